Context: an optimization exercise on an open-source flow, tuned for small area, a short achievable clock period and few clock cycles per item. The choices shown serve that exercise and are no tape-out recipe.
At most, simulation tests tie the RTL to the original design; equivalence was not proved.
Runs are listed by start time; runs that overlapped did not see each other's results, and the first one shown may already differ from the original design.
Not every run is shown, and edits may drop behaviour that the tests do not exercise.
No functional check of the RTL was part of runs 6, 7, 18 to 24, 34, 37 and 38.
Power is estimated from default activity; no workload was simulated.

==> flow/design.v <==
module top_fsm(
        input clk,
        input rst_n,
        input        ram_in_we,
        input [4 :0] ram_in_addr_wr,
        input [7 :0] ram_in_data_wr,
        input [3 :0] ram_out_addr_rd,
        output [15:0] ram_out_data_rd,
        input opmode_in,
        output reg done_out
);
    reg [7:0]  ram_in  [0:31];
    reg [15:0] ram_out [0:15];
    reg        busy;
    always @(posedge clk) begin
        if (ram_in_we)
            ram_in[ram_in_addr_wr] <= ram_in_data_wr;
    end
    integer k;
    always @(posedge clk) begin
        if (opmode_in)
            for (k = 0; k < 16; k = k + 1)
                ram_out[k] <= {ram_in[2*k], ram_in[2*k+1]};
    end
    assign ram_out_data_rd = ram_out[ram_out_addr_rd];
    always @(posedge clk or negedge rst_n) begin
        if (!rst_n)
            busy <= 1'b0;
        else
            busy <= opmode_in;
    end
    always @(posedge clk or negedge rst_n) begin
        if (!rst_n)
            done_out <= 1'b0;
        else if (opmode_in)
            done_out <= 1'b0;
        else if (busy)
            done_out <= 1'b1;
    end
endmodule
==> flow/run.sh <==
#!/bin/bash
# synth_recipe.tcl (not shown) runs the flow's synth.tcl, then flattens the netlist and writes it again
# the make line also repeats each setting of config.mk as NAME=value (left out here)
make -C /OpenROAD-flow-scripts/flow DESIGN_CONFIG=/design/flow/config.mk WORK_HOME=/design/flow/orfs CLKGATE_MAP_FILE= SYNTH_SCRIPT=/design/flow/synth_recipe.tcl finish
==> flow/config.mk <==
export PLATFORM = sky130hd
export DESIGN_NAME = top_fsm
export DESIGN_NICKNAME = top_fsm
export VERILOG_FILES = /design/flow/design.v
export SDC_FILE = /design/flow/constraint.sdc
export NUM_CORES = 4
export LEC_CHECK = 0
export CAP_MARGIN = 20
export CORE_MARGIN = 2
export CORE_UTILIZATION = 40
export SLEW_MARGIN = 20
==> flow/constraint.sdc <==
create_clock -name core_clock -period 4.5 [get_ports {clk}]
set_input_delay 0.9000 -clock core_clock [delete_from_list [all_inputs] [get_ports {clk}]]
set_output_delay 0.9000 -clock core_clock [all_outputs]
set_load 0.01 [all_outputs]
==> results of run 1 <==
-- per-layer routing --
| layer | wire length [um] | global-route usage, % | vias to the layer above |
|---|---|---|---|
| met5 | 0 | 0 | - |
| met3 | 3160 | 4.23 | 64 |
| met2 | 18700 | 28.0 | 359 |
| met4 | 1200 | 6.15 | 0 |
| li1 | - | - | 3835 |
| met1 | 16300 | 23.5 | 4383 |
-- power by group --
group          switching [W]  leakage (nW)  internal [W]
clock network        0.00161         0.674       0.00198
registers          0.0000313          4.84       0.00537
logic               0.000301          1.26      0.000176
total                0.00195          6.77       0.00753
-- sequential cells by signal, indices dropped and copies added (netlist names) --
signal / flops
ram_in: 256
busy: 1
ram_out: 256
done_out: 1
-- worst max path at each step --
stage	from	slack [ns]	to	depth (start not counted)
final	ram_out_addr_rd[3]	0.06	ram_out_data_rd[15]	9
after global routing	ram_out_addr_rd[3]	-0.01	ram_out_data_rd[15]	9
after CTS	ram_out_addr_rd[2]	0.01	ram_out_data_rd[15]	9
after detailed placement	ram_out_addr_rd[0]	-0.04	ram_out_data_rd[8]	7
after global placement	ram_out_addr_rd[3]	-0.09	ram_out_data_rd[14]	6
after floorplan	ram_out_addr_rd[0]	1.39	ram_out_data_rd[10]	7
-- logic make-up (layout without fill, tap and decap cells) --
| logic type | count (synthesis) | after routing |
|---|---|---|
| and+or+nand+nor | 103 | 103 |
| buffers and inverters | 52 | 224 |
| AOI/OAI and AO/OA | 199 | 199 |
| other | 0 | 1 |
| DFF | 514 | 514 |
| muxes | 3 | 3 |
-- worst max-delay path, delay by kind of cell --
| kind | cells | cell delay (ns) |
|---|---|---|
| AO/OA/AOI/OAI | 3 | 0.79 |
| AND/OR/NAND/NOR | 1 | 0.25 |
| buffers and inverters | 5 | 1.58 |
-- layout make-up --
cell class | instances | area [um^2]
multi-input cells | 305 | 1990
repair buffers | 123 | 1110
clock buffers | 59 | 1260
flip-flops and latches | 514 | 15400
clock inverters | 27 | 119
well taps | 585 | 732
inverters | 15 | 56.3
diodes | 1 | 2.50
fillers | 3577 | 22600
-- repair_timing --
action / CTS / global route
endpoints found under the setup margin: 4 / 12
pin swaps: 0 / 0
gates resized for setup: 1 / 11
-- metrics by stage --
stage,utilization (%),setup TNS (ns),cells,power [W],hold slack [ns]
after floorplan,-,0,871,0.00565,0.400
after global placement,44.5,-0.190,1542,0.00597,0.400
after detailed placement,44.5,-0.0649,1542,0.00598,0.405
after CTS,47.7,0,1628,0.00956,0.412
after global routing,47.8,-0.0176,1628,0.00977,0.421
final,47.9,0,1629,0.00947,0.415
-- cells in the final DEF (no fill, tap or decap), types with 3 or more instances in the layout --
cell	synthesis	final
a21oi_1	49	49
a221oi_1	16	12
a221oi_2	0	4
a222oi_1	12	12
a22o_1	15	15
a22oi_1	45	44
a311oi_1	5	4
a31oi_1	6	6
a32oi_1	5	5
and3_1	9	9
buf_12	0	7
buf_4	1	78
clkbuf_1	26	10
clkbuf_16	0	49
clkdlybuf4s50_1	0	35
clkinv_1	0	17
clkinv_2	0	8
edfxtp_1	512	512
inv_1	12	12
inv_2	3	3
nand2_1	15	15
nand3_1	7	7
nand3b_1	6	6
nor2_1	46	45
nor2b_1	9	5
nor2b_2	0	4
o21ai_0	6	6
o21ai_1	11	11
o22ai_1	14	14
o32a_1	11	11
==> impl_metrics.csv, run 1 <==
group,metric,value,unit
timing,slew_viol_final,0,
clock_network,h-tree-depth,2,
floorplan,initial_core_util,40.7,%
synth,synth_most_common_cell,"edfxtp_1",
worst_setup_path,crit_required,3.60,ns
timing,min_period_over_period,98.7,%
clock_network,clock-root-buffer,"clkbuf_16",
run,cap_violations,0,
worst_setup_path,reg2regPathDepth,2,
clock_network,post_cts_buffers,0,
floorplan,die_area,0.0457,mm^2
synth,synth-compound-area-share,8.03,%
worst_setup_path,cp.arrival,3.54,ns
route,routed_wl,39.4,mm
synth,yosysSeqAreaShare,87.7,%
min_path,hold_path_depth,0,
route,drt_iter0_drc,1027,
floorplan,rows,76,
clock_network,cts_tree,"done",
route,wire_per_inst,24.2,um
worst_setup_path,timing.critical_path.mode_cell,"clkdlybuf4s50_1",
synth,synth_top_area_cell,"edfxtp_1",
global_routing,groute.usage.overall,17.5,%
placement,finalWeightedCongestion,0.848,
final_layout,drive_gt1_share,15.9,%
timing,finClkSkew,0.00691,ns
min_path,holdCritStartpoint,"ram_in[13][7]",
floorplan,num_io_pins,38,
synth,syn_area,0.0176,mm^2
global_routing,grt_pass1_wl,56.4,mm
placement,port_buffers,37,
clock_network,cts-hold-fix-buffers,0,
synth,synthTopCellsByCount,"edfxtp_1, a21oi_1, nor2_1, a22oi_1, clkbuf_1",
synth,synth_xor_area_share,0,%
synth,ys_types,38,
route,ant_nets,0,
pwr,p_leak,6.77,nW
synth,synth_area_leaders,"edfxtp_1, a22oi_1, a21oi_1",
synth,synth_area_per_cell,20.2,um^2
worst_setup_path,crit_chain,"clkdlybuf4s50_1, buf_4, inv_2, and3_1, buf_12, a222oi_1, o21ai_1, o32a_1, clkdlybuf4s50_1",
timing,tightest_slew,1.06,ns
worst_setup_path,worstSetupStartpointType,"input port",
timing,setup_ws,0.0587,ns
synth,synthMuxAreaShare,0.178,%
route,via_per_inst,5.30,
clock_network,clk_latency,0.55,ns
timing,fin_crit,4.44,ns
pwr,max-vdd-ir-drop,0.240,mV
synth,yosysWarnings,2,
synth,synth_fa_ha_area_share,0,%
worst_setup_path,critPathMaxStageDelay,0.55,ns
synth,yosys_most_used_dff,"edfxtp_1",
synth,synthArstFlopShare,0.389,%
synth,synth-simple-area-share,2.83,%
floorplan,fp.coreArea,0.0433,mm^2
clock_network,numCtsBuffers,48,
floorplan,die_y,214,um
timing,finalHoldViolations,0,
timing,slew_headroom,28.9,%
final_layout,syn2layout_area_growth,17.7,%
clock_network,cts_sinks,514,
worst_setup_path,slowest_stage,"clkdlybuf4s50_1",
min_path,whs_endpoint,"ram_out[6][7]",
synth,ys_ff_latch,514,
placement,hpwl,24.8,mm
outcome,status,"finished clean",
worst_setup_path,crit_path_end_kind,"output pin",
global_routing,antenna_found_initial,0,
route,drc,0,
worst_setup_path,cp_max_fo,12,
floorplan,die-width,214,um
global_routing,grt_overflow,0,
worst_setup_path,rrSetupSlack,3.85,ns
worst_setup_path,crit_type,"input port to output pin",
placement,pre_cts_slack,-0.0416,ns
synth,postSynthCellCount,871,
final_layout,layout.nets,1028,
global_routing,grt_max_degree,125,
timing,clock.fmax,225,MHz
synth,synth_top_family_by_area,"compound AO/OA/AOI/OAI gates",
worst_setup_path,r2r_start,"done_out",
timing,finalSetupViolations,0,
clock_network,clkTransAtPathRegs,0.06,ns
placement,place_area,0.0193,mm^2
synth,synth_edf_count,512,
global_routing,grt_pass1_vias,8554,
timing,rsz0062_at_grt,"true",
clock_network,clk_path_buf_depth,3,
worst_setup_path,worstReg2RegEnd,"done_out",
synth,synth_nets,892,
synth,synth_top_area_share,87.4,%
min_path,min_path_type,"flip-flop to flip-flop",
route,drtPass1Iterations,6,
route,via_count,8641,
pwr,p_per_area,457,mW/mm^2
final_layout,fin_area,0.0207,mm^2
Testbench counts, summed over its fixed seeds: cycles 384, transfers 192.
==> run 2, diff against run 1 <==
--- a/flow/config.mk
+++ b/flow/config.mk
@@ -9,3 +9,4 @@
 export CORE_MARGIN = 2
 export CORE_UTILIZATION = 40
+export SETUP_SLACK_MARGIN = 1.5
 export SLEW_MARGIN = 20
==> impl_metrics.csv, run 2 <==
group,metric,value,unit
route,via_per_inst,5.44,
placement,port_buffers,37,
timing,whs,0.409,ns
floorplan,initial_core_util,40.7,%
timing,fin_setup_tns,0,ns
clock_network,clk_latency,0.56,ns
worst_setup_path,cp_max_fo,7,
synth,synth_edf_count,512,
worst_setup_path,cp.arrival,2.84,ns
run,cap_violations,0,
synth,synthArstFlopShare,0.389,%
timing,slew_viol_final,0,
global_routing,grt_max_degree,103,
timing,rsz0062_at_grt,"true",
worst_setup_path,cp-startpoint,"ram_out_addr_rd[1]",
pwr,p_leak,7.03,nW
synth,syn_area,0.0176,mm^2
final_layout,layout.nets,1030,
synth,yosysWarnings,2,
synth,ys_ff_latch,514,
final_layout,post-route-util,49.4,%
worst_setup_path,rrSetupSlack,3.84,ns
worst_setup_path,worstSetupStartpointType,"input port",
floorplan,die_area,0.0457,mm^2
synth,synth_area_leaders,"edfxtp_1, a22oi_1, a21oi_1",
clock_network,clock-root-buffer,"clkbuf_16",
worst_setup_path,r2r_start,"ram_in[19][0]",
synth,synthTopCellsByCount,"edfxtp_1, a21oi_1, nor2_1, a22oi_1, clkbuf_1",
timing,finalSetupViolations,0,
synth,synth_top_area_cell,"edfxtp_1",
floorplan,die_y,214,um
global_routing,grt_pass1_wl,59.5,mm
pwr,max-vdd-ir-drop,0.264,mV
route,drtPass1Iterations,7,
min_path,min_path_type,"flip-flop to flip-flop",
clock_network,clk_path_buf_depth,3,
min_path,holdCritStartpoint,"ram_in[17][4]",
clock_network,cts_tree,"done",
synth,yosysSeqAreaShare,87.7,%
final_layout,syn2layout_area_growth,21.5,%
pwr,p_per_area,463,mW/mm^2
global_routing,groute.usage.overall,18.5,%
floorplan,num_io_pins,38,
synth,ys_types,38,
worst_setup_path,cp_num_buf_inv,3,
synth,synth_nets,892,
route,ant_nets,0,
outcome,status,"finished clean",
route,via_count,8882,
worst_setup_path,crit_chain,"buf_12, buf_12, and2_4, a22o_1, a222oi_1, o21ai_1, o32a_1, buf_2",
worst_setup_path,reg2regPathDepth,0,
route,drc,0,
floorplan,die-width,214,um
synth,synth_top_area_share,87.4,%
clock_network,cts_sinks,514,
timing,finClkSkew,0.0100,ns
timing,min_period_over_period,83.0,%
placement,finalWeightedCongestion,0.833,
placement,dp.cells,1502,
synth,synth_most_common_cell,"edfxtp_1",
clock_network,h-tree-depth,2,
clock_network,clkTransAtPathRegs,0.06,ns
pwr,total_power,0.00989,W
worst_setup_path,crit_type,"input port to output pin",
final_layout,final_cells,1632,
clock_network,numCtsBuffers,49,
worst_setup_path,worstReg2RegEnd,"ram_out[9][0]",
global_routing,grt_pass1_vias,8793,
timing,tightest_slew,1.18,ns
route,wire_per_inst,25.7,um
timing,finalHoldViolations,0,
min_path,whs_endpoint,"ram_out[8][4]",
worst_setup_path,critPathMaxStageDelay,0.50,ns
global_routing,antenna_found_initial,1,
worst_setup_path,crit_path_end_kind,"output pin",
synth,synth_area_per_cell,20.2,um^2
final_layout,layout_commonest_cell,"edfxtp_1",
final_layout,fillCellCount,3459,
min_path,hold_path_depth,0,
route,routed_wl,41.9,mm
floorplan,fp.coreArea,0.0433,mm^2
final_layout,drive_gt1_share,23.6,%
floorplan,rows,76,
placement,hpwl,24.4,mm
global_routing,grt_overflow,0,
worst_setup_path,slowest_stage,"a222oi_1",
clock_network,cts-hold-fix-buffers,0,
final_layout,largestRegisters,"ram_in: 256 flops, ram_out: 256 flops",
final_layout,most-common-layout-cells,"edfxtp_1, clkbuf_16, buf_4",
timing,clock.fmax,268,MHz
synth,yosys_most_used_dff,"edfxtp_1",
timing,slew_headroom,20.9,%
worst_setup_path,crit_family,"compound AO/OA/AOI/OAI gates",
worst_setup_path,timing.critical_path.mode_cell,"buf_12",
route,drt_iter0_drc,1141,
timing,fin_crit,3.74,ns
synth,postSynthCellCount,871,
worst_setup_path,crit_required,3.60,ns
==> run 2: logic make-up (layout without fill, tap and decap cells) <==
logic type | count (synthesis) | in the layout | share of synthesized area (%)
AOI/OAI and AO/OA | 199 | 199 | 8.03
buffers and inverters | 52 | 226 | 1.27
DFF | 514 | 514 | 87.7
muxes | 3 | 3 | 0.178
other | 0 | 1 | 0
and+or+nand+nor | 103 | 104 | 2.83
==> run 2: layer usage <==
| metal | vias to the layer above | track usage (%) | part of all wire (%) |
|---|---|---|---|
| met5 | - | 0 | 0 |
| met4 | 0 | 5.36 | 2.4 |
| met3 | 76 | 4.73 | 9.6 |
| met2 | 481 | 30.0 | 48 |
| met1 | 4478 | 24.9 | 40 |
| li1 | 3847 | - | - |
==> run 2: power by group <==
group          total (W)  internal (W)  switching, W  leakage, nW
Clock            0.00396       0.00229       0.00167        0.752
Combinational   0.000525      0.000195      0.000330         1.44
Sequential       0.00540       0.00537     0.0000356         4.84
Total            0.00989       0.00786       0.00203         7.03
==> run 2: how the worst max path moves through the flow <==
stage,end,slack (ns),cells past startpoint
after floorplan,ram_out_data_rd[10],1.41,7
after CTS,ram_out_data_rd[9],0.85,9
after global routing,ram_out_data_rd[9],0.77,9
after detailed placement,ram_out_data_rd[9],0.08,8
after global placement,ram_out_data_rd[10],0.03,8
final,ram_out_data_rd[1],0.76,8
==> run 2: per-stage QoR <==
step | worst slack (ns) | area, um^2
6_report | 0.764 | 21400
5_1_grt | 0.774 | 21400
2_1_floorplan | 1.41 | 17700
3_5_place_dp | 0.0758 | 19000
3_3_place_gp | 0.0303 | 19000
4_1_cts | 0.854 | 21200
==> run 2: cell type report <==
type,instances,area [um^2],area share (%)
multi-input cells,306,2330,10.9
clock inverters,25,218,1.02
clock buffers,63,1320,6.18
repair buffers,123,1290,6.03
flip-flops and latches,514,15400,72.2
diodes,1,2.50,0.0117
well taps,585,732,3.42
inverters,15,56.3,0.263
==> run 2: repair_timing <==
item	in CTS	in global routing
pin swaps	53	38
cloned	9	0
resized for setup	162	27
endpoints found under the setup margin	16	16
setup buffers	24	8
==> run 3, diff against run 2 <==
--- a/flow/config.mk
+++ b/flow/config.mk
@@ -9,4 +9,4 @@
 export CORE_MARGIN = 2
 export CORE_UTILIZATION = 40
-export SETUP_SLACK_MARGIN = 1.5
+export SETUP_SLACK_MARGIN = 2.2
 export SLEW_MARGIN = 20
==> impl_metrics.csv, run 3 <==
group,metric,value,unit
outcome,status,"finished clean",
worst_setup_path,rrSetupSlack,3.84,ns
route,ant_nets,0,
synth,synth_area_leaders,"edfxtp_1, a22oi_1, a21oi_1",
route,via_count,9054,
worst_setup_path,crit_family,"compound AO/OA/AOI/OAI gates",
floorplan,die-width,214,um
synth,postSynthCellCount,871,
worst_setup_path,worstSetupStartpointType,"input port",
worst_setup_path,cp.arrival,2.65,ns
synth,synth_nets,892,
worst_setup_path,crit_type,"input port to output pin",
route,drc,0,
clock_network,clk_latency,0.56,ns
timing,slew_viol_final,0,
worst_setup_path,worstReg2RegEnd,"ram_out[4][7]",
route,drtPass1Iterations,7,
pwr,p_per_area,446,mW/mm^2
pwr,p_leak,7.21,nW
synth,synth_area_per_cell,20.2,um^2
worst_setup_path,critPathMaxStageDelay,0.38,ns
synth,synth_edf_count,512,
synth,yosysWarnings,2,
global_routing,grt_pass1_vias,8980,
worst_setup_path,cp.depth,9,
final_layout,layout_commonest_cell,"edfxtp_1",
min_path,min_path_type,"flip-flop to flip-flop",
worst_setup_path,slowest_stage,"a222oi_1",
global_routing,grt_overflow,0,
clock_network,h-tree-depth,2,
final_layout,layout.nets,1067,
min_path,holdCritStartpoint,"ram_in[15][0]",
final_layout,post-route-util,50.8,%
route,routed_wl,42.0,mm
timing,finClkSkew,0.0170,ns
worst_setup_path,cp-startpoint,"ram_out_addr_rd[2]",
global_routing,grt_pass1_wl,60.4,mm
synth,yosys_most_used_dff,"edfxtp_1",
final_layout,drive_gt1_share,30.4,%
placement,port_buffers,37,
floorplan,die_y,214,um
synth,yosysSeqAreaShare,87.7,%
placement,finalWeightedCongestion,0.823,
route,via_per_inst,5.41,
route,drt_iter0_drc,1120,
global_routing,grt_max_degree,109,
timing,min_period_over_period,79.0,%
timing,tightest_slew,0.925,ns
floorplan,rows,76,
clock_network,cts_tree,"done",
placement,pre_cts_slack,0.0793,ns
synth,syn_area,0.0176,mm^2
clock_network,numCtsBuffers,48,
worst_setup_path,cp_max_fo,7,
run,cap_violations,0,
clock_network,cts_sinks,514,
min_path,hold_path_depth,0,
timing,setup_ws,0.946,ns
synth,synthTopCellsByCount,"edfxtp_1, a21oi_1, nor2_1, a22oi_1, clkbuf_1",
clock_network,clkTransAtPathRegs,0.06,ns
min_path,whs_endpoint,"ram_out[7][0]",
worst_setup_path,reg2regPathDepth,0,
timing,rsz0062_at_grt,"true",
clock_network,cts-hold-fix-buffers,0,
pwr,total_power,0.00981,W
clock_network,clock-root-buffer,"clkbuf_16",
route,wire_per_inst,25.1,um
final_layout,most-common-layout-cells,"edfxtp_1, buf_4, clkbuf_16",
floorplan,num_io_pins,38,
timing,fin_crit,3.55,ns
timing,finalHoldViolations,0,
worst_setup_path,crit_required,3.60,ns
synth,synth_most_common_cell,"edfxtp_1",
synth,synthArstFlopShare,0.389,%
synth,synth_top_area_share,87.4,%
synth,ys_types,38,
clock_network,clk_path_buf_depth,3,
floorplan,initial_core_util,40.7,%
floorplan,die_area,0.0457,mm^2
synth,synth_top_area_cell,"edfxtp_1",
final_layout,syn2layout_area_growth,25.0,%
worst_setup_path,crit_chain,"buf_6, buf_12, and2_4, buf_6, a22o_1, a222oi_1, o21ai_1, o32a_1, buf_2",
timing,fin_setup_tns,0,ns
worst_setup_path,r2r_start,"ram_in[9][7]",
final_layout,largestRegisters,"ram_in: 256 flops, ram_out: 256 flops",
floorplan,fp.coreArea,0.0433,mm^2
worst_setup_path,cp_num_buf_inv,4,
pwr,max-vdd-ir-drop,0.255,mV
synth,ys_ff_latch,514,
worst_setup_path,timing.critical_path.mode_cell,"buf_6",
timing,slew_headroom,38.3,%
timing,clock.fmax,281,MHz
placement,hpwl,25.0,mm
timing,finalSetupViolations,0,
global_routing,antenna_found_initial,4,
global_routing,groute.usage.overall,18.7,%
worst_setup_path,crit_path_end_kind,"output pin",
run 3: metrics by stage:
stage          cells  hold WS, ns  instance area, um^2
6_report        1673        0.405                22000
2_1_floorplan    871        0.400                17800
3_5_place_dp    1521        0.405                19200
5_1_grt         1672        0.419                22000
3_3_place_gp    1521        0.400                19200
4_1_cts         1656        0.412                21700
run 3: how the worst max path moves through the flow:
| stage | endpoint | slack (ns) |
|---|---|---|
| global placement | ram_out_data_rd[4] | 0.03 |
| finish | ram_out_data_rd[1] | 0.95 |
| CTS | ram_out_data_rd[1] | 0.94 |
| detailed placement | ram_out_data_rd[4] | 0.08 |
| global route | ram_out_data_rd[14] | 0.92 |
| floorplan | ram_out_data_rd[10] | 1.41 |
run 3: layer usage:
metal  vias up  routed length, um  GRT usage [%]
met5         -                 24              0
met4         4                883           5.29
met3        65               3710           3.98
met2       452              19900           29.7
met1      4592              17400           26.2
li1       3941                  -              -
run 3: cell families after synthesis:
kind of cell	count (synthesis)	synth area share (%)
AND/OR/NAND/NOR	103	2.83
multiplexers	3	0.178
AO/OA/AOI/OAI	199	8.03
flip-flops	514	87.7
buffers and inverters	52	1.27
run 3: final cells by class:
cell class	instances	area, um^2
Clock inverter	31	235
Timing Repair Buffer	160	1580
Sequential cell	514	15400
Inverter	15	58.8
Tap cell	585	732
Multi-Input combinational cell	307	2680
Antenna cell	2	5.00
Fill cell	3360	21300
Clock buffer	59	1260
run 3: power by group:
| part | switching, W | internal [W] |
|---|---|---|
| registers | 0.0000356 | 0.00537 |
| clock network | 0.00165 | 0.00217 |
| logic | 0.000358 | 0.000223 |
| total | 0.00205 | 0.00776 |
run 3: what timing repair did:
item / 4_1_cts / 5_1_grt
pin swaps: 46 / 29
buffers inserted: 40 / 15
setup endpoints to repair: 233 / 168
cloned: 5 / 0
resized for setup: 219 / 40
==> run 4, diff against run 3 <==
--- a/flow/config.mk
+++ b/flow/config.mk
@@ -8,5 +8,5 @@
 export CAP_MARGIN = 20
 export CORE_MARGIN = 2
-export CORE_UTILIZATION = 40
+export CORE_UTILIZATION = 65
 export SETUP_SLACK_MARGIN = 2.2
 export SLEW_MARGIN = 20
==> impl_metrics.csv, run 4 <==
group,metric,value,unit
floorplan,initial_core_util,65.8,%
final_layout,regArea,0.0154,mm^2
timing,slew_viol_final,0,
timing,finalHoldViolations,0,
synth,yosysSeqAreaShare,87.7,%
run,cap_violations,0,
timing,finalSetupViolations,0,
clock_network,clock-root-buffer,"clkbuf_16",
worst_setup_path,cp_max_fo,9,
synth,ys_types,38,
clock_network,clkTransAtPathRegs,0.06,ns
final_layout,post-route-util,80.5,%
global_routing,grt_pass1_vias,9137,
worst_setup_path,crit_path_end_kind,"output pin",
route,top_layer_used,"met4",
synth,synth_most_common_cell,"edfxtp_1",
final_layout,layout.nets,1060,
timing,whs,0.413,ns
route,routed_wl,41.5,mm
floorplan,die_y,169,um
worst_setup_path,crit_required,3.60,ns
synth,synth_area_leaders,"edfxtp_1, a22oi_1, a21oi_1",
clock_network,clk_path_buf_depth,3,
synth,syn_area,0.0176,mm^2
timing,rsz0062_at_grt,"true",
timing,min_period_over_period,78.4,%
final_layout,diodes,0,
timing,finClkSkew,0.0103,ns
synth,synthTopCellsByCount,"edfxtp_1, a21oi_1, nor2_1, a22oi_1, clkbuf_1",
route,dr_wl_met3,3.88,mm
synth,yosysWarnings,2,
global_routing,grt_max_degree,127,
worst_setup_path,worstSetupStartpointType,"input port",
floorplan,die-width,169,um
min_path,min_path_type,"flip-flop to flip-flop",
placement,place_area,0.0187,mm^2
synth,synth_nets,892,
final_layout,fillCellCount,1316,
clock_network,cts_sinks,514,
route,via_per_inst,6.52,
synth,ys_ff_latch,514,
global_routing,grt_overflow,0,
floorplan,num_io_pins,38,
route,drt-met1-wl,16.1,mm
synth,synth_area_per_cell,20.2,um^2
worst_setup_path,crit_type,"input port to output pin",
final_layout,drive_gt1_share,27.7,%
synth,synth_top_area_cell,"edfxtp_1",
placement,finalWeightedCongestion,0.833,
clock_network,h-tree-depth,2,
pwr,p_leak,7.16,nW
clock_network,cts_tree,"done",
final_layout,most-common-layout-cells,"edfxtp_1, buf_4, clkbuf_16",
synth,synth_edf_count,512,
floorplan,rows,60,
floorplan,fp.coreArea,0.0267,mm^2
timing,slew_headroom,29.7,%
final_layout,largestRegisters,"ram_in: 256 flops, ram_out: 256 flops",
pwr,p_per_area,456,mW/mm^2
final_layout,fin_area,0.0215,mm^2
route,ant_nets,0,
pwr,total_power,0.00981,W
placement,port_buffers,37,
synth,synth_top_area_share,87.4,%
clock_network,clk_latency,0.55,ns
timing,fin_crit,3.53,ns
floorplan,die_area,0.0284,mm^2
route,wire_per_inst,29.3,um
final_layout,multi_input_area,0.00255,mm^2
clock_network,numCtsBuffers,49,
pwr,max-vdd-ir-drop,0.433,mV
route,via_count,9238,
timing,clock.fmax,283,MHz
route,met2_length,20.3,mm
synth,synthArstFlopShare,0.389,%
worst_setup_path,cp.arrival,2.63,ns
route,drtPass1Iterations,7,
global_routing,groute.usage.overall,30.0,%
timing,tightest_slew,1.05,ns
synth,yosys_most_used_dff,"edfxtp_1",
outcome,status,"finished clean",
placement,hpwl,23.8,mm
global_routing,grt_pass1_wl,60.5,mm
final_layout,layout_commonest_cell,"edfxtp_1",
final_layout,syn2layout_area_growth,22.3,%
route,drc,0,
global_routing,antenna_found_initial,0,
route,drt_iter0_drc,1343,
synth,postSynthCellCount,871,
## run 4: cell counts after synthesis
No cell type changed its count.
## run 4: path summary, 6_finish.rpt
path | slack (ns) | start | cells after the start | end
setup / recovery | 0.97 | ram_out_addr_rd[2] | 9 | ram_out_data_rd[15]
hold / removal | 0.41 | ram_in[16][0] | 0 | ram_out[8][8]
setup reg to reg | 3.83 | ram_in[8][2] | 0 | ram_out[4][10]
hold reg to reg | 0.41 | ram_in[16][0] | 0 | ram_out[8][8]
max in group asynchronous | 3.88 | rst_n | 1 | busy
min in group asynchronous | 0.51 | rst_n | 1 | busy
## run 4: logic make-up (layout without fill, tap and decap cells)
family	after synthesis	after routing	share of synthesized area, %
compound gates	199	199	8.03
buf+inv	52	253	1.27
flops	514	514	87.7
mux	3	3	0.178
simple gates	103	106	2.83
## run 4: area by class of cell
class / count / share of cell area [%]
clock buffers: 62 / 6.13
flip-flops and latches: 514 / 71.7
inverters: 15 / 0.285
multi-input cells: 308 / 11.9
clock inverters: 25 / 0.849
repair buffers: 151 / 7.19
well taps: 341 / 1.98
## run 4: metal layers
layer | GRT usage (%) | vias up
met3 | 6.48 | 96
met1 | 43.0 | 4642
met5 | 0 | -
met2 | 48.1 | 592
li1 | - | 3908
met4 | 8.85 | 0
## run 4: worst max-delay path: stages
cell      delay (ns)
buf_12          0.10
buf_12          0.13
nor2_2          0.07
buf_6           0.14
a22o_1          0.19
a222oi_1        0.38
o21ai_1         0.14
o32a_1          0.39
buf_2           0.18
## run 4: per-stage QoR
step / setup slack, ns / TNS [ns] / cells
after CTS: 1.02 / 0 / 1393
after floorplan: 1.41 / 0 / 871
after global routing: 0.903 / 0 / 1416
after global placement: -0.0411 / -0.0411 / 1261
after detailed placement: -0.0866 / -0.0866 / 1261
final: 0.972 / 0 / 1416
## run 4: report_power, final
part,internal (W),total [W],switching (W)
registers,0.00537,0.00540,0.0000345
clock network,0.00223,0.00384,0.00161
logic,0.000216,0.000568,0.000352
## run 4: repair_timing
item,4_1_cts,5_1_grt
hold buffers,0,0
pin swaps,58,27
hold endpoints to repair,0,0
resized for setup,226,23
setup endpoints to repair,249,184
setup buffers,35,23
cloned,10,0
==> run 5, diff against run 4 <==
--- a/flow/config.mk
+++ b/flow/config.mk
@@ -8,5 +8,6 @@
 export CAP_MARGIN = 20
 export CORE_MARGIN = 2
-export CORE_UTILIZATION = 65
+export CORE_UTILIZATION = 40
+export CTS_BUF_LIST = sky130_fd_sc_hd__clkbuf_4 sky130_fd_sc_hd__clkbuf_8
 export SETUP_SLACK_MARGIN = 2.2
 export SLEW_MARGIN = 20
==> impl_metrics.csv, run 5 <==
group,metric,value,unit
route,routed_wl,42.1,mm
pwr,p_per_area,435,mW/mm^2
placement,finalWeightedCongestion,0.823,
synth,synth_nets,892,
floorplan,die_area,0.0457,mm^2
timing,clock.fmax,278,MHz
clock_network,h-tree-depth,3,
floorplan,rows,76,
route,wire_per_inst,24.7,um
pwr,max-vdd-ir-drop,0.185,mV
synth,synthArstFlopShare,0.389,%
floorplan,num_io_pins,38,
worst_setup_path,worstSetupStartpointType,"input port",
timing,min_period_over_period,80.0,%
timing,tightest_slew,0.911,ns
synth,syn_area,0.0176,mm^2
route,via_count,9105,
worst_setup_path,cp.arrival,2.70,ns
placement,port_buffers,37,
floorplan,die_y,214,um
clock_network,numCtsBuffers,77,
synth,yosys_most_used_dff,"edfxtp_1",
synth,ys_ff_latch,514,
clock_network,clk_path_buf_depth,3,
final_layout,final_cells,1705,
final_layout,fillCellCount,3444,
timing,fin_crit,3.60,ns
synth,yosysWarnings,2,
synth,synthTopCellsByCount,"edfxtp_1, a21oi_1, nor2_1, a22oi_1, clkbuf_1",
global_routing,grt_pass1_vias,9205,
run,cap_violations,0,
synth,postSynthCellCount,871,
timing,finClkSkew,0.0282,ns
synth,yosysSeqAreaShare,87.7,%
worst_setup_path,crit_type,"input port to output pin",
route,drc,0,
clock_network,clock-root-buffer,"clkbuf_8",
synth,synth_top_area_share,87.4,%
synth,synth_top_area_cell,"edfxtp_1",
synth,synth_area_per_cell,20.2,um^2
final_layout,layout.nets,1088,
route,drt_iter0_drc,1026,
final_layout,post-route-util,50.1,%
final_layout,layout_commonest_cell,"edfxtp_1",
pwr,p_leak,7.17,nW
clock_network,cts_sinks,514,
worst_setup_path,crit_path_end_kind,"output pin",
final_layout,most-common-layout-cells,"edfxtp_1, buf_4, clkbuf_8",
final_layout,syn2layout_area_growth,23.2,%
placement,dp.cells,1521,
synth,synth_edf_count,512,
floorplan,initial_core_util,40.7,%
worst_setup_path,crit_required,3.60,ns
route,ant_nets,0,
outcome,status,"finished clean",
placement,place_area,0.0192,mm^2
synth,synth_area_leaders,"edfxtp_1, a22oi_1, a21oi_1",
global_routing,grt_overflow,0,
floorplan,die-width,214,um
global_routing,groute.usage.overall,18.7,%
final_layout,drive_gt1_share,31.9,%
worst_setup_path,cp_max_fo,7,
route,via_per_inst,5.34,
final_layout,fin_area,0.0217,mm^2
global_routing,grt_max_degree,109,
timing,finalHoldViolations,0,
clock_network,clk_latency,0.59,ns
route,drtPass1Iterations,5,
synth,synth_most_common_cell,"edfxtp_1",
timing,slew_headroom,39.2,%
timing,rsz0062_at_grt,"true",
global_routing,antenna_found_initial,3,
synth,ys_types,38,
clock_network,cts_tree,"done",
final_layout,largestRegisters,"ram_in: 256 flops, ram_out: 256 flops",
floorplan,fp.coreArea,0.0433,mm^2
timing,finalSetupViolations,0,
placement,hpwl,25.0,mm
clock_network,clkTransAtPathRegs,0.06,ns
timing,fin_setup_tns,0,ns
min_path,min_path_type,"flip-flop to flip-flop",
global_routing,grt_pass1_wl,60.4,mm
timing,slew_viol_final,0,
-- run 5: cell type report --
class                           instances  area (um^2)  area share, %
Sequential cell                       514        15400           71.2
Multi-Input combinational cell        307         2580           11.9
Tap cell                              585          732           3.38
Antenna cell                            1         2.50         0.0115
Timing Repair Buffer                  152         1490           6.86
Clock inverter                         27          110          0.508
Inverter                               15         58.8          0.271
Clock buffer                          104         1270           5.88
-- run 5: cell families (layout without fill, tap and decap cells) --
kind of cell,after synthesis,in the layout,synth area share [%]
buf+inv,52,298,1.27
simple gates,103,105,2.83
compound gates,199,199,8.03
flops,514,514,87.7
other cells,0,1,0
mux,3,3,0.178
-- run 5: metal layers --
layer	share of wire [%]	global-route usage, %
met5	0.057	0
met4	1.9	5.36
met3	9.2	5.08
met2	48	29.7
met1	41	25.5
-- run 5: per-stage QoR --
stage	hold WS [ns]	setup WS (ns)	total power [W]
final	0.387	0.898	0.00943
after detailed placement	0.405	0.0793	0.00597
after global routing	0.402	0.914	0.00975
after global placement	0.400	0.0266	0.00597
after floorplan	0.400	1.41	0.00567
after CTS	0.388	0.935	0.00948
-- run 5: repair_timing --
action,in CTS,in global routing
buffers inserted,39,6
resized for setup,208,35
gates cloned,6,1
pin swaps,45,25
setup endpoints to repair,226,183
hold buffers,0,0
-- run 5: where the power goes --
part	leakage, nW	internal [W]	switching [W]	total [W]
registers	4.84	0.00537	0.0000344	0.00540
logic	1.60	0.000213	0.000349	0.000563
clock network	0.733	0.00182	0.00164	0.00346
total	7.17	0.00741	0.00202	0.00943
-- run 5: worst paths after layout --
path	from	to	slack, ns	cells past startpoint
worst max-delay path	ram_out_addr_rd[2]	ram_out_data_rd[15]	0.90	9
max in group asynchronous	rst_n	busy	3.91	1
min in group asynchronous	rst_n	done_out	0.47	1
worst min register to register	ram_in[0][4]	ram_out[0][12]	0.39	0
worst min-delay path	ram_in[0][4]	ram_out[0][12]	0.39	0
worst max register to register	done_out	done_out	3.85	2
-- run 5: worst max-delay path, stage by stage --
cell      delay, ns
buf_6          0.10
buf_12         0.13
and2_4         0.20
buf_4          0.15
a22o_1         0.22
a222oi_1       0.40
o21ai_1        0.12
o32a_1         0.33
buf_2          0.15
==> run 6, diff against run 5 <==
--- a/flow/design.v
+++ b/flow/design.v
@@ -23,5 +23,21 @@
                 ram_out[k] <= {ram_in[2*k], ram_in[2*k+1]};
     end
-    assign ram_out_data_rd = ram_out[ram_out_addr_rd];
+    wire [15:0] rd_sel;
+    rd_decode u_rd_dec (.a(ram_out_addr_rd), .s(rd_sel));
+    genvar b, g;
+    generate
+        for (b = 0; b < 16; b = b + 1) begin : rd_bit
+            wire [7:0] pair_n;
+            wire [1:0] half;
+            for (g = 0; g < 8; g = g + 1) begin : pair
+                rd_ao22n u_ao (.a(rd_sel[2*g]),   .b(ram_out[2*g][b]),
+                               .c(rd_sel[2*g+1]), .d(ram_out[2*g+1][b]),
+                               .y(pair_n[g]));
+            end
+            rd_nand4 u_n0 (.a(pair_n[0]), .b(pair_n[1]), .c(pair_n[2]), .d(pair_n[3]), .y(half[0]));
+            rd_nand4 u_n1 (.a(pair_n[4]), .b(pair_n[5]), .c(pair_n[6]), .d(pair_n[7]), .y(half[1]));
+            rd_or2   u_or (.a(half[0]), .b(half[1]), .y(ram_out_data_rd[b]));
+        end
+    endgenerate
     always @(posedge clk or negedge rst_n) begin
         if (!rst_n)
@@ -39,2 +55,14 @@
     end
 endmodule
+module rd_decode(input [3:0] a, output [15:0] s);
+    assign s = 16'b1 << a;
+endmodule
+module rd_ao22n(input a, input b, input c, input d, output y);
+    assign y = ~((a & b) | (c & d));
+endmodule
+module rd_nand4(input a, input b, input c, input d, output y);
+    assign y = ~(a & b & c & d);
+endmodule
+module rd_or2(input a, input b, output y);
+    assign y = a | b;
+endmodule
--- a/flow/config.mk
+++ b/flow/config.mk
@@ -8,6 +8,7 @@
 export CAP_MARGIN = 20
 export CORE_MARGIN = 2
-export CORE_UTILIZATION = 40
-export CTS_BUF_LIST = sky130_fd_sc_hd__clkbuf_4 sky130_fd_sc_hd__clkbuf_8
+export CORE_UTILIZATION = 65
 export SETUP_SLACK_MARGIN = 2.2
 export SLEW_MARGIN = 20
+export SYNTH_HIERARCHICAL = 1
+export SYNTH_MINIMUM_KEEP_SIZE = 0
==> impl_metrics.csv, run 6 <==
group,metric,value,unit
final_layout,largestRegisters,"ram_in: 256 flops, ram_out: 256 flops",
synth,synth_edf_count,512,
outcome,status,"finished clean",
floorplan,fp.coreArea,0.0270,mm^2
global_routing,groute.usage.overall,25.8,%
synth,synth_most_common_cell,"edfxtp_1",
final_layout,final_cells,1306,
global_routing,grt_overflow,0,
route,routed_wl,36.1,mm
placement,finalWeightedCongestion,0.756,
floorplan,die-width,170,um
clock_network,clk_path_buf_depth,3,
synth,synth_top_area_share,86.0,%
worst_setup_path,reg2regPathDepth,0,
synth,synth_top_area_cell,"edfxtp_1",
synth,synth_area_per_cell,23.5,um^2
global_routing,grt_pass1_vias,8310,
worst_setup_path,r2r_start,"ram_in[4][2]",
clock_network,clock-root-buffer,"clkbuf_16",
clock_network,h-tree-depth,2,
synth,ys_types,22,
route,ant_nets,0,
timing,fin_crit,3.33,ns
synth,synthArstFlopShare,0.389,%
worst_setup_path,cp.arrival,2.43,ns
worst_setup_path,crit_path_end_kind,"output pin",
timing,finalSetupViolations,0,
timing,tightest_slew,0.750,ns
route,drc,0,
pwr,total_power,0.00978,W
min_path,hold_path_depth,0,
final_layout,layout.nets,947,
clock_network,cts_sinks,514,
global_routing,grt_max_degree,91,
timing,clock.fmax,300,MHz
final_layout,most-common-layout-cells,"edfxtp_1, a22oi_2, clkbuf_16",
final_layout,syn2layout_area_growth,20.6,%
placement,port_buffers,37,
pwr,p_leak,6.93,nW
final_layout,post-route-util,80.0,%
synth,synth_nets,783,
timing,rsz0062_at_grt,"true",
global_routing,grt_pass1_wl,52.5,mm
worst_setup_path,crit_required,3.60,ns
run,cap_violations,0,
worst_setup_path,rrSetupSlack,3.85,ns
route,drt_iter0_drc,1045,
synth,synth_area_leaders,"edfxtp_1, a22oi_2, nand4_1",
floorplan,num_io_pins,38,
route,via_per_inst,6.25,
worst_setup_path,worstReg2RegEnd,"ram_out[2][10]",
final_layout,drive_gt1_share,35.1,%
final_layout,layout_commonest_cell,"edfxtp_1",
clock_network,numCtsBuffers,48,
synth,postSynthCellCount,762,
worst_setup_path,crit_type,"input port to output pin",
synth,yosysWarnings,9,
timing,min_period_over_period,74.0,%
route,via_count,8157,
min_path,min_path_type,"flip-flop to flip-flop",
min_path,holdCritStartpoint,"ram_in[6][5]",
timing,slew_viol_final,0,
placement,hpwl,19.4,mm
floorplan,die_y,170,um
route,wire_per_inst,27.6,um
worst_setup_path,worstSetupStartpointType,"input port",
timing,finClkSkew,0.0115,ns
floorplan,initial_core_util,66.4,%
floorplan,die_area,0.0289,mm^2
global_routing,antenna_found_initial,0,
placement,dp.cells,1165,
timing,finalHoldViolations,0,
pwr,p_per_area,454,mW/mm^2
worst_setup_path,cp_max_fo,8,
clock_network,clk_latency,0.55,ns
synth,yosys_most_used_dff,"edfxtp_1",
timing,fin_setup_tns,0,ns
synth,ys_ff_latch,514,
final_layout,fin_area,0.0216,mm^2
clock_network,cts_tree,"done",
route,drtPass1Iterations,5,
final_layout,fillCellCount,1288,
synth,synthTopCellsByCount,"edfxtp_1, a22oi_2, nand4_1, nor2_1, or2_1",
synth,yosysSeqAreaShare,86.3,%
timing,slew_headroom,50.0,%
clock_network,clkTransAtPathRegs,0.06,ns
pwr,max-vdd-ir-drop,0.401,mV
floorplan,rows,60,
placement,place_area,0.0190,mm^2
min_path,whs_endpoint,"ram_out[3][13]",
final_layout,diodes,0,
synth,syn_area,0.0179,mm^2
run 6: worst max-delay path, stage by stage:
cell     delay [ns]
buf_8          0.08
buf_6          0.11
buf_6          0.12
nor4b_4        0.05
buf_12         0.14
buf_8          0.12
buf_12         0.14
a22oi_2        0.24
nand4_1        0.12
or2_1          0.25
buf_2          0.14
run 6: per-layer routing:
metal  GRT usage, %  part of all wire, %
met1           36.0                   41
met2           43.8                   51
met3           3.44                  6.1
met4           7.25                  2.1
met5              0                    0
run 6: how the worst max path moves through the flow:
stage                             from                  end  slack, ns  depth (start not counted)
floorplan           ram_out_addr_rd[1]   ram_out_data_rd[0]       1.31                          5
global placement    ram_out_addr_rd[0]  ram_out_data_rd[10]       0.18                          7
detailed placement  ram_out_addr_rd[2]   ram_out_data_rd[5]       0.15                          7
CTS                 ram_out_addr_rd[1]   ram_out_data_rd[3]       1.22                         11
global route        ram_out_addr_rd[1]   ram_out_data_rd[3]       1.12                         11
finish              ram_out_addr_rd[1]   ram_out_data_rd[4]       1.17                         11
run 6: cell type report:
cell class	instances	area (um^2)	share of cell area (%)
multi-input combinational	240	2640	12.2
sequential	514	15400	71.5
timing repair buffer	122	1510	7.02
tap	341	427	1.98
clock buffer	61	1270	5.90
clock inverter	28	287	1.33
run 6: modules after synthesis (local to each module, per instance):
module,times used,cells inside
top_fsm,1,566
rd_or2,16,1
rd_nand4,32,1
rd_decode,1,20
rd_ao22n,128,1
run 6: metrics by stage:
stage | setup WS, ns | hold WS, ns
finish | 1.17 | 0.412
CTS | 1.22 | 0.399
global placement | 0.182 | 0.400
global route | 1.12 | 0.415
detailed placement | 0.147 | 0.405
floorplan | 1.31 | 0.400
run 6: timing repair:
action | CTS | global route
pin swaps | 73 | 28
setup endpoints to repair | 233 | 248
setup buffers | 39 | 7
resized for setup | 186 | 18
cloned | 6 | 0
hold buffers | 0 | 0
run 6: kinds of logic (layout without fill, tap and decap cells):
family                 Yosys count  after routing  synth area share (%)
buffers and inverters            8            211                 0.385
AO/OA/AOI/OAI                  128            128                  8.96
AND/OR/NAND/NOR                112            112                  4.40
flip-flops                     514            514                  86.3
run 6: power breakdown:
part / leakage (nW) / internal (W) / switching, W / total (W)
registers: 4.84 / 0.00537 / 0.0000406 / 0.00541
logic: 1.34 / 0.000152 / 0.000255 / 0.000407
clock network: 0.761 / 0.00234 / 0.00162 / 0.00396
==> run 7, diff against run 6 <==
--- a/flow/design.v
+++ b/flow/design.v
@@ -23,19 +23,24 @@
                 ram_out[k] <= {ram_in[2*k], ram_in[2*k+1]};
     end
-    wire [15:0] rd_sel;
-    rd_decode u_rd_dec (.a(ram_out_addr_rd), .s(rd_sel));
+    wire [15:0] rd_sel_q [0:3];
+    genvar q;
+    generate
+        for (q = 0; q < 4; q = q + 1) begin : rd_dec
+            rd_decode u_rd_dec (.a(ram_out_addr_rd), .s(rd_sel_q[q]));
+        end
+    endgenerate
     genvar b, g;
     generate
         for (b = 0; b < 16; b = b + 1) begin : rd_bit
-            wire [7:0] pair_n;
             wire [1:0] half;
-            for (g = 0; g < 8; g = g + 1) begin : pair
-                rd_ao22n u_ao (.a(rd_sel[2*g]),   .b(ram_out[2*g][b]),
-                               .c(rd_sel[2*g+1]), .d(ram_out[2*g+1][b]),
-                               .y(pair_n[g]));
+            for (g = 0; g < 2; g = g + 1) begin : oct
+                rd_oct u_oct (.s(rd_sel_q[b/4][8*g+7:8*g]),
+                              .d({ram_out[8*g+7][b], ram_out[8*g+6][b], ram_out[8*g+5][b], ram_out[8*g+4][b],
+                                  ram_out[8*g+3][b], ram_out[8*g+2][b], ram_out[8*g+1][b], ram_out[8*g][b]}),
+                              .y(half[g]));
             end
-            rd_nand4 u_n0 (.a(pair_n[0]), .b(pair_n[1]), .c(pair_n[2]), .d(pair_n[3]), .y(half[0]));
-            rd_nand4 u_n1 (.a(pair_n[4]), .b(pair_n[5]), .c(pair_n[6]), .d(pair_n[7]), .y(half[1]));
-            rd_or2   u_or (.a(half[0]), .b(half[1]), .y(ram_out_data_rd[b]));
+            wire out_n;
+            rd_nor2  u_or (.a(half[0]), .b(half[1]), .y(out_n));
+            rd_inv   u_iv (.a(out_n), .y(ram_out_data_rd[b]));
         end
     endgenerate
@@ -64,5 +69,11 @@
     assign y = ~(a & b & c & d);
 endmodule
-module rd_or2(input a, input b, output y);
-    assign y = a | b;
+module rd_nor2(input a, input b, output y);
+    assign y = ~(a | b);
 endmodule
+module rd_inv(input a, output y);
+    assign y = ~a;
+endmodule
+module rd_oct(input [7:0] s, input [7:0] d, output y);
+    assign y = |(s & d);
+endmodule
==> impl_metrics.csv, run 7 <==
group,metric,value,unit
outcome,status,"finished clean",
worst_setup_path,reg2regPathDepth,0,
floorplan,rows,60,
final_layout,multi_input_area,0.00316,mm^2
final_layout,layout.nets,1002,
run,cap_violations,0,
global_routing,grt_pass1_vias,8922,
final_layout,diodes,0,
final_layout,post-route-util,81.6,%
placement,port_buffers,37,
worst_setup_path,cp-startpoint,"ram_out_addr_rd[1]",
timing,slew_viol_final,0,
floorplan,initial_core_util,66.2,%
pwr,total_power,0.00990,W
final_layout,largestRegisters,"ram_in: 256 flops, ram_out: 256 flops",
route,wire_per_inst,28.1,um
global_routing,grt_overflow,0,
global_routing,grt_max_degree,110,
route,ant_nets,0,
worst_setup_path,r2r_start,"ram_in[4][6]",
final_layout,regArea,0.0154,mm^2
min_path,holdCritStartpoint,"ram_in[17][0]",
placement,hpwl,21.1,mm
min_path,min_path_type,"flip-flop to flip-flop",
pwr,p_leak,7.20,nW
worst_setup_path,crit_path_end_kind,"output pin",
worst_setup_path,crit_chain,"buf_16, buf_16, buf_8, and4bb_4, a22oi_2, nand4_1, nor2_2, inv_1, buf_2",
synth,yosysWarnings,9,
final_layout,most-common-layout-cells,"edfxtp_1, a22oi_2, clkbuf_16",
timing,fin_setup_tns,0,ns
synth,postSynthCellCount,838,
final_layout,final_cells,1359,
timing,finalHoldViolations,0,
worst_setup_path,crit_type,"input port to output pin",
timing,slew_headroom,44.2,%
timing,min_period_over_period,74.6,%
route,routed_wl,38.1,mm
timing,finClkSkew,0.00926,ns
route,drt_iter0_drc,1037,
timing,fin_crit,3.36,ns
synth,ys_types,22,
final_layout,layout_commonest_cell,"edfxtp_1",
synth,syn_area,0.0179,mm^2
worst_setup_path,rrSetupSlack,3.84,ns
floorplan,die_y,170,um
route,via_count,8913,
clock_network,cts-hold-fix-buffers,0,
clock_network,h-tree-depth,2,
synth,yosys_most_used_dff,"edfxtp_1",
worst_setup_path,crit_required,3.60,ns
floorplan,num_io_pins,38,
worst_setup_path,cp_max_fo,6,
synth,synth_nets,859,
placement,finalWeightedCongestion,0.828,
pwr,p_per_area,449,mW/mm^2
final_layout,fillCellCount,1240,
clock_network,cts_tree,"done",
synth,yosysSeqAreaShare,86.2,%
timing,tightest_slew,0.836,ns
timing,clock.fmax,298,MHz
placement,dp.cells,1217,
synth,synth_area_leaders,"edfxtp_1, a22oi_1, and4bb_2",
synth,synth_edf_count,512,
clock_network,clk_path_buf_depth,3,
timing,rsz0062_at_grt,"true",
clock_network,clk_latency,0.54,ns
global_routing,grt_pass1_wl,55.7,mm
floorplan,die-width,170,um
synth,synth_area_per_cell,21.3,um^2
clock_network,numCtsBuffers,49,
worst_setup_path,worstSetupStartpointType,"input port",
route,drtPass1Iterations,5,
worst_setup_path,timing.critical_path.mode_cell,"buf_16",
global_routing,antenna_found_initial,0,
global_routing,groute.usage.overall,27.1,%
pwr,max-vdd-ir-drop,0.427,mV
route,drc,0,
synth,synth_top_area_cell,"edfxtp_1",
worst_setup_path,critPathMaxStageDelay,0.26,ns
floorplan,fp.coreArea,0.0270,mm^2
synth,synth_most_common_cell,"edfxtp_1",
clock_network,clkTransAtPathRegs,0.06,ns
final_layout,syn2layout_area_growth,23.2,%
worst_setup_path,cp-endpoint,"ram_out_data_rd[7]",
timing,whs,0.410,ns
synth,synthTopCellsByCount,"edfxtp_1, a22oi_1, nor2_1, nand4_1, and4bb_2",
worst_setup_path,slowest_stage,"nor2_2",
floorplan,die_area,0.0289,mm^2
synth,synth_top_area_share,85.9,%
synth,synthArstFlopShare,0.389,%
clock_network,cts_sinks,514,
worst_setup_path,worstReg2RegEnd,"ram_out[2][14]",
timing,finalSetupViolations,0,
synth,ys_ff_latch,514,
final_layout,drive_gt1_share,34.4,%
clock_network,clock-root-buffer,"clkbuf_16",
worst_setup_path,cp.arrival,2.46,ns
route,via_per_inst,6.56,
run 7: cell types whose count changed after synthesis, sizes merged:
cell / before / now
and4: 1 / 4
and4b: 4 / 16
and4bb: 6 / 24
buf: 6 / 18
inv: 0 / 16
nor2: 26 / 42
nor4: 1 / 4
nor4b: 4 / 16
or2: 16 / 0
run 7: cell type report:
| cell class | instances | share of cell area, % |
|---|---|---|
| Sequential cell | 514 | 70.0 |
| Clock inverter | 25 | 1.18 |
| Timing Repair Buffer | 112 | 6.38 |
| Inverter | 16 | 0.272 |
| Tap cell | 341 | 1.94 |
| Clock buffer | 63 | 5.94 |
| Multi-Input combinational cell | 288 | 14.3 |
run 7: kinds of logic (layout without fill, tap and decap cells):
group | count (synthesis) | count (layout) | synth area share [%]
and+or+nand+nor | 160 | 160 | 7.27
DFF | 514 | 514 | 86.2
AOI/OAI and AO/OA | 128 | 128 | 5.37
buffers and inverters | 36 | 216 | 1.14
run 7: how the worst min path moves through the flow:
stage,end,slack (ns),cells past startpoint
4_1_cts,ram_out[13][3],0.41,0
5_1_grt,ram_out[5][10],0.42,0
2_1_floorplan,ram_out[0][0],0.40,0
3_5_place_dp,ram_out[0][3],0.40,0
6_report,ram_out[8][0],0.41,0
3_3_place_gp,ram_out[11][1],0.40,0
run 7: what timing repair did:
item,4_1_cts,5_1_grt
gates cloned,12,0
setup buffers,31,11
endpoints found under the setup margin,249,178
resized for setup,234,47
pin swaps,97,64
run 7: report_power, final:
part | total, W | internal, W | switching [W]
clock network | 0.00399 | 0.00234 | 0.00165
logic | 0.000503 | 0.000194 | 0.000309
registers | 0.00541 | 0.00537 | 0.0000408
run 7: modules after synthesis (local to each module, per instance):
module | flops+latches | cell area, um^2 | cells
rd_oct | 0 | 36.3 | 5
top_fsm | 514 | 15700 | 566
rd_nor2 | 0 | 3.75 | 1
rd_decode | 0 | 226 | 20
rd_inv | 0 | 3.75 | 1
run 7: worst max-delay path, delay by kind of cell:
kind                   cells  cell delay (ns)
buffers and inverters      5             0.62
and+or+nand+nor            3             0.73
AOI/OAI and AO/OA          1             0.20
run 7: layer usage:
layer | wire (um) | global-route usage (%)
met4 | 1210 | 8.58
met1 | 15600 | 39.4
met2 | 18300 | 42.6
met5 | 0 | 0
met3 | 3090 | 5.47
run 7: metrics by stage:
step / instance area [um^2] / setup slack [ns]
3_3_place_gp: 19000 / 0.598
6_report: 22000 / 1.14
4_1_cts: 21800 / 1.25
5_1_grt: 22000 / 1.12
3_5_place_dp: 19000 / 0.557
2_1_floorplan: 18200 / 1.90
==> run 8, diff against run 7 <==
--- a/flow/design.v
+++ b/flow/design.v
@@ -23,11 +23,6 @@
                 ram_out[k] <= {ram_in[2*k], ram_in[2*k+1]};
     end
-    wire [15:0] rd_sel_q [0:3];
-    genvar q;
-    generate
-        for (q = 0; q < 4; q = q + 1) begin : rd_dec
-            rd_decode u_rd_dec (.a(ram_out_addr_rd), .s(rd_sel_q[q]));
-        end
-    endgenerate
+    wire [15:0] rd_sel;
+    rd_decode u_rd_dec (.a(ram_out_addr_rd), .s(rd_sel));
     genvar b, g;
     generate
@@ -35,5 +30,5 @@
             wire [1:0] half;
             for (g = 0; g < 2; g = g + 1) begin : oct
-                rd_oct u_oct (.s(rd_sel_q[b/4][8*g+7:8*g]),
+                rd_oct u_oct (.s(rd_sel[8*g+7:8*g]),
                               .d({ram_out[8*g+7][b], ram_out[8*g+6][b], ram_out[8*g+5][b], ram_out[8*g+4][b],
                                   ram_out[8*g+3][b], ram_out[8*g+2][b], ram_out[8*g+1][b], ram_out[8*g][b]}),
==> impl_metrics.csv, run 8 <==
group,metric,value,unit
worst_setup_path,cp.arrival,2.32,ns
floorplan,rows,59,
floorplan,initial_core_util,66.0,%
global_routing,grt_overflow,0,
timing,finalHoldViolations,0,
timing,finClkSkew,0.00915,ns
synth,postSynthCellCount,778,
placement,dp.cells,1176,
final_layout,most-common-layout-cells,"edfxtp_1, a22oi_2, a22oi_1",
route,wire_per_inst,28.0,um
synth,synth_area_leaders,"edfxtp_1, a22oi_1, nand4_1",
timing,whs,0.414,ns
run,cap_violations,0,
clock_network,cts_sinks,514,
synth,synthTopCellsByCount,"edfxtp_1, a22oi_1, nor2_1, nand4_1, inv_1",
route,ant_nets,0,
worst_setup_path,crit_required,3.60,ns
synth,synth_area_per_cell,22.1,um^2
synth,synth_top_area_share,89.3,%
floorplan,die_y,167,um
timing,fin_crit,3.22,ns
worst_setup_path,cp_max_fo,8,
timing,rsz0062_at_grt,"true",
global_routing,grt_max_degree,115,
clock_network,clkTransAtPathRegs,0.06,ns
global_routing,antenna_found_initial,0,
global_routing,groute.usage.overall,26.9,%
pwr,p_per_area,446,mW/mm^2
final_layout,drive_gt1_share,28.9,%
global_routing,grt_pass1_vias,8303,
synth,synthArstFlopShare,0.389,%
synth,yosysSeqAreaShare,89.6,%
placement,port_buffers,37,
synth,synth_edf_count,512,
worst_setup_path,reg2regPathDepth,0,
synth,synth_top_area_cell,"edfxtp_1",
placement,hpwl,19.5,mm
clock_network,clk_path_buf_depth,3,
clock_network,clock-root-buffer,"clkbuf_16",
route,routed_wl,36.6,mm
synth,ys_types,22,
timing,clock.fmax,311,MHz
global_routing,grt_pass1_wl,54.2,mm
timing,fin_setup_tns,0,ns
placement,place_area,0.0183,mm^2
clock_network,clk_latency,0.54,ns
route,drt_iter0_drc,1131,
floorplan,fp.coreArea,0.0261,mm^2
route,via_per_inst,6.35,
final_layout,largestRegisters,"ram_in: 256 flops, ram_out: 256 flops",
timing,slew_headroom,40.7,%
outcome,status,"finished clean",
route,via_count,8296,
clock_network,numCtsBuffers,46,
timing,tightest_slew,0.889,ns
route,drc,0,
floorplan,die-width,167,um
synth,syn_area,0.0172,mm^2
min_path,hold_path_depth,0,
worst_setup_path,worstSetupStartpointType,"input port",
pwr,max-vdd-ir-drop,0.379,mV
timing,slew_viol_final,0,
min_path,min_path_type,"flip-flop to flip-flop",
synth,yosys_most_used_dff,"edfxtp_1",
pwr,p_leak,6.87,nW
final_layout,layout_commonest_cell,"edfxtp_1",
final_layout,syn2layout_area_growth,22.6,%
clock_network,cts_tree,"done",
synth,synth_most_common_cell,"edfxtp_1",
final_layout,final_cells,1306,
clock_network,h-tree-depth,2,
final_layout,diodes,0,
timing,finalSetupViolations,0,
synth,ys_ff_latch,514,
floorplan,num_io_pins,38,
final_layout,fin_area,0.0211,mm^2
timing,min_period_over_period,71.5,%
worst_setup_path,crit_path_end_kind,"output pin",
worst_setup_path,rrSetupSlack,3.82,ns
synth,yosysWarnings,8,
worst_setup_path,crit_type,"input port to output pin",
final_layout,layout.nets,956,
route,drtPass1Iterations,5,
floorplan,die_area,0.0278,mm^2
synth,synth_nets,799,
placement,finalWeightedCongestion,0.742,
## run 8: changes by cell type in the layout (fill, tap and decap cells not counted), moves of 7 or more
cell and change:
a22oi_2 -17, buf_6 +10, a22oi_1 +17, clkinv_1 +7, nor4b_4 -12, buf_4 -8, and4b_2 -13, and4bb_2 -14
buf_12 +9
## run 8: layer usage
layer / routed length (um) / vias to the layer above / part of all wire [%] / track usage [%]
met4: 1090 / 0 / 3.0 / 7.76
met1: 14500 / 4262 / 40 / 38.5
li1: - / 3578 / - / -
met3: 2640 / 76 / 7.2 / 4.04
met2: 18400 / 380 / 50 / 44.6
met5: 0 / - / 0 / 0
## run 8: critical path, stage by stage
cell     delay, ns
buf_12        0.11
buf_8         0.13
and4b_4       0.25
buf_12        0.16
a22oi_2       0.17
nand4_1       0.24
nor2_1        0.16
inv_1         0.05
buf_2         0.13
## run 8: metrics by stage
stage	utilization, %	worst slack, ns	power, W
floorplan	-	1.60	0.00560
global placement	70.4	0.235	0.00582
detailed placement	70.4	0.169	0.00583
CTS	80.4	1.30	0.00944
global route	81.0	1.23	0.00967
finish	81.0	1.28	0.00942
## run 8: path summary, 6_finish.rpt
kind | start | end
setup / recovery | ram_out_addr_rd[2] | ram_out_data_rd[9]
hold / removal | ram_in[9][6] | ram_out[4][6]
setup reg to reg | ram_in[8][3] | ram_out[4][11]
hold reg to reg | ram_in[9][6] | ram_out[4][6]
max in group asynchronous | rst_n | busy
min in group asynchronous | rst_n | done_out
## run 8: logic make-up after synthesis
family | share of synthesized area (%)
flops | 89.6
simple gates | 4.14
buf+inv | 0.662
compound gates | 5.58
## run 8: repair_timing
item / in CTS / in global routing
setup buffers: 31 / 4
gates resized for setup: 268 / 29
setup endpoints to repair: 249 / 264
gates cloned: 11 / 0
pin swaps: 82 / 25
hold buffers: 0 / 0
## run 8: cell type report
class / instances / area [um^2]
Clock inverter: 25 / 159
Fill cell: 1221 / 4960
Clock buffer: 59 / 1220
Multi-Input combinational cell: 240 / 2370
Inverter: 16 / 60.1
Tap cell: 335 / 419
Sequential cell: 514 / 15400
Timing Repair Buffer: 117 / 1450
## run 8: power by group
group          total (W)  internal (W)  leakage [nW]  switching (W)
registers        0.00540       0.00537          4.84      0.0000360
logic           0.000411      0.000147          1.36       0.000264
clock network    0.00360       0.00202         0.675        0.00158
## run 8: Yosys stat by module (local to each module, per instance)
module | cells inside | flops+latches | times used
rd_decode | 20 | 0 | 1
rd_inv | 1 | 0 | 16
rd_nor2 | 1 | 0 | 16
rd_oct | 5 | 0 | 32
top_fsm | 566 | 514 | 1
Testbench counts for the RTL of run 8, summed over its fixed seeds: cycles 384, transfers 192.
==> run 9, diff against run 8 <==
--- a/flow/config.mk
+++ b/flow/config.mk
@@ -9,4 +9,6 @@
 export CORE_MARGIN = 2
 export CORE_UTILIZATION = 65
+export CTS_CLUSTER_DIAMETER = 100
+export CTS_CLUSTER_SIZE = 30
 export SETUP_SLACK_MARGIN = 2.2
 export SLEW_MARGIN = 20
==> impl_metrics.csv, run 9 <==
group,metric,value,unit
floorplan,die-width,167,um
synth,ys_ff_latch,514,
synth,synthArstFlopShare,0.389,%
route,via_per_inst,6.39,
pwr,max-vdd-ir-drop,0.370,mV
final_layout,largestRegisters,"ram_in: 256 flops, ram_out: 256 flops",
clock_network,clk_path_buf_depth,3,
worst_setup_path,rrSetupSlack,3.82,ns
placement,dp.cells,1176,
timing,rsz0062_at_grt,"true",
route,via_count,7988,
global_routing,grt_max_degree,115,
worst_setup_path,timing.critical_path.mode_cell,"buf_6",
pwr,p_per_area,394,mW/mm^2
synth,synthMuxAreaShare,0,%
outcome,status,"finished clean",
synth,postSynthCellCount,778,
timing,slew_viol_final,0,
clock_network,clk_latency,0.53,ns
synth,synth_area_leaders,"edfxtp_1, a22oi_1, nand4_1",
clock_network,h-tree-depth,1,
worst_setup_path,worstReg2RegEnd,"ram_out[4][10]",
route,drt_iter0_drc,987,
floorplan,die_area,0.0278,mm^2
run,cap_violations,0,
timing,clock.fmax,305,MHz
synth,yosysSeqAreaShare,89.6,%
floorplan,num_io_pins,38,
worst_setup_path,crit_path_end_kind,"output pin",
floorplan,fp.coreArea,0.0261,mm^2
final_layout,fin_area,0.0203,mm^2
final_layout,drive_gt1_share,26.2,%
placement,hpwl,19.5,mm
worst_setup_path,worstSetupStartpointType,"input port",
synth,syn_area,0.0172,mm^2
synth,synth_top_family_by_area,"compound AO/OA/AOI/OAI gates",
floorplan,die_y,167,um
timing,fin_crit,3.27,ns
worst_setup_path,crit_family,"buffers and inverters",
worst_setup_path,cp_num_buf_inv,7,
synth,synthTopCellsByCount,"edfxtp_1, a22oi_1, nor2_1, nand4_1, inv_1",
timing,finalHoldViolations,0,
min_path,min_path_type,"flip-flop to flip-flop",
route,ant_nets,0,
placement,port_buffers,37,
placement,place_area,0.0183,mm^2
worst_setup_path,cp.depth,11,
synth,synth-compound-area-share,5.58,%
global_routing,grt_pass1_vias,7975,
worst_setup_path,r2r_start,"ram_in[8][2]",
floorplan,initial_core_util,66.0,%
clock_network,cts_sinks,514,
final_layout,fillCellCount,1324,
timing,slew_headroom,41.7,%
timing,finClkSkew,0.0219,ns
timing,tightest_slew,0.875,ns
route,drtPass1Iterations,6,
pwr,p_leak,6.46,nW
route,drc,0,
route,wire_per_inst,28.0,um
final_layout,layout_commonest_cell,"edfxtp_1",
final_layout,layout.nets,929,
final_layout,syn2layout_area_growth,17.7,%
worst_setup_path,crit_required,3.60,ns
synth,yosysWarnings,8,
worst_setup_path,crit_type,"input port to output pin",
timing,min_period_over_period,72.8,%
synth,synth_top_area_share,89.3,%
synth,synth_fa_ha_area_share,0,%
worst_setup_path,slowest_stage,"nor4b_4",
worst_setup_path,critPathMaxStageDelay,0.33,ns
worst_setup_path,crit_chain,"buf_12, buf_8, buf_6, nor4b_4, buf_6, buf_6, a22oi_2, nand4_1, nor2_1, inv_1, buf_2",
clock_network,cts-hold-fix-buffers,0,
floorplan,rows,59,
worst_setup_path,cp-startpoint,"ram_out_addr_rd[0]",
synth,synth_top_area_cell,"edfxtp_1",
synth,synth_xor_area_share,0,%
global_routing,grt_overflow,0,
timing,finalSetupViolations,0,
synth,synth_edf_count,512,
route,routed_wl,35.0,mm
worst_setup_path,cp.arrival,2.37,ns
global_routing,antenna_found_initial,0,
synth,synth_most_common_cell,"edfxtp_1",
placement,finalWeightedCongestion,0.742,
worst_setup_path,cp_max_fo,6,
clock_network,numCtsBuffers,21,
final_layout,most-common-layout-cells,"edfxtp_1, a22oi_2, a22oi_1",
synth,synth_area_per_cell,22.1,um^2
synth,yosys_most_used_dff,"edfxtp_1",
timing,fin_setup_tns,0,ns
global_routing,groute.usage.overall,25.7,%
clock_network,clock-root-buffer,"clkbuf_16",
synth,synth_nets,799,
clock_network,cts_tree,"done",
final_layout,diodes,0,
synth,ys_types,22,
worst_setup_path,cp-endpoint,"ram_out_data_rd[9]",
synth,synth-simple-area-share,4.14,%
worst_setup_path,reg2regPathDepth,0,
global_routing,grt_pass1_wl,51.7,mm
clock_network,clkTransAtPathRegs,0.11,ns
final_layout,final_cells,1250,
## run 9: routing by layer
metal | vias up | share of wire, % | GRT usage (%)
met4 | 0 | 2.4 | 6.45
li1 | 3488 | - | -
met1 | 4065 | 39 | 36.6
met5 | - | 0 | 0
met2 | 373 | 50 | 42.9
met3 | 62 | 8.4 | 4.25
## run 9: through the flow
stage / power (W) / hold slack, ns / utilization (%) / worst slack, ns
after floorplan: 0.00560 / 0.400 / - / 1.60
after global placement: 0.00582 / 0.400 / 70.4 / 0.235
final: 0.00798 / 0.423 / 77.7 / 1.23
after CTS: 0.00798 / 0.424 / 77.4 / 1.33
after detailed placement: 0.00583 / 0.405 / 70.4 / 0.169
after global routing: 0.00818 / 0.427 / 77.7 / 1.19
## run 9: area by class of cell
| class | count | area, um^2 | area share, % |
|---|---|---|---|
| clock buffer | 29 | 556 | 2.74 |
| clock inverter | 1 | 30.0 | 0.148 |
| inverter | 16 | 60.1 | 0.296 |
| multi-input combinational | 240 | 2350 | 11.6 |
| sequential | 514 | 15400 | 76.1 |
| tap | 335 | 419 | 2.07 |
| timing repair buffer | 115 | 1410 | 6.97 |
## run 9: cell families after synthesis
| family | after synthesis |
|---|---|
| and+or+nand+nor | 112 |
| DFF | 514 |
| AOI/OAI and AO/OA | 128 |
| buffers and inverters | 24 |
## run 9: worst min path at each step
stage                  start             end  slack (ns)  cells after the start
6_report       ram_in[31][2]  ram_out[15][2]        0.42                      0
5_1_grt         ram_in[9][5]   ram_out[4][5]        0.43                      0
4_1_cts         ram_in[9][5]   ram_out[4][5]        0.42                      0
3_5_place_dp    ram_in[1][2]   ram_out[0][2]        0.40                      0
3_3_place_gp   ram_in[15][7]   ram_out[7][7]        0.40                      0
2_1_floorplan   ram_in[1][0]   ram_out[0][0]        0.40                      0
## run 9: repair_timing
action	CTS	global route
gates cloned	10	0
buffers inserted	31	3
resized for setup	276	15
pin swaps	93	11
setup endpoints to repair	249	245
## run 9: where the power goes
part           switching, W  total [W]  internal (W)
Combinational      0.000257   0.000401      0.000144
Clock               0.00130    0.00218      0.000886
Sequential        0.0000357    0.00539       0.00536
## run 9: modules after synthesis (local to each module, per instance)
module | cells inside | times used | cell area [um^2] | flip-flops and latches
top_fsm | 566 | 1 | 15700 | 514
rd_decode | 20 | 1 | 226 | 0
rd_oct | 5 | 32 | 36.3 | 0
rd_inv | 1 | 16 | 3.75 | 0
rd_nor2 | 1 | 16 | 3.75 | 0
==> run 10, diff against run 9 <==
--- a/flow/config.mk
+++ b/flow/config.mk
@@ -8,5 +8,5 @@
 export CAP_MARGIN = 20
 export CORE_MARGIN = 2
-export CORE_UTILIZATION = 65
+export CORE_UTILIZATION = 80
 export CTS_CLUSTER_DIAMETER = 100
 export CTS_CLUSTER_SIZE = 30
==> impl_metrics.csv, run 10 <==
group,metric,value,unit
clock_network,clk_path_buf_depth,3,
synth,synth_area_per_cell,22.1,um^2
clock_network,cts_sinks,514,
synth,postSynthCellCount,778,
floorplan,rows,53,
synth,synth_top_area_share,89.3,%
synth,synthTopCellsByCount,"edfxtp_1, a22oi_1, nor2_1, nand4_1, inv_1",
synth,syn_area,0.0172,mm^2
synth,yosys_most_used_dff,"edfxtp_1",
clock_network,cts_resized,263,
floorplan,die-width,151,um
clock_network,clock-root-buffer,"clkbuf_16",
outcome,status,"did not finish",
placement,hpwl,21.3,mm
synth,synth_top_area_cell,"edfxtp_1",
clock_network,numCtsBuffers,21,
outcome,haltStage,"clock tree synthesis (4_1_cts)",
synth,yosysSeqAreaShare,89.6,%
synth,synth_most_common_cell,"edfxtp_1",
synth,synthArstFlopShare,0.389,%
clock_network,post_cts_buffers,36,
synth,synth_nets,799,
floorplan,num_io_pins,38,
synth,yosysWarnings,8,
outcome,tool.error,"[ERROR DPL-0033] detailed placement checks failed during check placement.",
synth,synth_area_leaders,"edfxtp_1, a22oi_1, nand4_1",
clock_network,cts-hold-fix-buffers,0,
synth,ys_types,22,
synth,synth_edf_count,512,
floorplan,initial_core_util,81.6,%
clock_network,h-tree-depth,1,
placement,port_buffers,37,
synth,ys_ff_latch,514,
placement,finalWeightedCongestion,0.838,
floorplan,die_y,151,um
[run 10: worst max path at each step]
| stage | end | slack, ns |
|---|---|---|
| 2_1_floorplan | ram_out_data_rd[0] | 1.60 |
| 3_3_place_gp | ram_out_data_rd[8] | 0.19 |
| 3_5_place_dp | ram_out_data_rd[10] | -0.11 |
[run 10: logic make-up after synthesis]
family	synth area share (%)
and+or+nand+nor	4.14
AOI/OAI and AO/OA	5.58
DFF	89.6
buffers and inverters	0.662
[run 10: per-stage QoR]
stage / area, um^2 / setup slack, ns / instances / hold slack (ns)
after floorplan: 17300 / 1.60 / 778 / 0.400
after global placement: 18200 / 0.187 / 1114 / 0.400
after detailed placement: 18200 / -0.106 / 1114 / 0.405
[run 10: power by group through the flow]
stage	clock network, W	logic, W	registers (W)
after floorplan	0	0.000114	0.00549
after global placement	0	0.000317	0.00549
after detailed placement	0	0.000339	0.00550
[run 10: per-module statistics from Yosys, one instance, submodules excluded]
module	cell area, um^2	flip-flops and latches	times used	cells inside
rd_inv	3.75	0	16	1
rd_oct	36.3	0	32	5
top_fsm	15700	514	1	566
rd_decode	226	0	1	20
rd_nor2	3.75	0	16	1
==> run 11, diff against run 10 <==
--- a/flow/config.mk
+++ b/flow/config.mk
@@ -8,5 +8,5 @@
 export CAP_MARGIN = 20
 export CORE_MARGIN = 2
-export CORE_UTILIZATION = 80
+export CORE_UTILIZATION = 72
 export CTS_CLUSTER_DIAMETER = 100
 export CTS_CLUSTER_SIZE = 30
==> impl_metrics.csv, run 11 <==
group,metric,value,unit
outcome,status,"finished clean",
worst_setup_path,worstSetupStartpointType,"input port",
floorplan,initial_core_util,73.3,%
route,ant_nets,0,
global_routing,antenna_found_initial,0,
synth,ys_types,22,
floorplan,num_io_pins,38,
pwr,power_switching,0.00164,W
timing,finClkSkew,0.0246,ns
synth,yosysWarnings,8,
worst_setup_path,cp.arrival,2.37,ns
placement,pre_cts_slack,-0.0922,ns
pwr,p_per_area,397,mW/mm^2
timing,fin_crit,3.27,ns
timing,clock.fmax,306,MHz
final_layout,drive_gt1_share,28.3,%
route,drt_iter0_drc,993,
pwr,comb_power_share,5.3,%
timing,min_period_over_period,72.6,%
placement,hpwl,19.8,mm
global_routing,grt_overflow,0,
synth,yosys_most_used_dff,"edfxtp_1",
timing,slew_headroom,45.0,%
clock_network,cts-hold-fix-buffers,0,
synth,synth_top_area_share,89.3,%
worst_setup_path,crit_type,"input port to output pin",
synth,synth_edf_count,512,
global_routing,grt_max_degree,107,
synth,synth_area_per_cell,22.1,um^2
global_routing,groute.usage.overall,30.5,%
route,wire_per_inst,30.0,um
final_layout,layout.nets,936,
synth,synthArstFlopShare,0.389,%
worst_setup_path,cp_max_fo,7,
synth,postSynthCellCount,778,
pwr,power.internal,0.00640,W
clock_network,clock-root-buffer,"clkbuf_16",
global_routing,grt_pass1_vias,8246,
timing,rsz0062_at_grt,"true",
min_path,min_path_type,"flip-flop to flip-flop",
pwr,switching_share,20.4,%
placement,port_buffers,37,
clock_network,h-tree-depth,1,
final_layout,largestRegisters,"ram_in: 256 flops, ram_out: 256 flops",
worst_setup_path,crit_required,3.60,ns
route,via_count,8414,
placement,finalWeightedCongestion,0.777,
clock_network,numCtsBuffers,21,
run,cap_violations,0,
synth,yosysSeqAreaShare,89.6,%
synth,ys_ff_latch,514,
pwr,max-vdd-ir-drop,0.448,mV
synth,synth_area_leaders,"edfxtp_1, a22oi_1, nand4_1",
floorplan,die_y,159,um
timing,slew_viol_final,0,
synth,synth_nets,799,
floorplan,fp.coreArea,0.0235,mm^2
synth,synthTopCellsByCount,"edfxtp_1, a22oi_1, nor2_1, nand4_1, inv_1",
final_layout,diodes,0,
pwr,p_leak,6.45,nW
route,routed_wl,37.2,mm
worst_setup_path,crit_path_end_kind,"output pin",
final_layout,layout_commonest_cell,"edfxtp_1",
final_layout,fillCellCount,932,
floorplan,rows,56,
timing,setup_ws,1.23,ns
synth,synth_top_area_cell,"edfxtp_1",
timing,tightest_slew,0.825,ns
pwr,pwr-share-clk,27.5,%
floorplan,die-width,159,um
floorplan,die_area,0.0252,mm^2
timing,finalSetupViolations,0,
timing,finalHoldViolations,0,
route,drc,0,
final_layout,syn2layout_area_growth,17.7,%
clock_network,cts_sinks,514,
pwr,total_power,0.00804,W
global_routing,grt_pass1_wl,53.4,mm
clock_network,clkTransAtPathRegs,0.10,ns
clock_network,clk_path_buf_depth,3,
synth,syn_area,0.0172,mm^2
route,via_per_inst,6.78,
clock_network,clk_latency,0.55,ns
route,drtPass1Iterations,5,
synth,synth_most_common_cell,"edfxtp_1",
final_layout,most-common-layout-cells,"edfxtp_1, a22oi_2, a22oi_1",
clock_network,cts_tree,"done",
pwr,p_seq_share,67.2,%
==> run 11: cells by family (layout without fill, tap and decap cells) <==
| logic type | Yosys count | in the layout | share of synthesized area [%] |
|---|---|---|---|
| simple gates | 112 | 116 | 4.14 |
| compound gates | 128 | 128 | 5.58 |
| buf+inv | 24 | 164 | 0.662 |
| flops | 514 | 514 | 89.6 |
==> run 11: layout make-up <==
class                      instances  area (um^2)  area share (%)
sequential                       514        15400            76.1
clock buffer                      28          552            2.72
inverter                          16         60.1           0.296
clock inverter                     2         38.8           0.191
tap                              319          399            1.97
timing repair buffer             118         1340            6.61
multi-input combinational        244         2450            12.1
==> run 11: layer usage <==
| metal | wire (um) | GRT usage [%] | up-vias |
|---|---|---|---|
| met5 | 0 | 0 | - |
| met4 | 1080 | 9.35 | 0 |
| met3 | 3210 | 3.86 | 63 |
| met2 | 18800 | 50.5 | 512 |
| met1 | 14100 | 43.8 | 4326 |
| li1 | - | - | 3513 |
==> run 11: timing repair <==
| action | CTS | global route |
|---|---|---|
| cloned | 12 | 0 |
| gates resized for setup | 289 | 31 |
| setup buffers | 43 | 7 |
| endpoints found under the setup margin | 249 | 185 |
| pin swaps | 86 | 47 |
| hold endpoints to repair | 0 | 0 |
==> run 11: modules after synthesis, one instance, submodules excluded <==
module,area (um^2),cells inside,flip-flops and latches,times used
top_fsm,15700,566,514,1
rd_oct,36.3,5,0,32
rd_inv,3.75,1,0,16
rd_nor2,3.75,1,0,16
rd_decode,226,20,0,1
==> run 11: worst max-delay path, cell delays in order <==
cell,delay [ns]
buf_12,0.11
buf_6,0.14
and4bb_4,0.27
buf_6,0.15
a22oi_2,0.21
nand4_1,0.17
nor2_2,0.21
inv_2,0.07
buf_6,0.12
==> run 11: final timing paths <==
kind                                             to  slack (ns)                from  depth (start not counted)
worst max register to register       ram_out[8][13]        3.80       ram_in[16][5]                          0
worst min-delay path                 ram_out[3][14]        0.39        ram_in[6][6]                          0
worst max-delay path            ram_out_data_rd[15]        1.23  ram_out_addr_rd[0]                          9
max in group asynchronous                      busy        3.87               rst_n                          1
worst min register to register       ram_out[3][14]        0.39        ram_in[6][6]                          0
min in group asynchronous                  done_out        0.51               rst_n                          1
==> run 11: metrics by stage <==
step	setup TNS (ns)	instances	util, %	hold slack [ns]	area, um^2
final	0	1241	86.3	0.395	20300
after global routing	0	1241	86.3	0.407	20300
after CTS	0	1234	85.5	0.396	20100
after detailed placement	-0.154	1149	77.4	0.405	18200
after global placement	0	1149	77.5	0.400	18200
after floorplan	0	778	-	0.400	17300
==> run 11: power groups by stage <==
stage | clock network, W | registers (W) | logic [W]
after floorplan | 0 | 0.00549 | 0.000114
after global placement | 0 | 0.00549 | 0.000319
after detailed placement | 0 | 0.00550 | 0.000329
after CTS | 0.00220 | 0.00540 | 0.000402
after global routing | 0.00235 | 0.00541 | 0.000444
final | 0.00221 | 0.00540 | 0.000423
==> run 12, diff against run 11 <==
--- a/flow/design.v
+++ b/flow/design.v
@@ -56,5 +56,19 @@
 endmodule
 module rd_decode(input [3:0] a, output [15:0] s);
-    assign s = 16'b1 << a;
+    wire [3:0] lo, hi;
+    rd_pre u_lo (.a(a[1:0]), .p(lo));
+    rd_pre u_hi (.a(a[3:2]), .p(hi));
+    genvar i;
+    generate
+        for (i = 0; i < 16; i = i + 1) begin : line
+            rd_and2 u_and (.a(lo[i%4]), .b(hi[i/4]), .y(s[i]));
+        end
+    endgenerate
+endmodule
+module rd_pre(input [1:0] a, output [3:0] p);
+    assign p = 4'b1 << a;
+endmodule
+module rd_and2(input a, input b, output y);
+    assign y = a & b;
 endmodule
 module rd_ao22n(input a, input b, input c, input d, output y);
--- a/flow/config.mk
+++ b/flow/config.mk
@@ -8,8 +8,8 @@
 export CAP_MARGIN = 20
 export CORE_MARGIN = 2
-export CORE_UTILIZATION = 72
+export CORE_UTILIZATION = 65
 export CTS_CLUSTER_DIAMETER = 100
 export CTS_CLUSTER_SIZE = 30
-export SETUP_SLACK_MARGIN = 2.2
+export SETUP_SLACK_MARGIN = 1.4
 export SLEW_MARGIN = 20
 export SYNTH_HIERARCHICAL = 1
==> impl_metrics.csv, run 12 <==
group,metric,value,unit
outcome,status,"finished clean",
timing,slew_viol_final,0,
synth,ys_ff_latch,514,
pwr,max-vdd-ir-drop,0.580,mV
floorplan,num_io_pins,38,
timing,slew_headroom,26.0,%
clock_network,clk_path_buf_depth,3,
floorplan,initial_core_util,66.0,%
timing,fin_setup_tns,0,ns
synth,synthArstFlopShare,0.389,%
route,routed_wl,34.7,mm
final_layout,most-common-layout-cells,"edfxtp_1, a22oi_2, a22oi_1",
clock_network,numCtsBuffers,21,
final_layout,largestRegisters,"ram_in: 256 flops, ram_out: 256 flops",
route,via_count,8038,
clock_network,cts_sinks,514,
placement,port_buffers,37,
route,drc,0,
final_layout,final_cells,1249,
placement,hpwl,20.5,mm
timing,tightest_slew,1.11,ns
worst_setup_path,crit_required,3.60,ns
placement,finalWeightedCongestion,0.795,
final_layout,fin_area,0.0196,mm^2
global_routing,grt_pass1_wl,50.6,mm
pwr,total_power,0.00796,W
worst_setup_path,cp.arrival,2.39,ns
timing,whs,0.400,ns
synth,synth_top_area_cell,"edfxtp_1",
run,cap_violations,0,
clock_network,h-tree-depth,1,
floorplan,die_area,0.0277,mm^2
timing,finClkSkew,0.0267,ns
synth,synth_top_area_share,89.7,%
timing,clock.fmax,304,MHz
final_layout,layout_commonest_cell,"edfxtp_1",
synth,synth_most_common_cell,"edfxtp_1",
final_layout,fillCellCount,1481,
route,wire_per_inst,27.8,um
timing,finalHoldViolations,0,
floorplan,die_y,166,um
final_layout,layout.nets,928,
route,drtPass1Iterations,5,
global_routing,grt_pass1_vias,8028,
global_routing,antenna_found_initial,0,
timing,fin_crit,3.29,ns
min_path,min_path_type,"flip-flop to flip-flop",
clock_network,cts-hold-fix-buffers,0,
floorplan,die-width,166,um
timing,rsz0062_at_grt,"true",
worst_setup_path,cp_max_fo,8,
clock_network,clk_latency,0.54,ns
clock_network,cts_tree,"done",
route,ant_nets,0,
synth,syn_area,0.0171,mm^2
synth,yosysWarnings,8,
synth,synth_edf_count,512,
synth,synthTopCellsByCount,"edfxtp_1, a22oi_1, nor2_1, nand4_1",
route,drt_iter0_drc,1093,
synth,synth_nets,803,
worst_setup_path,crit_path_end_kind,"output pin",
synth,postSynthCellCount,782,
floorplan,fp.coreArea,0.0260,mm^2
synth,synth_area_per_cell,21.9,um^2
route,via_per_inst,6.44,
final_layout,multi_input_area,0.00205,mm^2
clock_network,clkTransAtPathRegs,0.10,ns
final_layout,regArea,0.0154,mm^2
clock_network,clock-root-buffer,"clkbuf_16",
floorplan,rows,59,
placement,place_area,0.0182,mm^2
synth,yosys_most_used_dff,"edfxtp_1",
global_routing,groute.usage.overall,25.2,%
synth,synth_area_leaders,"edfxtp_1, a22oi_1, nand4_1",
placement,dp.cells,1190,
synth,yosysSeqAreaShare,90.0,%
global_routing,grt_overflow,0,
timing,min_period_over_period,73.0,%
pwr,p_per_area,406,mW/mm^2
synth,ys_types,20,
final_layout,diodes,0,
worst_setup_path,crit_type,"input port to output pin",
global_routing,grt_max_degree,117,
timing,finalSetupViolations,0,
final_layout,drive_gt1_share,22.5,%
worst_setup_path,worstSetupStartpointType,"input port",
pwr,p_leak,6.29,nW
final_layout,syn2layout_area_growth,14.4,%
==> run 12: critical path, cell delays in order <==
cell	delay, ns
buf_8	0.09
and2b_2	0.27
and2_4	0.21
buf_12	0.15
buf_4	0.13
a22oi_2	0.19
nand4_1	0.12
nor2_1	0.13
inv_1	0.06
buf_2	0.13
==> run 12: per-stage QoR <==
stage | worst slack (ns) | utilization, %
after floorplan | 1.74 | -
after global placement | 0.217 | 70.1
after detailed placement | 0.193 | 70.1
after CTS | 1.25 | 74.8
after global routing | 1.12 | 75.4
final | 1.21 | 75.4
==> run 12: power breakdown <==
part,internal [W],switching [W]
Clock,0.000886,0.00132
Combinational,0.000122,0.000236
Sequential,0.00536,0.0000368
==> run 12: final cells by class <==
cell class,instances,area share [%]
clock inverters,1,0.153
repair buffers,104,5.41
clock buffers,29,2.83
flip-flops and latches,514,78.7
multi-input cells,250,10.5
inverters,16,0.306
well taps,335,2.14
==> run 12: worst paths after layout <==
kind / startpoint / to / slack [ns] / depth (start not counted)
max: ram_out_addr_rd[3] / ram_out_data_rd[5] / 1.21 / 10
min: ram_in[2][6] / ram_out[1][14] / 0.40 / 0
max reg2reg: ram_in[28][0] / ram_out[14][8] / 3.80 / 0
min reg2reg: ram_in[2][6] / ram_out[1][14] / 0.40 / 0
max in group asynchronous: rst_n / busy / 3.87 / 1
min in group asynchronous: rst_n / done_out / 0.51 / 1
==> run 12: timing repair <==
action	in CTS	in global routing
resized for setup	216	12
setup endpoints to repair	16	16
gates cloned	5	0
buffers inserted	11	13
pin swaps	79	37
==> run 12: logic make-up (layout without fill, tap and decap cells) <==
kind of cell | Yosys count | after routing | share of synthesized area [%]
buffers and inverters | 20 | 150 | 0.489
AO/OA/AOI/OAI | 128 | 128 | 5.61
flip-flops | 514 | 514 | 90.0
AND/OR/NAND/NOR | 120 | 122 | 3.90
==> run 12: per-layer routing <==
layer / routed length [um] / track usage (%) / part of all wire, % / vias up
met5: 0 / 0 / 0 / -
met4: 625 / 4.65 / 1.8 / 0
met3: 2900 / 4.46 / 8.4 / 41
met2: 17000 / 40.2 / 49 / 376
met1: 14200 / 38.1 / 41 / 4165
li1: - / - / - / 3456
==> run 12: per-module statistics from Yosys (local to each module, per instance), excerpt <==
| module | cell area, um^2 | cells | times used | flops+latches |
|---|---|---|---|---|
| rd_pre | 26.3 | 4 | 2 | 0 |
| rd_nor2 | 3.75 | 1 | 16 | 0 |
| rd_oct | 36.3 | 5 | 32 | 0 |
| rd_inv | 3.75 | 1 | 16 | 0 |
| top_fsm | 15700 | 566 | 1 | 514 |
| rd_and2 | 6.26 | 1 | 16 | 0 |
Testbench counts for the RTL of run 12, summed over its fixed seeds: cycles 384, transfers 192.
==> run 13, diff against run 12 <==
--- a/flow/config.mk
+++ b/flow/config.mk
@@ -11,6 +11,7 @@
 export CTS_CLUSTER_DIAMETER = 100
 export CTS_CLUSTER_SIZE = 30
-export SETUP_SLACK_MARGIN = 1.4
+export SETUP_SLACK_MARGIN = 2.2
 export SLEW_MARGIN = 20
 export SYNTH_HIERARCHICAL = 1
 export SYNTH_MINIMUM_KEEP_SIZE = 0
+export TNS_END_PERCENT = 5
==> impl_metrics.csv, run 13 <==
group,metric,value,unit
pwr,power.internal,0.00636,W
worst_setup_path,cp-startpoint,"ram_out_addr_rd[0]",
global_routing,grt_overflow,0,
worst_setup_path,cp_max_fo,4,
worst_setup_path,worstSetupStartpointType,"input port",
min_path,min_path_type,"flip-flop to flip-flop",
timing,finalSetupViolations,0,
clock_network,cts_tree,"done",
final_layout,syn2layout_area_growth,13.1,%
floorplan,die_area,0.0277,mm^2
final_layout,layout.nets,930,
floorplan,fp.coreArea,0.0260,mm^2
timing,slew_headroom,27.3,%
floorplan,initial_core_util,66.0,%
placement,pre_cts_slack,0.395,ns
pwr,switching_share,19.9,%
pwr,max-vdd-ir-drop,0.474,mV
global_routing,grt_pass1_vias,7967,
timing,rsz0062_at_grt,"true",
worst_setup_path,cp.depth,12,
outcome,status,"finished clean",
worst_setup_path,crit_chain,"buf_8, and2b_2, and2_4, buf_6, buf_6, buf_6, buf_6, a22oi_2, nand4_1, nor2_1, inv_1, buf_6",
pwr,pwr-share-clk,27.6,%
worst_setup_path,cp.arrival,2.58,ns
worst_setup_path,cp_num_buf_inv,7,
worst_setup_path,crit_required,3.60,ns
run,cap_violations,0,
synth,yosysSeqAreaShare,90.0,%
synth,synthTopCellsByCount,"edfxtp_1, a22oi_1, nor2_1, nand4_1",
pwr,comb_power_share,4.5,%
worst_setup_path,worstReg2RegEnd,"done_out",
worst_setup_path,cp-endpoint,"ram_out_data_rd[15]",
synth,synth_top_area_share,89.7,%
route,via_per_inst,6.44,
clock_network,cts_sinks,514,
route,via_count,8053,
final_layout,drive_gt1_share,20.0,%
timing,finClkSkew,0.0272,ns
final_layout,fillCellCount,1461,
clock_network,clkTransAtPathRegs,0.11,ns
worst_setup_path,reg2regPathDepth,2,
pwr,p_seq_share,68.0,%
global_routing,antenna_found_initial,0,
pwr,p_leak,6.27,nW
floorplan,die_y,166,um
synth,synth_edf_count,512,
clock_network,h-tree-depth,1,
timing,slew_viol_final,0,
timing,fin_setup_tns,0,ns
worst_setup_path,r2r_start,"busy",
route,wire_per_inst,27.9,um
placement,hpwl,19.2,mm
pwr,p_per_area,409,mW/mm^2
timing,finalHoldViolations,0,
timing,min_period_over_period,77.4,%
clock_network,cts-hold-fix-buffers,0,
worst_setup_path,crit_family,"simple AND/OR/NAND/NOR gates",
clock_network,clk_path_buf_depth,3,
synth,synth_nets,803,
clock_network,clock-root-buffer,"clkbuf_16",
synth,yosys_most_used_dff,"edfxtp_1",
synth,ys_ff_latch,514,
route,ant_nets,0,
pwr,power_switching,0.00158,W
global_routing,groute.usage.overall,25.1,%
worst_setup_path,critPathMaxStageDelay,0.25,ns
floorplan,rows,59,
route,drtPass1Iterations,5,
placement,finalWeightedCongestion,0.748,
floorplan,die-width,166,um
final_layout,most-common-layout-cells,"edfxtp_1, a22oi_1, buf_4",
global_routing,grt_max_degree,97,
floorplan,num_io_pins,38,
worst_setup_path,crit_path_end_kind,"output pin",
synth,synthArstFlopShare,0.389,%
route,routed_wl,34.9,mm
worst_setup_path,timing.critical_path.mode_cell,"buf_6",
clock_network,numCtsBuffers,21,
synth,yosysWarnings,8,
final_layout,largestRegisters,"ram_in: 256 flops, ram_out: 256 flops",
worst_setup_path,slowest_stage,"nand4_1",
route,drc,0,
timing,clock.fmax,287,MHz
clock_network,clk_latency,0.54,ns
synth,synth_top_area_cell,"edfxtp_1",
final_layout,diodes,0,
worst_setup_path,crit_type,"input port to output pin",
route,drt_iter0_drc,1025,
timing,fin_crit,3.48,ns
timing,tightest_slew,1.09,ns
synth,postSynthCellCount,782,
synth,synth_area_per_cell,21.9,um^2
synth,ys_types,20,
timing,setup_ws,1.02,ns
worst_setup_path,rrSetupSlack,3.83,ns
global_routing,grt_pass1_wl,50.3,mm
synth,synth_most_common_cell,"edfxtp_1",
final_layout,layout_commonest_cell,"edfxtp_1",
placement,port_buffers,37,
synth,syn_area,0.0171,mm^2
synth,synth_area_leaders,"edfxtp_1, a22oi_1, nand4_1",
==> run 13: cell counts after synthesis <==
No cell type changed its count.
==> run 13: Yosys stat by module, one instance, submodules excluded, a selection <==
module | flip-flops and latches | area, um^2 | cells inside
rd_and2 | 0 | 6.26 | 1
rd_inv | 0 | 3.75 | 1
rd_nor2 | 0 | 3.75 | 1
rd_oct | 0 | 36.3 | 5
rd_pre | 0 | 26.3 | 4
top_fsm | 514 | 15700 | 566
==> run 13: power by group through the flow <==
stage / Sequential (W) / Combinational (W) / Clock (W)
final: 0.00539 / 0.000354 / 0.00219
after global routing: 0.00540 / 0.000376 / 0.00238
after CTS: 0.00539 / 0.000339 / 0.00222
after detailed placement: 0.00550 / 0.000317 / 0
after global placement: 0.00549 / 0.000310 / 0
after floorplan: 0.00549 / 0.000105 / 0
==> run 13: cells by family after synthesis <==
| logic type | share of synthesized area (%) |
|---|---|
| flops | 90.0 |
| compound gates | 5.61 |
| simple gates | 3.90 |
| buf+inv | 0.489 |
==> run 13: cell type report <==
type,count,area [um^2],share of cell area (%)
Multi-Input combinational cell,256,1970,10.2
Clock inverter,1,30.0,0.155
Clock buffer,28,552,2.85
Sequential cell,514,15400,79.6
Tap cell,335,419,2.16
Inverter,16,60.1,0.310
Timing Repair Buffer,100,932,4.81
==> run 13: how the worst min path moves through the flow <==
stage                       start               to  slack, ns  depth (start not counted)
CTS                 ram_in[10][6]   ram_out[5][14]       0.42                          0
floorplan            ram_in[1][0]    ram_out[0][0]       0.40                          0
global placement    ram_in[10][3]   ram_out[5][11]       0.40                          0
detailed placement   ram_in[0][3]   ram_out[0][11]       0.40                          0
global route        ram_in[26][2]  ram_out[13][10]       0.42                          0
finish              ram_in[17][2]    ram_out[8][2]       0.42                          0
==> run 13: stage by stage <==
stage | util [%] | hold WS, ns | total power [W] | instances | area (um^2)
finish | 74.6 | 0.419 | 0.00793 | 1250 | 19400
CTS | 73.1 | 0.417 | 0.00795 | 1219 | 19000
floorplan | - | 0.400 | 0.00559 | 782 | 17200
global route | 74.6 | 0.417 | 0.00816 | 1250 | 19400
global placement | 69.6 | 0.400 | 0.00580 | 1163 | 18100
detailed placement | 69.6 | 0.405 | 0.00581 | 1163 | 18100
==> run 13: what timing repair did <==
item	CTS	global route
buffers inserted	21	29
pin swaps	8	40
setup endpoints to repair	233	233
cloned	6	2
gates resized for setup	84	63
==> run 13: layer usage <==
layer	global-route usage, %	vias up	wire [um]
met5	0	-	0
met4	4.65	0	578
met3	3.91	40	2440
met2	43.7	319	18000
met1	34.8	4224	13900
li1	-	3470	-
==> run 14, diff against run 13 <==
--- a/flow/config.mk
+++ b/flow/config.mk
@@ -11,7 +11,7 @@
 export CTS_CLUSTER_DIAMETER = 100
 export CTS_CLUSTER_SIZE = 30
+export PLACE_DENSITY = 0.85
 export SETUP_SLACK_MARGIN = 2.2
 export SLEW_MARGIN = 20
 export SYNTH_HIERARCHICAL = 1
 export SYNTH_MINIMUM_KEEP_SIZE = 0
-export TNS_END_PERCENT = 5
==> impl_metrics.csv, run 14 <==
group,metric,value,unit
final_layout,multi_input_area,0.00227,mm^2
clock_network,cts-hold-fix-buffers,0,
worst_setup_path,critPathMaxStageDelay,0.26,ns
floorplan,initial_core_util,66.0,%
route,via_count,8482,
worst_setup_path,crit_type,"input port to output pin",
floorplan,die_y,166,um
placement,port_buffers,37,
route,via_per_inst,6.67,
worst_setup_path,crit_chain,"buf_8, and2b_2, and2_4, buf_12, buf_6, a22oi_2, nand4_1, nor2_2, inv_1, buf_2",
worst_setup_path,worstSetupStartpointType,"input port",
placement,hpwl,19.0,mm
floorplan,num_io_pins,38,
placement,place_area,0.0181,mm^2
global_routing,grt_max_degree,102,
clock_network,clk_latency,0.54,ns
route,ant_nets,0,
clock_network,clk_path_buf_depth,3,
final_layout,fillCellCount,1276,
global_routing,groute.usage.overall,26.5,%
synth,ys_types,20,
synth,synth_area_leaders,"edfxtp_1, a22oi_1, nand4_1",
final_layout,post-route-util,76.9,%
global_routing,grt_overflow,0,
timing,tightest_slew,0.838,ns
global_routing,grt_use_met1,37.3,%
timing,slew_viol_final,0,
clock_network,clkTransAtPathRegs,0.10,ns
floorplan,die-width,166,um
synth,syn_area,0.0171,mm^2
synth,ys_ff_latch,514,
clock_network,h-tree-depth,1,
floorplan,die_area,0.0277,mm^2
placement,finalWeightedCongestion,0.782,
final_layout,syn2layout_area_growth,16.5,%
final_layout,regArea,0.0154,mm^2
global_routing,antenna_found_initial,3,
timing,fin_crit,3.30,ns
clock_network,cts_sinks,514,
worst_setup_path,cp.arrival,2.40,ns
timing,finalSetupViolations,0,
clock_network,numCtsBuffers,21,
synth,synth_top_area_share,89.7,%
synth,synth_nets,803,
route,drtPass1Iterations,5,
synth,postSynthCellCount,782,
global_routing,top_usage_layer,"met2",
clock_network,clock-root-buffer,"clkbuf_16",
final_layout,layout.nets,946,
floorplan,rows,59,
worst_setup_path,cp_num_buf_inv,5,
final_layout,drive_gt1_share,27.0,%
clock_network,cts_tree,"done",
synth,yosys_most_used_dff,"edfxtp_1",
timing,whs,0.405,ns
pwr,p_leak,6.44,nW
timing,finalHoldViolations,0,
synth,yosysWarnings,8,
synth,synth_edf_count,512,
final_layout,fin_area,0.0200,mm^2
worst_setup_path,crit_path_end_kind,"output pin",
synth,yosysSeqAreaShare,90.0,%
route,drt_iter0_drc,1245,
timing,fin_setup_tns,0,ns
worst_setup_path,crit_required,3.60,ns
worst_setup_path,crit_family,"simple AND/OR/NAND/NOR gates",
run,cap_violations,0,
timing,rsz0062_at_grt,"true",
final_layout,largestRegisters,"ram_in: 256 flops, ram_out: 256 flops",
synth,synthTopCellsByCount,"edfxtp_1, a22oi_1, nor2_1, nand4_1",
synth,synth_most_common_cell,"edfxtp_1",
worst_setup_path,slowest_stage,"and2b_2",
final_layout,most-common-layout-cells,"edfxtp_1, a22oi_1, a22oi_2",
route,routed_wl,38.0,mm
route,drc,0,
pwr,total_power,0.00798,W
timing,finClkSkew,0.0272,ns
route,wire_per_inst,29.9,um
pwr,p_per_area,400,mW/mm^2
floorplan,fp.coreArea,0.0260,mm^2
outcome,status,"finished clean",
worst_setup_path,cp_max_fo,6,
final_layout,layout_commonest_cell,"edfxtp_1",
pwr,max-vdd-ir-drop,0.544,mV
min_path,min_path_type,"flip-flop to flip-flop",
synth,synthArstFlopShare,0.389,%
timing,min_period_over_period,73.4,%
global_routing,grt_pass1_vias,8092,
global_routing,use_met3,4.74,%
timing,clock.fmax,303,MHz
global_routing,grt_pass1_wl,53.0,mm
synth,synth_top_area_cell,"edfxtp_1",
global_routing,gr-usage-met2,43.9,%
synth,synth_area_per_cell,21.9,um^2
timing,slew_headroom,44.1,%
[run 14: cell count changes in the layout (fill, tap and decap cells not counted), sizes merged, moves of 2 or more]
cell           delta
buf              +24
clkdlybuf4s50     -6
dlygate4sd2       +2
dlymetal6s2s      +2
clkbuf            -4
diode             +4
and2              -2
[run 14: modules after synthesis, one instance, submodules excluded, a selection]
module   cells  times used  cell area (um^2)
rd_nor2      1          16              3.75
top_fsm    566           1             15700
rd_pre       4           2              26.3
rd_inv       1          16              3.75
rd_oct       5          32              36.3
rd_and2      1          16              6.26
[run 14: area by class of cell]
type                       instances  area share (%)
antenna                            4          0.0501
tap                              335            2.10
inverter                          16           0.301
multi-input combinational        254            11.3
sequential                       514            77.2
timing repair buffer             118            6.03
clock inverter                     1           0.150
clock buffer                      29            2.78
[run 14: path summary, 6_finish.rpt]
kind	from	cells after the start	slack, ns	to
max	ram_out_addr_rd[3]	10	1.20	ram_out_data_rd[13]
min	ram_in[0][6]	0	0.41	ram_out[0][14]
max reg2reg	ram_in[19][3]	0	3.78	ram_out[9][3]
min reg2reg	ram_in[0][6]	0	0.41	ram_out[0][14]
max in group asynchronous	rst_n	1	3.87	done_out
min in group asynchronous	rst_n	1	0.51	busy
[run 14: cells by family after synthesis]
kind of cell | after synthesis | synth area share, %
flip-flops | 514 | 90.0
AO/OA/AOI/OAI | 128 | 5.61
AND/OR/NAND/NOR | 120 | 3.90
buffers and inverters | 20 | 0.489
[run 14: timing repair]
action / 4_1_cts / 5_1_grt
pin swaps: 70 / 37
endpoints found under the setup margin: 249 / 264
setup buffers: 52 / 16
resized for setup: 210 / 36
gates cloned: 6 / 1
endpoints found under the hold margin: 0 / 0
[run 14: report_power, final]
group	total [W]	internal [W]	leakage [nW]	switching, W
clock network	0.00220	0.000886	0.280	0.00131
logic	0.000387	0.000126	1.32	0.000262
registers	0.00540	0.00536	4.84	0.0000370
total	0.00798	0.00637	6.44	0.00161
[run 14: metrics by stage]
stage / cells / setup WS [ns]
after floorplan: 782 / 1.87
final: 1271 / 1.20
after global placement: 1161 / 0.507
after CTS: 1250 / 1.21
after global routing: 1267 / 1.17
after detailed placement: 1162 / 0.476
[run 14: metal layers]
layer / wire (um) / part of all wire (%) / vias up
li1: - / - / 3506
met1: 14100 / 37 / 4328
met2: 18900 / 50 / 556
met3: 3890 / 10 / 90
met4: 1200 / 3.1 / 2
met5: 13 / 0.034 / -
==> run 15, diff against run 14 <==
--- a/flow/config.mk
+++ b/flow/config.mk
@@ -11,6 +11,5 @@
 export CTS_CLUSTER_DIAMETER = 100
 export CTS_CLUSTER_SIZE = 30
-export PLACE_DENSITY = 0.85
-export SETUP_SLACK_MARGIN = 2.2
+export SETUP_SLACK_MARGIN = 3.0
 export SLEW_MARGIN = 20
 export SYNTH_HIERARCHICAL = 1
==> impl_metrics.csv, run 15 <==
group,metric,value,unit
pwr,total_power,0.00800,W
route,met2_length,18.6,mm
timing,whs,0.409,ns
worst_setup_path,cp_num_buf_inv,4,
worst_setup_path,cp.arrival,2.42,ns
final_layout,final_cells,1289,
clock_network,clkTransAtPathRegs,0.11,ns
run,cap_violations,0,
worst_setup_path,crit_path_end_kind,"output pin",
global_routing,grt_pass1_wl,53.8,mm
global_routing,antenna_found_initial,0,
clock_network,cts_sinks,514,
synth,synth_top_area_cell,"edfxtp_1",
pwr,p_seq_share,67.4,%
synth,synth_most_common_cell,"edfxtp_1",
floorplan,initial_core_util,66.0,%
final_layout,drive_gt1_share,31.1,%
synth,synth_top_area_share,89.7,%
synth,yosysWarnings,8,
timing,finClkSkew,0.0171,ns
clock_network,numCtsBuffers,21,
pwr,p_leak,6.64,nW
synth,yosysSeqAreaShare,90.0,%
clock_network,clk_path_buf_depth,3,
route,dr_wl_met3,2.84,mm
final_layout,regArea,0.0154,mm^2
timing,tightest_slew,0.852,ns
synth,syn_area,0.0171,mm^2
route,via_per_inst,6.49,
timing,min_period_over_period,73.7,%
synth,synth_area_per_cell,21.9,um^2
timing,rsz0062_at_grt,"true",
timing,clock.fmax,302,MHz
clock_network,cts_tree,"done",
placement,finalWeightedCongestion,0.805,
pwr,pwr-share-clk,27.3,%
floorplan,die-width,166,um
worst_setup_path,crit_type,"input port to output pin",
timing,fin_setup_tns,0,ns
pwr,p_per_area,390,mW/mm^2
pwr,max-vdd-ir-drop,0.401,mV
synth,synth_nets,803,
worst_setup_path,critPathMaxStageDelay,0.25,ns
route,ant_nets,0,
global_routing,grt_pass1_vias,8292,
worst_setup_path,crit_chain,"buf_8, and2b_2, buf_6, and2_4, a22oi_2, nand4_1, nor2_1, inv_1, buf_2",
timing,finalHoldViolations,0,
route,drtPass1Iterations,5,
clock_network,cts-hold-fix-buffers,0,
route,top_layer_used,"met4",
synth,synthTopCellsByCount,"edfxtp_1, a22oi_1, nor2_1, nand4_1",
synth,synthArstFlopShare,0.389,%
synth,yosys_most_used_dff,"edfxtp_1",
clock_network,clock-root-buffer,"clkbuf_16",
placement,hpwl,19.7,mm
worst_setup_path,crit_required,3.60,ns
floorplan,die_area,0.0277,mm^2
global_routing,grt_overflow,0,
final_layout,syn2layout_area_growth,19.7,%
outcome,status,"finished clean",
worst_setup_path,slowest_stage,"and2b_2",
placement,place_area,0.0184,mm^2
worst_setup_path,crit_family,"simple AND/OR/NAND/NOR gates",
timing,slew_viol_final,0,
synth,synth_area_leaders,"edfxtp_1, a22oi_1, nand4_1",
synth,postSynthCellCount,782,
timing,fin_crit,3.32,ns
final_layout,largestRegisters,"ram_in: 256 flops, ram_out: 256 flops",
route,drt_iter0_drc,967,
global_routing,grt_max_degree,64,
worst_setup_path,worstSetupStartpointType,"input port",
final_layout,fillCellCount,1316,
timing,finalSetupViolations,0,
synth,ys_types,20,
worst_setup_path,cp_max_fo,8,
final_layout,most-common-layout-cells,"edfxtp_1, a22oi_1, a22oi_2",
pwr,comb_power_share,5.3,%
route,routed_wl,37.1,mm
final_layout,fin_area,0.0205,mm^2
synth,synth_edf_count,512,
pwr,switching_share,20.1,%
clock_network,clk_latency,0.53,ns
clock_network,h-tree-depth,1,
floorplan,die_y,166,um
final_layout,multi_input_area,0.00245,mm^2
route,drc,0,
floorplan,fp.coreArea,0.0260,mm^2
timing,slew_headroom,43.2,%
min_path,min_path_type,"flip-flop to flip-flop",
route,drt-met1-wl,14.9,mm
route,wire_per_inst,28.8,um
pwr,power_switching,0.00160,W
final_layout,layout.nets,967,
floorplan,rows,59,
global_routing,groute.usage.overall,26.9,%
synth,ys_ff_latch,514,
floorplan,num_io_pins,38,
route,via_count,8361,
placement,dp.cells,1161,
placement,port_buffers,37,
pwr,power.internal,0.00639,W
final_layout,layout_commonest_cell,"edfxtp_1",
[run 15: cell count changes in the layout (fill, tap and decap cells not counted), moves of 4 or more]
cell / delta
buf_12: +17
nor2_2: -10
buf_8: -4
buf_2: +5
buf_4: -5
a22oi_2: +11
nor2_1: +7
clkdlybuf4s50_1: -5
a22oi_1: -11
buf_6: +18
[run 15: final timing paths]
kind                                    start                  end  slack [ns]  cells after the start
max                        ram_out_addr_rd[1]  ram_out_data_rd[12]        1.18                      9
max in group asynchronous               rst_n             done_out        3.87                      1
min in group asynchronous               rst_n                 busy        0.51                      1
max reg2reg                     ram_in[10][1]        ram_out[5][9]        3.82                      0
min                             ram_in[14][5]       ram_out[7][13]        0.41                      0
min reg2reg                     ram_in[14][5]       ram_out[7][13]        0.41                      0
[run 15: logic make-up (layout without fill, tap and decap cells)]
kind of cell	count (synthesis)	after routing	share of synthesized area, %
buffers and inverters	20	183	0.489
other	0	1	0
AOI/OAI and AO/OA	128	128	5.61
DFF	514	514	90.0
and+or+nand+nor	120	128	3.90
[run 15: Yosys stat by module, one instance, submodules excluded, a selection]
module	copies in the design	cells inside	area (um^2)
rd_oct	32	5	36.3
rd_and2	16	1	6.26
rd_inv	16	1	3.75
rd_pre	2	4	26.3
rd_nor2	16	1	3.75
top_fsm	1	566	15700
[run 15: power groups by stage]
| stage | Combinational, W | Clock, W | Sequential, W |
|---|---|---|---|
| 6_report | 0.000422 | 0.00218 | 0.00539 |
| 5_1_grt | 0.000446 | 0.00236 | 0.00540 |
| 4_1_cts | 0.000397 | 0.00222 | 0.00539 |
| 3_5_place_dp | 0.000345 | 0 | 0.00550 |
| 3_3_place_gp | 0.000338 | 0 | 0.00549 |
| 2_1_floorplan | 0.000132 | 0 | 0.00549 |
[run 15: routing by layer]
metal / vias up / GRT usage, %
li1: 3548 / -
met1: 4368 / 40.4
met2: 393 / 44.1
met3: 52 / 2.96
met4: 0 / 6.22
met5: - / 0
[run 15: final cells by class]
type / count / share of cell area (%)
antenna: 1 / 0.0122
clock buffer: 29 / 2.71
clock inverter: 1 / 0.146
inverter: 16 / 0.293
multi-input combinational: 256 / 11.9
sequential: 514 / 75.2
tap: 335 / 2.04
timing repair buffer: 137 / 7.68
[run 15: what timing repair did]
item,CTS,global route
resized for setup,225,35
pin swaps,91,54
endpoints found under the setup margin,495,243
setup buffers,68,20
hold endpoints to repair,0,0
cloned,9,0
[run 15: metrics by stage]
stage / setup slack [ns] / utilization [%]
after floorplan: 1.87 / -
after global placement: 0.473 / 70.7
after detailed placement: 0.428 / 70.7
after CTS: 1.21 / 77.4
after global routing: 1.16 / 79.0
final: 1.18 / 79.0
==> run 16, diff against run 15 <==
--- a/flow/config.mk
+++ b/flow/config.mk
@@ -11,5 +11,5 @@
 export CTS_CLUSTER_DIAMETER = 100
 export CTS_CLUSTER_SIZE = 30
-export SETUP_SLACK_MARGIN = 3.0
+export SETUP_SLACK_MARGIN = 2.2
 export SLEW_MARGIN = 20
 export SYNTH_HIERARCHICAL = 1
==> impl_metrics.csv, run 16 <==
group,metric,value,unit
worst_setup_path,crit_path_end_kind,"output pin",
synth,synthArstFlopShare,0.389,%
pwr,comb_power_share,4.7,%
final_layout,layout.nets,943,
synth,yosysSeqAreaShare,90.0,%
synth,synth_most_common_cell,"edfxtp_1",
synth,synth_area_per_cell,21.9,um^2
global_routing,groute.usage.overall,25.9,%
worst_setup_path,rrSetupSlack,3.83,ns
pwr,switching_share,20.0,%
global_routing,grt_pass1_wl,51.7,mm
synth,synth_fa_ha_area_share,0,%
timing,slew_viol_final,0,
route,drc,0,
worst_setup_path,critPathMaxStageDelay,0.25,ns
synth,synth_xor_area_share,0,%
worst_setup_path,crit_chain,"buf_8, and2_4, and2_4, buf_6, a22oi_2, nand4_1, nor2_1, inv_1, buf_2",
route,via_count,8093,
outcome,status,"finished clean",
min_path,hold_path_depth,0,
timing,fin_crit,3.28,ns
timing,clock.fmax,305,MHz
pwr,power_switching,0.00159,W
synth,synth-simple-area-share,3.90,%
synth,ys_types,20,
timing,min_period_over_period,72.9,%
route,wire_per_inst,28.1,um
route,drtPass1Iterations,7,
route,drt_iter0_drc,1011,
final_layout,most-common-layout-cells,"edfxtp_1, a22oi_1, buf_4",
synth,synth_top_area_share,89.7,%
worst_setup_path,crit_type,"input port to output pin",
final_layout,syn2layout_area_growth,15.8,%
timing,finalHoldViolations,0,
floorplan,rows,59,
timing,tightest_slew,0.891,ns
worst_setup_path,worstSetupStartpointType,"input port",
clock_network,cts_tree,"done",
placement,finalWeightedCongestion,0.762,
clock_network,clk_path_buf_depth,3,
timing,slew_headroom,40.6,%
timing,rsz0062_at_grt,"true",
synth,synth_area_leaders,"edfxtp_1, a22oi_1, nand4_1",
pwr,p_leak,6.42,nW
min_path,holdCritStartpoint,"ram_in[22][5]",
worst_setup_path,cp-startpoint,"ram_out_addr_rd[1]",
worst_setup_path,cp_num_buf_inv,4,
route,via_per_inst,6.40,
synth,synthMuxAreaShare,0,%
placement,dp.cells,1166,
worst_setup_path,cp.arrival,2.38,ns
worst_setup_path,r2r_start,"ram_in[14][1]",
final_layout,fin_area,0.0198,mm^2
route,ant_nets,0,
global_routing,grt_overflow,0,
floorplan,num_io_pins,38,
clock_network,numCtsBuffers,21,
worst_setup_path,worstReg2RegEnd,"ram_out[7][9]",
placement,port_buffers,37,
synth,synthTopCellsByCount,"edfxtp_1, a22oi_1, nor2_1, nand4_1",
placement,place_area,0.0181,mm^2
worst_setup_path,timing.critical_path.mode_cell,"and2_4",
min_path,min_path_type,"flip-flop to flip-flop",
timing,whs,0.386,ns
synth,syn_area,0.0171,mm^2
final_layout,fillCellCount,1397,
pwr,power.internal,0.00637,W
final_layout,drive_gt1_share,25.2,%
synth,ys_ff_latch,514,
global_routing,antenna_found_initial,2,
clock_network,cts_sinks,514,
synth,synth-compound-area-share,5.61,%
final_layout,final_cells,1265,
worst_setup_path,crit_family,"simple AND/OR/NAND/NOR gates",
worst_setup_path,slowest_stage,"nand4_1",
synth,yosys_most_used_dff,"edfxtp_1",
clock_network,h-tree-depth,1,
placement,hpwl,19.4,mm
floorplan,fp.coreArea,0.0260,mm^2
run,cap_violations,0,
timing,finClkSkew,0.0306,ns
timing,finalSetupViolations,0,
worst_setup_path,cp.depth,9,
synth,yosysWarnings,8,
synth,synth_top_area_cell,"edfxtp_1",
floorplan,die_y,166,um
final_layout,layout_commonest_cell,"edfxtp_1",
floorplan,die-width,166,um
global_routing,grt_max_degree,115,
clock_network,clk_latency,0.54,ns
pwr,p_per_area,401,mW/mm^2
synth,synth_top_family_by_area,"compound AO/OA/AOI/OAI gates",
worst_setup_path,reg2regPathDepth,0,
floorplan,die_area,0.0277,mm^2
min_path,whs_endpoint,"ram_out[11][13]",
timing,fin_setup_tns,0,ns
route,routed_wl,35.6,mm
floorplan,initial_core_util,66.0,%
synth,synth_nets,803,
final_layout,largestRegisters,"ram_in: 256 flops, ram_out: 256 flops",
global_routing,grt_pass1_vias,7992,
synth,postSynthCellCount,782,
clock_network,cts-hold-fix-buffers,0,
synth,synth_edf_count,512,
clock_network,clock-root-buffer,"clkbuf_16",
worst_setup_path,crit_required,3.60,ns
pwr,p_seq_share,67.8,%
pwr,pwr-share-clk,27.5,%
clock_network,clkTransAtPathRegs,0.11,ns
pwr,max-vdd-ir-drop,0.491,mV
worst_setup_path,cp_max_fo,6,
==> run 16: logic make-up after synthesis <==
family | count (synthesis)
AOI/OAI and AO/OA | 128
buffers and inverters | 20
DFF | 514
and+or+nand+nor | 120
==> run 16: per-stage QoR <==
| stage | util [%] | total power (W) | setup slack, ns |
|---|---|---|---|
| CTS | 75.8 | 0.00798 | 1.24 |
| floorplan | - | 0.00559 | 1.87 |
| global route | 76.3 | 0.00818 | 1.18 |
| finish | 76.4 | 0.00795 | 1.22 |
| global placement | 69.7 | 0.00581 | 0.457 |
| detailed placement | 69.7 | 0.00582 | 0.440 |
==> run 16: worst max path at each step <==
stage | to | slack, ns
4_1_cts | ram_out_data_rd[10] | 1.24
2_1_floorplan | ram_out_data_rd[0] | 1.87
3_3_place_gp | ram_out_data_rd[0] | 0.46
5_1_grt | ram_out_data_rd[0] | 1.18
6_report | ram_out_data_rd[0] | 1.22
3_5_place_dp | ram_out_data_rd[8] | 0.44
==> run 16: layer usage <==
layer	up-vias	wire length, um	global-route usage, %
met2	345	17400	41.2
met1	4204	14500	39.5
li1	3500	-	-
met4	2	717	5.55
met5	-	10	0
met3	42	2950	4.05
==> run 16: repair_timing <==
item,CTS,global route
cloned,7,0
resized for setup,213,19
pin swaps,67,23
buffers inserted,55,6
setup endpoints to repair,241,272
==> run 16: layout make-up <==
class,count,area (um^2),share of cell area (%)
Clock buffer,29,556,2.80
Tap cell,335,419,2.11
Multi-Input combinational cell,255,2230,11.2
Antenna cell,1,2.50,0.0126
Inverter,16,60.1,0.303
Sequential cell,514,15400,77.7
Clock inverter,1,30.0,0.151
Timing Repair Buffer,114,1120,5.64
==> run 16: power groups by stage <==
stage	clock network [W]	logic, W	registers [W]
2_1_floorplan	0	0.000106	0.00549
3_3_place_gp	0	0.000314	0.00549
3_5_place_dp	0	0.000321	0.00550
4_1_cts	0.00222	0.000362	0.00539
5_1_grt	0.00238	0.000397	0.00540
6_report	0.00219	0.000374	0.00539
==> run 16: modules after synthesis, one instance, submodules excluded, excerpt <==
module / cell area [um^2] / cells / times used / flip-flops and latches
rd_and2: 6.26 / 1 / 16 / 0
rd_inv: 3.75 / 1 / 16 / 0
rd_nor2: 3.75 / 1 / 16 / 0
rd_oct: 36.3 / 5 / 32 / 0
rd_pre: 26.3 / 4 / 2 / 0
top_fsm: 15700 / 566 / 1 / 514
==> run 17, diff against run 16 <==
--- a/flow/config.mk
+++ b/flow/config.mk
@@ -6,5 +6,5 @@
 export NUM_CORES = 4
 export LEC_CHECK = 0
-export CAP_MARGIN = 20
+export CAP_MARGIN = 0
 export CORE_MARGIN = 2
 export CORE_UTILIZATION = 65
@@ -12,5 +12,5 @@
 export CTS_CLUSTER_SIZE = 30
 export SETUP_SLACK_MARGIN = 2.2
-export SLEW_MARGIN = 20
+export SLEW_MARGIN = 0
 export SYNTH_HIERARCHICAL = 1
 export SYNTH_MINIMUM_KEEP_SIZE = 0
==> impl_metrics.csv, run 17 <==
group,metric,value,unit
synth,yosysWarnings,8,
placement,finalWeightedCongestion,0.762,
pwr,max-vdd-ir-drop,0.491,mV
worst_setup_path,critPathMaxStageDelay,0.25,ns
synth,syn_area,0.0171,mm^2
synth,synth_top_area_cell,"edfxtp_1",
synth,synthArstFlopShare,0.389,%
floorplan,fp.coreArea,0.0260,mm^2
floorplan,initial_core_util,66.0,%
timing,finalHoldViolations,0,
synth,synth_top_area_share,89.7,%
route,ant_nets,0,
floorplan,rows,59,
pwr,p_per_area,401,mW/mm^2
timing,fin_crit,3.28,ns
min_path,min_path_type,"flip-flop to flip-flop",
global_routing,use_met3,4.05,%
timing,tightest_slew,0.891,ns
pwr,p_seq_share,67.8,%
clock_network,cts_tree,"done",
pwr,p_leak,6.42,nW
timing,min_period_over_period,72.9,%
global_routing,groute.usage.overall,25.9,%
global_routing,grt_use_met1,39.5,%
global_routing,gr-usage-met2,41.2,%
final_layout,layout.nets,943,
final_layout,drive_gt1_share,25.2,%
route,drt_iter0_drc,1011,
route,via_per_inst,6.40,
pwr,power_switching,0.00159,W
worst_setup_path,cp_max_fo,6,
worst_setup_path,cp_num_buf_inv,4,
clock_network,numCtsBuffers,21,
global_routing,antenna_found_initial,2,
outcome,status,"finished clean",
worst_setup_path,timing.critical_path.mode_cell,"and2_4",
global_routing,grt_pass1_vias,7992,
synth,synth_most_common_cell,"edfxtp_1",
floorplan,die_y,166,um
worst_setup_path,crit_type,"input port to output pin",
route,routed_wl,35.6,mm
worst_setup_path,crit_required,3.60,ns
timing,whs,0.386,ns
clock_network,clkTransAtPathRegs,0.11,ns
clock_network,cts_sinks,514,
clock_network,clk_latency,0.54,ns
placement,port_buffers,37,
synth,synth_area_per_cell,21.9,um^2
route,via_count,8093,
clock_network,h-tree-depth,1,
global_routing,grt_pass1_wl,51.7,mm
final_layout,largestRegisters,"ram_in: 256 flops, ram_out: 256 flops",
worst_setup_path,crit_family,"simple AND/OR/NAND/NOR gates",
synth,synth_nets,803,
timing,rsz0062_at_grt,"true",
synth,yosysSeqAreaShare,90.0,%
timing,finalSetupViolations,0,
synth,postSynthCellCount,782,
global_routing,grt_overflow,0,
route,drc,0,
clock_network,clk_path_buf_depth,3,
floorplan,die_area,0.0277,mm^2
timing,slew_headroom,40.6,%
worst_setup_path,crit_path_end_kind,"output pin",
placement,hpwl,19.4,mm
worst_setup_path,slowest_stage,"nand4_1",
synth,ys_ff_latch,514,
worst_setup_path,worstSetupStartpointType,"input port",
synth,yosys_most_used_dff,"edfxtp_1",
pwr,pwr-share-clk,27.5,%
worst_setup_path,cp.arrival,2.38,ns
pwr,power.internal,0.00637,W
route,wire_per_inst,28.1,um
global_routing,grt_max_degree,115,
clock_network,cts-hold-fix-buffers,0,
floorplan,die-width,166,um
synth,synth_edf_count,512,
final_layout,layout_commonest_cell,"edfxtp_1",
placement,dp.cells,1166,
synth,synth_area_leaders,"edfxtp_1, a22oi_1, nand4_1",
floorplan,num_io_pins,38,
timing,fin_setup_tns,0,ns
final_layout,syn2layout_area_growth,15.8,%
timing,finClkSkew,0.0306,ns
clock_network,clock-root-buffer,"clkbuf_16",
pwr,comb_power_share,4.7,%
route,drtPass1Iterations,7,
pwr,switching_share,20.0,%
run,cap_violations,0,
timing,slew_viol_final,0,
worst_setup_path,crit_chain,"buf_8, and2_4, and2_4, buf_6, a22oi_2, nand4_1, nor2_1, inv_1, buf_2",
final_layout,final_cells,1265,
synth,synthTopCellsByCount,"edfxtp_1, a22oi_1, nor2_1, nand4_1",
synth,ys_types,20,
timing,clock.fmax,305,MHz
final_layout,most-common-layout-cells,"edfxtp_1, a22oi_1, buf_4",
global_routing,top_usage_layer,"met2",
-- run 17: worst paths after layout --
path	cells past startpoint	to	startpoint	slack, ns
setup / recovery	9	ram_out_data_rd[0]	ram_out_addr_rd[1]	1.22
hold / removal	0	ram_out[11][13]	ram_in[22][5]	0.39
setup reg to reg	0	ram_out[7][9]	ram_in[14][1]	3.83
hold reg to reg	0	ram_out[11][13]	ram_in[22][5]	0.39
max in group asynchronous	1	busy	rst_n	3.87
min in group asynchronous	1	done_out	rst_n	0.52
-- run 17: cell type report --
class / count / area, um^2
Sequential cell: 514 / 15400
Fill cell: 1397 / 6140
Multi-Input combinational cell: 255 / 2230
Timing Repair Buffer: 114 / 1120
Clock buffer: 29 / 556
Tap cell: 335 / 419
Inverter: 16 / 60.1
Clock inverter: 1 / 30.0
Antenna cell: 1 / 2.50
-- run 17: metal layers --
| metal | vias up | part of all wire (%) |
|---|---|---|
| met5 | - | 0.028 |
| met4 | 2 | 2.0 |
| met3 | 42 | 8.3 |
| met2 | 345 | 49 |
| met1 | 4204 | 41 |
| li1 | 3500 | - |
-- run 17: repair_timing --
item / in CTS / in global routing
resized for setup: 213 / 19
setup endpoints to repair: 241 / 272
buffers inserted: 55 / 6
hold endpoints to repair: 0 / 0
cloned: 7 / 0
pin swaps: 67 / 23
-- run 17: modules after synthesis, one instance, submodules excluded, excerpt --
module,flops+latches,times used,area (um^2),cells
rd_pre,0,2,26.3,4
rd_and2,0,16,6.26,1
rd_inv,0,16,3.75,1
top_fsm,514,1,15700,566
rd_nor2,0,16,3.75,1
rd_oct,0,32,36.3,5
-- run 17: per-stage QoR --
step / instance area, um^2 / setup WS, ns / power [W] / util, %
finish: 19800 / 1.22 / 0.00795 / 76.4
global route: 19800 / 1.18 / 0.00818 / 76.3
CTS: 19700 / 1.24 / 0.00798 / 75.8
detailed placement: 18100 / 0.440 / 0.00582 / 69.7
global placement: 18100 / 0.457 / 0.00581 / 69.7
floorplan: 17200 / 1.87 / 0.00559 / -
-- run 17: cell families after synthesis --
kind of cell / after synthesis / share of synthesized area, %
DFF: 514 / 90.0
and+or+nand+nor: 120 / 3.90
buffers and inverters: 20 / 0.489
AOI/OAI and AO/OA: 128 / 5.61
-- run 17: power by group through the flow --
stage / combinational, W / sequential (W) / clock (W)
2_1_floorplan: 0.000106 / 0.00549 / 0
3_3_place_gp: 0.000314 / 0.00549 / 0
3_5_place_dp: 0.000321 / 0.00550 / 0
4_1_cts: 0.000362 / 0.00539 / 0.00222
5_1_grt: 0.000397 / 0.00540 / 0.00238
6_report: 0.000374 / 0.00539 / 0.00219
==> run 18, diff against run 17 <==
--- a/flow/design.v
+++ b/flow/design.v
@@ -23,6 +23,16 @@
                 ram_out[k] <= {ram_in[2*k], ram_in[2*k+1]};
     end
-    wire [15:0] rd_sel;
-    rd_decode u_rd_dec (.a(ram_out_addr_rd), .s(rd_sel));
+    wire [3:0] rd_lo, rd_hi;
+    rd_pre u_rd_lo (.a(ram_out_addr_rd[1:0]), .p(rd_lo));
+    rd_pre u_rd_hi (.a(ram_out_addr_rd[3:2]), .p(rd_hi));
+    wire [15:0] rd_sel_c [0:1];
+    genvar c, w;
+    generate
+        for (c = 0; c < 2; c = c + 1) begin : rd_copy
+            for (w = 0; w < 16; w = w + 1) begin : line
+                rd_and2 u_and (.a(rd_lo[w%4]), .b(rd_hi[w/4]), .y(rd_sel_c[c][w]));
+            end
+        end
+    endgenerate
     genvar b, g;
     generate
@@ -30,5 +40,5 @@
             wire [1:0] half;
             for (g = 0; g < 2; g = g + 1) begin : oct
-                rd_oct u_oct (.s(rd_sel[8*g+7:8*g]),
+                rd_oct u_oct (.s(rd_sel_c[b/8][8*g+7:8*g]),
                               .d({ram_out[8*g+7][b], ram_out[8*g+6][b], ram_out[8*g+5][b], ram_out[8*g+4][b],
                                   ram_out[8*g+3][b], ram_out[8*g+2][b], ram_out[8*g+1][b], ram_out[8*g][b]}),
@@ -55,15 +65,4 @@
     end
 endmodule
-module rd_decode(input [3:0] a, output [15:0] s);
-    wire [3:0] lo, hi;
-    rd_pre u_lo (.a(a[1:0]), .p(lo));
-    rd_pre u_hi (.a(a[3:2]), .p(hi));
-    genvar i;
-    generate
-        for (i = 0; i < 16; i = i + 1) begin : line
-            rd_and2 u_and (.a(lo[i%4]), .b(hi[i/4]), .y(s[i]));
-        end
-    endgenerate
-endmodule
 module rd_pre(input [1:0] a, output [3:0] p);
     assign p = 4'b1 << a;
--- a/flow/config.mk
+++ b/flow/config.mk
@@ -6,5 +6,5 @@
 export NUM_CORES = 4
 export LEC_CHECK = 0
-export CAP_MARGIN = 0
+export CAP_MARGIN = 20
 export CORE_MARGIN = 2
 export CORE_UTILIZATION = 65
@@ -12,5 +12,5 @@
 export CTS_CLUSTER_SIZE = 30
 export SETUP_SLACK_MARGIN = 2.2
-export SLEW_MARGIN = 0
+export SLEW_MARGIN = 20
 export SYNTH_HIERARCHICAL = 1
 export SYNTH_MINIMUM_KEEP_SIZE = 0
==> impl_metrics.csv, run 18 <==
group,metric,value,unit
outcome,status,"finished clean",
pwr,total_power,0.00794,W
route,drtPass1Iterations,7,
clock_network,numCtsBuffers,21,
synth,syn_area,0.0172,mm^2
synth,ys_types,20,
worst_setup_path,crit_required,3.60,ns
route,ant_nets,0,
floorplan,die_area,0.0278,mm^2
timing,rsz0062_at_grt,"true",
placement,finalWeightedCongestion,0.784,
pwr,power.internal,0.00636,W
timing,fin_crit,3.20,ns
final_layout,layout_commonest_cell,"edfxtp_1",
synth,yosysWarnings,9,
synth,synth_most_common_cell,"edfxtp_1",
worst_setup_path,reg2regPathDepth,0,
synth,postSynthCellCount,798,
floorplan,die-width,167,um
worst_setup_path,slowest_stage,"nand4_1",
synth,synth_nets,819,
clock_network,cts_tree,"done",
placement,pre_cts_slack,0.130,ns
synth,yosys_most_used_dff,"edfxtp_1",
timing,tightest_slew,0.773,ns
floorplan,num_io_pins,38,
final_layout,largestRegisters,"ram_in: 256 flops, ram_out: 256 flops",
pwr,pwr-share-clk,27.5,%
placement,port_buffers,37,
synth,synthArstFlopShare,0.389,%
synth,ys_ff_latch,514,
clock_network,cts_sinks,514,
pwr,max-vdd-ir-drop,0.401,mV
clock_network,clk_path_buf_depth,3,
timing,min_period_over_period,71.2,%
synth,yosysSeqAreaShare,89.5,%
run,cap_violations,0,
worst_setup_path,crit_path_end_kind,"output pin",
route,drt_iter0_drc,850,
synth,synth_area_leaders,"edfxtp_1, a22oi_1, nand4_1",
floorplan,rows,59,
clock_network,h-tree-depth,1,
pwr,p_leak,6.18,nW
pwr,comb_power_share,4.5,%
worst_setup_path,worstSetupStartpointType,"input port",
min_path,min_path_type,"flip-flop to flip-flop",
global_routing,grt_max_degree,99,
pwr,p_per_area,405,mW/mm^2
pwr,power_switching,0.00158,W
route,via_count,7766,
route,drc,0,
route,via_per_inst,6.32,
timing,finClkSkew,0.0224,ns
global_routing,grt_overflow,0,
synth,synth_top_area_share,89.2,%
final_layout,layout.nets,908,
worst_setup_path,cp_max_fo,8,
pwr,switching_share,20.0,%
min_path,hold_path_depth,0,
timing,clock.fmax,312,MHz
synth,synth_area_per_cell,21.6,um^2
global_routing,grt_pass1_vias,7812,
worst_setup_path,crit_type,"input port to output pin",
floorplan,die_y,167,um
placement,dp.cells,1182,
synth,synth_top_area_cell,"edfxtp_1",
timing,fin_setup_tns,0,ns
timing,slew_viol_final,0,
timing,finalSetupViolations,0,
route,wire_per_inst,26.6,um
clock_network,clk_latency,0.54,ns
timing,whs,0.395,ns
clock_network,clkTransAtPathRegs,0.10,ns
pwr,p_seq_share,68.0,%
timing,setup_ws,1.30,ns
route,routed_wl,32.7,mm
floorplan,fp.coreArea,0.0261,mm^2
final_layout,final_cells,1229,
placement,hpwl,20.0,mm
synth,synth_edf_count,512,
synth,synthTopCellsByCount,"edfxtp_1, a22oi_1, nor2_1, nand4_1, and2_1",
global_routing,groute.usage.overall,23.5,%
final_layout,diodes,0,
global_routing,grt_pass1_wl,48.2,mm
final_layout,most-common-layout-cells,"edfxtp_1, a22oi_2, a22oi_1",
clock_network,clock-root-buffer,"clkbuf_16",
worst_setup_path,crit_chain,"buf_8, nor2b_4, buf_6, and2_4, a22oi_2, nand4_1, nor2_2, inv_1, buf_2",
floorplan,initial_core_util,66.1,%
global_routing,antenna_found_initial,0,
final_layout,drive_gt1_share,25.8,%
final_layout,syn2layout_area_growth,13.7,%
timing,finalHoldViolations,0,
timing,slew_headroom,48.3,%
worst_setup_path,cp.arrival,2.30,ns
worst_setup_path,critPathMaxStageDelay,0.24,ns
==> run 18: cell count changes in the layout (fill, tap and decap cells not counted), moves of 2 or more <==
cell,change
a22oi_1,-29
a22oi_2,+29
buf_4,-29
and2_4,+12
buf_12,-7
buf_8,-5
buf_6,-4
and2_2,-3
dlygate4sd2_1,+2
dlymetal6s2s_1,-2
nor2_2,+2
nor2_4,-2
==> run 18: cell families after synthesis <==
kind of cell    after synthesis  synth area share, %
flops                       514                 89.5
buf+inv                      20                0.486
simple gates                136                 4.46
compound gates              128                 5.57
==> run 18: worst paths after layout <==
check	startpoint	endpoint	slack, ns
setup reg to reg	ram_in[9][6]	ram_out[4][6]	3.84
min in group asynchronous	rst_n	busy	0.51
hold reg to reg	ram_in[14][4]	ram_out[7][12]	0.39
setup / recovery	ram_out_addr_rd[3]	ram_out_data_rd[8]	1.30
max in group asynchronous	rst_n	done_out	3.88
hold / removal	ram_in[14][4]	ram_out[7][12]	0.39
==> run 18: area by class of cell <==
cell class / instances / area [um^2]
Sequential cell: 514 / 15400
Fill cell: 1455 / 6450
Multi-Input combinational cell: 264 / 2470
Timing Repair Buffer: 70 / 643
Clock buffer: 29 / 556
Tap cell: 335 / 419
Inverter: 16 / 60.1
Clock inverter: 1 / 30.0
==> run 18: worst max-delay path, delay by kind of cell <==
kind / cells / cell delay [ns]
simple gates: 4 / 0.75
buf+inv: 4 / 0.43
compound gates: 1 / 0.21
==> run 18: power groups by stage <==
| stage | Sequential, W | Clock [W] | Combinational [W] |
|---|---|---|---|
| after floorplan | 0.00549 | 0 | 0.000111 |
| after global placement | 0.00549 | 0 | 0.000329 |
| after detailed placement | 0.00550 | 0 | 0.000334 |
| after CTS | 0.00540 | 0.00221 | 0.000354 |
| after global routing | 0.00541 | 0.00236 | 0.000385 |
| final | 0.00540 | 0.00218 | 0.000361 |
==> run 18: routing by layer <==
layer	part of all wire, %	global-route usage (%)
met5	0	0
met4	1.6	3.90
met3	5.9	3.64
met2	48	38.0
met1	44	35.8
==> run 18: repair_timing <==
action	CTS	global route
setup buffers	11	6
hold buffers	0	0
setup endpoints to repair	255	245
gates resized for setup	250	22
pin swaps	91	22
==> run 18: per-module statistics from Yosys (local to each module, per instance) <==
module	area (um^2)	flops+latches
rd_pre	26.3	0
rd_inv	3.75	0
rd_oct	36.3	0
top_fsm	15700	514
rd_nor2	3.75	0
rd_and2	6.26	0
==> run 18: stage by stage <==
stage / util, % / cell area, um^2
after global placement: 69.9 / 18200
after global routing: 75.2 / 19600
after floorplan: - / 17300
final: 75.2 / 19600
after CTS: 74.7 / 19500
after detailed placement: 69.9 / 18200
==> run 19, diff against run 18 <==
--- a/flow/design.v
+++ b/flow/design.v
@@ -26,8 +26,8 @@
     rd_pre u_rd_lo (.a(ram_out_addr_rd[1:0]), .p(rd_lo));
     rd_pre u_rd_hi (.a(ram_out_addr_rd[3:2]), .p(rd_hi));
-    wire [15:0] rd_sel_c [0:1];
+    wire [15:0] rd_sel_c [0:3];
     genvar c, w;
     generate
-        for (c = 0; c < 2; c = c + 1) begin : rd_copy
+        for (c = 0; c < 4; c = c + 1) begin : rd_copy
             for (w = 0; w < 16; w = w + 1) begin : line
                 rd_and2 u_and (.a(rd_lo[w%4]), .b(rd_hi[w/4]), .y(rd_sel_c[c][w]));
@@ -40,5 +40,5 @@
             wire [1:0] half;
             for (g = 0; g < 2; g = g + 1) begin : oct
-                rd_oct u_oct (.s(rd_sel_c[b/8][8*g+7:8*g]),
+                rd_oct u_oct (.s(rd_sel_c[b/4][8*g+7:8*g]),
                               .d({ram_out[8*g+7][b], ram_out[8*g+6][b], ram_out[8*g+5][b], ram_out[8*g+4][b],
                                   ram_out[8*g+3][b], ram_out[8*g+2][b], ram_out[8*g+1][b], ram_out[8*g][b]}),
==> impl_metrics.csv, run 19 <==
group,metric,value,unit
outcome,status,"finished clean",
final_layout,fillCellCount,1428,
floorplan,die_y,168,um
worst_setup_path,reg2regPathDepth,0,
synth,ys_types,20,
pwr,max-vdd-ir-drop,0.384,mV
worst_setup_path,r2r_start,"ram_in[10][6]",
clock_network,cts_sinks,514,
synth,synth_area_leaders,"edfxtp_1, a22oi_1, and2_1",
final_layout,layout.nets,937,
final_layout,syn2layout_area_growth,13.9,%
floorplan,die-width,168,um
route,drtPass1Iterations,5,
synth,synthArstFlopShare,0.389,%
final_layout,diodes,0,
clock_network,numCtsBuffers,21,
final_layout,largestRegisters,"ram_in: 256 flops, ram_out: 256 flops",
pwr,total_power,0.00797,W
worst_setup_path,crit_path_end_kind,"output pin",
timing,finalHoldViolations,0,
final_layout,final_cells,1258,
global_routing,grt_max_degree,120,
synth,yosysWarnings,9,
timing,finalSetupViolations,0,
synth,synth_area_per_cell,21.0,um^2
synth,synth_nets,851,
clock_network,clock-root-buffer,"clkbuf_16",
floorplan,num_io_pins,38,
clock_network,h-tree-depth,1,
worst_setup_path,cp.arrival,2.35,ns
floorplan,initial_core_util,66.5,%
worst_setup_path,slowest_stage,"a22oi_2",
synth,synth_top_area_cell,"edfxtp_1",
worst_setup_path,crit_family,"simple AND/OR/NAND/NOR gates",
min_path,hold_path_depth,0,
timing,slew_headroom,40.6,%
timing,clock.fmax,308,MHz
global_routing,grt_pass1_wl,49.8,mm
placement,hpwl,20.2,mm
floorplan,rows,59,
route,ant_nets,0,
synth,postSynthCellCount,830,
worst_setup_path,worstSetupStartpointType,"input port",
worst_setup_path,cp_max_fo,5,
synth,synth_edf_count,512,
synth,synth_most_common_cell,"edfxtp_1",
pwr,p_leak,6.30,nW
final_layout,most-common-layout-cells,"edfxtp_1, a22oi_2, a22oi_1",
final_layout,layout_commonest_cell,"edfxtp_1",
global_routing,antenna_found_initial,0,
clock_network,clk_latency,0.54,ns
pwr,p_per_area,401,mW/mm^2
worst_setup_path,worstReg2RegEnd,"ram_out[5][14]",
route,drt_iter0_drc,953,
final_layout,drive_gt1_share,26.0,%
timing,min_period_over_period,72.2,%
timing,tightest_slew,0.891,ns
route,wire_per_inst,26.9,um
global_routing,grt_pass1_vias,8092,
worst_setup_path,rrSetupSlack,3.84,ns
clock_network,clk_path_buf_depth,3,
synth,synthTopCellsByCount,"edfxtp_1, a22oi_1, and2_1, nor2_1, nand4_1",
timing,fin_crit,3.25,ns
synth,yosysSeqAreaShare,88.5,%
worst_setup_path,cp_num_buf_inv,4,
timing,rsz0062_at_grt,"true",
route,drc,0,
clock_network,cts_tree,"done",
synth,synth_top_area_share,88.2,%
synth,yosys_most_used_dff,"edfxtp_1",
min_path,holdCritStartpoint,"ram_in[19][2]",
clock_network,clkTransAtPathRegs,0.11,ns
route,via_per_inst,6.40,
run,cap_violations,0,
min_path,min_path_type,"flip-flop to flip-flop",
synth,ys_ff_latch,514,
worst_setup_path,crit_required,3.60,ns
route,via_count,8055,
worst_setup_path,critPathMaxStageDelay,0.25,ns
placement,port_buffers,37,
worst_setup_path,timing.critical_path.mode_cell,"and2_4",
route,routed_wl,33.8,mm
placement,dp.cells,1207,
floorplan,fp.coreArea,0.0262,mm^2
timing,slew_viol_final,0,
timing,finClkSkew,0.0254,ns
placement,finalWeightedCongestion,0.831,
synth,syn_area,0.0174,mm^2
global_routing,groute.usage.overall,24.6,%
min_path,whs_endpoint,"ram_out[9][2]",
worst_setup_path,crit_chain,"buf_8, and2_4, buf_12, and2_4, a22oi_2, nand4_1, nor2_2, inv_1, buf_2",
global_routing,grt_overflow,0,
worst_setup_path,crit_type,"input port to output pin",
timing,fin_setup_tns,0,ns
floorplan,die_area,0.0282,mm^2
run 19: cell count changes in the layout (fill, tap and decap cells not counted), moves of 4 or more:
cell and delta:
and2_1 +25, and2_4 +7, buf_4 -8, clkdlybuf4s50_1 -5, nor2_1 -6, nor2_4 +4
run 19: report_power, final:
| group | internal, W | switching (W) | total, W |
|---|---|---|---|
| Combinational | 0.000126 | 0.000265 | 0.000390 |
| Sequential | 0.00536 | 0.0000408 | 0.00540 |
| Clock | 0.000885 | 0.00129 | 0.00218 |
run 19: worst max path at each step:
stage	start	slack, ns	to	cells after the start
global placement	ram_out_addr_rd[3]	0.22	ram_out_data_rd[5]	8
detailed placement	ram_out_addr_rd[3]	0.17	ram_out_data_rd[0]	8
finish	ram_out_addr_rd[1]	1.25	ram_out_data_rd[5]	9
CTS	ram_out_addr_rd[1]	1.29	ram_out_data_rd[5]	9
global route	ram_out_addr_rd[1]	1.22	ram_out_data_rd[5]	9
floorplan	ram_out_addr_rd[3]	1.87	ram_out_data_rd[0]	6
run 19: logic make-up (layout without fill, tap and decap cells):
kind of cell,count (synthesis),count (layout),share of synthesized area [%]
flip-flops,514,514,88.5
buffers and inverters,20,110,0.481
AND/OR/NAND/NOR,168,171,5.55
AO/OA/AOI/OAI,128,128,5.51
run 19: metrics by stage:
step	hold slack (ns)	utilization [%]	worst slack [ns]	area (um^2)
after floorplan	0.400	-	1.87	17500
after global placement	0.400	70.0	0.223	18300
after detailed placement	0.405	70.0	0.174	18300
after CTS	0.420	75.2	1.29	19700
after global routing	0.422	75.8	1.22	19900
final	0.420	75.8	1.25	19900
run 19: layer usage:
layer  global-route usage [%]  vias to the layer above  routed length [um]
met4                     5.75                        0                 800
met3                     3.41                       50                2130
li1                         -                     3538                   -
met5                        0                        -                   0
met2                     40.9                      290               16700
met1                     35.7                     4177               14200
run 19: per-module statistics from Yosys, one instance, submodules excluded:
module | cell area, um^2 | flip-flops and latches | cells inside
rd_oct | 36.3 | 0 | 5
rd_nor2 | 3.75 | 0 | 1
rd_and2 | 6.26 | 0 | 1
top_fsm | 15700 | 514 | 566
rd_pre | 26.3 | 0 | 4
rd_inv | 3.75 | 0 | 1
run 19: layout make-up:
cell class / count / area (um^2) / share of cell area, %
Timing Repair Buffer: 64 / 631 / 3.18
Clock buffer: 29 / 556 / 2.80
Clock inverter: 1 / 30.0 / 0.151
Multi-Input combinational cell: 299 / 2730 / 13.8
Tap cell: 335 / 419 / 2.11
Inverter: 16 / 60.1 / 0.302
Sequential cell: 514 / 15400 / 77.7
run 19: repair_timing:
item	in CTS	in global routing
endpoints found under the hold margin	0	0
hold buffers	0	0
setup buffers	17	1
pin swaps	91	46
endpoints found under the setup margin	249	220
resized for setup	257	29
cloned	3	0
==> run 20, diff against run 19 <==
--- a/flow/design.v
+++ b/flow/design.v
@@ -26,8 +26,8 @@
     rd_pre u_rd_lo (.a(ram_out_addr_rd[1:0]), .p(rd_lo));
     rd_pre u_rd_hi (.a(ram_out_addr_rd[3:2]), .p(rd_hi));
-    wire [15:0] rd_sel_c [0:3];
+    wire [15:0] rd_sel_c [0:1];
     genvar c, w;
     generate
-        for (c = 0; c < 4; c = c + 1) begin : rd_copy
+        for (c = 0; c < 2; c = c + 1) begin : rd_copy
             for (w = 0; w < 16; w = w + 1) begin : line
                 rd_and2 u_and (.a(rd_lo[w%4]), .b(rd_hi[w/4]), .y(rd_sel_c[c][w]));
@@ -40,5 +40,5 @@
             wire [1:0] half;
             for (g = 0; g < 2; g = g + 1) begin : oct
-                rd_oct u_oct (.s(rd_sel_c[b/4][8*g+7:8*g]),
+                rd_oct u_oct (.s(rd_sel_c[b/8][8*g+7:8*g]),
                               .d({ram_out[8*g+7][b], ram_out[8*g+6][b], ram_out[8*g+5][b], ram_out[8*g+4][b],
                                   ram_out[8*g+3][b], ram_out[8*g+2][b], ram_out[8*g+1][b], ram_out[8*g][b]}),
--- a/flow/config.mk
+++ b/flow/config.mk
@@ -11,4 +11,5 @@
 export CTS_CLUSTER_DIAMETER = 100
 export CTS_CLUSTER_SIZE = 30
+export GPL_ROUTABILITY_DRIVEN = 0
 export SETUP_SLACK_MARGIN = 2.2
 export SLEW_MARGIN = 20
==> impl_metrics.csv, run 20 <==
group,metric,value,unit
outcome,status,"finished clean",
route,drc,0,
final_layout,fillCellCount,1455,
synth,synthTopCellsByCount,"edfxtp_1, a22oi_1, nor2_1, nand4_1, and2_1",
route,routed_wl,32.7,mm
final_layout,diodes,0,
timing,min_period_over_period,71.2,%
min_path,hold_path_depth,0,
worst_setup_path,crit_chain,"buf_8, nor2b_4, buf_6, and2_4, a22oi_2, nand4_1, nor2_2, inv_1, buf_2",
synth,yosys_most_used_dff,"edfxtp_1",
timing,slew_headroom,48.3,%
timing,fin_crit,3.20,ns
pwr,p_leak,6.18,nW
worst_setup_path,cp_max_fo,8,
route,via_per_inst,6.32,
floorplan,fp.coreArea,0.0261,mm^2
pwr,max-vdd-ir-drop,0.401,mV
synth,syn_area,0.0172,mm^2
route,wire_per_inst,26.6,um
timing,whs,0.395,ns
synth,synth_most_common_cell,"edfxtp_1",
worst_setup_path,cp_num_buf_inv,4,
min_path,holdCritStartpoint,"ram_in[14][4]",
synth,synth_top_area_cell,"edfxtp_1",
final_layout,drive_gt1_share,25.8,%
worst_setup_path,r2r_start,"ram_in[9][6]",
synth,synth_fa_ha_area_share,0,%
worst_setup_path,crit_path_end_kind,"output pin",
min_path,min_path_type,"flip-flop to flip-flop",
synth,synth_area_per_cell,21.6,um^2
worst_setup_path,cp.arrival,2.30,ns
placement,pre_cts_slack,0.130,ns
final_layout,layout.nets,908,
synth,yosysWarnings,9,
global_routing,groute.usage.overall,23.5,%
synth,ys_types,20,
worst_setup_path,slowest_stage,"nand4_1",
clock_network,h-tree-depth,1,
clock_network,cts_sinks,514,
clock_network,clk_latency,0.54,ns
synth,synth_top_area_share,89.2,%
clock_network,clock-root-buffer,"clkbuf_16",
final_layout,most-common-layout-cells,"edfxtp_1, a22oi_2, a22oi_1",
global_routing,grt_pass1_vias,7812,
placement,port_buffers,37,
global_routing,grt_overflow,0,
clock_network,clkTransAtPathRegs,0.10,ns
worst_setup_path,crit_required,3.60,ns
synth,ys_ff_latch,514,
pwr,p_per_area,405,mW/mm^2
timing,finalHoldViolations,0,
worst_setup_path,worstSetupStartpointType,"input port",
synth,synthArstFlopShare,0.389,%
timing,fin_setup_tns,0,ns
global_routing,grt_pass1_wl,48.2,mm
synth,synth_top_family_by_area,"compound AO/OA/AOI/OAI gates",
worst_setup_path,reg2regPathDepth,0,
route,ant_nets,0,
global_routing,grt_max_degree,99,
clock_network,cts_tree,"done",
global_routing,antenna_found_initial,0,
final_layout,layout_commonest_cell,"edfxtp_1",
route,drt_iter0_drc,850,
final_layout,largestRegisters,"ram_in: 256 flops, ram_out: 256 flops",
clock_network,clk_path_buf_depth,3,
timing,clock.fmax,312,MHz
synth,yosysSeqAreaShare,89.5,%
floorplan,num_io_pins,38,
timing,finClkSkew,0.0224,ns
synth,synth_nets,819,
floorplan,die-width,167,um
route,via_count,7766,
worst_setup_path,rrSetupSlack,3.84,ns
floorplan,die_area,0.0278,mm^2
floorplan,die_y,167,um
min_path,whs_endpoint,"ram_out[7][12]",
floorplan,initial_core_util,66.1,%
worst_setup_path,worstReg2RegEnd,"ram_out[4][6]",
timing,finalSetupViolations,0,
timing,slew_viol_final,0,
final_layout,fin_area,0.0196,mm^2
synth,synth_edf_count,512,
synth,synth_xor_area_share,0,%
synth,postSynthCellCount,798,
placement,place_area,0.0182,mm^2
final_layout,post-route-util,75.2,%
route,drtPass1Iterations,7,
synth,synth_area_leaders,"edfxtp_1, a22oi_1, nand4_1",
clock_network,numCtsBuffers,21,
final_layout,syn2layout_area_growth,13.7,%
placement,hpwl,20.0,mm
worst_setup_path,crit_type,"input port to output pin",
run,cap_violations,0,
synth,synthMuxAreaShare,0,%
worst_setup_path,crit_family,"simple AND/OR/NAND/NOR gates",
timing,rsz0062_at_grt,"true",
synth,synth-compound-area-share,5.57,%
floorplan,rows,59,
timing,tightest_slew,0.773,ns
synth,synth-simple-area-share,4.46,%
timing,setup_ws,1.30,ns
worst_setup_path,critPathMaxStageDelay,0.24,ns
run 20: changes by cell type after synthesis:
| cell | change |
|---|---|
| and2_1 | -32 |
run 20: worst max-delay path by stage:
stage,slack (ns),to,startpoint,cells past startpoint
after floorplan,1.86,ram_out_data_rd[0],ram_out_addr_rd[1],6
after detailed placement,0.13,ram_out_data_rd[12],ram_out_addr_rd[1],8
after global placement,0.14,ram_out_data_rd[12],ram_out_addr_rd[1],8
after CTS,1.31,ram_out_data_rd[8],ram_out_addr_rd[3],9
after global routing,1.25,ram_out_data_rd[8],ram_out_addr_rd[3],9
final,1.30,ram_out_data_rd[8],ram_out_addr_rd[3],9
run 20: power by group:
| group | switching [W] | internal [W] |
|---|---|---|
| Combinational | 0.000249 | 0.000112 |
| Sequential | 0.0000375 | 0.00536 |
| Clock | 0.00130 | 0.000884 |
run 20: routing by layer:
metal  track usage (%)  vias to the layer above  part of all wire [%]  wire length (um)
li1                  -                     3439                     -                 -
met1              35.8                     4048                    44             14500
met2              38.0                      242                    48             15800
met3              3.64                       37                   5.9              1930
met4              3.90                        0                   1.6               520
met5                 0                        -                     0                 0
run 20: area by class of cell:
type,count,area (um^2),area share [%]
inverters,16,60.1,0.306
well taps,335,419,2.14
multi-input cells,264,2470,12.6
flip-flops and latches,514,15400,78.7
repair buffers,70,643,3.28
clock inverters,1,30.0,0.153
clock buffers,29,556,2.83
run 20: cell families after synthesis:
kind of cell / after synthesis
flops: 514
simple gates: 136
compound gates: 128
buf+inv: 20
run 20: repair_timing:
item / in CTS / in global routing
resized for setup: 250 / 22
buffers inserted: 11 / 6
cloned: 0 / 0
setup endpoints to repair: 255 / 245
hold buffers: 0 / 0
pin swaps: 91 / 22
run 20: Yosys stat by module (local to each module, per instance):
module	area, um^2	cells inside	copies in the design
rd_and2	6.26	1	32
rd_inv	3.75	1	16
rd_nor2	3.75	1	16
rd_oct	36.3	5	32
rd_pre	26.3	4	2
top_fsm	15700	566	1
run 20: metrics by stage:
step	total power, W	cells
6_report	0.00794	1229
5_1_grt	0.00816	1229
4_1_cts	0.00796	1223
3_5_place_dp	0.00583	1182
3_3_place_gp	0.00582	1182
2_1_floorplan	0.00560	798
==> run 21, diff against run 20 <==
--- a/flow/design.v
+++ b/flow/design.v
@@ -40,12 +40,10 @@
             wire [1:0] half;
             for (g = 0; g < 2; g = g + 1) begin : oct
-                rd_oct u_oct (.s(rd_sel_c[b/8][8*g+7:8*g]),
+                rd_octn u_oct (.s(rd_sel_c[b/8][8*g+7:8*g]),
                               .d({ram_out[8*g+7][b], ram_out[8*g+6][b], ram_out[8*g+5][b], ram_out[8*g+4][b],
                                   ram_out[8*g+3][b], ram_out[8*g+2][b], ram_out[8*g+1][b], ram_out[8*g][b]}),
                               .y(half[g]));
             end
-            wire out_n;
-            rd_nor2  u_or (.a(half[0]), .b(half[1]), .y(out_n));
-            rd_inv   u_iv (.a(out_n), .y(ram_out_data_rd[b]));
+            rd_nand2 u_or (.a(half[0]), .b(half[1]), .y(ram_out_data_rd[b]));
         end
     endgenerate
@@ -77,11 +75,8 @@
     assign y = ~(a & b & c & d);
 endmodule
-module rd_nor2(input a, input b, output y);
-    assign y = ~(a | b);
+module rd_octn(input [7:0] s, input [7:0] d, output y);
+    assign y = ~|(s & d);
 endmodule
-module rd_inv(input a, output y);
-    assign y = ~a;
+module rd_nand2(input a, input b, output y);
+    assign y = ~(a & b);
 endmodule
-module rd_oct(input [7:0] s, input [7:0] d, output y);
-    assign y = |(s & d);
-endmodule
--- a/flow/config.mk
+++ b/flow/config.mk
@@ -11,5 +11,4 @@
 export CTS_CLUSTER_DIAMETER = 100
 export CTS_CLUSTER_SIZE = 30
-export GPL_ROUTABILITY_DRIVEN = 0
 export SETUP_SLACK_MARGIN = 2.2
 export SLEW_MARGIN = 20
==> impl_metrics.csv, run 21 <==
group,metric,value,unit
worst_setup_path,crit_family,"simple AND/OR/NAND/NOR gates",
clock_network,clkTransAtPathRegs,0.11,ns
placement,hpwl,19.9,mm
min_path,min_path_type,"flip-flop to flip-flop",
worst_setup_path,cp.arrival,2.25,ns
clock_network,clock-root-buffer,"clkbuf_16",
floorplan,initial_core_util,66.2,%
final_layout,layout.nets,898,
final_layout,final_cells,1219,
clock_network,clk_latency,0.54,ns
synth,yosys_most_used_dff,"edfxtp_1",
timing,fin_crit,3.15,ns
synth,synth_nets,803,
min_path,holdCritStartpoint,"ram_in[10][6]",
final_layout,post-route-util,75.7,%
floorplan,die_y,167,um
worst_setup_path,timing.critical_path.mode_cell,"buf_6",
floorplan,die_area,0.0279,mm^2
clock_network,cts_tree,"done",
global_routing,groute.usage.overall,23.4,%
worst_setup_path,slowest_stage,"and2b_4",
timing,slew_viol_final,0,
floorplan,num_io_pins,38,
route,drtPass1Iterations,5,
synth,synthArstFlopShare,0.389,%
worst_setup_path,cp_max_fo,8,
final_layout,most-common-layout-cells,"edfxtp_1, a22oi_2, a22oi_1",
synth,yosysSeqAreaShare,89.4,%
placement,port_buffers,37,
worst_setup_path,cp_num_buf_inv,4,
synth,synth_most_common_cell,"edfxtp_1",
placement,finalWeightedCongestion,0.788,
synth,synth_top_area_share,89.1,%
pwr,p_leak,6.14,nW
worst_setup_path,cp-startpoint,"ram_out_addr_rd[3]",
clock_network,numCtsBuffers,21,
route,via_count,7693,
timing,finalHoldViolations,0,
route,ant_nets,0,
route,drc,0,
synth,synth_area_leaders,"edfxtp_1, a22oi_1, and4_1",
final_layout,fin_area,0.0197,mm^2
clock_network,cts-hold-fix-buffers,0,
global_routing,grt_pass1_wl,47.9,mm
synth,ys_ff_latch,514,
worst_setup_path,crit_path_end_kind,"output pin",
route,via_per_inst,6.31,
global_routing,grt_pass1_vias,7742,
floorplan,die-width,167,um
timing,min_period_over_period,69.9,%
synth,postSynthCellCount,782,
synth,synth_edf_count,512,
final_layout,largestRegisters,"ram_in: 256 flops, ram_out: 256 flops",
timing,tightest_slew,0.875,ns
worst_setup_path,crit_chain,"buf_8, and2b_4, buf_6, and2_4, buf_6, a22oi_2, and4_1, nand2_1, buf_2",
worst_setup_path,critPathMaxStageDelay,0.35,ns
pwr,max-vdd-ir-drop,0.446,mV
route,wire_per_inst,26.2,um
synth,synth_area_per_cell,22.1,um^2
timing,fin_setup_tns,0,ns
worst_setup_path,worstSetupStartpointType,"input port",
final_layout,diodes,0,
placement,place_area,0.0183,mm^2
route,drt_iter0_drc,834,
final_layout,drive_gt1_share,27.9,%
route,routed_wl,32.0,mm
placement,dp.cells,1164,
timing,rsz0062_at_grt,"true",
timing,finalSetupViolations,0,
clock_network,cts_sinks,514,
outcome,status,"finished clean",
clock_network,clk_path_buf_depth,3,
worst_setup_path,crit_type,"input port to output pin",
synth,synthTopCellsByCount,"edfxtp_1, a22oi_1, and2_1, and4_1, nor2_1",
floorplan,rows,59,
synth,syn_area,0.0173,mm^2
pwr,p_per_area,403,mW/mm^2
final_layout,syn2layout_area_growth,14.2,%
global_routing,grt_overflow,0,
global_routing,antenna_found_initial,0,
synth,synth_top_area_cell,"edfxtp_1",
synth,yosysWarnings,9,
synth,ys_types,20,
timing,whs,0.417,ns
timing,clock.fmax,318,MHz
global_routing,grt_max_degree,105,
timing,slew_headroom,41.5,%
final_layout,layout_commonest_cell,"edfxtp_1",
run,cap_violations,0,
timing,finClkSkew,0.0205,ns
clock_network,h-tree-depth,1,
worst_setup_path,crit_required,3.60,ns
floorplan,fp.coreArea,0.0261,mm^2
worst_setup_path,r2r_start,"ram_in[20][0]",
## run 21: changes by cell type after synthesis
cell | before | now
and4_1 | 0 | 32
inv_1 | 16 | 0
nand2_1 | 2 | 18
nand4_1 | 33 | 1
nor2_1 | 44 | 28
## run 21: report_power, final
group | internal (W) | leakage, nW | switching, W
sequential | 0.00536 | 4.84 | 0.0000357
combinational | 0.000137 | 1.02 | 0.000243
clock | 0.000884 | 0.283 | 0.00128
total | 0.00638 | 6.14 | 0.00156
## run 21: layout make-up
type	instances	area, um^2
clock buffer	28	552
multi-input combinational	264	2530
sequential	514	15400
clock inverter	2	38.8
tap	335	419
fill	1420	6340
timing repair buffer	76	751
## run 21: cells by family after synthesis
logic type	synth area share, %
flops	89.4
compound gates	5.57
buf+inv	0.138
simple gates	4.92
## run 21: per-module statistics from Yosys, one instance, submodules excluded
module | copies in the design | cells
rd_octn | 32 | 5
rd_nand2 | 16 | 1
rd_and2 | 32 | 1
top_fsm | 1 | 566
rd_pre | 2 | 4
## run 21: per-layer routing
layer / wire length, um / up-vias / track usage (%)
li1: - / 3417 / -
met2: 15400 / 266 / 37.3
met3: 2180 / 36 / 2.66
met4: 597 / 0 / 4.46
met5: 0 / - / 0
met1: 13800 / 3974 / 36.4
## run 21: metrics by stage
stage	worst slack [ns]	power, W
6_report	1.35	0.00794
5_1_grt	1.34	0.00817
4_1_cts	1.39	0.00799
3_5_place_dp	0.445	0.00583
3_3_place_gp	0.459	0.00582
2_1_floorplan	1.86	0.00560
## run 21: worst paths after layout
| path | to | slack, ns | depth (start not counted) |
|---|---|---|---|
| min | ram_out[5][14] | 0.42 | 0 |
| min in group asynchronous | done_out | 0.51 | 1 |
| max | ram_out_data_rd[9] | 1.35 | 9 |
| max reg2reg | ram_out[10][8] | 3.84 | 0 |
| max in group asynchronous | busy | 3.86 | 1 |
| min reg2reg | ram_out[5][14] | 0.42 | 0 |
## run 21: what timing repair did
item	4_1_cts	5_1_grt
endpoints found under the hold margin	0	0
setup buffers	20	5
gates cloned	0	0
gates resized for setup	256	22
pin swaps	78	22
setup endpoints to repair	241	239
==> run 22, diff against run 21 <==
--- a/flow/design.v
+++ b/flow/design.v
@@ -40,10 +40,12 @@
             wire [1:0] half;
             for (g = 0; g < 2; g = g + 1) begin : oct
-                rd_octn u_oct (.s(rd_sel_c[b/8][8*g+7:8*g]),
+                rd_oct u_oct (.s(rd_sel_c[b/8][8*g+7:8*g]),
                               .d({ram_out[8*g+7][b], ram_out[8*g+6][b], ram_out[8*g+5][b], ram_out[8*g+4][b],
                                   ram_out[8*g+3][b], ram_out[8*g+2][b], ram_out[8*g+1][b], ram_out[8*g][b]}),
                               .y(half[g]));
             end
-            rd_nand2 u_or (.a(half[0]), .b(half[1]), .y(ram_out_data_rd[b]));
+            wire out_n;
+            rd_nor2  u_or (.a(half[0]), .b(half[1]), .y(out_n));
+            rd_inv   u_iv (.a(out_n), .y(ram_out_data_rd[b]));
         end
     endgenerate
@@ -75,8 +77,11 @@
     assign y = ~(a & b & c & d);
 endmodule
-module rd_octn(input [7:0] s, input [7:0] d, output y);
-    assign y = ~|(s & d);
+module rd_nor2(input a, input b, output y);
+    assign y = ~(a | b);
 endmodule
-module rd_nand2(input a, input b, output y);
-    assign y = ~(a & b);
+module rd_inv(input a, output y);
+    assign y = ~a;
 endmodule
+module rd_oct(input [7:0] s, input [7:0] d, output y);
+    assign y = |(s & d);
+endmodule
--- a/flow/config.mk
+++ b/flow/config.mk
@@ -9,4 +9,5 @@
 export CORE_MARGIN = 2
 export CORE_UTILIZATION = 65
+export CTS_BUF_LIST = sky130_fd_sc_hd__clkbuf_8 sky130_fd_sc_hd__clkbuf_16
 export CTS_CLUSTER_DIAMETER = 100
 export CTS_CLUSTER_SIZE = 30
==> impl_metrics.csv, run 22 <==
group,metric,value,unit
outcome,status,"finished clean",
synth,yosysWarnings,9,
floorplan,die_area,0.0278,mm^2
final_layout,layout_commonest_cell,"edfxtp_1",
floorplan,die-width,167,um
route,drtPass1Iterations,5,
route,wire_per_inst,26.6,um
floorplan,die_y,167,um
timing,slew_viol_final,0,
timing,finalHoldViolations,0,
final_layout,diodes,0,
floorplan,num_io_pins,38,
route,top_layer_used,"met4",
synth,yosysSeqAreaShare,89.5,%
synth,postSynthCellCount,798,
worst_setup_path,cp-endpoint,"ram_out_data_rd[8]",
pwr,p_leak,6.22,nW
global_routing,groute.usage.overall,23.5,%
min_path,min_path_type,"flip-flop to flip-flop",
worst_setup_path,crit_type,"input port to output pin",
synth,ys_ff_latch,514,
clock_network,cts-hold-fix-buffers,0,
worst_setup_path,cp_max_fo,8,
final_layout,drive_gt1_share,25.8,%
pwr,total_power,0.00792,W
clock_network,clkTransAtPathRegs,0.10,ns
clock_network,clk_latency,0.54,ns
global_routing,grt_pass1_wl,48.2,mm
timing,finClkSkew,0.0230,ns
route,met2_length,15.8,mm
timing,fin_crit,3.22,ns
clock_network,clk_path_buf_depth,3,
timing,finalSetupViolations,0,
route,via_count,7768,
synth,ys_types,20,
synth,synth_area_leaders,"edfxtp_1, a22oi_1, nand4_1",
final_layout,most-common-layout-cells,"edfxtp_1, a22oi_2, a22oi_1",
placement,hpwl,20.0,mm
global_routing,grt_overflow,0,
route,routed_wl,32.7,mm
synth,synth_nets,819,
route,dr_wl_met3,2.00,mm
final_layout,largestRegisters,"ram_in: 256 flops, ram_out: 256 flops",
floorplan,rows,59,
timing,fin_setup_tns,0,ns
timing,min_period_over_period,71.6,%
worst_setup_path,crit_required,3.60,ns
worst_setup_path,r2r_start,"ram_in[9][6]",
floorplan,fp.coreArea,0.0261,mm^2
placement,finalWeightedCongestion,0.784,
timing,rsz0062_at_grt,"true",
clock_network,cts_sinks,514,
worst_setup_path,reg2regPathDepth,0,
synth,yosys_most_used_dff,"edfxtp_1",
worst_setup_path,crit_path_end_kind,"output pin",
clock_network,h-tree-depth,1,
synth,synthArstFlopShare,0.389,%
route,via_per_inst,6.32,
pwr,max-vdd-ir-drop,0.402,mV
pwr,p_per_area,404,mW/mm^2
timing,clock.fmax,310,MHz
synth,synth_area_per_cell,21.6,um^2
placement,port_buffers,37,
route,ant_nets,0,
synth,synth_top_area_share,89.2,%
synth,synthTopCellsByCount,"edfxtp_1, a22oi_1, nor2_1, nand4_1, and2_1",
worst_setup_path,worstReg2RegEnd,"ram_out[4][6]",
run,cap_violations,0,
worst_setup_path,cp.arrival,2.32,ns
worst_setup_path,cp-startpoint,"ram_out_addr_rd[3]",
synth,synth_edf_count,512,
synth,syn_area,0.0172,mm^2
floorplan,initial_core_util,66.1,%
clock_network,numCtsBuffers,21,
timing,slew_headroom,47.7,%
global_routing,grt_max_degree,99,
final_layout,post-route-util,75.2,%
global_routing,antenna_found_initial,0,
clock_network,clock-root-buffer,"clkbuf_16",
route,drc,0,
timing,tightest_slew,0.782,ns
route,drt-met1-wl,14.5,mm
synth,synth_top_area_cell,"edfxtp_1",
final_layout,layout.nets,908,
final_layout,syn2layout_area_growth,13.7,%
worst_setup_path,rrSetupSlack,3.84,ns
clock_network,cts_tree,"done",
synth,synth_most_common_cell,"edfxtp_1",
worst_setup_path,worstSetupStartpointType,"input port",
route,drt_iter0_drc,895,
global_routing,grt_pass1_vias,7812,
==> run 22: changes by cell type after synthesis, sizes merged <==
cell   before  now
and4       32    0
nand4       1   33
inv         0   16
nand2      18    2
nor2       28   44
==> run 22: worst max-delay path, stage by stage <==
cell	delay (ns)
buf_8	0.11
nor2b_4	0.12
buf_6	0.13
and2_4	0.20
a22oi_2	0.21
nand4_1	0.25
nor2_2	0.20
inv_1	0.06
buf_2	0.14
==> run 22: how the worst min path moves through the flow <==
stage | startpoint | endpoint | slack, ns | cells past startpoint
after global routing | ram_in[14][1] | ram_out[7][9] | 0.40 | 0
after global placement | ram_in[24][4] | ram_out[12][12] | 0.40 | 0
final | ram_in[14][4] | ram_out[7][12] | 0.39 | 0
after detailed placement | ram_in[1][7] | ram_out[0][7] | 0.40 | 0
after floorplan | ram_in[1][0] | ram_out[0][0] | 0.40 | 0
after CTS | ram_in[14][4] | ram_out[7][12] | 0.40 | 0
==> run 22: stage by stage <==
step | cell area (um^2) | instances | setup slack, ns | hold WS [ns]
finish | 19600 | 1229 | 1.28 | 0.394
global placement | 18200 | 1182 | 0.135 | 0.400
CTS | 19500 | 1223 | 1.31 | 0.396
global route | 19600 | 1229 | 1.25 | 0.399
floorplan | 17300 | 798 | 1.86 | 0.400
detailed placement | 18200 | 1182 | 0.130 | 0.405
==> run 22: cell type report <==
| class | count | area [um^2] |
|---|---|---|
| Sequential cell | 514 | 15400 |
| Clock buffer | 21 | 526 |
| Timing Repair Buffer | 70 | 643 |
| Multi-Input combinational cell | 264 | 2470 |
| Clock inverter | 9 | 60.1 |
| Tap cell | 335 | 419 |
| Fill cell | 1455 | 6450 |
| Inverter | 16 | 60.1 |
==> run 22: what timing repair did <==
item                                   in CTS  in global routing
gates cloned                                0                  0
resized for setup                         250                 22
pin swaps                                  91                 22
endpoints found under the hold margin       0                  0
setup endpoints to repair                 255                245
setup buffers                              11                  6
==> run 22: routing by layer <==
layer	up-vias	GRT usage [%]
met5	-	0
met4	0	3.90
li1	3441	-
met1	4033	35.8
met3	35	3.64
met2	259	38.0
==> run 22: cell families after synthesis <==
| logic type | after synthesis | synth area share (%) |
|---|---|---|
| simple gates | 136 | 4.46 |
| buf+inv | 20 | 0.486 |
| compound gates | 128 | 5.57 |
| flops | 514 | 89.5 |
==> run 22: power by group <==
| part | switching (W) | leakage, nW | internal [W] |
|---|---|---|---|
| Sequential | 0.0000374 | 4.84 | 0.00536 |
| Clock | 0.00130 | 0.313 | 0.000866 |
| Combinational | 0.000249 | 1.07 | 0.000112 |
| Total | 0.00158 | 6.22 | 0.00634 |
==> run 22: per-module statistics from Yosys (local to each module, per instance) <==
module	cells	cell area, um^2	flip-flops and latches	times used
top_fsm	566	15700	514	1
rd_oct	5	36.3	0	32
rd_pre	4	26.3	0	2
rd_and2	1	6.26	0	32
rd_inv	1	3.75	0	16
rd_nor2	1	3.75	0	16
==> run 23, diff against run 22 <==
--- a/flow/design.v
+++ b/flow/design.v
@@ -40,12 +40,10 @@
             wire [1:0] half;
             for (g = 0; g < 2; g = g + 1) begin : oct
-                rd_oct u_oct (.s(rd_sel_c[b/8][8*g+7:8*g]),
+                rd_octn u_oct (.s(rd_sel_c[b/8][8*g+7:8*g]),
                               .d({ram_out[8*g+7][b], ram_out[8*g+6][b], ram_out[8*g+5][b], ram_out[8*g+4][b],
                                   ram_out[8*g+3][b], ram_out[8*g+2][b], ram_out[8*g+1][b], ram_out[8*g][b]}),
                               .y(half[g]));
             end
-            wire out_n;
-            rd_nor2  u_or (.a(half[0]), .b(half[1]), .y(out_n));
-            rd_inv   u_iv (.a(out_n), .y(ram_out_data_rd[b]));
+            rd_nand2 u_or (.a(half[0]), .b(half[1]), .y(ram_out_data_rd[b]));
         end
     endgenerate
@@ -77,11 +75,8 @@
     assign y = ~(a & b & c & d);
 endmodule
-module rd_nor2(input a, input b, output y);
-    assign y = ~(a | b);
+module rd_octn(input [7:0] s, input [7:0] d, output y);
+    assign y = ~|(s & d);
 endmodule
-module rd_inv(input a, output y);
-    assign y = ~a;
+module rd_nand2(input a, input b, output y);
+    assign y = ~(a & b);
 endmodule
-module rd_oct(input [7:0] s, input [7:0] d, output y);
-    assign y = |(s & d);
-endmodule
--- a/flow/config.mk
+++ b/flow/config.mk
@@ -9,8 +9,7 @@
 export CORE_MARGIN = 2
 export CORE_UTILIZATION = 65
-export CTS_BUF_LIST = sky130_fd_sc_hd__clkbuf_8 sky130_fd_sc_hd__clkbuf_16
 export CTS_CLUSTER_DIAMETER = 100
 export CTS_CLUSTER_SIZE = 30
-export SETUP_SLACK_MARGIN = 2.2
+export SETUP_SLACK_MARGIN = 1.8
 export SLEW_MARGIN = 20
 export SYNTH_HIERARCHICAL = 1
==> impl_metrics.csv, run 23 <==
group,metric,value,unit
worst_setup_path,cp_num_buf_inv,3,
clock_network,clock-root-buffer,"clkbuf_16",
synth,yosysWarnings,9,
outcome,status,"finished clean",
timing,finClkSkew,0.0274,ns
clock_network,post_cts_buffers,0,
worst_setup_path,timing.critical_path.mode_cell,"buf_6",
pwr,max-vdd-ir-drop,0.546,mV
route,routed_wl,32.9,mm
worst_setup_path,cp.depth,8,
pwr,p_per_area,408,mW/mm^2
placement,dp.cells,1171,
final_layout,final_cells,1201,
timing,clock.fmax,327,MHz
floorplan,initial_core_util,66.2,%
synth,ys_ff_latch,514,
synth,synth_area_leaders,"edfxtp_1, a22oi_1, and4_1",
clock_network,cts-hold-fix-buffers,0,
global_routing,groute.usage.overall,23.9,%
floorplan,die_y,167,um
final_layout,diodes,0,
clock_network,numCtsBuffers,21,
final_layout,most-common-layout-cells,"edfxtp_1, a22oi_2, and2_4",
final_layout,syn2layout_area_growth,13.2,%
route,drtPass1Iterations,5,
synth,synthArstFlopShare,0.389,%
route,drc,0,
timing,rsz0062_at_grt,"true",
synth,syn_area,0.0173,mm^2
final_layout,layout.nets,880,
route,via_per_inst,6.40,
route,drt_iter0_drc,795,
timing,fin_setup_tns,0,ns
clock_network,cts_sinks,514,
global_routing,grt_pass1_wl,48.4,mm
timing,tightest_slew,1.04,ns
synth,synth_edf_count,512,
floorplan,num_io_pins,38,
min_path,min_path_type,"flip-flop to flip-flop",
synth,synth_top_area_cell,"edfxtp_1",
floorplan,die_area,0.0279,mm^2
min_path,holdCritStartpoint,"ram_in[4][1]",
synth,yosys_most_used_dff,"edfxtp_1",
global_routing,grt_overflow,0,
placement,finalWeightedCongestion,0.817,
synth,synthTopCellsByCount,"edfxtp_1, a22oi_1, and2_1, and4_1, nor2_1",
synth,postSynthCellCount,782,
worst_setup_path,crit_family,"simple AND/OR/NAND/NOR gates",
timing,slew_viol_final,0,
worst_setup_path,cp_max_fo,8,
timing,fin_crit,3.06,ns
worst_setup_path,cp-startpoint,"ram_out_addr_rd[3]",
worst_setup_path,worstReg2RegEnd,"ram_out[13][4]",
synth,ys_types,20,
synth,synth_nets,803,
final_layout,layout_commonest_cell,"edfxtp_1",
worst_setup_path,crit_required,3.60,ns
worst_setup_path,crit_type,"input port to output pin",
final_layout,regArea,0.0154,mm^2
worst_setup_path,reg2regPathDepth,0,
placement,hpwl,20.4,mm
clock_network,h-tree-depth,1,
clock_network,clk_path_buf_depth,3,
worst_setup_path,crit_chain,"buf_8, nor2b_4, buf_6, and2_4, a22oi_2, and4_4, nand2_2, buf_6",
final_layout,fillCellCount,1450,
worst_setup_path,rrSetupSlack,3.84,ns
synth,yosysSeqAreaShare,89.4,%
floorplan,die-width,167,um
synth,synth_most_common_cell,"edfxtp_1",
worst_setup_path,critPathMaxStageDelay,0.29,ns
global_routing,antenna_found_initial,0,
timing,min_period_over_period,68.1,%
worst_setup_path,cp-endpoint,"ram_out_data_rd[1]",
synth,synth_area_per_cell,22.1,um^2
worst_setup_path,slowest_stage,"and4_4",
floorplan,fp.coreArea,0.0261,mm^2
route,ant_nets,0,
worst_setup_path,r2r_start,"ram_in[27][4]",
clock_network,clkTransAtPathRegs,0.10,ns
pwr,p_leak,6.01,nW
clock_network,clk_latency,0.54,ns
synth,synth_top_area_share,89.1,%
worst_setup_path,cp.arrival,2.16,ns
global_routing,grt_pass1_vias,7548,
timing,finalHoldViolations,0,
floorplan,rows,59,
placement,port_buffers,37,
final_layout,largestRegisters,"ram_in: 256 flops, ram_out: 256 flops",
timing,slew_headroom,30.2,%
timing,finalSetupViolations,0,
worst_setup_path,worstSetupStartpointType,"input port",
global_routing,grt_max_degree,110,
final_layout,drive_gt1_share,27.8,%
route,wire_per_inst,27.4,um
worst_setup_path,crit_path_end_kind,"output pin",
route,via_count,7685,
clock_network,cts_tree,"done",
run,cap_violations,0,
final_layout,multi_input_area,0.00253,mm^2
[run 23: Yosys stat by module, one instance, submodules excluded]
module	flip-flops and latches	area, um^2	cells inside
rd_nand2	0	3.75	1
top_fsm	514	15700	566
rd_and2	0	6.26	1
rd_octn	0	38.8	5
rd_pre	0	26.3	4
[run 23: how the worst min path moves through the flow]
stage | end | slack [ns] | cells past startpoint
detailed placement | ram_out[0][7] | 0.40 | 0
finish | ram_out[2][9] | 0.40 | 0
global route | ram_out[2][10] | 0.41 | 0
CTS | ram_out[2][9] | 0.41 | 0
global placement | ram_out[13][11] | 0.40 | 0
floorplan | ram_out[0][0] | 0.40 | 0
[run 23: cell type report]
class,count,area share (%)
Timing Repair Buffer,58,2.93
Tap cell,335,2.15
Sequential cell,514,79.0
Clock buffer,29,2.84
Clock inverter,1,0.154
Multi-Input combinational cell,264,12.9
[run 23: repair_timing]
action / CTS / global route
gates resized for setup: 278 / 42
setup endpoints to repair: 16 / 38
hold endpoints to repair: 0 / 0
pin swaps: 79 / 50
[run 23: per-layer routing]
| metal | track usage, % | part of all wire (%) | up-vias | wire length, um |
|---|---|---|---|---|
| met5 | 0 | 0 | - | 0 |
| met4 | 5.21 | 2.2 | 0 | 719 |
| met3 | 2.90 | 7.0 | 50 | 2290 |
| met2 | 38.6 | 48 | 297 | 15700 |
| met1 | 36.4 | 43 | 3964 | 14200 |
| li1 | - | - | 3374 | - |
[run 23: logic make-up after synthesis]
kind of cell	Yosys count	share of synthesized area, %
AOI/OAI and AO/OA	128	5.57
buffers and inverters	4	0.138
DFF	514	89.4
and+or+nand+nor	136	4.92
[run 23: metrics by stage]
stage / setup WS (ns) / cell area [um^2] / hold WS, ns / total power, W / utilization, %
2_1_floorplan: 1.81 / 17300 / 0.400 / 0.00559 / -
3_3_place_gp: 0.387 / 18200 / 0.400 / 0.00581 / 69.9
3_5_place_dp: 0.381 / 18200 / 0.405 / 0.00582 / 69.9
4_1_cts: 1.41 / 19400 / 0.407 / 0.00798 / 74.3
5_1_grt: 1.41 / 19500 / 0.412 / 0.00820 / 74.9
6_report: 1.44 / 19500 / 0.398 / 0.00796 / 74.9
[run 23: where the power goes]
part           total (W)  switching, W  internal (W)
clock network    0.00218       0.00130      0.000884
registers        0.00540     0.0000422       0.00536
logic           0.000380      0.000237      0.000143
total            0.00796       0.00157       0.00639
==> run 24, diff against run 23 <==
--- a/flow/config.mk
+++ b/flow/config.mk
@@ -9,7 +9,7 @@
 export CORE_MARGIN = 2
 export CORE_UTILIZATION = 65
-export CTS_CLUSTER_DIAMETER = 100
-export CTS_CLUSTER_SIZE = 30
-export SETUP_SLACK_MARGIN = 1.8
+export CTS_CLUSTER_DIAMETER = 60
+export CTS_CLUSTER_SIZE = 40
+export SETUP_SLACK_MARGIN = 2.2
 export SLEW_MARGIN = 20
 export SYNTH_HIERARCHICAL = 1
==> impl_metrics.csv, run 24 <==
group,metric,value,unit
clock_network,h-tree-depth,1,
final_layout,post-route-util,77.2,%
synth,synth_nets,803,
timing,finalSetupViolations,0,
timing,fin_setup_tns,0,ns
worst_setup_path,crit_type,"input port to output pin",
pwr,comb_power_share,4.3,%
timing,slew_headroom,41.2,%
floorplan,die_area,0.0279,mm^2
timing,rsz0062_at_grt,"true",
synth,synth_top_area_cell,"edfxtp_1",
synth,synthTopCellsByCount,"edfxtp_1, a22oi_1, and2_1, and4_1, nor2_1",
pwr,p_per_area,436,mW/mm^2
worst_setup_path,worstSetupStartpointType,"input port",
global_routing,groute.usage.overall,23.7,%
worst_setup_path,crit_required,3.60,ns
clock_network,clock-root-buffer,"clkbuf_16",
synth,yosys_most_used_dff,"edfxtp_1",
final_layout,multi_input_area,0.00254,mm^2
clock_network,cts_sinks,514,
timing,clock.fmax,322,MHz
synth,syn_area,0.0173,mm^2
synth,ys_types,20,
final_layout,regArea,0.0154,mm^2
synth,yosysWarnings,9,
worst_setup_path,crit_path_end_kind,"output pin",
global_routing,grt_overflow,0,
floorplan,die_y,167,um
timing,fin_crit,3.11,ns
synth,postSynthCellCount,782,
worst_setup_path,cp-endpoint,"ram_out_data_rd[7]",
global_routing,grt_pass1_vias,7814,
pwr,max-vdd-ir-drop,0.477,mV
route,drc,0,
final_layout,fillCellCount,1360,
synth,synthArstFlopShare,0.389,%
global_routing,grt_max_degree,105,
clock_network,clk_latency,0.59,ns
pwr,power_switching,0.00187,W
worst_setup_path,critPathMaxStageDelay,0.34,ns
route,routed_wl,32.3,mm
pwr,power.internal,0.00690,W
final_layout,drive_gt1_share,30.3,%
worst_setup_path,timing.critical_path.mode_cell,"buf_6",
synth,synth_top_area_share,89.1,%
route,via_count,7769,
pwr,switching_share,21.3,%
worst_setup_path,r2r_start,"ram_in[20][2]",
placement,hpwl,19.9,mm
timing,finalHoldViolations,0,
floorplan,die-width,167,um
clock_network,numCtsBuffers,29,
worst_setup_path,worstReg2RegEnd,"ram_out[10][10]",
placement,finalWeightedCongestion,0.788,
final_layout,largestRegisters,"ram_in: 256 flops, ram_out: 256 flops",
worst_setup_path,slowest_stage,"and2b_4",
clock_network,cts_tree,"done",
worst_setup_path,cp.arrival,2.21,ns
synth,synth_edf_count,512,
final_layout,layout.nets,901,
floorplan,initial_core_util,66.2,%
route,drt_iter0_drc,806,
min_path,min_path_type,"flip-flop to flip-flop",
global_routing,antenna_found_initial,0,
final_layout,layout_commonest_cell,"edfxtp_1",
synth,ys_ff_latch,514,
final_layout,syn2layout_area_growth,16.5,%
final_layout,diodes,0,
worst_setup_path,reg2regPathDepth,0,
synth,yosysSeqAreaShare,89.4,%
worst_setup_path,crit_chain,"buf_8, and2b_4, and2_4, buf_6, a22oi_2, and4_1, nand2_2, buf_6",
floorplan,fp.coreArea,0.0261,mm^2
placement,port_buffers,37,
clock_network,clk_path_buf_depth,3,
global_routing,grt_pass1_wl,48.5,mm
synth,synth_area_leaders,"edfxtp_1, a22oi_1, and4_1",
worst_setup_path,rrSetupSlack,3.83,ns
floorplan,num_io_pins,38,
synth,synth_most_common_cell,"edfxtp_1",
final_layout,most-common-layout-cells,"edfxtp_1, a22oi_2, a22oi_1",
worst_setup_path,cp_max_fo,7,
run,cap_violations,0,
outcome,status,"finished clean",
timing,slew_viol_final,0,
route,ant_nets,0,
clock_network,cts-hold-fix-buffers,0,
clock_network,clkTransAtPathRegs,0.10,ns
synth,synth_area_per_cell,22.1,um^2
route,wire_per_inst,26.1,um
route,drtPass1Iterations,4,
pwr,pwr-share-clk,34.1,%
timing,finClkSkew,0.0178,ns
pwr,p_leak,6.32,nW
timing,min_period_over_period,69.1,%
worst_setup_path,cp-startpoint,"ram_out_addr_rd[3]",
route,via_per_inst,6.28,
pwr,p_seq_share,61.6,%
timing,tightest_slew,0.879,ns
floorplan,rows,59,
-- run 24: cell count changes in the layout (fill, tap and decap cells not counted), sizes merged --
| cell | before | now |
|---|---|---|
| buf | 42 | 56 |
| inv | 0 | 11 |
| clkinv | 1 | 9 |
| clkdlybuf4s50 | 16 | 9 |
| dlygate4sd2 | 0 | 4 |
| clkbuf | 29 | 32 |
| bufinv | 0 | 2 |
| dlymetal6s2s | 0 | 2 |
-- run 24: routing by layer --
layer  share of wire (%)  global-route usage (%)  wire [um]  vias to the layer above
li1                    -                       -          -                     3451
met4                 1.9                    4.61        626                        0
met2                  48                    37.6      15400                      307
met1                  43                    36.6      13800                     3973
met5                   0                       0          0                        -
met3                 7.7                    3.52       2490                       38
-- run 24: cell type report --
class                           count  area share (%)
Tap cell                          335            2.08
Sequential cell                   514            76.7
Timing Repair Buffer               71            3.45
Clock buffer                       32            3.66
Clock inverter                     22            1.47
Multi-Input combinational cell    264            12.6
-- run 24: cells by family after synthesis --
group                  synth area share (%)
DFF                                    89.4
buffers and inverters                 0.138
and+or+nand+nor                        4.92
AOI/OAI and AO/OA                      5.57
-- run 24: what timing repair did --
| action | 4_1_cts | 5_1_grt |
|---|---|---|
| buffers inserted | 19 | 1 |
| pin swaps | 73 | 22 |
| endpoints found under the setup margin | 241 | 174 |
| resized for setup | 257 | 16 |
-- run 24: power groups by stage --
stage / logic, W / clock network, W / registers (W)
floorplan: 0.000110 / 0 / 0.00549
global placement: 0.000324 / 0 / 0.00549
detailed placement: 0.000330 / 0 / 0.00550
CTS: 0.000373 / 0.00304 / 0.00539
global route: 0.000400 / 0.00321 / 0.00541
finish: 0.000377 / 0.00299 / 0.00540
-- run 24: worst min-delay path by stage --
stage,depth (start not counted),slack [ns],start,endpoint
2_1_floorplan,0,0.40,ram_in[1][0],ram_out[0][0]
3_3_place_gp,0,0.40,ram_in[27][2],ram_out[13][2]
3_5_place_dp,0,0.40,ram_in[1][0],ram_out[0][0]
4_1_cts,0,0.42,ram_in[10][6],ram_out[5][14]
5_1_grt,0,0.42,ram_in[10][6],ram_out[5][14]
6_report,0,0.41,ram_in[10][6],ram_out[5][14]
-- run 24: per-stage QoR --
stage,hold WS (ns),instance area [um^2],power [W],std cells,setup slack [ns]
after floorplan,0.400,17400,0.00560,782,1.86
after global placement,0.400,18300,0.00582,1164,0.459
after detailed placement,0.405,18300,0.00583,1164,0.445
after CTS,0.416,20000,0.00881,1237,1.40
after global routing,0.416,20100,0.00901,1238,1.37
final,0.413,20100,0.00876,1238,1.39
-- run 24: Yosys stat by module (local to each module, per instance) --
module	cell area, um^2	cells inside	times used
top_fsm	15700	566	1
rd_and2	6.26	1	32
rd_nand2	3.75	1	16
rd_pre	26.3	4	2
rd_octn	38.8	5	32
-- run 24: worst max-delay path: cells and delay by family --
kind,cells,cell delay (ns)
and+or+nand+nor,4,0.89
buffers and inverters,3,0.36
AOI/OAI and AO/OA,1,0.06
==> run 25, diff against run 24 <==
--- a/flow/design.v
+++ b/flow/design.v
@@ -41,7 +41,7 @@
             for (g = 0; g < 2; g = g + 1) begin : oct
                 rd_octn u_oct (.s(rd_sel_c[b/8][8*g+7:8*g]),
-                              .d({ram_out[8*g+7][b], ram_out[8*g+6][b], ram_out[8*g+5][b], ram_out[8*g+4][b],
-                                  ram_out[8*g+3][b], ram_out[8*g+2][b], ram_out[8*g+1][b], ram_out[8*g][b]}),
-                              .y(half[g]));
+                               .d({ram_out[8*g+7][b], ram_out[8*g+6][b], ram_out[8*g+5][b], ram_out[8*g+4][b],
+                                   ram_out[8*g+3][b], ram_out[8*g+2][b], ram_out[8*g+1][b], ram_out[8*g][b]}),
+                               .y(half[g]));
             end
             rd_nand2 u_or (.a(half[0]), .b(half[1]), .y(ram_out_data_rd[b]));
@@ -69,10 +69,4 @@
     assign y = a & b;
 endmodule
-module rd_ao22n(input a, input b, input c, input d, output y);
-    assign y = ~((a & b) | (c & d));
-endmodule
-module rd_nand4(input a, input b, input c, input d, output y);
-    assign y = ~(a & b & c & d);
-endmodule
 module rd_octn(input [7:0] s, input [7:0] d, output y);
     assign y = ~|(s & d);
--- a/flow/config.mk
+++ b/flow/config.mk
@@ -9,7 +9,7 @@
 export CORE_MARGIN = 2
 export CORE_UTILIZATION = 65
-export CTS_CLUSTER_DIAMETER = 60
-export CTS_CLUSTER_SIZE = 40
-export SETUP_SLACK_MARGIN = 2.2
+export CTS_CLUSTER_DIAMETER = 100
+export CTS_CLUSTER_SIZE = 30
+export SETUP_SLACK_MARGIN = 1.8
 export SLEW_MARGIN = 20
 export SYNTH_HIERARCHICAL = 1
==> impl_metrics.csv, run 25 <==
group,metric,value,unit
pwr,power.internal,0.00639,W
floorplan,die_y,167,um
timing,finClkSkew,0.0274,ns
final_layout,fillCellCount,1450,
synth,synth_top_family_by_area,"compound AO/OA/AOI/OAI gates",
synth,synth_fa_ha_area_share,0,%
synth,synth_edf_count,512,
route,via_count,7685,
pwr,power_switching,0.00157,W
worst_setup_path,crit_type,"input port to output pin",
synth,synth_area_per_cell,22.1,um^2
synth,synth_nets,803,
synth,synth-simple-area-share,4.92,%
floorplan,initial_core_util,66.2,%
floorplan,num_io_pins,38,
synth,ys_types,20,
route,drtPass1Iterations,5,
clock_network,clk_latency,0.54,ns
synth,synth_area_leaders,"edfxtp_1, a22oi_1, and4_1",
final_layout,diodes,0,
pwr,p_leak,6.01,nW
worst_setup_path,timing.critical_path.mode_cell,"buf_6",
final_layout,most-common-layout-cells,"edfxtp_1, a22oi_2, and2_4",
worst_setup_path,cp_max_fo,8,
synth,synth_xor_area_share,0,%
min_path,min_path_type,"flip-flop to flip-flop",
synth,synth-compound-area-share,5.57,%
synth,synth_top_area_share,89.1,%
pwr,comb_power_share,4.8,%
final_layout,post-route-util,74.9,%
synth,postSynthCellCount,782,
worst_setup_path,cp.arrival,2.16,ns
pwr,p_seq_share,67.8,%
clock_network,h-tree-depth,1,
final_layout,layout.nets,880,
global_routing,grt_overflow,0,
global_routing,grt_max_degree,110,
timing,finalSetupViolations,0,
timing,slew_viol_final,0,
global_routing,grt_pass1_vias,7548,
clock_network,clkTransAtPathRegs,0.10,ns
placement,hpwl,20.4,mm
floorplan,rows,59,
route,drc,0,
route,ant_nets,0,
route,via_per_inst,6.40,
run,cap_violations,0,
pwr,switching_share,19.8,%
worst_setup_path,crit_chain,"buf_8, nor2b_4, buf_6, and2_4, a22oi_2, and4_4, nand2_2, buf_6",
pwr,max-vdd-ir-drop,0.546,mV
synth,yosys_most_used_dff,"edfxtp_1",
final_layout,largestRegisters,"ram_in: 256 flops, ram_out: 256 flops",
pwr,total_power,0.00796,W
clock_network,numCtsBuffers,21,
floorplan,fp.coreArea,0.0261,mm^2
global_routing,grt_pass1_wl,48.4,mm
floorplan,die-width,167,um
clock_network,clk_path_buf_depth,3,
synth,synth_most_common_cell,"edfxtp_1",
timing,min_period_over_period,68.1,%
clock_network,cts_tree,"done",
timing,clock.fmax,327,MHz
synth,ys_ff_latch,514,
synth,synthTopCellsByCount,"edfxtp_1, a22oi_1, and2_1, and4_1, nor2_1",
timing,fin_setup_tns,0,ns
timing,tightest_slew,1.04,ns
worst_setup_path,crit_required,3.60,ns
placement,port_buffers,37,
synth,synthMuxAreaShare,0,%
global_routing,antenna_found_initial,0,
pwr,p_per_area,408,mW/mm^2
synth,syn_area,0.0173,mm^2
worst_setup_path,critPathMaxStageDelay,0.29,ns
synth,synthArstFlopShare,0.389,%
route,routed_wl,32.9,mm
synth,yosysWarnings,9,
timing,fin_crit,3.06,ns
timing,finalHoldViolations,0,
global_routing,groute.usage.overall,23.9,%
final_layout,drive_gt1_share,27.8,%
outcome,status,"finished clean",
worst_setup_path,worstSetupStartpointType,"input port",
worst_setup_path,slowest_stage,"and4_4",
final_layout,syn2layout_area_growth,13.2,%
timing,rsz0062_at_grt,"true",
synth,yosysSeqAreaShare,89.4,%
clock_network,clock-root-buffer,"clkbuf_16",
final_layout,layout_commonest_cell,"edfxtp_1",
timing,slew_headroom,30.2,%
pwr,pwr-share-clk,27.4,%
route,wire_per_inst,27.4,um
clock_network,cts_sinks,514,
placement,finalWeightedCongestion,0.817,
route,drt_iter0_drc,795,
floorplan,die_area,0.0279,mm^2
clock_network,cts-hold-fix-buffers,0,
synth,synth_top_area_cell,"edfxtp_1",
worst_setup_path,crit_path_end_kind,"output pin",
==> run 25: cell counts after synthesis <==
Identical to the previous run, type by type.
==> run 25: path summary, 6_finish.rpt <==
kind                                    start                  to  slack [ns]  cells past startpoint
setup / recovery           ram_out_addr_rd[3]  ram_out_data_rd[1]        1.44                      8
hold / removal                   ram_in[4][1]       ram_out[2][9]        0.40                      0
setup reg to reg                ram_in[27][4]      ram_out[13][4]        3.84                      0
hold reg to reg                  ram_in[4][1]       ram_out[2][9]        0.40                      0
max in group asynchronous               rst_n                busy        3.88                      1
min in group asynchronous               rst_n            done_out        0.50                      1
==> run 25: cells by family after synthesis <==
group / Yosys count
AOI/OAI and AO/OA: 128
buffers and inverters: 4
DFF: 514
and+or+nand+nor: 136
==> run 25: repair_timing <==
item	in CTS	in global routing
pin swaps	79	50
setup buffers	0	0
setup endpoints to repair	16	38
resized for setup	278	42
==> run 25: modules after synthesis (local to each module, per instance) <==
module | area (um^2) | cells | flip-flops and latches | copies in the design
top_fsm | 15700 | 566 | 514 | 1
rd_octn | 38.8 | 5 | 0 | 32
rd_pre | 26.3 | 4 | 0 | 2
rd_and2 | 6.26 | 1 | 0 | 32
rd_nand2 | 3.75 | 1 | 0 | 16
==> run 25: critical path, delay by kind of cell <==
kind | cells | cell delay (ns)
AND/OR/NAND/NOR | 4 | 0.67
AO/OA/AOI/OAI | 1 | 0.23
buffers and inverters | 3 | 0.35
==> run 25: area by class of cell <==
| class | count | area (um^2) | area share (%) |
|---|---|---|---|
| sequential | 514 | 15400 | 79.0 |
| multi-input combinational | 264 | 2530 | 12.9 |
| timing repair buffer | 58 | 572 | 2.93 |
| clock buffer | 29 | 556 | 2.84 |
| tap | 335 | 419 | 2.15 |
| clock inverter | 1 | 30.0 | 0.154 |
==> run 25: metrics by stage <==
step | hold WS [ns] | setup WS (ns) | instances | instance area (um^2)
after CTS | 0.407 | 1.41 | 1201 | 19400
final | 0.398 | 1.44 | 1201 | 19500
after global routing | 0.412 | 1.41 | 1201 | 19500
after detailed placement | 0.405 | 0.381 | 1171 | 18200
after global placement | 0.400 | 0.387 | 1171 | 18200
after floorplan | 0.400 | 1.81 | 782 | 17300
==> run 25: power by group through the flow <==
stage                     clock (W)  combinational, W  sequential [W]
after floorplan                   0          0.000101         0.00549
after global placement            0          0.000318         0.00550
after detailed placement          0          0.000324         0.00550
after CTS                   0.00222          0.000368         0.00540
after global routing        0.00238          0.000403         0.00541
final                       0.00218          0.000380         0.00540
==> run 25: routing by layer <==
metal / track usage [%] / share of wire, %
met1: 36.4 / 43
met2: 38.6 / 48
met3: 2.90 / 7.0
met4: 5.21 / 2.2
met5: 0 / 0
Testbench counts for the RTL of run 25, summed over its fixed seeds: cycles 384, transfers 192.
==> run 26, diff against run 25 <==
--- a/flow/config.mk
+++ b/flow/config.mk
@@ -11,5 +11,5 @@
 export CTS_CLUSTER_DIAMETER = 100
 export CTS_CLUSTER_SIZE = 30
-export SETUP_SLACK_MARGIN = 1.8
+export SETUP_SLACK_MARGIN = 1.6
 export SLEW_MARGIN = 20
 export SYNTH_HIERARCHICAL = 1
==> impl_metrics.csv, run 26 <==
group,metric,value,unit
outcome,status,"finished clean",
final_layout,fillCellCount,1443,
worst_setup_path,cp_max_fo,8,
placement,port_buffers,37,
timing,slew_headroom,36.2,%
timing,finalHoldViolations,0,
synth,yosys_most_used_dff,"edfxtp_1",
clock_network,clkTransAtPathRegs,0.10,ns
pwr,p_leak,6.03,nW
synth,syn_area,0.0173,mm^2
clock_network,clk_latency,0.53,ns
timing,finClkSkew,0.0266,ns
route,drc,0,
pwr,p_per_area,409,mW/mm^2
final_layout,syn2layout_area_growth,12.4,%
synth,synth_area_leaders,"edfxtp_1, a22oi_1, and4_1",
floorplan,rows,59,
synth,yosysWarnings,9,
route,routed_wl,32.3,mm
final_layout,largestRegisters,"ram_in: 256 flops, ram_out: 256 flops",
timing,rsz0062_at_grt,"true",
worst_setup_path,cp.arrival,2.27,ns
synth,yosysSeqAreaShare,89.4,%
final_layout,fin_area,0.0194,mm^2
min_path,holdCritStartpoint,"ram_in[14][0]",
final_layout,drive_gt1_share,24.2,%
global_routing,grt_pass1_wl,48.1,mm
route,via_per_inst,6.39,
worst_setup_path,crit_required,3.60,ns
clock_network,cts_tree,"done",
placement,hpwl,20.0,mm
floorplan,initial_core_util,66.2,%
timing,fin_crit,3.17,ns
global_routing,grt_pass1_vias,7627,
floorplan,die_y,167,um
placement,finalWeightedCongestion,0.771,
synth,synth_most_common_cell,"edfxtp_1",
final_layout,layout_commonest_cell,"edfxtp_1",
timing,min_period_over_period,70.5,%
synth,synth_top_area_cell,"edfxtp_1",
synth,synth_nets,803,
floorplan,die_area,0.0279,mm^2
floorplan,die-width,167,um
synth,synth_area_per_cell,22.1,um^2
global_routing,grt_max_degree,101,
clock_network,h-tree-depth,1,
worst_setup_path,crit_path_end_kind,"output pin",
global_routing,grt_overflow,0,
route,wire_per_inst,26.6,um
run,cap_violations,0,
timing,fin_setup_tns,0,ns
final_layout,layout.nets,890,
timing,finalSetupViolations,0,
clock_network,clk_path_buf_depth,3,
route,via_count,7743,
clock_network,clock-root-buffer,"clkbuf_16",
route,ant_nets,0,
global_routing,antenna_found_initial,1,
worst_setup_path,worstSetupStartpointType,"input port",
clock_network,numCtsBuffers,21,
worst_setup_path,r2r_start,"ram_in[3][6]",
synth,synth_edf_count,512,
synth,synthArstFlopShare,0.389,%
placement,place_area,0.0182,mm^2
route,drtPass1Iterations,5,
floorplan,num_io_pins,38,
synth,ys_types,20,
route,drt_iter0_drc,1013,
floorplan,fp.coreArea,0.0261,mm^2
clock_network,cts-hold-fix-buffers,0,
pwr,max-vdd-ir-drop,0.406,mV
timing,slew_viol_final,0,
synth,postSynthCellCount,782,
worst_setup_path,crit_type,"input port to output pin",
final_layout,most-common-layout-cells,"edfxtp_1, a22oi_2, a22oi_1",
synth,ys_ff_latch,514,
synth,synth_top_area_share,89.1,%
min_path,min_path_type,"flip-flop to flip-flop",
synth,synthTopCellsByCount,"edfxtp_1, a22oi_1, and2_1, and4_1, nor2_1",
clock_network,cts_sinks,514,
global_routing,groute.usage.overall,23.6,%
timing,tightest_slew,0.953,ns
worst_setup_path,cp-startpoint,"ram_out_addr_rd[1]",
timing,clock.fmax,315,MHz
-- run 26: changes by cell type in the layout (fill, tap and decap cells not counted), moves of 3 or more --
cell | before | now
a22oi_2 | 102 | 71
nor2_1 | 24 | 27
and4_4 | 20 | 15
buf_4 | 15 | 20
buf_6 | 15 | 20
and4_1 | 12 | 17
a22oi_1 | 26 | 57
nor2_2 | 4 | 1
buf_2 | 6 | 9
-- run 26: path summary, 6_finish.rpt --
| kind | endpoint | slack (ns) | cells after the start |
|---|---|---|---|
| setup / recovery | ram_out_data_rd[4] | 1.33 | 9 |
| hold / removal | ram_out[7][8] | 0.40 | 0 |
| setup reg to reg | ram_out[1][6] | 3.82 | 0 |
| hold reg to reg | ram_out[7][8] | 0.40 | 0 |
| max in group asynchronous | busy | 3.88 | 1 |
| min in group asynchronous | done_out | 0.51 | 1 |
-- run 26: metrics by stage --
step	hold WS, ns	util (%)	power (W)	setup slack (ns)	cells
2_1_floorplan	0.400	-	0.00559	1.80	782
3_3_place_gp	0.400	69.8	0.00581	0.382	1170
3_5_place_dp	0.405	69.8	0.00582	0.343	1170
4_1_cts	0.397	73.9	0.00796	1.32	1211
5_1_grt	0.391	74.5	0.00819	1.29	1212
6_report	0.400	74.5	0.00794	1.33	1212
-- run 26: Yosys stat by module, one instance, submodules excluded --
module / flip-flops and latches / cell area (um^2) / times used / cells
top_fsm: 514 / 15700 / 1 / 566
rd_octn: 0 / 38.8 / 32 / 5
rd_pre: 0 / 26.3 / 2 / 4
rd_and2: 0 / 6.26 / 32 / 1
rd_nand2: 0 / 3.75 / 16 / 1
-- run 26: worst max-delay path, stage by stage --
cell	delay [ns]
buf_8	0.10
nor2b_4	0.12
buf_6	0.14
and2_4	0.19
buf_6	0.13
a22oi_2	0.23
and4_4	0.29
nand2_2	0.06
buf_6	0.12
-- run 26: cells by family after synthesis --
logic type      after synthesis  share of synthesized area, %
compound gates              128                          5.57
buf+inv                       4                         0.138
flops                       514                          89.4
simple gates                136                          4.92
-- run 26: area by class of cell --
cell class | count | area, um^2 | area share (%)
Timing Repair Buffer | 68 | 633 | 3.26
Tap cell | 335 | 419 | 2.16
Multi-Input combinational cell | 264 | 2340 | 12.1
Clock buffer | 29 | 556 | 2.86
Sequential cell | 514 | 15400 | 79.5
Antenna cell | 1 | 2.50 | 0.0129
Clock inverter | 1 | 30.0 | 0.155
-- run 26: timing repair --
item                       CTS  global route
pin swaps                   62            34
setup buffers               11             0
setup endpoints to repair   16            16
resized for setup          251            30
cloned                       0             0
-- run 26: layer usage --
layer | vias up | track usage [%] | routed length, um
met1 | 4022 | 37.8 | 14400
met4 | 0 | 4.42 | 590
met5 | - | 0 | 0
met2 | 288 | 36.0 | 15200
li1 | 3399 | - | -
met3 | 34 | 3.42 | 2140
-- run 26: where the power goes --
part	internal (W)	leakage, nW	switching, W	total [W]
Sequential	0.00536	4.84	0.0000363	0.00540
Combinational	0.000136	0.914	0.000235	0.000371
Clock	0.000885	0.280	0.00129	0.00218
Total	0.00638	6.03	0.00156	0.00794
==> run 27, diff against run 26 <==
==> flow/flow/run.sh (new file) <==
#!/bin/bash
# Standard layout (standard.sh: standard synthesis, floorplan, power grid,
# placement, CTS, routing), with stronger timing-driven global placement.
set -euo pipefail
export GLOBAL_PLACEMENT_ARGS="-timing_driven_net_weight_max 5 -timing_driven_nets_percentage 25"
bash standard.sh > standard_flow.log 2>&1
==> flow/standard.sh (new file) <==
#!/bin/bash
# synth_recipe.tcl (not shown) runs the flow's synth.tcl, then flattens the netlist and writes it again
# the make line also repeats each setting of config.mk as NAME=value (left out here)
make -C /OpenROAD-flow-scripts/flow DESIGN_CONFIG=/design/flow/config.mk WORK_HOME=/design/flow/orfs CLKGATE_MAP_FILE= SYNTH_SCRIPT=/design/flow/synth_recipe.tcl "${@:-finish}"
--- a/flow/config.mk
+++ b/flow/config.mk
@@ -11,5 +11,5 @@
 export CTS_CLUSTER_DIAMETER = 100
 export CTS_CLUSTER_SIZE = 30
-export SETUP_SLACK_MARGIN = 1.6
+export SETUP_SLACK_MARGIN = 1.8
 export SLEW_MARGIN = 20
 export SYNTH_HIERARCHICAL = 1
removed: flow/run.sh
==> impl_metrics.csv, run 27 <==
group,metric,value,unit
synth,synthArstFlopShare,0.389,%
final_layout,syn2layout_area_growth,13.0,%
synth,synth-compound-area-share,5.57,%
global_routing,grt_pass1_vias,7730,
min_path,holdCritStartpoint,"ram_in[0][5]",
worst_setup_path,cp_max_fo,8,
clock_network,clock-root-buffer,"clkbuf_16",
worst_setup_path,crit_required,3.60,ns
synth,synth_fa_ha_area_share,0,%
final_layout,multi_input_area,0.00247,mm^2
worst_setup_path,worstSetupStartpointType,"input port",
worst_setup_path,crit_family,"simple AND/OR/NAND/NOR gates",
placement,finalWeightedCongestion,0.915,
route,wire_per_inst,29.2,um
synth,synthMuxAreaShare,0,%
final_layout,most-common-layout-cells,"edfxtp_1, a22oi_2, a22oi_1",
worst_setup_path,cp_num_buf_inv,3,
worst_setup_path,cp-startpoint,"ram_out_addr_rd[1]",
timing,min_period_over_period,69.6,%
clock_network,numCtsBuffers,21,
synth,yosysSeqAreaShare,89.4,%
floorplan,die_y,167,um
synth,synth_top_family_by_area,"compound AO/OA/AOI/OAI gates",
synth,ys_ff_latch,514,
timing,finClkSkew,0.0163,ns
clock_network,cts_sinks,514,
floorplan,die_area,0.0279,mm^2
pwr,p_per_area,413,mW/mm^2
timing,fin_crit,3.13,ns
synth,synth_xor_area_share,0,%
final_layout,regArea,0.0154,mm^2
final_layout,post-route-util,74.9,%
final_layout,fin_area,0.0195,mm^2
clock_network,clk_latency,0.54,ns
synth,synth_area_leaders,"edfxtp_1, a22oi_1, and4_1",
route,drc,0,
floorplan,initial_core_util,66.2,%
worst_setup_path,crit_type,"input port to output pin",
route,drtPass1Iterations,5,
floorplan,fp.coreArea,0.0261,mm^2
final_layout,layout_commonest_cell,"edfxtp_1",
clock_network,h-tree-depth,1,
pwr,p_leak,6.01,nW
synth,ys_types,20,
synth,synth_top_area_share,89.1,%
floorplan,die-width,167,um
synth,synth-simple-area-share,4.92,%
synth,yosysWarnings,9,
synth,yosys_most_used_dff,"edfxtp_1",
synth,synth_most_common_cell,"edfxtp_1",
synth,synth_area_per_cell,22.1,um^2
synth,syn_area,0.0173,mm^2
placement,port_buffers,37,
final_layout,largestRegisters,"ram_in: 256 flops, ram_out: 256 flops",
run,cap_violations,0,
timing,slew_headroom,35.3,%
route,routed_wl,35.1,mm
floorplan,num_io_pins,38,
final_layout,drive_gt1_share,26.5,%
final_layout,diodes,0,
global_routing,groute.usage.overall,25.3,%
floorplan,rows,59,
outcome,status,"finished clean",
synth,synth_top_area_cell,"edfxtp_1",
synth,synth_nets,803,
placement,hpwl,21.7,mm
route,via_per_inst,6.55,
clock_network,clkTransAtPathRegs,0.10,ns
worst_setup_path,r2r_start,"ram_in[30][5]",
clock_network,clk_path_buf_depth,3,
route,drt_iter0_drc,995,
clock_network,cts-hold-fix-buffers,0,
final_layout,final_cells,1202,
worst_setup_path,slowest_stage,"a22oi_2",
route,via_count,7875,
placement,place_area,0.0182,mm^2
timing,finalHoldViolations,0,
pwr,max-vdd-ir-drop,0.504,mV
worst_setup_path,crit_chain,"buf_8, nor2b_4, buf_6, and2_4, a22oi_2, and4_1, nand2_1, buf_2",
synth,synthTopCellsByCount,"edfxtp_1, a22oi_1, and2_1, and4_1, nor2_1",
synth,postSynthCellCount,782,
clock_network,cts_tree,"done",
worst_setup_path,cp.arrival,2.23,ns
timing,tightest_slew,0.970,ns
placement,dp.cells,1169,
min_path,min_path_type,"flip-flop to flip-flop",
timing,clock.fmax,319,MHz
final_layout,layout.nets,880,
timing,finalSetupViolations,0,
timing,fin_setup_tns,0,ns
timing,rsz0062_at_grt,"true",
worst_setup_path,crit_path_end_kind,"output pin",
global_routing,grt_max_degree,127,
global_routing,antenna_found_initial,0,
global_routing,grt_overflow,0,
synth,synth_edf_count,512,
global_routing,grt_pass1_wl,50.9,mm
route,ant_nets,0,
timing,slew_viol_final,0,
final_layout,fillCellCount,1424,
worst_setup_path,critPathMaxStageDelay,0.32,ns
-- run 27: stage by stage --
| step | worst slack [ns] | hold slack, ns | total power [W] |
|---|---|---|---|
| 2_1_floorplan | 1.81 | 0.400 | 0.00559 |
| 3_3_place_gp | 0.337 | 0.401 | 0.00583 |
| 3_5_place_dp | 0.316 | 0.405 | 0.00583 |
| 4_1_cts | 1.39 | 0.413 | 0.00805 |
| 5_1_grt | 1.34 | 0.418 | 0.00826 |
| 6_report | 1.37 | 0.413 | 0.00805 |
-- run 27: kinds of logic (layout without fill, tap and decap cells) --
logic type      after synthesis  in the layout
buf+inv                       4             89
simple gates                136            136
compound gates              128            128
flops                       514            514
-- run 27: final cells by class --
type	instances	share of cell area [%]
sequential	514	79.1
multi-input combinational	264	12.6
timing repair buffer	58	2.98
clock buffer	29	2.85
tap	335	2.15
clock inverter	2	0.308
-- run 27: final timing paths --
kind | to | slack [ns] | cells after the start
setup / recovery | ram_out_data_rd[4] | 1.37 | 8
hold / removal | ram_out[0][13] | 0.41 | 0
setup reg to reg | ram_out[15][13] | 3.83 | 0
hold reg to reg | ram_out[0][13] | 0.41 | 0
max in group asynchronous | busy | 3.88 | 1
min in group asynchronous | done_out | 0.51 | 1
-- run 27: layer usage --
metal	wire length, um	vias to the layer above	track usage [%]
met1	14500	4116	37.5
met5	0	-	0
met2	17100	338	40.5
met4	765	0	5.40
met3	2690	50	4.97
li1	-	3371	-
-- run 27: what timing repair did --
action,4_1_cts,5_1_grt
endpoints found under the setup margin,32,105
buffers inserted,0,2
gates resized for setup,252,58
pin swaps,71,33
cloned,0,0
-- run 27: report_power, final --
part | switching [W] | internal, W
Sequential | 0.0000492 | 0.00536
Combinational | 0.000239 | 0.000143
Clock | 0.00131 | 0.000944
Total | 0.00160 | 0.00645
-- run 27: modules after synthesis, one instance, submodules excluded --
module	area [um^2]	flip-flops and latches	copies in the design
rd_pre	26.3	0	2
rd_nand2	3.75	0	16
rd_octn	38.8	0	32
top_fsm	15700	514	1
rd_and2	6.26	0	32
==> run 28, diff against run 27 <==
==> flow/flow/run.sh (replaced) <==
#!/bin/bash
# Standard layout (standard.sh: standard synthesis, floorplan, power grid,
# placement, CTS, routing) with smaller port buffers and no dummy clock loads.
set -euo pipefail
export BUFFER_PORTS_ARGS="-buffer_cell sky130_fd_sc_hd__buf_1"
export CTS_ARGS="-sink_clustering_enable -repair_clock_nets -sink_clustering_size 30 -sink_clustering_max_diameter 100 -dont_use_dummy_load"
bash standard.sh > standard_flow.log 2>&1
==> impl_metrics.csv, run 28 <==
group,metric,value,unit
outcome,status,"finished clean",
pwr,max-vdd-ir-drop,0.368,mV
floorplan,rows,59,
worst_setup_path,critPathMaxStageDelay,0.30,ns
clock_network,h-tree-depth,1,
floorplan,die_area,0.0279,mm^2
synth,ys_types,20,
clock_network,cts_sinks,514,
floorplan,die_y,167,um
route,drc,0,
worst_setup_path,crit_chain,"buf_6, nor2b_4, buf_6, and2_4, a22oi_2, and4_4, nand2_1, buf_1",
clock_network,cts-hold-fix-buffers,0,
route,via_count,7619,
global_routing,grt_pass1_vias,7655,
timing,slew_headroom,29.1,%
clock_network,clk_latency,0.52,ns
synth,ys_ff_latch,514,
timing,fin_setup_tns,0,ns
timing,clock.fmax,322,MHz
synth,postSynthCellCount,782,
timing,rsz0062_at_grt,"true",
run,cap_violations,0,
clock_network,numCtsBuffers,21,
synth,synth_most_common_cell,"edfxtp_1",
worst_setup_path,worstReg2RegEnd,"ram_out[7][8]",
worst_setup_path,crit_type,"input port to output pin",
floorplan,fp.coreArea,0.0261,mm^2
timing,finalSetupViolations,0,
clock_network,clk_path_buf_depth,3,
synth,synthArstFlopShare,0.389,%
final_layout,most-common-layout-cells,"edfxtp_1, a22oi_2, a22oi_1",
min_path,min_path_type,"input port to asynchronous set/reset pin",
timing,finClkSkew,0.0553,ns
global_routing,grt_overflow,0,
final_layout,layout.nets,874,
global_routing,groute.usage.overall,23.7,%
global_routing,grt_max_degree,95,
synth,synth_top_area_cell,"edfxtp_1",
global_routing,grt_pass1_wl,48.4,mm
worst_setup_path,cp.arrival,2.20,ns
clock_network,cts_tree,"done",
placement,finalWeightedCongestion,0.784,
route,wire_per_inst,27.2,um
route,via_per_inst,6.42,
route,drt_iter0_drc,1039,
worst_setup_path,cp_max_fo,8,
timing,finalHoldViolations,0,
timing,fin_crit,3.10,ns
timing,setup_ws,1.40,ns
floorplan,initial_core_util,66.2,%
synth,synth_area_per_cell,22.1,um^2
floorplan,die-width,167,um
placement,place_area,0.0179,mm^2
worst_setup_path,crit_required,3.60,ns
worst_setup_path,timing.critical_path.mode_cell,"buf_6",
placement,port_buffers,37,
final_layout,syn2layout_area_growth,10.4,%
worst_setup_path,crit_path_end_kind,"output pin",
route,drtPass1Iterations,5,
floorplan,num_io_pins,38,
final_layout,layout_commonest_cell,"edfxtp_1",
placement,pre_cts_slack,0.995,ns
worst_setup_path,worstSetupStartpointType,"input port",
final_layout,fin_area,0.0191,mm^2
worst_setup_path,slowest_stage,"and4_4",
clock_network,clock-root-buffer,"clkbuf_16",
synth,syn_area,0.0173,mm^2
synth,synth_top_area_share,89.1,%
worst_setup_path,crit_family,"simple AND/OR/NAND/NOR gates",
final_layout,diodes,0,
worst_setup_path,r2r_start,"ram_in[14][0]",
route,routed_wl,32.3,mm
pwr,p_per_area,411,mW/mm^2
synth,yosysWarnings,9,
final_layout,largestRegisters,"ram_in: 256 flops, ram_out: 256 flops",
synth,synth_edf_count,512,
synth,synthTopCellsByCount,"edfxtp_1, a22oi_1, and2_1, and4_1, nor2_1",
timing,min_period_over_period,69.0,%
final_layout,drive_gt1_share,21.9,%
global_routing,antenna_found_initial,0,
timing,slew_viol_final,0,
timing,tightest_slew,1.06,ns
worst_setup_path,rrSetupSlack,3.80,ns
pwr,p_leak,5.87,nW
worst_setup_path,cp_num_buf_inv,3,
synth,yosys_most_used_dff,"edfxtp_1",
synth,yosysSeqAreaShare,89.4,%
synth,synth_nets,803,
synth,synth_area_leaders,"edfxtp_1, a22oi_1, and4_1",
final_layout,post-route-util,73.1,%
worst_setup_path,reg2regPathDepth,0,
placement,hpwl,20.7,mm
route,ant_nets,0,
clock_network,clkTransAtPathRegs,0.10,ns
==> run 28: timing repair <==
| action | 4_1_cts | 5_1_grt |
|---|---|---|
| buffers inserted | 1 | 0 |
| pin swaps | 45 | 26 |
| setup endpoints to repair | 16 | 16 |
| gates resized for setup | 162 | 30 |
==> run 28: per-layer routing <==
metal	track usage [%]	share of wire [%]	wire length [um]
met1	37.6	45	14700
met2	36.5	47	15300
met3	3.09	5.4	1760
met4	4.95	1.9	614
met5	0	0	0
==> run 28: Yosys stat by module (local to each module, per instance) <==
module / copies in the design / area (um^2)
rd_and2: 32 / 6.26
rd_nand2: 16 / 3.75
rd_octn: 32 / 38.8
top_fsm: 1 / 15700
rd_pre: 2 / 26.3
==> run 28: cell type report <==
class | instances | area (um^2)
tap | 335 | 419
clock buffer | 21 | 526
sequential | 514 | 15400
fill | 1463 | 7010
timing repair buffer | 52 | 367
multi-input combinational | 264 | 2320
==> run 28: worst max-delay path by stage <==
| stage | start | end | cells after the start |
|---|---|---|---|
| 3_3_place_gp | ram_out_addr_rd[2] | ram_out_data_rd[8] | 7 |
| 6_report | ram_out_addr_rd[1] | ram_out_data_rd[9] | 8 |
| 2_1_floorplan | ram_out_addr_rd[3] | ram_out_data_rd[0] | 5 |
| 4_1_cts | ram_out_addr_rd[1] | ram_out_data_rd[10] | 8 |
| 5_1_grt | ram_out_addr_rd[1] | ram_out_data_rd[10] | 8 |
| 3_5_place_dp | ram_out_addr_rd[3] | ram_out_data_rd[8] | 7 |
==> run 28: where the power goes <==
group	switching, W	internal [W]	total, W
logic	0.000227	0.000111	0.000338
registers	0.0000380	0.00536	0.00540
clock network	0.00125	0.000842	0.00209
==> run 28: logic make-up (layout without fill, tap and decap cells) <==
logic type,after synthesis,count (layout),share of synthesized area (%)
flops,514,514,89.4
compound gates,128,128,5.57
buf+inv,4,73,0.138
simple gates,136,136,4.92
==> run 28: metrics by stage <==
stage	hold slack [ns]	cells	power, W
after floorplan	0.400	782	0.00559
after global placement	0.400	1163	0.00577
after detailed placement	0.405	1164	0.00578
after CTS	0.116	1186	0.00786
after global routing	0.118	1186	0.00808
final	0.131	1186	0.00783
==> run 29, diff against run 28 <==
==> flow/flow/run.sh (replaced) <==
#!/bin/bash
# Standard layout (standard.sh: standard synthesis, floorplan, power grid,
# placement, CTS, routing) with smaller port buffers, clkbuf_8 clock-tree leaf
# buffers, no dummy clock loads, and the read tree's AND-OR gates sized back
# down after global routing (downsize.tcl).
set -euo pipefail
HERE="$(cd "$(dirname "$0")" && pwd)"
export BUFFER_PORTS_ARGS="-buffer_cell sky130_fd_sc_hd__buf_1"
export CTS_ARGS="-sink_clustering_enable -repair_clock_nets -sink_clustering_size 20 -sink_clustering_max_diameter 60 -buf_list {sky130_fd_sc_hd__clkbuf_8 sky130_fd_sc_hd__clkbuf_16} -sink_clustering_buffer sky130_fd_sc_hd__clkbuf_8 -dont_use_dummy_load"
export POST_GLOBAL_ROUTE_TCL="$HERE/downsize.tcl"
bash standard.sh > standard_flow.log 2>&1
==> flow/flow/downsize.tcl (new file) <==
# Runs after global routing (POST_GLOBAL_ROUTE_TCL): puts every a22oi back to
# its smallest size, then legalizes and re-routes the nets that changed.
puts "WNS before downsizing: [sta::worst_slack -max]"
global_route -start_incremental
set n 0
foreach inst [get_cells *] {
  if { [regexp {^sky130_fd_sc_hd__a22oi_[24]$} [get_property $inst ref_name]] } {
    replace_cell $inst sky130_fd_sc_hd__a22oi_1
    incr n
  }
}
detailed_placement
global_route -end_incremental
estimate_parasitics -global_routing
write_guides $::env(RESULTS_DIR)/route.guide
puts "Downsized $n a22oi; WNS after: [sta::worst_slack -max]"
==> impl_metrics.csv, run 29 <==
group,metric,value,unit
global_routing,antenna_found_initial,0,
synth,postSynthCellCount,782,
floorplan,die-width,167,um
route,drt_iter0_drc,980,
synth,synth_top_family_by_area,"compound AO/OA/AOI/OAI gates",
worst_setup_path,cp.arrival,2.26,ns
synth,synth_top_area_share,89.1,%
synth,synthArstFlopShare,0.389,%
clock_network,numCtsBuffers,31,
synth,synthMuxAreaShare,0,%
synth,yosysSeqAreaShare,89.4,%
synth,synth_most_common_cell,"edfxtp_1",
global_routing,grt_pass1_vias,7733,
timing,min_period_over_period,70.3,%
timing,finClkSkew,0.0404,ns
placement,place_area,0.0179,mm^2
placement,finalWeightedCongestion,0.784,
synth,synth_fa_ha_area_share,0,%
worst_setup_path,crit_required,3.60,ns
run,cap_violations,0,
synth,synthTopCellsByCount,"edfxtp_1, a22oi_1, and2_1, and4_1, nor2_1",
route,drtPass1Iterations,5,
worst_setup_path,crit_path_end_kind,"output pin",
final_layout,syn2layout_area_growth,8.05,%
timing,slew_headroom,30.6,%
timing,whs,0.139,ns
final_layout,most-common-layout-cells,"edfxtp_1, a22oi_1, and2_4",
synth,synth_edf_count,512,
timing,fin_crit,3.16,ns
clock_network,h-tree-depth,1,
global_routing,grt_max_degree,95,
clock_network,cts_tree,"done",
timing,finalSetupViolations,0,
synth,yosys_most_used_dff,"edfxtp_1",
route,wire_per_inst,27.3,um
synth,ys_ff_latch,514,
clock_network,clkTransAtPathRegs,0.11,ns
final_layout,fillCellCount,1540,
synth,synth_top_area_cell,"edfxtp_1",
final_layout,diodes,0,
floorplan,num_io_pins,38,
synth,synth-simple-area-share,4.92,%
clock_network,post_cts_buffers,1,
floorplan,initial_core_util,66.2,%
global_routing,groute.usage.overall,23.7,%
final_layout,drive_gt1_share,14.9,%
clock_network,clk_path_buf_depth,3,
global_routing,grt_overflow,0,
synth,synth-compound-area-share,5.57,%
final_layout,largestRegisters,"ram_in: 256 flops, ram_out: 256 flops",
final_layout,layout_commonest_cell,"edfxtp_1",
clock_network,clk_latency,0.55,ns
min_path,min_path_type,"input port to asynchronous set/reset pin",
timing,tightest_slew,1.04,ns
floorplan,rows,59,
synth,yosysWarnings,9,
worst_setup_path,cp_max_fo,8,
worst_setup_path,rrSetupSlack,3.80,ns
pwr,p_per_area,410,mW/mm^2
floorplan,die_y,167,um
route,drc,0,
placement,port_buffers,37,
synth,ys_types,20,
clock_network,cts-hold-fix-buffers,0,
timing,slew_viol_final,0,
global_routing,grt_pass1_wl,48.6,mm
worst_setup_path,worstSetupStartpointType,"input port",
final_layout,fin_area,0.0186,mm^2
pwr,p_leak,5.81,nW
final_layout,layout.nets,884,
clock_network,clock-root-buffer,"clkbuf_16",
clock_network,cts_sinks,514,
synth,synth_nets,803,
timing,fin_setup_tns,0,ns
route,routed_wl,32.6,mm
synth,synth_area_per_cell,22.1,um^2
clock_network,cts_resized,162,
route,via_count,7585,
synth,synth_xor_area_share,0,%
placement,hpwl,20.7,mm
synth,synth_area_leaders,"edfxtp_1, a22oi_1, and4_1",
timing,clock.fmax,316,MHz
placement,dp.cells,1164,
floorplan,die_area,0.0279,mm^2
synth,syn_area,0.0173,mm^2
floorplan,fp.coreArea,0.0261,mm^2
route,ant_nets,0,
outcome,status,"finished clean",
worst_setup_path,crit_type,"input port to output pin",
timing,finalHoldViolations,0,
final_layout,final_cells,1196,
route,via_per_inst,6.34,
pwr,max-vdd-ir-drop,0.346,mV
==> run 29: cell families (layout without fill, tap and decap cells) <==
| family | after synthesis | count (layout) |
|---|---|---|
| AOI/OAI and AO/OA | 128 | 128 |
| and+or+nand+nor | 136 | 136 |
| buffers and inverters | 4 | 83 |
| DFF | 514 | 514 |
==> run 29: stage by stage <==
| step | util, % | setup WS, ns | power, W |
|---|---|---|---|
| 2_1_floorplan | - | 1.81 | 0.00559 |
| 3_3_place_gp | 68.8 | 1.03 | 0.00577 |
| 3_5_place_dp | 68.8 | 0.995 | 0.00578 |
| 4_1_cts | 72.5 | 1.37 | 0.00770 |
| 6_report | 71.6 | 1.34 | 0.00765 |
==> run 29: where the power goes <==
group	internal [W]	leakage [nW]	total (W)	switching, W
Combinational	0.000101	0.739	0.000322	0.000221
Sequential	0.00536	4.84	0.00539	0.0000325
Clock	0.000684	0.238	0.00194	0.00126
Total	0.00614	5.81	0.00765	0.00151
==> run 29: path summary, 6_finish.rpt <==
check / from / cells after the start / endpoint
setup / recovery: ram_out_addr_rd[1] / 8 / ram_out_data_rd[9]
hold / removal: rst_n / 1 / busy
setup reg to reg: ram_in[7][4] / 0 / ram_out[3][4]
hold reg to reg: ram_in[4][4] / 0 / ram_out[2][12]
max in group asynchronous: rst_n / 1 / done_out
min in group core_clock: ram_in[4][4] / 0 / ram_out[2][12]
==> run 29: final cells by class <==
class | instances | area [um^2] | area share [%]
sequential | 514 | 15400 | 82.7
multi-input combinational | 264 | 1970 | 10.6
clock buffer | 31 | 460 | 2.47
tap | 335 | 419 | 2.25
timing repair buffer | 52 | 368 | 1.97
==> run 29: critical path, stage by stage <==
cell	delay [ns]
buf_6	0.10
nor2b_4	0.11
buf_6	0.14
and2_4	0.17
a22oi_1	0.34
and4_4	0.31
nand2_1	0.06
buf_1	0.12
==> run 29: per-layer routing <==
layer / vias up / wire [um] / track usage, %
met2: 284 / 15600 / 37.0
met4: 0 / 386 / 3.86
met5: - / 0 / 0
li1: 3363 / - / -
met1: 3907 / 14500 / 38.0
met3: 31 / 2130 / 2.71
==> run 29: per-module statistics from Yosys (local to each module, per instance) <==
module,flip-flops and latches,area [um^2]
top_fsm,514,15700
rd_and2,0,6.26
rd_pre,0,26.3
rd_octn,0,38.8
rd_nand2,0,3.75
==> run 30, diff against run 29 <==
==> flow/flow/run.sh (replaced) <==
#!/bin/bash
# Standard layout (standard.sh: standard synthesis, floorplan, power grid,
# placement, CTS, routing) with smaller port buffers, clkbuf_8 clock-tree leaf
# buffers and no dummy clock loads.
set -euo pipefail
export BUFFER_PORTS_ARGS="-buffer_cell sky130_fd_sc_hd__buf_1"
export CTS_ARGS="-sink_clustering_enable -repair_clock_nets -sink_clustering_size 20 -sink_clustering_max_diameter 60 -buf_list {sky130_fd_sc_hd__clkbuf_8 sky130_fd_sc_hd__clkbuf_16} -sink_clustering_buffer sky130_fd_sc_hd__clkbuf_8 -dont_use_dummy_load"
bash standard.sh > standard_flow.log 2>&1
removed: flow/flow/downsize.tcl
==> impl_metrics.csv, run 30 <==
group,metric,value,unit
worst_setup_path,reg2regPathDepth,0,
synth,synth_top_area_cell,"edfxtp_1",
timing,finClkSkew,0.0402,ns
worst_setup_path,crit_type,"input port to output pin",
pwr,max-vdd-ir-drop,0.355,mV
floorplan,die_area,0.0279,mm^2
floorplan,die_y,167,um
timing,finalSetupViolations,0,
global_routing,grt_pass1_wl,48.6,mm
clock_network,h-tree-depth,1,
worst_setup_path,crit_required,3.60,ns
route,wire_per_inst,27.2,um
synth,synth_area_leaders,"edfxtp_1, a22oi_1, and4_1",
floorplan,num_io_pins,38,
final_layout,most-common-layout-cells,"edfxtp_1, a22oi_1, a22oi_2",
global_routing,grt_pass1_vias,7733,
pwr,p_per_area,404,mW/mm^2
worst_setup_path,timing.critical_path.mode_cell,"buf_6",
floorplan,initial_core_util,66.2,%
placement,port_buffers,37,
synth,ys_ff_latch,514,
floorplan,rows,59,
worst_setup_path,worstReg2RegEnd,"ram_out[3][4]",
final_layout,layout_commonest_cell,"edfxtp_1",
global_routing,grt_overflow,0,
timing,tightest_slew,1.06,ns
worst_setup_path,critPathMaxStageDelay,0.29,ns
synth,syn_area,0.0173,mm^2
synth,synth_nets,803,
floorplan,die-width,167,um
timing,clock.fmax,324,MHz
timing,whs,0.143,ns
worst_setup_path,crit_chain,"buf_6, nor2b_4, buf_6, and2_4, a22oi_1, and4_1, nand2_2, buf_6",
floorplan,fp.coreArea,0.0261,mm^2
final_layout,largestRegisters,"ram_in: 256 flops, ram_out: 256 flops",
synth,yosys_most_used_dff,"edfxtp_1",
clock_network,numCtsBuffers,31,
worst_setup_path,worstSetupStartpointType,"input port",
timing,finalHoldViolations,0,
clock_network,clk_path_buf_depth,3,
synth,synth_area_per_cell,22.1,um^2
clock_network,clk_latency,0.54,ns
placement,hpwl,20.7,mm
final_layout,drive_gt1_share,22.3,%
final_layout,syn2layout_area_growth,9.90,%
synth,postSynthCellCount,782,
worst_setup_path,crit_path_end_kind,"output pin",
placement,finalWeightedCongestion,0.784,
global_routing,antenna_found_initial,0,
worst_setup_path,crit_family,"simple AND/OR/NAND/NOR gates",
worst_setup_path,slowest_stage,"and4_1",
clock_network,clock-root-buffer,"clkbuf_16",
timing,slew_headroom,29.4,%
synth,synthTopCellsByCount,"edfxtp_1, a22oi_1, and2_1, and4_1, nor2_1",
worst_setup_path,cp.arrival,2.19,ns
timing,slew_viol_final,0,
run,cap_violations,0,
worst_setup_path,cp_max_fo,8,
worst_setup_path,cp_num_buf_inv,3,
route,drtPass1Iterations,5,
route,via_count,7630,
clock_network,clkTransAtPathRegs,0.11,ns
synth,ys_types,20,
min_path,min_path_type,"input port to asynchronous set/reset pin",
synth,synth_most_common_cell,"edfxtp_1",
global_routing,groute.usage.overall,23.7,%
pwr,p_leak,5.84,nW
worst_setup_path,r2r_start,"ram_in[7][4]",
synth,yosysSeqAreaShare,89.4,%
clock_network,cts_tree,"done",
clock_network,cts_sinks,514,
synth,synthArstFlopShare,0.389,%
final_layout,diodes,0,
timing,fin_setup_tns,0,ns
clock_network,cts-hold-fix-buffers,0,
synth,synth_top_area_share,89.1,%
route,drc,0,
timing,fin_crit,3.09,ns
timing,rsz0062_at_grt,"true",
route,via_per_inst,6.38,
global_routing,grt_max_degree,95,
timing,min_period_over_period,68.6,%
synth,synth_edf_count,512,
route,ant_nets,0,
synth,yosysWarnings,9,
outcome,status,"finished clean",
final_layout,layout.nets,884,
worst_setup_path,rrSetupSlack,3.81,ns
route,routed_wl,32.6,mm
route,drt_iter0_drc,1079,
## run 30: cell count changes in the layout (fill, tap and decap cells not counted)
cell,change
a22oi_2,+64
a22oi_1,-64
## run 30: worst max-delay path by stage
stage / from / end / slack [ns] / depth (start not counted)
floorplan: ram_out_addr_rd[3] / ram_out_data_rd[0] / 1.81 / 5
global placement: ram_out_addr_rd[2] / ram_out_data_rd[8] / 1.03 / 7
detailed placement: ram_out_addr_rd[3] / ram_out_data_rd[8] / 1.0 / 7
CTS: ram_out_addr_rd[1] / ram_out_data_rd[10] / 1.37 / 8
global route: ram_out_addr_rd[1] / ram_out_data_rd[8] / 1.39 / 8
finish: ram_out_addr_rd[1] / ram_out_data_rd[8] / 1.41 / 8
## run 30: report_power, final
part | internal (W) | switching, W
combinational | 0.000108 | 0.000226
clock | 0.000684 | 0.00125
sequential | 0.00536 | 0.0000380
## run 30: metrics by stage
stage	instances	instance area, um^2	power, W	worst slack (ns)	util, %
3_3_place_gp	1163	17900	0.00577	1.03	68.8
4_1_cts	1196	18900	0.00770	1.37	72.5
5_1_grt	1196	19000	0.00792	1.39	72.8
2_1_floorplan	782	17300	0.00559	1.81	-
6_report	1196	19000	0.00766	1.41	72.8
3_5_place_dp	1164	17900	0.00578	0.995	68.8
## run 30: cell families (layout without fill, tap and decap cells)
group	Yosys count	count (layout)	share of synthesized area (%)
flip-flops	514	514	89.4
AND/OR/NAND/NOR	136	136	4.92
AO/OA/AOI/OAI	128	128	5.57
buffers and inverters	4	83	0.138
## run 30: area by class of cell
cell class / count / area, um^2
sequential: 514 / 15400
fill: 1486 / 7090
multi-input combinational: 264 / 2290
tap: 335 / 419
clock buffer: 31 / 460
timing repair buffer: 52 / 368
## run 30: what timing repair did
action / in CTS / in global routing
pin swaps: 45 / 36
resized for setup: 162 / 23
setup buffers: 1 / 0
setup endpoints to repair: 16 / 16
cloned: 0 / 0
## run 30: Yosys stat by module (local to each module, per instance)
module,flops+latches,times used
rd_octn,0,32
rd_and2,0,32
rd_pre,0,2
rd_nand2,0,16
top_fsm,514,1
## run 30: routing by layer
| metal | vias to the layer above | GRT usage, % | wire length, um |
|---|---|---|---|
| li1 | 3363 | - | - |
| met2 | 290 | 37.0 | 15500 |
| met1 | 3944 | 38.0 | 14500 |
| met5 | - | 0 | 0 |
| met3 | 33 | 2.71 | 2120 |
| met4 | 0 | 3.86 | 398 |
==> run 31, diff against run 30 <==
--- a/flow/config.mk
+++ b/flow/config.mk
@@ -8,7 +8,5 @@
 export CAP_MARGIN = 20
 export CORE_MARGIN = 2
-export CORE_UTILIZATION = 65
-export CTS_CLUSTER_DIAMETER = 100
-export CTS_CLUSTER_SIZE = 30
+export CORE_UTILIZATION = 72
 export SETUP_SLACK_MARGIN = 1.8
 export SLEW_MARGIN = 20
==> impl_metrics.csv, run 31 <==
group,metric,value,unit
worst_setup_path,cp_num_buf_inv,3,
global_routing,antenna_found_initial,0,
floorplan,die-width,159,um
synth,ys_ff_latch,514,
timing,fin_setup_tns,0,ns
floorplan,rows,56,
global_routing,grt_pass1_wl,46.5,mm
global_routing,groute.usage.overall,25.4,%
synth,syn_area,0.0173,mm^2
pwr,comb_power_share,4.7,%
clock_network,numCtsBuffers,30,
final_layout,syn2layout_area_growth,10.3,%
timing,fin_crit,3.14,ns
timing,tightest_slew,1.03,ns
clock_network,clk_latency,0.53,ns
floorplan,initial_core_util,73.5,%
timing,rsz0062_at_grt,"true",
worst_setup_path,cp_max_fo,8,
pwr,p_seq_share,70.5,%
worst_setup_path,crit_required,3.60,ns
timing,min_period_over_period,69.7,%
synth,synth_edf_count,512,
placement,port_buffers,37,
route,drt_iter0_drc,951,
synth,yosysSeqAreaShare,89.4,%
final_layout,most-common-layout-cells,"edfxtp_1, a22oi_1, a22oi_2",
pwr,max-vdd-ir-drop,0.367,mV
placement,pre_cts_slack,0.868,ns
clock_network,cts-hold-fix-buffers,0,
worst_setup_path,timing.critical_path.mode_cell,"buf_8",
synth,synth_nets,803,
timing,setup_ws,1.36,ns
synth,synth_most_common_cell,"edfxtp_1",
pwr,p_leak,5.89,nW
timing,slew_viol_final,0,
timing,slew_headroom,31.1,%
route,routed_wl,31.7,mm
worst_setup_path,crit_family,"simple AND/OR/NAND/NOR gates",
worst_setup_path,cp.arrival,2.24,ns
global_routing,grt_max_degree,71,
final_layout,largestRegisters,"ram_in: 256 flops, ram_out: 256 flops",
placement,hpwl,19.8,mm
timing,finalHoldViolations,0,
floorplan,fp.coreArea,0.0235,mm^2
clock_network,cts_sinks,514,
timing,finClkSkew,0.0174,ns
route,ant_nets,0,
route,drtPass1Iterations,7,
floorplan,die_y,159,um
pwr,pwr-share-clk,24.8,%
floorplan,num_io_pins,38,
timing,finalSetupViolations,0,
clock_network,cts_tree,"done",
route,dr_wl_met3,2.93,mm
worst_setup_path,worstSetupStartpointType,"input port",
floorplan,die_area,0.0252,mm^2
route,via_count,7733,
synth,synthTopCellsByCount,"edfxtp_1, a22oi_1, and2_1, and4_1, nor2_1",
clock_network,clkTransAtPathRegs,0.10,ns
route,met2_length,15.0,mm
timing,clock.fmax,319,MHz
clock_network,h-tree-depth,1,
outcome,status,"finished clean",
synth,postSynthCellCount,782,
global_routing,grt_pass1_vias,7516,
min_path,min_path_type,"input port to asynchronous set/reset pin",
final_layout,drive_gt1_share,23.0,%
route,drt-met1-wl,13.3,mm
worst_setup_path,slowest_stage,"and4_4",
synth,synth_top_area_share,89.1,%
synth,synth_top_area_cell,"edfxtp_1",
route,wire_per_inst,26.8,um
worst_setup_path,crit_chain,"buf_8, nor2b_4, buf_8, and2_4, a22oi_2, and4_4, nand2_1, buf_2",
clock_network,clk_path_buf_depth,3,
worst_setup_path,crit_path_end_kind,"output pin",
synth,ys_types,20,
worst_setup_path,critPathMaxStageDelay,0.30,ns
run,cap_violations,0,
final_layout,layout_commonest_cell,"edfxtp_1",
synth,synthArstFlopShare,0.389,%
worst_setup_path,crit_type,"input port to output pin",
synth,yosys_most_used_dff,"edfxtp_1",
route,top_layer_used,"met4",
route,drc,0,
synth,synth_area_per_cell,22.1,um^2
pwr,switching_share,19.6,%
clock_network,clock-root-buffer,"clkbuf_16",
pwr,power_switching,0.00150,W
route,via_per_inst,6.53,
pwr,power.internal,0.00615,W
global_routing,grt_overflow,0,
final_layout,layout.nets,888,
synth,synth_area_leaders,"edfxtp_1, a22oi_1, and4_1",
pwr,p_per_area,402,mW/mm^2
final_layout,diodes,0,
synth,yosysWarnings,9,
placement,finalWeightedCongestion,0.795,
-- run 31: cell counts after synthesis --
Identical to the previous run, type by type.
-- run 31: kinds of logic after synthesis --
logic type             Yosys count  share of synthesized area, %
AO/OA/AOI/OAI                  128                          5.57
buffers and inverters            4                         0.138
flip-flops                     514                          89.4
AND/OR/NAND/NOR                136                          4.92
-- run 31: path summary, 6_finish.rpt --
| kind | startpoint | end | slack, ns | cells after the start |
|---|---|---|---|---|
| hold / removal | rst_n | busy | 0.13 | 1 |
| hold reg to reg | ram_in[11][0] | ram_out[5][0] | 0.41 | 0 |
| setup / recovery | ram_out_addr_rd[1] | ram_out_data_rd[10] | 1.36 | 8 |
| setup reg to reg | ram_in[10][6] | ram_out[5][14] | 3.83 | 0 |
| min in group core_clock | ram_in[11][0] | ram_out[5][0] | 0.41 | 0 |
| max in group asynchronous | rst_n | done_out | 4.23 | 1 |
-- run 31: modules after synthesis, one instance, submodules excluded --
module / copies in the design / area, um^2
rd_octn: 32 / 38.8
rd_and2: 32 / 6.26
rd_nand2: 16 / 3.75
rd_pre: 2 / 26.3
top_fsm: 1 / 15700
-- run 31: layer usage --
| metal | track usage [%] | vias to the layer above |
|---|---|---|
| li1 | - | 3378 |
| met1 | 39.7 | 3958 |
| met2 | 39.6 | 358 |
| met3 | 4.00 | 39 |
| met4 | 5.21 | 0 |
| met5 | 0 | - |
-- run 31: area by class of cell --
class                      instances  area, um^2
timing repair buffer              57         457
fill                            1100        4440
sequential                       514       15400
multi-input combinational        264        2310
tap                              319         399
clock buffer                      30         447
-- run 31: timing repair --
action / CTS / global route
pin swaps: 49 / 18
resized for setup: 175 / 25
setup buffers: 2 / 2
endpoints found under the setup margin: 16 / 16
-- run 31: metrics by stage --
| stage | power (W) | cells | hold WS (ns) | utilization, % | instance area (um^2) |
|---|---|---|---|---|---|
| finish | 0.00765 | 1184 | 0.134 | 81.1 | 19000 |
| global route | 0.00786 | 1184 | 0.123 | 81.1 | 19000 |
| CTS | 0.00766 | 1182 | 0.122 | 80.6 | 18900 |
| detailed placement | 0.00578 | 1150 | 0.405 | 76.4 | 17900 |
| global placement | 0.00577 | 1150 | 0.400 | 76.4 | 17900 |
| floorplan | 0.00559 | 782 | 0.400 | - | 17300 |
-- run 31: power groups by stage --
stage,Sequential (W),Clock (W),Combinational [W]
3_5_place_dp,0.00550,0,0.000285
6_report,0.00539,0.00190,0.000357
4_1_cts,0.00539,0.00193,0.000341
3_3_place_gp,0.00549,0,0.000278
2_1_floorplan,0.00549,0,0.000101
5_1_grt,0.00540,0.00208,0.000378
==> run 32, diff against run 31 <==
--- a/flow/config.mk
+++ b/flow/config.mk
@@ -8,6 +8,6 @@
 export CAP_MARGIN = 20
 export CORE_MARGIN = 2
-export CORE_UTILIZATION = 72
-export SETUP_SLACK_MARGIN = 1.8
+export CORE_UTILIZATION = 65
+export SETUP_SLACK_MARGIN = 2.0
 export SLEW_MARGIN = 20
 export SYNTH_HIERARCHICAL = 1
==> impl_metrics.csv, run 32 <==
group,metric,value,unit
outcome,status,"finished clean",
final_layout,layout_commonest_cell,"edfxtp_1",
final_layout,largestRegisters,"ram_in: 256 flops, ram_out: 256 flops",
timing,whs,0.133,ns
synth,yosysSeqAreaShare,89.4,%
final_layout,diodes,0,
clock_network,clkTransAtPathRegs,0.11,ns
timing,fin_setup_tns,0,ns
timing,clock.fmax,324,MHz
synth,synth_top_area_cell,"edfxtp_1",
worst_setup_path,crit_family,"simple AND/OR/NAND/NOR gates",
synth,synth_area_leaders,"edfxtp_1, a22oi_1, and4_1",
synth,yosys_most_used_dff,"edfxtp_1",
synth,synth_most_common_cell,"edfxtp_1",
route,routed_wl,32.5,mm
pwr,total_power,0.00769,W
floorplan,num_io_pins,38,
clock_network,cts_tree,"done",
timing,tightest_slew,0.905,ns
final_layout,layout.nets,886,
timing,fin_crit,3.09,ns
timing,finClkSkew,0.0254,ns
synth,ys_ff_latch,514,
placement,hpwl,20.4,mm
clock_network,clk_path_buf_depth,3,
worst_setup_path,crit_required,3.60,ns
run,cap_violations,0,
global_routing,grt_pass1_vias,7826,
placement,port_buffers,37,
floorplan,die_y,167,um
pwr,p_per_area,401,mW/mm^2
synth,synthArstFlopShare,0.389,%
clock_network,clock-root-buffer,"clkbuf_16",
timing,finalSetupViolations,0,
worst_setup_path,crit_chain,"buf_8, nor2b_4, buf_6, and2_4, a22oi_2, and4_4, nand2_2, buf_6",
timing,slew_headroom,39.4,%
worst_setup_path,cp_max_fo,8,
synth,synth_nets,803,
worst_setup_path,cp.depth,8,
floorplan,die_area,0.0279,mm^2
synth,postSynthCellCount,782,
floorplan,die-width,167,um
worst_setup_path,cp_num_buf_inv,3,
worst_setup_path,critPathMaxStageDelay,0.30,ns
final_layout,syn2layout_area_growth,11.1,%
worst_setup_path,timing.critical_path.mode_cell,"buf_6",
synth,synth_area_per_cell,22.1,um^2
clock_network,numCtsBuffers,31,
final_layout,fillCellCount,1468,
route,wire_per_inst,27.1,um
synth,synth_edf_count,512,
clock_network,cts_sinks,514,
clock_network,cts-hold-fix-buffers,0,
pwr,p_leak,5.90,nW
final_layout,post-route-util,73.6,%
final_layout,most-common-layout-cells,"edfxtp_1, a22oi_2, a22oi_1",
worst_setup_path,worstSetupStartpointType,"input port",
synth,syn_area,0.0173,mm^2
route,drtPass1Iterations,5,
floorplan,rows,59,
synth,synthTopCellsByCount,"edfxtp_1, a22oi_1, and2_1, and4_1, nor2_1",
min_path,min_path_type,"input port to asynchronous set/reset pin",
global_routing,grt_overflow,0,
final_layout,drive_gt1_share,25.6,%
worst_setup_path,crit_path_end_kind,"output pin",
clock_network,h-tree-depth,1,
worst_setup_path,reg2regPathDepth,2,
global_routing,grt_max_degree,97,
timing,rsz0062_at_grt,"true",
worst_setup_path,slowest_stage,"and4_4",
synth,ys_types,20,
pwr,max-vdd-ir-drop,0.311,mV
global_routing,antenna_found_initial,0,
floorplan,initial_core_util,66.2,%
placement,pre_cts_slack,0.977,ns
route,drc,0,
worst_setup_path,cp.arrival,2.19,ns
placement,finalWeightedCongestion,0.831,
timing,finalHoldViolations,0,
timing,setup_ws,1.41,ns
synth,synth_top_area_share,89.1,%
route,via_count,7653,
timing,slew_viol_final,0,
global_routing,grt_pass1_wl,48.6,mm
floorplan,fp.coreArea,0.0261,mm^2
worst_setup_path,crit_type,"input port to output pin",
synth,yosysWarnings,9,
route,drt_iter0_drc,810,
global_routing,groute.usage.overall,23.8,%
clock_network,clk_latency,0.54,ns
timing,min_period_over_period,68.7,%
route,via_per_inst,6.39,
route,ant_nets,0,
[run 32: cell counts after synthesis]
Identical to the previous run, type by type.
[run 32: worst reg2reg max path, cell delays in order (launching register included)]
cell     delay, ns
dfrtp_1       0.38
nor2_1        0.11
nor2_1        0.04
[run 32: worst paths after layout]
kind / slack [ns] / start / endpoint
worst max-delay path: 1.41 / ram_out_addr_rd[1] / ram_out_data_rd[10]
worst min-delay path: 0.13 / rst_n / busy
worst max register to register: 3.83 / busy / done_out
worst min register to register: 0.40 / ram_in[26][7] / ram_out[13][15]
max in group asynchronous: 4.22 / rst_n / done_out
min in group core_clock: 0.40 / ram_in[26][7] / ram_out[13][15]
[run 32: layer usage]
layer	vias up	GRT usage [%]	routed length [um]
li1	3371	-	-
met1	3970	34.9	14000
met2	259	37.8	15700
met3	53	4.61	2100
met4	0	6.41	800
met5	-	0	0
[run 32: per-stage QoR]
stage | area, um^2 | cells
after detailed placement | 18000 | 1164
final | 19200 | 1198
after global placement | 18000 | 1164
after CTS | 19000 | 1198
after global routing | 19200 | 1198
after floorplan | 17300 | 782
[run 32: final cells by class]
class,count,area (um^2),share of cell area (%)
tap,335,419,2.19
clock buffer,31,460,2.40
multi-input combinational,264,2400,12.5
sequential,514,15400,80.5
timing repair buffer,54,467,2.43
[run 32: modules after synthesis, one instance, submodules excluded]
module	times used	cells
rd_octn	32	5
rd_nand2	16	1
rd_and2	32	1
rd_pre	2	4
top_fsm	1	566
[run 32: repair_timing]
action,4_1_cts,5_1_grt
resized for setup,137,36
pin swaps,55,43
buffers inserted,3,0
endpoints found under the setup margin,26,19
[run 32: report_power, final]
part	switching [W]	internal [W]
clock	0.00123	0.000685
combinational	0.000238	0.000137
sequential	0.0000384	0.00536
total	0.00151	0.00618
[run 32: kinds of logic after synthesis]
group,synth area share (%)
AOI/OAI and AO/OA,5.57
DFF,89.4
and+or+nand+nor,4.92
buffers and inverters,0.138
==> run 33, diff against run 32 <==
--- a/flow/design.v
+++ b/flow/design.v
@@ -40,5 +40,5 @@
             wire [1:0] half;
             for (g = 0; g < 2; g = g + 1) begin : oct
-                rd_octn u_oct (.s(rd_sel_c[b/8][8*g+7:8*g]),
+                rd_octn u_oct (.s(rd_sel_c[(b%8)/4][8*g+7:8*g]),
                                .d({ram_out[8*g+7][b], ram_out[8*g+6][b], ram_out[8*g+5][b], ram_out[8*g+4][b],
                                    ram_out[8*g+3][b], ram_out[8*g+2][b], ram_out[8*g+1][b], ram_out[8*g][b]}),
==> flow/flow/run.sh (replaced) <==
#!/bin/bash
# Standard layout (standard.sh: standard synthesis, floorplan, power grid,
# placement, CTS, routing) with:
#  - the buffer flip-flops pre-placed in one block per output bit (place_flops.tcl,
#    released again after detailed placement by place_unfix.tcl),
#  - smaller port buffers, clkbuf_8 clock-tree leaf buffers and no dummy clock loads.
set -euo pipefail
HERE="$(cd "$(dirname "$0")" && pwd)"
export BUFFER_PORTS_ARGS="-buffer_cell sky130_fd_sc_hd__buf_1"
export CTS_ARGS="-sink_clustering_enable -repair_clock_nets -sink_clustering_size 20 -sink_clustering_max_diameter 60 -buf_list {sky130_fd_sc_hd__clkbuf_8 sky130_fd_sc_hd__clkbuf_16} -sink_clustering_buffer sky130_fd_sc_hd__clkbuf_8 -dont_use_dummy_load"
export PRE_GLOBAL_PLACE_SKIP_IO_TCL="$HERE/place_flops.tcl"
export POST_DETAIL_PLACE_TCL="$HERE/place_unfix.tcl"
bash standard.sh > standard_flow.log 2>&1
==> flow/flow/place_flops.tcl (new file) <==
# Runs before the first global placement (PRE_GLOBAL_PLACE_SKIP_IO_TCL).
# Places the 512 buffer flip-flops in 16 blocks, one per output bit: block b holds
# RAM_OUT[k][b] and the RAM_IN bit that feeds it, for k = 0..15, so that each
# bit's read tree is local. Blocks of bits j and j+8 (which share ram_in_data_wr[j])
# sit side by side on a 4 x 4 grid. The flip-flops are marked FIRM so that global
# placement puts the rest of the logic around them; place_unfix.tcl releases them.
set block [ord::get_db_block]
set core [$block getCoreArea]
set X0 [$core xMin]; set Y0 [$core yMin]; set X1 [$core xMax]; set Y1 [$core yMax]
set cw [expr {($X1 - $X0) / 4}]
set ch [expr {($Y1 - $Y0) / 4}]

# occupied x intervals per row y (tap cells and fixed cells)
array set occ {}
foreach inst [$block getInsts] {
  if { [$inst isFixed] } {
    set bb [$inst getBBox]
    lappend occ([$bb yMin]) [list [$bb xMin] [$bb xMax]]
  }
}
set rows {}
foreach row [$block getRows] {
  set bb [$row getBBox]
  lappend rows [list [$bb yMin] [$bb xMin] [$bb xMax] [$row getOrient] [[$row getSite] getWidth]]
}
set rows [lsort -integer -index 0 $rows]

# flip-flops of each block, in word order (RAM_IN bit, then the RAM_OUT bit it feeds)
array set grp {}
foreach inst [$block getInsts] {
  set n [$inst getName]
  if { [regexp {^ram_in\\?\[(\d+)\\?\]\\?\[(\d+)\\?\]} $n -> i j] } {
    set b [expr {($i % 2) == 0 ? $j + 8 : $j}]
    set k [expr {$i / 2}]
    lappend grp($b) [list [expr {2 * $k}] $inst]
  } elseif { [regexp {^ram_out\\?\[(\d+)\\?\]\\?\[(\d+)\\?\]} $n -> k b] } {
    lappend grp($b) [list [expr {2 * $k + 1}] $inst]
  }
}

proc overlaps { list a b } {
  foreach iv $list {
    if { $a < [lindex $iv 1] && [lindex $iv 0] < $b } { return 1 }
  }
  return 0
}

set placed 0
for {set j 0} {$j < 8} {incr j} {
  foreach b [list $j [expr {$j + 8}]] {
    set r [expr {$j / 2}]
    set c [expr {2 * ($j % 2) + ($b >= 8 ? 1 : 0)}]
    set gx0 [expr {$X0 + $c * $cw}]; set gx1 [expr {$gx0 + $cw}]
    set gy0 [expr {$Y0 + $r * $ch}]; set gy1 [expr {$gy0 + $ch}]
    set flops [lsort -integer -index 0 $grp($b)]
    set idx 0
    foreach row $rows {
      lassign $row y rx0 rx1 orient sw
      if { $y < $gy0 || $y >= $gy1 } { continue }
      if { ![info exists occ($y)] } { set occ($y) {} }
      # start at a site-aligned x inside the block
      set x [expr {$rx0 + (($gx0 - $rx0 + $sw - 1) / $sw) * $sw}]
      while { $idx < [llength $flops] } {
        set inst [lindex [lindex $flops $idx] 1]
        set w [[$inst getMaster] getWidth]
        if { $x + $w > $gx1 || $x + $w > $rx1 } { break }
        if { [overlaps $occ($y) $x [expr {$x + $w}]] } {
          set x [expr {$x + $sw}]
          continue
        }
        $inst setOrient $orient
        $inst setLocation $x $y
        $inst setPlacementStatus FIRM
        lappend occ($y) [list $x [expr {$x + $w}]]
        set x [expr {$x + $w}]
        incr idx
        incr placed
      }
      if { $idx >= [llength $flops] } { break }
    }
    if { $idx < [llength $flops] } {
      puts "place_flops: block $b has room for only $idx of [llength $flops] flip-flops"
    }
  }
}
puts "place_flops: placed $placed flip-flops"
==> flow/flow/place_unfix.tcl (new file) <==
# Runs after detailed placement (POST_DETAIL_PLACE_TCL): releases the flip-flops
# that place_flops.tcl fixed, so later steps may nudge them like any other cell.
set n 0
foreach inst [[ord::get_db_block] getInsts] {
  if { [$inst getPlacementStatus] eq "FIRM" } {
    $inst setPlacementStatus PLACED
    incr n
  }
}
puts "place_unfix: released $n cells"
--- a/flow/config.mk
+++ b/flow/config.mk
@@ -9,5 +9,7 @@
 export CORE_MARGIN = 2
 export CORE_UTILIZATION = 65
-export SETUP_SLACK_MARGIN = 2.0
+export CTS_CLUSTER_DIAMETER = 100
+export CTS_CLUSTER_SIZE = 30
+export SETUP_SLACK_MARGIN = 1.8
 export SLEW_MARGIN = 20
 export SYNTH_HIERARCHICAL = 1
==> impl_metrics.csv, run 33 <==
group,metric,value,unit
timing,tightest_slew,1.06,ns
route,drc,0,
timing,clock.fmax,325,MHz
placement,pre_cts_slack,0.872,ns
synth,synthTopCellsByCount,"edfxtp_1, a22oi_1, and2_1, and4_1, nor2_1",
clock_network,clk_path_buf_depth,3,
synth,synth_top_area_share,89.1,%
worst_setup_path,crit_chain,"buf_8, and2b_4, and2_4, a22oi_2, and4_1, nand2_1, buf_2",
worst_setup_path,worstSetupStartpointType,"input port",
worst_setup_path,worstReg2RegEnd,"ram_out[4][10]",
synth,ys_ff_latch,514,
timing,rsz0062_at_grt,"true",
outcome,status,"finished clean",
pwr,p_seq_share,71.0,%
placement,hpwl,26.9,mm
pwr,power.internal,0.00613,W
synth,ys_types,20,
worst_setup_path,cp.arrival,2.17,ns
pwr,p_per_area,399,mW/mm^2
floorplan,initial_core_util,66.2,%
final_layout,drive_gt1_share,22.7,%
global_routing,antenna_found_initial,1,
synth,synth_area_leaders,"edfxtp_1, a22oi_1, and4_1",
clock_network,clk_latency,0.54,ns
synth,synthArstFlopShare,0.389,%
min_path,min_path_type,"input port to asynchronous set/reset pin",
worst_setup_path,crit_type,"input port to output pin",
clock_network,clkTransAtPathRegs,0.10,ns
synth,synth_top_area_cell,"edfxtp_1",
final_layout,syn2layout_area_growth,10.4,%
timing,finClkSkew,0.0307,ns
route,via_count,8231,
clock_network,cts_sinks,514,
worst_setup_path,slowest_stage,"and2_4",
worst_setup_path,crit_path_end_kind,"output pin",
route,drtPass1Iterations,5,
timing,setup_ws,1.43,ns
floorplan,die_y,167,um
worst_setup_path,critPathMaxStageDelay,0.33,ns
global_routing,grt_overflow,0,
timing,fin_crit,3.07,ns
synth,yosysWarnings,9,
run,cap_violations,0,
floorplan,fp.coreArea,0.0261,mm^2
synth,yosysSeqAreaShare,89.4,%
pwr,power_switching,0.00148,W
pwr,total_power,0.00761,W
global_routing,groute.usage.overall,30.2,%
synth,synth_edf_count,512,
placement,port_buffers,37,
timing,finalHoldViolations,0,
route,drt_iter0_drc,1279,
worst_setup_path,cp_num_buf_inv,2,
timing,slew_headroom,29.5,%
worst_setup_path,r2r_start,"ram_in[8][2]",
final_layout,layout_commonest_cell,"edfxtp_1",
timing,slew_viol_final,0,
timing,min_period_over_period,68.3,%
worst_setup_path,crit_family,"simple AND/OR/NAND/NOR gates",
pwr,max-vdd-ir-drop,0.301,mV
pwr,comb_power_share,4.3,%
floorplan,die_area,0.0279,mm^2
final_layout,most-common-layout-cells,"edfxtp_1, a22oi_1, a22oi_2",
route,routed_wl,41.7,mm
floorplan,rows,59,
worst_setup_path,rrSetupSlack,3.78,ns
worst_setup_path,cp_max_fo,8,
final_layout,multi_input_area,0.00225,mm^2
route,wire_per_inst,34.4,um
timing,fin_setup_tns,0,ns
synth,postSynthCellCount,782,
clock_network,h-tree-depth,1,
clock_network,numCtsBuffers,30,
pwr,pwr-share-clk,24.7,%
final_layout,fillCellCount,1350,
clock_network,clock-root-buffer,"clkbuf_16",
placement,finalWeightedCongestion,0.891,
clock_network,cts_tree,"done",
global_routing,grt_pass1_wl,56.8,mm
synth,yosys_most_used_dff,"edfxtp_1",
synth,syn_area,0.0173,mm^2
synth,synth_area_per_cell,22.1,um^2
pwr,p_leak,5.89,nW
final_layout,regArea,0.0154,mm^2
floorplan,die-width,167,um
global_routing,grt_max_degree,136,
pwr,switching_share,19.5,%
worst_setup_path,crit_required,3.60,ns
route,via_per_inst,6.80,
timing,finalSetupViolations,0,
synth,synth_nets,803,
synth,synth_most_common_cell,"edfxtp_1",
floorplan,num_io_pins,38,
final_layout,layout.nets,898,
final_layout,largestRegisters,"ram_in: 256 flops, ram_out: 256 flops",
route,ant_nets,0,
global_routing,grt_pass1_vias,8078,
worst_setup_path,reg2regPathDepth,0,
## run 33: cells by family (layout without fill, tap and decap cells)
logic type / Yosys count / count (layout) / share of synthesized area [%]
other: 0 / 1 / 0
buffers and inverters: 4 / 97 / 0.138
AND/OR/NAND/NOR: 136 / 136 / 4.92
flip-flops: 514 / 514 / 89.4
AO/OA/AOI/OAI: 128 / 128 / 5.57
## run 33: final cells by class
| type | instances | area share (%) |
|---|---|---|
| well taps | 335 | 2.20 |
| repair buffers | 67 | 2.67 |
| flip-flops and latches | 514 | 81.0 |
| clock buffers | 30 | 2.34 |
| diodes | 1 | 0.0131 |
| multi-input cells | 264 | 11.8 |
## run 33: power by group through the flow
stage | Sequential (W) | Combinational (W) | Clock (W)
floorplan | 0.00549 | 0.000101 | 0
global placement | 0.00551 | 0.000264 | 0
detailed placement | 0.00551 | 0.000267 | 0
CTS | 0.00540 | 0.000308 | 0.00191
global route | 0.00541 | 0.000335 | 0.00206
finish | 0.00540 | 0.000324 | 0.00188
## run 33: repair_timing
action | CTS | global route
hold buffers | 0 | 0
gates resized for setup | 148 | 17
setup buffers | 0 | 2
pin swaps | 48 | 42
endpoints found under the setup margin | 16 | 16
## run 33: per-module statistics from Yosys, one instance, submodules excluded
module    times used  flip-flops and latches  cells  area [um^2]
rd_pre             2                       0      4         26.3
top_fsm            1                     514    566        15700
rd_octn           32                       0      5         38.8
rd_nand2          16                       0      1         3.75
rd_and2           32                       0      1         6.26
## run 33: how the worst max path moves through the flow
| stage | slack [ns] | depth (start not counted) | startpoint | end |
|---|---|---|---|---|
| finish | 1.43 | 7 | ram_out_addr_rd[1] | ram_out_data_rd[8] |
| global route | 1.43 | 7 | ram_out_addr_rd[1] | ram_out_data_rd[13] |
| CTS | 1.46 | 7 | ram_out_addr_rd[3] | ram_out_data_rd[8] |
| detailed placement | 0.87 | 7 | ram_out_addr_rd[1] | ram_out_data_rd[5] |
| global placement | 0.91 | 7 | ram_out_addr_rd[1] | ram_out_data_rd[12] |
| floorplan | 1.81 | 5 | ram_out_addr_rd[3] | ram_out_data_rd[0] |
## run 33: layer usage
layer  global-route usage, %  share of wire (%)
met2                    44.1                 44
met3                    9.91                 16
met4                    13.9                4.8
met1                    42.5                 35
met5                       0                  0
## run 33: through the flow
stage / util [%] / instances / hold WS [ns] / area (um^2)
2_1_floorplan: - / 782 / 0.400 / 17300
4_1_cts: 72.7 / 1208 / 0.114 / 18900
6_report: 73.1 / 1211 / 0.139 / 19000
3_3_place_gp: 69.4 / 1178 / 0.405 / 18100
3_5_place_dp: 69.4 / 1178 / 0.405 / 18100
5_1_grt: 73.1 / 1210 / 0.116 / 19000
Testbench counts for the RTL of run 33, summed over its fixed seeds: cycles 384, transfers 192.
==> run 34, diff against run 33 <==
--- a/flow/design.v
+++ b/flow/design.v
@@ -26,8 +26,8 @@
     rd_pre u_rd_lo (.a(ram_out_addr_rd[1:0]), .p(rd_lo));
     rd_pre u_rd_hi (.a(ram_out_addr_rd[3:2]), .p(rd_hi));
-    wire [15:0] rd_sel_c [0:1];
+    wire [15:0] rd_sel_c [0:3];
     genvar c, w;
     generate
-        for (c = 0; c < 2; c = c + 1) begin : rd_copy
+        for (c = 0; c < 4; c = c + 1) begin : rd_copy
             for (w = 0; w < 16; w = w + 1) begin : line
                 rd_and2 u_and (.a(rd_lo[w%4]), .b(rd_hi[w/4]), .y(rd_sel_c[c][w]));
@@ -40,5 +40,5 @@
             wire [1:0] half;
             for (g = 0; g < 2; g = g + 1) begin : oct
-                rd_octn u_oct (.s(rd_sel_c[(b%8)/4][8*g+7:8*g]),
+                rd_octn u_oct (.s(rd_sel_c[((b%8)/4)*2 + (b%2)][8*g+7:8*g]),
                                .d({ram_out[8*g+7][b], ram_out[8*g+6][b], ram_out[8*g+5][b], ram_out[8*g+4][b],
                                    ram_out[8*g+3][b], ram_out[8*g+2][b], ram_out[8*g+1][b], ram_out[8*g][b]}),
==> impl_metrics.csv, run 34 <==
group,metric,value,unit
worst_setup_path,worstSetupStartpointType,"input port",
timing,slew_viol_final,0,
worst_setup_path,reg2regPathDepth,2,
floorplan,die_y,168,um
synth,ys_ff_latch,514,
min_path,min_path_type,"input port to asynchronous set/reset pin",
route,via_per_inst,6.68,
outcome,status,"finished clean",
final_layout,fillCellCount,1281,
clock_network,h-tree-depth,1,
worst_setup_path,r2r_start,"done_out",
clock_network,cts_tree,"done",
worst_setup_path,worstReg2RegEnd,"done_out",
clock_network,numCtsBuffers,31,
timing,setup_ws,1.44,ns
synth,synthArstFlopShare,0.389,%
global_routing,grt_overflow,0,
timing,finClkSkew,0.0253,ns
synth,synth_area_per_cell,21.4,um^2
clock_network,clk_path_buf_depth,3,
worst_setup_path,crit_type,"input port to output pin",
clock_network,cts_sinks,514,
route,drtPass1Iterations,5,
synth,postSynthCellCount,814,
synth,syn_area,0.0175,mm^2
final_layout,largestRegisters,"ram_in: 256 flops, ram_out: 256 flops",
worst_setup_path,cp.arrival,2.16,ns
pwr,switching_share,19.3,%
final_layout,layout_commonest_cell,"edfxtp_1",
route,drt_iter0_drc,1246,
timing,tightest_slew,1.05,ns
synth,synth_top_area_cell,"edfxtp_1",
placement,place_area,0.0183,mm^2
final_layout,syn2layout_area_growth,12.1,%
synth,yosysWarnings,9,
clock_network,clkTransAtPathRegs,0.11,ns
pwr,comb_power_share,4.8,%
final_layout,post-route-util,74.7,%
route,wire_per_inst,33.7,um
pwr,power.internal,0.00617,W
placement,finalWeightedCongestion,0.889,
floorplan,rows,59,
route,routed_wl,42.4,mm
floorplan,fp.coreArea,0.0262,mm^2
pwr,p_leak,6.16,nW
synth,synthTopCellsByCount,"edfxtp_1, a22oi_1, and2_1, and4_1, nor2_1",
floorplan,die-width,168,um
timing,fin_crit,3.06,ns
synth,ys_types,20,
worst_setup_path,rrSetupSlack,3.75,ns
pwr,total_power,0.00764,W
timing,min_period_over_period,68.0,%
run,cap_violations,0,
placement,pre_cts_slack,0.848,ns
timing,slew_headroom,30.0,%
timing,fin_setup_tns,0,ns
timing,clock.fmax,327,MHz
route,ant_nets,0,
final_layout,most-common-layout-cells,"edfxtp_1, a22oi_1, and2_4",
clock_network,clock-root-buffer,"clkbuf_16",
timing,finalSetupViolations,0,
timing,rsz0062_at_grt,"true",
global_routing,grt_pass1_vias,8578,
worst_setup_path,crit_required,3.60,ns
synth,yosysSeqAreaShare,88.4,%
final_layout,fin_area,0.0196,mm^2
pwr,power_switching,0.00147,W
synth,synth_top_area_share,88.1,%
global_routing,antenna_found_initial,0,
worst_setup_path,crit_path_end_kind,"output pin",
pwr,p_per_area,391,mW/mm^2
pwr,max-vdd-ir-drop,0.334,mV
clock_network,clk_latency,0.54,ns
route,drc,0,
route,via_count,8416,
worst_setup_path,cp_max_fo,8,
final_layout,diodes,0,
global_routing,groute.usage.overall,30.6,%
pwr,pwr-share-clk,24.5,%
placement,hpwl,28.5,mm
global_routing,grt_max_degree,75,
synth,synth_area_leaders,"edfxtp_1, a22oi_1, and2_1",
global_routing,grt_pass1_wl,57.8,mm
synth,synth_edf_count,512,
timing,finalHoldViolations,0,
synth,yosys_most_used_dff,"edfxtp_1",
placement,port_buffers,37,
synth,synth_most_common_cell,"edfxtp_1",
final_layout,layout.nets,947,
floorplan,die_area,0.0282,mm^2
final_layout,drive_gt1_share,27.1,%
synth,synth_nets,835,
pwr,p_seq_share,70.8,%
floorplan,initial_core_util,66.6,%
floorplan,num_io_pins,38,
-- run 34: cell count changes after synthesis, sizes merged --
cell	delta
and2	+32
-- run 34: cell families after synthesis --
logic type	synth area share (%)
compound gates	5.50
buf+inv	0.136
flops	88.4
simple gates	6.01
-- run 34: power by group through the flow --
stage | sequential [W] | clock (W) | combinational, W
floorplan | 0.00549 | 0 | 0.000108
global placement | 0.00551 | 0 | 0.000271
detailed placement | 0.00551 | 0 | 0.000274
CTS | 0.00541 | 0.00191 | 0.000339
global route | 0.00542 | 0.00204 | 0.000378
finish | 0.00541 | 0.00187 | 0.000364
-- run 34: modules after synthesis, one instance, submodules excluded --
module | cells inside | flip-flops and latches
top_fsm | 566 | 514
rd_octn | 5 | 0
rd_pre | 4 | 0
rd_and2 | 1 | 0
rd_nand2 | 1 | 0
-- run 34: layer usage --
layer	up-vias	part of all wire (%)	global-route usage, %
li1	3542	-	-
met1	3923	34	39.9
met2	767	47	48.4
met3	184	12	7.24
met4	0	6.8	17.3
met5	-	0	0
-- run 34: metrics by stage --
step / hold WS [ns] / cells
after floorplan: 0.400 / 814
after global placement: 0.405 / 1218
after detailed placement: 0.405 / 1218
after CTS: 0.123 / 1259
after global routing: 0.126 / 1259
final: 0.145 / 1259
-- run 34: area by class of cell --
cell class / instances / area (um^2) / area share [%]
sequential: 514 / 15400 / 78.8
clock buffer: 31 / 460 / 2.35
tap: 335 / 419 / 2.14
multi-input combinational: 300 / 2580 / 13.2
timing repair buffer: 79 / 679 / 3.47
-- run 34: worst max-delay path, cell delays in order --
cell and delay (ns):
buf_12 0.11, nor2b_4 0.15, buf_12 0.15, and2_4 0.20
a22oi_2 0.18, and4_1 0.22, nand2_1 0.09, buf_2 0.15
-- run 34: repair_timing --
action                                  CTS  global route
gates cloned                              6             0
buffers inserted                          4             0
resized for setup                       197            33
pin swaps                                65            36
endpoints found under the setup margin   16            16
hold buffers                              0             0
-- run 34: worst max path at each step --
stage,start,end,depth (start not counted)
after floorplan,ram_out_addr_rd[0],ram_out_data_rd[0],5
after global placement,ram_out_addr_rd[3],ram_out_data_rd[10],7
after detailed placement,ram_out_addr_rd[3],ram_out_data_rd[10],7
after CTS,ram_out_addr_rd[3],ram_out_data_rd[3],8
after global routing,ram_out_addr_rd[3],ram_out_data_rd[2],8
final,ram_out_addr_rd[1],ram_out_data_rd[3],8
==> run 35, diff against run 34 <==
--- a/flow/design.v
+++ b/flow/design.v
@@ -26,8 +26,8 @@
     rd_pre u_rd_lo (.a(ram_out_addr_rd[1:0]), .p(rd_lo));
     rd_pre u_rd_hi (.a(ram_out_addr_rd[3:2]), .p(rd_hi));
-    wire [15:0] rd_sel_c [0:3];
+    wire [15:0] rd_sel_c [0:1];
     genvar c, w;
     generate
-        for (c = 0; c < 4; c = c + 1) begin : rd_copy
+        for (c = 0; c < 2; c = c + 1) begin : rd_copy
             for (w = 0; w < 16; w = w + 1) begin : line
                 rd_and2 u_and (.a(rd_lo[w%4]), .b(rd_hi[w/4]), .y(rd_sel_c[c][w]));
@@ -40,5 +40,5 @@
             wire [1:0] half;
             for (g = 0; g < 2; g = g + 1) begin : oct
-                rd_octn u_oct (.s(rd_sel_c[((b%8)/4)*2 + (b%2)][8*g+7:8*g]),
+                rd_octn u_oct (.s(rd_sel_c[(b%8)/4][8*g+7:8*g]),
                                .d({ram_out[8*g+7][b], ram_out[8*g+6][b], ram_out[8*g+5][b], ram_out[8*g+4][b],
                                    ram_out[8*g+3][b], ram_out[8*g+2][b], ram_out[8*g+1][b], ram_out[8*g][b]}),
--- a/flow/config.mk
+++ b/flow/config.mk
@@ -9,7 +9,5 @@
 export CORE_MARGIN = 2
 export CORE_UTILIZATION = 65
-export CTS_CLUSTER_DIAMETER = 100
-export CTS_CLUSTER_SIZE = 30
-export SETUP_SLACK_MARGIN = 1.8
+export SETUP_SLACK_MARGIN = 2.2
 export SLEW_MARGIN = 20
 export SYNTH_HIERARCHICAL = 1
==> impl_metrics.csv, run 35 <==
group,metric,value,unit
outcome,status,"finished clean",
final_layout,post-route-util,73.2,%
final_layout,syn2layout_area_growth,10.5,%
global_routing,grt_pass1_vias,8138,
placement,port_buffers,37,
route,drt_iter0_drc,1323,
worst_setup_path,crit_required,3.60,ns
timing,slew_viol_final,0,
route,drtPass1Iterations,6,
final_layout,layout_commonest_cell,"edfxtp_1",
timing,rsz0062_at_grt,"true",
clock_network,clk_path_buf_depth,3,
run,cap_violations,0,
final_layout,diodes,0,
timing,finalHoldViolations,0,
floorplan,die_area,0.0279,mm^2
timing,slew_headroom,32.8,%
placement,pre_cts_slack,1.17,ns
floorplan,rows,59,
synth,ys_ff_latch,514,
floorplan,die_y,167,um
clock_network,cts-hold-fix-buffers,0,
floorplan,fp.coreArea,0.0261,mm^2
global_routing,groute.usage.overall,30.3,%
synth,synthTopCellsByCount,"edfxtp_1, a22oi_1, and2_1, and4_1, nor2_1",
synth,postSynthCellCount,782,
clock_network,clkTransAtPathRegs,0.10,ns
timing,fin_crit,3.10,ns
route,routed_wl,41.8,mm
synth,synth_most_common_cell,"edfxtp_1",
timing,clock.fmax,323,MHz
global_routing,grt_overflow,0,
timing,finalSetupViolations,0,
clock_network,cts_tree,"done",
clock_network,cts_sinks,514,
clock_network,clock-root-buffer,"clkbuf_16",
worst_setup_path,r2r_start,"ram_in[8][2]",
global_routing,grt_pass1_wl,56.9,mm
final_layout,drive_gt1_share,22.7,%
route,dr_wl_met3,6.43,mm
worst_setup_path,cp_max_fo,8,
worst_setup_path,crit_path_end_kind,"output pin",
floorplan,die-width,167,um
synth,synthArstFlopShare,0.389,%
pwr,max-vdd-ir-drop,0.377,mV
synth,synth_area_per_cell,22.1,um^2
timing,fin_setup_tns,0,ns
route,wire_per_inst,34.6,um
synth,synth_top_area_share,89.1,%
route,met2_length,18.1,mm
floorplan,num_io_pins,38,
final_layout,largestRegisters,"ram_in: 256 flops, ram_out: 256 flops",
route,top_layer_used,"met4",
route,drc,0,
final_layout,most-common-layout-cells,"edfxtp_1, a22oi_1, a22oi_2, and2_4, and4_1",
synth,yosysWarnings,9,
route,ant_nets,0,
timing,finClkSkew,0.0322,ns
global_routing,antenna_found_initial,0,
floorplan,initial_core_util,66.2,%
min_path,min_path_type,"input port to asynchronous set/reset pin",
worst_setup_path,cp.arrival,2.20,ns
worst_setup_path,crit_type,"input port to output pin",
route,via_count,8346,
route,drt-met1-wl,14.9,mm
synth,synth_top_area_cell,"edfxtp_1",
worst_setup_path,worstSetupStartpointType,"input port",
placement,dp.cells,1177,
clock_network,clk_latency,0.54,ns
synth,yosys_most_used_dff,"edfxtp_1",
timing,tightest_slew,1.01,ns
pwr,p_per_area,400,mW/mm^2
placement,finalWeightedCongestion,0.904,
synth,syn_area,0.0173,mm^2
final_layout,fillCellCount,1329,
synth,synth_area_leaders,"edfxtp_1, a22oi_1, and4_1",
placement,place_area,0.0182,mm^2
route,via_per_inst,6.90,
synth,yosysSeqAreaShare,89.4,%
final_layout,final_cells,1210,
clock_network,numCtsBuffers,31,
synth,synth_nets,803,
global_routing,grt_max_degree,136,
worst_setup_path,cp-startpoint,"ram_out_addr_rd[3]",
timing,setup_ws,1.40,ns
clock_network,h-tree-depth,1,
timing,min_period_over_period,68.8,%
placement,hpwl,26.8,mm
synth,ys_types,20,
synth,synth_edf_count,512,
pwr,p_leak,5.90,nW
final_layout,fin_area,0.0191,mm^2
final_layout,layout.nets,898,
## run 35: cell type report
| class | instances | area, um^2 | area share [%] |
|---|---|---|---|
| sequential | 514 | 15400 | 80.9 |
| timing repair buffer | 66 | 487 | 2.55 |
| clock buffer | 31 | 460 | 2.42 |
| multi-input combinational | 264 | 2270 | 11.9 |
| tap | 335 | 419 | 2.20 |
## run 35: stage by stage
step | hold WS, ns | total power [W]
after floorplan | 0.400 | 0.00560
after global placement | 0.405 | 0.00578
after detailed placement | 0.405 | 0.00578
after CTS | 0.109 | 0.00763
after global routing | 0.129 | 0.00783
final | 0.142 | 0.00763
## run 35: timing repair
| item | CTS | global route |
|---|---|---|
| endpoints found under the setup margin | 120 | 98 |
| resized for setup | 87 | 28 |
| setup buffers | 2 | 0 |
| pin swaps | 26 | 21 |
## run 35: final timing paths
path / end / slack (ns) / cells past startpoint
min in group core_clock: ram_out[0][10] / 0.39 / 0
min: done_out / 0.14 / 1
max in group asynchronous: busy / 4.23 / 1
max: ram_out_data_rd[10] / 1.40 / 7
max reg2reg: ram_out[4][10] / 3.78 / 0
min reg2reg: ram_out[0][10] / 0.39 / 0
## run 35: power breakdown
part / total [W] / internal (W) / switching, W
Clock: 0.00190 / 0.000683 / 0.00122
Sequential: 0.00540 / 0.00536 / 0.0000404
Combinational: 0.000326 / 0.0000983 / 0.000227
## run 35: layer usage
metal  GRT usage [%]  vias to the layer above
met5           0.870                        -
met4            14.4                        0
met3            9.81                      157
met2            44.0                      872
met1            42.5                     3919
li1                -                     3398
## run 35: worst max-delay path: stages
cell and delay, ns:
buf_8 0.10, and2b_4 0.31, and2_4 0.34, a22oi_2 0.13
and4_1 0.16, nand2_1 0.10, buf_2 0.15
## run 35: per-module statistics from Yosys, one instance, submodules excluded
module    area, um^2  flip-flops and latches  times used  cells
rd_octn         38.8                       0          32      5
rd_and2         6.26                       0          32      1
rd_nand2        3.75                       0          16      1
rd_pre          26.3                       0           2      4
top_fsm        15700                     514           1    566
## run 35: logic make-up (layout without fill, tap and decap cells)
| group | Yosys count | after routing | share of synthesized area [%] |
|---|---|---|---|
| flip-flops | 514 | 514 | 89.4 |
| AO/OA/AOI/OAI | 128 | 128 | 5.57 |
| AND/OR/NAND/NOR | 136 | 136 | 4.92 |
| buffers and inverters | 4 | 97 | 0.138 |
Testbench counts for the RTL of run 35, summed over its fixed seeds: cycles 384, transfers 192.
==> run 36, diff against run 35 <==
--- a/flow/config.mk
+++ b/flow/config.mk
@@ -9,5 +9,5 @@
 export CORE_MARGIN = 2
 export CORE_UTILIZATION = 65
-export SETUP_SLACK_MARGIN = 2.2
+export SETUP_SLACK_MARGIN = 1.6
 export SLEW_MARGIN = 20
 export SYNTH_HIERARCHICAL = 1
==> impl_metrics.csv, run 36 <==
group,metric,value,unit
placement,finalWeightedCongestion,0.895,
floorplan,die-width,167,um
synth,yosys_most_used_dff,"edfxtp_1",
worst_setup_path,crit_required,3.60,ns
timing,finClkSkew,0.0285,ns
route,ant_nets,0,
floorplan,initial_core_util,66.2,%
timing,fin_crit,3.06,ns
synth,synthArstFlopShare,0.389,%
floorplan,die_y,167,um
final_layout,layout_commonest_cell,"edfxtp_1",
route,via_per_inst,6.79,
synth,synth-simple-area-share,4.92,%
worst_setup_path,cp_max_fo,8,
timing,tightest_slew,1.05,ns
synth,synth_edf_count,512,
synth,synthTopCellsByCount,"edfxtp_1, a22oi_1, and2_1, and4_1, nor2_1",
synth,synth_area_per_cell,22.1,um^2
final_layout,final_cells,1207,
worst_setup_path,cp_num_buf_inv,2,
clock_network,numCtsBuffers,30,
clock_network,clock-root-buffer,"clkbuf_16",
synth,synth_xor_area_share,0,%
synth,synth_top_area_cell,"edfxtp_1",
final_layout,syn2layout_area_growth,9.78,%
worst_setup_path,cp.arrival,2.16,ns
worst_setup_path,crit_type,"input port to output pin",
timing,finalHoldViolations,0,
timing,rsz0062_at_grt,"true",
synth,synthMuxAreaShare,0,%
floorplan,die_area,0.0279,mm^2
min_path,min_path_type,"input port to asynchronous set/reset pin",
timing,fin_setup_tns,0,ns
route,routed_wl,41.8,mm
clock_network,h-tree-depth,1,
outcome,status,"finished clean",
worst_setup_path,crit_family,"simple AND/OR/NAND/NOR gates",
timing,slew_headroom,29.6,%
placement,dp.cells,1177,
clock_network,clk_latency,0.55,ns
placement,hpwl,26.8,mm
route,wire_per_inst,34.6,um
floorplan,fp.coreArea,0.0261,mm^2
global_routing,grt_max_degree,136,
synth,synth_top_family_by_area,"compound AO/OA/AOI/OAI gates",
global_routing,antenna_found_initial,0,
route,drt_iter0_drc,1217,
route,via_count,8197,
run,cap_violations,0,
clock_network,cts_tree,"done",
synth,synth-compound-area-share,5.57,%
worst_setup_path,crit_chain,"buf_8, and2b_4, and2_4, a22oi_1, and4_1, nand2_1, buf_2",
clock_network,clk_path_buf_depth,3,
route,drc,0,
final_layout,most-common-layout-cells,"edfxtp_1, a22oi_1, a22oi_2",
global_routing,groute.usage.overall,30.3,%
clock_network,clkTransAtPathRegs,0.11,ns
clock_network,cts_sinks,514,
worst_setup_path,slowest_stage,"and2_4",
final_layout,fillCellCount,1335,
synth,synth_top_area_share,89.1,%
final_layout,drive_gt1_share,21.3,%
synth,postSynthCellCount,782,
pwr,max-vdd-ir-drop,0.294,mV
clock_network,cts-hold-fix-buffers,0,
final_layout,largestRegisters,"ram_in: 256 flops, ram_out: 256 flops",
pwr,p_leak,5.86,nW
worst_setup_path,critPathMaxStageDelay,0.32,ns
synth,yosysWarnings,9,
worst_setup_path,crit_path_end_kind,"output pin",
synth,ys_ff_latch,514,
placement,port_buffers,37,
synth,synth_area_leaders,"edfxtp_1, a22oi_1, and4_1",
synth,syn_area,0.0173,mm^2
synth,yosysSeqAreaShare,89.4,%
final_layout,layout.nets,895,
pwr,p_per_area,402,mW/mm^2
synth,ys_types,20,
global_routing,grt_pass1_vias,8007,
global_routing,grt_overflow,0,
global_routing,grt_pass1_wl,56.8,mm
route,drtPass1Iterations,5,
timing,min_period_over_period,68.0,%
timing,finalSetupViolations,0,
synth,synth_nets,803,
floorplan,num_io_pins,38,
timing,slew_viol_final,0,
synth,synth_fa_ha_area_share,0,%
synth,synth_most_common_cell,"edfxtp_1",
timing,clock.fmax,327,MHz
final_layout,diodes,0,
worst_setup_path,worstSetupStartpointType,"input port",
floorplan,rows,59,
-- run 36: cell types whose count changed in the layout (fill, tap and decap cells not counted), moves of 2 or more --
| cell | delta |
|---|---|
| a22oi_1 | -4 |
| a22oi_2 | +4 |
| buf_1 | +3 |
| buf_2 | -3 |
| buf_4 | -2 |
| buf_6 | +2 |
| nor2_1 | +10 |
| nor2_4 | -9 |
| nor3_2 | +5 |
| nor3_4 | -5 |
-- run 36: path summary, 6_finish.rpt --
check | startpoint | to | slack (ns) | depth (start not counted)
worst max-delay path | ram_out_addr_rd[3] | ram_out_data_rd[11] | 1.44 | 7
worst min-delay path | rst_n | done_out | 0.11 | 1
worst max register to register | ram_in[8][2] | ram_out[4][10] | 3.78 | 0
worst min register to register | ram_in[18][2] | ram_out[9][10] | 0.40 | 0
max in group asynchronous | rst_n | busy | 4.26 | 1
min in group core_clock | ram_in[18][2] | ram_out[9][10] | 0.40 | 0
-- run 36: modules after synthesis, one instance, submodules excluded --
module | flops+latches | cells inside | area [um^2]
top_fsm | 514 | 566 | 15700
rd_octn | 0 | 5 | 38.8
rd_and2 | 0 | 1 | 6.26
rd_nand2 | 0 | 1 | 3.75
rd_pre | 0 | 4 | 26.3
-- run 36: cells by family (layout without fill, tap and decap cells) --
logic type	Yosys count	in the layout
DFF	514	514
AOI/OAI and AO/OA	128	128
buffers and inverters	4	94
and+or+nand+nor	136	136
-- run 36: report_power, final --
group	internal, W	total [W]	switching [W]
clock	0.000664	0.00189	0.00123
sequential	0.00536	0.00540	0.0000421
combinational	0.0000982	0.000318	0.000220
total	0.00612	0.00761	0.00149
-- run 36: timing repair --
item | 4_1_cts | 5_1_grt
pin swaps | 35 | 20
cloned | 0 | 0
setup endpoints to repair | 16 | 16
setup buffers | 0 | 0
resized for setup | 135 | 19
-- run 36: per-layer routing --
layer  track usage [%]  up-vias  routed length (um)
li1                  -     3396                   -
met1              42.6     3852               14500
met2              43.9      813               18300
met3              9.65      134                6790
met4              14.2        2                2150
met5              2.43        -                  83
-- run 36: metrics by stage --
step	instance area, um^2	hold WS [ns]	utilization [%]	total power [W]	worst slack, ns
4_1_cts	18900	0.0871	72.3	0.00761	1.45
2_1_floorplan	17300	0.400	-	0.00559	1.80
3_5_place_dp	18100	0.405	69.4	0.00577	0.903
6_report	18900	0.106	72.7	0.00761	1.44
3_3_place_gp	18100	0.405	69.4	0.00577	0.946
5_1_grt	18900	0.0964	72.7	0.00781	1.43
-- run 36: final cells by class --
class                   count  area [um^2]  area share, %
multi-input cells         264         2190           11.6
repair buffers             64          465           2.46
clock buffers              30          447           2.36
flip-flops and latches    514        15400           81.4
well taps                 335          419           2.21
==> run 37, diff against run 36 <==
--- a/flow/design.v
+++ b/flow/design.v
@@ -26,8 +26,8 @@
     rd_pre u_rd_lo (.a(ram_out_addr_rd[1:0]), .p(rd_lo));
     rd_pre u_rd_hi (.a(ram_out_addr_rd[3:2]), .p(rd_hi));
-    wire [15:0] rd_sel_c [0:1];
+    wire [15:0] rd_sel_c [0:0];
     genvar c, w;
     generate
-        for (c = 0; c < 2; c = c + 1) begin : rd_copy
+        for (c = 0; c < 1; c = c + 1) begin : rd_copy
             for (w = 0; w < 16; w = w + 1) begin : line
                 rd_and2 u_and (.a(rd_lo[w%4]), .b(rd_hi[w/4]), .y(rd_sel_c[c][w]));
@@ -40,5 +40,5 @@
             wire [1:0] half;
             for (g = 0; g < 2; g = g + 1) begin : oct
-                rd_octn u_oct (.s(rd_sel_c[(b%8)/4][8*g+7:8*g]),
+                rd_octn u_oct (.s(rd_sel_c[0][8*g+7:8*g]),
                                .d({ram_out[8*g+7][b], ram_out[8*g+6][b], ram_out[8*g+5][b], ram_out[8*g+4][b],
                                    ram_out[8*g+3][b], ram_out[8*g+2][b], ram_out[8*g+1][b], ram_out[8*g][b]}),
==> impl_metrics.csv, run 37 <==
group,metric,value,unit
worst_setup_path,cp_max_fo,8,
timing,finClkSkew,0.0357,ns
pwr,switching_share,19.6,%
floorplan,rows,59,
worst_setup_path,cp.arrival,2.26,ns
pwr,p_leak,6.06,nW
synth,synth_area_leaders,"edfxtp_1, a22oi_1, and4_1",
worst_setup_path,crit_required,3.60,ns
clock_network,clkTransAtPathRegs,0.10,ns
route,wire_per_inst,36.2,um
pwr,comb_power_share,4.6,%
timing,finalHoldViolations,0,
placement,place_area,0.0181,mm^2
route,drc,0,
floorplan,num_io_pins,38,
synth,yosysWarnings,9,
placement,pre_cts_slack,0.752,ns
route,routed_wl,44.3,mm
clock_network,h-tree-depth,1,
pwr,p_per_area,393,mW/mm^2
route,via_count,8418,
clock_network,cts_tree,"done",
route,via_per_inst,6.88,
synth,ys_types,20,
global_routing,grt_pass1_wl,59.0,mm
timing,tightest_slew,1.10,ns
timing,slew_headroom,26.7,%
global_routing,grt_overflow,0,
pwr,power_switching,0.00151,W
floorplan,die_area,0.0277,mm^2
worst_setup_path,slowest_stage,"and2b_2",
final_layout,drive_gt1_share,24.8,%
final_layout,fin_area,0.0195,mm^2
timing,fin_setup_tns,0,ns
synth,synthArstFlopShare,0.389,%
floorplan,initial_core_util,66.0,%
final_layout,fillCellCount,1303,
pwr,power.internal,0.00616,W
global_routing,antenna_found_initial,0,
timing,finalSetupViolations,0,
placement,port_buffers,37,
final_layout,layout.nets,911,
synth,postSynthCellCount,766,
pwr,max-vdd-ir-drop,0.327,mV
synth,syn_area,0.0172,mm^2
pwr,pwr-share-clk,25.0,%
worst_setup_path,worstSetupStartpointType,"input port",
route,met2_length,19.5,mm
global_routing,groute.usage.overall,32.0,%
outcome,status,"finished clean",
worst_setup_path,critPathMaxStageDelay,0.27,ns
placement,hpwl,25.9,mm
synth,synth_top_area_share,89.6,%
timing,clock.fmax,316,MHz
final_layout,largestRegisters,"ram_in: 256 flops, ram_out: 256 flops",
clock_network,numCtsBuffers,31,
route,top_layer_used,"met4",
clock_network,clk_path_buf_depth,3,
pwr,p_seq_share,70.5,%
synth,synth_edf_count,512,
worst_setup_path,crit_path_end_kind,"output pin",
worst_setup_path,cp_num_buf_inv,3,
synth,ys_ff_latch,514,
route,drtPass1Iterations,5,
final_layout,post-route-util,75.0,%
worst_setup_path,crit_type,"input port to output pin",
worst_setup_path,crit_chain,"buf_8, and2b_2, and2_4, buf_12, a22oi_2, and4_1, nand2_2, buf_6",
global_routing,grt_pass1_vias,8116,
placement,finalWeightedCongestion,0.868,
clock_network,cts_sinks,514,
worst_setup_path,crit_family,"simple AND/OR/NAND/NOR gates",
floorplan,die-width,166,um
final_layout,diodes,0,
synth,synth_most_common_cell,"edfxtp_1",
clock_network,clock-root-buffer,"clkbuf_16",
final_layout,layout_commonest_cell,"edfxtp_1",
timing,setup_ws,1.34,ns
global_routing,grt_max_degree,115,
worst_setup_path,rrSetupSlack,3.76,ns
route,drt_iter0_drc,1406,
final_layout,syn2layout_area_growth,13.6,%
synth,yosysSeqAreaShare,89.9,%
timing,slew_viol_final,0,
min_path,min_path_type,"input port to asynchronous set/reset pin",
route,dr_wl_met3,6.52,mm
synth,synth_top_area_cell,"edfxtp_1",
timing,fin_crit,3.16,ns
timing,min_period_over_period,70.3,%
clock_network,clk_latency,0.55,ns
synth,synth_area_per_cell,22.4,um^2
synth,yosys_most_used_dff,"edfxtp_1",
timing,rsz0062_at_grt,"true",
final_layout,most-common-layout-cells,"edfxtp_1, a22oi_1, a22oi_2",
clock_network,cts-hold-fix-buffers,0,
route,drt-met1-wl,15.6,mm
route,ant_nets,0,
floorplan,fp.coreArea,0.0260,mm^2
synth,synthTopCellsByCount,"edfxtp_1, a22oi_1, and4_1, nor2_1, nand2_1",
floorplan,die_y,166,um
synth,synth_nets,787,
run,cap_violations,0,
==> run 37: changes by cell type after synthesis <==
| cell | delta |
|---|---|
| and2_1 | -16 |
==> run 37: cell families after synthesis <==
kind of cell / Yosys count / synth area share (%)
buf+inv: 4 / 0.139
simple gates: 120 / 4.36
flops: 514 / 89.9
compound gates: 128 / 5.60
==> run 37: routing by layer <==
layer	vias up	GRT usage (%)
li1	3408	-
met1	3978	44.2
met2	877	47.5
met3	155	9.93
met4	0	15.8
met5	-	0
==> run 37: path summary, 6_finish.rpt <==
kind / from / endpoint / cells past startpoint
hold reg to reg: ram_in[0][2] / ram_out[0][10] / 0
min in group core_clock: ram_in[0][2] / ram_out[0][10] / 0
max in group asynchronous: rst_n / busy / 1
setup reg to reg: ram_in[14][2] / ram_out[7][10] / 0
hold / removal: rst_n / done_out / 1
setup / recovery: ram_out_addr_rd[1] / ram_out_data_rd[12] / 8
==> run 37: per-stage QoR <==
step / cells / hold WS [ns] / power [W]
floorplan: 766 / 0.400 / 0.00558
global placement: 1178 / 0.405 / 0.00577
detailed placement: 1178 / 0.405 / 0.00578
CTS: 1222 / 0.117 / 0.00764
global route: 1223 / 0.128 / 0.00787
finish: 1223 / 0.141 / 0.00767
==> run 37: area by class of cell <==
cell class	instances	area, um^2	area share (%)
well taps	335	419	2.15
clock buffers	31	460	2.36
repair buffers	95	1040	5.36
flip-flops and latches	514	15400	79.1
multi-input cells	248	2140	11.0
==> run 37: what timing repair did <==
action                                  4_1_cts  5_1_grt
pin swaps                                    38       48
resized for setup                           119       65
endpoints found under the setup margin       16       16
setup buffers                                 6        0
gates cloned                                  7        1
==> run 37: power groups by stage <==
stage	registers [W]	logic, W	clock network [W]
5_1_grt	0.00541	0.000359	0.00210
3_3_place_gp	0.00550	0.000268	0
3_5_place_dp	0.00551	0.000270	0
2_1_floorplan	0.00549	0.0000967	0
4_1_cts	0.00540	0.000317	0.00193
6_report	0.00540	0.000349	0.00192
==> run 37: modules after synthesis (local to each module, per instance) <==
| module | cell area [um^2] | copies in the design | flops+latches | cells |
|---|---|---|---|---|
| rd_octn | 38.8 | 32 | 0 | 5 |
| rd_pre | 26.3 | 2 | 0 | 4 |
| top_fsm | 15700 | 1 | 514 | 566 |
| rd_and2 | 6.26 | 16 | 0 | 1 |
| rd_nand2 | 3.75 | 16 | 0 | 1 |
==> run 38, diff against run 37 <==
--- a/flow/design.v
+++ b/flow/design.v
@@ -23,13 +23,24 @@
                 ram_out[k] <= {ram_in[2*k], ram_in[2*k+1]};
     end
-    wire [3:0] rd_lo, rd_hi;
-    rd_pre u_rd_lo (.a(ram_out_addr_rd[1:0]), .p(rd_lo));
-    rd_pre u_rd_hi (.a(ram_out_addr_rd[3:2]), .p(rd_hi));
-    wire [15:0] rd_sel_c [0:0];
+    wire [3:0] rd_a_n;
+    wire [3:0] rd_lo_n, rd_hi_n;
+    genvar a, p;
+    generate
+        for (a = 0; a < 4; a = a + 1) begin : rd_ainv
+            rd_inv u_inv (.a(ram_out_addr_rd[a]), .y(rd_a_n[a]));
+        end
+        for (p = 0; p < 4; p = p + 1) begin : rd_pre
+            rd_nand2 u_lo (.a(p[1] ? ram_out_addr_rd[1] : rd_a_n[1]),
+                           .b(p[0] ? ram_out_addr_rd[0] : rd_a_n[0]), .y(rd_lo_n[p]));
+            rd_nand2 u_hi (.a(p[1] ? ram_out_addr_rd[3] : rd_a_n[3]),
+                           .b(p[0] ? ram_out_addr_rd[2] : rd_a_n[2]), .y(rd_hi_n[p]));
+        end
+    endgenerate
+    wire [15:0] rd_sel_c [0:1];
     genvar c, w;
     generate
-        for (c = 0; c < 1; c = c + 1) begin : rd_copy
+        for (c = 0; c < 2; c = c + 1) begin : rd_copy
             for (w = 0; w < 16; w = w + 1) begin : line
-                rd_and2 u_and (.a(rd_lo[w%4]), .b(rd_hi[w/4]), .y(rd_sel_c[c][w]));
+                rd_nor2 u_sel (.a(rd_lo_n[w%4]), .b(rd_hi_n[w/4]), .y(rd_sel_c[c][w]));
             end
         end
@@ -40,5 +51,5 @@
             wire [1:0] half;
             for (g = 0; g < 2; g = g + 1) begin : oct
-                rd_octn u_oct (.s(rd_sel_c[0][8*g+7:8*g]),
+                rd_octn u_oct (.s(rd_sel_c[(b%8)/4][8*g+7:8*g]),
                                .d({ram_out[8*g+7][b], ram_out[8*g+6][b], ram_out[8*g+5][b], ram_out[8*g+4][b],
                                    ram_out[8*g+3][b], ram_out[8*g+2][b], ram_out[8*g+1][b], ram_out[8*g][b]}),
@@ -63,9 +74,9 @@
     end
 endmodule
-module rd_pre(input [1:0] a, output [3:0] p);
-    assign p = 4'b1 << a;
+module rd_inv(input a, output y);
+    assign y = ~a;
 endmodule
-module rd_and2(input a, input b, output y);
-    assign y = a & b;
+module rd_nor2(input a, input b, output y);
+    assign y = ~(a | b);
 endmodule
 module rd_octn(input [7:0] s, input [7:0] d, output y);
==> impl_metrics.csv, run 38 <==
group,metric,value,unit
run,cap_violations,0,
final_layout,largestRegisters,"ram_in: 256 flops, ram_out: 256 flops",
route,wire_per_inst,35.6,um
synth,synth_area_per_cell,21.8,um^2
placement,port_buffers,37,
clock_network,cts_sinks,514,
synth,postSynthCellCount,786,
worst_setup_path,cp.arrival,2.13,ns
worst_setup_path,rrSetupSlack,3.77,ns
min_path,min_path_type,"input port to asynchronous set/reset pin",
worst_setup_path,crit_path_end_kind,"output pin",
worst_setup_path,cp-endpoint,"ram_out_data_rd[2]",
pwr,p_leak,6.09,nW
clock_network,numCtsBuffers,30,
synth,ys_ff_latch,514,
timing,tightest_slew,1.16,ns
global_routing,grt_overflow,0,
final_layout,layout.nets,935,
synth,synth_most_common_cell,"edfxtp_1",
timing,slew_viol_final,0,
timing,finClkSkew,0.0289,ns
global_routing,groute.usage.overall,32.3,%
route,drc,0,
route,ant_nets,0,
synth,ys_types,17,
global_routing,antenna_found_initial,0,
synth,synth_edf_count,512,
worst_setup_path,reg2regPathDepth,0,
route,drtPass1Iterations,5,
worst_setup_path,r2r_start,"ram_in[20][2]",
floorplan,initial_core_util,66.1,%
synth,synth_nets,807,
route,via_count,8581,
floorplan,die-width,167,um
floorplan,num_io_pins,38,
placement,finalWeightedCongestion,0.853,
worst_setup_path,worstSetupStartpointType,"input port",
synth,synth_top_area_cell,"edfxtp_1",
worst_setup_path,cp-startpoint,"ram_out_addr_rd[2]",
global_routing,grt_pass1_wl,60.2,mm
final_layout,layout_commonest_cell,"edfxtp_1",
synth,yosys_most_used_dff,"edfxtp_1",
worst_setup_path,cp_max_fo,8,
final_layout,syn2layout_area_growth,15.5,%
floorplan,rows,59,
synth,yosysSeqAreaShare,89.8,%
synth,syn_area,0.0172,mm^2
synth,synth_top_area_share,89.5,%
synth,synthArstFlopShare,0.389,%
final_layout,drive_gt1_share,26.8,%
placement,place_area,0.0181,mm^2
placement,hpwl,26.7,mm
floorplan,die_area,0.0277,mm^2
global_routing,grt_pass1_vias,8493,
clock_network,h-tree-depth,1,
timing,finalSetupViolations,0,
clock_network,cts-hold-fix-buffers,0,
worst_setup_path,crit_type,"input port to output pin",
timing,slew_headroom,22.3,%
final_layout,most-common-layout-cells,"edfxtp_1, a22oi_1, a22oi_2",
synth,yosysWarnings,9,
outcome,status,"finished clean",
global_routing,grt_max_degree,85,
worst_setup_path,worstReg2RegEnd,"ram_out[10][10]",
worst_setup_path,crit_required,3.60,ns
route,routed_wl,44.5,mm
floorplan,fp.coreArea,0.0260,mm^2
final_layout,fillCellCount,1267,
floorplan,die_y,167,um
timing,finalHoldViolations,0,
timing,clock.fmax,330,MHz
clock_network,clock-root-buffer,"clkbuf_16",
route,drt_iter0_drc,1407,
synth,synthTopCellsByCount,"edfxtp_1, a22oi_1, nor2_1, and4_1, nand2_1",
timing,min_period_over_period,67.4,%
timing,fin_crit,3.03,ns
clock_network,cts_tree,"done",
final_layout,fin_area,0.0198,mm^2
clock_network,clk_latency,0.55,ns
pwr,max-vdd-ir-drop,0.314,mV
timing,fin_setup_tns,0,ns
clock_network,clk_path_buf_depth,3,
pwr,p_per_area,388,mW/mm^2
timing,rsz0062_at_grt,"true",
synth,synth_area_leaders,"edfxtp_1, a22oi_1, and4_1",
route,via_per_inst,6.88,
clock_network,clkTransAtPathRegs,0.10,ns
run 38: cell types whose count changed in the layout (fill, tap and decap cells not counted), moves of 5 or more:
cell / change
nor2_4: +24
and2_4: -16
buf_2: +5
nand2_8: +7
buf_12: +16
buf_16: -7
run 38: cell type report:
class                           instances  area (um^2)  area share (%)
Antenna cell                            1         2.50          0.0126
Clock buffer                           30          447            2.25
Inverter                                4         40.0           0.202
Multi-Input combinational cell        264         2400            12.1
Sequential cell                       514        15400            77.8
Tap cell                              335          419            2.11
Timing Repair Buffer                  100         1100            5.56
run 38: cell families after synthesis:
kind of cell,synth area share [%]
buf+inv,0.226
simple gates,4.34
flops,89.8
compound gates,5.60
run 38: worst min path at each step:
stage / endpoint / cells after the start
2_1_floorplan: ram_out[0][0] / 0
3_3_place_gp: ram_out[0][12] / 0
3_5_place_dp: ram_out[0][12] / 0
4_1_cts: done_out / 1
5_1_grt: busy / 1
6_report: done_out / 1
run 38: Yosys stat by module (local to each module, per instance):
module    flops+latches  cell area [um^2]  cells  copies in the design
top_fsm             514             15700    566                     1
rd_octn               0              38.8      5                    32
rd_inv                0              3.75      1                     4
rd_nand2              0              3.75      1                    24
rd_nor2               0              3.75      1                    32
run 38: critical path: stages:
cell and delay [ns]:
buf_12 0.12, inv_8 0.08, nand2_8 0.10, buf_12 0.15, nor2_4 0.15, buf_12 0.17
a22oi_2 0.08, and4_1 0.16, nand2_2 0.09, buf_6 0.11
run 38: per-layer routing:
layer / wire length [um] / vias up / GRT usage (%)
met5: 0 / - / 0
met4: 2260 / 0 / 15.5
met3: 6500 / 156 / 10.9
met2: 19500 / 878 / 46.5
met1: 16200 / 4072 / 45.3
li1: - / 3475 / -
run 38: where the power goes:
part / total [W] / internal [W] / switching, W
registers: 0.00540 / 0.00536 / 0.0000443
clock network: 0.00190 / 0.000665 / 0.00124
logic: 0.000388 / 0.000130 / 0.000259
run 38: per-stage QoR:
| stage | power, W | hold slack [ns] | worst slack [ns] | std cells | utilization [%] |
|---|---|---|---|---|---|
| final | 0.00770 | 0.132 | 1.47 | 1248 | 76.3 |
| after global routing | 0.00789 | 0.121 | 1.44 | 1247 | 76.3 |
| after CTS | 0.00768 | 0.108 | 1.56 | 1247 | 76.2 |
| after detailed placement | 0.00578 | 0.405 | 0.581 | 1192 | 69.7 |
| after global placement | 0.00577 | 0.405 | 0.650 | 1191 | 69.6 |
| after floorplan | 0.00559 | 0.400 | 1.75 | 786 | - |
run 38: repair_timing:
item	in CTS	in global routing
setup endpoints to repair	16	16
gates resized for setup	196	9
pin swaps	75	9
buffers inserted	25	0
endpoints found under the hold margin	0	0

[what the ideal ports hide]
How much do the figures lean on ideal ports? The routed layouts below were timed once more, with nothing changed but the port constraints.
Step 1 sets driving cells, clkbuf_16 on the clock port and buf_2 on the other inputs (assumed; they add their load-dependent delay and slew).
Step 2, shift: input delay + t, output delay - t, t = (earliest + latest rising clock arrival at the registers) / 2. This alone moves slack from input paths to output paths.
Three values: ideal, step 1, step 2; two values: the first two.
run | t, ns | setup slack, ns | worst setup path after step 2 | slew at the worst register clock pin (ns) | pins driven straight from the clock port
run 1 | 0.599 | 0.059 / 0.031 / 0.031 | input to output | 0.06 / 0.06 | 1
run 2 | 0.611 | 0.764 / 0.718 / 0.718 | input to output | 0.06 / 0.06 | 1
run 3 | 0.611 | 0.946 / 0.915 / 0.915 | input to output | 0.06 / 0.06 | 1
run 4 | 0.599 | 0.972 / 0.909 / 0.909 | input to output | 0.06 / 0.06 | 1
run 5 | 0.634 | 0.898 / 0.866 / 0.866 | input to output | 0.07 / 0.07 | 1
run 6 | 0.591 | 1.172 / 1.028 / 1.028 | input to output | 0.06 / 0.06 | 1
run 7 | 0.589 | 1.141 / 1.017 / 1.017 | input to output | 0.06 / 0.06 | 1
run 8 | 0.587 | 1.281 / 1.155 / 1.155 | input to output | 0.07 / 0.07 | 1
run 9 | 0.575 | 1.226 / 1.135 / 1.135 | input to output | 0.11 / 0.11 | 1
run 11 | 0.587 | 1.234 / 1.099 / 1.099 | input to output | 0.12 / 0.12 | 1
run 12 | 0.580 | 1.214 / 1.138 / 1.114 | input to register | 0.11 / 0.11 | 1
run 13 | 0.583 | 1.018 / 0.967 / 0.967 | input to output | 0.11 / 0.11 | 1
run 14 | 0.582 | 1.196 / 1.144 / 1.144 | input to output | 0.12 / 0.12 | 1
run 15 | 0.571 | 1.185 / 1.131 / 1.131 | input to output | 0.11 / 0.11 | 1
run 16 | 0.577 | 1.221 / 1.181 / 1.181 | input to output | 0.11 / 0.11 | 1
run 17 | 0.577 | 1.221 / 1.181 / 1.181 | input to output | 0.11 / 0.11 | 1
run 18 | 0.580 | 1.298 / 1.258 / 1.258 | input to output | 0.11 / 0.11 | 1
run 19 | 0.584 | 1.251 / 1.177 / 1.177 | input to output | 0.11 / 0.11 | 1
run 20 | 0.580 | 1.298 / 1.258 / 1.258 | input to output | 0.11 / 0.11 | 1
run 21 | 0.585 | 1.354 / 1.309 / 1.309 | input to output | 0.11 / 0.11 | 1
run 22 | 0.580 | 1.276 / 1.236 / 1.236 | input to output | 0.11 / 0.11 | 1
run 23 | 0.581 | 1.438 / 1.374 / 1.280 | input to register | 0.11 / 0.11 | 1
run 24 | 0.625 | 1.391 / 1.346 / 1.346 | input to output | 0.10 / 0.10 | 1
run 25 | 0.581 | 1.438 / 1.374 / 1.280 | input to register | 0.11 / 0.11 | 1
run 26 | 0.571 | 1.329 / 1.288 / 1.208 | input to register | 0.11 / 0.11 | 1
run 27 | 0.582 | 1.369 / 1.328 / 1.284 | input to register | 0.11 / 0.11 | 1
run 28 | 0.553 | 1.395 / 1.332 / 1.332 | input to output | 0.11 / 0.11 | 1
run 29 | 0.566 | 1.339 / 1.276 / 1.276 | input to output | 0.12 / 0.12 | 1
run 30 | 0.562 | 1.413 / 1.350 / 1.350 | input to output | 0.11 / 0.11 | 1
run 31 | 0.573 | 1.363 / 1.321 / 1.321 | input to output | 0.11 / 0.11 | 1
run 32 | 0.568 | 1.409 / 1.366 / 1.366 | input to output | 0.11 / 0.11 | 1
run 33 | 0.574 | 1.426 / 1.370 / 1.320 | input to register | 0.12 / 0.12 | 1
run 34 | 0.570 | 1.439 / 1.363 / 1.242 | input to register | 0.11 / 0.11 | 1
run 35 | 0.575 | 1.403 / 1.351 / 1.351 | input to output | 0.11 / 0.11 | 1
run 36 | 0.581 | 1.439 / 1.386 / 1.315 | input to register | 0.11 / 0.11 | 1
run 37 | 0.579 | 1.337 / 1.283 / 1.283 | input to output | 0.12 / 0.12 | 1
run 38 | 0.585 | 1.467 / 1.419 / 1.391 | input to register | 0.12 / 0.12 | 1
After both steps setup and hold are still met in every run listed. The setup slack of run 34, which loses most, moves by -0.076 ns with the drivers and by -0.197 ns with both steps.
